What follows belongs to an exercise in optimizing a design on an open flow for small area, a short achievable clock period and few clock cycles; a production flow would make more cautious choices.
Where RTL was checked, it was by simulation tests only, not by an equivalence proof against the original.
Runs are listed by start time; runs that overlapped did not see each other's results, and the first one shown may already differ from the original design.
Some runs may be left out. An edit can pass the tests and still lose a function that they never use.
Function not checked in runs 1 to 13, 17, 18, 34, 42 to 47 and 60: the RTL went through the layout flow alone.
In runs 16 to 60 the design's own scripts or RTL, not TritonCTS, make the clock network.
The flow treats the clock pin as an ideal source. Dropping or thinning the clock tree relies on that and would not hold on a real chip.

==> design/flow/design.v <==
module linear_layer_with_mem #(
    parameter DATA_WIDTH    = 8,
    parameter W_WIDTH       = 8,
    parameter ACC_WIDTH     = 32,
    parameter ADDR_WIDTH    = 8,
    parameter DATABUS_WIDTH = 32,
    parameter N = 8,
    parameter M = 8
)(
    input  wire clk,
    input  wire rst,
    input  wire start,
    input  wire [ADDR_WIDTH-1:0] activ_base,
    input  wire [ADDR_WIDTH-1:0] weight_base,
    input  wire [ADDR_WIDTH-1:0] bias_base,
    input  wire [ADDR_WIDTH-1:0] output_base,
    output reg mem_w,
    output reg mem_sel,
    output reg done,
    output reg out_valid,
    output wire [ADDR_WIDTH-1:0]    address_bus,
    input  wire [DATABUS_WIDTH-1:0] data_bus_in,
    output wire [DATABUS_WIDTH-1:0] data_bus_out,
    input  wire                     ready
);
    integer i, j;
    (* mem2reg *) reg signed [DATA_WIDTH-1:0] activations [0:N-1];
    (* mem2reg *) reg signed [W_WIDTH-1:0]    weights     [0:M-1][0:N-1];
    (* mem2reg *) reg signed [ACC_WIDTH-1:0]  bias        [0:M-1];
    reg signed [ACC_WIDTH-1:0]  acc;
    typedef enum logic [2:0] {
        IDLE,
        LOAD_ACTIV,
        LOAD_WEIGHTS,
        LOAD_BIAS,
        COMPUTE,
        WRITE_OUT,
        NEXT,
        FINISH
    } state_t;
    (* fsm_encoding = "none" *) state_t state;
    reg [ADDR_WIDTH-1:0] address;
    assign address_bus = address;
    reg [DATABUS_WIDTH-1:0] data;
    assign data_bus_out = data;
    reg stall;  
    always @(posedge clk or posedge rst) begin
        if (rst) begin
            state <= IDLE;
            i <= 0; j <= 0;
            mem_w <= 0; mem_sel <= 0;
            done <= 0; out_valid <= 0;
            acc <= 0;
            address <= 0; data <= 0;
            stall <= 0;
        end else begin
            if (stall) begin
                mem_sel <= 0;
                mem_w   <= 0;
                stall   <= 0;
            end else begin
                case(state)
                IDLE: begin
                    done <= 0;
                    out_valid <= 0;
                    mem_sel <= 0;
                    mem_w   <= 0;
                    if (start) begin
                        i <= 0;
                        address <= activ_base;
                        state <= LOAD_ACTIV;
                    end
                end
                LOAD_ACTIV: begin
                    mem_sel <= 1;
                    mem_w   <= 0;
                    if (ready) begin
                        activations[i] <= data_bus_in[DATA_WIDTH-1:0];
                        i <= i + 1;
                        address <= address + 1;
                        mem_sel <= 0;
                        stall <= 1;  
                        if (i == N-1) begin
                            i <= 0; j <= 0;
                            address <= weight_base;
                            state <= LOAD_WEIGHTS;
                        end
                    end
                end
                LOAD_WEIGHTS: begin
                    mem_sel <= 1;
                    mem_w   <= 0;
                    if (ready) begin
                        weights[i][j] <= data_bus_in[W_WIDTH-1:0];
                        j <= j + 1;
                        address <= address + 1;
                        mem_sel <= 0;
                        stall <= 1;
                        if (i == M-1 && j == N-1) begin
                            i <= 0; j <= 0;
                            address <= bias_base;
                            state <= LOAD_BIAS;
                        end else if (j == N-1) begin
                            j <= 0; i <= i + 1;
                        end
                    end
                end
                LOAD_BIAS: begin
                    mem_sel <= 1;
                    mem_w   <= 0;
                    if (ready) begin
                        bias[i] <= data_bus_in[ACC_WIDTH-1:0];
                        i <= i + 1;
                        address <= address + 1;
                        mem_sel <= 0;
                        stall <= 1;
                        if (i == M-1) begin
                            i <= 0; j <= 0;
                            acc <= bias[0];
                            state <= COMPUTE;
                        end
                    end
                end
                COMPUTE: begin
                    acc <= acc + activations[j] * weights[i][j];
                    if (j == N-1) begin
                        data <= acc + activations[j] * weights[i][j];
                        address <= output_base + i;
                        state <= WRITE_OUT;
                        j <= 0;
                    end else begin
                        j <= j + 1;
                    end
                end
                WRITE_OUT: begin
                    mem_sel <= 1;
                    mem_w   <= 1;
                    if (ready) begin
                        mem_sel <= 0;
                        mem_w   <= 0;
                        stall   <= 1;
                        out_valid <= 1;
                        state <= NEXT;
                    end
                end
                NEXT: begin
                    out_valid <= 0;
                    if (i == M-1) begin
                        state <= FINISH;
                    end else begin
                        i <= i + 1;
                        acc <= bias[i+1];
                        state <= COMPUTE;
                    end
                end
                FINISH: begin
                    done <= 1;
                end
                endcase
            end
        end
    end
endmodule
==> design/flow/run.sh <==
#!/bin/bash
# synth_recipe.tcl (not shown) runs the flow's synth.tcl, then flattens the netlist and writes it again
# the make line also repeats each setting of config.mk as NAME=value (left out here)
make -C /OpenROAD-flow-scripts/flow DESIGN_CONFIG=/design/flow/config.mk WORK_HOME=/design/flow/orfs CLKGATE_MAP_FILE= SYNTH_SCRIPT=/design/flow/synth_recipe.tcl finish
==> design/flow/config.mk <==
export PLATFORM = sky130hd
export DESIGN_NAME = linear_layer_with_mem
export DESIGN_NICKNAME = linear_layer_with_mem
export VERILOG_FILES = /design/flow/design.v
export SDC_FILE = /design/flow/constraint.sdc
export NUM_CORES = 8
export LEC_CHECK = 0
export CAP_MARGIN = 20
export CORE_MARGIN = 2
export CORE_UTILIZATION = 40
export SLEW_MARGIN = 20
==> design/flow/constraint.sdc <==
create_clock -name core_clock -period 11.0 [get_ports {clk}]
set_input_delay 2.2000 -clock core_clock [delete_from_list [all_inputs] [get_ports {clk}]]
set_output_delay 2.2000 -clock core_clock [all_outputs]
set_load 0.01 [all_outputs]
==> results of run 1 <==
==> cells by family (layout without fill, tap and decap cells) <==
group	after synthesis	after routing	synth area share [%]
compound gates	762	762	12.3
xor+xnor	94	94	1.89
fa+ha+maj	230	230	8.76
buf+inv	335	549	3.02
flops	976	976	63.9
mux	75	75	1.83
simple gates	764	764	8.29
==> synth_stat cells (6+ instances only) <==
library cell  instances
edfxtp_1            832
nand2_1             205
nor2_1              191
a21oi_1             144
dfrtp_1             144
fa_1                139
inv_1               137
o21ai_0             117
clkbuf_1            116
a222oi_1             97
ha_1                 91
a22oi_1              89
nor3_1               86
nand3_1              79
a221oi_1             65
xor2_1               53
a31oi_1              49
mux2i_1              43
buf_2                38
xnor2_1              38
and3_1               34
buf_1                29
mux2_2               28
nand4_1              26
nor2b_1              26
a22o_1               24
a211oi_1             18
nand2b_1             18
a21o_1               17
nor4_1               16
or3_1                15
o211ai_1             14
o22ai_1              12
a311oi_1             11
and2_1               11
o2111ai_1            11
o21a_1               11
and4_1               10
o31ai_1              10
and3b_1               9
a221o_1               8
buf_4                 8
or2_1                 8
o221ai_1              6
==> state kept, by name (all words and copies together) (netlist names), 3 cells and up <==
register	count
activations	64
data	32
acc	32
weights	512
address	8
bias	256
i	32
state	3
j	32
==> cells in the final DEF (no fill, tap or decap), types with 38 or more instances in the layout <==
| cell | instances |
|---|---|
| o21ai_0 | 117 |
| edfxtp_1 | 832 |
| nor3_2 | 39 |
| clkbuf_16 | 98 |
| xor2_1 | 53 |
| fa_1 | 138 |
| buf_4 | 113 |
| a31oi_1 | 48 |
| a21oi_1 | 144 |
| nor2_1 | 188 |
| xnor2_1 | 38 |
| mux2i_1 | 43 |
| inv_1 | 136 |
| ha_1 | 82 |
| nand2_1 | 205 |
| a22oi_1 | 89 |
| nand3_1 | 79 |
| clkdlybuf4s50_1 | 103 |
| dfrtp_1 | 143 |
| nor3_1 | 43 |
| a221oi_1 | 65 |
| a222oi_1 | 97 |
==> final cells by class <==
class / instances / share of cell area, %
clock buffers: 131 / 5.12
clock inverters: 51 / 1.01
inverters: 142 / 1.05
multi-input cells: 1925 / 29.6
flip-flops and latches: 976 / 55.8
well taps: 1488 / 3.63
repair buffers: 225 / 3.78
==> worst paths after layout <==
kind,start,end
setup reg to reg,i[0],data[22]
hold reg to reg,acc[5],acc[5]
setup / recovery,i[0],data[22]
max in group asynchronous,rst,data[9]
min in group asynchronous,rst,out_valid
hold / removal,acc[5],acc[5]
==> critical path: cells and delay by family (launching register included) <==
kind	cells	cell delay, ns
flops	1	0.51
simple gates	5	1.90
compound gates	12	3.79
fa+ha+maj	8	3.36
buf+inv	5	0.79
==> layer usage <==
metal	global-route usage, %	routed length [um]	vias up
met2	35.4	60900	1707
met1	33.4	57100	15100
met4	8.96	5630	2
met5	0	13	-
met3	6.15	14800	321
li1	-	-	12700
==> stage by stage <==
step                setup slack (ns)  area (um2)  instances
floorplan                       1.69       44800       3236
global placement               0.945       48100       4754
detailed placement             0.835       48100       4756
CTS                            0.721       51300       4938
global route                  0.0202       51300       4938
finish                         0.518       51300       4938
==> reports/metrics.cfg, run 1 <==
[outcome]
status = finished clean

[worst_setup_path]
slowest_stage = ha_4
required_ns = 11.59
crit_type = reg -> reg
ff2ff_setup_slack_ns = 0.52
start_kind = register
path_common_cell = fa_1
cp-end-kind = register
arrival_ns = 11.07
cp_max_fo = 34
reg2regPathDepth = 30
cpPeakStageDelay_ns = 0.71

[clock_network]
h-tree-depth = 3
cts_tree = yes
cts_resized = 0
path_clk_slew_ns = 0.06
cts_buffer_depth = 3
clk_latency_ns = 0.70
root_buffer = clkbuf_16
cts_setup_buffers = 0
numCtsBuffers = 97
cts_sinks = 976
hold_buffers = 0

[floorplanning]
start_util_pct = 40.4
die-area_um2 = 115000
ios = 112
core-area_um2 = 111000
die_y_um = 338
num_rows = 122
chipWidth_um = 338

[synthesis]
synth_edf_count = 832
syn_nets = 3534
ys_ff_latch = 976
synth_ff_type = edfxtp_1
synth.distinct_cells = 95
syn-instance-count = 3236
yosysTopAreaCell = edfxtp_1
yosys.area.top_type_share_pct = 55.8
synth.area.top_cells = edfxtp_1 (56%), dfrtp_1 (8.1%), fa_1 (6.2%)
syn_area_um2 = 44800
synth_warnings = 1
synth-seq-area-share_pct = 63.9
synth_area_per_cell_um2 = 13.8
async_flop_share_pct = 14.8

[sta]
post-route-period-util_pct = 95.3
fmax_ghz = 0.0954
layout_min_cycle_time_ns = 10.48
holdWs_ns = 0.482
finClkSkew_ns = 0.0559
slew_violations = 0
setup_violations = 0
worst_pin_slew_ns = 1.16
rsz0062_at_grt = false
hold_viol_final = 0
maxSlewHeadroom_pct = 22.6
finalSetupTns_ns = 0

[global_routing]
grt_max_degree = 83
gr-usage-all-layers_pct = 23.8
grt_pass1_vias = 29400
grt-ovfl-total = 0
antenna_found_initial = 2
grt_pass1_wl_um = 203000

[place]
gp_congestion = 1.01
io_buffers = 111
dpl.hpwl_um = 88600

[flow_run]
max-cap-violations = 0

[layout]
layout-drive-gt1-share_pct = 11.4
seq_area_um2 = 28600
nNetsFinal = 3665
fin_util_pct = 46.3
area_growth_pct = 14.6
multi_input_area_um2 = 15200
fill_cells = 9904
antenna_cells = 0

[routing]
vias = 29800
ant_nets = 0
drt-total-wl_um = 138000
detail_route.wl_per_cell_um = 28.0
drt_first_pass_iters = 8
drtIter0Drc = 4514
drcViolationCount = 0
viasPerCell = 6.04

[worst_hold_path]
whs_path_depth = 2
hold_path.class = reg -> reg

Power of run 1 is not shown: default switching activity piles up to over one toggle a cycle in this logic, so the estimate is an artifact.
==> inputs of run 2 (changes only) <==
==> design/flow/design.v (replaced) <==
module linear_layer_with_mem #(
    parameter DATA_WIDTH    = 8,
    parameter W_WIDTH       = 8,
    parameter ACC_WIDTH     = 32,
    parameter ADDR_WIDTH    = 8,
    parameter DATABUS_WIDTH = 32,
    parameter N = 8,
    parameter M = 8
)(
    input  wire clk,
    input  wire rst,
    input  wire start,
    input  wire [ADDR_WIDTH-1:0] activ_base,
    input  wire [ADDR_WIDTH-1:0] weight_base,
    input  wire [ADDR_WIDTH-1:0] bias_base,
    input  wire [ADDR_WIDTH-1:0] output_base,
    output reg mem_w,
    output reg mem_sel,
    output reg done,
    output reg out_valid,
    output wire [ADDR_WIDTH-1:0]    address_bus,
    input  wire [DATABUS_WIDTH-1:0] data_bus_in,
    output wire [DATABUS_WIDTH-1:0] data_bus_out,
    input  wire                     ready
);
    localparam PH_IDLE = 3'd0, PH_ACT = 3'd1, PH_BIAS = 3'd2, PH_WGT = 3'd3,
               PH_OUT = 3'd4, PH_DONE = 3'd5;
    reg [2:0] phase;
    reg [2:0] i, j;
    reg [1:0] k;           
    reg       busy;        
    reg       ov1;
    reg [7:0]  act [0:7];  
    reg [8:0]  wq;         
    reg [31:0] r;          
    reg [7:0]  address;
    assign address_bus  = address;
    assign data_bus_out = r;
    wire xfer = mem_sel & ready;
    wire [7:0] a  = act[0];
    wire       neg = wq[2] & ~(wq[1] & wq[0]);
    wire       one = wq[1] ^ wq[0];
    wire       two = (wq[2] & ~wq[1] & ~wq[0]) | (~wq[2] & wq[1] & wq[0]);
    wire [9:0] mag = one ? {{2{a[7]}}, a} : two ? {a[7], a, 1'b0} : 10'd0;
    wire [9:0] pp  = neg ? -mag : mag;
    wire [31:0] pps = {{22{pp[9]}}, pp} << {k, 1'b0};
    reg [7:0] nbase, noff;
    reg [2:0] nphase;
    always @* begin
        nphase = phase;
        case (phase)
            PH_ACT:  nphase = (j == 3'd7) ? PH_BIAS : PH_ACT;
            PH_BIAS: nphase = PH_WGT;
            PH_WGT:  nphase = (j == 3'd7) ? PH_OUT : PH_WGT;
            PH_OUT:  nphase = (i == 3'd7) ? PH_DONE : PH_BIAS;
            default: nphase = phase;
        endcase
    end
    wire [2:0] j1 = j + 3'd1;
    wire [2:0] i_n = (phase == PH_OUT) ? i + 3'd1 : i;
    wire [2:0] j_n = (phase == PH_ACT || phase == PH_WGT) ? j1 : j;
    always @* begin
        case (nphase)
            PH_ACT:  begin nbase = activ_base;  noff = {5'd0, j_n}; end
            PH_BIAS: begin nbase = bias_base;   noff = {5'd0, i_n}; end
            PH_WGT:  begin nbase = weight_base; noff = {2'd0, i_n, j_n}; end
            default: begin nbase = output_base; noff = {5'd0, i_n}; end
        endcase
    end
    integer n;
    always @(posedge clk or posedge rst) begin
        if (rst) begin
            phase <= PH_IDLE;
            i <= 0; j <= 0; k <= 0;
            busy <= 0;
            mem_sel <= 0; mem_w <= 0;
            done <= 0; out_valid <= 0; ov1 <= 0;
        end else begin
            ov1 <= xfer & mem_w;
            out_valid <= (xfer & mem_w) | ov1;
            if (busy) begin
                k <= k + 2'd1;
                if (k == 2'd3) busy <= 0;
            end
            case (phase)
                PH_IDLE: if (start) begin
                    phase <= PH_ACT;
                    mem_sel <= 1;
                end
                PH_DONE: ;
                default: begin
                    if (xfer) begin
                        mem_sel <= 0;
                        phase <= nphase;
                        i <= i_n;
                        j <= j_n;
                        mem_w <= (nphase == PH_OUT);
                        if (nphase == PH_DONE) done <= 1;
                        if (phase == PH_WGT) begin
                            busy <= 1;
                            k <= 0;
                        end
                    end else begin
                        mem_sel <= 1;
                    end
                end
            endcase
        end
    end
    always @(posedge clk) begin
        if (phase == PH_IDLE)
            address <= activ_base;
        else if (xfer)
            address <= nbase + noff;
        if (xfer && phase == PH_ACT) begin
            for (n = 0; n < 7; n = n + 1) act[n] <= act[n+1];
            act[7] <= data_bus_in[7:0];
        end else if (busy && k == 2'd3) begin
            for (n = 0; n < 7; n = n + 1) act[n] <= act[n+1];
            act[7] <= act[0];
        end
        if (xfer && phase == PH_WGT)
            wq <= {data_bus_in[7:0], 1'b0};
        else if (busy)
            wq <= {2'b00, wq[8:2]};
        if (xfer && phase == PH_BIAS)
            r <= data_bus_in;
        else if (busy)
            r <= r + pps;
    end
endmodule
==> reports/metrics.cfg, run 2 <==
[worst_setup_path]
reg2reg_from = wq[1]
cp-end-kind = register
crit_end = r[26]
cp_max_fo = 19  ; -44%
cp_top_family = compound AO/OA/AOI/OAI gates
cp.depth = 19  ; -37%
crit_type = reg -> reg
path_buf_inv = 0  ; -5
timing.rr.end = r[26]
required_ns = 11.15  ; -0.44 ns
start_kind = register
path_cells = ha_1 > or3_1 > nand2_1 > ha_1 > o21ai_0 > a22oi_1 > a31oi_1 > nor2_1 > a21oi_1 > a21o_1 > ha_1 > and2_1 > a311o_1 > a221o_1 > a211oi_2 > a21oi_2 > a31oi_1 > xor2_1 > a21oi_1
reg2regPathDepth = 19  ; -37%
ff2ff_setup_slack_ns = 5.76  ; +5.24 ns
arrival_ns = 5.39  ; -5.68 ns
slowest_stage = or3_1
path_common_cell = ha_1
cpPeakStageDelay_ns = 0.59  ; -0.12 ns
crit_start = wq[1]

[flow_run]
max-cap-violations = 0  ; unchanged

[layout]
layout_common_cells = edfxtp_1 (112), clkdlybuf4s50_1 (111), nand2_1 (70), a21oi_1 (70), nor2_1 (68)
largestRegisters = act x64, r x32, wq x9
layout-drive-gt1-share_pct = 8.16  ; -3.2 points
area_growth_pct = 24.9
largest_reg_flops = 64  ; -88%
fill_cells = 1755  ; -82%
finalNonFillerCells = 1147  ; -77%
layout.cells.most_common = edfxtp_1
regMostFlops = act
nNetsFinal = 983  ; -73%
antenna_cells = 0  ; unchanged

[sta]
finClkSkew_ns = 0.0102  ; -0.0457 ns
layout_min_cycle_time_ns = 5.24  ; -5.24 ns
post-route-period-util_pct = 47.7  ; -48 points
rsz0062_at_grt = false
hold_viol_final = 0  ; unchanged
holdWs_ns = 0.413  ; -0.0689 ns
fmax_ghz = 0.191  ; +100%
maxSlewHeadroom_pct = 32.7  ; +10 points
finalSetupTns_ns = 0  ; unchanged
setup_violations = 0  ; unchanged
worst_pin_slew_ns = 1.01  ; -0.152 ns
slew_violations = 0  ; unchanged

[clock_network]
root_buffer = clkbuf_16
h-tree-depth = 4  ; +1
numCtsBuffers = 17  ; -82%
hold_buffers = 0  ; unchanged
cts_resized = 0  ; unchanged
clk_latency_ns = 0.43  ; -0.27 ns
cts_tree = yes
cts_sinks = 130  ; -87%
cts_buffer_depth = 2  ; -1
cts_setup_buffers = 0  ; unchanged
path_clk_slew_ns = 0.07  ; about the same

[routing]
drcViolationCount = 0  ; unchanged
viasPerCell = 5.42  ; -10%
drt-total-wl_um = 19400  ; -86%
drt_first_pass_iters = 5  ; -3
vias = 6212  ; -79%
drtIter0Drc = 360  ; -92%
ant_nets = 0  ; unchanged
detail_route.wl_per_cell_um = 16.9  ; -40%

[synthesis]
yosysTopAreaCell = edfxtp_1
synth.distinct_cells = 67  ; -29%
yosysMostFrequentCell = edfxtp_1
syn_area_um2 = 7920  ; -82%
synth-seq-area-share_pct = 48.1  ; -16 points
synth_area_per_cell_um2 = 10.3  ; -25%
yosys-top-cells-count = edfxtp_1 (112), a21oi_1 (70), nand2_1 (70)
syn_nets = 880  ; -75%
yosys.area.top_type_share_pct = 42.4  ; -13 points
synth_ff_type = edfxtp_1
async_flop_share_pct = 13.1  ; -1.7 points
syn-instance-count = 766  ; -76%
synth_edf_count = 112  ; -87%
ys_ff_latch = 130  ; -87%
synth_warnings = 2  ; +1
synth.area.top_cells = edfxtp_1 (42%), ha_1 (6.9%), dfrtp_1 (5.4%)

[global_routing]
grt_pass1_wl_um = 30900  ; -85%
grt_max_degree = 65  ; -22%
antenna_found_initial = 0  ; -2
gr-usage-all-layers_pct = 19.1  ; -4.7 points
grt_pass1_vias = 6073  ; -79%
grt-ovfl-total = 0  ; unchanged

[floorplanning]
chipWidth_um = 145  ; -57%
ios = 112  ; unchanged
die-area_um2 = 21000  ; -82%
die_y_um = 145  ; -57%
core-area_um2 = 19500  ; -82%
start_util_pct = 40.7  ; +0.33 points
num_rows = 51  ; -58%

[place]
dpl.hpwl_um = 14100  ; -84%
gp_congestion = 0.899  ; -11%
io_buffers = 111  ; unchanged
placedCellCount = 1115  ; -77%

[worst_hold_path]
whs_path_depth = 0  ; -2
hold_path.class = reg -> reg

[outcome]
status = finished clean

## run 2: changes by cell type after synthesis, sizes merged, moves of 70 or more
cell and delta:
buf -71, nor3 -75, a22oi -83, nand3 -70, a21oi -74, a222oi -97, fa -137, nand2 -135
clkbuf -90, nor2 -124, o21ai -71, inv -119, dfrtp -127, edfxtp -720
## run 2: cells by family after synthesis
| group | Yosys count | synth area share (%) |
|---|---|---|
| AO/OA/AOI/OAI | 233 | 19.2 |
| XOR/XNOR | 39 | 4.31 |
| adder cells (fa/ha/maj) | 46 | 7.45 |
| buffers and inverters | 53 | 2.57 |
| flip-flops | 130 | 48.1 |
| multiplexers | 28 | 3.85 |
| AND/OR/NAND/NOR | 237 | 14.6 |
## run 2: layer usage
layer | vias up | wire, um | GRT usage (%)
met2 | 150 | 9540 | 32.0
li1 | 3066 | - | -
met5 | - | 0 | 0
met4 | 0 | 335 | 5.93
met3 | 25 | 716 | 3.92
met1 | 2971 | 8850 | 24.8
## run 2: final cells by class
class | instances | area [um2] | share of cell area [%]
well taps | 265 | 332 | 3.35
flip-flops and latches | 130 | 3810 | 38.5
clock buffers | 17 | 425 | 4.30
inverters | 21 | 78.8 | 0.796
repair buffers | 116 | 1150 | 11.6
multi-input cells | 583 | 3920 | 39.6
clock inverters | 15 | 186 | 1.88
## run 2: worst min-delay path by stage
stage | startpoint | endpoint | slack, ns
3_5_place_dp | act[1][2] | act[0][2] | 0.40
2_1_floorplan | act[1][0] | act[0][0] | 0.40
3_3_place_gp | act[7][4] | act[6][4] | 0.40
4_1_cts | act[6][1] | act[5][1] | 0.41
6_report | act[6][1] | act[5][1] | 0.41
5_1_grt | act[6][1] | act[5][1] | 0.42
## run 2: metrics by stage
step	setup slack, ns	instance area (um2)	util (%)
global placement	5.90	9290	47.7
CTS	5.80	9900	50.9
global route	5.33	9900	50.9
finish	5.76	9900	50.9
floorplan	6.02	7920	-
detailed placement	5.82	9290	47.7
Power of run 2 is not shown: the default activity estimate is doubtful for this run.
==> inputs of run 3 (changes only) <==
==> design/flow/design.v (replaced) <==
module linear_layer_with_mem #(
    parameter DATA_WIDTH    = 8,
    parameter W_WIDTH       = 8,
    parameter ACC_WIDTH     = 32,
    parameter ADDR_WIDTH    = 8,
    parameter DATABUS_WIDTH = 32,
    parameter N = 8,
    parameter M = 8
)(
    input  wire clk,
    input  wire rst,
    input  wire start,
    input  wire [ADDR_WIDTH-1:0] activ_base,
    input  wire [ADDR_WIDTH-1:0] weight_base,
    input  wire [ADDR_WIDTH-1:0] bias_base,
    input  wire [ADDR_WIDTH-1:0] output_base,
    output reg mem_w,
    output reg mem_sel,
    output reg done,
    output reg out_valid,
    output wire [ADDR_WIDTH-1:0]    address_bus,
    input  wire [DATABUS_WIDTH-1:0] data_bus_in,
    output wire [DATABUS_WIDTH-1:0] data_bus_out,
    input  wire                     ready
);
    localparam PH_IDLE = 3'd0, PH_ACT = 3'd1, PH_BIAS = 3'd2, PH_WGT = 3'd3,
               PH_OUT = 3'd4, PH_DONE = 3'd5;
    reg [2:0] phase;
    reg [2:0] i, j;        
    reg [1:0] k;           
    reg       busy;        
    reg       rdy_q, rdy_qq;    
    reg       ov1;
    reg [7:0]  act [0:7];
    reg [6:0]  wq;         
    reg [15:0] bl;         
    reg        pneg;       
    reg        psgn;       
    reg [31:0] r;
    reg [7:0]  address;
    assign address_bus  = address;
    assign data_bus_out = r;
    wire xfer = mem_sel & ready;
    wire [7:0] a = act[0];
    wire w0 = data_bus_in[0];
    wire w1 = data_bus_in[1];
    wire [9:0] ppx_new = (({10{w0}} & {{2{a[7]}}, a}) |
                          ({10{w1 & ~w0}} & {a[7], a, 1'b0})) ^ {10{w1}};
    wire [2:0] trip = wq[2:0];
    wire s_neg = trip[2] & ~(trip[1] & trip[0]);
    wire s_one = trip[1] ^ trip[0];
    wire s_two = (trip[2] & ~trip[1] & ~trip[0]) | (~trip[2] & trip[1] & trip[0]);
    wire [9:0] ppx_s = (({10{s_one}} & {{2{a[7]}}, a}) |
                        ({10{s_two}} & {a[7], a, 1'b0})) ^ {10{s_neg}};
    reg  [15:0] bl_s;
    always @* begin
        case (k)
            2'd0: bl_s = {{4{ppx_s[9]}}, ppx_s, {2{s_neg}}};
            2'd1: bl_s = {{2{ppx_s[9]}}, ppx_s, {4{s_neg}}};
            default: bl_s = {ppx_s, {6{s_neg}}};
        endcase
    end
    wire new_w   = xfer & (phase == PH_WGT);
    wire more    = busy & (k != 2'd3);
    wire [15:0] bl_n   = new_w ? {{6{ppx_new[9]}}, ppx_new} : more ? bl_s : 16'd0;
    wire        pneg_n = new_w ? w1 : more & s_neg;
    wire        psgn_n = new_w ? ppx_new[9] : more & ppx_s[9];
    wire [15:0] lsum;
    wire        c16;
    llwm_add16 u_add (.a(r[15:0]), .b(bl), .ci(pneg), .s(lsum), .co(c16));
    wire [15:0] hi1, hi0;
    llwm_hi u_hi (.h(r[31:16]), .sgn(psgn), .o1(hi1), .o0(hi0));
    wire [31:0] sum = {c16 ? hi1 : hi0, lsum};
    reg [7:0] nbase, noff;
    always @* begin
        case (phase)
            PH_BIAS: begin nbase = bias_base;   noff = {5'd0, i}; end
            PH_WGT:  begin nbase = weight_base; noff = {2'd0, i, j}; end
            PH_OUT:  begin nbase = output_base; noff = {5'd0, i}; end
            default: begin nbase = activ_base;  noff = {5'd0, j}; end
        endcase
    end
    always @(posedge clk or posedge rst) begin
        if (rst) begin
            phase <= PH_IDLE;
            i <= 0; j <= 0; k <= 0;
            busy <= 0; rdy_q <= 0; rdy_qq <= 0;
            mem_sel <= 0; mem_w <= 0;
            done <= 0; out_valid <= 0; ov1 <= 0;
        end else begin
            rdy_q <= xfer;
            rdy_qq <= rdy_q;
            ov1 <= xfer & mem_w;
            out_valid <= (xfer & mem_w) | ov1;
            mem_w <= (phase == PH_OUT);
            if (busy) begin
                k <= k + 2'd1;
                if (k == 2'd3) busy <= 0;
            end
            case (phase)
                PH_IDLE: if (start) begin
                    phase <= PH_ACT;
                    mem_sel <= 1;
                end
                PH_DONE: ;
                default: begin
                    mem_sel <= ~xfer;
                    if (xfer) begin
                        case (phase)
                            PH_ACT: begin
                                j <= j + 3'd1;
                                if (j == 3'd7) phase <= PH_BIAS;
                            end
                            PH_BIAS: phase <= PH_WGT;
                            PH_WGT: begin
                                busy <= 1;
                                j <= j + 3'd1;
                                if (j == 3'd7) phase <= PH_OUT;
                            end
                            default: begin
                                i <= i + 3'd1;
                                if (i == 3'd7) begin
                                    phase <= PH_DONE;
                                    done <= 1;
                                end else
                                    phase <= PH_BIAS;
                            end
                        endcase
                    end
                end
            endcase
        end
    end
    wire rot = busy & (k == 2'd3);
    integer n;
    always @(posedge clk) begin
        if (phase == PH_IDLE)
            address <= activ_base;
        else if (rdy_q)
            address <= nbase;
        else
            address <= address + (rdy_qq ? noff : 8'd0);
        wq <= busy ? {2'b00, wq[6:2]} : data_bus_in[7:1];
        bl <= bl_n;
        pneg <= pneg_n;
        psgn <= psgn_n;
        if (phase == PH_ACT)
            act[7] <= data_bus_in[7:0];
        else if (rot)
            act[7] <= act[0];
        if ((rdy_q && phase == PH_ACT) || rot)
            for (n = 0; n < 7; n = n + 1) act[n] <= act[n+1];
        r <= (phase == PH_BIAS) ? data_bus_in : sum;
    end
endmodule
module llwm_add16 (
    input  wire [15:0] a,
    input  wire [15:0] b,
    input  wire        ci,
    output wire [15:0] s,
    output wire        co
);
    wire [15:0] g0 = a & b;
    wire [15:0] p0 = a ^ b;
    reg  [15:0] G [0:4];
    reg  [15:0] P [0:4];
    integer lv, n;
    always @* begin
        G[0] = g0; P[0] = p0;
        for (lv = 0; lv < 4; lv = lv + 1) begin
            G[lv+1] = G[lv]; P[lv+1] = P[lv];
            for (n = (1 << lv); n < 16; n = n + 1) begin
                G[lv+1][n] = G[lv][n] | (P[lv][n] & G[lv][n - (1 << lv)]);
                P[lv+1][n] = P[lv][n] & P[lv][n - (1 << lv)];
            end
        end
    end
    wire [16:0] c = {G[4] | (P[4] & {16{ci}}), ci};
    assign s  = p0 ^ c[15:0];
    assign co = c[16];
endmodule
module llwm_hi (
    input  wire [15:0] h,
    input  wire        sgn,
    output wire [15:0] o1,
    output wire [15:0] o0
);
    wire [15:0] all1, all0;
    assign all1[0] = 1'b1;
    assign all0[0] = 1'b1;
    genvar gi;
    generate for (gi = 1; gi < 16; gi = gi + 1) begin : pre
        assign all1[gi] = &h[gi-1:0];
        assign all0[gi] = ~|h[gi-1:0];
    end endgenerate
    assign o1 = h ^ ({16{~sgn}} & all1);
    assign o0 = h ^ ({16{sgn}} & all0);
endmodule
--- a/design/flow/config.mk
+++ b/design/flow/config.mk
@@ -10,2 +10,4 @@
 export CORE_UTILIZATION = 40
 export SLEW_MARGIN = 20
+export SYNTH_HIERARCHICAL = 1
+export SYNTH_MINIMUM_KEEP_SIZE = 0
==> reports/metrics.cfg, run 3 <==
[layout]
layout-drive-gt1-share_pct = 11.8  ; +3.7 points
area_growth_pct = 24.4
antenna_cells = 0  ; unchanged
nNetsFinal = 925  ; -5.9%
largest_reg_flops = 64  ; unchanged
layout.cells.most_common = clkdlybuf4s50_1
largestRegisters = act x64, r x32, bl x14
fin_area_um2 = 9710  ; -1.9%
regMostFlops = act
fin_util_pct = 50.2  ; -0.63 points
layout_common_cells = clkdlybuf4s50_1 (111), nand2_1 (71), edfxtp_1 (64)
finalNonFillerCells = 1101  ; -4.0%

[clock_network]
numCtsBuffers = 17  ; unchanged
cts_setup_buffers = 0  ; unchanged
root_buffer = clkbuf_16
clk_latency_ns = 0.43  ; about the same
path_clk_slew_ns = 0.07  ; about the same
cts_resized = 0  ; unchanged
cts_sinks = 146  ; +12%
cts_tree = yes
h-tree-depth = 4  ; unchanged
cts_buffer_depth = 2  ; unchanged
hold_buffers = 0  ; unchanged

[synthesis]
synth.distinct_cells = 81  ; +21%
yosysMostFrequentCell = nand2_1
syn_area_um2 = 7800  ; -1.5%
async_flop_share_pct = 13.0  ; -0.063 points
synth_area_per_cell_um2 = 10.7  ; +3.8%
synth_warnings = 11  ; +9
yosysTopAreaCell = edfxtp_1
syn-instance-count = 727  ; -5.1%
yosys.area.top_type_share_pct = 24.6  ; -18 points
synth-seq-area-share_pct = 46.9  ; -1.2 points
ys_ff_latch = 146  ; +12%
synth_ff_type = edfxtp_1
yosys-top-cells-count = nand2_1 (71), edfxtp_1 (64), dfxtp_1 (63)
synth.area.top_cells = edfxtp_1 (25%), dfxtp_1 (16%), dfrtp_1 (6.1%)
synth_edf_count = 64  ; -43%
syn_nets = 829  ; -5.8%

[place]
dpl.hpwl_um = 13800  ; -2.2%
gp_congestion = 0.847  ; -5.8%
io_buffers = 111  ; unchanged
placedCellCount = 1069  ; -4.1%
place_area_um2 = 9100  ; -2.0%

[sta]
maxSlewHeadroom_pct = 31.6  ; -1.1 points
rsz0062_at_grt = false
fmax_ghz = 0.245  ; +29%
setup_violations = 0  ; unchanged
layout_min_cycle_time_ns = 4.08  ; -1.17 ns
slew_violations = 0  ; unchanged
hold_viol_final = 0  ; unchanged
finalSetupTns_ns = 0  ; unchanged
post-route-period-util_pct = 37.1  ; -11 points
worst_pin_slew_ns = 1.02  ; +0.00837 ns
finClkSkew_ns = 0.0124  ; +0.00222 ns

[floorplanning]
die-area_um2 = 20600  ; -1.5%
start_util_pct = 40.4  ; -0.35 points
num_rows = 51  ; unchanged
die_y_um = 144  ; -0.73%
core-area_um2 = 19300  ; -0.66%
ios = 112  ; unchanged
chipWidth_um = 144  ; -0.73%

[global_routing]
grt_use_met3_pct = 3.90  ; -0.017 points
gr-usage-all-layers_pct = 18.9  ; -0.19 points
busiest_layer = met2
grt_pass1_wl_um = 30300  ; -1.7%
grt.met2_usage_pct = 29.5  ; -2.5 points
grt_pass1_vias = 5750  ; -5.3%
grt_use_met1_pct = 26.0  ; +1.1 points
grt_max_degree = 57  ; -12%
grt-ovfl-total = 0  ; unchanged
antenna_found_initial = 0  ; unchanged

[outcome]
status = finished clean

[routing]
drcViolationCount = 0  ; unchanged
vias = 5957  ; -4.1%
viasPerCell = 5.41  ; about the same
drtIter0Drc = 317  ; -12%
drt-total-wl_um = 19100  ; -1.7%
ant_nets = 0  ; unchanged
drt_first_pass_iters = 5  ; unchanged
detail_route.wl_per_cell_um = 17.4  ; +2.4%

[worst_setup_path]
crit_type = in -> reg
cp-end-kind = register
arrival_ns = 4.41  ; -0.98 ns
start_kind = input port
cp_max_fo = 11  ; -8
required_ns = 11.34  ; +0.19 ns

[worst_hold_path]
hold_path.class = reg -> reg

[flow_run]
max-cap-violations = 0  ; unchanged

[run 3: changes by cell type in the layout (fill, tap and decap cells not counted), sizes merged, moves of 15 or more]
cell	before	now
mux2	20	35
edfxtp	112	64
a21oi	71	38
nor2	68	32
dfxtp	1	63
mux2i	8	30
[run 3: cells by family (layout without fill, tap and decap cells)]
kind of cell / count (synthesis) / in the layout / share of synthesized area [%]
compound gates: 179 / 179 / 15.5
xor+xnor: 53 / 53 / 5.95
fa+ha+maj: 34 / 34 / 5.64
buf+inv: 55 / 164 / 3.22
flops: 146 / 146 / 46.9
mux: 65 / 65 / 8.90
simple gates: 195 / 195 / 13.9
[run 3: worst max-delay path: stages]
cell	delay, ns
clkdlybuf4s50_1	0.87
nor2b_1	0.55
nand2_1	0.19
a21o_1	0.23
and3_1	0.18
a22oi_1	0.19
[run 3: path summary, 6_finish.rpt]
path	startpoint	to	slack [ns]	depth (start not counted)
worst max-delay path	data_bus_in[0]	bl[10]	6.92	6
worst min-delay path	act[3][3]	act[2][3]	0.41	0
worst max register to register	phase[2]	address[6]	7.29	13
worst min register to register	act[3][3]	act[2][3]	0.41	0
max in group asynchronous	rst	i[0]	8.27	2
min in group asynchronous	rst	i[2]	2.24	2
[run 3: per-stage QoR]
stage               setup slack, ns  hold slack (ns)
floorplan                      7.78            0.352
global placement               6.61            0.403
detailed placement             6.55            0.405
CTS                            6.98            0.411
global route                   6.82            0.424
finish                         6.92            0.412
[run 3: final cells by class]
| type | instances | area (um2) |
|---|---|---|
| clock buffer | 17 | 425 |
| clock inverter | 15 | 179 |
| fill | 1702 | 9620 |
| inverter | 17 | 63.8 |
| multi-input combinational | 526 | 3910 |
| sequential | 146 | 3660 |
| tap | 265 | 332 |
| timing repair buffer | 115 | 1140 |
[run 3: metal layers]
layer,up-vias,share of wire [%]
li1,2898,-
met1,2883,47
met2,153,47
met3,23,4.4
met4,0,1.7
met5,-,0
Power of run 3 is not shown: the default activity estimate is doubtful for this run.
==> inputs of run 4 (changes only) <==
==> design/flow/flow/run.sh (new file) <==
#!/bin/bash
# Own layout flow: the standard ORFS flow (standard.sh, unchanged synthesis),
# with small port buffers and timing repair aimed past the clock period.
# Each tool's full output goes to the ORFS logs under orfs/logs/; make's own
# output goes to flow_make.log in the work folder.
set -euo pipefail
MARGIN=$(cat flow/margin.txt 2>/dev/null || echo 7.4)
bash standard.sh \
  "BUFFER_PORTS_ARGS=-buffer_cell sky130_fd_sc_hd__buf_2" \
  "SETUP_SLACK_MARGIN=$MARGIN" \
  finish > flow_make.log 2>&1
==> design/flow/flow/margin.txt (new file) <==
7.4
==> design/flow/standard.sh (new file) <==
#!/bin/bash
# synth_recipe.tcl (not shown) runs the flow's synth.tcl, then flattens the netlist and writes it again
# the make line also repeats each setting of config.mk as NAME=value (left out here)
make -C /OpenROAD-flow-scripts/flow DESIGN_CONFIG=/design/flow/config.mk WORK_HOME=/design/flow/orfs CLKGATE_MAP_FILE= SYNTH_SCRIPT=/design/flow/synth_recipe.tcl "${@:-finish}"
removed: design/flow/run.sh
==> reports/metrics.cfg, run 4 <==
[floorplanning]
die_y_um = 144  ; unchanged
num_rows = 51  ; unchanged
ios = 112  ; unchanged
core-area_um2 = 19300  ; unchanged
die-area_um2 = 20600  ; unchanged
start_util_pct = 40.4  ; unchanged
chipWidth_um = 144  ; unchanged

[outcome]
status = finished clean

[routing]
drt_first_pass_iters = 4  ; -1
viasPerCell = 5.31  ; -1.8%
drt-total-wl_um = 17400  ; -9.1%
drtIter0Drc = 312  ; -1.6%
detail_route.wl_per_cell_um = 15.8  ; -9.2%
ant_nets = 0  ; unchanged
vias = 5857  ; -1.7%
drcViolationCount = 0  ; unchanged

[clock_network]
cts_sinks = 146  ; unchanged
clk_latency_ns = 0.43  ; about the same
root_buffer = clkbuf_16
path_clk_slew_ns = 0.06  ; about the same
numCtsBuffers = 17  ; unchanged
cts_tree = yes
cts_buffer_depth = 2  ; unchanged
cts_resized = 0  ; unchanged
hold_buffers = 0  ; unchanged
cts_setup_buffers = 0  ; unchanged
h-tree-depth = 4  ; unchanged

[global_routing]
grt_pass1_vias = 5304  ; -7.8%
grt_pass1_wl_um = 27200  ; -10%
gr-usage-all-layers_pct = 16.9  ; -2.0 points
grt-ovfl-total = 0  ; unchanged
antenna_found_initial = 2  ; +2
grt_max_degree = 57  ; unchanged

[worst_setup_path]
path_cells = buf_2
cp_max_fo = 11  ; unchanged
cpPeakStageDelay_ns = 0.57  ; -0.30 ns
crit_start = r[24]
path_buf_inv = 1  ; unchanged
crit_type = reg -> out
required_ns = 8.80  ; -2.54 ns
reg2reg_from = phase[2]
arrival_ns = 1.21  ; -3.20 ns
cp-end-kind = output pin
start_kind = register
cp_top_family = flip-flops
slowest_stage = dfxtp_1

[place]
io_buffers = 111  ; unchanged
placedCellCount = 1069  ; unchanged
gp_congestion = 0.888  ; +4.9%
place_area_um2 = 8540  ; -6.1%
dpl.hpwl_um = 12500  ; -9.2%

[sta]
worst_pin_slew_ns = 0.759  ; -0.259 ns
layout_min_cycle_time_ns = 3.41  ; -0.671 ns
slew_violations = 0  ; unchanged
fmax_ghz = 0.294  ; +20%
maxSlewHeadroom_pct = 49.4  ; +18 points
hold_viol_final = 0  ; unchanged
rsz0062_at_grt = true
finClkSkew_ns = 0.0151  ; +0.00265 ns
post-route-period-util_pct = 31.0  ; -6.1 points
setup_violations = 0  ; unchanged
finalSetupTns_ns = 0  ; unchanged

[layout]
antenna_cells = 0  ; unchanged
layout-drive-gt1-share_pct = 25.1  ; +13 points
fin_area_um2 = 9190  ; -5.4%
nNetsFinal = 926  ; +0.11%
layout_common_cells = buf_2 (112), nand2_1 (71), edfxtp_1 (64)
finalNonFillerCells = 1102  ; +0.091%
largestRegisters = act x64, r x32, bl x14
largest_reg_flops = 64  ; unchanged
layout.cells.most_common = buf_2
fill_cells = 1814  ; +6.6%
area_growth_pct = 17.7
regMostFlops = act

[synthesis]
synth.area.top_cells = edfxtp_1 (25%), dfxtp_1 (16%), dfrtp_1 (6.1%)
synth_ff_type = edfxtp_1
synth_area_per_cell_um2 = 10.7  ; unchanged
synth-seq-area-share_pct = 46.9  ; unchanged
syn-instance-count = 727  ; unchanged
async_flop_share_pct = 13.0  ; unchanged
syn_area_um2 = 7800  ; unchanged
yosys-top-cells-count = nand2_1 (71), edfxtp_1 (64), dfxtp_1 (63)
ys_ff_latch = 146  ; unchanged
yosys.area.top_type_share_pct = 24.6  ; unchanged
syn_nets = 829  ; unchanged
yosysTopAreaCell = edfxtp_1
synth_edf_count = 64  ; unchanged
yosysMostFrequentCell = nand2_1
synth.distinct_cells = 81  ; unchanged
synth_warnings = 11  ; unchanged

[flow_run]
max-cap-violations = 0  ; unchanged

[worst_hold_path]
hp-start = act[4][5]
hold_path.class = reg -> reg

==> run 4: cell counts after synthesis <==
No cell type changed its count.
==> run 4: final timing paths <==
path                               endpoint  slack [ns]  depth (start not counted)
min in group asynchronous          phase[1]        1.92                          2
setup / recovery           data_bus_out[24]        7.59                          1
max in group asynchronous          phase[2]        8.56                          2
hold / removal                    act[3][5]        0.42                          0
hold reg to reg                   act[3][5]        0.42                          0
setup reg to reg                 address[6]        7.71                         13
==> run 4: cells by family (layout without fill, tap and decap cells) <==
logic type                 after synthesis  in the layout  synth area share, %
and+or+nand+nor                        195            195                 13.9
AOI/OAI and AO/OA                      179            179                 15.5
DFF                                    146            146                 46.9
muxes                                   65             65                 8.90
buffers and inverters                   55            165                 3.22
xor gates and xnor gates                53             53                 5.95
adders and majority gates               34             34                 5.64
==> run 4: layout make-up <==
type	instances	area [um2]	area share, %
multi-input cells	526	3920	42.6
repair buffers	116	594	6.47
clock buffers	21	440	4.79
flip-flops and latches	146	3660	39.9
clock inverters	11	178	1.93
well taps	265	332	3.61
inverters	17	63.8	0.695
==> run 4: per-module statistics from Yosys (local to each module, per instance) <==
module,cells inside,flops+latches
llwm_add16,106,0
llwm_hi,78,0
linear_layer_with_mem,543,146
==> run 4: stage by stage <==
| stage | setup WS [ns] | hold WS [ns] | utilization, % |
|---|---|---|---|
| floorplan | 7.78 | 0.352 | - |
| global placement | 7.07 | 0.401 | 44.2 |
| detailed placement | 7.02 | 0.405 | 44.2 |
| CTS | 7.41 | 0.417 | 47.4 |
| global route | 7.39 | 0.420 | 47.5 |
| finish | 7.59 | 0.416 | 47.5 |
==> run 4: layer usage <==
metal | track usage, % | vias up | wire [um]
met1 | 24.0 | 2800 | 8450
li1 | - | 2891 | -
met4 | 6.30 | 0 | 248
met3 | 3.37 | 22 | 813
met2 | 25.6 | 144 | 7850
met5 | 0 | - | 0
Power of run 4 is not shown: the default activity estimate is doubtful for this run.
==> inputs of run 5 (changes only) <==
==> design/flow/flow/run.sh (replaced) <==
#!/bin/bash
# Own layout flow: the standard ORFS flow (standard.sh, unchanged
# synthesis) with the make settings listed in flow/knobs.txt (one per line):
# smaller port buffers and clock buffers, and timing repair aimed past the
# clock period. Each tool's full output goes to its ORFS log under orfs/logs/;
# make's own output goes to flow_make.log in the work folder.
set -euo pipefail
args=()
while IFS= read -r line; do
  [[ -z "$line" || "$line" == \#* ]] && continue
  args+=("$line")
done < flow/knobs.txt
bash standard.sh "${args[@]}" finish > flow_make.log 2>&1
==> design/flow/flow/knobs.txt (new file) <==
BUFFER_PORTS_ARGS=-buffer_cell sky130_fd_sc_hd__buf_2
SETUP_SLACK_MARGIN=8.0
removed: design/flow/flow/margin.txt
==> reports/metrics.cfg, run 5 <==
[clock_network]
cts_tree = yes
h-tree-depth = 4  ; unchanged
numCtsBuffers = 17  ; unchanged
clk_latency_ns = 0.43  ; about the same
path_clk_slew_ns = 0.07  ; about the same
root_buffer = clkbuf_16
cts_buffer_depth = 2  ; unchanged
cts_sinks = 146  ; unchanged

[floorplanning]
num_rows = 51  ; unchanged
core-area_um2 = 19300  ; unchanged
start_util_pct = 40.4  ; unchanged
chipWidth_um = 144  ; unchanged
ios = 112  ; unchanged
die_y_um = 144  ; unchanged
die-area_um2 = 20600  ; unchanged

[synthesis]
synth.area.top_cells = edfxtp_1 (25%), dfxtp_1 (16%), dfrtp_1 (6.1%)
yosysTopAreaCell = edfxtp_1
synth.distinct_cells = 81  ; unchanged
yosysMostFrequentCell = nand2_1
syn_area_um2 = 7800  ; unchanged
yosys-top-cells-count = nand2_1 (71), edfxtp_1 (64), dfxtp_1 (63)
syn_nets = 829  ; unchanged
synth_area_per_cell_um2 = 10.7  ; unchanged
synth_warnings = 11  ; unchanged
ys_ff_latch = 146  ; unchanged
synth-seq-area-share_pct = 46.9  ; unchanged
syn-instance-count = 727  ; unchanged
synth_ff_type = edfxtp_1
synth_edf_count = 64  ; unchanged
yosys.area.top_type_share_pct = 24.6  ; unchanged
async_flop_share_pct = 13.0  ; unchanged

[place]
io_buffers = 111  ; unchanged
dpl.hpwl_um = 12400  ; -0.77%
gp_congestion = 0.847  ; -4.6%

[global_routing]
gr-usage-all-layers_pct = 17.5  ; +0.54 points
grt_pass1_wl_um = 28100  ; +3.4%
grt_max_degree = 57  ; unchanged
antenna_found_initial = 0  ; -2
grt-ovfl-total = 0  ; unchanged
grt_pass1_vias = 5515  ; +4.0%

[worst_setup_path]
cp_top_family = flip-flops
required_ns = 8.80  ; about the same
path_buf_inv = 1  ; unchanged
path_cells = buf_6
crit_start = mem_sel
reg2regPathDepth = 14  ; +1
ff2ff_setup_slack_ns = 8.13  ; +0.42 ns
cp-end-kind = output pin
start_kind = register
timing.rr.end = address[6]
crit_end = mem_sel
crit_type = reg -> out
cpPeakStageDelay_ns = 0.42  ; -0.15 ns
cp_max_fo = 2  ; -9
reg2reg_from = phase[0]
slowest_stage = dfrtp_2
cp.depth = 1  ; unchanged
arrival_ns = 0.96  ; -0.25 ns

[sta]
rsz0062_at_grt = true
worst_pin_slew_ns = 1.02  ; +0.265 ns
maxSlewHeadroom_pct = 31.2  ; -18 points
finalSetupTns_ns = 0  ; unchanged
finClkSkew_ns = 0.0153  ; +0.000279 ns
setup_violations = 0  ; unchanged
post-route-period-util_pct = 28.7  ; -2.2 points
fmax_ghz = 0.316  ; +7.8%
hold_viol_final = 0  ; unchanged
slew_violations = 0  ; unchanged
layout_min_cycle_time_ns = 3.16  ; -0.246 ns

[layout]
fill_cells = 1736  ; -4.3%
largestRegisters = act x64, r x32, bl x14
layout.cells.most_common = nand2_1
nNetsFinal = 973  ; +5.1%
largest_reg_flops = 64  ; unchanged
area_growth_pct = 27.5
layout_common_cells = nand2_1 (69), buf_2 (67), edfxtp_1 (64)
regMostFlops = act
layout-drive-gt1-share_pct = 35.3  ; +10 points
antenna_cells = 0  ; unchanged

[routing]
detail_route.wl_per_cell_um = 15.8  ; about the same
ant_nets = 0  ; unchanged
vias = 5992  ; +2.3%
drtIter0Drc = 365  ; +17%
drt_first_pass_iters = 4  ; unchanged
drt-total-wl_um = 18100  ; +4.3%
drcViolationCount = 0  ; unchanged
viasPerCell = 5.21  ; -1.9%

[worst_hold_path]
hold_path.class = reg -> reg

[flow_run]
max-cap-violations = 0  ; unchanged

[outcome]
status = finished clean

## run 5: logic make-up (layout without fill, tap and decap cells)
group           after synthesis  in the layout  synth area share [%]
simple gates                195            195                  13.9
compound gates              179            179                  15.5
flops                       146            146                  46.9
mux                          65             65                  8.90
buf+inv                      55            212                  3.22
xor+xnor                     53             53                  5.95
fa+ha+maj                    34             34                  5.64
## run 5: through the flow
step / area (um2) / utilization (%) / hold slack [ns] / setup slack [ns] / std cells
4_1_cts: 9830 / 50.8 / 0.419 / 7.82 / 1140
3_5_place_dp: 8600 / 44.5 / 0.405 / 7.26 / 1069
5_1_grt: 9950 / 51.5 / 0.423 / 7.81 / 1149
6_report: 9950 / 51.5 / 0.416 / 7.84 / 1149
3_3_place_gp: 8600 / 44.5 / 0.400 / 7.30 / 1069
2_1_floorplan: 7870 / - / 0.352 / 7.90 / 727
## run 5: how the worst min path moves through the flow
stage / start / end / depth (start not counted) / slack, ns
after global routing: act[2][4] / act[1][4] / 0 / 0.42
after detailed placement: act[2][3] / act[1][3] / 0 / 0.40
after floorplan: rdy_q / rdy_qq / 0 / 0.35
after CTS: act[6][5] / act[5][5] / 0 / 0.42
after global placement: act[1][4] / act[0][4] / 0 / 0.40
final: act[6][5] / act[5][5] / 0 / 0.42
## run 5: repair_timing
action	4_1_cts	5_1_grt
gates cloned	0	1
resized for setup	106	9
hold buffers	0	0
pin swaps	0	1
buffers inserted	39	8
setup endpoints to repair	69	53
## run 5: cell type report
class	count	area [um2]	share of cell area, %
Timing Repair Buffer	163	1260	12.7
Clock buffer	17	425	4.27
Multi-Input combinational cell	526	3980	40.0
Tap cell	265	332	3.33
Inverter	17	66.3	0.666
Clock inverter	15	141	1.42
Sequential cell	146	3750	37.7
## run 5: metal layers
| metal | vias up | part of all wire, % | global-route usage (%) | wire length [um] |
|---|---|---|---|---|
| met5 | - | 0 | 0 | 0 |
| met4 | 0 | 1.2 | 5.47 | 213 |
| met3 | 19 | 4.4 | 4.27 | 803 |
| met2 | 126 | 46 | 26.2 | 8250 |
| met1 | 2860 | 49 | 24.8 | 8850 |
| li1 | 2987 | - | - | - |
Power of run 5 is not shown: the default activity estimate is doubtful for this run.
==> inputs of run 6 (changes only) <==
==> design/flow/flow/knobs.txt (replaced) <==
BUFFER_PORTS_ARGS=-buffer_cell sky130_fd_sc_hd__buf_1
SETUP_SLACK_MARGIN=7.8
CTS_ARGS=-sink_clustering_enable -repair_clock_nets -dont_use_dummy_load -buf_list sky130_fd_sc_hd__clkbuf_8 -sink_clustering_size 40 -sink_clustering_max_diameter 100
==> reports/metrics.cfg, run 6 <==
[layout]
layout.cells.most_common = buf_1
regMostFlops = act
nNetsFinal = 946  ; -2.8%
fill_cells = 1854  ; +6.8%
largestRegisters = act x64, r x32, bl x14
antenna_cells = 0  ; unchanged
layout_common_cells = buf_1 (79), nand2_1 (71), edfxtp_1 (64)
layout-drive-gt1-share_pct = 20.3  ; -15 points
largest_reg_flops = 64  ; unchanged
area_growth_pct = 15.4

[sta]
finalSetupTns_ns = 0  ; unchanged
slew_violations = 0  ; unchanged
fmax_ghz = 0.315  ; -0.37%
worst_pin_slew_ns = 1.03  ; +0.00910 ns
hold_viol_final = 0  ; unchanged
rsz0062_at_grt = true
post-route-period-util_pct = 28.8  ; +0.11 points
finClkSkew_ns = 0.0303  ; +0.0150 ns
maxSlewHeadroom_pct = 30.6  ; -0.61 points
setup_violations = 0  ; unchanged
holdWs_ns = 0.398  ; -0.0173 ns
layout_min_cycle_time_ns = 3.17  ; +0.0119 ns

[routing]
detail_route.wl_per_cell_um = 15.6  ; -0.86%
drtIter0Drc = 362  ; -0.82%
drt_first_pass_iters = 5  ; +1
ant_nets = 0  ; unchanged
drt-total-wl_um = 17300  ; -4.5%
vias = 5818  ; -2.9%
viasPerCell = 5.26  ; +0.78%
drcViolationCount = 0  ; unchanged

[clock_network]
cts_tree = yes
cts_buffer_depth = 2  ; unchanged
h-tree-depth = 4  ; unchanged
path_clk_slew_ns = 0.09  ; +0.02 ns
root_buffer = clkbuf_8
hold_buffers = 0  ; unchanged
numCtsBuffers = 17  ; unchanged
clk_latency_ns = 0.44  ; about the same
cts_sinks = 146  ; unchanged

[floorplanning]
die-area_um2 = 20600  ; unchanged
die_y_um = 144  ; unchanged
start_util_pct = 40.4  ; unchanged
num_rows = 51  ; unchanged
ios = 112  ; unchanged
core-area_um2 = 19300  ; unchanged
chipWidth_um = 144  ; unchanged

[worst_setup_path]
reg2reg_from = phase[2]
cp_max_fo = 2  ; unchanged
slowest_stage = dfrtp_1
required_ns = 8.80  ; about the same
cpPeakStageDelay_ns = 0.40  ; -0.02 ns
arrival_ns = 0.97  ; about the same
cp_top_family = flip-flops
ff2ff_setup_slack_ns = 7.95  ; -0.18 ns
timing.rr.end = address[6]
path_cells = clkbuf_2
start_kind = register
crit_type = reg -> out
cp-end-kind = output pin
path_buf_inv = 1  ; unchanged
reg2regPathDepth = 13  ; -1

[global_routing]
busiest_layer = met2
grt_max_degree = 57  ; unchanged
grt_pass1_wl_um = 26200  ; -6.7%
grt_use_met1_pct = 23.6  ; -1.3 points
antenna_found_initial = 1  ; +1
grt_pass1_vias = 5179  ; -6.1%
gr-usage-all-layers_pct = 16.4  ; -1.1 points
grt.met2_usage_pct = 23.8  ; -2.4 points
grt_use_met3_pct = 4.07  ; -0.20 points
grt-ovfl-total = 0  ; unchanged

[worst_hold_path]
hold_end = act[1][6]
whs_path_depth = 0  ; unchanged
hold_path.class = reg -> reg
hp-start = act[2][6]

[synthesis]
synth_compound_area_share_pct = 15.5  ; unchanged
synth_top_family_by_area = compound AO/OA/AOI/OAI gates
synth_ff_type = edfxtp_1
yosys.area.top_type_share_pct = 24.6  ; unchanged
synthAdderAreaFrac_pct = 5.64  ; unchanged
synth-seq-area-share_pct = 46.9  ; unchanged
ys_ff_latch = 146  ; unchanged
synth_warnings = 11  ; unchanged
synthMuxAreaShare_pct = 8.90  ; unchanged
yosys-top-cells-count = nand2_1 (71), edfxtp_1 (64), dfxtp_1 (63)
synth_edf_count = 64  ; unchanged
synth_area_per_cell_um2 = 10.7  ; unchanged
synth.distinct_cells = 81  ; unchanged
synth.area.top_cells = edfxtp_1 (25%), dfxtp_1 (16%), dfrtp_1 (6.1%)
syn_area_um2 = 7800  ; unchanged
synth_xor_xnor_area_share_pct = 5.95  ; unchanged
syn-instance-count = 727  ; unchanged
syn_nets = 829  ; unchanged
yosysTopAreaCell = edfxtp_1
async_flop_share_pct = 13.0  ; unchanged
synthSimpleGateAreaFrac_pct = 13.9  ; unchanged
yosysMostFrequentCell = nand2_1

[flow_run]
max-cap-violations = 0  ; unchanged

[place]
gp_congestion = 0.875  ; +3.2%
dpl.hpwl_um = 12300  ; -0.79%
io_buffers = 111  ; unchanged

[outcome]
status = finished clean

[run 6: cell counts after synthesis]
Identical to the previous run, type by type.
[run 6: stage by stage]
stage / setup slack [ns] / area [um2] / util [%] / cells
CTS: 7.66 / 8790 / 45.5 / 1092
detailed placement: 7.05 / 8410 / 43.5 / 1069
global placement: 7.08 / 8410 / 43.5 / 1069
global route: 7.76 / 9000 / 46.6 / 1107
floorplan: 7.81 / 7810 / - / 727
finish: 7.83 / 9000 / 46.6 / 1107
[run 6: per-module statistics from Yosys (local to each module, per instance)]
| module | copies in the design | flip-flops and latches | area [um2] | cells |
|---|---|---|---|---|
| llwm_add16 | 1 | 0 | 774 | 106 |
| llwm_hi | 1 | 0 | 613 | 78 |
| linear_layer_with_mem | 1 | 146 | 6420 | 543 |
[run 6: final cells by class]
cell class / count / area [um2] / area share, %
Multi-Input combinational cell: 526 / 3960 / 44.0
Sequential cell: 146 / 3730 / 41.4
Timing Repair Buffer: 136 / 683 / 7.59
Tap cell: 265 / 332 / 3.68
Clock buffer: 17 / 234 / 2.60
Inverter: 17 / 66.3 / 0.737
[run 6: how the worst max path moves through the flow]
stage | cells after the start | startpoint | endpoint | slack, ns
3_5_place_dp | 6 | data_bus_in[0] | bl[10] | 7.05
4_1_cts | 14 | phase[2] | address[6] | 7.66
2_1_floorplan | 6 | ready | bl[9] | 7.81
6_report | 1 | mem_sel | mem_sel | 7.83
3_3_place_gp | 6 | data_bus_in[0] | bl[10] | 7.08
5_1_grt | 13 | phase[2] | address[6] | 7.76
[run 6: layer usage]
| layer | vias to the layer above | share of wire (%) |
|---|---|---|
| li1 | 2916 | - |
| met1 | 2723 | 49 |
| met2 | 153 | 44 |
| met3 | 26 | 5.5 |
| met4 | 0 | 1.6 |
| met5 | - | 0 |
[run 6: repair_timing]
item                                    CTS  global route
pin swaps                                 0             1
endpoints found under the hold margin     0             0
cloned                                    0             1
endpoints found under the setup margin   36            39
setup buffers                             6            14
resized for setup                        56            35
Power of run 6 is not shown: the default activity estimate is doubtful for this run.
==> inputs of run 7 (changes only) <==
==> design/flow/flow/knobs.txt (replaced) <==
BUFFER_PORTS_ARGS=-buffer_cell sky130_fd_sc_hd__buf_1
SETUP_SLACK_MARGIN=7.6
CTS_ARGS=-sink_clustering_enable -repair_clock_nets -dont_use_dummy_load -buf_list sky130_fd_sc_hd__clkbuf_8 -sink_clustering_size 40 -sink_clustering_max_diameter 100
==> reports/metrics.cfg, run 7 <==
[sta]
finClkSkew_ns = 0.0287  ; -0.00164 ns
hold_viol_final = 0  ; unchanged
finalSetupTns_ns = 0  ; unchanged
layout_min_cycle_time_ns = 3.33  ; +0.154 ns
fmax_ghz = 0.301  ; -4.6%
setup_ws_ns = 7.67  ; -0.154 ns
worst_pin_slew_ns = 1.12  ; +0.0870 ns
slew_violations = 0  ; unchanged
rsz0062_at_grt = true
maxSlewHeadroom_pct = 25.3  ; -5.3 points
post-route-period-util_pct = 30.2  ; +1.4 points
holdWs_ns = 0.406  ; +0.00785 ns
setup_violations = 0  ; unchanged

[global_routing]
grt_pass1_vias = 5156  ; -0.44%
gr-usage-all-layers_pct = 16.6  ; +0.26 points
grt.met2_usage_pct = 25.1  ; +1.3 points
antenna_found_initial = 0  ; -1
grt_use_met3_pct = 3.27  ; -0.80 points
grt-ovfl-total = 0  ; unchanged
grt_use_met1_pct = 24.0  ; +0.43 points
grt_pass1_wl_um = 26800  ; +2.2%
busiest_layer = met2
grt_max_degree = 57  ; unchanged

[layout]
layout_common_cells = buf_1 (110), nand2_1 (71), edfxtp_1 (64)
area_growth_pct = 11.2
regMostFlops = act
fin_util_pct = 44.9  ; -1.7 points
multi_input_area_um2 = 3920  ; -0.89%
largestRegisters = act x64, r x32, bl x14
layout.cells.most_common = buf_1
largest_reg_flops = 64  ; unchanged
seq_area_um2 = 3670  ; -1.6%
nNetsFinal = 925  ; -2.2%
antenna_cells = 0  ; unchanged
fill_cells = 1892  ; +2.0%
layout-drive-gt1-share_pct = 12.1  ; -8.3 points

[synthesis]
synth_warnings = 11  ; unchanged
synth_edf_count = 64  ; unchanged
ys_ff_latch = 146  ; unchanged
synth.area.top_cells = edfxtp_1 (25%), dfxtp_1 (16%), dfrtp_1 (6.1%)
yosys-top-cells-count = nand2_1 (71), edfxtp_1 (64), dfxtp_1 (63)
syn-instance-count = 727  ; unchanged
yosysTopAreaCell = edfxtp_1
syn_nets = 829  ; unchanged
syn_area_um2 = 7800  ; unchanged
synth.distinct_cells = 81  ; unchanged
async_flop_share_pct = 13.0  ; unchanged
synth_area_per_cell_um2 = 10.7  ; unchanged
synth-seq-area-share_pct = 46.9  ; unchanged
yosysMostFrequentCell = nand2_1
yosys.area.top_type_share_pct = 24.6  ; unchanged
synth_ff_type = edfxtp_1

[floorplanning]
ios = 112  ; unchanged
core-area_um2 = 19300  ; unchanged
chipWidth_um = 144  ; unchanged
start_util_pct = 40.4  ; unchanged
die_y_um = 144  ; unchanged
die-area_um2 = 20600  ; unchanged
num_rows = 51  ; unchanged

[worst_setup_path]
start_kind = register
cpPeakStageDelay_ns = 0.48  ; +0.08 ns
path_buf_inv = 1  ; unchanged
cp_max_fo = 5  ; +3
crit_type = reg -> out
slowest_stage = dfxtp_1
cp-end-kind = output pin
path_cells = buf_1
cp_top_family = flip-flops
arrival_ns = 1.13  ; +0.16 ns
required_ns = 8.80  ; about the same

[clock_network]
h-tree-depth = 4  ; unchanged
path_clk_slew_ns = 0.09  ; about the same
numCtsBuffers = 17  ; unchanged
clk_latency_ns = 0.46  ; +0.02 ns
root_buffer = clkbuf_8
cts_buffer_depth = 2  ; unchanged
cts_setup_buffers = 0  ; -6
cts_sinks = 146  ; unchanged
cts_tree = yes

[place]
io_buffers = 111  ; unchanged
dpl.hpwl_um = 12500  ; +1.5%
gp_congestion = 0.893  ; +2.0%
post-place-ws_ns = 6.99  ; -0.0534 ns

[flow_run]
max-cap-violations = 0  ; unchanged

[routing]
drt_first_pass_iters = 7  ; +2
drtIter0Drc = 407  ; +12%
vias = 5733  ; -1.5%
detail_route.wl_per_cell_um = 15.9  ; +1.8%
viasPerCell = 5.28  ; +0.44%
drcViolationCount = 0  ; unchanged
drt-total-wl_um = 17300  ; -0.17%
ant_nets = 0  ; unchanged

[outcome]
status = finished clean

[worst_hold_path]
hold_path.class = reg -> reg

-- run 7: cell counts after synthesis --
Identical to the previous run, type by type.
-- run 7: final timing paths --
kind,to,cells after the start,startpoint,slack [ns]
min in group asynchronous,k[0],2,rst,1.88
setup reg to reg,address[6],13,phase[2],7.83
setup / recovery,data_bus_out[18],1,r[18],7.67
hold / removal,act[5][4],0,act[6][4],0.41
hold reg to reg,act[5][4],0,act[6][4],0.41
max in group asynchronous,phase[2],2,rst,8.56
-- run 7: Yosys stat by module, one instance, submodules excluded --
module	cells inside	copies in the design	area (um2)	flip-flops and latches
llwm_add16	106	1	774	0
linear_layer_with_mem	543	1	6420	146
llwm_hi	78	1	613	0
-- run 7: cell type report --
type,count,area share (%)
well taps,265,3.82
multi-input cells,526,45.2
clock buffers,17,2.70
inverters,17,0.735
repair buffers,115,5.25
flip-flops and latches,146,42.3
-- run 7: cells by family after synthesis --
kind of cell               count (synthesis)  share of synthesized area (%)
adders and majority gates                 34                           5.64
muxes                                     65                           8.90
DFF                                      146                           46.9
AOI/OAI and AO/OA                        179                           15.5
and+or+nand+nor                          195                           13.9
buffers and inverters                     55                           3.22
xor gates and xnor gates                  53                           5.95
-- run 7: repair_timing --
item / 4_1_cts / 5_1_grt
gates resized for setup: 6 / 13
hold buffers: 0 / 0
setup endpoints to repair: 11 / 16
-- run 7: routing by layer --
metal | part of all wire (%) | routed length (um)
met5 | 0 | 0
met3 | 4.6 | 800
met1 | 49 | 8480
met4 | 1.3 | 227
met2 | 45 | 7770
-- run 7: through the flow --
step	std cells	cell area, um2
finish	1086	8680
global route	1086	8680
CTS	1086	8650
global placement	1069	8410
floorplan	727	7800
detailed placement	1069	8410
Power of run 7 is not shown: the default activity estimate is doubtful for this run.
==> inputs of run 8 (changes only) <==
==> design/flow/flow/knobs.txt (replaced) <==
BUFFER_PORTS_ARGS=-buffer_cell sky130_fd_sc_hd__buf_1
SETUP_SLACK_MARGIN=7.9
CTS_ARGS=-sink_clustering_enable -repair_clock_nets -dont_use_dummy_load -buf_list sky130_fd_sc_hd__clkbuf_8 -sink_clustering_size 40 -sink_clustering_max_diameter 100
==> reports/metrics.cfg, run 8 <==
[global_routing]
grt_pass1_wl_um = 28400  ; +6.0%
gr-usage-all-layers_pct = 17.6  ; +1.0 points
antenna_found_initial = 0  ; unchanged
grt_pass1_vias = 5630  ; +9.2%
grt-ovfl-total = 0  ; unchanged
grt_max_degree = 57  ; unchanged

[floorplanning]
die-area_um2 = 20600  ; unchanged
num_rows = 51  ; unchanged
start_util_pct = 40.4  ; unchanged
chipWidth_um = 144  ; unchanged
die_y_um = 144  ; unchanged
core-area_um2 = 19300  ; unchanged
ios = 112  ; unchanged

[layout]
largestRegisters = act x64, r x32, bl x14
area_growth_pct = 22.0
antenna_cells = 0  ; unchanged
nNetsFinal = 977  ; +5.6%
fin_util_pct = 49.2  ; +4.4 points
finalNonFillerCells = 1138  ; +4.8%
layout-drive-gt1-share_pct = 26.8  ; +15 points
layout.cells.most_common = nand2_1
layout_common_cells = nand2_1 (69), buf_1 (66), edfxtp_1 (64)
regMostFlops = act
largest_reg_flops = 64  ; unchanged

[worst_hold_path]
hold_path.class = reg -> reg
hold_end = act[4][4]
whs_path_depth = 0  ; unchanged
hp-start = act[5][4]

[sta]
fmax_ghz = 0.316  ; +5.0%
setup_violations = 0  ; unchanged
maxSlewHeadroom_pct = 31.1  ; +5.7 points
rsz0062_at_grt = true
hold_viol_final = 0  ; unchanged
finClkSkew_ns = 0.0350  ; +0.00629 ns
layout_min_cycle_time_ns = 3.17  ; -0.157 ns
worst_pin_slew_ns = 1.03  ; -0.0935 ns
slew_violations = 0  ; unchanged
post-route-period-util_pct = 28.8  ; -1.4 points
finalSetupTns_ns = 0  ; unchanged

[worst_setup_path]
required_ns = 8.80  ; about the same
arrival_ns = 0.97  ; -0.16 ns
slowest_stage = dfrtp_1
crit_type = reg -> out
timing.rr.end = address[6]
reg2reg_from = phase[2]
start_kind = register
cp_max_fo = 2  ; -3
path_buf_inv = 1  ; unchanged
ff2ff_setup_slack_ns = 8.04  ; +0.21 ns
cp-end-kind = output pin
cp_top_family = flip-flops
path_cells = clkbuf_2
cpPeakStageDelay_ns = 0.40  ; -0.08 ns
reg2regPathDepth = 13  ; unchanged

[synthesis]
synth.area.top_cells = edfxtp_1 (25%), dfxtp_1 (16%), dfrtp_1 (6.1%)
yosysMostFrequentCell = nand2_1
syn_nets = 829  ; unchanged
synth_area_per_cell_um2 = 10.7  ; unchanged
yosysTopAreaCell = edfxtp_1
synth-seq-area-share_pct = 46.9  ; unchanged
synth_ff_type = edfxtp_1
yosys.area.top_type_share_pct = 24.6  ; unchanged
syn_area_um2 = 7800  ; unchanged
synth.distinct_cells = 81  ; unchanged
syn-instance-count = 727  ; unchanged
async_flop_share_pct = 13.0  ; unchanged
synth_edf_count = 64  ; unchanged
synth_warnings = 11  ; unchanged
ys_ff_latch = 146  ; unchanged
yosys-top-cells-count = nand2_1 (71), edfxtp_1 (64), dfxtp_1 (63)

[routing]
viasPerCell = 5.23  ; -0.97%
detail_route.wl_per_cell_um = 15.6  ; -1.8%
drcViolationCount = 0  ; unchanged
drt_first_pass_iters = 4  ; -3
vias = 5949  ; +3.8%
drtIter0Drc = 437  ; +7.4%
ant_nets = 0  ; unchanged
drt-total-wl_um = 17800  ; +2.9%

[outcome]
status = finished clean

[place]
dpl.hpwl_um = 12200  ; -2.3%
gp_congestion = 0.867  ; -2.9%
io_buffers = 111  ; unchanged
placedCellCount = 1069  ; unchanged

[clock_network]
cts_tree = yes
root_buffer = clkbuf_8
numCtsBuffers = 17  ; unchanged
cts_sinks = 146  ; unchanged
cts_buffer_depth = 2  ; unchanged
clk_latency_ns = 0.45  ; about the same
h-tree-depth = 4  ; unchanged
hold_buffers = 0  ; unchanged
path_clk_slew_ns = 0.09  ; about the same

[flow_run]
max-cap-violations = 0  ; unchanged

-- run 8: how the worst max path moves through the flow --
stage / from / end / slack, ns / cells after the start
2_1_floorplan: data_bus_in[0] / bl[10] / 7.90 / 6
5_1_grt: done / done / 7.78 / 1
6_report: mem_sel / mem_sel / 7.83 / 1
3_3_place_gp: data_bus_in[0] / bl[10] / 7.06 / 6
3_5_place_dp: data_bus_in[0] / bl[10] / 6.96 / 6
4_1_cts: mem_sel / mem_sel / 7.80 / 1
-- run 8: area by class of cell --
| cell class | count | area, um2 |
|---|---|---|
| clock buffer | 17 | 234 |
| fill | 1770 | 9810 |
| sequential | 146 | 3750 |
| tap | 265 | 332 |
| inverter | 17 | 66.3 |
| timing repair buffer | 167 | 1170 |
| multi-input combinational | 526 | 3980 |
-- run 8: logic make-up (layout without fill, tap and decap cells) --
kind of cell | Yosys count | after routing | share of synthesized area (%)
and+or+nand+nor | 195 | 195 | 13.9
AOI/OAI and AO/OA | 179 | 179 | 15.5
DFF | 146 | 146 | 46.9
muxes | 65 | 65 | 8.90
buffers and inverters | 55 | 201 | 3.22
xor gates and xnor gates | 53 | 53 | 5.95
adders and majority gates | 34 | 34 | 5.64
-- run 8: per-module statistics from Yosys (local to each module, per instance) --
module                 cells inside  area [um2]  flops+latches
linear_layer_with_mem           543        6420            146
llwm_add16                      106         774              0
llwm_hi                          78         613              0
-- run 8: stage by stage --
step	worst slack, ns	hold WS (ns)	cell area, um2
2_1_floorplan	7.90	0.352	7850
3_3_place_gp	7.06	0.401	8440
3_5_place_dp	6.96	0.405	8440
4_1_cts	7.80	0.406	9370
5_1_grt	7.78	0.413	9520
6_report	7.83	0.402	9520
-- run 8: what timing repair did --
item,CTS,global route
endpoints found under the setup margin,63,56
gates resized for setup,144,13
endpoints found under the hold margin,0,0
pin swaps,0,0
setup buffers,38,14
-- run 8: routing by layer --
layer  share of wire [%]  track usage [%]
met2                  45             27.0
met1                  49             24.9
met3                 3.7             4.07
met4                 1.4             5.42
met5                   0                0
Power of run 8 is not shown: the default activity estimate is doubtful for this run.
==> inputs of run 9 (changes only) <==
==> design/flow/flow/knobs.txt (replaced) <==
BUFFER_PORTS_ARGS=-buffer_cell sky130_fd_sc_hd__buf_1
SETUP_SLACK_MARGIN=7.8
CTS_ARGS=-sink_clustering_enable -repair_clock_nets -dont_use_dummy_load -buf_list sky130_fd_sc_hd__clkbuf_8 -sink_clustering_size 40 -sink_clustering_max_diameter 100
--- a/design/flow/config.mk
+++ b/design/flow/config.mk
@@ -8,5 +8,5 @@
 export CAP_MARGIN = 20
 export CORE_MARGIN = 2
-export CORE_UTILIZATION = 40
+export CORE_UTILIZATION = 65
 export SLEW_MARGIN = 20
 export SYNTH_HIERARCHICAL = 1
==> reports/metrics.cfg, run 9 <==
[routing]
ant_nets = 0  ; unchanged
drt_first_pass_iters = 5  ; +1
drtIter0Drc = 544  ; +24%
detail_route.wl_per_cell_um = 17.6  ; +13%
drt-total-wl_um = 17400  ; -2.4%
drcViolationCount = 0  ; unchanged
viasPerCell = 6.15  ; +18%
vias = 6059  ; +1.8%

[sta]
fmax_ghz = 0.316  ; +0.15%
layout_min_cycle_time_ns = 3.16  ; -0.00479 ns
post-route-period-util_pct = 28.8  ; -0.044 points
finClkSkew_ns = 0.0259  ; -0.00903 ns
rsz0062_at_grt = false
finalSetupTns_ns = 0  ; unchanged
hold_viol_final = 0  ; unchanged
slew_violations = 0  ; unchanged
maxSlewHeadroom_pct = 34.4  ; +3.3 points
worst_pin_slew_ns = 0.977  ; -0.0493 ns
setup_violations = 0  ; unchanged

[worst_hold_path]
hold_path.class = reg -> reg
hp-start = act[5][2]
whs_path_depth = 0  ; unchanged

[global_routing]
grt_pass1_wl_um = 27800  ; -2.1%
grt_pass1_vias = 5688  ; +1.0%
grt-ovfl-total = 0  ; unchanged
antenna_found_initial = 0  ; unchanged
gr-usage-all-layers_pct = 27.2  ; +9.5 points
grt_max_degree = 57  ; unchanged

[floorplanning]
start_util_pct = 65.8  ; +25 points
die-area_um2 = 12900  ; -38%
ios = 112  ; unchanged
die_y_um = 114  ; -21%
num_rows = 40  ; -22%
core-area_um2 = 11900  ; -39%
chipWidth_um = 114  ; -21%

[synthesis]
synth_edf_count = 64  ; unchanged
synth_ff_type = edfxtp_1
synth_area_per_cell_um2 = 10.7  ; unchanged
ys_ff_latch = 146  ; unchanged
yosysMostFrequentCell = nand2_1
async_flop_share_pct = 13.0  ; unchanged
yosysTopAreaCell = edfxtp_1
synth-seq-area-share_pct = 46.9  ; unchanged
synth_warnings = 11  ; unchanged
syn-instance-count = 727  ; unchanged
synth.area.top_cells = edfxtp_1 (25%), dfxtp_1 (16%), dfrtp_1 (6.1%)
yosys.area.top_type_share_pct = 24.6  ; unchanged
synth.distinct_cells = 81  ; unchanged
syn_area_um2 = 7800  ; unchanged
syn_nets = 829  ; unchanged
yosys-top-cells-count = nand2_1 (71), edfxtp_1 (64), dfxtp_1 (63)

[worst_setup_path]
reg2regPathDepth = 13  ; unchanged
crit_end = address_bus[7]
crit_start = address[7]
ff2ff_setup_slack_ns = 8.06  ; +0.02 ns
arrival_ns = 0.96  ; about the same
path_cells = buf_1
cp.depth = 1  ; unchanged
crit_type = reg -> out
cp_max_fo = 2  ; unchanged
path_buf_inv = 1  ; unchanged
required_ns = 8.80  ; about the same
start_kind = register
timing.rr.end = address[6]
reg2reg_from = phase[1]
cp-end-kind = output pin
cp_top_family = flip-flops
cpPeakStageDelay_ns = 0.37  ; -0.03 ns
slowest_stage = dfxtp_1

[clock_network]
h-tree-depth = 4  ; unchanged
numCtsBuffers = 17  ; unchanged
hold_buffers = 0  ; unchanged
cts_buffer_depth = 2  ; unchanged
cts_sinks = 146  ; unchanged
cts_tree = yes
path_clk_slew_ns = 0.07  ; -0.02 ns
root_buffer = clkbuf_8
clk_latency_ns = 0.44  ; about the same

[layout]
largestRegisters = act x64, r x32, bl x14
area_growth_pct = 12.4
layout.cells.most_common = buf_1
antenna_cells = 0  ; unchanged
layout_common_cells = buf_1 (89), nand2_1 (70), edfxtp_1 (64)
layout-drive-gt1-share_pct = 18.1  ; -8.7 points
largest_reg_flops = 64  ; unchanged
regMostFlops = act
nNetsFinal = 943  ; -3.5%

[outcome]
status = finished clean

[place]
dpl.hpwl_um = 12000  ; -2.1%
io_buffers = 111  ; unchanged
gp_congestion = 0.927  ; +7.0%

[flow_run]
max-cap-violations = 0  ; unchanged

-- run 9: worst min-delay path by stage --
stage / slack, ns / end
finish: 0.41 / act[4][2]
CTS: 0.41 / act[4][2]
detailed placement: 0.40 / act[0][1]
global route: 0.42 / act[0][7]
global placement: 0.40 / act[0][4]
floorplan: 0.35 / rdy_qq
-- run 9: layout make-up --
cell class | count | area (um2)
inverter | 17 | 66.3
sequential | 146 | 3720
multi-input combinational | 528 | 3970
fill | 859 | 3090
timing repair buffer | 131 | 594
tap | 147 | 184
clock buffer | 17 | 234
-- run 9: metal layers --
metal  GRT usage (%)  wire length, um
met5               0                0
met1            39.1             8000
met3            5.05             1070
met2            42.8             8060
met4            7.40              223
-- run 9: stage by stage --
stage / setup slack [ns] / hold WS (ns) / std cells / util [%] / instance area [um2]
2_1_floorplan: 7.81 / 0.352 / 727 / - / 7810
3_3_place_gp: 7.07 / 0.402 / 949 / 69.5 / 8250
3_5_place_dp: 6.98 / 0.405 / 949 / 69.5 / 8250
4_1_cts: 7.80 / 0.411 / 972 / 72.6 / 8610
6_report: 7.84 / 0.414 / 986 / 73.9 / 8770
5_1_grt: 7.80 / 0.418 / 986 / 73.9 / 8770
-- run 9: cells by family after synthesis --
kind of cell	synth area share, %
AOI/OAI and AO/OA	15.5
xor gates and xnor gates	5.95
adders and majority gates	5.64
buffers and inverters	3.22
DFF	46.9
muxes	8.90
and+or+nand+nor	13.9
-- run 9: repair_timing --
action                                  4_1_cts  5_1_grt
pin swaps                                     1        0
gates resized for setup                      45       23
endpoints found under the setup margin       34       28
gates cloned                                  2        0
setup buffers                                 4       14
-- run 9: modules after synthesis (local to each module, per instance) --
module / flip-flops and latches / cells / copies in the design
llwm_add16: 0 / 106 / 1
llwm_hi: 0 / 78 / 1
linear_layer_with_mem: 146 / 543 / 1
Power of run 9 is not shown: the default activity estimate is doubtful for this run.
==> inputs of run 10 (changes only) <==
--- a/design/flow/config.mk
+++ b/design/flow/config.mk
@@ -9,4 +9,5 @@
 export CORE_MARGIN = 2
 export CORE_UTILIZATION = 65
+export PLACE_DENSITY = 0.8
 export SLEW_MARGIN = 20
 export SYNTH_HIERARCHICAL = 1
==> reports/metrics.cfg, run 10 <==
[routing]
vias = 6042  ; -0.28%
ant_nets = 0  ; unchanged
drt_first_pass_iters = 5  ; unchanged
viasPerCell = 6.12  ; -0.38%
drcViolationCount = 0  ; unchanged
drt-total-wl_um = 17100  ; -1.6%
detail_route.wl_per_cell_um = 17.3  ; -1.7%
drtIter0Drc = 621  ; +14%

[synthesis]
synth.distinct_cells = 81  ; unchanged
synth_area_per_cell_um2 = 10.7  ; unchanged
synth-seq-area-share_pct = 46.9  ; unchanged
synth_edf_count = 64  ; unchanged
yosysMostFrequentCell = nand2_1
yosys.area.top_type_share_pct = 24.6  ; unchanged
synth.area.top_cells = edfxtp_1 (25%), dfxtp_1 (16%), dfrtp_1 (6.1%)
syn-instance-count = 727  ; unchanged
syn_nets = 829  ; unchanged
async_flop_share_pct = 13.0  ; unchanged
yosysTopAreaCell = edfxtp_1
ys_ff_latch = 146  ; unchanged
syn_area_um2 = 7800  ; unchanged
synth_ff_type = edfxtp_1
synth_warnings = 11  ; unchanged
yosys-top-cells-count = nand2_1 (71), edfxtp_1 (64), dfxtp_1 (63)

[layout]
layout_common_cells = buf_1 (83), nand2_1 (71), edfxtp_1 (64)
largest_reg_flops = 64  ; unchanged
fill_cells = 846  ; -1.5%
multi_input_area_um2 = 3970  ; about the same
fin_util_pct = 74.0  ; +0.084 points
area_growth_pct = 12.5
antenna_cells = 0  ; unchanged
seq_area_um2 = 3720  ; unchanged
layout-drive-gt1-share_pct = 19.0  ; +0.93 points
regMostFlops = act
nNetsFinal = 944  ; +0.11%
largestRegisters = act x64, r x32, bl x14
layout.cells.most_common = buf_1

[clock_network]
cts_buffer_depth = 2  ; unchanged
cts_tree = yes
hold_buffers = 0  ; unchanged
clk_latency_ns = 0.45  ; about the same
h-tree-depth = 4  ; unchanged
numCtsBuffers = 17  ; unchanged
cts_sinks = 146  ; unchanged
root_buffer = clkbuf_8
path_clk_slew_ns = 0.07  ; about the same

[worst_setup_path]
ff2ff_setup_slack_ns = 8.05  ; about the same
cp_top_family = flip-flops
cp_max_fo = 2  ; unchanged
required_ns = 8.80  ; about the same
reg2reg_from = phase[2]
cpPeakStageDelay_ns = 0.40  ; +0.03 ns
cp-end-kind = output pin
path_cells = clkbuf_2
slowest_stage = dfrtp_1
crit_start = mem_w
arrival_ns = 0.98  ; +0.02 ns
crit_type = reg -> out
start_kind = register
path_buf_inv = 1  ; unchanged

[global_routing]
grt_max_degree = 57  ; unchanged
antenna_found_initial = 0  ; unchanged
grt_pass1_vias = 5676  ; -0.21%
gr-usage-all-layers_pct = 26.7  ; -0.44 points
grt-ovfl-total = 0  ; unchanged
grt_pass1_wl_um = 27000  ; -3.0%

[floorplanning]
die-area_um2 = 12900  ; unchanged
num_rows = 40  ; unchanged
chipWidth_um = 114  ; unchanged
die_y_um = 114  ; unchanged
ios = 112  ; unchanged
start_util_pct = 65.8  ; unchanged
core-area_um2 = 11900  ; unchanged

[sta]
layout_min_cycle_time_ns = 3.18  ; +0.0181 ns
fmax_ghz = 0.314  ; -0.57%
finClkSkew_ns = 0.0263  ; +0.000316 ns
finalSetupTns_ns = 0  ; unchanged
hold_viol_final = 0  ; unchanged
slew_violations = 0  ; unchanged
worst_pin_slew_ns = 1.03  ; +0.0577 ns
post-route-period-util_pct = 28.9  ; +0.16 points
holdWs_ns = 0.415  ; +0.00109 ns
maxSlewHeadroom_pct = 30.5  ; -3.9 points
setup_violations = 0  ; unchanged
rsz0062_at_grt = true

[worst_hold_path]
hp-start = act[1][2]
hold_path.class = reg -> reg

[place]
gp_congestion = 0.930  ; +0.36%
dpl.hpwl_um = 12100  ; +0.83%
io_buffers = 111  ; unchanged

[flow_run]
max-cap-violations = 0  ; unchanged

[outcome]
status = finished clean

-- run 10: cell counts after synthesis --
No cell type changed its count.
-- run 10: per-stage QoR --
step | area, um2 | std cells | setup WS [ns]
2_1_floorplan | 7810 | 727 | 7.81
3_3_place_gp | 8250 | 949 | 7.21
3_5_place_dp | 8250 | 949 | 7.09
4_1_cts | 8660 | 978 | 7.80
5_1_grt | 8780 | 987 | 7.77
6_report | 8780 | 987 | 7.82
-- run 10: metal layers --
| metal | global-route usage, % | wire [um] |
|---|---|---|
| met1 | 36.9 | 7810 |
| met2 | 42.7 | 7990 |
| met3 | 5.47 | 1010 |
| met4 | 8.78 | 280 |
| met5 | 0 | 0 |
-- run 10: per-module statistics from Yosys (local to each module, per instance) --
module / times used / flops+latches
linear_layer_with_mem: 1 / 146
llwm_add16: 1 / 0
llwm_hi: 1 / 0
-- run 10: kinds of logic after synthesis --
logic type / Yosys count / synth area share (%)
xor gates and xnor gates: 53 / 5.95
and+or+nand+nor: 195 / 13.9
AOI/OAI and AO/OA: 179 / 15.5
buffers and inverters: 55 / 3.22
adders and majority gates: 34 / 5.64
DFF: 146 / 46.9
muxes: 65 / 8.90
-- run 10: area by class of cell --
class	count	share of cell area, %
sequential	146	42.4
timing repair buffer	132	6.94
inverter	17	0.727
clock buffer	17	2.66
multi-input combinational	528	45.2
tap	147	2.09
-- run 10: repair_timing --
item                                    in CTS  in global routing
cloned                                       2                  0
endpoints found under the setup margin      37                 26
resized for setup                           54                 19
buffers inserted                            10                  9
pin swaps                                    1                  0
-- run 10: final timing paths --
kind,cells past startpoint,endpoint
setup / recovery,1,mem_w
hold / removal,0,act[0][2]
setup reg to reg,13,address[6]
hold reg to reg,0,act[0][2]
max in group asynchronous,2,phase[0]
min in group asynchronous,2,rdy_qq
Power of run 10 is not shown: the default activity estimate is doubtful for this run.
==> inputs of run 11 (changes only) <==
--- a/design/flow/design.v
+++ b/design/flow/design.v
@@ -33,5 +33,5 @@
     reg       ov1;
     reg [7:0]  act [0:7];
-    reg [6:0]  wq;         
+    reg [8:0]  wq;         
     reg [15:0] bl;         
     reg        pneg;       
@@ -42,28 +42,8 @@
     assign data_bus_out = r;
     wire xfer = mem_sel & ready;
-    wire [7:0] a = act[0];
-    wire w0 = data_bus_in[0];
-    wire w1 = data_bus_in[1];
-    wire [9:0] ppx_new = (({10{w0}} & {{2{a[7]}}, a}) |
-                          ({10{w1 & ~w0}} & {a[7], a, 1'b0})) ^ {10{w1}};
-    wire [2:0] trip = wq[2:0];
-    wire s_neg = trip[2] & ~(trip[1] & trip[0]);
-    wire s_one = trip[1] ^ trip[0];
-    wire s_two = (trip[2] & ~trip[1] & ~trip[0]) | (~trip[2] & trip[1] & trip[0]);
-    wire [9:0] ppx_s = (({10{s_one}} & {{2{a[7]}}, a}) |
-                        ({10{s_two}} & {a[7], a, 1'b0})) ^ {10{s_neg}};
-    reg  [15:0] bl_s;
-    always @* begin
-        case (k)
-            2'd0: bl_s = {{4{ppx_s[9]}}, ppx_s, {2{s_neg}}};
-            2'd1: bl_s = {{2{ppx_s[9]}}, ppx_s, {4{s_neg}}};
-            default: bl_s = {ppx_s, {6{s_neg}}};
-        endcase
-    end
-    wire new_w   = xfer & (phase == PH_WGT);
-    wire more    = busy & (k != 2'd3);
-    wire [15:0] bl_n   = new_w ? {{6{ppx_new[9]}}, ppx_new} : more ? bl_s : 16'd0;
-    wire        pneg_n = new_w ? w1 : more & s_neg;
-    wire        psgn_n = new_w ? ppx_new[9] : more & ppx_s[9];
+    wire [15:0] bl_n;
+    wire        pneg_n, psgn_n;
+    llwm_pp u_pp (.a(act[0]), .trip(wq[2:0]), .k(k), .en(busy),
+                  .bl(bl_n), .pneg(pneg_n), .psgn(psgn_n));
     wire [15:0] lsum;
     wire        c16;
@@ -72,13 +52,10 @@
     llwm_hi u_hi (.h(r[31:16]), .sgn(psgn), .o1(hi1), .o0(hi0));
     wire [31:0] sum = {c16 ? hi1 : hi0, lsum};
-    reg [7:0] nbase, noff;
-    always @* begin
-        case (phase)
-            PH_BIAS: begin nbase = bias_base;   noff = {5'd0, i}; end
-            PH_WGT:  begin nbase = weight_base; noff = {2'd0, i, j}; end
-            PH_OUT:  begin nbase = output_base; noff = {5'd0, i}; end
-            default: begin nbase = activ_base;  noff = {5'd0, j}; end
-        endcase
-    end
+    wire [7:0] addr_n;
+    llwm_addr u_addr (.phase(phase), .i(i), .j(j), .rdy_q(rdy_q), .rdy_qq(rdy_qq),
+                      .address(address),
+                      .activ_base(activ_base), .weight_base(weight_base),
+                      .bias_base(bias_base), .output_base(output_base),
+                      .o(addr_n));
     always @(posedge clk or posedge rst) begin
         if (rst) begin
@@ -105,5 +82,5 @@
                 PH_DONE: ;
                 default: begin
-                    mem_sel <= ~xfer;
+                    mem_sel <= ~xfer & ~((rdy_q | rdy_qq) & (phase == PH_OUT));
                     if (xfer) begin
                         case (phase)
@@ -135,11 +112,6 @@
     integer n;
     always @(posedge clk) begin
-        if (phase == PH_IDLE)
-            address <= activ_base;
-        else if (rdy_q)
-            address <= nbase;
-        else
-            address <= address + (rdy_qq ? noff : 8'd0);
-        wq <= busy ? {2'b00, wq[6:2]} : data_bus_in[7:1];
+        address <= addr_n;
+        wq <= busy ? {2'b00, wq[8:2]} : {data_bus_in[7:0], 1'b0};
         bl <= bl_n;
         pneg <= pneg_n;
@@ -153,4 +125,55 @@
         r <= (phase == PH_BIAS) ? data_bus_in : sum;
     end
+endmodule
+module llwm_pp (
+    input  wire [7:0]  a,
+    input  wire [2:0]  trip,
+    input  wire [1:0]  k,
+    input  wire        en,
+    output wire [15:0] bl,
+    output wire        pneg,
+    output wire        psgn
+);
+    wire s_neg = trip[2] & ~(trip[1] & trip[0]);
+    wire s_one = trip[1] ^ trip[0];
+    wire s_two = (trip[2] & ~trip[1] & ~trip[0]) | (~trip[2] & trip[1] & trip[0]);
+    wire [9:0] ppx = (({10{s_one}} & {{2{a[7]}}, a}) |
+                      ({10{s_two}} & {a[7], a, 1'b0})) ^ {10{s_neg}};
+    reg  [15:0] b;
+    always @* begin
+        case (k)
+            2'd0: b = {{6{ppx[9]}}, ppx};
+            2'd1: b = {{4{ppx[9]}}, ppx, {2{s_neg}}};
+            2'd2: b = {{2{ppx[9]}}, ppx, {4{s_neg}}};
+            default: b = {ppx, {6{s_neg}}};
+        endcase
+    end
+    assign bl   = en ? b : 16'd0;
+    assign pneg = en & s_neg;
+    assign psgn = en & ppx[9];
+endmodule
+module llwm_addr (
+    input  wire [2:0] phase,
+    input  wire [2:0] i,
+    input  wire [2:0] j,
+    input  wire       rdy_q,
+    input  wire       rdy_qq,
+    input  wire [7:0] address,
+    input  wire [7:0] activ_base,
+    input  wire [7:0] weight_base,
+    input  wire [7:0] bias_base,
+    input  wire [7:0] output_base,
+    output wire [7:0] o
+);
+    reg [7:0] nbase, noff;
+    always @* begin
+        case (phase)
+            3'd2:    begin nbase = bias_base;   noff = {5'd0, i}; end
+            3'd3:    begin nbase = weight_base; noff = {2'd0, i, j}; end
+            3'd4:    begin nbase = output_base; noff = {5'd0, i}; end
+            default: begin nbase = activ_base;  noff = {5'd0, j}; end
+        endcase
+    end
+    assign o = (phase == 3'd0 || rdy_q) ? nbase : address + (rdy_qq ? noff : 8'd0);
 endmodule
 module llwm_add16 (
==> design/flow/flow/knobs.txt (replaced) <==
BUFFER_PORTS_ARGS=-buffer_cell sky130_fd_sc_hd__buf_1
SETUP_SLACK_MARGIN=7.6
CTS_ARGS=-sink_clustering_enable -repair_clock_nets -dont_use_dummy_load -buf_list sky130_fd_sc_hd__clkbuf_8 -sink_clustering_size 40 -sink_clustering_max_diameter 100
--- a/design/flow/config.mk
+++ b/design/flow/config.mk
@@ -8,6 +8,5 @@
 export CAP_MARGIN = 20
 export CORE_MARGIN = 2
-export CORE_UTILIZATION = 65
-export PLACE_DENSITY = 0.8
+export CORE_UTILIZATION = 40
 export SLEW_MARGIN = 20
 export SYNTH_HIERARCHICAL = 1
==> reports/metrics.cfg, run 11 <==
[outcome]
status = finished clean

[worst_hold_path]
hold_path.class = reg -> reg

[worst_setup_path]
slowest_stage = dfxtp_1
required_ns = 8.80  ; about the same
cpPeakStageDelay_ns = 0.51  ; +0.11 ns
ff2ff_setup_slack_ns = 8.02  ; -0.03 ns
reg2reg_from = phase[2]
crit_start = r[16]
cp_max_fo = 7  ; +5
path_buf_inv = 1  ; unchanged

[layout]
inverters = 25  ; +8
multi_input_area_share_pct = 44.7  ; -0.47 points
largest_class = multi-input combinational cells
area_growth_pct = 9.72
fill_cells = 1911  ; +130%
seq_cells = 150  ; +2.7%
largestRegisters = act x64, r x32, bl x16
clkCellAreaFrac_pct = 2.66  ; about the same
clkbuf_count = 17  ; unchanged
layout-drive-gt1-share_pct = 12.2  ; -6.9 points
regMostFlops = act
num-multi-input-gates = 513  ; -2.8%
largest_reg_flops = 64  ; unchanged
buffers = 116  ; -12%

[clock_network]
cts_buffer_depth = 2  ; unchanged
cts_sinks = 150  ; +2.7%
cts_setup_buffers = 0  ; -10
h-tree-depth = 4  ; unchanged
cts_tree = yes
hold_buffers = 0  ; unchanged
path_clk_slew_ns = 0.09  ; +0.02 ns
clk_latency_ns = 0.45  ; about the same

[synthesis]
synth.distinct_cells = 83  ; +2.5%
synth_area_per_cell_um2 = 11.0  ; +2.8%
synth-seq-area-share_pct = 46.7  ; -0.20 points
synthAdderAreaFrac_pct = 5.19  ; -0.46 points
synth_warnings = 14  ; +3
syn-instance-count = 726  ; -0.14%
yosys.area.top_type_share_pct = 24.0  ; -0.63 points
syn_nets = 826  ; -0.36%
yosysMostFrequentCell = dfxtp_1
syn_area_um2 = 8010  ; +2.6%
synth_edf_count = 64  ; unchanged
synth_compound_area_share_pct = 15.3  ; -0.26 points
synth_xor_xnor_area_share_pct = 5.58  ; -0.37 points
synthSimpleGateAreaFrac_pct = 14.1  ; +0.19 points

[floorplanning]
ios = 112  ; unchanged
nWellTaps = 265  ; +80%
num_rows = 51  ; +28%
chipWidth_um = 146  ; +28%

[global_routing]
gr-usage-all-layers_pct = 16.0  ; -11 points
grt_pass1_vias = 5351  ; -5.7%
grt_pass1_wl_um = 27400  ; +1.4%
grt-ovfl-total = 0  ; unchanged

[place]
dpl.hpwl_um = 12000  ; -0.72%
post-place-ws_ns = 7.65  ; +0.561 ns
gp_congestion = 0.832  ; -11%

[routing]
drcViolationCount = 0  ; unchanged
ant_nets = 0  ; unchanged
drt_first_pass_iters = 4  ; -1

[sta]
layout_min_cycle_time_ns = 3.33  ; +0.148 ns
post-route-period-util_pct = 30.3  ; +1.3 points
holdWs_ns = 0.408  ; -0.00773 ns
hold_viol_final = 0  ; unchanged
finClkSkew_ns = 0.0318  ; +0.00553 ns
rsz0062_at_grt = false
finalSetupTns_ns = 0  ; unchanged
slew_violations = 0  ; unchanged
maxSlewHeadroom_pct = 37.6  ; +7.1 points
fmax_ghz = 0.300  ; -4.4%
setup_ws_ns = 7.67  ; -0.148 ns

-- run 11: cell types whose count changed in the layout (fill, tap and decap cells not counted), sizes merged, moves of 7 or more --
cell / delta
nor3: +8
nor2: +15
nand2: -29
buf: -8
clkbuf: -8
a21oi: -7
a21o: +7
o21ai: -12
a22oi: -7
inv: +8
-- run 11: through the flow --
stage               util, %  cell area (um2)
CTS                    45.0             8780
finish                 45.0             8790
detailed placement     43.8             8550
floorplan                 -             8010
global route           45.0             8790
global placement       43.8             8550
-- run 11: what timing repair did --
action / in CTS / in global routing
resized for setup: 2 / 3
setup endpoints to repair: 2 / 3
pin swaps: 0 / 0
-- run 11: kinds of logic (layout without fill, tap and decap cells) --
| kind of cell | count (synthesis) | in the layout |
|---|---|---|
| adders and majority gates | 32 | 32 |
| buffers and inverters | 63 | 158 |
| muxes | 66 | 66 |
| xor gates and xnor gates | 51 | 51 |
| DFF | 150 | 150 |
| AOI/OAI and AO/OA | 167 | 167 |
| and+or+nand+nor | 197 | 197 |
-- run 11: per-module statistics from Yosys, one instance, submodules excluded --
module                 cell area [um2]  flip-flops and latches  copies in the design
linear_layer_with_mem             4880                     150                     1
llwm_addr                          826                       0                     1
llwm_pp                            831                       0                     1
llwm_add16                         861                       0                     1
llwm_hi                            613                       0                     1
-- run 11: worst reg2reg max path, stage by stage, from the launching register on --
cell,delay [ns]
dfrtp_1,0.32
buf_4,0.29
and2b_1,0.33
o21ba_2,0.28
mux2i_1,0.13
nor2b_1,0.12
ha_1,0.19
inv_1,0.07
fa_1,0.42
nor2b_1,0.17
o31a_1,0.17
o21ai_0,0.11
mux2i_1,0.17
nand3_1,0.08
-- run 11: per-layer routing --
layer | track usage [%] | part of all wire, %
met2 | 24.8 | 46
met5 | 0 | 0
met1 | 22.2 | 48
met4 | 4.51 | 1.3
met3 | 4.17 | 4.7
-- run 11: path summary, 6_finish.rpt --
path / to / cells after the start
setup / recovery: data_bus_out[16] / 1
hold / removal: act[3][3] / 0
setup reg to reg: address[6] / 13
hold reg to reg: act[3][3] / 0
max in group asynchronous: k[0] / 2
min in group asynchronous: ov1 / 2
Power of run 11 is not shown: the default activity estimate is doubtful for this run.
==> inputs of run 12 (changes only) <==
==> design/flow/flow/knobs.txt (replaced) <==
BUFFER_PORTS_ARGS=-buffer_cell sky130_fd_sc_hd__buf_1
SETUP_SLACK_MARGIN=7.8
CTS_ARGS=-sink_clustering_enable -repair_clock_nets -dont_use_dummy_load -buf_list sky130_fd_sc_hd__clkbuf_8 -sink_clustering_size 40 -sink_clustering_max_diameter 100
==> reports/metrics.cfg, run 12 <==
[global_routing]
gr-usage-all-layers_pct = 16.1  ; +0.12 points
busiest_layer = met2
grt.met2_usage_pct = 25.0  ; +0.24 points
grt_pass1_vias = 5405  ; +1.0%
grt_use_met3_pct = 4.17  ; unchanged
grt_max_degree = 57
grt-ovfl-total = 0  ; unchanged
antenna_found_initial = 0
grt_use_met1_pct = 22.4  ; +0.16 points
grt_pass1_wl_um = 27600  ; +0.76%

[layout]
nNetsFinal = 939
layout.cells.most_common = buf_1
finalNonFillerCells = 1102
antenna_cells = 0
layout-drive-gt1-share_pct = 20.4  ; +8.2 points
regMostFlops = act
largest_reg_flops = 64  ; unchanged
largestRegisters = act x64, r x32, bl x16
layout_common_cells = buf_1 (74), edfxtp_1 (64), nor2_1 (48)
area_growth_pct = 12.7
fin_area_um2 = 9020  ; +2.7%

[worst_setup_path]
arrival_ns = 0.97
start_kind = register
cp_top_family = flip-flops
path_buf_inv = 1  ; unchanged
required_ns = 8.80  ; about the same
cp_max_fo = 2  ; -5
cpPeakStageDelay_ns = 0.41  ; -0.10 ns
slowest_stage = dfrtp_2
crit_type = reg -> out
path_cells = clkbuf_2
cp-end-kind = output pin

[synthesis]
yosys-top-cells-count = dfxtp_1 (67), edfxtp_1 (64), nor2_1 (48)
synth-seq-area-share_pct = 46.7  ; unchanged
synth.distinct_cells = 83  ; unchanged
synth_ff_type = dfxtp_1
synth_area_per_cell_um2 = 11.0  ; unchanged
ys_ff_latch = 150
yosysTopAreaCell = edfxtp_1
synth_warnings = 14  ; unchanged
syn_area_um2 = 8010  ; unchanged
yosys.area.top_type_share_pct = 24.0  ; unchanged
synth_edf_count = 64  ; unchanged
syn_nets = 826  ; unchanged
synth.area.top_cells = edfxtp_1 (24%), dfxtp_1 (17%), dfrtp_1 (5.9%)
yosysMostFrequentCell = dfxtp_1
syn-instance-count = 726  ; unchanged
async_flop_share_pct = 12.7

[clock_network]
cts_tree = yes
root_buffer = clkbuf_8
numCtsBuffers = 17
cts_buffer_depth = 2  ; unchanged
clk_latency_ns = 0.45  ; about the same
cts_sinks = 150  ; unchanged
path_clk_slew_ns = 0.09  ; about the same
h-tree-depth = 4  ; unchanged

[floorplanning]
die-area_um2 = 21200
core-area_um2 = 19500
num_rows = 51  ; unchanged
start_util_pct = 41.0
chipWidth_um = 146  ; unchanged
ios = 112  ; unchanged
die_y_um = 146

[sta]
rsz0062_at_grt = true
setup_violations = 0
finalSetupTns_ns = 0  ; unchanged
maxSlewHeadroom_pct = 36.7  ; -0.97 points
worst_pin_slew_ns = 0.950
slew_violations = 0  ; unchanged
layout_min_cycle_time_ns = 3.17  ; -0.163 ns
hold_viol_final = 0  ; unchanged
fmax_ghz = 0.316  ; +5.2%
finClkSkew_ns = 0.0317  ; -0.0000623 ns
post-route-period-util_pct = 28.8  ; -1.5 points

[place]
dpl.hpwl_um = 12000  ; unchanged
io_buffers = 111
gp_congestion = 0.832  ; unchanged
placedCellCount = 1069
place_area_um2 = 8550  ; unchanged

[routing]
drt-total-wl_um = 16900
vias = 5774
drcViolationCount = 0  ; unchanged
drtIter0Drc = 312
ant_nets = 0  ; unchanged
drt_first_pass_iters = 4  ; unchanged
detail_route.wl_per_cell_um = 15.4
viasPerCell = 5.24

[flow_run]
max-cap-violations = 0

[outcome]
status = finished clean

[worst_hold_path]
hold_path.class = reg -> reg

run 12: cell counts after synthesis:
No cell type changed its count.
run 12: worst paths after layout:
path	startpoint	to	slack, ns	cells past startpoint
min in group asynchronous	rst	ov1	1.85	2
max in group asynchronous	rst	mem_sel	8.65	2
worst max register to register	r[0]	r[30]	8.06	8
worst min register to register	act[4][3]	act[3][3]	0.41	0
worst min-delay path	act[4][3]	act[3][3]	0.41	0
worst max-delay path	mem_sel	mem_sel	7.83	1
run 12: cell type report:
cell class	count	area (um2)
well taps	265	332
flip-flops and latches	150	3810
multi-input cells	513	3930
clock buffers	17	234
fillers	1885	10500
repair buffers	132	627
inverters	25	93.8
run 12: repair_timing:
item | in CTS | in global routing
gates resized for setup | 57 | 21
cloned | 0 | 0
setup buffers | 7 | 9
setup endpoints to repair | 29 | 26
hold buffers | 0 | 0
run 12: kinds of logic after synthesis:
group           Yosys count  share of synthesized area [%]
compound gates          167                           15.3
xor+xnor                 51                           5.58
fa+ha+maj                32                           5.19
buf+inv                  63                           4.36
flops                   150                           46.7
mux                      66                           8.86
simple gates            197                           14.1
run 12: per-module statistics from Yosys (local to each module, per instance):
module	flops+latches	times used	cells inside	area, um2
llwm_hi	0	1	78	613
llwm_add16	0	1	116	861
llwm_addr	0	1	123	826
linear_layer_with_mem	150	1	299	4880
llwm_pp	0	1	110	831
run 12: metrics by stage:
step	util, %	setup WS [ns]	hold WS, ns
2_1_floorplan	-	7.92	0.400
3_3_place_gp	43.8	7.68	0.401
3_5_place_dp	43.8	7.65	0.405
4_1_cts	45.7	7.77	0.411
5_1_grt	46.2	7.79	0.422
6_report	46.2	7.83	0.408
run 12: layer usage:
| metal | up-vias | wire, um |
|---|---|---|
| li1 | 2902 | - |
| met3 | 11 | 819 |
| met2 | 142 | 7830 |
| met5 | - | 0 |
| met1 | 2719 | 8050 |
| met4 | 0 | 215 |
Power of run 12 is not shown: the default activity estimate is doubtful for this run.
==> inputs of run 13 (changes only) <==
==> design/flow/flow/knobs.txt (replaced) <==
BUFFER_PORTS_ARGS=-buffer_cell sky130_fd_sc_hd__buf_1
SETUP_SLACK_MARGIN=7.8
CTS_ARGS=-sink_clustering_enable -repair_clock_nets -dont_use_dummy_load -buf_list sky130_fd_sc_hd__clkbuf_16 -sink_clustering_size 100 -sink_clustering_max_diameter 300
==> reports/metrics.cfg, run 13 <==
[outcome]
status = finished clean

[synthesis]
syn_area_um2 = 8010  ; unchanged
synth_edf_count = 64  ; unchanged
yosys.area.top_type_share_pct = 24.0  ; unchanged
synth_area_per_cell_um2 = 11.0  ; unchanged
synth_ff_type = dfxtp_1
synth-seq-area-share_pct = 46.7  ; unchanged
yosys-top-cells-count = dfxtp_1 (67), edfxtp_1 (64), nor2_1 (48)
syn_nets = 826  ; unchanged
synth.area.top_cells = edfxtp_1 (24%), dfxtp_1 (17%), dfrtp_1 (5.9%)
yosysMostFrequentCell = dfxtp_1
ys_ff_latch = 150  ; unchanged
synth.distinct_cells = 83  ; unchanged
syn-instance-count = 726  ; unchanged
yosysTopAreaCell = edfxtp_1
synth_warnings = 14  ; unchanged
async_flop_share_pct = 12.7  ; unchanged

[clock_network]
hold_buffers = 0  ; unchanged
h-tree-depth = 4  ; unchanged
numCtsBuffers = 17  ; unchanged
path_clk_slew_ns = 0.07  ; -0.02 ns
cts_buffer_depth = 2  ; unchanged
clk_latency_ns = 0.42  ; -0.03 ns
cts_sinks = 150  ; unchanged
root_buffer = clkbuf_16
cts_tree = yes

[global_routing]
grt_max_degree = 57  ; unchanged
gr-usage-all-layers_pct = 16.1  ; -0.044 points
grt-ovfl-total = 0  ; unchanged
antenna_found_initial = 0  ; unchanged
grt_pass1_vias = 5392  ; -0.24%
grt_pass1_wl_um = 27500  ; -0.22%

[sta]
post-route-period-util_pct = 28.9  ; +0.13 points
worst_pin_slew_ns = 0.942  ; -0.00783 ns
setup_violations = 0  ; unchanged
slew_violations = 0  ; unchanged
layout_min_cycle_time_ns = 3.18  ; +0.0148 ns
hold_viol_final = 0  ; unchanged
finalSetupTns_ns = 0  ; unchanged
holdWs_ns = 0.410  ; +0.00245 ns
setup_ws_ns = 7.82  ; -0.0148 ns
fmax_ghz = 0.314  ; -0.46%
maxSlewHeadroom_pct = 37.2  ; +0.52 points
rsz0062_at_grt = true
finClkSkew_ns = 0.0217  ; -0.0101 ns

[routing]
detail_route.wl_per_cell_um = 15.5  ; +0.83%
viasPerCell = 5.22  ; -0.38%
drtIter0Drc = 347  ; +11%
ant_nets = 0  ; unchanged
drcViolationCount = 0  ; unchanged
vias = 5674  ; -1.7%
drt-total-wl_um = 16800  ; -0.54%
drt_first_pass_iters = 4  ; unchanged

[worst_setup_path]
cpPeakStageDelay_ns = 0.41  ; about the same
cp_max_fo = 11  ; +9
crit_start = r[24]
reg2reg_from = phase[2]
start_kind = register
path_buf_inv = 1  ; unchanged
slowest_stage = dfxtp_4
path_cells = clkbuf_2
arrival_ns = 0.98  ; about the same
required_ns = 8.80  ; about the same
cp-end-kind = output pin
crit_type = reg -> out
cp_top_family = flip-flops

[place]
io_buffers = 111  ; unchanged
place_area_um2 = 8550  ; unchanged
dpl.hpwl_um = 12000  ; unchanged
post-place-ws_ns = 7.65  ; unchanged
placedCellCount = 1069  ; unchanged
gp_congestion = 0.832  ; unchanged

[floorplanning]
die_y_um = 146  ; unchanged
die-area_um2 = 21200  ; unchanged
ios = 112  ; unchanged
num_rows = 51  ; unchanged
chipWidth_um = 146  ; unchanged
core-area_um2 = 19500  ; unchanged
start_util_pct = 41.0  ; unchanged

[layout]
largestRegisters = act x64, r x32, bl x16
finalNonFillerCells = 1087  ; -1.4%
nNetsFinal = 924  ; -1.6%
fin_util_pct = 46.4  ; +0.15 points
largest_reg_flops = 64  ; unchanged
regMostFlops = act
area_growth_pct = 13.0
layout.cells.most_common = buf_1
fill_cells = 1866  ; -1.0%
antenna_cells = 0  ; unchanged
layout_common_cells = buf_1 (98), edfxtp_1 (64), dfxtp_1 (49)
fin_area_um2 = 9050  ; +0.32%
layout-drive-gt1-share_pct = 15.6  ; -4.9 points

[flow_run]
max-cap-violations = 0  ; unchanged

[worst_hold_path]
hold_path.class = reg -> reg
hp-start = act[4][3]

run 13: cell count changes in the layout (fill, tap and decap cells not counted), sizes merged:
cell / change
buf: -10
clkbuf: -5
run 13: modules after synthesis (local to each module, per instance):
| module | area (um2) | flops+latches |
|---|---|---|
| llwm_pp | 831 | 0 |
| llwm_addr | 826 | 0 |
| linear_layer_with_mem | 4880 | 150 |
| llwm_hi | 613 | 0 |
| llwm_add16 | 861 | 0 |
run 13: layer usage:
metal | up-vias | share of wire (%) | global-route usage [%]
met5 | - | 0 | 0
met4 | 0 | 1.4 | 4.51
met3 | 12 | 4.8 | 4.08
met2 | 137 | 45 | 25.0
met1 | 2661 | 48 | 22.3
li1 | 2864 | - | -
run 13: path summary, 6_finish.rpt:
check / slack (ns) / endpoint / cells after the start
max reg2reg: 8.08 / address[6] / 13
max: 7.82 / data_bus_out[24] / 1
max in group asynchronous: 8.62 / mem_sel / 2
min reg2reg: 0.41 / act[3][3] / 0
min: 0.41 / act[3][3] / 0
min in group asynchronous: 1.87 / ov1 / 2
run 13: worst register-to-register path: stages (launching register included):
cell and delay, ns:
dfrtp_1 0.33, buf_6 0.23, and2b_1 0.32, o21ba_2 0.28, mux2i_1 0.13, nor2b_1 0.12, ha_1 0.19, inv_1 0.07
fa_1 0.42, nor2b_1 0.17, o31a_1 0.17, o21ai_0 0.11, mux2i_1 0.17, nand3_1 0.08
run 13: logic make-up after synthesis:
group,count (synthesis),synth area share (%)
simple gates,197,14.1
compound gates,167,15.3
flops,150,46.7
mux,66,8.86
buf+inv,63,4.36
xor+xnor,51,5.58
fa+ha+maj,32,5.19
run 13: layout make-up:
class / instances / area, um2 / area share [%]
Clock buffer: 17 / 425 / 4.70
Inverter: 25 / 93.8 / 1.04
Multi-Input combinational cell: 513 / 3930 / 43.4
Sequential cell: 150 / 3790 / 41.9
Tap cell: 265 / 332 / 3.66
Timing Repair Buffer: 117 / 482 / 5.32
run 13: repair_timing:
item	in CTS	in global routing
resized for setup	30	14
gates cloned	0	0
setup endpoints to repair	18	13
endpoints found under the hold margin	0	0
setup buffers	1	0
Power of run 13 is not shown: the default activity estimate is doubtful for this run.
==> inputs of run 14 (changes only) <==
--- a/design/flow/design.v
+++ b/design/flow/design.v
@@ -24,6 +24,6 @@
     input  wire                     ready
 );
-    localparam PH_IDLE = 3'd0, PH_ACT = 3'd1, PH_BIAS = 3'd2, PH_WGT = 3'd3,
-               PH_OUT = 3'd4, PH_DONE = 3'd5;
+    localparam PH_IDLE = 3'b100, PH_ACT = 3'b000, PH_BIAS = 3'b001,
+               PH_WGT = 3'b010, PH_OUT = 3'b011, PH_DONE = 3'b111;
     reg [2:0] phase;
     reg [2:0] i, j;        
@@ -166,14 +166,16 @@
     output wire [7:0] o
 );
-    reg [7:0] nbase, noff;
+    reg [7:0] nbase;
     always @* begin
-        case (phase)
-            3'd2:    begin nbase = bias_base;   noff = {5'd0, i}; end
-            3'd3:    begin nbase = weight_base; noff = {2'd0, i, j}; end
-            3'd4:    begin nbase = output_base; noff = {5'd0, i}; end
-            default: begin nbase = activ_base;  noff = {5'd0, j}; end
+        case (phase[1:0])
+            2'd0: nbase = activ_base;
+            2'd1: nbase = bias_base;
+            2'd2: nbase = weight_base;
+            default: nbase = output_base;
         endcase
     end
-    assign o = (phase == 3'd0 || rdy_q) ? nbase : address + (rdy_qq ? noff : 8'd0);
+    wire [5:0] off = {i & {3{phase[1] & ~phase[0]}}, j | (i & {3{phase[0]}})};
+    wire [5:0] offg = off & {6{rdy_qq}};
+    assign o = (phase[2] | rdy_q) ? nbase : address + {2'd0, offg};
 endmodule
 module llwm_add16 (
@@ -186,18 +188,22 @@
     wire [15:0] g0 = a & b;
     wire [15:0] p0 = a ^ b;
-    reg  [15:0] G [0:4];
-    reg  [15:0] P [0:4];
+    reg  [15:0] G, P;
     integer lv, n;
     always @* begin
-        G[0] = g0; P[0] = p0;
-        for (lv = 0; lv < 4; lv = lv + 1) begin
-            G[lv+1] = G[lv]; P[lv+1] = P[lv];
-            for (n = (1 << lv); n < 16; n = n + 1) begin
-                G[lv+1][n] = G[lv][n] | (P[lv][n] & G[lv][n - (1 << lv)]);
-                P[lv+1][n] = P[lv][n] & P[lv][n - (1 << lv)];
-            end
-        end
-    end
-    wire [16:0] c = {G[4] | (P[4] & {16{ci}}), ci};
+        G = g0; P = p0;
+        for (lv = 0; lv < 4; lv = lv + 1)
+            for (n = 0; n < 16; n = n + 1)
+                if ((n % (2 << lv)) == (2 << lv) - 1) begin
+                    G[n] = G[n] | (P[n] & G[n - (1 << lv)]);
+                    P[n] = P[n] & P[n - (1 << lv)];
+                end
+        for (lv = 2; lv >= 0; lv = lv - 1)
+            for (n = 0; n < 16; n = n + 1)
+                if ((n % (2 << lv)) == (1 << lv) - 1 && n >= (2 << lv)) begin
+                    G[n] = G[n] | (P[n] & G[n - (1 << lv)]);
+                    P[n] = P[n] & P[n - (1 << lv)];
+                end
+    end
+    wire [16:0] c = {G | (P & {16{ci}}), ci};
     assign s  = p0 ^ c[15:0];
     assign co = c[16];
==> design/flow/flow/knobs.txt (replaced) <==
BUFFER_PORTS_ARGS=-buffer_cell sky130_fd_sc_hd__buf_1
SETUP_SLACK_MARGIN=7.6
CTS_ARGS=-sink_clustering_enable -repair_clock_nets -dont_use_dummy_load -buf_list sky130_fd_sc_hd__clkbuf_8 -sink_clustering_size 40 -sink_clustering_max_diameter 100
--- a/design/flow/config.mk
+++ b/design/flow/config.mk
@@ -10,4 +10,2 @@
 export CORE_UTILIZATION = 40
 export SLEW_MARGIN = 20
-export SYNTH_HIERARCHICAL = 1
-export SYNTH_MINIMUM_KEEP_SIZE = 0
==> reports/metrics.cfg, run 14 <==
[clock_network]
root_buffer = clkbuf_8
path_clk_slew_ns = 0.08  ; about the same
cts_tree = yes
h-tree-depth = 4  ; unchanged
cts_sinks = 149  ; -0.67%
clk_latency_ns = 0.45  ; +0.03 ns
cts_setup_buffers = 0  ; -1
cts_buffer_depth = 2  ; unchanged
numCtsBuffers = 17  ; unchanged

[global_routing]
grt_pass1_vias = 4842  ; -10%
grt-ovfl-total = 0  ; unchanged
gr-usage-all-layers_pct = 16.4  ; +0.35 points
grt_pass1_wl_um = 23500  ; -15%
antenna_found_initial = 0  ; unchanged
grt_max_degree = 57  ; unchanged

[worst_setup_path]
start_kind = register
required_ns = 8.80  ; about the same
crit_type = reg -> out
arrival_ns = 1.14  ; +0.16 ns
path_buf_inv = 1  ; unchanged
cp_top_family = flip-flops
cpPeakStageDelay_ns = 0.49  ; +0.08 ns
cp-end-kind = output pin
path_cells = buf_1
cp.depth = 1  ; unchanged
reg2regPathDepth = 9  ; -4
cp_max_fo = 7  ; -4
slowest_stage = dfxtp_1

[sta]
rsz0062_at_grt = false
post-route-period-util_pct = 30.4  ; +1.4 points
worst_pin_slew_ns = 0.893  ; -0.0491 ns
maxSlewHeadroom_pct = 40.4  ; +3.1 points
finalSetupTns_ns = 0  ; unchanged
setup_ws_ns = 7.66  ; -0.157 ns
hold_viol_final = 0  ; unchanged
slew_violations = 0  ; unchanged
layout_min_cycle_time_ns = 3.34  ; +0.157 ns
fmax_ghz = 0.300  ; -4.7%
setup_violations = 0  ; unchanged
finClkSkew_ns = 0.0242  ; +0.00250 ns

[synthesis]
ys_ff_latch = 149  ; -0.67%
syn-instance-count = 620  ; -15%
synth_edf_count = 64  ; unchanged
synth_ff_type = dfxtp_1
async_flop_share_pct = 12.8  ; +0.085 points
synth.distinct_cells = 64  ; -23%
synth.area.top_cells = edfxtp_1 (28%), dfxtp_1 (19%), dfrtp_1 (6.5%)
syn_area_um2 = 6950  ; -13%
synth-seq-area-share_pct = 53.5  ; +6.9 points
yosys-top-cells-count = dfxtp_1 (66), nand2_1 (66), edfxtp_1 (64)
syn_nets = 721  ; -13%
synth_warnings = 6  ; -8
synth_area_per_cell_um2 = 11.2  ; +1.6%
yosys.area.top_type_share_pct = 27.7  ; +3.7 points
yosysTopAreaCell = edfxtp_1

[layout]
layout_common_cells = buf_1 (111), nand2_1 (66), dfxtp_1 (66)
nNetsFinal = 828  ; -10%
regMostFlops = act
layout-drive-gt1-share_pct = 8.83  ; -6.7 points
largestRegisters = act x64, r x32, bl x15
largest_reg_flops = 64  ; unchanged
area_growth_pct = 12.6
antenna_cells = 0  ; unchanged
layout.cells.most_common = buf_1

[floorplanning]
core-area_um2 = 17100  ; -12%
start_util_pct = 40.6  ; -0.43 points
num_rows = 48  ; -5.9%
die-area_um2 = 18400  ; -13%
chipWidth_um = 136  ; -6.7%
ios = 112  ; unchanged
die_y_um = 136  ; -6.7%

[flow_run]
max-cap-violations = 0  ; unchanged

[worst_hold_path]
whs_path_depth = 0  ; unchanged
hold_path.class = reg -> reg

[place]
gp_congestion = 0.829  ; -0.25%
io_buffers = 111  ; unchanged
dpl.hpwl_um = 10500  ; -12%
post-place-ws_ns = 7.49  ; -0.159 ns

[routing]
drtIter0Drc = 367  ; +5.8%
drt_first_pass_iters = 5  ; +1
drcViolationCount = 0  ; unchanged
detail_route.wl_per_cell_um = 15.5  ; about the same
ant_nets = 0  ; unchanged
vias = 4961  ; -13%
viasPerCell = 5.22  ; about the same
drt-total-wl_um = 14700  ; -13%

[outcome]
status = finished clean

run 14: cell count changes in the layout (fill, tap and decap cells not counted), moves of 14 or more:
cell       before  now
clkbuf_16      17    0
dfxtp_1        49   66
mux2i_1        27   10
nor2_1         48   34
clkbuf_8        0   17
mux2_2         37   19
nand2_1        42   66
run 14: final timing paths:
kind,startpoint,endpoint,slack (ns)
setup / recovery,r[23],data_bus_out[23],7.66
hold / removal,act[1][4],act[0][4],0.42
setup reg to reg,r[6],r[20],7.92
hold reg to reg,act[1][4],act[0][4],0.42
max in group asynchronous,rst,phase[0],8.63
min in group asynchronous,rst,done,1.86
run 14: routing by layer:
layer  track usage [%]  up-vias  wire (um)
met3              4.08       14        708
met1              21.6     2375       6750
met4              5.56        0        181
met2              26.6      126       7050
met5                 0        -          0
li1                  -     2446          -
run 14: area by class of cell:
type / count / area, um2
Multi-Input combinational cell: 425 / 3080
Tap cell: 225 / 282
Sequential cell: 149 / 3720
Clock buffer: 17 / 234
Timing Repair Buffer: 114 / 439
Inverter: 20 / 75.1
Fill cell: 1619 / 9290
run 14: through the flow:
step	hold slack, ns	area [um2]	util, %	instances
finish	0.416	7830	45.7	950
global route	0.428	7830	45.7	950
CTS	0.413	7820	45.7	950
detailed placement	0.405	7590	44.3	933
global placement	0.402	7590	44.3	933
floorplan	0.387	6950	-	620
run 14: timing repair:
action | CTS | global route
hold buffers | 0 | 0
setup endpoints to repair | 0 | 10
resized for setup | 0 | 1
run 14: kinds of logic (layout without fill, tap and decap cells):
| kind of cell | Yosys count | in the layout | share of synthesized area, % |
|---|---|---|---|
| buf+inv | 46 | 151 | 2.50 |
| fa+ha+maj | 33 | 33 | 6.16 |
| compound gates | 140 | 140 | 12.7 |
| xor+xnor | 39 | 39 | 4.92 |
| mux | 37 | 37 | 7.11 |
| flops | 149 | 149 | 53.5 |
| simple gates | 176 | 176 | 13.1 |
Testbench counts for the RTL of run 14, summed over its fixed seeds: cycles 85,824.
Power of run 14 is not shown: the default activity estimate is doubtful for this run.
==> inputs of run 15 (changes only) <==
==> design/flow/flow/knobs.txt (replaced) <==
BUFFER_PORTS_ARGS=-buffer_cell sky130_fd_sc_hd__buf_1
SETUP_SLACK_MARGIN=7.8
CTS_ARGS=-sink_clustering_enable -repair_clock_nets -dont_use_dummy_load -buf_list sky130_fd_sc_hd__clkbuf_8 -sink_clustering_size 40 -sink_clustering_max_diameter 100
==> reports/metrics.cfg, run 15 <==
[outcome]
status = finished clean

[synthesis]
synth.distinct_cells = 64  ; unchanged
ys_ff_latch = 149  ; unchanged
synth_area_per_cell_um2 = 11.2  ; unchanged
syn-instance-count = 620  ; unchanged
synth_edf_count = 64  ; unchanged
yosys.area.top_type_share_pct = 27.7  ; unchanged
yosys-top-cells-count = dfxtp_1 (66), nand2_1 (66), edfxtp_1 (64)
async_flop_share_pct = 12.8  ; unchanged
yosysTopAreaCell = edfxtp_1
synth.area.top_cells = edfxtp_1 (28%), dfxtp_1 (19%), dfrtp_1 (6.5%)
syn_nets = 721  ; unchanged
syn_area_um2 = 6950  ; unchanged
synth_ff_type = dfxtp_1
synth-seq-area-share_pct = 53.5  ; unchanged
synth_warnings = 6  ; unchanged

[routing]
drt-total-wl_um = 15200  ; +3.1%
wl_met2_um = 7320  ; +3.9%
vias = 5001  ; +0.81%
drt_first_pass_iters = 5  ; unchanged
wl_met1_um = 6910  ; +2.4%
wl_met3_um = 734  ; +3.7%
drtIter0Drc = 360  ; -1.9%
detail_route.wl_per_cell_um = 15.7  ; +1.5%
drcViolationCount = 0  ; unchanged
routed.top_layer = met4
viasPerCell = 5.18  ; -0.76%
ant_nets = 0  ; unchanged

[global_routing]
antenna_found_initial = 0  ; unchanged
gr-usage-all-layers_pct = 16.6  ; +0.16 points
grt-ovfl-total = 0  ; unchanged
grt.met2_usage_pct = 27.1  ; +0.53 points
grt_pass1_vias = 4895  ; +1.1%
grt_max_degree = 57  ; unchanged
grt_use_met3_pct = 4.08  ; unchanged
busiest_layer = met2
grt_use_met1_pct = 21.6  ; +0.024 points
grt_pass1_wl_um = 23700  ; +1.0%

[sta]
worst_pin_slew_ns = 0.899  ; +0.00612 ns
post-route-period-util_pct = 28.6  ; -1.7 points
slew_violations = 0  ; unchanged
setup_violations = 0  ; unchanged
setup_ws_ns = 7.85  ; +0.189 ns
holdWs_ns = 0.418  ; +0.00213 ns
finClkSkew_ns = 0.0246  ; +0.000481 ns
hold_viol_final = 0  ; unchanged
maxSlewHeadroom_pct = 39.9  ; -0.41 points
layout_min_cycle_time_ns = 3.15  ; -0.189 ns
fmax_ghz = 0.317  ; +6.0%
rsz0062_at_grt = false
finalSetupTns_ns = 0  ; unchanged

[floorplanning]
chipWidth_um = 136  ; unchanged
start_util_pct = 40.6  ; unchanged
die_y_um = 136  ; unchanged
die-area_um2 = 18400  ; unchanged
ios = 112  ; unchanged
core-area_um2 = 17100  ; unchanged
num_rows = 48  ; unchanged

[worst_setup_path]
arrival_ns = 0.95  ; -0.19 ns
cp_top_family = flip-flops
cp_max_fo = 2  ; -5
path_buf_inv = 1  ; unchanged
ff2ff_setup_slack_ns = 8.10  ; +0.18 ns
reg2regPathDepth = 9  ; unchanged
start_kind = register
slowest_stage = dfxtp_1
cp.depth = 1  ; unchanged
required_ns = 8.80  ; about the same
cp-end-kind = output pin
cpPeakStageDelay_ns = 0.36  ; -0.13 ns
path_cells = buf_1
crit_type = reg -> out

[layout]
fin_util_pct = 47.0  ; +1.3 points
layout.cells.most_common = buf_1
layout-drive-gt1-share_pct = 17.6  ; +8.7 points
nNetsFinal = 843  ; +1.8%
largestRegisters = act x64, r x32, bl x15
regMostFlops = act
layout_common_cells = buf_1 (79), nand2_1 (66), edfxtp_1 (64)
antenna_cells = 0  ; unchanged
area_growth_pct = 15.9
largest_reg_flops = 64  ; unchanged

[clock_network]
path_clk_slew_ns = 0.06  ; -0.02 ns
root_buffer = clkbuf_8
cts_tree = yes
cts_sinks = 149  ; unchanged
numCtsBuffers = 17  ; unchanged
hold_buffers = 0  ; unchanged
h-tree-depth = 4  ; unchanged
cts_buffer_depth = 2  ; unchanged
clk_latency_ns = 0.45  ; about the same

[flow_run]
max-cap-violations = 0  ; unchanged

[worst_hold_path]
hold_path.class = reg -> reg
whs_path_depth = 0  ; unchanged

[place]
post-place-ws_ns = 7.49  ; unchanged
dpl.hpwl_um = 10500  ; unchanged
gp_congestion = 0.829  ; unchanged
io_buffers = 111  ; unchanged

==> run 15: cell count changes in the layout (fill, tap and decap cells not counted), moves of 4 or more <==
| cell | change |
|---|---|
| buf_1 | -32 |
| buf_2 | +20 |
| dfxtp_1 | -17 |
| buf_4 | +15 |
| dfxtp_4 | +13 |
| clkbuf_2 | +12 |
| dfxtp_2 | +4 |
==> run 15: final timing paths <==
check | from | end
max in group asynchronous | rst | phase[0]
max reg2reg | r[17] | r[31]
min in group asynchronous | rst | rdy_q
min | act[1][4] | act[0][4]
min reg2reg | act[1][4] | act[0][4]
max | r[8] | data_bus_out[8]
==> run 15: worst reg2reg max path: cells and delay by family (launching register included) <==
| kind | cells | cell delay (ns) |
|---|---|---|
| DFF | 1 | 0.35 |
| and+or+nand+nor | 5 | 1.83 |
| xor gates and xnor gates | 1 | 0.16 |
| muxes | 1 | 0.21 |
| buffers and inverters | 1 | 0.14 |
| AOI/OAI and AO/OA | 1 | 0.08 |
==> run 15: layout make-up <==
| cell class | instances | area, um2 |
|---|---|---|
| Sequential cell | 149 | 3770 |
| Tap cell | 225 | 282 |
| Multi-Input combinational cell | 425 | 3090 |
| Clock buffer | 17 | 234 |
| Inverter | 20 | 75.1 |
| Timing Repair Buffer | 129 | 592 |
| Fill cell | 1624 | 9060 |
==> run 15: through the flow <==
stage / cells / instance area, um2
floorplan: 620 / 6950
global placement: 933 / 7590
detailed placement: 933 / 7590
CTS: 953 / 7920
global route: 965 / 8050
finish: 965 / 8050
==> run 15: repair_timing <==
item                                    in CTS  in global routing
endpoints found under the setup margin      22                 34
setup buffers                                3                 12
cloned                                       0                  0
resized for setup                           46                 20
==> run 15: cells by family (layout without fill, tap and decap cells) <==
| family | after synthesis | in the layout | synth area share (%) |
|---|---|---|---|
| compound gates | 140 | 140 | 12.7 |
| simple gates | 176 | 176 | 13.1 |
| fa+ha+maj | 33 | 33 | 6.16 |
| flops | 149 | 149 | 53.5 |
| xor+xnor | 39 | 39 | 4.92 |
| mux | 37 | 37 | 7.11 |
| buf+inv | 46 | 166 | 2.50 |
Power of run 15 is not shown: the default activity estimate is doubtful for this run.
==> inputs of run 16 (changes only) <==
==> design/flow/flow/run.sh (replaced) <==
#!/bin/bash
# Own layout flow: the standard ORFS flow (standard.sh; the synthesis is
# the standard one, run first on its own), with
#  - the make settings listed in flow/knobs.txt (one per line): small port
#    buffers and timing repair aimed past the clock period;
#  - the clock tree built by flow/mycts.tcl instead of TritonCTS: the clock
#    port drives a few clkbuf_16 cells, each driving the flip-flops of one
#    region, all with the same number of buffers on the clock path. Only that
#    call in a copy of ORFS's cts.tcl is changed.
# Each tool's full output goes to its ORFS log under orfs/logs/; make's own
# output goes to flow_make_*.log in the work folder.
set -euo pipefail
args=()
while IFS= read -r line; do
  [[ -z "$line" || "$line" == \#* ]] && continue
  args+=("$line")
done < flow/knobs.txt
bash standard.sh "${args[@]}" synth > flow_make_synth.log 2>&1
rm -rf myscripts
cp -r "$FLOW_HOME/scripts" myscripts
python3 - <<'PY'
p = 'myscripts/cts.tcl'
s = open(p).read()
old = 'log_cmd clock_tree_synthesis {*}$cts_args'
assert s.count(old) == 1
s = s.replace(old, 'source $::env(MYCTS_TCL)\nmy_cts_auto')
open(p, 'w').write(s)
PY
bash standard.sh "${args[@]}" "SCRIPTS_DIR=$PWD/myscripts" "MYCTS_TCL=$PWD/flow/mycts.tcl" finish > flow_make_finish.log 2>&1
==> design/flow/flow/knobs.txt (replaced) <==
BUFFER_PORTS_ARGS=-buffer_cell sky130_fd_sc_hd__buf_1
SETUP_SLACK_MARGIN=7.8
MYCTS_NR=4
MYCTS_NL=8
MYCTS_ROOT=sky130_fd_sc_hd__clkbuf_8
MYCTS_LEAF=sky130_fd_sc_hd__clkbuf_16
==> design/flow/flow/mycts.tcl (new file) <==
# Clock tree built by hand: the clock port drives NR root buffers; each root
# drives its share of NL leaf buffers; each leaf drives the flip-flops of
# one region. Regions come from a size-balanced k-means on the flip-flop
# positions. With NR = 0 the port drives the leaf buffers directly.
proc mycts_kmeans {pts k} {
  set n [llength $pts]
  set cap [expr {int(ceil(double($n) / $k))}]
  set cent {}
  set xs [lsort -real -index 0 $pts]
  for {set c 0} {$c < $k} {incr c} { lappend cent [lindex $xs [expr {int(($c + 0.5) * $n / $k)}]] }
  for {set iter 0} {$iter < 40} {incr iter} {
    # balanced assignment: points in order of their best-distance advantage
    set cand {}
    set idx 0
    foreach p $pts {
      set ds {}
      for {set c 0} {$c < $k} {incr c} {
        set q [lindex $cent $c]
        lappend ds [list $c [expr {abs([lindex $p 0]-[lindex $q 0]) + abs([lindex $p 1]-[lindex $q 1])}]]
      }
      set ds [lsort -real -index 1 $ds]
      set gap [expr {$k > 1 ? [lindex $ds 1 1] - [lindex $ds 0 1] : 0}]
      lappend cand [list $idx $gap $ds]
      incr idx
    }
    set cand [lsort -real -decreasing -index 1 $cand]
    set cnt [lrepeat $k 0]
    set asg [lrepeat $n 0]
    foreach cd $cand {
      foreach d [lindex $cd 2] {
        set c [lindex $d 0]
        if {[lindex $cnt $c] < $cap} {
          lset asg [lindex $cd 0] $c
          lset cnt $c [expr {[lindex $cnt $c] + 1}]
          break
        }
      }
    }
    set newc {}
    for {set c 0} {$c < $k} {incr c} {
      set xl {}; set yl {}
      foreach p $pts a $asg { if {$a == $c} { lappend xl [lindex $p 0]; lappend yl [lindex $p 1] } }
      if {[llength $xl] > 0} {
        set xl [lsort -real $xl]; set yl [lsort -real $yl]
        set m [expr {[llength $xl] / 2}]
        lappend newc [list [lindex $xl $m] [lindex $yl $m]]
      } else { lappend newc [lindex $cent $c] }
    }
    set cent $newc
  }
  return [list $asg $cent]
}

proc mycts_inst_center {inst} {
  set b [$inst getBBox]
  return [list [expr {([$b xMin]+[$b xMax])/2.0}] [expr {([$b yMin]+[$b yMax])/2.0}]]
}

proc mycts_add_buf {block master name innet x y} {
  set inst [odb::dbInst_create $block $master $name]
  set net [odb::dbNet_create $block "${name}_net"]
  $net setSigType CLOCK
  [$inst findITerm A] connect $innet
  [$inst findITerm X] connect $net
  # place with the cell centred on (x, y)
  set w [[$inst getMaster] getWidth]
  set h [[$inst getMaster] getHeight]
  $inst setLocation [expr {int($x - $w/2)}] [expr {int($y - $h/2)}]
  $inst setPlacementStatus PLACED
  return [list $inst $net]
}

proc my_cts {nr nl root_master leaf_master {clkname clk}} {
  set db [ord::get_db]
  set block [ord::get_db_block]
  set rm [$db findMaster $root_master]
  set lm [$db findMaster $leaf_master]
  set clknet [$block findNet $clkname]
  set sinks {}
  set pts {}
  foreach it [$clknet getITerms] {
    set inst [$it getInst]
    if {[[$inst getMaster] isSequential]} {
      lappend sinks $it
      lappend pts [mycts_inst_center $inst]
    }
  }
  lassign [mycts_kmeans $pts $nl] asg cent
  # roots
  set rootnets {}
  set rasg {}
  if {$nr > 0} {
    lassign [mycts_kmeans $cent $nr] rasg rcent
    for {set r 0} {$r < $nr} {incr r} {
      set q [lindex $rcent $r]
      lassign [mycts_add_buf $block $rm "mycts_root_$r" $clknet [lindex $q 0] [lindex $q 1]] inst net
      lappend rootnets $net
    }
  }
  for {set c 0} {$c < $nl} {incr c} {
    set q [lindex $cent $c]
    set innet $clknet
    if {$nr > 0} { set innet [lindex $rootnets [lindex $rasg $c]] }
    lassign [mycts_add_buf $block $lm "mycts_leaf_$c" $innet [lindex $q 0] [lindex $q 1]] inst net
    set cnt 0
    foreach it $sinks a $asg { if {$a == $c} { $it disconnect; $it connect $net; incr cnt } }
    puts "mycts: leaf $c at $q drives $cnt flip-flops"
  }
}

# Called from the patched cts.tcl in place of clock_tree_synthesis.
proc my_cts_auto {} {
  my_cts $::env(MYCTS_NR) $::env(MYCTS_NL) $::env(MYCTS_ROOT) $::env(MYCTS_LEAF)
}
--- a/design/flow/config.mk
+++ b/design/flow/config.mk
@@ -8,4 +8,4 @@
 export CAP_MARGIN = 20
 export CORE_MARGIN = 2
-export CORE_UTILIZATION = 40
+export CORE_UTILIZATION = 65
 export SLEW_MARGIN = 20
==> reports/metrics.cfg, run 16 <==
[outcome]
status = finished clean

[sta]
finClkSkew_ns = 0.0236  ; -0.00107 ns
maxSlewHeadroom_pct = 40.9  ; +0.92 points
hold_viol_final = 0  ; unchanged
worst_pin_slew_ns = 0.887  ; -0.0120 ns
post-route-period-util_pct = 28.6  ; -0.086 points
fmax_ghz = 0.318  ; +0.30%
finalSetupTns_ns = 0  ; unchanged
rsz0062_at_grt = false
layout_min_cycle_time_ns = 3.14  ; -0.00943 ns
setup_violations = 0  ; unchanged
slew_violations = 0  ; unchanged

[layout]
layout_common_cells = buf_1 (111), nand2_1 (65), dfxtp_1 (65)
multi_input_area_um2 = 3120  ; +0.81%
antenna_cells = 0  ; unchanged
layout-drive-gt1-share_pct = 9.02  ; -8.6 points
regMostFlops = act
fill_cells = 731  ; -55%
largest_reg_flops = 64  ; unchanged
seq_area_um2 = 3720  ; -1.4%
nNetsFinal = 824  ; -2.3%
largestRegisters = act x64, r x32, bl x15
area_growth_pct = 12.1
layout.cells.most_common = buf_1

[worst_setup_path]
start_kind = register
path_cells = buf_1
arrival_ns = 0.94  ; about the same
required_ns = 8.80  ; about the same
slowest_stage = dfxtp_1
cp_top_family = flip-flops
crit_type = reg -> out
path_buf_inv = 1  ; unchanged
cpPeakStageDelay_ns = 0.47  ; +0.11 ns
cp_max_fo = 6  ; +4
crit_start = r[24]
reg2reg_from = bl[6]
cp-end-kind = output pin

[synthesis]
synth.area.top_cells = edfxtp_1 (28%), dfxtp_1 (19%), dfrtp_1 (6.5%)
synth_warnings = 6  ; unchanged
syn-instance-count = 620  ; unchanged
yosys-top-cells-count = dfxtp_1 (66), nand2_1 (66), edfxtp_1 (64)
synth_area_per_cell_um2 = 11.2  ; unchanged
syn_nets = 721  ; unchanged
synthAdderAreaFrac_pct = 6.16  ; unchanged
synth_top_family_by_area = simple AND/OR/NAND/NOR gates
synth.distinct_cells = 64  ; unchanged
synth_edf_count = 64  ; unchanged
async_flop_share_pct = 12.8  ; unchanged
synthSimpleGateAreaFrac_pct = 13.1  ; unchanged
synth_ff_type = dfxtp_1
synthMuxAreaShare_pct = 7.11  ; unchanged
synth_xor_xnor_area_share_pct = 4.92  ; unchanged
yosysTopAreaCell = edfxtp_1
synth_compound_area_share_pct = 12.7  ; unchanged
yosys.area.top_type_share_pct = 27.7  ; unchanged
ys_ff_latch = 149  ; unchanged
syn_area_um2 = 6950  ; unchanged
synth-seq-area-share_pct = 53.5  ; unchanged

[routing]
vias = 4950  ; -1.0%
drcViolationCount = 0  ; unchanged
drt-total-wl_um = 14100  ; -7.1%
viasPerCell = 5.78  ; +11%
drtIter0Drc = 402  ; +12%
detail_route.wl_per_cell_um = 16.4  ; +4.7%
drt_first_pass_iters = 5  ; unchanged
ant_nets = 0  ; unchanged

[place]
dpl.hpwl_um = 9810  ; -6.9%
gp_congestion = 0.860  ; +3.7%
io_buffers = 111  ; unchanged

[worst_hold_path]
hp-start = act[1][6]
hold_path.class = reg -> reg

[clock_network]
path_clk_slew_ns = 0.08  ; +0.02 ns
hold_buffers = 0  ; unchanged
clk_latency_ns = 0.30  ; -0.15 ns

[floorplanning]
start_util_pct = 67.0  ; +26 points
core-area_um2 = 10400  ; -39%
num_rows = 37  ; -23%
ios = 112  ; unchanged
die_y_um = 107  ; -21%
chipWidth_um = 107  ; -21%
die-area_um2 = 11500  ; -37%

[global_routing]
grt_pass1_wl_um = 22500  ; -5.1%
grt-ovfl-total = 0  ; unchanged
grt_max_degree = 57  ; unchanged
antenna_found_initial = 0  ; unchanged
grt_pass1_vias = 4685  ; -4.3%
gr-usage-all-layers_pct = 24.1  ; +7.5 points

[flow_run]
max-cap-violations = 0  ; unchanged

## run 16: stage by stage
step | setup slack (ns) | hold WS [ns] | std cells | instance area (um2) | util (%)
2_1_floorplan | 7.83 | 0.387 | 620 | 6950 | -
3_3_place_gp | 7.61 | 0.403 | 844 | 7470 | 72.1
3_5_place_dp | 7.50 | 0.405 | 844 | 7470 | 72.1
4_1_cts | 7.75 | 0.405 | 857 | 7770 | 75.0
5_1_grt | 7.80 | 0.417 | 857 | 7790 | 75.1
6_report | 7.86 | 0.407 | 857 | 7790 | 75.1
## run 16: layout make-up
class	count	area share, %
multi-input combinational	425	40.0
inverter	20	0.964
timing repair buffer	115	5.73
buffer	12	3.28
sequential	149	47.8
tap	136	2.18
## run 16: cells by family (layout without fill, tap and decap cells)
kind of cell	count (synthesis)	in the layout
and+or+nand+nor	176	176
DFF	149	149
AOI/OAI and AO/OA	140	140
buffers and inverters	46	147
xor gates and xnor gates	39	39
muxes	37	37
adders and majority gates	33	33
## run 16: routing by layer
layer / GRT usage, % / vias up / share of wire [%]
met4: 5.04 / 0 / 2.1
met1: 33.8 / 2346 / 45
li1: - / 2445 / -
met3: 2.72 / 24 / 5.1
met2: 40.9 / 135 / 48
met5: 0 / - / 0
## run 16: final timing paths
path / slack (ns) / end / cells past startpoint
hold / removal: 0.41 / act[0][6] / 0
hold reg to reg: 0.41 / act[0][6] / 0
setup reg to reg: 8.18 / r[20] / 9
max in group asynchronous: 8.52 / phase[0] / 2
min in group asynchronous: 1.98 / j[2] / 2
setup / recovery: 7.86 / data_bus_out[24] / 1
## run 16: timing repair
action                                  in CTS  in global routing
endpoints found under the setup margin       7                  4
buffers inserted                             1                  0
cloned                                       0                  0
endpoints found under the hold margin        0                  0
resized for setup                            6                  3
pin swaps                                    2                  0
Power of run 16 is not shown: the default activity estimate is doubtful for this run.
==> inputs of run 17 (changes only) <==
--- a/design/flow/design.v
+++ b/design/flow/design.v
@@ -30,5 +30,5 @@
     reg [1:0] k;           
     reg       busy;        
-    reg       rdy_q, rdy_qq;    
+    reg       rdy_q, rdy_qq, rdy_q3;   
     reg       ov1;
     reg [7:0]  act [0:7];
@@ -53,14 +53,15 @@
     wire [31:0] sum = {c16 ? hi1 : hi0, lsum};
     wire [7:0] addr_n;
-    llwm_addr u_addr (.phase(phase), .i(i), .j(j), .rdy_q(rdy_q), .rdy_qq(rdy_qq),
+    llwm_addr u_addr (.phase(phase), .i(i), .j(j), .rdy_q(rdy_qq), .rdy_qq(rdy_q3),
                       .address(address),
                       .activ_base(activ_base), .weight_base(weight_base),
                       .bias_base(bias_base), .output_base(output_base),
                       .o(addr_n));
+    wire last_w = (phase == PH_WGT) & (j == 3'd7);
     always @(posedge clk or posedge rst) begin
         if (rst) begin
             phase <= PH_IDLE;
             i <= 0; j <= 0; k <= 0;
-            busy <= 0; rdy_q <= 0; rdy_qq <= 0;
+            busy <= 0; rdy_q <= 0; rdy_qq <= 0; rdy_q3 <= 0;
             mem_sel <= 0; mem_w <= 0;
             done <= 0; out_valid <= 0; ov1 <= 0;
@@ -68,4 +69,5 @@
             rdy_q <= xfer;
             rdy_qq <= rdy_q;
+            rdy_q3 <= rdy_qq;
             ov1 <= xfer & mem_w;
             out_valid <= (xfer & mem_w) | ov1;
@@ -75,34 +77,31 @@
                 if (k == 2'd3) busy <= 0;
             end
+            if (xfer && phase == PH_WGT) busy <= 1;
+            if (xfer && phase == PH_OUT && i == 3'd7) done <= 1;
+            if (phase == PH_IDLE)
+                mem_sel <= start;
+            else if (phase != PH_DONE && !done)
+                mem_sel <= ~xfer & ~(rdy_q & last_w) & ~(rdy_qq & (phase == PH_OUT));
+            else
+                mem_sel <= 0;
             case (phase)
-                PH_IDLE: if (start) begin
-                    phase <= PH_ACT;
-                    mem_sel <= 1;
-                end
+                PH_IDLE: if (start) phase <= PH_ACT;
                 PH_DONE: ;
-                default: begin
-                    mem_sel <= ~xfer & ~((rdy_q | rdy_qq) & (phase == PH_OUT));
-                    if (xfer) begin
-                        case (phase)
-                            PH_ACT: begin
-                                j <= j + 3'd1;
-                                if (j == 3'd7) phase <= PH_BIAS;
-                            end
-                            PH_BIAS: phase <= PH_WGT;
-                            PH_WGT: begin
-                                busy <= 1;
-                                j <= j + 3'd1;
-                                if (j == 3'd7) phase <= PH_OUT;
-                            end
-                            default: begin
-                                i <= i + 3'd1;
-                                if (i == 3'd7) begin
-                                    phase <= PH_DONE;
-                                    done <= 1;
-                                end else
-                                    phase <= PH_BIAS;
-                            end
-                        endcase
-                    end
+                default: if (rdy_q) begin
+                    case (phase)
+                        PH_ACT: begin
+                            j <= j + 3'd1;
+                            if (j == 3'd7) phase <= PH_BIAS;
+                        end
+                        PH_BIAS: phase <= PH_WGT;
+                        PH_WGT: begin
+                            j <= j + 3'd1;
+                            if (j == 3'd7) phase <= PH_OUT;
+                        end
+                        default: begin
+                            i <= i + 3'd1;
+                            phase <= (i == 3'd7) ? PH_DONE : PH_BIAS;
+                        end
+                    endcase
                 end
             endcase
@@ -110,4 +109,6 @@
     end
     wire rot = busy & (k == 2'd3);
+    wire act_ph = (phase == PH_ACT);
+    wire act_last = rdy_q & (j == 3'd7);
     integer n;
     always @(posedge clk) begin
@@ -117,11 +118,11 @@
         pneg <= pneg_n;
         psgn <= psgn_n;
-        if (phase == PH_ACT)
+        if (act_ph && !act_last)
             act[7] <= data_bus_in[7:0];
         else if (rot)
             act[7] <= act[0];
-        if ((rdy_q && phase == PH_ACT) || rot)
+        if ((act_ph && rdy_q && !act_last) || rot)
             for (n = 0; n < 7; n = n + 1) act[n] <= act[n+1];
-        r <= (phase == PH_BIAS) ? data_bus_in : sum;
+        r <= (phase == PH_BIAS && !rdy_q) ? data_bus_in : sum;
     end
 endmodule
==> reports/metrics.cfg, run 17 <==
[outcome]
status = finished clean

[global_routing]
grt.met2_usage_pct = 43.2  ; +2.3 points
grt_use_met3_pct = 2.00  ; -0.73 points
antenna_found_initial = 0  ; unchanged
busiest_layer = met2
gr-usage-all-layers_pct = 24.6  ; +0.54 points
grt-ovfl-total = 0  ; unchanged
grt_pass1_wl_um = 23900  ; +6.2%
grt_max_degree = 57  ; unchanged
grt_use_met1_pct = 33.5  ; -0.28 points
grt_pass1_vias = 5134  ; +9.6%

[clock_network]
clk_latency_ns = 0.31  ; about the same
path_clk_slew_ns = 0.08  ; about the same

[worst_setup_path]
cp_max_fo = 8  ; +2
crit_type = reg -> out
required_ns = 8.80  ; about the same
cpPeakStageDelay_ns = 0.47  ; about the same
cp-end-kind = output pin
path_buf_inv = 1  ; unchanged
cp_top_family = flip-flops
slowest_stage = dfxtp_1
path_cells = buf_1
start_kind = register
arrival_ns = 0.95  ; about the same

[routing]
ant_nets = 0  ; unchanged
drt-total-wl_um = 15300  ; +8.7%
drtIter0Drc = 451  ; +12%
viasPerCell = 6.06  ; +4.9%
detail_route.wl_per_cell_um = 16.6  ; +1.1%
drcViolationCount = 0  ; unchanged
drt_first_pass_iters = 6  ; +1
vias = 5582  ; +13%

[synthesis]
synth_ff_type = dfxtp_1
yosys.area.top_type_share_pct = 26.1  ; -1.5 points
synth.distinct_cells = 71  ; +11%
synth_area_per_cell_um2 = 10.7  ; -4.6%
yosys-top-cells-count = dfxtp_1 (66), edfxtp_1 (64), nand2_1 (57)
yosysTopAreaCell = edfxtp_1
synth.area.top_cells = edfxtp_1 (26%), dfxtp_1 (18%), dfrtp_1 (6.5%)
syn_nets = 789  ; +9.4%
syn_area_um2 = 7350  ; +5.8%
async_flop_share_pct = 13.3  ; +0.58 points
synth_warnings = 6  ; unchanged
ys_ff_latch = 150  ; +0.67%
synth_edf_count = 64  ; unchanged
synth-seq-area-share_pct = 50.9  ; -2.6 points
syn-instance-count = 688  ; +11%
yosysMostFrequentCell = dfxtp_1

[floorplanning]
start_util_pct = 67.2  ; +0.23 points
chipWidth_um = 110  ; +2.8%
ios = 112  ; unchanged
die_y_um = 110  ; +2.8%
core-area_um2 = 10900  ; +5.5%
die-area_um2 = 12200  ; +5.6%
num_rows = 38  ; +2.7%

[sta]
post-route-period-util_pct = 28.6  ; +0.074 points
worst_pin_slew_ns = 0.804  ; -0.0828 ns
finalSetupTns_ns = 0  ; unchanged
fmax_ghz = 0.318  ; -0.26%
slew_violations = 0  ; unchanged
maxSlewHeadroom_pct = 46.1  ; +5.2 points
hold_viol_final = 0  ; unchanged
rsz0062_at_grt = false
setup_violations = 0  ; unchanged
layout_min_cycle_time_ns = 3.15  ; +0.00810 ns
finClkSkew_ns = 0.0321  ; +0.00856 ns

[flow_run]
max-cap-violations = 0  ; unchanged

[layout]
layout_common_cells = buf_1 (111), edfxtp_1 (64), dfxtp_1 (64)
antenna_cells = 0  ; unchanged
area_growth_pct = 10.6
regMostFlops = act
largestRegisters = act x64, r x32, bl x15
layout.cells.most_common = buf_1
largest_reg_flops = 64  ; unchanged
layout-drive-gt1-share_pct = 8.45  ; -0.56 points
nNetsFinal = 884  ; +7.3%

[place]
io_buffers = 111  ; unchanged
dpl.hpwl_um = 10700  ; +9.1%
gp_congestion = 0.857  ; -0.36%

[worst_hold_path]
hold_path.class = reg -> reg

[run 17: cell types whose count changed after synthesis, moves of 5 or more]
cell and change:
nand3_1 +9, o21ai_0 -7, a21oi_1 +11, nor2b_1 +5, nor3_1 +7, nor2_1 +15
xor2_1 -6, and3_1 +5, mux2i_1 -7, nand2_1 -9, nand2b_1 +5, o211ai_1 +5
o2111ai_1 +5
[run 17: final timing paths]
path / start / endpoint / slack [ns] / depth (start not counted)
setup / recovery: r[16] / data_bus_out[16] / 7.85 / 1
hold / removal: rdy_qq / rdy_q3 / 0.38 / 0
setup reg to reg: j[0] / act[2][7] / 8.12 / 6
hold reg to reg: rdy_qq / rdy_q3 / 0.38 / 0
max in group asynchronous: rst / phase[1] / 8.50 / 2
min in group asynchronous: rst / rdy_q / 1.98 / 2
[run 17: timing repair]
item                                    4_1_cts  5_1_grt
gates resized for setup                       1        3
buffers inserted                              0        0
endpoints found under the setup margin       56        3
hold buffers                                  0        0
[run 17: cell families after synthesis]
group                      synth area share [%]
and+or+nand+nor                            15.1
AOI/OAI and AO/OA                          16.2
DFF                                        50.9
buffers and inverters                      2.84
adders and majority gates                  5.82
xor gates and xnor gates                   3.57
muxes                                      5.46
[run 17: final cells by class]
type / count / area [um2]
inverters: 21 / 78.8
fillers: 789 / 2800
well taps: 140 / 175
flip-flops and latches: 150 / 3750
multi-input cells: 483 / 3430
plain buffers: 12 / 255
repair buffers: 115 / 447
[run 17: routing by layer]
layer	part of all wire, %	vias up
met5	0	-
li1	-	2724
met2	49	160
met3	4.1	27
met4	2.2	0
met1	45	2671
[run 17: stage by stage]
step	worst slack [ns]	hold slack (ns)	instances	instance area [um2]	util, %
6_report	7.85	0.383	921	8130	74.4
5_1_grt	7.80	0.389	921	8130	74.4
4_1_cts	7.90	0.364	921	8130	74.3
3_5_place_dp	7.76	0.366	909	7860	71.9
3_3_place_gp	7.92	0.352	909	7860	71.9
2_1_floorplan	7.93	0.346	688	7360	-
Power of run 17 is not shown: the default activity estimate is doubtful for this run.
==> inputs of run 18 (changes only) <==
==> design/flow/flow/knobs.txt (replaced) <==
BUFFER_PORTS_ARGS=-buffer_cell sky130_fd_sc_hd__buf_1
SETUP_SLACK_MARGIN=8.0
MYCTS_NR=4
MYCTS_NL=8
MYCTS_ROOT=sky130_fd_sc_hd__clkbuf_8
MYCTS_LEAF=sky130_fd_sc_hd__clkbuf_16
==> reports/metrics.cfg, run 18 <==
[outcome]
status = finished clean

[global_routing]
grt_max_degree = 57  ; unchanged
gr-usage-all-layers_pct = 24.7  ; +0.13 points
grt_pass1_vias = 5235  ; +2.0%
grt-ovfl-total = 0  ; unchanged
antenna_found_initial = 0  ; unchanged
grt_pass1_wl_um = 24300  ; +1.6%

[synthesis]
yosysMostFrequentCell = dfxtp_1
synth_warnings = 6  ; unchanged
yosysTopAreaCell = edfxtp_1
synth.area.top_cells = edfxtp_1 (26%), dfxtp_1 (18%), dfrtp_1 (6.5%)
synthAdderAreaFrac_pct = 5.82  ; unchanged
synth_xor_xnor_area_share_pct = 3.57  ; unchanged
synth_compound_area_share_pct = 16.2  ; unchanged
synth.distinct_cells = 71  ; unchanged
ys_ff_latch = 150  ; unchanged
synth_ff_type = dfxtp_1
synth-seq-area-share_pct = 50.9  ; unchanged
synth_area_per_cell_um2 = 10.7  ; unchanged
yosys.area.top_type_share_pct = 26.1  ; unchanged
synthSimpleGateAreaFrac_pct = 15.1  ; unchanged
async_flop_share_pct = 13.3  ; unchanged
syn_area_um2 = 7350  ; unchanged
syn_nets = 789  ; unchanged
syn-instance-count = 688  ; unchanged
synthMuxAreaShare_pct = 5.46  ; unchanged
yosys-top-cells-count = dfxtp_1 (66), edfxtp_1 (64), nand2_1 (57)
synth_edf_count = 64  ; unchanged
synth_top_family_by_area = compound AO/OA/AOI/OAI gates

[layout]
largest_reg_flops = 64  ; unchanged
layout-drive-gt1-share_pct = 19.8  ; +11 points
antenna_cells = 0  ; unchanged
fill_cells = 735  ; -6.8%
layout_common_cells = buf_1 (69), edfxtp_1 (64), nand2_1 (57)
nNetsFinal = 899  ; +1.7%
regMostFlops = act
largestRegisters = act x64, r x32, bl x15
area_growth_pct = 14.7
layout.cells.most_common = buf_1
fin_util_pct = 77.1  ; +2.7 points

[floorplanning]
num_rows = 38  ; unchanged
core-area_um2 = 10900  ; unchanged
die-area_um2 = 12200  ; unchanged
start_util_pct = 67.2  ; unchanged
ios = 112  ; unchanged
chipWidth_um = 110  ; unchanged
die_y_um = 110  ; unchanged

[worst_setup_path]
path_buf_inv = 1  ; unchanged
cp_max_fo = 12  ; +4
crit_type = reg -> out
cp_top_family = flip-flops
slowest_stage = dfxtp_2
cpPeakStageDelay_ns = 0.45  ; -0.02 ns
path_cells = buf_1
start_kind = register
ff2ff_setup_slack_ns = 8.15  ; +0.03 ns
crit_start = r[24]
arrival_ns = 0.92  ; -0.03 ns
cp-end-kind = output pin
reg2reg_from = r[7]
required_ns = 8.80  ; about the same

[sta]
finalSetupTns_ns = 0  ; unchanged
layout_min_cycle_time_ns = 3.12  ; -0.0289 ns
finClkSkew_ns = 0.0228  ; -0.00930 ns
setup_violations = 0  ; unchanged
fmax_ghz = 0.321  ; +0.93%
hold_viol_final = 0  ; unchanged
worst_pin_slew_ns = 0.778  ; -0.0258 ns
rsz0062_at_grt = true
post-route-period-util_pct = 28.4  ; -0.26 points
maxSlewHeadroom_pct = 47.8  ; +1.7 points
slew_violations = 0  ; unchanged
setup_ws_ns = 7.88  ; +0.0289 ns

[place]
dpl.hpwl_um = 10500  ; -1.5%
post-place-ws_ns = 7.82  ; +0.0574 ns
io_buffers = 111  ; unchanged
gp_congestion = 0.855  ; -0.22%

[routing]
drt_first_pass_iters = 5  ; -1
drcViolationCount = 0  ; unchanged
ant_nets = 0  ; unchanged
viasPerCell = 6.03  ; -0.44%
vias = 5648  ; +1.2%
drtIter0Drc = 350  ; -22%
drt-total-wl_um = 15500  ; +0.94%
detail_route.wl_per_cell_um = 16.5  ; -0.68%

[clock_network]
path_clk_slew_ns = 0.09  ; about the same
clk_latency_ns = 0.30  ; about the same

[worst_hold_path]
hp-start = rdy_qq
hold_path.class = reg -> reg

[flow_run]
max-cap-violations = 0  ; unchanged

## run 18: area by class of cell
type / count / area, um2 / area share (%)
flip-flops and latches: 150 / 3820 / 45.3
multi-input cells: 483 / 3430 / 40.7
well taps: 140 / 175 / 2.08
plain buffers: 12 / 255 / 3.03
repair buffers: 130 / 672 / 7.97
inverters: 21 / 78.8 / 0.935
## run 18: what timing repair did
action | CTS | global route
setup buffers | 0 | 15
hold buffers | 0 | 0
gates cloned | 0 | 0
resized for setup | 6 | 110
endpoints found under the setup margin | 61 | 102
## run 18: cells by family (layout without fill, tap and decap cells)
kind of cell	Yosys count	after routing
buf+inv	55	163
flops	150	150
xor+xnor	30	30
compound gates	174	174
fa+ha+maj	33	33
simple gates	218	218
mux	28	28
## run 18: final timing paths
path / to / cells after the start
max in group asynchronous: phase[1] / 2
min in group asynchronous: j[1] / 2
max: data_bus_out[24] / 1
max reg2reg: r[27] / 8
min reg2reg: rdy_q3 / 0
min: rdy_q3 / 0
## run 18: per-stage QoR
| stage | area [um2] | instances | hold slack [ns] |
|---|---|---|---|
| after floorplan | 7360 | 688 | 0.346 |
| after global placement | 7860 | 909 | 0.353 |
| after detailed placement | 7860 | 909 | 0.364 |
| after CTS | 8130 | 921 | 0.358 |
| after global routing | 8430 | 936 | 0.386 |
| final | 8430 | 936 | 0.376 |
## run 18: per-layer routing
layer,global-route usage (%),part of all wire (%)
met1,34.7,45
met2,43.1,49
met3,1.82,4.6
met4,4.38,2.1
met5,0,0
Power of run 18 is not shown: the default activity estimate is doubtful for this run.
==> inputs of run 19 (changes only) <==
--- a/design/flow/design.v
+++ b/design/flow/design.v
@@ -42,20 +42,41 @@
     assign data_bus_out = r;
     wire xfer = mem_sel & ready;
-    wire [15:0] bl_n;
-    wire        pneg_n, psgn_n;
-    llwm_pp u_pp (.a(act[0]), .trip(wq[2:0]), .k(k), .en(busy),
-                  .bl(bl_n), .pneg(pneg_n), .psgn(psgn_n));
+    wire [2:0] trip = wq[2:0];
+    wire [7:0] a = act[0];
+    wire s_neg = trip[2] & ~(trip[1] & trip[0]);
+    wire s_one = trip[1] ^ trip[0];
+    wire s_two = (trip[2] & ~trip[1] & ~trip[0]) | (~trip[2] & trip[1] & trip[0]);
+    wire [9:0] ppx = (({10{s_one}} & {{2{a[7]}}, a}) |
+                      ({10{s_two}} & {a[7], a, 1'b0})) ^ {10{s_neg}};
+    reg  [15:0] bsh;
+    always @* begin
+        case (k)
+            2'd0: bsh = {{6{ppx[9]}}, ppx};
+            2'd1: bsh = {{4{ppx[9]}}, ppx, {2{s_neg}}};
+            2'd2: bsh = {{2{ppx[9]}}, ppx, {4{s_neg}}};
+            default: bsh = {ppx, {6{s_neg}}};
+        endcase
+    end
+    wire [15:0] bl_n   = busy ? bsh : 16'd0;
+    wire        pneg_n = busy & s_neg;
+    wire        psgn_n = busy & ppx[9];
     wire [15:0] lsum;
     wire        c16;
     llwm_add16 u_add (.a(r[15:0]), .b(bl), .ci(pneg), .s(lsum), .co(c16));
-    wire [15:0] hi1, hi0;
-    llwm_hi u_hi (.h(r[31:16]), .sgn(psgn), .o1(hi1), .o0(hi0));
-    wire [31:0] sum = {c16 ? hi1 : hi0, lsum};
-    wire [7:0] addr_n;
-    llwm_addr u_addr (.phase(phase), .i(i), .j(j), .rdy_q(rdy_qq), .rdy_qq(rdy_q3),
-                      .address(address),
-                      .activ_base(activ_base), .weight_base(weight_base),
-                      .bias_base(bias_base), .output_base(output_base),
-                      .o(addr_n));
+    wire [15:0] hpm;
+    llwm_hi u_hi (.h(r[31:16]), .sgn(psgn), .o(hpm));
+    wire [31:0] sum = {r[31:16] ^ (hpm & {16{c16 ^ psgn}}), lsum};
+    reg [7:0] nbase;
+    always @* begin
+        case (phase[1:0])
+            2'd0: nbase = activ_base;
+            2'd1: nbase = bias_base;
+            2'd2: nbase = weight_base;
+            default: nbase = output_base;
+        endcase
+    end
+    wire [5:0] off  = {i & {3{phase[1] & ~phase[0]}}, j | (i & {3{phase[0]}})};
+    wire [5:0] offg = off & {6{rdy_q3}};
+    wire [7:0] addr_n = (phase[2] | rdy_qq) ? nbase : address + {2'd0, offg};
     wire last_w = (phase == PH_WGT) & (j == 3'd7);
     always @(posedge clk or posedge rst) begin
@@ -127,57 +148,4 @@
     end
 endmodule
-module llwm_pp (
-    input  wire [7:0]  a,
-    input  wire [2:0]  trip,
-    input  wire [1:0]  k,
-    input  wire        en,
-    output wire [15:0] bl,
-    output wire        pneg,
-    output wire        psgn
-);
-    wire s_neg = trip[2] & ~(trip[1] & trip[0]);
-    wire s_one = trip[1] ^ trip[0];
-    wire s_two = (trip[2] & ~trip[1] & ~trip[0]) | (~trip[2] & trip[1] & trip[0]);
-    wire [9:0] ppx = (({10{s_one}} & {{2{a[7]}}, a}) |
-                      ({10{s_two}} & {a[7], a, 1'b0})) ^ {10{s_neg}};
-    reg  [15:0] b;
-    always @* begin
-        case (k)
-            2'd0: b = {{6{ppx[9]}}, ppx};
-            2'd1: b = {{4{ppx[9]}}, ppx, {2{s_neg}}};
-            2'd2: b = {{2{ppx[9]}}, ppx, {4{s_neg}}};
-            default: b = {ppx, {6{s_neg}}};
-        endcase
-    end
-    assign bl   = en ? b : 16'd0;
-    assign pneg = en & s_neg;
-    assign psgn = en & ppx[9];
-endmodule
-module llwm_addr (
-    input  wire [2:0] phase,
-    input  wire [2:0] i,
-    input  wire [2:0] j,
-    input  wire       rdy_q,
-    input  wire       rdy_qq,
-    input  wire [7:0] address,
-    input  wire [7:0] activ_base,
-    input  wire [7:0] weight_base,
-    input  wire [7:0] bias_base,
-    input  wire [7:0] output_base,
-    output wire [7:0] o
-);
-    reg [7:0] nbase;
-    always @* begin
-        case (phase[1:0])
-            2'd0: nbase = activ_base;
-            2'd1: nbase = bias_base;
-            2'd2: nbase = weight_base;
-            default: nbase = output_base;
-        endcase
-    end
-    wire [5:0] off = {i & {3{phase[1] & ~phase[0]}}, j | (i & {3{phase[0]}})};
-    wire [5:0] offg = off & {6{rdy_qq}};
-    assign o = (phase[2] | rdy_q) ? nbase : address + {2'd0, offg};
-endmodule
 module llwm_add16 (
     input  wire [15:0] a,
@@ -213,16 +181,13 @@
     input  wire [15:0] h,
     input  wire        sgn,
-    output wire [15:0] o1,
-    output wire [15:0] o0
+    output wire [15:0] o
 );
-    wire [15:0] all1, all0;
-    assign all1[0] = 1'b1;
-    assign all0[0] = 1'b1;
+    wire [15:0] t = h ^ {16{sgn}};
+    wire [15:0] m;
+    assign m[0] = 1'b1;
     genvar gi;
     generate for (gi = 1; gi < 16; gi = gi + 1) begin : pre
-        assign all1[gi] = &h[gi-1:0];
-        assign all0[gi] = ~|h[gi-1:0];
+        assign m[gi] = m[gi-1] & t[gi-1];
     end endgenerate
-    assign o1 = h ^ ({16{~sgn}} & all1);
-    assign o0 = h ^ ({16{sgn}} & all0);
+    assign o = m;
 endmodule
==> design/flow/flow/knobs.txt (replaced) <==
BUFFER_PORTS_ARGS=-buffer_cell sky130_fd_sc_hd__buf_1
SETUP_SLACK_MARGIN=7.8
MYCTS_NR=4
MYCTS_NL=8
MYCTS_ROOT=sky130_fd_sc_hd__buf_8
MYCTS_LEAF=sky130_fd_sc_hd__clkbuf_16
==> reports/metrics.cfg, run 19 <==
[outcome]
status = finished clean

[place]
dpl.hpwl_um = 10200  ; -2.8%
io_buffers = 111  ; unchanged
gp_congestion = 0.843  ; -1.4%
post-place-ws_ns = 7.96  ; +0.135 ns

[global_routing]
gr-usage-all-layers_pct = 24.5  ; -0.22 points
antenna_found_initial = 0  ; unchanged
grt_pass1_wl_um = 23700  ; -2.3%
grt_max_degree = 57  ; unchanged
grt-ovfl-total = 0  ; unchanged
grt_pass1_vias = 5114  ; -2.3%

[flow_run]
max-cap-violations = 0  ; unchanged

[synthesis]
syn_nets = 779  ; -1.3%
syn_area_um2 = 7220  ; -1.8%
synth_area_per_cell_um2 = 10.6  ; -0.34%
synth_warnings = 3  ; -3
synth-seq-area-share_pct = 51.9  ; +0.93 points
synth.distinct_cells = 68  ; -4.2%
yosysTopAreaCell = edfxtp_1
yosysMostFrequentCell = nand2_1
synth_ff_type = dfxtp_1
yosys.area.top_type_share_pct = 26.6  ; +0.48 points
synth.area.top_cells = edfxtp_1 (27%), dfxtp_1 (18%), dfrtp_1 (6.6%)
yosys-top-cells-count = nand2_1 (67), dfxtp_1 (66), edfxtp_1 (64)
async_flop_share_pct = 13.3  ; unchanged
synth_edf_count = 64  ; unchanged
syn-instance-count = 678  ; -1.5%
ys_ff_latch = 150  ; unchanged

[routing]
viasPerCell = 6.04  ; +0.12%
drt_first_pass_iters = 5  ; unchanged
ant_nets = 0  ; unchanged
drcViolationCount = 0  ; unchanged
drt-total-wl_um = 14800  ; -4.1%
detail_route.wl_per_cell_um = 16.2  ; -1.6%
vias = 5510  ; -2.4%
drtIter0Drc = 376  ; +7.4%

[worst_setup_path]
cp_top_family = flip-flops
path_cells = buf_1
required_ns = 8.80  ; about the same
cp_max_fo = 7  ; -5
reg2reg_from = r[2]
cp-end-kind = output pin
arrival_ns = 0.90  ; -0.02 ns
path_buf_inv = 1  ; unchanged
slowest_stage = dfxtp_1
cpPeakStageDelay_ns = 0.44  ; about the same
crit_start = r[17]
start_kind = register
crit_type = reg -> out

[layout]
regMostFlops = act
area_growth_pct = 10.7
layout-drive-gt1-share_pct = 7.77  ; -12 points
antenna_cells = 0  ; unchanged
largest_reg_flops = 64  ; unchanged
largestRegisters = act x64, r x32, bl x15
layout_common_cells = buf_1 (111), nand2_1 (67), dfxtp_1 (66)
nNetsFinal = 875  ; -2.7%
layout.cells.most_common = buf_1

[clock_network]
clk_latency_ns = 0.26  ; -0.04 ns
hold_buffers = 0  ; unchanged
cts_resized = 0  ; -6
cts_setup_buffers = 0  ; unchanged
path_clk_slew_ns = 0.09  ; about the same

[sta]
maxSlewHeadroom_pct = 25.0  ; -23 points
finClkSkew_ns = 0.0277  ; +0.00483 ns
post-route-period-util_pct = 28.2  ; -0.16 points
setup_violations = 0  ; unchanged
slew_violations = 0  ; unchanged
fmax_ghz = 0.322  ; +0.57%
worst_pin_slew_ns = 1.12  ; +0.346 ns
finalSetupTns_ns = 0  ; unchanged
layout_min_cycle_time_ns = 3.10  ; -0.0178 ns
setup_ws_ns = 7.90  ; +0.0178 ns
hold_viol_final = 0  ; unchanged
rsz0062_at_grt = false

[floorplanning]
num_rows = 38  ; unchanged
chipWidth_um = 109  ; -0.87%
ios = 112  ; unchanged
start_util_pct = 66.6  ; -0.62 points
die_y_um = 109  ; -0.87%
core-area_um2 = 10800  ; -0.87%
die-area_um2 = 12000  ; -1.7%

[worst_hold_path]
hold_path.class = reg -> reg
hp-start = rdy_qq

run 19: layout make-up:
class / count / area, um2
Inverter: 14 / 52.6
Tap cell: 140 / 175
Sequential cell: 150 / 3750
Timing Repair Buffer: 115 / 447
Multi-Input combinational cell: 481 / 3310
Buffer: 12 / 260
Fill cell: 789 / 2850
run 19: kinds of logic after synthesis:
family                   synth area share, %
AO/OA/AOI/OAI                           14.6
multiplexers                            6.01
flip-flops                              51.9
XOR/XNOR                                2.43
buffers and inverters                   2.50
adder cells (fa/ha/maj)                 5.93
AND/OR/NAND/NOR                         16.7
run 19: through the flow:
stage / utilization [%] / cells / hold slack (ns) / instance area [um2]
6_report: 73.7 / 912 / 0.398 / 7990
5_1_grt: 73.7 / 912 / 0.414 / 7990
4_1_cts: 73.7 / 912 / 0.405 / 7990
3_5_place_dp: 71.3 / 900 / 0.404 / 7730
3_3_place_gp: 71.3 / 900 / 0.401 / 7730
2_1_floorplan: - / 678 / 0.352 / 7220
run 19: path summary, 6_finish.rpt:
path / depth (start not counted) / slack, ns / endpoint
worst max-delay path: 1 / 7.90 / data_bus_out[17]
max in group asynchronous: 2 / 8.42 / phase[0]
worst min-delay path: 0 / 0.40 / rdy_q3
worst min register to register: 0 / 0.40 / rdy_q3
min in group asynchronous: 2 / 2.03 / rdy_q3
worst max register to register: 8 / 8.15 / r[30]
run 19: routing by layer:
metal  vias to the layer above  GRT usage (%)  routed length [um]
met1                      2596           34.0                6520
met2                       188           42.0                7110
met4                         0           5.88                 331
met5                         -              0                   0
met3                        26           2.25                 853
li1                       2700              -                   -
Testbench counts for the RTL of run 19, summed over its fixed seeds: cycles 85,824.
Power of run 19 is not shown: the default activity estimate is doubtful for this run.
==> inputs of run 20 (changes only) <==
==> design/flow/flow/knobs.txt (replaced) <==
BUFFER_PORTS_ARGS=-buffer_cell sky130_fd_sc_hd__buf_1
SETUP_SLACK_MARGIN=7.9
MYCTS_NR=4
MYCTS_NL=8
MYCTS_ROOT=sky130_fd_sc_hd__buf_8
MYCTS_LEAF=sky130_fd_sc_hd__clkbuf_16
==> reports/metrics.cfg, run 20 <==
[routing]
ant_nets = 0  ; unchanged
drt_first_pass_iters = 7  ; +2
vias = 5535  ; +0.45%
viasPerCell = 6.07  ; +0.45%
drcViolationCount = 0  ; unchanged
detail_route.wl_per_cell_um = 16.3  ; +0.38%
drt-total-wl_um = 14900  ; +0.38%
drtIter0Drc = 438  ; +16%

[place]
dpl.hpwl_um = 10200  ; unchanged
gp_congestion = 0.843  ; unchanged
io_buffers = 111  ; unchanged

[worst_setup_path]
slowest_stage = dfxtp_1
arrival_ns = 0.86  ; -0.04 ns
crit_type = reg -> out
start_kind = register
reg2regPathDepth = 8  ; unchanged
crit_start = r[28]
cp-end-kind = output pin
path_cells = buf_1
cp_max_fo = 5  ; -2
cp_top_family = flip-flops
path_buf_inv = 1  ; unchanged
crit_end = data_bus_out[28]
required_ns = 8.80  ; about the same
cpPeakStageDelay_ns = 0.43  ; about the same
cp.depth = 1  ; unchanged
timing.rr.end = r[30]
reg2reg_from = r[2]
ff2ff_setup_slack_ns = 8.16  ; about the same

[synthesis]
syn_nets = 779  ; unchanged
syn_area_um2 = 7220  ; unchanged
yosysMostFrequentCell = nand2_1
syn-instance-count = 678  ; unchanged
yosysTopAreaCell = edfxtp_1
async_flop_share_pct = 13.3  ; unchanged
yosys.area.top_type_share_pct = 26.6  ; unchanged
yosys-top-cells-count = nand2_1 (67), dfxtp_1 (66), edfxtp_1 (64)
synth_area_per_cell_um2 = 10.6  ; unchanged
synth_ff_type = dfxtp_1
synth.distinct_cells = 68  ; unchanged
ys_ff_latch = 150  ; unchanged
synth_edf_count = 64  ; unchanged
synth_warnings = 3  ; unchanged
synth-seq-area-share_pct = 51.9  ; unchanged
synth.area.top_cells = edfxtp_1 (27%), dfxtp_1 (18%), dfrtp_1 (6.6%)

[sta]
rsz0062_at_grt = false
slew_violations = 0  ; unchanged
fmax_ghz = 0.327  ; +1.5%
post-route-period-util_pct = 27.8  ; -0.41 points
finClkSkew_ns = 0.0278  ; +0.000108 ns
hold_viol_final = 0  ; unchanged
maxSlewHeadroom_pct = 24.2  ; -0.87 points
finalSetupTns_ns = 0  ; unchanged
layout_min_cycle_time_ns = 3.06  ; -0.0452 ns
setup_violations = 0  ; unchanged
worst_pin_slew_ns = 1.14  ; +0.0131 ns

[layout]
layout-drive-gt1-share_pct = 8.81  ; +1.0 points
largest_reg_flops = 64  ; unchanged
area_growth_pct = 10.8
regMostFlops = act
largestRegisters = act x64, r x32, bl x15
layout.cells.most_common = buf_1
layout_common_cells = buf_1 (111), nand2_1 (67), edfxtp_1 (64)
antenna_cells = 0  ; unchanged
nNetsFinal = 875  ; unchanged

[global_routing]
grt_pass1_wl_um = 23700  ; unchanged
grt_pass1_vias = 5114  ; unchanged
gr-usage-all-layers_pct = 24.5  ; unchanged
grt-ovfl-total = 0  ; unchanged
antenna_found_initial = 0  ; unchanged
grt_max_degree = 57  ; unchanged

[worst_hold_path]
hold_path.class = reg -> reg
whs_path_depth = 0  ; unchanged

[clock_network]
clk_latency_ns = 0.26  ; about the same
cts_setup_buffers = 0  ; unchanged
path_clk_slew_ns = 0.09  ; about the same

[floorplanning]
die_y_um = 109  ; unchanged
die-area_um2 = 12000  ; unchanged
start_util_pct = 66.6  ; unchanged
ios = 112  ; unchanged
chipWidth_um = 109  ; unchanged
num_rows = 38  ; unchanged
core-area_um2 = 10800  ; unchanged

[outcome]
status = finished clean

[flow_run]
max-cap-violations = 0  ; unchanged

run 20: cell counts after synthesis:
Identical to the previous run, type by type.
run 20: layout make-up:
| type | instances | area, um2 |
|---|---|---|
| timing repair buffer | 115 | 447 |
| fill | 794 | 2840 |
| buffer | 12 | 260 |
| sequential | 150 | 3760 |
| multi-input combinational | 481 | 3310 |
| tap | 140 | 175 |
| inverter | 14 | 52.6 |
run 20: logic make-up (layout without fill, tap and decap cells):
logic type | Yosys count | after routing | synth area share (%)
DFF | 150 | 150 | 51.9
xor gates and xnor gates | 20 | 20 | 2.43
buffers and inverters | 47 | 141 | 2.50
AOI/OAI and AO/OA | 164 | 164 | 14.6
adders and majority gates | 33 | 33 | 5.93
and+or+nand+nor | 234 | 234 | 16.7
muxes | 30 | 30 | 6.01
run 20: per-stage QoR:
step	utilization, %	hold WS (ns)	instances	setup WS [ns]	area, um2
floorplan	-	0.352	678	7.95	7220
global placement	71.3	0.401	900	8.02	7730
detailed placement	71.3	0.404	900	7.96	7730
CTS	73.7	0.405	912	7.96	7990
global route	73.8	0.414	912	7.90	8000
finish	73.8	0.398	912	7.94	8000
run 20: worst min-delay path by stage:
stage	slack, ns	from	endpoint
CTS	0.40	act[1][2]	act[0][2]
global route	0.41	rdy_qq	rdy_q3
global placement	0.40	act[3][5]	act[2][5]
detailed placement	0.40	rdy_qq	rdy_q3
finish	0.40	rdy_qq	rdy_q3
floorplan	0.35	rdy_q	rdy_qq
run 20: routing by layer:
| metal | routed length (um) | vias up | track usage, % |
|---|---|---|---|
| met5 | 0 | - | 0 |
| met4 | 342 | 0 | 5.88 |
| met3 | 882 | 30 | 2.25 |
| met2 | 7120 | 195 | 42.0 |
| met1 | 6530 | 2614 | 34.0 |
| li1 | - | 2696 | - |
run 20: timing repair:
item	in CTS	in global routing
hold endpoints to repair	0	0
gates resized for setup	0	8
hold buffers	0	0
endpoints found under the setup margin	0	8
Power of run 20 is not shown: the default activity estimate is doubtful for this run.
==> inputs of run 21 (changes only) <==
==> design/flow/flow/knobs.txt (replaced) <==
BUFFER_PORTS_ARGS=-buffer_cell sky130_fd_sc_hd__buf_1
SETUP_SLACK_MARGIN=7.7
MYCTS_NR=4
MYCTS_NL=8
MYCTS_ROOT=sky130_fd_sc_hd__buf_8
MYCTS_LEAF=sky130_fd_sc_hd__clkbuf_16
==> reports/metrics.cfg, run 21 <==
[layout]
fin_util_pct = 73.7  ; -0.092 points
area_growth_pct = 10.7
fill_cells = 789  ; -0.63%
antenna_cells = 0  ; unchanged
finalNonFillerCells = 912  ; unchanged
layout.cells.most_common = buf_1
layout_common_cells = buf_1 (111), nand2_1 (67), dfxtp_1 (66)
layout-drive-gt1-share_pct = 7.77  ; -1.0 points
largest_reg_flops = 64  ; unchanged
largestRegisters = act x64, r x32, bl x15
regMostFlops = act
nNetsFinal = 875  ; unchanged

[worst_setup_path]
cp_top_family = flip-flops
path_cells = buf_1
cp-end-kind = output pin
cp_max_fo = 7  ; +2
arrival_ns = 0.90  ; +0.04 ns
crit_type = reg -> out
cpPeakStageDelay_ns = 0.44  ; about the same
slowest_stage = dfxtp_1
path_buf_inv = 1  ; unchanged
required_ns = 8.80  ; about the same
start_kind = register

[routing]
vias = 5510  ; -0.45%
drt-total-wl_um = 14800  ; -0.38%
drcViolationCount = 0  ; unchanged
detail_route.wl_per_cell_um = 16.2  ; -0.38%
ant_nets = 0  ; unchanged
drt_first_pass_iters = 5  ; -2
drtIter0Drc = 376  ; -14%
viasPerCell = 6.04  ; -0.45%

[place]
placedCellCount = 900  ; unchanged
dpl.hpwl_um = 10200  ; unchanged
gp_congestion = 0.843  ; unchanged
io_buffers = 111  ; unchanged

[sta]
worst_pin_slew_ns = 1.12  ; -0.0131 ns
rsz0062_at_grt = false
hold_viol_final = 0  ; unchanged
finClkSkew_ns = 0.0277  ; -0.000108 ns
holdWs_ns = 0.398  ; -0.0000940 ns
setup_violations = 0  ; unchanged
slew_violations = 0  ; unchanged
fmax_ghz = 0.322  ; -1.5%
layout_min_cycle_time_ns = 3.10  ; +0.0452 ns
maxSlewHeadroom_pct = 25.0  ; +0.87 points
finalSetupTns_ns = 0  ; unchanged
post-route-period-util_pct = 28.2  ; +0.41 points

[clock_network]
clk_latency_ns = 0.26  ; about the same
cts_resized = 0  ; unchanged
path_clk_slew_ns = 0.09  ; about the same
cts_setup_buffers = 0  ; unchanged
hold_buffers = 0  ; unchanged

[synthesis]
yosys.area.top_type_share_pct = 26.6  ; unchanged
ys_ff_latch = 150  ; unchanged
synth_area_per_cell_um2 = 10.6  ; unchanged
syn_nets = 779  ; unchanged
syn-instance-count = 678  ; unchanged
yosysTopAreaCell = edfxtp_1
synth.area.top_cells = edfxtp_1 (27%), dfxtp_1 (18%), dfrtp_1 (6.6%)
synth_edf_count = 64  ; unchanged
synth-seq-area-share_pct = 51.9  ; unchanged
async_flop_share_pct = 13.3  ; unchanged
synth_ff_type = dfxtp_1
synth.distinct_cells = 68  ; unchanged
syn_area_um2 = 7220  ; unchanged
yosys-top-cells-count = nand2_1 (67), dfxtp_1 (66), edfxtp_1 (64)
yosysMostFrequentCell = nand2_1
synth_warnings = 3  ; unchanged

[global_routing]
grt_pass1_vias = 5114  ; unchanged
gr-usage-all-layers_pct = 24.5  ; unchanged
antenna_found_initial = 0  ; unchanged
grt.met2_usage_pct = 42.0  ; unchanged
busiest_layer = met2
grt-ovfl-total = 0  ; unchanged
grt_use_met1_pct = 34.0  ; unchanged
grt_use_met3_pct = 2.25  ; unchanged
grt_max_degree = 57  ; unchanged
grt_pass1_wl_um = 23700  ; unchanged

[floorplanning]
num_rows = 38  ; unchanged
chipWidth_um = 109  ; unchanged
start_util_pct = 66.6  ; unchanged
core-area_um2 = 10800  ; unchanged
die-area_um2 = 12000  ; unchanged
ios = 112  ; unchanged
die_y_um = 109  ; unchanged

[flow_run]
max-cap-violations = 0  ; unchanged

[outcome]
status = finished clean

[worst_hold_path]
hold_path.class = reg -> reg

-- run 21: cell counts after synthesis --
Identical to the previous run, type by type.
-- run 21: routing by layer --
metal	wire length [um]	share of wire, %
met1	6520	44
met2	7110	48
met3	853	5.8
met4	331	2.2
met5	0	0
-- run 21: per-stage QoR --
| stage | setup slack, ns | area (um2) |
|---|---|---|
| floorplan | 7.95 | 7220 |
| global placement | 8.02 | 7730 |
| detailed placement | 7.96 | 7730 |
| CTS | 7.96 | 7990 |
| global route | 7.84 | 7990 |
| finish | 7.90 | 7990 |
-- run 21: path summary, 6_finish.rpt --
| check | slack (ns) | cells after the start | to | startpoint |
|---|---|---|---|---|
| setup / recovery | 7.90 | 1 | data_bus_out[17] | r[17] |
| hold / removal | 0.40 | 0 | rdy_q3 | rdy_qq |
| setup reg to reg | 8.15 | 8 | r[30] | r[2] |
| hold reg to reg | 0.40 | 0 | rdy_q3 | rdy_qq |
| max in group asynchronous | 8.42 | 2 | phase[0] | rst |
| min in group asynchronous | 2.03 | 2 | rdy_q3 | rst |
-- run 21: kinds of logic (layout without fill, tap and decap cells) --
kind of cell             count (synthesis)  in the layout  share of synthesized area (%)
XOR/XNOR                                20             20                           2.43
adder cells (fa/ha/maj)                 33             33                           5.93
AO/OA/AOI/OAI                          164            164                           14.6
flip-flops                             150            150                           51.9
AND/OR/NAND/NOR                        234            234                           16.7
multiplexers                            30             30                           6.01
buffers and inverters                   47            141                           2.50
-- run 21: layout make-up --
cell class	count	area (um2)	share of cell area, %
Buffer	12	260	3.26
Inverter	14	52.6	0.657
Multi-Input combinational cell	481	3310	41.4
Sequential cell	150	3750	46.9
Tap cell	140	175	2.19
Timing Repair Buffer	115	447	5.59
Power of run 21 is not shown: the default activity estimate is doubtful for this run.
==> inputs of run 22 (changes only) <==
--- a/design/flow/flow/run.sh
+++ b/design/flow/flow/run.sh
@@ -2,6 +2,7 @@
 # Own layout flow: the standard ORFS flow (standard.sh; the synthesis is
 # the standard one, run first on its own), with
-#  - the make settings listed in flow/knobs.txt (one per line): small port
-#    buffers and timing repair aimed past the clock period;
+#  - the make settings listed in flow/knobs.txt (one per line, @WORK@ stands
+#    for the work folder): small port buffers and timing repair aimed past the
+#    clock period;
 #  - the clock tree built by flow/mycts.tcl instead of TritonCTS: the clock
 #    port drives a few clkbuf_16 cells, each driving the flip-flops of one
@@ -14,5 +15,5 @@
 while IFS= read -r line; do
   [[ -z "$line" || "$line" == \#* ]] && continue
-  args+=("$line")
+  args+=("${line//@WORK@/$PWD}")
 done < flow/knobs.txt
 bash standard.sh "${args[@]}" synth > flow_make_synth.log 2>&1
==> design/flow/flow/knobs.txt (replaced) <==
BUFFER_PORTS_ARGS=-buffer_cell sky130_fd_sc_hd__buf_1
SETUP_SLACK_MARGIN=8.0
MYCTS_NR=4
MYCTS_NL=8
MYCTS_ROOT=sky130_fd_sc_hd__buf_8
MYCTS_LEAF=sky130_fd_sc_hd__clkbuf_16
==> reports/metrics.cfg, run 22 <==
[sta]
maxSlewHeadroom_pct = 47.8  ; +23 points
setup_violations = 0  ; unchanged
hold_viol_final = 0  ; unchanged
finalSetupTns_ns = 0  ; unchanged
layout_min_cycle_time_ns = 2.99  ; -0.107 ns
rsz0062_at_grt = true
fmax_ghz = 0.334  ; +3.6%
post-route-period-util_pct = 27.2  ; -0.97 points
worst_pin_slew_ns = 0.782  ; -0.342 ns
slew_violations = 0  ; unchanged
finClkSkew_ns = 0.0232  ; -0.00441 ns

[worst_setup_path]
cp_max_fo = 4  ; -3
required_ns = 8.80  ; about the same
cp.depth = 1  ; unchanged
slowest_stage = dfxtp_4
reg2regPathDepth = 8  ; unchanged
cp-end-kind = output pin
ff2ff_setup_slack_ns = 8.21  ; +0.06 ns
cp_top_family = flip-flops
arrival_ns = 0.79  ; -0.11 ns
crit_type = reg -> out
cpPeakStageDelay_ns = 0.39  ; -0.05 ns
path_cells = clkbuf_2
path_buf_inv = 1  ; unchanged
start_kind = register

[worst_hold_path]
whs_path_depth = 0  ; unchanged
hold_path.class = reg -> reg

[routing]
drtIter0Drc = 397  ; +5.6%
drt_first_pass_iters = 5  ; unchanged
drcViolationCount = 0  ; unchanged
viasPerCell = 6.09  ; +0.85%
detail_route.wl_per_cell_um = 16.6  ; +2.2%
ant_nets = 0  ; unchanged
drt-total-wl_um = 15200  ; +2.6%
vias = 5575  ; +1.2%

[synthesis]
synthAdderAreaFrac_pct = 5.93  ; unchanged
synth.area.top_cells = edfxtp_1 (27%), dfxtp_1 (18%), dfrtp_1 (6.6%)
ys_ff_latch = 150  ; unchanged
synth-seq-area-share_pct = 51.9  ; unchanged
yosysTopAreaCell = edfxtp_1
async_flop_share_pct = 13.3  ; unchanged
synth.distinct_cells = 68  ; unchanged
synthMuxAreaShare_pct = 6.01  ; unchanged
yosysMostFrequentCell = nand2_1
yosys.area.top_type_share_pct = 26.6  ; unchanged
synth_compound_area_share_pct = 14.6  ; unchanged
yosys-top-cells-count = nand2_1 (67), dfxtp_1 (66), edfxtp_1 (64)
synth_ff_type = dfxtp_1
synth_area_per_cell_um2 = 10.6  ; unchanged
syn-instance-count = 678  ; unchanged
syn_area_um2 = 7220  ; unchanged
synthSimpleGateAreaFrac_pct = 16.7  ; unchanged
synth_warnings = 3  ; unchanged
syn_nets = 779  ; unchanged
synth_xor_xnor_area_share_pct = 2.43  ; unchanged
synth_top_family_by_area = simple AND/OR/NAND/NOR gates
synth_edf_count = 64  ; unchanged

[place]
placedCellCount = 900  ; unchanged
io_buffers = 111  ; unchanged
dpl.hpwl_um = 10300  ; +0.30%
gp_congestion = 0.836  ; -0.85%

[clock_network]
path_clk_slew_ns = 0.09  ; about the same
hold_buffers = 0  ; unchanged
clk_latency_ns = 0.27  ; about the same

[floorplanning]
start_util_pct = 66.6  ; unchanged
chipWidth_um = 109  ; unchanged
core-area_um2 = 10800  ; unchanged
die_y_um = 109  ; unchanged
die-area_um2 = 12000  ; unchanged
ios = 112  ; unchanged
num_rows = 38  ; unchanged

[global_routing]
grt_use_met3_pct = 2.25  ; unchanged
gr-usage-all-layers_pct = 24.5  ; about the same
grt_pass1_wl_um = 23800  ; +0.27%
grt_use_met1_pct = 34.3  ; +0.33 points
grt-ovfl-total = 0  ; unchanged
busiest_layer = met2
antenna_found_initial = 0  ; unchanged
grt.met2_usage_pct = 42.5  ; +0.44 points
grt_max_degree = 57  ; unchanged
grt_pass1_vias = 5088  ; -0.51%

[layout]
largestRegisters = act x64, r x32, bl x15
layout-drive-gt1-share_pct = 15.9  ; +8.1 points
regMostFlops = act
fill_cells = 785  ; -0.51%
layout_common_cells = buf_1 (76), nand2_1 (67), edfxtp_1 (64)
largest_reg_flops = 64  ; unchanged
nNetsFinal = 878  ; +0.34%
finalNonFillerCells = 915  ; +0.33%
layout.cells.most_common = buf_1
area_growth_pct = 12.4
antenna_cells = 0  ; unchanged

[flow_run]
max-cap-violations = 0  ; unchanged

[outcome]
status = finished clean

-- run 22: final cells by class --
| cell class | count | area, um2 | area share, % |
|---|---|---|---|
| Multi-Input combinational cell | 481 | 3310 | 40.8 |
| Sequential cell | 150 | 3800 | 46.8 |
| Buffer | 12 | 260 | 3.21 |
| Inverter | 14 | 52.6 | 0.648 |
| Timing Repair Buffer | 118 | 513 | 6.32 |
| Tap cell | 140 | 175 | 2.16 |
-- run 22: logic make-up (layout without fill, tap and decap cells) --
family                     Yosys count  count (layout)
AOI/OAI and AO/OA                  164             164
xor gates and xnor gates            20              20
adders and majority gates           33              33
buffers and inverters               47             144
DFF                                150             150
muxes                               30              30
and+or+nand+nor                    234             234
-- run 22: worst paths after layout --
check | startpoint | end
min reg2reg | act[6][2] | act[5][2]
min in group asynchronous | rst | busy
max | r[21] | data_bus_out[21]
max reg2reg | r[2] | r[30]
min | act[6][2] | act[5][2]
max in group asynchronous | rst | phase[0]
-- run 22: metal layers --
layer | share of wire [%] | up-vias
met3 | 5.1 | 25
met2 | 48 | 194
met5 | 0 | -
met1 | 45 | 2642
li1 | - | 2714
met4 | 1.9 | 0
-- run 22: repair_timing --
item                                    in CTS  in global routing
endpoints found under the setup margin       4                 36
setup buffers                                0                  3
gates cloned                                 0                  0
gates resized for setup                      1                 68
-- run 22: metrics by stage --
step | cell area, um2 | hold WS [ns] | util (%) | setup WS, ns
4_1_cts | 7990 | 0.405 | 73.7 | 7.98
6_report | 8110 | 0.415 | 74.8 | 8.01
3_3_place_gp | 7730 | 0.402 | 71.3 | 8.02
5_1_grt | 8110 | 0.429 | 74.8 | 7.98
3_5_place_dp | 7730 | 0.405 | 71.3 | 7.95
2_1_floorplan | 7230 | 0.352 | - | 8.10
Power of run 22 is not shown: the default activity estimate is doubtful for this run.
==> inputs of run 23 (changes only) <==
==> design/flow/flow/knobs.txt (replaced) <==
BUFFER_PORTS_ARGS=-buffer_cell sky130_fd_sc_hd__buf_1
SETUP_SLACK_MARGIN=8.1
MYCTS_NR=4
MYCTS_NL=8
MYCTS_ROOT=sky130_fd_sc_hd__buf_8
MYCTS_LEAF=sky130_fd_sc_hd__clkbuf_16
==> reports/metrics.cfg, run 23 <==
[outcome]
status = finished clean

[sta]
finClkSkew_ns = 0.0218  ; -0.00144 ns
fmax_ghz = 0.335  ; +0.24%
rsz0062_at_grt = true
layout_min_cycle_time_ns = 2.99  ; -0.00718 ns
worst_pin_slew_ns = 0.773  ; -0.00964 ns
post-route-period-util_pct = 27.2  ; -0.065 points
holdWs_ns = 0.416  ; +0.00139 ns
hold_viol_final = 0  ; unchanged
maxSlewHeadroom_pct = 48.4  ; +0.64 points
finalSetupTns_ns = 0  ; unchanged
slew_violations = 0  ; unchanged
setup_violations = 0  ; unchanged

[layout]
antenna_cells = 0  ; unchanged
regMostFlops = act
nNetsFinal = 905  ; +3.1%
layout-drive-gt1-share_pct = 22.6  ; +6.7 points
layout_common_cells = nand2_1 (67), edfxtp_1 (64), buf_1 (64)
layout.cells.most_common = nand2_1
area_growth_pct = 19.3
largestRegisters = act x64, r x32, bl x15
largest_reg_flops = 64  ; unchanged

[worst_setup_path]
cpPeakStageDelay_ns = 0.39  ; about the same
cp_top_family = flip-flops
reg2regPathDepth = 9  ; +1
required_ns = 8.80  ; about the same
start_kind = register
path_cells = clkbuf_2
cp-end-kind = output pin
crit_type = reg -> out
slowest_stage = dfxtp_4
path_buf_inv = 1  ; unchanged
cp_max_fo = 4  ; unchanged
reg2reg_from = r[3]
arrival_ns = 0.79  ; about the same
crit_start = r[21]
cp.depth = 1  ; unchanged

[synthesis]
syn_area_um2 = 7220  ; unchanged
yosysMostFrequentCell = nand2_1
synth-seq-area-share_pct = 51.9  ; unchanged
yosys.area.top_type_share_pct = 26.6  ; unchanged
yosysTopAreaCell = edfxtp_1
syn-instance-count = 678  ; unchanged
synth.area.top_cells = edfxtp_1 (27%), dfxtp_1 (18%), dfrtp_1 (6.6%)
synth_warnings = 3  ; unchanged
synth_edf_count = 64  ; unchanged
syn_nets = 779  ; unchanged
ys_ff_latch = 150  ; unchanged
synth_ff_type = dfxtp_1
synth.distinct_cells = 68  ; unchanged
yosys-top-cells-count = nand2_1 (67), dfxtp_1 (66), edfxtp_1 (64)
async_flop_share_pct = 13.3  ; unchanged
synth_area_per_cell_um2 = 10.6  ; unchanged

[global_routing]
grt-ovfl-total = 0  ; unchanged
gr-usage-all-layers_pct = 24.6  ; +0.038 points
antenna_found_initial = 0  ; unchanged
grt_max_degree = 57  ; unchanged
grt_pass1_vias = 5071  ; -0.33%
grt_pass1_wl_um = 23800  ; about the same

[place]
dpl.hpwl_um = 10300  ; unchanged
io_buffers = 111  ; unchanged
gp_congestion = 0.836  ; unchanged

[clock_network]
path_clk_slew_ns = 0.09  ; about the same
hold_buffers = 0  ; unchanged
clk_latency_ns = 0.26  ; about the same

[routing]
drt_first_pass_iters = 6  ; +1
drt-total-wl_um = 16000  ; +5.4%
viasPerCell = 6.09  ; about the same
detail_route.wl_per_cell_um = 17.0  ; +2.4%
vias = 5734  ; +2.9%
drtIter0Drc = 457  ; +15%
drcViolationCount = 0  ; unchanged
ant_nets = 0  ; unchanged

[worst_hold_path]
whs_path_depth = 0  ; unchanged
hp-start = act[6][2]
hold_path.class = reg -> reg

[floorplanning]
ios = 112  ; unchanged
start_util_pct = 66.6  ; unchanged
die-area_um2 = 12000  ; unchanged
num_rows = 38  ; unchanged
core-area_um2 = 10800  ; unchanged
chipWidth_um = 109  ; unchanged
die_y_um = 109  ; unchanged

[flow_run]
max-cap-violations = 0  ; unchanged

## run 23: cell counts after synthesis
Identical to the previous run, type by type.
## run 23: stage by stage
| step | setup slack, ns | instances | instance area (um2) | utilization (%) |
|---|---|---|---|---|
| 3_3_place_gp | 8.02 | 900 | 7730 | 71.3 |
| 6_report | 8.01 | 942 | 8610 | 79.5 |
| 3_5_place_dp | 7.95 | 900 | 7730 | 71.3 |
| 5_1_grt | 7.99 | 942 | 8610 | 79.5 |
| 4_1_cts | 7.98 | 912 | 8010 | 73.9 |
| 2_1_floorplan | 8.10 | 678 | 7230 | - |
## run 23: cell type report
cell class / instances / area, um2
buffer: 12 / 260
multi-input combinational: 481 / 3330
inverter: 14 / 52.6
timing repair buffer: 145 / 968
tap: 140 / 175
fill: 691 / 2230
sequential: 150 / 3820
## run 23: routing by layer
| layer | routed length [um] | share of wire, % | track usage, % | up-vias |
|---|---|---|---|---|
| li1 | - | - | - | 2763 |
| met1 | 7030 | 44 | 34.3 | 2742 |
| met2 | 7900 | 49 | 42.6 | 204 |
| met3 | 804 | 5.0 | 2.25 | 25 |
| met4 | 289 | 1.8 | 4.16 | 0 |
| met5 | 0 | 0 | 0 | - |
## run 23: kinds of logic after synthesis
kind of cell	synth area share [%]
AND/OR/NAND/NOR	16.7
AO/OA/AOI/OAI	14.6
flip-flops	51.9
buffers and inverters	2.50
adder cells (fa/ha/maj)	5.93
multiplexers	6.01
XOR/XNOR	2.43
## run 23: what timing repair did
action | in CTS | in global routing
setup endpoints to repair | 14 | 51
resized for setup | 9 | 175
setup buffers | 0 | 30
cloned | 0 | 0
pin swaps | 2 | 0
## run 23: worst paths after layout
check / slack, ns / end
min in group asynchronous: 2.04 / busy
max reg2reg: 8.25 / r[27]
max: 8.01 / data_bus_out[21]
max in group asynchronous: 8.42 / phase[0]
min: 0.42 / act[5][2]
min reg2reg: 0.42 / act[5][2]
Power of run 23 is not shown: the default activity estimate is doubtful for this run.
==> inputs of run 24 (changes only) <==
--- a/design/flow/design.v
+++ b/design/flow/design.v
@@ -33,5 +33,5 @@
     reg       ov1;
     reg [7:0]  act [0:7];
-    reg [8:0]  wq;         
+    reg [6:0]  wq;         
     reg [15:0] bl;         
     reg        pneg;       
@@ -42,23 +42,33 @@
     assign data_bus_out = r;
     wire xfer = mem_sel & ready;
+    wire [7:0] a = act[0];
+    wire [9:0] ax = {{2{a[7]}}, a};
+    wire [1:0] w = data_bus_in[1:0];
+    reg  [9:0] ppx0;
+    always @* begin
+        case (w)
+            2'd0: ppx0 = 10'd0;
+            2'd1: ppx0 = ax;
+            2'd2: ppx0 = ~{ax[8:0], 1'b0};
+            default: ppx0 = ~ax;
+        endcase
+    end
     wire [2:0] trip = wq[2:0];
-    wire [7:0] a = act[0];
     wire s_neg = trip[2] & ~(trip[1] & trip[0]);
     wire s_one = trip[1] ^ trip[0];
     wire s_two = (trip[2] & ~trip[1] & ~trip[0]) | (~trip[2] & trip[1] & trip[0]);
-    wire [9:0] ppx = (({10{s_one}} & {{2{a[7]}}, a}) |
-                      ({10{s_two}} & {a[7], a, 1'b0})) ^ {10{s_neg}};
+    wire [9:0] ppx = (({10{s_one}} & ax) | ({10{s_two}} & {ax[8:0], 1'b0})) ^ {10{s_neg}};
     reg  [15:0] bsh;
     always @* begin
         case (k)
-            2'd0: bsh = {{6{ppx[9]}}, ppx};
-            2'd1: bsh = {{4{ppx[9]}}, ppx, {2{s_neg}}};
-            2'd2: bsh = {{2{ppx[9]}}, ppx, {4{s_neg}}};
+            2'd0: bsh = {{4{ppx[9]}}, ppx, {2{s_neg}}};
+            2'd1: bsh = {{2{ppx[9]}}, ppx, {4{s_neg}}};
             default: bsh = {ppx, {6{s_neg}}};
         endcase
     end
-    wire [15:0] bl_n   = busy ? bsh : 16'd0;
-    wire        pneg_n = busy & s_neg;
-    wire        psgn_n = busy & ppx[9];
+    wire new_w = xfer & (phase == PH_WGT);
+    wire [15:0] bl_n   = new_w ? {{6{ppx0[9]}}, ppx0} : busy ? bsh : 16'd0;
+    wire        pneg_n = new_w ? w[1] : busy & s_neg;
+    wire        psgn_n = new_w ? ppx0[9] : busy & ppx[9];
     wire [15:0] lsum;
     wire        c16;
@@ -79,5 +89,4 @@
     wire [5:0] offg = off & {6{rdy_q3}};
     wire [7:0] addr_n = (phase[2] | rdy_qq) ? nbase : address + {2'd0, offg};
-    wire last_w = (phase == PH_WGT) & (j == 3'd7);
     always @(posedge clk or posedge rst) begin
         if (rst) begin
@@ -95,6 +104,6 @@
             mem_w <= (phase == PH_OUT);
             if (busy) begin
-                k <= k + 2'd1;
-                if (k == 2'd3) busy <= 0;
+                k <= (k == 2'd2) ? 2'd0 : k + 2'd1;
+                if (k == 2'd2) busy <= 0;
             end
             if (xfer && phase == PH_WGT) busy <= 1;
@@ -103,5 +112,5 @@
                 mem_sel <= start;
             else if (phase != PH_DONE && !done)
-                mem_sel <= ~xfer & ~(rdy_q & last_w) & ~(rdy_qq & (phase == PH_OUT));
+                mem_sel <= ~xfer;
             else
                 mem_sel <= 0;
@@ -129,5 +138,5 @@
         end
     end
-    wire rot = busy & (k == 2'd3);
+    wire rot = busy & (k == 2'd2);
     wire act_ph = (phase == PH_ACT);
     wire act_last = rdy_q & (j == 3'd7);
@@ -135,5 +144,5 @@
     always @(posedge clk) begin
         address <= addr_n;
-        wq <= busy ? {2'b00, wq[8:2]} : {data_bus_in[7:0], 1'b0};
+        wq <= busy ? {2'b00, wq[6:2]} : data_bus_in[7:1];
         bl <= bl_n;
         pneg <= pneg_n;
==> design/flow/flow/knobs.txt (replaced) <==
BUFFER_PORTS_ARGS=-inputs -buffer_cell sky130_fd_sc_hd__buf_1
SETUP_SLACK_MARGIN=7.9
MYCTS_NR=4
MYCTS_NL=8
MYCTS_ROOT=sky130_fd_sc_hd__buf_8
MYCTS_LEAF=sky130_fd_sc_hd__clkbuf_16
PRE_GLOBAL_PLACE_TCL=@WORK@/flow/pre_gpl.tcl
==> design/flow/flow/pre_gpl.tcl (new file) <==
buffer_ports -outputs -buffer_cell sky130_fd_sc_hd__buf_2
==> reports/metrics.cfg, run 24 <==
[place]
place_area_um2 = 7660  ; -0.87%
gp_congestion = 0.920  ; +10%
post-place-ws_ns = 7.14  ; -0.813 ns
io_buffers = 111  ; unchanged
dpl.hpwl_um = 10800  ; +5.0%

[layout]
nNetsFinal = 852  ; -5.9%
seq_area_um2 = 3690  ; -3.6%
fin_area_um2 = 8030  ; -6.8%
largest_reg_flops = 64  ; unchanged
largestRegisters = act x64, r x32, bl x15
layout-drive-gt1-share_pct = 10.5  ; -12 points
antenna_cells = 0  ; unchanged
regMostFlops = act
layout_common_cells = buf_1 (65), edfxtp_1 (64), dfxtp_1 (63)
multi_input_area_um2 = 3520  ; +5.7%
area_growth_pct = 9.04
fill_cells = 802  ; +16%
layout.cells.most_common = buf_1

[sta]
layout_min_cycle_time_ns = 2.99  ; +0.00241 ns
setup_violations = 0  ; unchanged
hold_viol_final = 0  ; unchanged
rsz0062_at_grt = true
worst_pin_slew_ns = 0.774  ; +0.00152 ns
finalSetupTns_ns = 0  ; unchanged
post-route-period-util_pct = 27.2  ; about the same
finClkSkew_ns = 0.0206  ; -0.00120 ns
maxSlewHeadroom_pct = 48.3  ; -0.10 points
fmax_ghz = 0.334  ; about the same
setup_ws_ns = 8.01  ; -0.00241 ns
slew_violations = 0  ; unchanged

[clock_network]
path_clk_slew_ns = 0.08  ; about the same
clk_latency_ns = 0.26  ; about the same

[routing]
drt_first_pass_iters = 5  ; -1
detail_route.wl_per_cell_um = 17.0  ; about the same
viasPerCell = 6.14  ; +0.87%
drtIter0Drc = 405  ; -11%
ant_nets = 0  ; unchanged
vias = 5483  ; -4.4%
drt-total-wl_um = 15200  ; -5.3%
drcViolationCount = 0  ; unchanged

[floorplanning]
core-area_um2 = 10900  ; +0.88%
start_util_pct = 67.3  ; +0.73 points
die-area_um2 = 12200  ; +1.9%
ios = 112  ; unchanged
num_rows = 38  ; unchanged
chipWidth_um = 110  ; +0.95%
die_y_um = 110  ; +0.95%

[global_routing]
grt_use_met1_pct = 34.3  ; about the same
grt_use_met3_pct = 2.47  ; +0.22 points
grt.met2_usage_pct = 41.5  ; -1.2 points
gr-usage-all-layers_pct = 24.1  ; -0.46 points
grt-ovfl-total = 0  ; unchanged
grt_pass1_wl_um = 25300  ; +6.2%
grt_max_degree = 57  ; unchanged
busiest_layer = met2
grt_pass1_vias = 5289  ; +4.3%
antenna_found_initial = 0  ; unchanged

[flow_run]
max-cap-violations = 0  ; unchanged

[synthesis]
synth.area.top_cells = edfxtp_1 (26%), dfxtp_1 (17%), dfrtp_1 (6.5%)
yosys.area.top_type_share_pct = 26.1  ; -0.52 points
synth_area_per_cell_um2 = 10.4  ; -1.9%
yosysTopAreaCell = edfxtp_1
syn-instance-count = 705  ; +4.0%
synth_ff_type = edfxtp_1
synth_warnings = 3  ; unchanged
synth-seq-area-share_pct = 50.0  ; -1.8 points
yosys-top-cells-count = edfxtp_1 (64), nand2_1 (64), dfxtp_1 (63)
synth_edf_count = 64  ; unchanged
async_flop_share_pct = 13.6  ; +0.27 points
synth.distinct_cells = 66  ; -2.9%
syn_area_um2 = 7360  ; +2.0%
ys_ff_latch = 147  ; -2.0%
syn_nets = 802  ; +3.0%

[worst_setup_path]
start_kind = register
cp_max_fo = 8  ; +4
cp-end-kind = output pin
crit_type = reg -> out
arrival_ns = 0.79  ; about the same
required_ns = 8.80  ; about the same

[outcome]
status = finished clean

[worst_hold_path]
hold_path.class = reg -> reg

## run 24: cell types whose count changed in the layout (fill, tap and decap cells not counted), sizes merged, moves of 4 or more
cell | before | now
nor2 | 40 | 49
mux2i | 5 | 16
a22oi | 10 | 14
clkbuf | 14 | 8
o22ai | 2 | 9
ha | 31 | 27
buf | 143 | 81
## run 24: path summary, 6_finish.rpt
kind	startpoint	slack (ns)	endpoint	cells past startpoint
max	r[27]	8.01	data_bus_out[27]	0
min	rdy_qq	0.39	rdy_q3	0
max reg2reg	bl[14]	8.05	r[18]	7
min reg2reg	rdy_qq	0.39	rdy_q3	0
max in group asynchronous	rst	8.39	phase[0]	2
min in group asynchronous	rst	2.06	j[2]	2
## run 24: repair_timing
action	4_1_cts	5_1_grt
pin swaps	1	0
hold buffers	0	0
gates resized for setup	14	3
setup endpoints to repair	19	3
buffers inserted	6	0
## run 24: kinds of logic (layout without fill, tap and decap cells)
| logic type | Yosys count | after routing | share of synthesized area (%) |
|---|---|---|---|
| buffers and inverters | 55 | 103 | 2.94 |
| AND/OR/NAND/NOR | 244 | 244 | 17.3 |
| AO/OA/AOI/OAI | 167 | 167 | 14.6 |
| adder cells (fa/ha/maj) | 29 | 29 | 5.13 |
| flip-flops | 147 | 147 | 50.0 |
| multiplexers | 40 | 40 | 7.24 |
| XOR/XNOR | 23 | 23 | 2.74 |
## run 24: metal layers
metal | vias to the layer above | wire length (um)
li1 | 2690 | -
met1 | 2612 | 6750
met2 | 163 | 7360
met3 | 18 | 866
met4 | 0 | 208
met5 | - | 0
## run 24: stage by stage
| step | hold WS [ns] | instances | util (%) |
|---|---|---|---|
| floorplan | 0.352 | 705 | - |
| global placement | 0.377 | 875 | 70.1 |
| detailed placement | 0.375 | 875 | 70.1 |
| CTS | 0.379 | 893 | 73.3 |
| global route | 0.417 | 893 | 73.4 |
| finish | 0.395 | 893 | 73.4 |
## run 24: cell type report
type                            count  area share [%]
Multi-Input combinational cell    503            43.9
Inverter                           14           0.655
Sequential cell                   147            45.9
Tap cell                          140            2.18
Buffer                             12            3.24
Timing Repair Buffer               77            4.13
Testbench counts for the RTL of run 24, summed over its fixed seeds: cycles 84,288.
Power of run 24 is not shown: the default activity estimate is doubtful for this run.
==> inputs of run 25 (changes only) <==
--- a/design/flow/flow/knobs.txt
+++ b/design/flow/flow/knobs.txt
@@ -1,4 +1,4 @@
 BUFFER_PORTS_ARGS=-inputs -buffer_cell sky130_fd_sc_hd__buf_1
-SETUP_SLACK_MARGIN=7.9
+SETUP_SLACK_MARGIN=8.0
 MYCTS_NR=4
 MYCTS_NL=8
==> reports/metrics.cfg, run 25 <==
[worst_setup_path]
start_kind = register
cp-end-kind = output pin
required_ns = 8.80  ; about the same
crit_type = reg -> out
cp_max_fo = 4  ; -4
arrival_ns = 0.77  ; -0.02 ns

[clock_network]
clk_latency_ns = 0.27  ; about the same
path_clk_slew_ns = 0.08  ; about the same
hold_buffers = 0  ; unchanged

[routing]
drcViolationCount = 0  ; unchanged
drt_first_pass_iters = 4  ; -1
drt-total-wl_um = 15100  ; -0.66%
detail_route.wl_per_cell_um = 16.9  ; -0.44%
viasPerCell = 6.14  ; about the same
drtIter0Drc = 345  ; -15%
vias = 5472  ; -0.20%
ant_nets = 0  ; unchanged

[floorplanning]
die_y_um = 110  ; unchanged
num_rows = 38  ; unchanged
die-area_um2 = 12200  ; unchanged
chipWidth_um = 110  ; unchanged
ios = 112  ; unchanged
start_util_pct = 67.3  ; unchanged
core-area_um2 = 10900  ; unchanged

[place]
gp_congestion = 0.918  ; -0.28%
dpl.hpwl_um = 10500  ; -2.5%
io_buffers = 111  ; unchanged

[layout]
layout-drive-gt1-share_pct = 10.8  ; +0.29 points
nNetsFinal = 850  ; -0.23%
largestRegisters = act x64, r x32, bl x15
largest_reg_flops = 64  ; unchanged
antenna_cells = 0  ; unchanged
layout_common_cells = buf_1 (65), edfxtp_1 (64), nand2_1 (62)
layout.cells.most_common = buf_1
regMostFlops = act
area_growth_pct = 9.01  ; about the same

[synthesis]
synth_warnings = 3  ; unchanged
synth_ff_type = edfxtp_1
synth.distinct_cells = 66  ; unchanged
ys_ff_latch = 147  ; unchanged
synth_area_per_cell_um2 = 10.4  ; unchanged
yosys-top-cells-count = edfxtp_1 (64), nand2_1 (64), dfxtp_1 (63)
syn-instance-count = 705  ; unchanged
yosysTopAreaCell = edfxtp_1
synth_edf_count = 64  ; unchanged
synth.area.top_cells = edfxtp_1 (26%), dfxtp_1 (17%), dfrtp_1 (6.5%)
syn_area_um2 = 7360  ; unchanged
syn_nets = 802  ; unchanged
synth-seq-area-share_pct = 50.0  ; unchanged
yosys.area.top_type_share_pct = 26.1  ; unchanged
async_flop_share_pct = 13.6  ; unchanged

[sta]
maxSlewHeadroom_pct = 48.9  ; +0.61 points
finClkSkew_ns = 0.0304  ; +0.00985 ns
rsz0062_at_grt = true
hold_viol_final = 0  ; unchanged
slew_violations = 0  ; unchanged
setup_violations = 0  ; unchanged
worst_pin_slew_ns = 0.765  ; -0.00914 ns
finalSetupTns_ns = 0  ; unchanged
post-route-period-util_pct = 27.0  ; -0.17 points
fmax_ghz = 0.337  ; +0.64%
layout_min_cycle_time_ns = 2.97  ; -0.0190 ns

[global_routing]
antenna_found_initial = 0  ; unchanged
grt_pass1_wl_um = 24700  ; -2.3%
grt_max_degree = 57  ; unchanged
grt_pass1_vias = 5127  ; -3.1%
gr-usage-all-layers_pct = 23.8  ; -0.33 points
grt-ovfl-total = 0  ; unchanged

[worst_hold_path]
hold_path.class = reg -> reg

[flow_run]
max-cap-violations = 0  ; unchanged

[outcome]
status = finished clean

[run 25: changes by cell type in the layout (fill, tap and decap cells not counted), moves of 2 or more]
cell,previous run,this run
dfxtp_2,0,3
buf_4,11,9
o21ai_0,38,29
o21ai_1,0,8
dfxtp_1,63,60
[run 25: kinds of logic after synthesis]
logic type / synth area share [%]
buffers and inverters: 2.94
and+or+nand+nor: 17.3
adders and majority gates: 5.13
AOI/OAI and AO/OA: 14.6
muxes: 7.24
xor gates and xnor gates: 2.74
DFF: 50.0
[run 25: routing by layer]
layer / wire length, um / share of wire [%] / GRT usage, %
met5: 0 / 0 / 0
met4: 323 / 2.1 / 4.92
met3: 971 / 6.4 / 3.07
met2: 7110 / 47 / 40.1
met1: 6680 / 44 / 33.4
[run 25: path summary, 6_finish.rpt]
path | start | slack [ns] | depth (start not counted) | end
worst max-delay path | r[21] | 8.03 | 0 | data_bus_out[21]
worst min-delay path | rdy_qq | 0.40 | 0 | rdy_q3
worst max register to register | bl[14] | 8.09 | 7 | r[18]
worst min register to register | rdy_qq | 0.40 | 0 | rdy_q3
max in group asynchronous | rst | 8.42 | 2 | phase[0]
min in group asynchronous | rst | 2.03 | 2 | busy
[run 25: through the flow]
stage	instances	utilization [%]	cell area, um2	hold slack [ns]	worst slack (ns)
after CTS	891	73.2	8010	0.376	7.92
after global placement	875	70.2	7670	0.382	7.33
final	891	73.4	8030	0.400	8.03
after floorplan	705	-	7390	0.352	8.01
after global routing	891	73.4	8030	0.402	7.96
after detailed placement	875	70.2	7670	0.375	7.21
[run 25: timing repair]
action | 4_1_cts | 5_1_grt
setup buffers | 4 | 0
pin swaps | 2 | 0
resized for setup | 23 | 7
endpoints found under the setup margin | 27 | 10
endpoints found under the hold margin | 0 | 0
[run 25: area by class of cell]
cell class | instances | area [um2]
plain buffers | 12 | 260
fillers | 782 | 2910
inverters | 14 | 52.6
multi-input cells | 503 | 3520
flip-flops and latches | 147 | 3690
well taps | 140 | 175
repair buffers | 75 | 323
Power of run 25 is not shown: the default activity estimate is doubtful for this run.
==> inputs of run 26 (changes only) <==
==> design/flow/design.v: back to that of run 19 <==
--- a/design/flow/flow/knobs.txt
+++ b/design/flow/flow/knobs.txt
@@ -1,4 +1,4 @@
 BUFFER_PORTS_ARGS=-inputs -buffer_cell sky130_fd_sc_hd__buf_1
-SETUP_SLACK_MARGIN=8.0
+SETUP_SLACK_MARGIN=7.9
 MYCTS_NR=4
 MYCTS_NL=8
==> design/flow/flow/pre_gpl.tcl (replaced) <==
buffer_ports -outputs -buffer_cell sky130_fd_sc_hd__buf_4
==> reports/metrics.cfg, run 26 <==
[synthesis]
async_flop_share_pct = 13.3  ; -0.27 points
yosysTopAreaCell = edfxtp_1
yosys-top-cells-count = nand2_1 (67), dfxtp_1 (66), edfxtp_1 (64)
synth-seq-area-share_pct = 51.9  ; +1.8 points
synth_edf_count = 64  ; unchanged
syn_nets = 779  ; -2.9%
syn-instance-count = 678  ; -3.8%
ys_ff_latch = 150  ; +2.0%
synth.area.top_cells = edfxtp_1 (27%), dfxtp_1 (18%), dfrtp_1 (6.6%)
yosysMostFrequentCell = nand2_1
synth.distinct_cells = 68  ; +3.0%
synth_warnings = 3  ; unchanged
syn_area_um2 = 7220  ; -1.9%
synth_area_per_cell_um2 = 10.6  ; +2.0%
synth_ff_type = dfxtp_1
yosys.area.top_type_share_pct = 26.6  ; +0.52 points

[routing]
detail_route.wl_per_cell_um = 16.7  ; -1.5%
drt-total-wl_um = 14500  ; -4.0%
drcViolationCount = 0  ; unchanged
vias = 5260  ; -3.9%
drt_first_pass_iters = 5  ; +1
viasPerCell = 6.06  ; -1.3%
ant_nets = 0  ; unchanged
drtIter0Drc = 451  ; +31%

[worst_setup_path]
crit_type = reg -> out
cp-end-kind = output pin
reg2reg_from = r[3]
start_kind = register
ff2ff_setup_slack_ns = 8.18  ; +0.09 ns
required_ns = 8.80  ; about the same
timing.rr.end = r[30]
reg2regPathDepth = 8  ; +1
arrival_ns = 0.78  ; about the same
cp_max_fo = 8  ; +4

[layout]
regMostFlops = act
area_growth_pct = 8.42
fin_area_um2 = 7830  ; -2.5%
fill_cells = 779  ; -0.38%
layout_common_cells = nand2_1 (67), buf_1 (67), dfxtp_1 (66)
antenna_cells = 0  ; unchanged
largest_reg_flops = 64  ; unchanged
layout-drive-gt1-share_pct = 8.38  ; -2.4 points
largestRegisters = act x64, r x32, bl x15
nNetsFinal = 831  ; -2.2%
fin_util_pct = 72.2  ; -1.2 points

[clock_network]
cts_setup_buffers = 0  ; -4
cts_resized = 0  ; -100%
hold_buffers = 0  ; unchanged
clk_latency_ns = 0.27  ; about the same
path_clk_slew_ns = 0.08  ; about the same

[floorplanning]
num_rows = 38  ; unchanged
ios = 112  ; unchanged
start_util_pct = 66.6  ; -0.73 points
core-area_um2 = 10800  ; -0.87%
die-area_um2 = 12000  ; -1.9%
die_y_um = 109  ; -0.94%
chipWidth_um = 109  ; -0.94%

[sta]
maxSlewHeadroom_pct = 39.4  ; -9.5 points
fmax_ghz = 0.336  ; -0.26%
finalSetupTns_ns = 0  ; unchanged
layout_min_cycle_time_ns = 2.98  ; +0.00780 ns
slew_violations = 0  ; unchanged
worst_pin_slew_ns = 0.909  ; +0.144 ns
post-route-period-util_pct = 27.1  ; +0.071 points
setup_violations = 0  ; unchanged
rsz0062_at_grt = false
finClkSkew_ns = 0.0296  ; -0.000832 ns
hold_viol_final = 0  ; unchanged

[global_routing]
grt-ovfl-total = 0  ; unchanged
grt_max_degree = 57  ; unchanged
antenna_found_initial = 0  ; unchanged
grt_pass1_vias = 4960  ; -3.3%
grt_pass1_wl_um = 23100  ; -6.6%
gr-usage-all-layers_pct = 23.9  ; +0.095 points

[flow_run]
max-cap-violations = 0  ; unchanged

[worst_hold_path]
hold_path.class = reg -> reg
hp-start = act[4][5]
whs_path_depth = 0  ; unchanged
hold_end = act[3][5]

[place]
place_area_um2 = 7570  ; -1.4%
gp_congestion = 0.828  ; -9.8%
dpl.hpwl_um = 10100  ; -4.3%
io_buffers = 111  ; unchanged

[outcome]
status = finished clean

-- run 26: cell count changes in the layout (fill, tap and decap cells not counted), sizes merged, moves of 4 or more --
cell and change:
mux2i -11, ha +4, nor2 -9, buf -4
o22ai -7, a22oi -4
-- run 26: cells by family after synthesis --
family / Yosys count / synth area share [%]
flip-flops: 150 / 51.9
multiplexers: 30 / 6.01
AO/OA/AOI/OAI: 164 / 14.6
buffers and inverters: 47 / 2.50
adder cells (fa/ha/maj): 33 / 5.93
AND/OR/NAND/NOR: 234 / 16.7
XOR/XNOR: 20 / 2.43
-- run 26: worst max path at each step --
stage | from | to | slack (ns) | depth (start not counted)
floorplan | k[0] | act[0][0] | 7.95 | 5
global placement | output_base[7] | address[7] | 8.02 | 4
detailed placement | output_base[7] | address[7] | 7.95 | 4
CTS | output_base[7] | address[7] | 7.95 | 4
global route | phase[1] | address[6] | 7.98 | 9
finish | r[16] | data_bus_out[16] | 8.02 | 0
-- run 26: area by class of cell --
cell class / count / area (um2) / share of cell area [%]
buffer: 12 / 260 / 3.32
inverter: 14 / 52.6 / 0.671
multi-input combinational: 481 / 3310 / 42.3
sequential: 150 / 3750 / 47.9
tap: 140 / 175 / 2.24
timing repair buffer: 71 / 282 / 3.60
-- run 26: metrics by stage --
stage               hold slack [ns]  worst slack [ns]  std cells
floorplan                     0.352              7.95        678
global placement              0.401              8.02        856
detailed placement            0.405              7.95        856
CTS                           0.405              7.95        868
global route                  0.419              7.98        868
finish                        0.407              8.02        868
-- run 26: routing by layer --
layer | vias up | share of wire (%) | track usage (%)
met4 | 0 | 2.0 | 4.79
met3 | 25 | 5.5 | 2.79
met1 | 2485 | 45 | 32.7
met5 | - | 0 | 0
li1 | 2609 | - | -
met2 | 141 | 48 | 41.4
Testbench counts for the RTL of run 26, summed over its fixed seeds: cycles 85,824.
Power of run 26 is not shown: the default activity estimate is doubtful for this run.
==> inputs of run 27 (changes only) <==
==> design/flow/flow/pre_gpl.tcl (replaced) <==
buffer_ports -outputs -buffer_cell sky130_fd_sc_hd__buf_2
==> reports/metrics.cfg, run 27 <==
[layout]
fin_area_um2 = 7830  ; unchanged
antenna_cells = 0  ; unchanged
layout-drive-gt1-share_pct = 8.38  ; unchanged
multi_input_area_um2 = 3310  ; unchanged
seq_area_um2 = 3750  ; unchanged
largest_reg_flops = 64  ; unchanged
regMostFlops = act
layout_common_cells = nand2_1 (67), buf_1 (67), dfxtp_1 (66)
largestRegisters = act x64, r x32, bl x15
fill_cells = 779  ; unchanged
area_growth_pct = 8.42  ; unchanged
nNetsFinal = 831  ; unchanged

[synthesis]
synth-seq-area-share_pct = 51.9  ; unchanged
yosys-top-cells-count = nand2_1 (67), dfxtp_1 (66), edfxtp_1 (64)
synth_ff_type = dfxtp_1
ys_ff_latch = 150  ; unchanged
syn_area_um2 = 7220  ; unchanged
yosysMostFrequentCell = nand2_1
synth_area_per_cell_um2 = 10.6  ; unchanged
syn-instance-count = 678  ; unchanged
synth.distinct_cells = 68  ; unchanged
yosys.area.top_type_share_pct = 26.6  ; unchanged
synth_warnings = 3  ; unchanged
async_flop_share_pct = 13.3  ; unchanged
yosysTopAreaCell = edfxtp_1
synth_edf_count = 64  ; unchanged
syn_nets = 779  ; unchanged
synth.area.top_cells = edfxtp_1 (27%), dfxtp_1 (18%), dfrtp_1 (6.6%)

[sta]
finalSetupTns_ns = 0  ; unchanged
rsz0062_at_grt = false
slew_violations = 0  ; unchanged
setup_violations = 0  ; unchanged
holdWs_ns = 0.407  ; unchanged
fmax_ghz = 0.336  ; unchanged
layout_min_cycle_time_ns = 2.98  ; unchanged
maxSlewHeadroom_pct = 39.4  ; unchanged
hold_viol_final = 0  ; unchanged
post-route-period-util_pct = 27.1  ; unchanged
finClkSkew_ns = 0.0296  ; unchanged
worst_pin_slew_ns = 0.909  ; unchanged

[clock_network]
cts_setup_buffers = 0  ; unchanged
hold_buffers = 0  ; unchanged
clk_latency_ns = 0.27  ; about the same
cts_resized = 0  ; unchanged
path_clk_slew_ns = 0.08  ; about the same

[floorplanning]
core-area_um2 = 10800  ; unchanged
die_y_um = 109  ; unchanged
chipWidth_um = 109  ; unchanged
num_rows = 38  ; unchanged
die-area_um2 = 12000  ; unchanged
start_util_pct = 66.6  ; unchanged
ios = 112  ; unchanged

[routing]
drt_first_pass_iters = 5  ; unchanged
ant_nets = 0  ; unchanged
drcViolationCount = 0  ; unchanged
drt-total-wl_um = 14500  ; unchanged
vias = 5260  ; unchanged
viasPerCell = 6.06  ; unchanged
detail_route.wl_per_cell_um = 16.7  ; unchanged
drtIter0Drc = 451  ; unchanged

[place]
dpl.hpwl_um = 10100  ; unchanged
io_buffers = 111  ; unchanged
place_area_um2 = 7570  ; unchanged
gp_congestion = 0.828  ; unchanged

[worst_setup_path]
crit_type = reg -> out
reg2reg_from = r[3]
arrival_ns = 0.78  ; about the same
cp-end-kind = output pin
start_kind = register
required_ns = 8.80  ; about the same
crit_start = r[16]
cp_max_fo = 8  ; unchanged

[worst_hold_path]
hp-start = act[4][5]
hold_path.class = reg -> reg

[outcome]
status = finished clean

[global_routing]
grt_pass1_wl_um = 23100  ; unchanged
grt_max_degree = 57  ; unchanged
antenna_found_initial = 0  ; unchanged
gr-usage-all-layers_pct = 23.9  ; unchanged
grt-ovfl-total = 0  ; unchanged
grt_pass1_vias = 4960  ; unchanged

[flow_run]
max-cap-violations = 0  ; unchanged

[run 27: per-layer routing]
metal	track usage, %	up-vias	part of all wire, %	wire [um]
met2	41.4	141	48	6900
li1	-	2609	-	-
met3	2.79	25	5.5	803
met4	4.79	0	2.0	287
met5	0	-	0	0
met1	32.7	2485	45	6480
[run 27: cells by family (layout without fill, tap and decap cells)]
family          count (synthesis)  after routing  share of synthesized area, %
simple gates                  234            234                          16.7
mux                            30             30                          6.01
flops                         150            150                          51.9
fa+ha+maj                      33             33                          5.93
compound gates                164            164                          14.6
xor+xnor                       20             20                          2.43
buf+inv                        47             97                          2.50
[run 27: worst paths after layout]
check	depth (start not counted)	slack, ns	endpoint
max	0	8.02	data_bus_out[16]
max reg2reg	8	8.18	r[30]
min	0	0.41	act[3][5]
min in group asynchronous	2	2.04	j[1]
max in group asynchronous	2	8.43	phase[0]
min reg2reg	0	0.41	act[3][5]
[run 27: layout make-up]
cell class	count	area share [%]
well taps	140	2.24
inverters	14	0.671
plain buffers	12	3.32
multi-input cells	481	42.3
repair buffers	71	3.60
flip-flops and latches	150	47.9
[run 27: metrics by stage]
step                utilization (%)  setup WS, ns  std cells
finish                         72.2          8.02        868
global route                   72.2          7.98        868
detailed placement             69.8          7.95        856
global placement               69.8          8.02        856
floorplan                         -          7.95        678
CTS                            72.2          7.95        868
Power of run 27 is not shown: the default activity estimate is doubtful for this run.
==> inputs of run 28 (changes only) <==
==> design/flow/design.v: back to that of run 24 <==
--- a/design/flow/config.mk
+++ b/design/flow/config.mk
@@ -6,4 +6,5 @@
 export NUM_CORES = 8
 export LEC_CHECK = 0
+export ABC_AREA = 1
 export CAP_MARGIN = 20
 export CORE_MARGIN = 2
==> reports/metrics.cfg, run 28 <==
[layout]
largest_reg_flops = 64  ; unchanged
antenna_cells = 0  ; unchanged
fin_util_pct = 72.9  ; +0.65 points
layout.cells.most_common = nand2_1
area_growth_pct = 9.54
largestRegisters = act x64, r x32, bl x15
layout-drive-gt1-share_pct = 8.44  ; +0.056 points
regMostFlops = act
layout_common_cells = nand2_1 (235), inv_1 (92), buf_1 (66)
nNetsFinal = 1000  ; +20%

[routing]
detail_route.wl_per_cell_um = 15.0  ; -10%
ant_nets = 0  ; unchanged
vias = 5757  ; +9.4%
viasPerCell = 5.53  ; -8.7%
drt_first_pass_iters = 5  ; unchanged
drt-total-wl_um = 15600  ; +7.8%
drtIter0Drc = 557  ; +24%
drcViolationCount = 0  ; unchanged

[synthesis]
synth.area.top_cells = edfxtp_1 (27%), dfxtp_1 (17%), nand2_1 (12%)
yosysMostFrequentCell = nand2_1
async_flop_share_pct = 13.6  ; +0.27 points
synth_ff_type = edfxtp_1
yosysTopAreaCell = edfxtp_1
syn-instance-count = 831  ; +23%
ys_ff_latch = 147  ; -2.0%
synth.distinct_cells = 53  ; -22%
synth_edf_count = 64  ; unchanged
synth_area_per_cell_um2 = 8.68  ; -19%
synth-seq-area-share_pct = 51.1  ; -0.76 points
yosys-top-cells-count = nand2_1 (238), inv_1 (94), edfxtp_1 (64)
syn_area_um2 = 7210  ; -0.14%
yosys.area.top_type_share_pct = 26.7  ; +0.037 points
synth_warnings = 3  ; unchanged
syn_nets = 928  ; +19%

[global_routing]
grt_max_degree = 57  ; unchanged
grt-ovfl-total = 0  ; unchanged
gr-usage-all-layers_pct = 26.0  ; +2.2 points
grt_pass1_vias = 5463  ; +10%
antenna_found_initial = 0  ; unchanged
grt_pass1_wl_um = 25000  ; +8.4%

[floorplanning]
die_y_um = 109  ; about the same
start_util_pct = 66.5  ; -0.092 points
ios = 112  ; unchanged
core-area_um2 = 10800  ; unchanged
num_rows = 38  ; unchanged
die-area_um2 = 12000  ; -0.13%
chipWidth_um = 109  ; about the same

[worst_setup_path]
cp_max_fo = 6  ; -2
arrival_ns = 0.74  ; -0.04 ns
cp-end-kind = output pin
crit_type = reg -> out
required_ns = 8.80  ; about the same
start_kind = register

[sta]
fmax_ghz = 0.340  ; +1.3%
post-route-period-util_pct = 26.7  ; -0.34 points
finClkSkew_ns = 0.0129  ; -0.0167 ns
rsz0062_at_grt = false
layout_min_cycle_time_ns = 2.94  ; -0.0377 ns
finalSetupTns_ns = 0  ; unchanged
worst_pin_slew_ns = 0.767  ; -0.142 ns
slew_violations = 0  ; unchanged
setup_violations = 0  ; unchanged
maxSlewHeadroom_pct = 48.8  ; +9.4 points
hold_viol_final = 0  ; unchanged

[flow_run]
max-cap-violations = 0  ; unchanged

[clock_network]
path_clk_slew_ns = 0.08  ; about the same
hold_buffers = 0  ; unchanged
clk_latency_ns = 0.26  ; about the same

[outcome]
status = finished clean

[place]
gp_congestion = 0.887  ; +7.2%
dpl.hpwl_um = 11100  ; +10%
io_buffers = 111  ; unchanged

[worst_hold_path]
hold_path.class = reg -> reg

-- run 28: kinds of logic (layout without fill, tap and decap cells) --
kind of cell             after synthesis  after routing  synth area share (%)
buffers and inverters                122            192                  6.96
adder cells (fa/ha/maj)               29             29                  5.24
multiplexers                           3              3                 0.468
AND/OR/NAND/NOR                      372            372                  22.3
AO/OA/AOI/OAI                        137            137                  11.4
XOR/XNOR                              21             21                  2.55
flip-flops                           147            147                  51.1
-- run 28: final cells by class --
class                           count  area [um2]
Sequential cell                   147        3680
Timing Repair Buffer               75         314
Tap cell                          140         175
Multi-Input combinational cell    562        3070
Inverter                          105         394
Buffer                             12         260
Fill cell                         816        2940
-- run 28: final timing paths --
check                                   endpoint  depth (start not counted)  startpoint  slack (ns)
worst max-delay path            data_bus_out[27]                          0       r[27]        8.06
worst min-delay path                      rdy_q3                          0      rdy_qq        0.39
worst max register to register             r[27]                         13      bl[14]        8.38
worst min register to register            rdy_q3                          0      rdy_qq        0.39
max in group asynchronous                   done                          2         rst        8.45
min in group asynchronous               phase[0]                          2         rst        2.05
-- run 28: what timing repair did --
action / in CTS / in global routing
endpoints found under the hold margin: 0 / 0
resized for setup: 15 / 0
buffers inserted: 7 / 0
endpoints found under the setup margin: 16 / 0
-- run 28: per-layer routing --
metal / global-route usage (%) / vias up / wire length [um]
met4: 6.24 / 0 / 379
met5: 0 / - / 0
met3: 3.91 / 32 / 1020
li1: - / 2870 / -
met2: 46.5 / 205 / 7670
met1: 33.3 / 2650 / 6530
-- run 28: metrics by stage --
stage	instances	hold slack (ns)	area (um2)	worst slack, ns
2_1_floorplan	831	0.355	7210	7.93
3_3_place_gp	1022	0.369	7550	7.42
3_5_place_dp	1022	0.369	7550	7.36
4_1_cts	1041	0.375	7900	7.91
5_1_grt	1041	0.392	7900	8.01
6_report	1041	0.385	7900	8.06
Testbench counts for the RTL of run 28, summed over its fixed seeds: cycles 84,288.
Power of run 28 is not shown: the default activity estimate is doubtful for this run.
==> inputs of run 29 (changes only) <==
--- a/design/flow/flow/knobs.txt
+++ b/design/flow/flow/knobs.txt
@@ -1,4 +1,4 @@
 BUFFER_PORTS_ARGS=-inputs -buffer_cell sky130_fd_sc_hd__buf_1
-SETUP_SLACK_MARGIN=7.9
+SETUP_SLACK_MARGIN=8.0
 MYCTS_NR=4
 MYCTS_NL=8
==> reports/metrics.cfg, run 29 <==
[outcome]
status = finished clean

[sta]
fmax_ghz = 0.339  ; -0.21%
setup_ws_ns = 8.05  ; -0.00625 ns
hold_viol_final = 0  ; unchanged
post-route-period-util_pct = 26.8  ; +0.057 points
setup_violations = 0  ; unchanged
slew_violations = 0  ; unchanged
layout_min_cycle_time_ns = 2.95  ; +0.00625 ns
worst_pin_slew_ns = 0.763  ; -0.00404 ns
rsz0062_at_grt = false
finClkSkew_ns = 0.0239  ; +0.0110 ns
maxSlewHeadroom_pct = 49.1  ; +0.27 points
finalSetupTns_ns = 0  ; unchanged

[global_routing]
gr-usage-all-layers_pct = 26.4  ; +0.37 points
grt-ovfl-total = 0  ; unchanged
grt_max_degree = 57  ; unchanged
antenna_found_initial = 0  ; unchanged
grt_pass1_vias = 5502  ; +0.71%
grt_pass1_wl_um = 25400  ; +1.5%

[floorplanning]
chipWidth_um = 109  ; unchanged
core-area_um2 = 10800  ; unchanged
die_y_um = 109  ; unchanged
ios = 112  ; unchanged
die-area_um2 = 12000  ; unchanged
num_rows = 38  ; unchanged
start_util_pct = 66.5  ; unchanged

[worst_setup_path]
reg2reg_from = bl[14]
cp-end-kind = output pin
crit_type = reg -> out
reg2regPathDepth = 13  ; unchanged
start_kind = register
arrival_ns = 0.75  ; about the same
timing.rr.end = r[27]
cp_max_fo = 3  ; -3
ff2ff_setup_slack_ns = 8.36  ; -0.02 ns
required_ns = 8.80  ; about the same

[synthesis]
yosysTopAreaCell = edfxtp_1
synth_edf_count = 64  ; unchanged
synth_warnings = 3  ; unchanged
ys_ff_latch = 147  ; unchanged
synth_ff_type = edfxtp_1
syn-instance-count = 831  ; unchanged
syn_area_um2 = 7210  ; unchanged
synth.area.top_cells = edfxtp_1 (27%), dfxtp_1 (17%), nand2_1 (12%)
async_flop_share_pct = 13.6  ; unchanged
synth-seq-area-share_pct = 51.1  ; unchanged
synth_area_per_cell_um2 = 8.68  ; unchanged
yosys-top-cells-count = nand2_1 (238), inv_1 (94), edfxtp_1 (64)
yosysMostFrequentCell = nand2_1
synth.distinct_cells = 53  ; unchanged
syn_nets = 928  ; unchanged
yosys.area.top_type_share_pct = 26.7  ; unchanged

[clock_network]
hold_buffers = 0  ; unchanged
clk_latency_ns = 0.26  ; about the same
path_clk_slew_ns = 0.09  ; about the same

[routing]
drtIter0Drc = 499  ; -10%
drt_first_pass_iters = 5  ; unchanged
ant_nets = 0  ; unchanged
vias = 5778  ; +0.36%
drt-total-wl_um = 15800  ; +1.3%
detail_route.wl_per_cell_um = 15.2  ; +1.3%
drcViolationCount = 0  ; unchanged
viasPerCell = 5.55  ; +0.36%

[layout]
regMostFlops = act
layout-drive-gt1-share_pct = 8.77  ; +0.33 points
layout.cells.most_common = nand2_1
area_growth_pct = 10.1
layout_common_cells = nand2_1 (234), inv_1 (92), buf_1 (65)
fill_cells = 821  ; +0.61%
largestRegisters = act x64, r x32, bl x15
antenna_cells = 0  ; unchanged
nNetsFinal = 1000  ; unchanged
largest_reg_flops = 64  ; unchanged

[place]
io_buffers = 111  ; unchanged
post-place-ws_ns = 7.41  ; +0.0476 ns
dpl.hpwl_um = 11300  ; +1.6%
gp_congestion = 0.904  ; +2.0%

[worst_hold_path]
hold_end = rdy_q3
whs_path_depth = 0  ; unchanged
hold_path.class = reg -> reg
hp-start = rdy_qq

[flow_run]
max-cap-violations = 0  ; unchanged

==> run 29: routing by layer <==
layer | track usage [%] | share of wire [%] | wire, um
met5 | 0 | 0 | 0
met4 | 6.60 | 2.7 | 431
met3 | 3.97 | 6.7 | 1060
met2 | 46.8 | 50 | 7880
met1 | 34.0 | 41 | 6420
==> run 29: worst max path at each step <==
stage               depth (start not counted)  slack [ns]  startpoint         endpoint
CTS                                         8        7.91       ready            bl[6]
detailed placement                          8        7.41       ready            bl[4]
finish                                      0        8.05        r[0]  data_bus_out[0]
global route                                0        8.01        r[0]  data_bus_out[0]
global placement                            8        7.41       ready            bl[4]
floorplan                                   6        8.08       ready            bl[7]
==> run 29: timing repair <==
action,4_1_cts,5_1_grt
setup endpoints to repair,17,1
resized for setup,24,1
pin swaps,3,0
endpoints found under the hold margin,0,0
buffers inserted,7,0
==> run 29: through the flow <==
step	util, %	cell area (um2)	instances	hold slack (ns)
2_1_floorplan	-	7220	831	0.355
3_3_place_gp	69.6	7550	1022	0.370
3_5_place_dp	69.6	7550	1022	0.367
4_1_cts	73.2	7940	1041	0.375
5_1_grt	73.2	7940	1041	0.405
6_report	73.2	7940	1041	0.391
==> run 29: kinds of logic after synthesis <==
logic type | count (synthesis) | synth area share (%)
xor+xnor | 21 | 2.55
compound gates | 137 | 11.4
mux | 3 | 0.468
buf+inv | 122 | 6.96
fa+ha+maj | 29 | 5.24
flops | 147 | 51.1
simple gates | 372 | 22.3
==> run 29: cell type report <==
cell class              instances  area [um2]  area share [%]
plain buffers                  12         260            3.28
repair buffers                 75         339            4.27
multi-input cells             562        3080            38.8
inverters                     105         399            5.03
well taps                     140         175            2.21
flip-flops and latches        147        3690            46.4
Power of run 29 is not shown: the default activity estimate is doubtful for this run.
==> inputs of run 30 (changes only) <==
==> design/flow/design.v: back to that of run 19 <==
--- a/design/flow/flow/knobs.txt
+++ b/design/flow/flow/knobs.txt
@@ -1,4 +1,4 @@
 BUFFER_PORTS_ARGS=-inputs -buffer_cell sky130_fd_sc_hd__buf_1
-SETUP_SLACK_MARGIN=8.0
+SETUP_SLACK_MARGIN=7.9
 MYCTS_NR=4
 MYCTS_NL=8
==> reports/metrics.cfg, run 30 <==
[routing]
ant_nets = 0  ; unchanged
drcViolationCount = 0  ; unchanged
detail_route.wl_per_cell_um = 14.7  ; -3.1%
drt-total-wl_um = 15000  ; -4.9%
vias = 5678  ; -1.7%
viasPerCell = 5.56  ; about the same
drt_first_pass_iters = 8  ; +3
drtIter0Drc = 458  ; -8.2%

[synthesis]
yosys.area.top_type_share_pct = 26.7  ; +0.042 points
synth-seq-area-share_pct = 52.0  ; +0.91 points
async_flop_share_pct = 13.3  ; -0.27 points
syn_nets = 922  ; -0.65%
syn-instance-count = 821  ; -1.2%
yosysTopAreaCell = edfxtp_1
synth.distinct_cells = 48  ; -9.4%
yosysMostFrequentCell = nand2_1
yosys-top-cells-count = nand2_1 (235), inv_1 (100), dfxtp_1 (66)
synth_warnings = 3  ; unchanged
syn_area_um2 = 7200  ; -0.16%
ys_ff_latch = 150  ; +2.0%
synth_edf_count = 64  ; unchanged
synth.area.top_cells = edfxtp_1 (27%), dfxtp_1 (18%), nand2_1 (12%)
synth_ff_type = dfxtp_1
synth_area_per_cell_um2 = 8.77  ; +1.1%

[layout]
layout.cells.most_common = nand2_1
layout_common_cells = nand2_1 (235), inv_1 (100), buf_1 (67)
fin_area_um2 = 7770  ; -2.1%
nNetsFinal = 985  ; -1.5%
largest_reg_flops = 64  ; unchanged
largestRegisters = act x64, r x32, bl x15
regMostFlops = act
antenna_cells = 0  ; unchanged
area_growth_pct = 7.92
layout-drive-gt1-share_pct = 5.56  ; -3.2 points

[global_routing]
grt_pass1_wl_um = 24000  ; -5.5%
grt_pass1_vias = 5264  ; -4.3%
grt-ovfl-total = 0  ; unchanged
gr-usage-all-layers_pct = 25.0  ; -1.4 points
antenna_found_initial = 0  ; unchanged
grt_max_degree = 57  ; unchanged

[worst_setup_path]
cp-end-kind = output pin
start_kind = register
cp_max_fo = 6  ; +3
crit_start = r[25]
cp.depth = 0  ; unchanged
required_ns = 8.80  ; about the same
arrival_ns = 0.76  ; about the same
crit_end = data_bus_out[25]
ff2ff_setup_slack_ns = 8.21  ; -0.15 ns
reg2regPathDepth = 5  ; -8
reg2reg_from = phase[0]
timing.rr.end = act[3][6]
crit_type = reg -> out

[floorplanning]
die-area_um2 = 11900  ; -0.16%
core-area_um2 = 10800  ; unchanged
ios = 112  ; unchanged
num_rows = 38  ; unchanged
start_util_pct = 66.4  ; -0.10 points
die_y_um = 109  ; about the same
chipWidth_um = 109  ; about the same

[sta]
post-route-period-util_pct = 26.9  ; +0.15 points
hold_viol_final = 0  ; unchanged
slew_violations = 0  ; unchanged
holdWs_ns = 0.394  ; +0.00256 ns
layout_min_cycle_time_ns = 2.96  ; +0.0167 ns
rsz0062_at_grt = false
setup_violations = 0  ; unchanged
maxSlewHeadroom_pct = 41.8  ; -7.3 points
finClkSkew_ns = 0.0241  ; +0.000245 ns
finalSetupTns_ns = 0  ; unchanged
fmax_ghz = 0.337  ; -0.56%
worst_pin_slew_ns = 0.869  ; +0.107 ns

[clock_network]
hold_buffers = 0  ; unchanged
cts_setup_buffers = 0  ; -7
path_clk_slew_ns = 0.09  ; about the same
clk_latency_ns = 0.26  ; about the same

[outcome]
status = finished clean

[place]
place_area_um2 = 7500  ; -0.63%
gp_congestion = 0.926  ; +2.5%
dpl.hpwl_um = 11000  ; -2.7%
io_buffers = 111  ; unchanged

[worst_hold_path]
hold_path.class = reg -> reg

[flow_run]
max-cap-violations = 0  ; unchanged

run 30: changes by cell type after synthesis, moves of 4 or more:
cell | before | now
o22ai_1 | 20 | 14
inv_2 | 11 | 6
inv_1 | 94 | 100
o21ai_1 | 15 | 3
ha_1 | 27 | 31
a21o_2 | 0 | 4
nand3_1 | 39 | 57
nor2_1 | 63 | 44
o211ai_1 | 4 | 9
run 30: cell families after synthesis:
group	share of synthesized area, %
simple gates	21.7
flops	52.0
buf+inv	7.54
compound gates	9.98
fa+ha+maj	5.94
xor+xnor	2.55
mux	0.313
run 30: layout make-up:
class	count	area, um2
Fill cell	857	3070
Inverter	107	402
Buffer	12	260
Timing Repair Buffer	69	270
Tap cell	140	175
Sequential cell	150	3740
Multi-Input combinational cell	544	2920
run 30: repair_timing:
| item | CTS | global route |
|---|---|---|
| hold endpoints to repair | 0 | 0 |
| gates resized for setup | 1 | 1 |
| setup endpoints to repair | 56 | 56 |
run 30: worst min path at each step:
| stage | cells past startpoint | from | slack (ns) | to |
|---|---|---|---|---|
| after CTS | 0 | rdy_qq | 0.38 | rdy_q3 |
| after global routing | 0 | rdy_qq | 0.41 | rdy_q3 |
| final | 0 | rdy_qq | 0.39 | rdy_q3 |
| after floorplan | 0 | rdy_qq | 0.35 | rdy_q3 |
| after global placement | 0 | rdy_qq | 0.38 | rdy_q3 |
| after detailed placement | 0 | rdy_qq | 0.38 | rdy_q3 |
run 30: layer usage:
layer / part of all wire [%] / GRT usage, % / routed length [um] / vias to the layer above
met3: 6.6 / 3.53 / 997 / 39
met4: 2.0 / 5.06 / 301 / 0
met2: 48 / 42.2 / 7140 / 213
li1: - / - / - / 2824
met5: 0 / 0 / 0 / -
met1: 44 / 34.7 / 6590 / 2602
run 30: per-stage QoR:
step	util, %	std cells	setup slack, ns
5_1_grt	71.7	1022	7.98
4_1_cts	71.6	1022	8.03
3_3_place_gp	69.2	1010	7.97
3_5_place_dp	69.2	1010	7.84
6_report	71.7	1022	8.04
2_1_floorplan	-	821	8.22
Testbench counts for the RTL of run 30, summed over its fixed seeds: cycles 85,824.
Power of run 30 is not shown: the default activity estimate is doubtful for this run.
==> inputs of run 31 (changes only) <==
==> design/flow/design.v: back to that of run 24 <==
==> design/flow/flow/knobs.txt (replaced) <==
BUFFER_PORTS_ARGS=-inputs -buffer_cell sky130_fd_sc_hd__buf_1
SETUP_SLACK_MARGIN=7.9
MYCTS_NR=4
MYCTS_NL=8
MYCTS_ROOT=sky130_fd_sc_hd__buf_8
MYCTS_LEAF=sky130_fd_sc_hd__clkbuf_8
PRE_GLOBAL_PLACE_TCL=@WORK@/flow/pre_gpl.tcl
==> reports/metrics.cfg, run 31 <==
[synthesis]
synth_edf_count = 64  ; unchanged
yosysMostFrequentCell = nand2_1
synth_ff_type = edfxtp_1
async_flop_share_pct = 13.6  ; +0.27 points
ys_ff_latch = 147  ; -2.0%
syn_nets = 928  ; +0.65%
synth-seq-area-share_pct = 51.1  ; -0.91 points
yosysTopAreaCell = edfxtp_1
yosys-top-cells-count = nand2_1 (238), inv_1 (94), edfxtp_1 (64)
synth.distinct_cells = 53  ; +10%
synth_area_per_cell_um2 = 8.68  ; -1.0%
yosys.area.top_type_share_pct = 26.7  ; -0.042 points
syn-instance-count = 831  ; +1.2%
syn_area_um2 = 7210  ; +0.16%
synth_warnings = 3  ; unchanged
synth.area.top_cells = edfxtp_1 (27%), dfxtp_1 (17%), nand2_1 (12%)

[sta]
maxSlewHeadroom_pct = 49.2  ; +7.4 points
post-route-period-util_pct = 27.0  ; about the same
worst_pin_slew_ns = 0.761  ; -0.108 ns
finClkSkew_ns = 0.0296  ; +0.00546 ns
hold_viol_final = 0  ; unchanged
fmax_ghz = 0.337  ; about the same
rsz0062_at_grt = false
finalSetupTns_ns = 0  ; unchanged
layout_min_cycle_time_ns = 2.97  ; +0.00237 ns
slew_violations = 0  ; unchanged
setup_violations = 0  ; unchanged

[outcome]
status = finished clean

[place]
io_buffers = 111  ; unchanged
gp_congestion = 0.887  ; -4.3%
dpl.hpwl_um = 11100  ; +1.2%

[layout]
multi_input_area_um2 = 3070  ; +5.2%
largestRegisters = act x64, r x32, bl x15
area_growth_pct = 8.29
layout_common_cells = nand2_1 (235), inv_1 (92), buf_1 (66)
largest_reg_flops = 64  ; unchanged
layout.cells.most_common = nand2_1
seq_area_um2 = 3680  ; -1.6%
regMostFlops = act
antenna_cells = 0  ; unchanged
fill_cells = 839  ; -2.1%
layout-drive-gt1-share_pct = 8.44  ; +2.9 points
nNetsFinal = 1000  ; +1.5%

[global_routing]
grt_use_met1_pct = 32.5  ; -2.2 points
grt_pass1_vias = 5481  ; +4.1%
busiest_layer = met2
grt.met2_usage_pct = 45.9  ; +3.7 points
antenna_found_initial = 0  ; unchanged
grt_max_degree = 57  ; unchanged
gr-usage-all-layers_pct = 25.6  ; +0.62 points
grt_use_met3_pct = 4.45  ; +0.92 points
grt-ovfl-total = 0  ; unchanged
grt_pass1_wl_um = 24700  ; +2.8%

[worst_setup_path]
arrival_ns = 0.77  ; about the same
required_ns = 8.80  ; about the same
crit_type = reg -> out
cp-end-kind = output pin
cp_max_fo = 6  ; unchanged
start_kind = register

[floorplanning]
ios = 112  ; unchanged
chipWidth_um = 109  ; about the same
die-area_um2 = 12000  ; +0.16%
core-area_um2 = 10800  ; unchanged
die_y_um = 109  ; about the same
start_util_pct = 66.5  ; +0.10 points
num_rows = 38  ; unchanged

[flow_run]
max-cap-violations = 0  ; unchanged

[routing]
detail_route.wl_per_cell_um = 14.8  ; +0.46%
drt_first_pass_iters = 5  ; -3
viasPerCell = 5.51  ; -0.91%
drcViolationCount = 0  ; unchanged
vias = 5731  ; +0.93%
drtIter0Drc = 463  ; +1.1%
drt-total-wl_um = 15400  ; +2.3%
ant_nets = 0  ; unchanged

[clock_network]
hold_buffers = 0  ; unchanged
path_clk_slew_ns = 0.12  ; +0.03 ns
clk_latency_ns = 0.27  ; about the same

[worst_hold_path]
hold_path.class = reg -> reg

[run 31: cell count changes after synthesis, sizes merged, moves of 4 or more]
cell / delta
o21ai: +14
o211ai: -4
ha: -4
nor2: +21
o22ai: +9
nand3: -18
[run 31: cell type report]
class	count	share of cell area (%)
tap	140	2.24
timing repair buffer	75	4.02
sequential	147	47.2
multi-input combinational	562	39.3
inverter	105	5.05
buffer	12	2.18
[run 31: cells by family after synthesis]
| group | Yosys count | share of synthesized area, % |
|---|---|---|
| xor gates and xnor gates | 21 | 2.55 |
| muxes | 3 | 0.468 |
| adders and majority gates | 29 | 5.24 |
| buffers and inverters | 122 | 6.96 |
| AOI/OAI and AO/OA | 137 | 11.4 |
| and+or+nand+nor | 372 | 22.3 |
| DFF | 147 | 51.1 |
[run 31: final timing paths]
path                       slack (ns)  cells after the start    from               end
min reg2reg                      0.38                      0  rdy_qq            rdy_q3
min                              0.38                      0  rdy_qq            rdy_q3
max                              8.03                      0   r[27]  data_bus_out[27]
max in group asynchronous        8.47                      2     rst             mem_w
min in group asynchronous        2.03                      2     rst              j[2]
max reg2reg                      8.34                     13  bl[14]             r[25]
[run 31: metal layers]
metal / vias to the layer above / share of wire [%]
li1: 2878 / -
met1: 2645 / 42
met2: 180 / 49
met3: 28 / 6.6
met4: 0 / 2.0
met5: - / 0
[run 31: through the flow]
stage,setup WS (ns),hold slack [ns],instances,utilization [%],area [um2]
finish,8.03,0.382,1041,72.0,7810
global route,7.99,0.393,1041,72.0,7810
CTS,7.92,0.375,1041,72.0,7810
detailed placement,7.36,0.369,1022,69.6,7550
global placement,7.42,0.369,1022,69.6,7550
floorplan,7.93,0.355,831,-,7210
[run 31: timing repair]
action                     CTS  global route
buffers inserted             7             0
gates resized for setup     15             0
setup endpoints to repair   16             0
Testbench counts for the RTL of run 31, summed over its fixed seeds: cycles 84,288.
Power of run 31 is not shown: the default activity estimate is doubtful for this run.
==> inputs of run 32 (changes only) <==
==> design/flow/flow/knobs.txt (replaced) <==
BUFFER_PORTS_ARGS=-inputs -buffer_cell sky130_fd_sc_hd__buf_1
SETUP_SLACK_MARGIN=7.9
MYCTS_NR=4
MYCTS_NL=6
MYCTS_ROOT=sky130_fd_sc_hd__buf_8
MYCTS_LEAF=sky130_fd_sc_hd__clkbuf_16
PRE_GLOBAL_PLACE_TCL=@WORK@/flow/pre_gpl.tcl
==> reports/metrics.cfg, run 32 <==
[place]
dpl.hpwl_um = 11100  ; unchanged
io_buffers = 111  ; unchanged
gp_congestion = 0.887  ; unchanged

[routing]
vias = 5700  ; -0.54%
drtIter0Drc = 550  ; +19%
viasPerCell = 5.49  ; -0.35%
drt_first_pass_iters = 6  ; +1
drcViolationCount = 0  ; unchanged
ant_nets = 0  ; unchanged
detail_route.wl_per_cell_um = 14.9  ; +0.69%
drt-total-wl_um = 15500  ; +0.50%

[layout]
nNetsFinal = 998  ; -0.20%
layout_common_cells = nand2_1 (235), inv_1 (92), buf_1 (66)
antenna_cells = 0  ; unchanged
largestRegisters = act x64, r x32, bl x15
largest_reg_flops = 64  ; unchanged
layout.cells.most_common = nand2_1
layout-drive-gt1-share_pct = 8.23  ; -0.20 points
regMostFlops = act
fill_cells = 824  ; -1.8%
area_growth_pct = 8.85

[worst_setup_path]
arrival_ns = 0.77  ; about the same
required_ns = 8.80  ; about the same
start_kind = register
cp_max_fo = 5  ; -1
crit_type = reg -> out
cp-end-kind = output pin

[synthesis]
synth_xor_xnor_area_share_pct = 2.55  ; unchanged
synth_area_per_cell_um2 = 8.68  ; unchanged
synth_warnings = 3  ; unchanged
yosysTopAreaCell = edfxtp_1
synthSimpleGateAreaFrac_pct = 22.3  ; unchanged
synth-seq-area-share_pct = 51.1  ; unchanged
synth_top_family_by_area = simple AND/OR/NAND/NOR gates
yosys.area.top_type_share_pct = 26.7  ; unchanged
syn_nets = 928  ; unchanged
async_flop_share_pct = 13.6  ; unchanged
ys_ff_latch = 147  ; unchanged
yosys-top-cells-count = nand2_1 (238), inv_1 (94), edfxtp_1 (64)
syn-instance-count = 831  ; unchanged
synth_compound_area_share_pct = 11.4  ; unchanged
synth_edf_count = 64  ; unchanged
synthMuxAreaShare_pct = 0.469  ; unchanged
synth_ff_type = edfxtp_1
yosysMostFrequentCell = nand2_1
synthAdderAreaFrac_pct = 5.24  ; unchanged
syn_area_um2 = 7210  ; unchanged
synth.area.top_cells = edfxtp_1 (27%), dfxtp_1 (17%), nand2_1 (12%)
synth.distinct_cells = 53  ; unchanged

[sta]
slew_violations = 0  ; unchanged
hold_viol_final = 0  ; unchanged
layout_min_cycle_time_ns = 2.97  ; +0.00435 ns
setup_violations = 0  ; unchanged
post-route-period-util_pct = 27.0  ; +0.040 points
finalSetupTns_ns = 0  ; unchanged
worst_pin_slew_ns = 0.757  ; -0.00463 ns
fmax_ghz = 0.337  ; -0.15%
maxSlewHeadroom_pct = 49.5  ; +0.31 points
finClkSkew_ns = 0.0396  ; +0.00995 ns
rsz0062_at_grt = false

[floorplanning]
die_y_um = 109  ; unchanged
core-area_um2 = 10800  ; unchanged
chipWidth_um = 109  ; unchanged
start_util_pct = 66.5  ; unchanged
num_rows = 38  ; unchanged
ios = 112  ; unchanged
die-area_um2 = 12000  ; unchanged

[global_routing]
grt_pass1_wl_um = 24900  ; +0.78%
grt_max_degree = 57  ; unchanged
antenna_found_initial = 0  ; unchanged
grt.met2_usage_pct = 46.8  ; +0.88 points
grt_pass1_vias = 5460  ; -0.38%
gr-usage-all-layers_pct = 25.7  ; +0.098 points
grt_use_met1_pct = 33.1  ; +0.60 points
grt-ovfl-total = 0  ; unchanged
grt_use_met3_pct = 3.32  ; -1.1 points
busiest_layer = met2

[clock_network]
hold_buffers = 0  ; unchanged
clk_latency_ns = 0.27  ; about the same
path_clk_slew_ns = 0.10  ; -0.02 ns

[worst_hold_path]
hold_path.class = reg -> reg

[outcome]
status = finished clean

[flow_run]
max-cap-violations = 0  ; unchanged

[run 32: cell types whose count changed in the layout (fill, tap and decap cells not counted), sizes merged]
cell and delta:
clkbuf -2
[run 32: repair_timing]
item	4_1_cts	5_1_grt
endpoints found under the setup margin	16	0
endpoints found under the hold margin	0	0
setup buffers	7	0
resized for setup	15	0
[run 32: path summary, 6_finish.rpt]
kind | startpoint | end | slack (ns) | cells after the start
setup reg to reg | bl[14] | r[27] | 8.31 | 13
max in group asynchronous | rst | busy | 8.48 | 2
min in group asynchronous | rst | rdy_qq | 2.03 | 2
hold reg to reg | rdy_qq | rdy_q3 | 0.40 | 0
hold / removal | rdy_qq | rdy_q3 | 0.40 | 0
setup / recovery | r[17] | data_bus_out[17] | 8.03 | 0
[run 32: metal layers]
| metal | up-vias | share of wire (%) |
|---|---|---|
| met1 | 2621 | 42 |
| li1 | 2867 | - |
| met2 | 189 | 50 |
| met4 | 0 | 1.6 |
| met3 | 23 | 5.9 |
| met5 | - | 0 |
[run 32: cells by family (layout without fill, tap and decap cells)]
family / after synthesis / in the layout
AOI/OAI and AO/OA: 137 / 137
xor gates and xnor gates: 21 / 21
adders and majority gates: 29 / 29
buffers and inverters: 122 / 190
DFF: 147 / 147
muxes: 3 / 3
and+or+nand+nor: 372 / 372
[run 32: final cells by class]
cell class | instances | area (um2) | area share, %
Timing Repair Buffer | 75 | 314 | 4.00
Tap cell | 140 | 175 | 2.23
Inverter | 105 | 394 | 5.02
Multi-Input combinational cell | 562 | 3070 | 39.1
Buffer | 10 | 210 | 2.68
Sequential cell | 147 | 3680 | 46.9
[run 32: per-stage QoR]
stage               area (um2)  hold WS [ns]  std cells  util [%]  setup slack [ns]
floorplan                 7210         0.355        831         -              7.93
global placement          7550         0.369       1022      69.6              7.42
detailed placement        7550         0.369       1022      69.6              7.36
CTS                       7850         0.380       1039      72.4              7.91
finish                    7850         0.399       1039      72.4              8.03
global route              7850         0.423       1039      72.4              8.00
Power of run 32 is not shown: the default activity estimate is doubtful for this run.
==> inputs of run 33 (changes only) <==
--- a/design/flow/flow/knobs.txt
+++ b/design/flow/flow/knobs.txt
@@ -2,5 +2,5 @@
 SETUP_SLACK_MARGIN=7.9
 MYCTS_NR=4
-MYCTS_NL=6
+MYCTS_NL=8
 MYCTS_ROOT=sky130_fd_sc_hd__buf_8
 MYCTS_LEAF=sky130_fd_sc_hd__clkbuf_16
--- a/design/flow/config.mk
+++ b/design/flow/config.mk
@@ -9,4 +9,4 @@
 export CAP_MARGIN = 20
 export CORE_MARGIN = 2
-export CORE_UTILIZATION = 65
+export CORE_UTILIZATION = 75
 export SLEW_MARGIN = 20
==> reports/metrics.cfg, run 33 <==
[synthesis]
synth_edf_count = 64  ; unchanged
synth_area_per_cell_um2 = 8.68  ; unchanged
yosys.area.top_type_share_pct = 26.7  ; unchanged
yosys-top-cells-count = nand2_1 (238), inv_1 (94), edfxtp_1 (64)
synth_warnings = 3  ; unchanged
synth_top_family_by_area = simple AND/OR/NAND/NOR gates
async_flop_share_pct = 13.6  ; unchanged
syn_nets = 928  ; unchanged
synthMuxAreaShare_pct = 0.469  ; unchanged
yosysTopAreaCell = edfxtp_1
syn-instance-count = 831  ; unchanged
synthSimpleGateAreaFrac_pct = 22.3  ; unchanged
synth_compound_area_share_pct = 11.4  ; unchanged
synth_ff_type = edfxtp_1
synth-seq-area-share_pct = 51.1  ; unchanged
ys_ff_latch = 147  ; unchanged
synth.distinct_cells = 53  ; unchanged
synth_xor_xnor_area_share_pct = 2.55  ; unchanged
synthAdderAreaFrac_pct = 5.24  ; unchanged
yosysMostFrequentCell = nand2_1
synth.area.top_cells = edfxtp_1 (27%), dfxtp_1 (17%), nand2_1 (12%)
syn_area_um2 = 7210  ; unchanged

[layout]
layout-drive-gt1-share_pct = 7.70  ; -0.53 points
layout_common_cells = nand2_1 (235), inv_1 (93), buf_1 (66)
fin_area_um2 = 7840  ; about the same
antenna_cells = 0  ; unchanged
largest_reg_flops = 64  ; unchanged
nNetsFinal = 995  ; -0.30%
layout.cells.most_common = nand2_1
area_growth_pct = 8.75  ; about the same
largestRegisters = act x64, r x32, bl x15
regMostFlops = act
fill_cells = 560  ; -32%

[sta]
fmax_ghz = 0.338  ; +0.32%
maxSlewHeadroom_pct = 47.2  ; -2.3 points
setup_ws_ns = 8.04  ; +0.00947 ns
rsz0062_at_grt = false
layout_min_cycle_time_ns = 2.96  ; -0.00947 ns
post-route-period-util_pct = 26.9  ; -0.086 points
finClkSkew_ns = 0.0125  ; -0.0270 ns
finalSetupTns_ns = 0  ; unchanged
setup_violations = 0  ; unchanged
slew_violations = 0  ; unchanged
hold_viol_final = 0  ; unchanged
worst_pin_slew_ns = 0.790  ; +0.0331 ns

[worst_hold_path]
hold_path.class = reg -> reg

[global_routing]
gr-usage-all-layers_pct = 32.3  ; +6.6 points
grt-ovfl-total = 0  ; unchanged
grt_pass1_vias = 5770  ; +5.7%
grt_pass1_wl_um = 26800  ; +7.7%
antenna_found_initial = 0  ; unchanged
grt_max_degree = 57  ; unchanged

[worst_setup_path]
arrival_ns = 0.76  ; about the same
crit_type = reg -> out
cp_max_fo = 6  ; +1
cp-end-kind = output pin
ff2ff_setup_slack_ns = 8.28  ; -0.03 ns
required_ns = 8.80  ; about the same
start_kind = register

[place]
dpl.hpwl_um = 11400  ; +2.3%
io_buffers = 111  ; unchanged
place_area_um2 = 7530  ; -0.18%
gp_congestion = 0.905  ; +2.1%
post-place-ws_ns = 7.41  ; +0.0415 ns

[routing]
detail_route.wl_per_cell_um = 16.6  ; +11%
drt-total-wl_um = 17000  ; +10%
drt_first_pass_iters = 5  ; -1
viasPerCell = 5.84  ; +6.5%
drcViolationCount = 0  ; unchanged
ant_nets = 0  ; unchanged
drtIter0Drc = 489  ; -11%
vias = 5988  ; +5.1%

[floorplanning]
die-area_um2 = 10400  ; -13%
chipWidth_um = 102  ; -6.7%
die_y_um = 102  ; -6.7%
start_util_pct = 77.7  ; +11 points
ios = 112  ; unchanged
num_rows = 35  ; -7.9%
core-area_um2 = 9280  ; -14%

[clock_network]
clk_latency_ns = 0.26  ; about the same
path_clk_slew_ns = 0.08  ; -0.02 ns

[outcome]
status = finished clean

[flow_run]
max-cap-violations = 0  ; unchanged

## run 33: cells by family (layout without fill, tap and decap cells)
family,after synthesis,in the layout
AO/OA/AOI/OAI,137,137
XOR/XNOR,21,21
adder cells (fa/ha/maj),29,29
buffers and inverters,122,186
flip-flops,147,147
multiplexers,3,3
AND/OR/NAND/NOR,372,373
## run 33: layout make-up
class / count / area [um2] / share of cell area [%]
Tap cell: 129 / 161 / 2.06
Timing Repair Buffer: 69 / 268 / 3.41
Buffer: 12 / 260 / 3.32
Inverter: 105 / 394 / 5.03
Sequential cell: 147 / 3680 / 47.0
Multi-Input combinational cell: 563 / 3070 / 39.2
## run 33: timing repair
action | in CTS | in global routing
resized for setup | 11 | 0
endpoints found under the setup margin | 16 | 0
setup buffers | 1 | 0
hold buffers | 0 | 0
## run 33: worst paths after layout
check                        from               end  cells after the start
max                         r[27]  data_bus_out[27]                      0
min                        rdy_qq            rdy_q3                      0
max reg2reg                bl[14]             r[25]                     13
min reg2reg                rdy_qq            rdy_q3                      0
max in group asynchronous     rst            rdy_qq                      2
min in group asynchronous     rst              i[1]                      2
## run 33: metrics by stage
| step | instances | hold slack (ns) | utilization, % |
|---|---|---|---|
| 4_1_cts | 1025 | 0.377 | 84.5 |
| 5_1_grt | 1025 | 0.426 | 84.5 |
| 2_1_floorplan | 831 | 0.355 | - |
| 6_report | 1025 | 0.396 | 84.5 |
| 3_3_place_gp | 1011 | 0.364 | 81.2 |
| 3_5_place_dp | 1011 | 0.376 | 81.2 |
## run 33: worst reg2reg max path, stage by stage, from the launching register on
cell	delay, ns
dfxtp_1	0.80
ha_1	0.41
nand2_1	0.14
inv_1	0.05
nand2_1	0.06
nand2_1	0.05
a21oi_2	0.20
nand2_2	0.12
nand2_1	0.08
nand2_2	0.25
nand3b_1	0.20
nand2_1	0.08
nand2_1	0.08
nand2_1	0.08
## run 33: routing by layer
layer	part of all wire, %	track usage, %	wire length [um]
met1	38	40.0	6510
met2	50	59.6	8540
met3	8.3	3.76	1410
met4	3.1	9.33	529
met5	0	0	0
Power of run 33 is not shown: the default activity estimate is doubtful for this run.
==> inputs of run 34 (changes only) <==
--- a/design/flow/design.v
+++ b/design/flow/design.v
@@ -30,6 +30,5 @@
     reg [1:0] k;           
     reg       busy;        
-    reg       rdy_q, rdy_qq, rdy_q3;   
-    reg       ov1;
+    reg       rdy_q, rdy_qq;    
     reg [7:0]  act [0:7];
     reg [6:0]  wq;         
@@ -87,19 +86,17 @@
     end
     wire [5:0] off  = {i & {3{phase[1] & ~phase[0]}}, j | (i & {3{phase[0]}})};
-    wire [5:0] offg = off & {6{rdy_q3}};
-    wire [7:0] addr_n = (phase[2] | rdy_qq) ? nbase : address + {2'd0, offg};
+    wire [5:0] offg = off & {6{rdy_qq}};
+    wire [7:0] addr_n = (phase[2] | rdy_q) ? nbase : address + {2'd0, offg};
     always @(posedge clk or posedge rst) begin
         if (rst) begin
             phase <= PH_IDLE;
             i <= 0; j <= 0; k <= 0;
-            busy <= 0; rdy_q <= 0; rdy_qq <= 0; rdy_q3 <= 0;
+            busy <= 0; rdy_q <= 0; rdy_qq <= 0;
             mem_sel <= 0; mem_w <= 0;
-            done <= 0; out_valid <= 0; ov1 <= 0;
+            done <= 0; out_valid <= 0;
         end else begin
             rdy_q <= xfer;
             rdy_qq <= rdy_q;
-            rdy_q3 <= rdy_qq;
-            ov1 <= xfer & mem_w;
-            out_valid <= (xfer & mem_w) | ov1;
+            out_valid <= mem_w & (xfer | rdy_q);
             mem_w <= (phase == PH_OUT);
             if (busy) begin
@@ -118,5 +115,5 @@
                 PH_IDLE: if (start) phase <= PH_ACT;
                 PH_DONE: ;
-                default: if (rdy_q) begin
+                default: if (xfer) begin
                     case (phase)
                         PH_ACT: begin
@@ -140,5 +137,4 @@
     wire rot = busy & (k == 2'd2);
     wire act_ph = (phase == PH_ACT);
-    wire act_last = rdy_q & (j == 3'd7);
     integer n;
     always @(posedge clk) begin
@@ -148,11 +144,11 @@
         pneg <= pneg_n;
         psgn <= psgn_n;
-        if (act_ph && !act_last)
+        if (act_ph)
             act[7] <= data_bus_in[7:0];
         else if (rot)
             act[7] <= act[0];
-        if ((act_ph && rdy_q && !act_last) || rot)
+        if ((act_ph && rdy_q) || rot)
             for (n = 0; n < 7; n = n + 1) act[n] <= act[n+1];
-        r <= (phase == PH_BIAS && !rdy_q) ? data_bus_in : sum;
+        r <= (phase == PH_BIAS) ? data_bus_in : sum;
     end
 endmodule
--- a/design/flow/config.mk
+++ b/design/flow/config.mk
@@ -9,4 +9,4 @@
 export CAP_MARGIN = 20
 export CORE_MARGIN = 2
-export CORE_UTILIZATION = 75
+export CORE_UTILIZATION = 65
 export SLEW_MARGIN = 20
==> reports/metrics.cfg, run 34 <==
[outcome]
status = finished clean

[layout]
layout_common_cells = nand2_1 (230), inv_1 (93), buf_1 (66)
layout.cells.most_common = nand2_1
largestRegisters = act x64, r x32, bl x15
seq_area_um2 = 3630  ; -1.4%
antenna_cells = 0  ; unchanged
nNetsFinal = 994  ; -0.10%
regMostFlops = act
largest_reg_flops = 64  ; unchanged
fill_cells = 789  ; +41%
multi_input_area_um2 = 3070  ; about the same
layout-drive-gt1-share_pct = 8.60  ; +0.90 points
area_growth_pct = 10.0

[routing]
drtIter0Drc = 449  ; -8.2%
drcViolationCount = 0  ; unchanged
viasPerCell = 5.64  ; -3.5%
ant_nets = 0  ; unchanged
drt-total-wl_um = 16800  ; -1.1%
vias = 5833  ; -2.6%
detail_route.wl_per_cell_um = 16.2  ; -2.1%
drt_first_pass_iters = 6  ; +1

[worst_setup_path]
reg2regPathDepth = 13  ; unchanged
start_kind = register
cp.depth = 0  ; unchanged
ff2ff_setup_slack_ns = 8.36  ; +0.08 ns
reg2reg_from = bl[14]
timing.rr.end = r[27]
arrival_ns = 0.76  ; about the same
required_ns = 8.80  ; about the same
cp_max_fo = 6  ; unchanged
crit_type = reg -> out
cp-end-kind = output pin

[global_routing]
grt.met2_usage_pct = 49.6  ; -10 points
gr-usage-all-layers_pct = 27.9  ; -4.4 points
grt_pass1_wl_um = 26200  ; -2.0%
busiest_layer = met2
grt_use_met3_pct = 3.95  ; +0.18 points
grt-ovfl-total = 0  ; unchanged
grt_pass1_vias = 5570  ; -3.5%
grt_max_degree = 57  ; unchanged
grt_use_met1_pct = 35.5  ; -4.5 points
antenna_found_initial = 0  ; unchanged

[sta]
hold_viol_final = 0  ; unchanged
setup_violations = 0  ; unchanged
rsz0062_at_grt = false
post-route-period-util_pct = 26.9  ; about the same
slew_violations = 0  ; unchanged
finClkSkew_ns = 0.0246  ; +0.0120 ns
maxSlewHeadroom_pct = 35.2  ; -12 points
fmax_ghz = 0.338  ; about the same
layout_min_cycle_time_ns = 2.96  ; +0.000220 ns
finalSetupTns_ns = 0  ; unchanged
worst_pin_slew_ns = 0.971  ; +0.182 ns

[floorplanning]
die-area_um2 = 11900  ; +14%
die_y_um = 109  ; +6.8%
ios = 112  ; unchanged
num_rows = 38  ; +8.6%
chipWidth_um = 109  ; +6.8%
core-area_um2 = 10800  ; +16%
start_util_pct = 66.4  ; -11 points

[synthesis]
yosys-top-cells-count = nand2_1 (234), inv_1 (97), edfxtp_1 (64)
ys_ff_latch = 145  ; -1.4%
yosys.area.top_type_share_pct = 26.8  ; +0.17 points
synth_area_per_cell_um2 = 8.68  ; about the same
async_flop_share_pct = 12.4  ; -1.2 points
syn_nets = 922  ; -0.65%
synth.distinct_cells = 51  ; -3.8%
synth_edf_count = 64  ; unchanged
synth.area.top_cells = edfxtp_1 (27%), dfxtp_1 (18%), nand2_1 (12%)
syn_area_um2 = 7160  ; -0.64%
syn-instance-count = 825  ; -0.72%
synth_ff_type = edfxtp_1
yosysMostFrequentCell = nand2_1
yosysTopAreaCell = edfxtp_1
synth_warnings = 3  ; unchanged
synth-seq-area-share_pct = 50.7  ; -0.37 points

[worst_hold_path]
whs_path_depth = 0  ; unchanged
hold_end = act[2][5]
hold_path.class = reg -> reg
hp-start = act[3][5]

[clock_network]
clk_latency_ns = 0.26  ; about the same
hold_buffers = 0  ; unchanged
path_clk_slew_ns = 0.08  ; about the same

[flow_run]
max-cap-violations = 0  ; unchanged

[place]
dpl.hpwl_um = 11800  ; +3.7%
io_buffers = 111  ; unchanged
gp_congestion = 0.934  ; +3.2%

-- run 34: cell count changes after synthesis, sizes merged, moves of 3 or more --
cell    delta
a211oi     +3
a21oi      +6
nand3     +13
buf        +3
nor2      -14
o21ai      -8
-- run 34: worst max path at each step --
| stage | from | end | slack [ns] |
|---|---|---|---|
| after floorplan | ready | i[1] | 7.91 |
| after global placement | ready | bl[4] | 7.60 |
| after detailed placement | ready | bl[4] | 7.55 |
| after CTS | ready | bl[6] | 7.84 |
| after global routing | ready | bl[6] | 7.96 |
| final | r[25] | data_bus_out[25] | 8.04 |
-- run 34: final cells by class --
class | count | area share [%]
tap | 140 | 2.22
timing repair buffer | 77 | 4.36
inverter | 105 | 5.02
multi-input combinational | 556 | 39.0
buffer | 12 | 3.30
sequential | 145 | 46.1
-- run 34: timing repair --
item | in CTS | in global routing
buffers inserted | 8 | 0
setup endpoints to repair | 20 | 0
gates resized for setup | 20 | 0
-- run 34: stage by stage --
step | setup slack [ns] | instances | hold slack [ns] | area, um2 | util (%)
6_report | 8.04 | 1035 | 0.415 | 7880 | 73.0
2_1_floorplan | 7.91 | 825 | 0.390 | 7170 | -
4_1_cts | 7.84 | 1035 | 0.405 | 7880 | 73.0
3_3_place_gp | 7.60 | 1015 | 0.401 | 7500 | 69.5
3_5_place_dp | 7.55 | 1015 | 0.405 | 7500 | 69.5
5_1_grt | 7.96 | 1035 | 0.428 | 7880 | 73.0
-- run 34: layer usage --
metal	share of wire [%]	wire length (um)
met4	2.5	419
met2	50	8380
met3	6.2	1040
met5	0	0
met1	41	6970
-- run 34: cells by family after synthesis --
kind of cell	count (synthesis)	synth area share, %
simple gates	369	23.0
flops	145	50.7
compound gates	134	10.7
buf+inv	124	7.26
fa+ha+maj	29	5.27
xor+xnor	22	2.69
mux	2	0.314
Power of run 34 is not shown: the default activity estimate is doubtful for this run.
==> inputs of run 35 (changes only) <==
--- a/design/flow/design.v
+++ b/design/flow/design.v
@@ -30,5 +30,6 @@
     reg [1:0] k;           
     reg       busy;        
-    reg       rdy_q, rdy_qq;    
+    reg       rdy_q, rdy_qq, rdy_q3;   
+    reg       ov1;
     reg [7:0]  act [0:7];
     reg [6:0]  wq;         
@@ -86,17 +87,19 @@
     end
     wire [5:0] off  = {i & {3{phase[1] & ~phase[0]}}, j | (i & {3{phase[0]}})};
-    wire [5:0] offg = off & {6{rdy_qq}};
-    wire [7:0] addr_n = (phase[2] | rdy_q) ? nbase : address + {2'd0, offg};
+    wire [5:0] offg = off & {6{rdy_q3}};
+    wire [7:0] addr_n = (phase[2] | rdy_qq) ? nbase : address + {2'd0, offg};
     always @(posedge clk or posedge rst) begin
         if (rst) begin
             phase <= PH_IDLE;
             i <= 0; j <= 0; k <= 0;
-            busy <= 0; rdy_q <= 0; rdy_qq <= 0;
+            busy <= 0; rdy_q <= 0; rdy_qq <= 0; rdy_q3 <= 0;
             mem_sel <= 0; mem_w <= 0;
-            done <= 0; out_valid <= 0;
+            done <= 0; out_valid <= 0; ov1 <= 0;
         end else begin
             rdy_q <= xfer;
             rdy_qq <= rdy_q;
-            out_valid <= mem_w & (xfer | rdy_q);
+            rdy_q3 <= rdy_qq;
+            ov1 <= xfer & mem_w;
+            out_valid <= (xfer & mem_w) | ov1;
             mem_w <= (phase == PH_OUT);
             if (busy) begin
@@ -115,5 +118,5 @@
                 PH_IDLE: if (start) phase <= PH_ACT;
                 PH_DONE: ;
-                default: if (xfer) begin
+                default: if (rdy_q) begin
                     case (phase)
                         PH_ACT: begin
@@ -137,4 +140,5 @@
     wire rot = busy & (k == 2'd2);
     wire act_ph = (phase == PH_ACT);
+    wire act_last = rdy_q & (j == 3'd7);
     integer n;
     always @(posedge clk) begin
@@ -144,11 +148,11 @@
         pneg <= pneg_n;
         psgn <= psgn_n;
-        if (act_ph)
+        if (act_ph && !act_last)
             act[7] <= data_bus_in[7:0];
         else if (rot)
             act[7] <= act[0];
-        if ((act_ph && rdy_q) || rot)
+        if ((act_ph && rdy_q && !act_last) || rot)
             for (n = 0; n < 7; n = n + 1) act[n] <= act[n+1];
-        r <= (phase == PH_BIAS) ? data_bus_in : sum;
+        r <= (phase == PH_BIAS && !rdy_q) ? data_bus_in : sum;
     end
 endmodule
--- a/design/flow/flow/run.sh
+++ b/design/flow/flow/run.sh
@@ -29,2 +29,4 @@
 PY
 bash standard.sh "${args[@]}" "SCRIPTS_DIR=$PWD/myscripts" "MYCTS_TCL=$PWD/flow/mycts.tcl" finish > flow_make_finish.log 2>&1
+# every port keeps its own buffer
+FINAL_ODB=orfs/results/$FLOW_PLATFORM/linear_layer_with_mem/base/6_final.odb openroad -no_init -exit flow/check_ports.tcl > flow_check_ports.log 2>&1
==> design/flow/flow/check_ports.tcl (new file) <==
# Fail unless every signal port but the clock connects to exactly one cell,
# a buffer (as the standard flow leaves them).
read_db $::env(FINAL_ODB)
set block [ord::get_db_block]
set bad {}
foreach bt [$block getBTerms] {
  set net [$bt getNet]
  if {[$net getSigType] eq "POWER" || [$net getSigType] eq "GROUND"} { continue }
  if {[$bt getName] eq "clk"} { continue }
  set its [$net getITerms]
  set ok [expr {[llength $its] == 1}]
  foreach it $its {
    if {![string match "*buf*" [[[$it getInst] getMaster] getName]]} { set ok 0 }
  }
  if {!$ok} { lappend bad [$bt getName] }
}
if {[llength $bad] > 0} {
  puts "check_ports: ports without their own buffer: $bad"
  exit 1
}
puts "check_ports: every port has its own buffer"
==> design/flow/flow/knobs.txt (replaced) <==
BUFFER_PORTS_ARGS=-buffer_cell sky130_fd_sc_hd__buf_1
SETUP_SLACK_MARGIN=7.9
SKIP_BUFFER_REMOVAL=1
MYCTS_NR=4
MYCTS_NL=8
MYCTS_ROOT=sky130_fd_sc_hd__buf_8
MYCTS_LEAF=sky130_fd_sc_hd__clkbuf_16
removed: design/flow/flow/pre_gpl.tcl
==> reports/metrics.cfg, run 35 <==
[layout]
fill_cells = 827  ; +4.8%
largestRegisters = act x64, r x32, bl x15
layout.cells.most_common = nand2_1
layout_common_cells = nand2_1 (235), buf_1 (108), inv_1 (92)
layout-drive-gt1-share_pct = 8.17  ; -0.43 points
regMostFlops = act
nNetsFinal = 1041  ; +4.7%
area_growth_pct = 11.8
largest_reg_flops = 64  ; unchanged
antenna_cells = 0  ; unchanged

[synthesis]
syn_nets = 928  ; +0.65%
async_flop_share_pct = 13.6  ; +1.2 points
synth_warnings = 3  ; unchanged
synth.area.top_cells = edfxtp_1 (27%), dfxtp_1 (17%), nand2_1 (12%)
yosys-top-cells-count = nand2_1 (238), inv_1 (94), edfxtp_1 (64)
syn-instance-count = 831  ; +0.73%
synth_edf_count = 64  ; unchanged
synth.distinct_cells = 53  ; +3.9%
syn_area_um2 = 7210  ; +0.65%
synth_area_per_cell_um2 = 8.68  ; about the same
yosys.area.top_type_share_pct = 26.7  ; -0.17 points
synth-seq-area-share_pct = 51.1  ; +0.37 points
ys_ff_latch = 147  ; +1.4%
yosysMostFrequentCell = nand2_1
yosysTopAreaCell = edfxtp_1
synth_ff_type = edfxtp_1

[routing]
drtIter0Drc = 567  ; +26%
detail_route.wl_per_cell_um = 14.7  ; -9.6%
viasPerCell = 5.51  ; -2.2%
drt_first_pass_iters = 5  ; -1
vias = 5961  ; +2.2%
drt-total-wl_um = 15900  ; -5.5%
ant_nets = 0  ; unchanged
drcViolationCount = 0  ; unchanged

[floorplanning]
num_rows = 38  ; unchanged
die_y_um = 109  ; +0.31%
ios = 112  ; unchanged
start_util_pct = 66.5  ; +0.14 points
chipWidth_um = 109  ; +0.31%
die-area_um2 = 12000  ; +0.63%
core-area_um2 = 10800  ; +0.44%

[sta]
finalSetupTns_ns = 0  ; unchanged
finClkSkew_ns = 0.0182  ; -0.00639 ns
setup_violations = 0  ; unchanged
maxSlewHeadroom_pct = 48.0  ; +13 points
worst_pin_slew_ns = 0.779  ; -0.193 ns
fmax_ghz = 0.328  ; -3.0%
rsz0062_at_grt = false
layout_min_cycle_time_ns = 3.05  ; +0.0909 ns
post-route-period-util_pct = 27.7  ; +0.83 points
slew_violations = 0  ; unchanged
hold_viol_final = 0  ; unchanged

[global_routing]
grt-ovfl-total = 0  ; unchanged
grt_max_degree = 57  ; unchanged
grt_pass1_vias = 5682  ; +2.0%
antenna_found_initial = 0  ; unchanged
gr-usage-all-layers_pct = 26.5  ; -1.5 points
grt_pass1_wl_um = 25600  ; -2.4%

[worst_hold_path]
hold_path.class = reg -> reg

[worst_setup_path]
start_kind = register
cp-end-kind = output pin
crit_type = reg -> out
cp_top_family = flip-flops
cpPeakStageDelay_ns = 0.43
required_ns = 8.80  ; about the same
path_buf_inv = 1
path_cells = buf_1
cp_max_fo = 5  ; -1
slowest_stage = dfxtp_1
arrival_ns = 0.85  ; +0.09 ns

[flow_run]
max-cap-violations = 0  ; unchanged

[clock_network]
clk_latency_ns = 0.26  ; about the same
hold_buffers = 0  ; unchanged
path_clk_slew_ns = 0.09  ; about the same

[place]
io_buffers = 111  ; unchanged
gp_congestion = 0.976  ; +4.5%
dpl.hpwl_um = 11400  ; -3.6%

[outcome]
status = finished clean

[run 35: cell types whose count changed in the layout (fill, tap and decap cells not counted), moves of 4 or more]
cell	delta
nor2_1	+15
nand2_1	+5
buf_4	-4
o21ai_1	+9
a21oi_1	-6
buf_1	+42
nand3_1	-11
[run 35: logic make-up after synthesis]
logic type | after synthesis | synth area share, %
AND/OR/NAND/NOR | 372 | 22.3
multiplexers | 3 | 0.468
adder cells (fa/ha/maj) | 29 | 5.24
AO/OA/AOI/OAI | 137 | 11.4
flip-flops | 147 | 51.1
buffers and inverters | 122 | 6.96
XOR/XNOR | 21 | 2.55
[run 35: area by class of cell]
type / instances / area, um2 / share of cell area, %
sequential: 147 / 3690 / 45.7
multi-input combinational: 562 / 3070 / 38.1
timing repair buffer: 116 / 470 / 5.83
inverter: 105 / 397 / 4.92
buffer: 12 / 260 / 3.23
tap: 140 / 175 / 2.17
[run 35: layer usage]
metal	wire (um)	GRT usage [%]	share of wire [%]
met1	6600	34.5	42
met3	985	2.43	6.2
met2	7910	47.5	50
met4	382	6.69	2.4
met5	0	0	0
[run 35: final timing paths]
path	from	endpoint	slack [ns]	cells past startpoint
max	r[20]	data_bus_out[20]	7.95	1
min	act[5][6]	act[4][6]	0.40	0
max reg2reg	bl[14]	r[21]	8.38	13
min reg2reg	act[5][6]	act[4][6]	0.40	0
max in group asynchronous	rst	mem_sel	8.46	2
min in group asynchronous	rst	i[1]	2.04	2
[run 35: metrics by stage]
stage	hold WS, ns	utilization [%]	area (um2)	worst slack, ns	std cells
2_1_floorplan	0.355	-	7210	7.93	831
6_report	0.399	74.4	8060	7.95	1082
3_3_place_gp	0.368	71.2	7710	7.48	1066
4_1_cts	0.378	74.4	8060	7.91	1082
3_5_place_dp	0.377	71.2	7710	7.38	1066
5_1_grt	0.416	74.4	8060	7.91	1082
[run 35: timing repair]
| item | CTS | global route |
|---|---|---|
| endpoints found under the setup margin | 16 | 3 |
| setup buffers | 4 | 0 |
| gates resized for setup | 16 | 3 |
| pin swaps | 3 | 0 |
| gates cloned | 0 | 0 |
Testbench counts for the RTL of run 35, summed over its fixed seeds: cycles 84,288.
Power of run 35 is not shown: the default activity estimate is doubtful for this run.
==> inputs of run 36 (changes only) <==
--- a/design/flow/flow/knobs.txt
+++ b/design/flow/flow/knobs.txt
@@ -6,2 +6,4 @@
 MYCTS_ROOT=sky130_fd_sc_hd__buf_8
 MYCTS_LEAF=sky130_fd_sc_hd__clkbuf_16
+POST_GLOBAL_PLACE_TCL=@WORK@/flow/post_gpl.tcl
+OUTBUF_CELL=sky130_fd_sc_hd__buf_4
==> design/flow/flow/post_gpl.tcl (new file) <==
# Resize the output ports' buffers (inserted by buffer_ports) to OUTBUF_CELL.
set block [ord::get_db_block]
set n 0
foreach bt [$block getBTerms] {
  if {[$bt getIoType] ne "OUTPUT"} { continue }
  foreach it [[$bt getNet] getITerms] {
    set inst [$it getInst]
    if {[string match "*buf*" [[$inst getMaster] getName]]} {
      replace_cell [get_cells [$inst getName]] $::env(OUTBUF_CELL)
      incr n
    }
  }
}
puts "post_gpl: $n output buffers are now $::env(OUTBUF_CELL)"
==> reports/metrics.cfg, run 36 <==
[synthesis]
ys_ff_latch = 147  ; unchanged
synth.distinct_cells = 53  ; unchanged
synth_ff_type = edfxtp_1
yosys-top-cells-count = nand2_1 (238), inv_1 (94), edfxtp_1 (64)
async_flop_share_pct = 13.6  ; unchanged
synth_warnings = 3  ; unchanged
synth_edf_count = 64  ; unchanged
yosysTopAreaCell = edfxtp_1
syn_nets = 928  ; unchanged
syn_area_um2 = 7210  ; unchanged
synth-seq-area-share_pct = 51.1  ; unchanged
yosys.area.top_type_share_pct = 26.7  ; unchanged
synth_area_per_cell_um2 = 8.68  ; unchanged
synth.area.top_cells = edfxtp_1 (27%), dfxtp_1 (17%), nand2_1 (12%)
syn-instance-count = 831  ; unchanged
yosysMostFrequentCell = nand2_1

[worst_setup_path]
arrival_ns = 0.86  ; about the same
slowest_stage = dfxtp_1
crit_start = r[27]
start_kind = register
reg2reg_from = bl[14]
path_cells = buf_4
required_ns = 8.80  ; about the same
cpPeakStageDelay_ns = 0.45  ; +0.02 ns
path_buf_inv = 1  ; unchanged
ff2ff_setup_slack_ns = 8.34  ; -0.04 ns
cp_max_fo = 6  ; +1
crit_type = reg -> out
cp_top_family = flip-flops
cp-end-kind = output pin

[sta]
worst_pin_slew_ns = 0.785  ; +0.00652 ns
finClkSkew_ns = 0.0174  ; -0.000825 ns
maxSlewHeadroom_pct = 47.6  ; -0.44 points
fmax_ghz = 0.327  ; -0.32%
post-route-period-util_pct = 27.8  ; +0.090 points
finalSetupTns_ns = 0  ; unchanged
layout_min_cycle_time_ns = 3.06  ; +0.00993 ns
setup_violations = 0  ; unchanged
rsz0062_at_grt = false
slew_violations = 0  ; unchanged
hold_viol_final = 0  ; unchanged
holdWs_ns = 0.400  ; +0.00124 ns

[floorplanning]
start_util_pct = 66.5  ; unchanged
chipWidth_um = 109  ; unchanged
ios = 112  ; unchanged
core-area_um2 = 10800  ; unchanged
die-area_um2 = 12000  ; unchanged
die_y_um = 109  ; unchanged
num_rows = 38  ; unchanged

[global_routing]
grt_pass1_vias = 5688  ; +0.11%
grt_pass1_wl_um = 25700  ; +0.51%
grt_max_degree = 57  ; unchanged
gr-usage-all-layers_pct = 26.6  ; +0.18 points
antenna_found_initial = 0  ; unchanged
grt-ovfl-total = 0  ; unchanged

[clock_network]
clk_latency_ns = 0.26  ; about the same
path_clk_slew_ns = 0.07  ; -0.02 ns

[routing]
drt_first_pass_iters = 5  ; unchanged
ant_nets = 0  ; unchanged
viasPerCell = 5.51  ; about the same
vias = 5964  ; +0.050%
drtIter0Drc = 658  ; +16%
detail_route.wl_per_cell_um = 14.8  ; +0.60%
drcViolationCount = 0  ; unchanged
drt-total-wl_um = 16000  ; +0.60%

[layout]
largest_reg_flops = 64  ; unchanged
layout-drive-gt1-share_pct = 12.3  ; +4.1 points
largestRegisters = act x64, r x32, bl x15
fin_area_um2 = 8200  ; +1.7%
antenna_cells = 0  ; unchanged
layout.cells.most_common = nand2_1
regMostFlops = act
fill_cells = 806  ; -2.5%
nNetsFinal = 1041  ; unchanged
layout_common_cells = nand2_1 (236), inv_1 (92), buf_1 (66)
area_growth_pct = 13.7

[worst_hold_path]
hold_path.class = reg -> reg
hp-start = rdy_qq

[place]
place_area_um2 = 7880  ; +2.1%
io_buffers = 111  ; unchanged
dpl.hpwl_um = 11500  ; +0.88%

[flow_run]
max-cap-violations = 0  ; unchanged

[outcome]
status = finished clean

run 36: cells by family (layout without fill, tap and decap cells):
group | after synthesis | in the layout | synth area share (%)
AO/OA/AOI/OAI | 137 | 137 | 11.4
XOR/XNOR | 21 | 21 | 2.55
adder cells (fa/ha/maj) | 29 | 29 | 5.24
buffers and inverters | 122 | 233 | 6.96
flip-flops | 147 | 147 | 51.1
multiplexers | 3 | 3 | 0.468
AND/OR/NAND/NOR | 372 | 372 | 22.3
run 36: repair_timing:
item,in CTS,in global routing
buffers inserted,4,0
gates resized for setup,11,1
hold buffers,0,0
pin swaps,3,0
setup endpoints to repair,16,1
run 36: final cells by class:
type / count / area [um2] / area share (%)
Buffer: 12 / 260 / 3.17
Sequential cell: 147 / 3690 / 44.9
Tap cell: 140 / 175 / 2.14
Timing Repair Buffer: 116 / 621 / 7.57
Multi-Input combinational cell: 562 / 3060 / 37.4
Inverter: 105 / 394 / 4.81
run 36: routing by layer:
| layer | vias to the layer above | track usage, % | share of wire (%) | routed length, um |
|---|---|---|---|---|
| met2 | 205 | 47.5 | 51 | 8090 |
| met3 | 33 | 2.61 | 6.3 | 1010 |
| met1 | 2777 | 34.7 | 41 | 6510 |
| li1 | 2949 | - | - | - |
| met4 | 0 | 7.32 | 2.2 | 353 |
| met5 | - | 0 | 0 | 0 |
run 36: worst paths after layout:
kind / to / cells after the start
min in group asynchronous: ov1 / 2
max reg2reg: r[27] / 13
max: data_bus_out[27] / 1
max in group asynchronous: k[0] / 2
min reg2reg: rdy_q3 / 0
min: rdy_q3 / 0
run 36: through the flow:
step | utilization [%] | instances | setup slack, ns
global route | 75.6 | 1082 | 7.90
CTS | 75.6 | 1082 | 7.87
floorplan | - | 831 | 7.93
finish | 75.6 | 1082 | 7.94
global placement | 71.2 | 1066 | 7.48
detailed placement | 72.7 | 1066 | 7.37
Power of run 36 is not shown: the default activity estimate is doubtful for this run.
==> inputs of run 37 (changes only) <==
--- a/design/flow/flow/knobs.txt
+++ b/design/flow/flow/knobs.txt
@@ -1,4 +1,4 @@
 BUFFER_PORTS_ARGS=-buffer_cell sky130_fd_sc_hd__buf_1
-SETUP_SLACK_MARGIN=7.9
+SETUP_SLACK_MARGIN=8.0
 SKIP_BUFFER_REMOVAL=1
 MYCTS_NR=4
==> reports/metrics.cfg, run 37 <==
[outcome]
status = finished clean

[clock_network]
hold_buffers = 0  ; unchanged
path_clk_slew_ns = 0.08  ; about the same
clk_latency_ns = 0.26  ; about the same

[synthesis]
synth_area_per_cell_um2 = 8.68  ; unchanged
synth_ff_type = edfxtp_1
yosysMostFrequentCell = nand2_1
yosysTopAreaCell = edfxtp_1
synthSimpleGateAreaFrac_pct = 22.3  ; unchanged
yosys-top-cells-count = nand2_1 (238), inv_1 (94), edfxtp_1 (64)
synth_top_family_by_area = simple AND/OR/NAND/NOR gates
synth_warnings = 3  ; unchanged
synth_xor_xnor_area_share_pct = 2.55  ; unchanged
syn_area_um2 = 7210  ; unchanged
synth_edf_count = 64  ; unchanged
synth-seq-area-share_pct = 51.1  ; unchanged
synth_compound_area_share_pct = 11.4  ; unchanged
syn_nets = 928  ; unchanged
synth.area.top_cells = edfxtp_1 (27%), dfxtp_1 (17%), nand2_1 (12%)
yosys.area.top_type_share_pct = 26.7  ; unchanged
synth.distinct_cells = 53  ; unchanged
ys_ff_latch = 147  ; unchanged
synthMuxAreaShare_pct = 0.469  ; unchanged
syn-instance-count = 831  ; unchanged
async_flop_share_pct = 13.6  ; unchanged
synthAdderAreaFrac_pct = 5.24  ; unchanged

[worst_setup_path]
cp_top_family = flip-flops
cp_max_fo = 1  ; -5
reg2regPathDepth = 13  ; unchanged
start_kind = register
required_ns = 8.80  ; about the same
ff2ff_setup_slack_ns = 8.33  ; about the same
cp-end-kind = output pin
path_cells = buf_4
slowest_stage = dfrtp_1
path_buf_inv = 1  ; unchanged
crit_type = reg -> out
arrival_ns = 0.80  ; -0.06 ns
cpPeakStageDelay_ns = 0.40  ; -0.05 ns
reg2reg_from = bl[14]
timing.rr.end = r[27]

[global_routing]
antenna_found_initial = 0  ; unchanged
grt_use_met3_pct = 3.38  ; +0.77 points
grt_pass1_vias = 5693  ; +0.088%
gr-usage-all-layers_pct = 26.7  ; about the same
grt.met2_usage_pct = 47.4  ; -0.13 points
grt_max_degree = 57  ; unchanged
busiest_layer = met2
grt-ovfl-total = 0  ; unchanged
grt_use_met1_pct = 35.0  ; +0.28 points
grt_pass1_wl_um = 25800  ; +0.32%

[routing]
drt_first_pass_iters = 8  ; +3
drt-total-wl_um = 16100  ; +0.56%
drtIter0Drc = 570  ; -13%
detail_route.wl_per_cell_um = 14.8  ; about the same
drcViolationCount = 0  ; unchanged
vias = 6068  ; +1.7%
viasPerCell = 5.58  ; +1.3%
ant_nets = 0  ; unchanged

[sta]
slew_violations = 0  ; unchanged
finClkSkew_ns = 0.0152  ; -0.00217 ns
rsz0062_at_grt = true
hold_viol_final = 0  ; unchanged
fmax_ghz = 0.334  ; +2.2%
worst_pin_slew_ns = 0.769  ; -0.0164 ns
post-route-period-util_pct = 27.2  ; -0.60 points
finalSetupTns_ns = 0  ; unchanged
setup_violations = 0  ; unchanged
layout_min_cycle_time_ns = 3.00  ; -0.0655 ns
maxSlewHeadroom_pct = 48.7  ; +1.1 points

[floorplanning]
ios = 112  ; unchanged
die_y_um = 109  ; unchanged
chipWidth_um = 109  ; unchanged
start_util_pct = 66.5  ; unchanged
die-area_um2 = 12000  ; unchanged
num_rows = 38  ; unchanged
core-area_um2 = 10800  ; unchanged

[layout]
layout-drive-gt1-share_pct = 14.9  ; +2.6 points
antenna_cells = 0  ; unchanged
nNetsFinal = 1046  ; +0.48%
layout_common_cells = nand2_1 (235), inv_1 (92), buf_1 (65)
largest_reg_flops = 64  ; unchanged
layout.cells.most_common = nand2_1
area_growth_pct = 15.4
largestRegisters = act x64, r x32, bl x15
regMostFlops = act
fill_cells = 764  ; -5.2%

[worst_hold_path]
hp-start = rdy_qq
whs_path_depth = 0  ; unchanged
hold_path.class = reg -> reg
hold_end = rdy_q3

[place]
io_buffers = 111  ; unchanged
dpl.hpwl_um = 11300  ; -1.0%

[flow_run]
max-cap-violations = 0  ; unchanged

## run 37: cell counts after synthesis
No cell type changed its count.
## run 37: per-layer routing
layer	share of wire, %	vias to the layer above	routed length, um
met5	0	-	0
met4	2.0	0	327
met3	7.2	34	1160
met2	50	246	8030
met1	41	2820	6540
li1	-	2968	-
## run 37: worst max path at each step
stage / start / end / depth (start not counted)
after floorplan: ready / bl[7] / 6
after global placement: ready / bl[4] / 8
after detailed placement: ready / bl[4] / 8
after CTS: ready / bl[4] / 8
after global routing: done / done / 1
final: out_valid / out_valid / 1
## run 37: area by class of cell
type	count	area, um2	share of cell area [%]
repair buffers	121	683	8.21
well taps	140	175	2.10
inverters	105	402	4.83
flip-flops and latches	147	3710	44.6
multi-input cells	562	3090	37.1
plain buffers	12	260	3.13
## run 37: logic make-up (layout without fill, tap and decap cells)
kind of cell,count (synthesis),after routing
AO/OA/AOI/OAI,137,137
adder cells (fa/ha/maj),29,29
XOR/XNOR,21,21
flip-flops,147,147
multiplexers,3,3
AND/OR/NAND/NOR,372,372
buffers and inverters,122,238
## run 37: repair_timing
item,in CTS,in global routing
buffers inserted,7,2
setup endpoints to repair,17,20
gates cloned,0,0
pin swaps,4,0
resized for setup,27,22
## run 37: per-stage QoR
stage               util [%]  hold slack [ns]  setup WS [ns]  cells  area [um2]
floorplan                  -            0.355           8.08    831        7220
global placement        71.2            0.368           7.48   1066        7710
detailed placement      72.7            0.387           7.35   1066        7880
CTS                     76.3            0.389           7.95   1085        8270
global route            76.8            0.421           7.98   1087        8320
finish                  76.8            0.412           8.00   1087        8320
Power of run 37 is not shown: the default activity estimate is doubtful for this run.
==> inputs of run 38 (changes only) <==
--- a/design/flow/flow/run.sh
+++ b/design/flow/flow/run.sh
@@ -6,7 +6,8 @@
 #    clock period;
 #  - the clock tree built by flow/mycts.tcl instead of TritonCTS: the clock
-#    port drives a few clkbuf_16 cells, each driving the flip-flops of one
-#    region, all with the same number of buffers on the clock path. Only that
-#    call in a copy of ORFS's cts.tcl is changed.
+#    port drives a few root cells, each driving some of the leaf cells, each
+#    leaf driving the flip-flops of one region; every flip-flop has the same
+#    cells on its clock path (two inverters: the clock keeps its polarity).
+#    Only that call in a copy of ORFS's cts.tcl is changed.
 # Each tool's full output goes to its ORFS log under orfs/logs/; make's own
 # output goes to flow_make_*.log in the work folder.
==> design/flow/flow/knobs.txt (replaced) <==
BUFFER_PORTS_ARGS=-buffer_cell sky130_fd_sc_hd__buf_1
SETUP_SLACK_MARGIN=7.9
SKIP_BUFFER_REMOVAL=1
MYCTS_NR=4
MYCTS_NL=8
MYCTS_ROOT=sky130_fd_sc_hd__clkinv_8
MYCTS_LEAF=sky130_fd_sc_hd__clkinv_8
--- a/design/flow/flow/mycts.tcl
+++ b/design/flow/flow/mycts.tcl
@@ -62,5 +62,7 @@
   $net setSigType CLOCK
   [$inst findITerm A] connect $innet
-  [$inst findITerm X] connect $net
+  set out [$inst findITerm X]
+  if {$out eq "NULL"} { set out [$inst findITerm Y] }
+  $out connect $net
   # place with the cell centred on (x, y)
   set w [[$inst getMaster] getWidth]
removed: design/flow/flow/post_gpl.tcl
==> reports/metrics.cfg, run 38 <==
[layout]
regMostFlops = act
fin_area_um2 = 8000  ; -3.9%
layout_common_cells = nand2_1 (235), buf_1 (109), inv_1 (92)
area_growth_pct = 10.9
multi_input_area_um2 = 3070  ; -0.57%
fill_cells = 841  ; +10%
largest_reg_flops = 64  ; unchanged
seq_area_um2 = 3680  ; -0.71%
largestRegisters = act x64, r x32, bl x15
nNetsFinal = 1041  ; -0.48%
layout-drive-gt1-share_pct = 7.86  ; -7.0 points
antenna_cells = 0  ; unchanged
layout.cells.most_common = nand2_1

[synthesis]
yosys-top-cells-count = nand2_1 (238), inv_1 (94), edfxtp_1 (64)
synth_warnings = 3  ; unchanged
syn-instance-count = 831  ; unchanged
synth.area.top_cells = edfxtp_1 (27%), dfxtp_1 (17%), nand2_1 (12%)
yosysMostFrequentCell = nand2_1
synth_edf_count = 64  ; unchanged
ys_ff_latch = 147  ; unchanged
yosys.area.top_type_share_pct = 26.7  ; unchanged
synth_area_per_cell_um2 = 8.68  ; unchanged
syn_area_um2 = 7210  ; unchanged
syn_nets = 928  ; unchanged
async_flop_share_pct = 13.6  ; unchanged
yosysTopAreaCell = edfxtp_1
synth_ff_type = edfxtp_1
synth.distinct_cells = 53  ; unchanged
synth-seq-area-share_pct = 51.1  ; unchanged

[sta]
finClkSkew_ns = 0.0146  ; -0.000630 ns
setup_violations = 0  ; unchanged
hold_viol_final = 0  ; unchanged
post-route-period-util_pct = 26.9  ; -0.34 points
finalSetupTns_ns = 0  ; unchanged
maxSlewHeadroom_pct = 49.2  ; +0.46 points
worst_pin_slew_ns = 0.762  ; -0.00690 ns
fmax_ghz = 0.338  ; +1.2%
slew_violations = 0  ; unchanged
layout_min_cycle_time_ns = 2.96  ; -0.0369 ns
rsz0062_at_grt = false

[worst_hold_path]
whs_path_depth = 0  ; unchanged
hold_path.class = reg -> reg
hp-start = rdy_qq
hold_end = rdy_q3

[worst_setup_path]
reg2regPathDepth = 13  ; unchanged
crit_type = reg -> out
cp_top_family = flip-flops
timing.rr.end = r[25]
path_buf_inv = 1  ; unchanged
slowest_stage = dfxtp_1
cp_max_fo = 5  ; +4
path_cells = buf_1
ff2ff_setup_slack_ns = 8.36  ; +0.03 ns
cp-end-kind = output pin
required_ns = 8.80  ; about the same
arrival_ns = 0.76  ; -0.04 ns
cpPeakStageDelay_ns = 0.44  ; +0.04 ns
reg2reg_from = bl[14]
start_kind = register

[global_routing]
antenna_found_initial = 0  ; unchanged
busiest_layer = met2
grt_use_met1_pct = 34.4  ; -0.54 points
grt_pass1_vias = 5712  ; +0.33%
grt_pass1_wl_um = 25800  ; about the same
grt_use_met3_pct = 3.32  ; -0.059 points
grt.met2_usage_pct = 48.0  ; +0.66 points
grt_max_degree = 57  ; unchanged
grt-ovfl-total = 0  ; unchanged
gr-usage-all-layers_pct = 26.7  ; about the same

[floorplanning]
start_util_pct = 66.5  ; unchanged
die-area_um2 = 12000  ; unchanged
chipWidth_um = 109  ; unchanged
core-area_um2 = 10800  ; unchanged
ios = 112  ; unchanged
die_y_um = 109  ; unchanged
num_rows = 38  ; unchanged

[routing]
drt_first_pass_iters = 6  ; -2
ant_nets = 0  ; unchanged
drt-total-wl_um = 15900  ; -0.75%
vias = 6029  ; -0.64%
drcViolationCount = 0  ; unchanged
viasPerCell = 5.57  ; -0.18%
detail_route.wl_per_cell_um = 14.7  ; -0.29%
drtIter0Drc = 555  ; -2.6%

[clock_network]
clk_latency_ns = 0.15  ; -0.11 ns
path_clk_slew_ns = 0.07  ; about the same

[outcome]
status = finished clean

[place]
gp_congestion = 0.976
place_area_um2 = 7710  ; -2.1%
dpl.hpwl_um = 11400  ; +0.13%
io_buffers = 111  ; unchanged

[flow_run]
max-cap-violations = 0  ; unchanged

==> run 38: cell types whose count changed in the layout (fill, tap and decap cells not counted), sizes merged <==
cell and delta:
clkinv +12, clkbuf -8, buf -9
==> run 38: worst max path at each step <==
stage | start | endpoint | cells past startpoint
floorplan | j[0] | act[0][0] | 6
global placement | ready | bl[4] | 8
detailed placement | ready | bl[4] | 8
CTS | data_bus_in[0] | bl[12] | 7
global route | r[17] | data_bus_out[17] | 1
finish | r[17] | data_bus_out[17] | 1
==> run 38: kinds of logic (layout without fill, tap and decap cells) <==
group | count (synthesis) | count (layout) | synth area share (%)
XOR/XNOR | 21 | 21 | 2.55
buffers and inverters | 122 | 233 | 6.96
flip-flops | 147 | 147 | 51.1
adder cells (fa/ha/maj) | 29 | 29 | 5.24
multiplexers | 3 | 3 | 0.468
AO/OA/AOI/OAI | 137 | 137 | 11.4
AND/OR/NAND/NOR | 372 | 372 | 22.3
==> run 38: final cells by class <==
class / instances / share of cell area (%)
Timing Repair Buffer: 116 / 5.87
Inverter: 117 / 7.40
Sequential cell: 147 / 46.1
Tap cell: 140 / 2.19
Multi-Input combinational cell: 562 / 38.5
==> run 38: through the flow <==
| stage | setup slack [ns] | util [%] | hold WS [ns] | std cells |
|---|---|---|---|---|
| after floorplan | 7.93 | - | 0.355 | 831 |
| after global placement | 7.48 | 71.2 | 0.368 | 1066 |
| after detailed placement | 7.38 | 71.2 | 0.377 | 1066 |
| after CTS | 7.91 | 73.8 | 0.378 | 1082 |
| after global routing | 7.99 | 73.8 | 0.416 | 1082 |
| final | 8.04 | 73.8 | 0.394 | 1082 |
==> run 38: layer usage <==
layer	part of all wire (%)	vias to the layer above
li1	-	2960
met1	41	2784
met2	50	246
met3	6.7	39
met4	2.1	0
met5	0	-
==> run 38: repair_timing <==
| item | CTS | global route |
|---|---|---|
| hold buffers | 0 | 0 |
| resized for setup | 16 | 0 |
| hold endpoints to repair | 0 | 0 |
| setup buffers | 4 | 0 |
| setup endpoints to repair | 16 | 0 |
Power of run 38 is not shown: the default activity estimate is doubtful for this run.
==> inputs of run 39 (changes only) <==
==> design/flow/design.v: back to that of run 19 <==
==> design/flow/flow/knobs.txt (replaced) <==
BUFFER_PORTS_ARGS=-buffer_cell sky130_fd_sc_hd__buf_1
SETUP_SLACK_MARGIN=8.05
SKIP_BUFFER_REMOVAL=1
MYCTS_NR=4
MYCTS_NL=8
MYCTS_ROOT=sky130_fd_sc_hd__clkinv_8
MYCTS_LEAF=sky130_fd_sc_hd__clkinv_8
==> reports/metrics.cfg, run 39 <==
[synthesis]
yosysTopAreaCell = edfxtp_1
synth.area.top_cells = edfxtp_1 (27%), dfxtp_1 (18%), nand2_1 (12%)
syn_area_um2 = 7200  ; -0.16%
syn-instance-count = 821  ; -1.2%
ys_ff_latch = 150  ; +2.0%
synth.distinct_cells = 48  ; -9.4%
synth_edf_count = 64  ; unchanged
syn_nets = 922  ; -0.65%
yosysMostFrequentCell = nand2_1
yosys.area.top_type_share_pct = 26.7  ; +0.042 points
synth_warnings = 3  ; unchanged
yosys-top-cells-count = nand2_1 (235), inv_1 (100), dfxtp_1 (66)
synth_ff_type = dfxtp_1
synth-seq-area-share_pct = 52.0  ; +0.91 points
async_flop_share_pct = 13.3  ; -0.27 points
synth_area_per_cell_um2 = 8.77  ; +1.1%

[worst_setup_path]
arrival_ns = 0.72  ; -0.04 ns
crit_type = reg -> out
start_kind = register
cp-end-kind = output pin
required_ns = 8.80  ; about the same
cp_top_family = flip-flops
path_buf_inv = 1  ; unchanged
path_cells = buf_1
slowest_stage = dfxtp_1
cpPeakStageDelay_ns = 0.41  ; -0.03 ns
cp_max_fo = 3  ; -2

[global_routing]
gr-usage-all-layers_pct = 25.4  ; -1.2 points
grt_pass1_wl_um = 24100  ; -6.6%
grt_pass1_vias = 5286  ; -7.5%
grt.met2_usage_pct = 45.3  ; -2.7 points
grt-ovfl-total = 0  ; unchanged
grt_use_met3_pct = 2.09  ; -1.2 points
grt_max_degree = 57  ; unchanged
antenna_found_initial = 0  ; unchanged
grt_use_met1_pct = 34.3  ; -0.16 points
busiest_layer = met2

[sta]
worst_pin_slew_ns = 0.870  ; +0.109 ns
maxSlewHeadroom_pct = 41.8  ; -7.4 points
layout_min_cycle_time_ns = 2.92  ; -0.0380 ns
fmax_ghz = 0.342  ; +1.3%
slew_violations = 0  ; unchanged
finalSetupTns_ns = 0  ; unchanged
hold_viol_final = 0  ; unchanged
setup_violations = 0  ; unchanged
rsz0062_at_grt = false
finClkSkew_ns = 0.0224  ; +0.00788 ns
post-route-period-util_pct = 26.6  ; -0.35 points

[layout]
largest_reg_flops = 64  ; unchanged
fin_area_um2 = 7890  ; -1.3%
antenna_cells = 0  ; unchanged
fill_cells = 859  ; +2.1%
area_growth_pct = 9.61
largestRegisters = act x64, r x32, bl x15
finalNonFillerCells = 1066  ; -1.5%
layout.cells.most_common = nand2_1
regMostFlops = act
fin_util_pct = 72.8  ; -0.96 points
nNetsFinal = 1029  ; -1.2%
layout-drive-gt1-share_pct = 6.48  ; -1.4 points
layout_common_cells = nand2_1 (235), buf_1 (110), inv_1 (100)

[outcome]
status = finished clean

[place]
placedCellCount = 1054  ; -1.1%
gp_congestion = 0.912  ; -6.6%
place_area_um2 = 7670  ; -0.62%
io_buffers = 111  ; unchanged
dpl.hpwl_um = 11100  ; -2.4%

[routing]
vias = 5846  ; -3.0%
detail_route.wl_per_cell_um = 14.5  ; -1.7%
viasPerCell = 5.48  ; -1.6%
ant_nets = 0  ; unchanged
drcViolationCount = 0  ; unchanged
drtIter0Drc = 460  ; -17%
drt_first_pass_iters = 6  ; unchanged
drt-total-wl_um = 15400  ; -3.1%

[floorplanning]
num_rows = 38  ; unchanged
ios = 112  ; unchanged
die_y_um = 109  ; about the same
chipWidth_um = 109  ; about the same
die-area_um2 = 11900  ; -0.16%
start_util_pct = 66.4  ; -0.10 points
core-area_um2 = 10800  ; unchanged

[flow_run]
max-cap-violations = 0  ; unchanged

[worst_hold_path]
hold_path.class = reg -> reg

[clock_network]
clk_latency_ns = 0.15  ; about the same
path_clk_slew_ns = 0.08  ; about the same
hold_buffers = 0  ; unchanged

[run 39: cell types whose count changed in the layout (fill, tap and decap cells not counted), moves of 5 or more]
cell,change
dfxtp_1,-5
dfxtp_2,+8
inv_1,+8
inv_2,-6
nand3_1,+17
nor2_1,-19
o211ai_1,+5
o21ai_1,-12
o22ai_1,-6
[run 39: cell families after synthesis]
logic type | Yosys count | synth area share (%)
multiplexers | 2 | 0.313
AO/OA/AOI/OAI | 123 | 9.98
flip-flops | 150 | 52.0
XOR/XNOR | 21 | 2.55
AND/OR/NAND/NOR | 365 | 21.7
buffers and inverters | 127 | 7.54
adder cells (fa/ha/maj) | 33 | 5.94
[run 39: cell type report]
| type | instances | area, um2 | share of cell area (%) |
|---|---|---|---|
| tap | 140 | 175 | 2.22 |
| timing repair buffer | 113 | 437 | 5.53 |
| inverter | 119 | 597 | 7.56 |
| sequential | 150 | 3750 | 47.6 |
| multi-input combinational | 544 | 2930 | 37.1 |
[run 39: metal layers]
| layer | share of wire [%] | vias up |
|---|---|---|
| met5 | 0 | - |
| met2 | 49 | 208 |
| li1 | - | 2908 |
| met1 | 44 | 2708 |
| met4 | 1.8 | 0 |
| met3 | 5.3 | 22 |
[run 39: repair_timing]
item	CTS	global route
setup endpoints to repair	57	66
setup buffers	0	0
gates resized for setup	2	12
[run 39: worst register-to-register path: stages, from the launching register on]
cell and delay (ns):
dfrtp_1 0.56, nor2_4 0.33, nand3_2 0.32, nand2_1 0.43, o21a_2 0.21, buf_6 0.39
[run 39: stage by stage]
stage               worst slack (ns)  hold slack, ns
global placement                7.98           0.365
finish                          8.08           0.394
detailed placement              7.90           0.384
CTS                             8.06           0.384
floorplan                       8.22           0.355
global route                    8.05           0.415
[run 39: worst paths after layout]
path,startpoint,endpoint,slack [ns],cells after the start
setup / recovery,r[0],data_bus_out[0],8.08,1
hold / removal,rdy_qq,rdy_q3,0.39,0
setup reg to reg,phase[0],act[3][5],8.37,5
hold reg to reg,rdy_qq,rdy_q3,0.39,0
max in group asynchronous,rst,out_valid,8.33,2
min in group asynchronous,rst,i[1],2.16,2
Testbench counts for the RTL of run 39, summed over its fixed seeds: cycles 85,824.
Power of run 39 is not shown: the default activity estimate is doubtful for this run.
==> inputs of run 40 (changes only) <==
==> design/flow/design.v: back to that of run 24 <==
==> reports/metrics.cfg, run 40 <==
[worst_setup_path]
path_cells = buf_1
required_ns = 8.80  ; about the same
slowest_stage = dfrtp_1
crit_type = reg -> out
cp_top_family = flip-flops
arrival_ns = 0.71  ; about the same
start_kind = register
path_buf_inv = 1  ; unchanged
reg2regPathDepth = 13  ; +8
cp-end-kind = output pin
cp_max_fo = 3  ; unchanged
ff2ff_setup_slack_ns = 8.39  ; +0.02 ns
cpPeakStageDelay_ns = 0.40  ; about the same
cp.depth = 1  ; unchanged
crit_start = done
timing.rr.end = r[27]
reg2reg_from = bl[14]
crit_end = done

[layout]
antenna_cells = 0  ; unchanged
layout.cells.most_common = nand2_1
area_growth_pct = 11.5
largest_reg_flops = 64  ; unchanged
layout_common_cells = nand2_1 (234), buf_1 (107), inv_1 (92)
nNetsFinal = 1041  ; +1.2%
layout-drive-gt1-share_pct = 9.24  ; +2.8 points
regMostFlops = act
fin_area_um2 = 8040  ; +1.9%
largestRegisters = act x64, r x32, bl x15
finalNonFillerCells = 1082  ; +1.5%
fin_util_pct = 74.2  ; +1.4 points

[synthesis]
ys_ff_latch = 147  ; -2.0%
synthAdderAreaFrac_pct = 5.24  ; -0.70 points
synth_edf_count = 64  ; unchanged
synthSimpleGateAreaFrac_pct = 22.3  ; +0.61 points
synth_warnings = 3  ; unchanged
syn-instance-count = 831  ; +1.2%
yosys.area.top_type_share_pct = 26.7  ; -0.042 points
synth_ff_type = edfxtp_1
yosys-top-cells-count = nand2_1 (238), inv_1 (94), edfxtp_1 (64)
synth.distinct_cells = 53  ; +10%
synth_top_family_by_area = simple AND/OR/NAND/NOR gates
syn_nets = 928  ; +0.65%
synth-seq-area-share_pct = 51.1  ; -0.91 points
synthMuxAreaShare_pct = 0.469  ; +0.16 points
async_flop_share_pct = 13.6  ; +0.27 points
synth.area.top_cells = edfxtp_1 (27%), dfxtp_1 (17%), nand2_1 (12%)
synth_compound_area_share_pct = 11.4  ; +1.4 points
synth_xor_xnor_area_share_pct = 2.55  ; -0.0040 points
syn_area_um2 = 7210  ; +0.16%
yosysMostFrequentCell = nand2_1
synth_area_per_cell_um2 = 8.68  ; -1.0%
yosysTopAreaCell = edfxtp_1

[place]
post-place-ws_ns = 7.38  ; -0.520 ns
dpl.hpwl_um = 11200  ; +1.0%
place_area_um2 = 7710  ; +0.62%
gp_congestion = 0.972  ; +6.6%
placedCellCount = 1066  ; +1.1%
io_buffers = 111  ; unchanged

[sta]
setup_ws_ns = 8.09  ; +0.0161 ns
slew_violations = 0  ; unchanged
post-route-period-util_pct = 26.4  ; -0.15 points
hold_viol_final = 0  ; unchanged
finalSetupTns_ns = 0  ; unchanged
rsz0062_at_grt = true
layout_min_cycle_time_ns = 2.91  ; -0.0161 ns
worst_pin_slew_ns = 0.772  ; -0.0984 ns
setup_violations = 0  ; unchanged
holdWs_ns = 0.374  ; -0.0195 ns
maxSlewHeadroom_pct = 48.5  ; +6.7 points
finClkSkew_ns = 0.0195  ; -0.00297 ns
fmax_ghz = 0.344  ; +0.56%

[floorplanning]
start_util_pct = 66.5  ; +0.10 points
core-area_um2 = 10800  ; unchanged
die_y_um = 109  ; about the same
num_rows = 38  ; unchanged
chipWidth_um = 109  ; about the same
die-area_um2 = 12000  ; +0.16%
ios = 112  ; unchanged

[routing]
detail_route.wl_per_cell_um = 14.5  ; about the same
drt_first_pass_iters = 5  ; -1
drcViolationCount = 0  ; unchanged
drtIter0Drc = 556  ; +21%
viasPerCell = 5.57  ; +1.5%
ant_nets = 0  ; unchanged
vias = 6025  ; +3.1%
drt-total-wl_um = 15700  ; +1.6%

[global_routing]
gr-usage-all-layers_pct = 26.2  ; +0.75 points
grt_pass1_vias = 5610  ; +6.1%
antenna_found_initial = 0  ; unchanged
grt_pass1_wl_um = 25400  ; +5.2%
grt-ovfl-total = 0  ; unchanged
grt_max_degree = 57  ; unchanged

[clock_network]
clk_latency_ns = 0.15  ; about the same
path_clk_slew_ns = 0.08  ; about the same
hold_buffers = 0  ; unchanged

[flow_run]
max-cap-violations = 0  ; unchanged

[worst_hold_path]
hold_path.class = reg -> reg

[outcome]
status = finished clean

==> run 40: changes by cell type after synthesis, moves of 6 or more <==
| cell | change |
|---|---|
| o22ai_1 | +6 |
| o21ai_1 | +12 |
| nand3_1 | -18 |
| nor2_1 | +19 |
| inv_1 | -6 |
==> run 40: worst min-delay path by stage <==
stage	start	to	cells past startpoint
5_1_grt	rdy_qq	rdy_q3	0
4_1_cts	rdy_qq	rdy_q3	0
3_3_place_gp	rdy_qq	rdy_q3	0
6_report	rdy_qq	rdy_q3	0
2_1_floorplan	rdy_qq	rdy_q3	0
3_5_place_dp	rdy_qq	rdy_q3	0
==> run 40: per-layer routing <==
| metal | GRT usage [%] | wire, um | vias to the layer above |
|---|---|---|---|
| li1 | - | - | 2957 |
| met1 | 34.6 | 6500 | 2817 |
| met2 | 47.4 | 7930 | 226 |
| met3 | 2.37 | 960 | 25 |
| met4 | 4.97 | 298 | 0 |
| met5 | 0 | 0 | - |
==> run 40: kinds of logic (layout without fill, tap and decap cells) <==
family,count (synthesis),in the layout
AO/OA/AOI/OAI,137,137
XOR/XNOR,21,21
adder cells (fa/ha/maj),29,29
buffers and inverters,122,233
flip-flops,147,147
multiplexers,3,3
AND/OR/NAND/NOR,372,372
==> run 40: cell type report <==
| type | instances | area (um2) |
|---|---|---|
| Sequential cell | 147 | 3700 |
| Multi-Input combinational cell | 562 | 3090 |
| Fill cell | 826 | 2800 |
| Inverter | 117 | 597 |
| Timing Repair Buffer | 116 | 480 |
| Tap cell | 140 | 175 |
==> run 40: worst reg2reg max path: cells and delay by family, from the launching register on <==
family | cells | cell delay (ns)
AOI/OAI and AO/OA | 1 | 0.22
adders and majority gates | 1 | 0.39
buffers and inverters | 1 | 0.05
DFF | 1 | 0.75
and+or+nand+nor | 10 | 1.08
==> run 40: repair_timing <==
item / in CTS / in global routing
resized for setup: 29 / 12
pin swaps: 7 / 1
setup buffers: 4 / 0
endpoints found under the setup margin: 18 / 15
Testbench counts for the RTL of run 40, summed over its fixed seeds: cycles 84,288.
Power of run 40 is not shown: the default activity estimate is doubtful for this run.
==> inputs of run 41 (changes only) <==
==> design/flow/flow/knobs.txt (replaced) <==
BUFFER_PORTS_ARGS=-buffer_cell sky130_fd_sc_hd__buf_1
SETUP_SLACK_MARGIN=8.15
SKIP_BUFFER_REMOVAL=1
MYCTS_NR=4
MYCTS_NL=8
MYCTS_ROOT=sky130_fd_sc_hd__clkinv_8
MYCTS_LEAF=sky130_fd_sc_hd__clkinv_8
==> reports/metrics.cfg, run 41 <==
[sta]
rsz0062_at_grt = true
slew_violations = 0  ; unchanged
worst_pin_slew_ns = 0.759  ; -0.0134 ns
setup_violations = 0  ; unchanged
finClkSkew_ns = 0.0140  ; -0.00543 ns
layout_min_cycle_time_ns = 2.91  ; -0.000500 ns
finalSetupTns_ns = 0  ; unchanged
fmax_ghz = 0.344  ; about the same
post-route-period-util_pct = 26.4  ; about the same
setup_ws_ns = 8.09  ; +0.000500 ns
maxSlewHeadroom_pct = 49.4  ; +0.90 points
hold_viol_final = 0  ; unchanged

[clock_network]
clk_latency_ns = 0.14  ; about the same
hold_buffers = 0  ; unchanged
path_clk_slew_ns = 0.08  ; about the same

[routing]
vias = 6125  ; +1.7%
detail_route.wl_per_cell_um = 15.2  ; +4.8%
drtIter0Drc = 478  ; -14%
drt_first_pass_iters = 5  ; unchanged
viasPerCell = 5.55  ; -0.28%
ant_nets = 0  ; unchanged
drcViolationCount = 0  ; unchanged
drt-total-wl_um = 16800  ; +6.8%

[layout]
antenna_cells = 0  ; unchanged
layout.cells.most_common = nand2_1
fill_cells = 767  ; -7.1%
largest_reg_flops = 64  ; unchanged
regMostFlops = act
layout-drive-gt1-share_pct = 19.9  ; +11 points
nNetsFinal = 1062  ; +2.0%
layout_common_cells = nand2_1 (230), inv_1 (87), buf_1 (65)
multi_input_area_um2 = 3160  ; +2.2%
seq_area_um2 = 3760  ; +1.6%
largestRegisters = act x64, r x32, bl x15
area_growth_pct = 16.9

[synthesis]
synth.distinct_cells = 53  ; unchanged
yosys.area.top_type_share_pct = 26.7  ; unchanged
yosysMostFrequentCell = nand2_1
ys_ff_latch = 147  ; unchanged
synth_edf_count = 64  ; unchanged
async_flop_share_pct = 13.6  ; unchanged
syn_area_um2 = 7210  ; unchanged
yosys-top-cells-count = nand2_1 (238), inv_1 (94), edfxtp_1 (64)
synth_warnings = 3  ; unchanged
synth_ff_type = edfxtp_1
synth_area_per_cell_um2 = 8.68  ; unchanged
syn-instance-count = 831  ; unchanged
synth-seq-area-share_pct = 51.1  ; unchanged
yosysTopAreaCell = edfxtp_1
synth.area.top_cells = edfxtp_1 (27%), dfxtp_1 (17%), nand2_1 (12%)
syn_nets = 928  ; unchanged

[worst_hold_path]
hold_path.class = reg -> reg

[floorplanning]
ios = 112  ; unchanged
die-area_um2 = 12000  ; unchanged
die_y_um = 109  ; unchanged
core-area_um2 = 10800  ; unchanged
start_util_pct = 66.5  ; unchanged
chipWidth_um = 109  ; unchanged
num_rows = 38  ; unchanged

[place]
gp_congestion = 0.914  ; -6.0%
io_buffers = 111  ; unchanged
dpl.hpwl_um = 11400  ; +1.8%
post-place-ws_ns = 7.57  ; +0.186 ns

[global_routing]
antenna_found_initial = 0  ; unchanged
grt-ovfl-total = 0  ; unchanged
gr-usage-all-layers_pct = 26.4  ; +0.22 points
grt_pass1_wl_um = 25200  ; -0.89%
grt_pass1_vias = 5427  ; -3.3%
grt_max_degree = 57  ; unchanged

[worst_setup_path]
cp_max_fo = 7  ; +4
arrival_ns = 2.92  ; +2.21 ns
crit_type = in -> reg
cp-end-kind = register
start_kind = input port
required_ns = 11.02  ; +2.22 ns

[flow_run]
max-cap-violations = 0  ; unchanged

[outcome]
status = finished clean

run 41: path summary, 6_finish.rpt:
check                               startpoint         to  slack, ns  cells after the start
worst max-delay path            data_bus_in[0]     bl[12]       8.09                      7
worst min-delay path                    rdy_qq     rdy_q3       0.38                      0
worst max register to register        phase[0]  act[6][7]       8.53                      4
worst min register to register          rdy_qq     rdy_q3       0.38                      0
max in group asynchronous                  rst       busy       8.35                      2
min in group asynchronous                  rst       k[0]       2.17                      2
run 41: routing by layer:
layer	global-route usage [%]	wire length, um	vias up
met5	0	0	-
met1	37.4	7090	2836
met3	2.43	1030	28
met2	45.3	8400	261
met4	4.43	241	0
li1	-	-	3000
run 41: through the flow:
| stage | instances | instance area, um2 | hold slack, ns | util (%) |
|---|---|---|---|---|
| 6_report | 1103 | 8430 | 0.380 | 77.7 |
| 5_1_grt | 1103 | 8430 | 0.384 | 77.7 |
| 4_1_cts | 1085 | 8080 | 0.375 | 74.5 |
| 3_5_place_dp | 1066 | 7730 | 0.373 | 71.3 |
| 3_3_place_gp | 1066 | 7730 | 0.370 | 71.3 |
| 2_1_floorplan | 831 | 7240 | 0.355 | - |
run 41: logic make-up after synthesis:
family | Yosys count | share of synthesized area [%]
AO/OA/AOI/OAI | 137 | 11.4
XOR/XNOR | 21 | 2.55
adder cells (fa/ha/maj) | 29 | 5.24
buffers and inverters | 122 | 6.96
flip-flops | 147 | 51.1
multiplexers | 3 | 0.468
AND/OR/NAND/NOR | 372 | 22.3
run 41: worst max-delay path, stage by stage:
cell,delay [ns]
buf_12,0.11
inv_8,0.06
nor2_4,0.04
nand2_2,0.07
o21ai_4,0.07
o21ai_4,0.25
o21ai_1,0.11
run 41: area by class of cell:
type | count | share of cell area, %
Sequential cell | 147 | 44.6
Multi-Input combinational cell | 562 | 37.5
Timing Repair Buffer | 137 | 8.74
Inverter | 117 | 7.08
Tap cell | 140 | 2.08
run 41: what timing repair did:
item                       CTS  global route
pin swaps                    9             8
hold endpoints to repair     0             0
resized for setup           32           124
buffers inserted             7            17
setup endpoints to repair   26            70
cloned                       0             1
Power of run 41 is not shown: the default activity estimate is doubtful for this run.
==> inputs of run 42 (changes only) <==
--- a/design/flow/design.v
+++ b/design/flow/design.v
@@ -30,6 +30,5 @@
     reg [1:0] k;           
     reg       busy;        
-    reg       rdy_q, rdy_qq, rdy_q3;   
-    reg       ov1;
+    reg       rdy_q, rdy_qq;    
     reg [7:0]  act [0:7];
     reg [6:0]  wq;         
@@ -87,19 +86,17 @@
     end
     wire [5:0] off  = {i & {3{phase[1] & ~phase[0]}}, j | (i & {3{phase[0]}})};
-    wire [5:0] offg = off & {6{rdy_q3}};
-    wire [7:0] addr_n = (phase[2] | rdy_qq) ? nbase : address + {2'd0, offg};
+    wire [5:0] offg = off & {6{rdy_qq}};
+    wire [7:0] addr_n = (phase[2] | rdy_q) ? nbase : address + {2'd0, offg};
     always @(posedge clk or posedge rst) begin
         if (rst) begin
             phase <= PH_IDLE;
             i <= 0; j <= 0; k <= 0;
-            busy <= 0; rdy_q <= 0; rdy_qq <= 0; rdy_q3 <= 0;
+            busy <= 0; rdy_q <= 0; rdy_qq <= 0;
             mem_sel <= 0; mem_w <= 0;
-            done <= 0; out_valid <= 0; ov1 <= 0;
+            done <= 0; out_valid <= 0;
         end else begin
             rdy_q <= xfer;
             rdy_qq <= rdy_q;
-            rdy_q3 <= rdy_qq;
-            ov1 <= xfer & mem_w;
-            out_valid <= (xfer & mem_w) | ov1;
+            out_valid <= mem_w & (xfer | rdy_q);
             mem_w <= (phase == PH_OUT);
             if (busy) begin
@@ -118,5 +115,5 @@
                 PH_IDLE: if (start) phase <= PH_ACT;
                 PH_DONE: ;
-                default: if (rdy_q) begin
+                default: if (xfer) begin
                     case (phase)
                         PH_ACT: begin
@@ -140,5 +137,4 @@
     wire rot = busy & (k == 2'd2);
     wire act_ph = (phase == PH_ACT);
-    wire act_last = rdy_q & (j == 3'd7);
     integer n;
     always @(posedge clk) begin
@@ -148,11 +144,11 @@
         pneg <= pneg_n;
         psgn <= psgn_n;
-        if (act_ph && !act_last)
+        if (act_ph)
             act[7] <= data_bus_in[7:0];
         else if (rot)
             act[7] <= act[0];
-        if ((act_ph && rdy_q && !act_last) || rot)
+        if ((act_ph && rdy_q) || rot)
             for (n = 0; n < 7; n = n + 1) act[n] <= act[n+1];
-        r <= (phase == PH_BIAS && !rdy_q) ? data_bus_in : sum;
+        r <= (phase == PH_BIAS) ? data_bus_in : sum;
     end
 endmodule
==> design/flow/flow/knobs.txt (replaced) <==
BUFFER_PORTS_ARGS=-buffer_cell sky130_fd_sc_hd__buf_1
SETUP_SLACK_MARGIN=8.05
SKIP_BUFFER_REMOVAL=1
MYCTS_NR=4
MYCTS_NL=8
MYCTS_ROOT=sky130_fd_sc_hd__clkinv_8
MYCTS_LEAF=sky130_fd_sc_hd__clkinv_8
==> reports/metrics.cfg, run 42 <==
[worst_setup_path]
required_ns = 11.04  ; +0.02 ns
arrival_ns = 2.98  ; +0.06 ns
start_kind = input port
ff2ff_setup_slack_ns = 8.34  ; -0.19 ns
reg2reg_from = bl[14]
timing.rr.end = r[25]
cp-end-kind = register
cp_max_fo = 5  ; -2
reg2regPathDepth = 11  ; +7
crit_type = in -> reg

[sta]
fmax_ghz = 0.340  ; -1.3%
rsz0062_at_grt = true
slew_violations = 0  ; unchanged
maxSlewHeadroom_pct = 34.0  ; -15 points
worst_pin_slew_ns = 0.989  ; +0.230 ns
finalSetupTns_ns = 0  ; unchanged
layout_min_cycle_time_ns = 2.94  ; +0.0382 ns
post-route-period-util_pct = 26.8  ; +0.35 points
hold_viol_final = 0  ; unchanged
finClkSkew_ns = 0.0274  ; +0.0134 ns
setup_violations = 0  ; unchanged
setup_ws_ns = 8.06  ; -0.0382 ns

[routing]
vias = 5960  ; -2.7%
drtIter0Drc = 513  ; +7.3%
detail_route.wl_per_cell_um = 15.1  ; -0.89%
drcViolationCount = 0  ; unchanged
drt_first_pass_iters = 4  ; -1
ant_nets = 0  ; unchanged
drt-total-wl_um = 16300  ; -2.6%
viasPerCell = 5.50  ; -0.99%

[synthesis]
synth_ff_type = edfxtp_1
async_flop_share_pct = 12.4  ; -1.2 points
synth-seq-area-share_pct = 50.7  ; -0.37 points
yosys-top-cells-count = nand2_1 (234), inv_1 (97), edfxtp_1 (64)
syn_area_um2 = 7160  ; -0.64%
syn_nets = 922  ; -0.65%
synth_edf_count = 64  ; unchanged
ys_ff_latch = 145  ; -1.4%
synth.distinct_cells = 51  ; -3.8%
yosys.area.top_type_share_pct = 26.8  ; +0.17 points
synth.area.top_cells = edfxtp_1 (27%), dfxtp_1 (18%), nand2_1 (12%)
syn-instance-count = 825  ; -0.72%
yosysTopAreaCell = edfxtp_1
synth_area_per_cell_um2 = 8.68  ; about the same
synth_warnings = 3  ; unchanged
yosysMostFrequentCell = nand2_1

[global_routing]
grt-ovfl-total = 0  ; unchanged
grt_pass1_vias = 5672  ; +4.5%
antenna_found_initial = 0  ; unchanged
gr-usage-all-layers_pct = 27.5  ; +1.0 points
grt_pass1_wl_um = 26100  ; +3.8%
grt_max_degree = 57  ; unchanged

[layout]
nNetsFinal = 1043  ; -1.8%
layout_common_cells = nand2_1 (228), buf_1 (103), inv_1 (93)
antenna_cells = 0  ; unchanged
fill_cells = 810  ; +5.6%
largestRegisters = act x64, r x32, bl x15
layout.cells.most_common = nand2_1
largest_reg_flops = 64  ; unchanged
seq_area_um2 = 3640  ; -3.0%
multi_input_area_um2 = 3160  ; about the same
area_growth_pct = 13.9
layout-drive-gt1-share_pct = 11.3  ; -8.6 points
regMostFlops = act

[place]
gp_congestion = 0.911  ; -0.26%
dpl.hpwl_um = 11500  ; +0.45%
post-place-ws_ns = 7.52  ; -0.0444 ns
io_buffers = 111  ; unchanged

[floorplanning]
ios = 112  ; unchanged
die_y_um = 109  ; -0.31%
start_util_pct = 66.4  ; -0.14 points
num_rows = 38  ; unchanged
die-area_um2 = 11900  ; -0.62%
chipWidth_um = 109  ; -0.31%
core-area_um2 = 10800  ; -0.44%

[outcome]
status = finished clean

[flow_run]
max-cap-violations = 0  ; unchanged

[worst_hold_path]
hold_end = act[1][7]
whs_path_depth = 0  ; unchanged
hold_path.class = reg -> reg
hp-start = act[2][7]

[clock_network]
clk_latency_ns = 0.15  ; about the same
path_clk_slew_ns = 0.08  ; about the same

-- run 42: cell count changes after synthesis, moves of 4 or more --
cell,previous run,this run
nor2_1,63,47
nand3_1,39,51
o21ai_1,15,5
a21oi_1,19,25
inv_2,11,6
nand2_1,238,234
-- run 42: cell type report --
cell class	count	area share, %
inverters	117	7.42
multi-input cells	557	38.7
flip-flops and latches	145	44.7
well taps	140	2.15
repair buffers	125	7.02
-- run 42: logic make-up after synthesis --
family	after synthesis	share of synthesized area, %
compound gates	134	10.7
buf+inv	124	7.26
fa+ha+maj	29	5.27
xor+xnor	22	2.69
flops	145	50.7
simple gates	369	23.0
mux	2	0.314
-- run 42: worst max path at each step --
stage / start / end / slack, ns
3_5_place_dp: ready / bl[4] / 7.52
3_3_place_gp: ready / bl[4] / 7.62
2_1_floorplan: ready / i[1] / 8.05
4_1_cts: data_bus_in[0] / bl[14] / 7.92
5_1_grt: ready / i[1] / 8.05
6_report: ready / i[1] / 8.06
-- run 42: timing repair --
action,CTS,global route
cloned,1,0
hold endpoints to repair,0,0
endpoints found under the setup margin,28,19
buffers inserted,12,0
hold buffers,0,0
pin swaps,14,2
resized for setup,45,17
-- run 42: routing by layer --
metal | GRT usage [%] | routed length [um]
met1 | 36.2 | 6920
met3 | 2.33 | 982
met2 | 48.6 | 8010
met5 | 0 | 0
met4 | 7.51 | 413
-- run 42: per-stage QoR --
| step | hold slack, ns | area, um2 | util (%) | instances |
|---|---|---|---|---|
| after detailed placement | 0.405 | 7700 | 71.3 | 1059 |
| after CTS | 0.405 | 8130 | 75.3 | 1084 |
| after global routing | 0.410 | 8160 | 75.6 | 1084 |
| after floorplan | 0.390 | 7210 | - | 825 |
| final | 0.391 | 8160 | 75.6 | 1084 |
| after global placement | 0.401 | 7700 | 71.3 | 1059 |
-- run 42: worst max-delay path, cell delays in order --
cell and delay (ns):
buf_8 0.08, nand2_8 0.07, inv_8 0.07, nand3_2 0.07, inv_2 0.10, o21ai_4 0.08, mux2_4 0.30
Power of run 42 is not shown: the default activity estimate is doubtful for this run.
==> inputs of run 43 (changes only) <==
--- a/design/flow/design.v
+++ b/design/flow/design.v
@@ -28,12 +28,12 @@
     reg [2:0] phase;
     reg [2:0] i, j;        
-    reg [1:0] k;           
-    reg       busy;        
-    reg       rdy_q, rdy_qq;    
+    reg [2:0] st;          
+    wire      busy = |st;  
+    reg       rdy_q, rdy_qq, rdy_q3;   
     reg [7:0]  act [0:7];
     reg [6:0]  wq;         
     reg [15:0] bl;         
     reg        pneg;       
-    reg        psgn;       
+    wire       psgn = bl[15];   
     reg [31:0] r;
     reg [7:0]  address;
@@ -60,14 +60,11 @@
     reg  [15:0] bsh;
     always @* begin
-        case (k)
-            2'd0: bsh = {{4{ppx[9]}}, ppx, {2{s_neg}}};
-            2'd1: bsh = {{2{ppx[9]}}, ppx, {4{s_neg}}};
-            default: bsh = {ppx, {6{s_neg}}};
-        endcase
+        bsh = ({16{st[0]}} & {{4{ppx[9]}}, ppx, {2{s_neg}}}) |
+              ({16{st[1]}} & {{2{ppx[9]}}, ppx, {4{s_neg}}}) |
+              ({16{st[2]}} & {ppx, {6{s_neg}}});
     end
     wire new_w = xfer & (phase == PH_WGT);
     wire [15:0] bl_n   = new_w ? {{6{ppx0[9]}}, ppx0} : busy ? bsh : 16'd0;
     wire        pneg_n = new_w ? w[1] : busy & s_neg;
-    wire        psgn_n = new_w ? ppx0[9] : busy & ppx[9];
     wire [15:0] lsum;
     wire        c16;
@@ -86,11 +83,11 @@
     end
     wire [5:0] off  = {i & {3{phase[1] & ~phase[0]}}, j | (i & {3{phase[0]}})};
-    wire [5:0] offg = off & {6{rdy_qq}};
-    wire [7:0] addr_n = (phase[2] | rdy_q) ? nbase : address + {2'd0, offg};
+    wire [5:0] offg = off & {6{rdy_q3}};
+    wire [7:0] addr_n = (phase[2] | rdy_qq) ? nbase : address + {2'd0, offg};
     always @(posedge clk or posedge rst) begin
         if (rst) begin
             phase <= PH_IDLE;
-            i <= 0; j <= 0; k <= 0;
-            busy <= 0; rdy_q <= 0; rdy_qq <= 0;
+            i <= 0; j <= 0; st <= 0;
+            rdy_q <= 0; rdy_qq <= 0; rdy_q3 <= 0;
             mem_sel <= 0; mem_w <= 0;
             done <= 0; out_valid <= 0;
@@ -98,11 +95,8 @@
             rdy_q <= xfer;
             rdy_qq <= rdy_q;
+            rdy_q3 <= rdy_qq;
             out_valid <= mem_w & (xfer | rdy_q);
             mem_w <= (phase == PH_OUT);
-            if (busy) begin
-                k <= (k == 2'd2) ? 2'd0 : k + 2'd1;
-                if (k == 2'd2) busy <= 0;
-            end
-            if (xfer && phase == PH_WGT) busy <= 1;
+            st <= {st[1:0], xfer & (phase == PH_WGT)};
             if (xfer && phase == PH_OUT && i == 3'd7) done <= 1;
             if (phase == PH_IDLE)
@@ -115,5 +109,5 @@
                 PH_IDLE: if (start) phase <= PH_ACT;
                 PH_DONE: ;
-                default: if (xfer) begin
+                default: if (rdy_q) begin
                     case (phase)
                         PH_ACT: begin
@@ -135,6 +129,7 @@
         end
     end
-    wire rot = busy & (k == 2'd2);
+    wire rot = st[2];
     wire act_ph = (phase == PH_ACT);
+    wire act_last = rdy_q & (j == 3'd7);
     integer n;
     always @(posedge clk) begin
@@ -143,12 +138,11 @@
         bl <= bl_n;
         pneg <= pneg_n;
-        psgn <= psgn_n;
-        if (act_ph)
+        if (act_ph && !act_last)
             act[7] <= data_bus_in[7:0];
         else if (rot)
             act[7] <= act[0];
-        if ((act_ph && rdy_q) || rot)
+        if ((act_ph && rdy_q && !act_last) || rot)
             for (n = 0; n < 7; n = n + 1) act[n] <= act[n+1];
-        r <= (phase == PH_BIAS) ? data_bus_in : sum;
+        r <= (phase == PH_BIAS && !rdy_q) ? data_bus_in : sum;
     end
 endmodule
==> reports/metrics.cfg, run 43 <==
[worst_hold_path]
whs_path_depth = 0  ; unchanged
hold_path.class = reg -> reg
hold_end = rdy_q3
hp-start = rdy_qq

[synthesis]
synth-seq-area-share_pct = 51.2  ; +0.48 points
synth.area.top_cells = edfxtp_1 (27%), dfxtp_1 (18%), nand2_1 (14%)
yosysTopAreaCell = edfxtp_1
synth_warnings = 3  ; unchanged
syn_area_um2 = 7150  ; -0.26%
synth.distinct_cells = 53  ; +3.9%
ys_ff_latch = 146  ; +0.69%
syn_nets = 915  ; -0.76%
syn-instance-count = 818  ; -0.85%
synth_ff_type = edfxtp_1
async_flop_share_pct = 13.0  ; +0.60 points
yosys.area.top_type_share_pct = 26.9  ; +0.070 points
yosys-top-cells-count = nand2_1 (257), inv_1 (79), edfxtp_1 (64)
synth_edf_count = 64  ; unchanged
synth_area_per_cell_um2 = 8.74  ; +0.59%
yosysMostFrequentCell = nand2_1

[worst_setup_path]
cpPeakStageDelay_ns = 0.39  ; +0.09 ns
cp-end-kind = output pin
reg2reg_from = phase[0]
path_buf_inv = 1  ; -2
start_kind = register
ff2ff_setup_slack_ns = 8.39  ; +0.05 ns
path_cells = buf_1
slowest_stage = dfxtp_1
cp_max_fo = 2  ; -3
arrival_ns = 0.73  ; -2.25 ns
crit_type = reg -> out
timing.rr.end = act[1][5]
reg2regPathDepth = 5  ; -6
required_ns = 8.80  ; -2.24 ns
cp_top_family = flip-flops

[routing]
drtIter0Drc = 537  ; +4.7%
wl_met3_um = 1070  ; +8.6%
wl_met1_um = 6800  ; -1.7%
drt_first_pass_iters = 6  ; +2
viasPerCell = 5.55  ; +0.97%
drcViolationCount = 0  ; unchanged
wl_met2_um = 7570  ; -5.4%
drt-total-wl_um = 16000  ; -2.3%
detail_route.wl_per_cell_um = 14.9  ; -1.3%
ant_nets = 0  ; unchanged
routed.top_layer = met4
vias = 5957  ; -0.050%

[floorplanning]
num_rows = 38  ; unchanged
start_util_pct = 66.2  ; -0.17 points
ios = 112  ; unchanged
chipWidth_um = 109  ; -0.12%
die-area_um2 = 11800  ; -0.25%
die_y_um = 109  ; -0.12%
core-area_um2 = 10800  ; unchanged

[sta]
setup_violations = 0  ; unchanged
worst_pin_slew_ns = 0.868  ; -0.121 ns
layout_min_cycle_time_ns = 2.93  ; -0.0169 ns
finalSetupTns_ns = 0  ; unchanged
hold_viol_final = 0  ; unchanged
maxSlewHeadroom_pct = 41.9  ; +7.9 points
fmax_ghz = 0.342  ; +0.58%
finClkSkew_ns = 0.0214  ; -0.00601 ns
rsz0062_at_grt = false
post-route-period-util_pct = 26.6  ; -0.15 points
slew_violations = 0  ; unchanged

[layout]
layout_common_cells = nand2_1 (250), buf_1 (104), inv_1 (76)
layout-drive-gt1-share_pct = 10.1  ; -1.3 points
fill_cells = 816  ; +0.74%
area_growth_pct = 12.4
largest_reg_flops = 64  ; unchanged
regMostFlops = act
antenna_cells = 0  ; unchanged
layout.cells.most_common = nand2_1
largestRegisters = act x64, r x32, bl x15
nNetsFinal = 1032  ; -1.1%

[outcome]
status = finished clean

[global_routing]
grt.met2_usage_pct = 45.4  ; -3.3 points
grt_pass1_wl_um = 25500  ; -2.4%
grt_use_met3_pct = 2.51  ; +0.18 points
busiest_layer = met2
grt_use_met1_pct = 37.1  ; +0.93 points
grt_max_degree = 57  ; unchanged
gr-usage-all-layers_pct = 27.0  ; -0.47 points
antenna_found_initial = 0  ; unchanged
grt-ovfl-total = 0  ; unchanged
grt_pass1_vias = 5499  ; -3.1%

[place]
dpl.hpwl_um = 11400  ; -0.69%
io_buffers = 111  ; unchanged
gp_congestion = 0.914  ; +0.30%

[clock_network]
clk_latency_ns = 0.15  ; about the same
path_clk_slew_ns = 0.08  ; about the same

[flow_run]
max-cap-violations = 0  ; unchanged

run 43: changes by cell type after synthesis, moves of 2 or more:
cell,change
a21oi_1,-6
and2_1,-2
buf_4,-3
clkbuf_1,+3
inv_1,-18
inv_2,+2
nand2_1,+23
nor2_2,-5
o211ai_1,-3
o21ai_0,-22
o21ai_1,+12
o21bai_1,+3
run 43: through the flow:
stage / cells / instance area (um2) / hold slack [ns] / utilization, % / setup WS, ns
final: 1073 / 8030 / 0.385 / 74.4 / 8.07
after global routing: 1073 / 8030 / 0.404 / 74.4 / 8.05
after CTS: 1073 / 8020 / 0.363 / 74.3 / 8.00
after global placement: 1053 / 7660 / 0.360 / 71.0 / 7.55
after floorplan: 818 / 7160 / 0.355 / - / 8.06
after detailed placement: 1053 / 7660 / 0.362 / 71.0 / 7.49
run 43: timing repair:
item                                    CTS  global route
pin swaps                                10             0
hold endpoints to repair                  0             0
hold buffers                              0             0
setup buffers                             8             0
resized for setup                        37            12
endpoints found under the setup margin   20            12
run 43: logic make-up (layout without fill, tap and decap cells):
| family | after synthesis | in the layout | synth area share (%) |
|---|---|---|---|
| adders and majority gates | 29 | 29 | 5.29 |
| AOI/OAI and AO/OA | 121 | 121 | 10.1 |
| buffers and inverters | 109 | 224 | 6.29 |
| muxes | 3 | 3 | 0.473 |
| DFF | 146 | 146 | 51.2 |
| xor gates and xnor gates | 23 | 23 | 2.82 |
| and+or+nand+nor | 387 | 387 | 23.9 |
run 43: worst max-delay path by stage:
stage	from	end	slack, ns	cells after the start
5_1_grt	r[21]	data_bus_out[21]	8.05	1
3_5_place_dp	ready	pneg	7.49	8
2_1_floorplan	ready	bl[10]	8.06	7
4_1_cts	data_bus_in[0]	bl[13]	8.00	8
6_report	r[1]	data_bus_out[1]	8.07	1
3_3_place_gp	ready	pneg	7.55	8
run 43: layout make-up:
cell class	instances	area, um2	area share, %
multi-input combinational	563	3100	38.6
inverter	102	547	6.81
tap	140	175	2.18
timing repair buffer	122	541	6.73
sequential	146	3670	45.7
Power of run 43 is not shown: the default activity estimate is doubtful for this run.
==> inputs of run 44 (changes only) <==
==> design/flow/flow/knobs.txt (replaced) <==
BUFFER_PORTS_ARGS=-buffer_cell sky130_fd_sc_hd__buf_1
SETUP_SLACK_MARGIN=7.98
SKIP_BUFFER_REMOVAL=1
MYCTS_NR=4
MYCTS_NL=8
MYCTS_ROOT=sky130_fd_sc_hd__clkinv_8
MYCTS_LEAF=sky130_fd_sc_hd__clkinv_8
==> reports/metrics.cfg, run 44 <==
[outcome]
status = finished clean

[global_routing]
antenna_found_initial = 0  ; unchanged
grt_use_met1_pct = 36.8  ; -0.28 points
grt.met2_usage_pct = 45.1  ; -0.27 points
grt_pass1_wl_um = 25400  ; -0.33%
grt-ovfl-total = 0  ; unchanged
busiest_layer = met2
grt_use_met3_pct = 2.51  ; unchanged
gr-usage-all-layers_pct = 26.9  ; -0.12 points
grt_pass1_vias = 5499  ; unchanged
grt_max_degree = 57  ; unchanged

[clock_network]
path_clk_slew_ns = 0.09  ; about the same
hold_buffers = 0  ; unchanged
clk_latency_ns = 0.15  ; about the same

[synthesis]
synth_area_per_cell_um2 = 8.74  ; unchanged
syn_nets = 915  ; unchanged
async_flop_share_pct = 13.0  ; unchanged
synth.area.top_cells = edfxtp_1 (27%), dfxtp_1 (18%), nand2_1 (14%)
yosysMostFrequentCell = nand2_1
synth-seq-area-share_pct = 51.2  ; unchanged
synth.distinct_cells = 53  ; unchanged
syn_area_um2 = 7150  ; unchanged
yosysTopAreaCell = edfxtp_1
synth_warnings = 3  ; unchanged
yosys-top-cells-count = nand2_1 (257), inv_1 (79), edfxtp_1 (64)
synth_edf_count = 64  ; unchanged
ys_ff_latch = 146  ; unchanged
synth_ff_type = edfxtp_1
yosys.area.top_type_share_pct = 26.9  ; unchanged
syn-instance-count = 818  ; unchanged

[worst_setup_path]
path_buf_inv = 1  ; unchanged
path_cells = buf_1
slowest_stage = dfxtp_1
arrival_ns = 0.75  ; +0.02 ns
crit_type = reg -> out
cp_max_fo = 5  ; +3
cp_top_family = flip-flops
start_kind = register
cpPeakStageDelay_ns = 0.41  ; +0.02 ns
cp-end-kind = output pin
required_ns = 8.80  ; about the same

[routing]
ant_nets = 0  ; unchanged
vias = 5936  ; -0.35%
detail_route.wl_per_cell_um = 14.8  ; -0.23%
drt_first_pass_iters = 5  ; -1
viasPerCell = 5.55  ; about the same
drcViolationCount = 0  ; unchanged
drtIter0Drc = 536  ; -0.19%
drt-total-wl_um = 15900  ; -0.60%

[place]
gp_congestion = 0.914  ; unchanged
placedCellCount = 1053  ; unchanged
dpl.hpwl_um = 11400  ; unchanged
io_buffers = 111  ; unchanged
post-place-ws_ns = 7.49  ; unchanged

[layout]
largestRegisters = act x64, r x32, bl x15
area_growth_pct = 11.3
regMostFlops = act
finalNonFillerCells = 1069  ; -0.37%
layout_common_cells = nand2_1 (250), buf_1 (109), inv_1 (76)
fill_cells = 833  ; +2.1%
layout.cells.most_common = nand2_1
largest_reg_flops = 64  ; unchanged
antenna_cells = 0  ; unchanged
layout-drive-gt1-share_pct = 8.29  ; -1.8 points
nNetsFinal = 1028  ; -0.39%

[sta]
rsz0062_at_grt = false
fmax_ghz = 0.339  ; -0.70%
maxSlewHeadroom_pct = 40.7  ; -1.2 points
layout_min_cycle_time_ns = 2.95  ; +0.0207 ns
hold_viol_final = 0  ; unchanged
holdWs_ns = 0.386  ; +0.00156 ns
post-route-period-util_pct = 26.8  ; +0.19 points
slew_violations = 0  ; unchanged
finalSetupTns_ns = 0  ; unchanged
setup_violations = 0  ; unchanged
finClkSkew_ns = 0.0236  ; +0.00221 ns
worst_pin_slew_ns = 0.886  ; +0.0175 ns
setup_ws_ns = 8.05  ; -0.0207 ns

[floorplanning]
ios = 112  ; unchanged
chipWidth_um = 109  ; unchanged
core-area_um2 = 10800  ; unchanged
start_util_pct = 66.2  ; unchanged
die-area_um2 = 11800  ; unchanged
die_y_um = 109  ; unchanged
num_rows = 38  ; unchanged

[worst_hold_path]
hold_path.class = reg -> reg

[flow_run]
max-cap-violations = 0  ; unchanged

## run 44: cell families (layout without fill, tap and decap cells)
kind of cell,Yosys count,count (layout),share of synthesized area [%]
fa+ha+maj,29,29,5.29
buf+inv,109,220,6.29
flops,146,146,51.2
simple gates,387,387,23.9
compound gates,121,121,10.1
mux,3,3,0.473
xor+xnor,23,23,2.82
## run 44: layer usage
layer	vias to the layer above	wire length, um
li1	2926	-
met1	2746	6790
met2	227	7480
met3	37	1060
met4	0	527
met5	-	0
## run 44: area by class of cell
class / instances / area, um2 / share of cell area [%]
Inverter: 102 / 542 / 6.81
Multi-Input combinational cell: 563 / 3090 / 38.9
Sequential cell: 146 / 3660 / 46.0
Tap cell: 140 / 175 / 2.20
Timing Repair Buffer: 118 / 484 / 6.09
## run 44: final timing paths
kind                       slack (ns)          endpoint  startpoint  cells past startpoint
setup / recovery                 8.05  data_bus_out[28]       r[28]                      1
hold / removal                   0.39            rdy_q3      rdy_qq                      0
setup reg to reg                 8.28             r[23]      bl[14]                     13
hold reg to reg                  0.39            rdy_q3      rdy_qq                      0
max in group asynchronous        8.34             st[0]         rst                      2
min in group asynchronous        2.16         out_valid         rst                      2
## run 44: repair_timing
| item | 4_1_cts | 5_1_grt |
|---|---|---|
| gates cloned | 0 | 0 |
| setup endpoints to repair | 20 | 1 |
| pin swaps | 5 | 0 |
| resized for setup | 26 | 1 |
| buffers inserted | 4 | 0 |
## run 44: per-stage QoR
step / cell area [um2] / utilization [%]
floorplan: 7160 / -
detailed placement: 7660 / 71.0
CTS: 7950 / 73.6
global placement: 7660 / 71.0
finish: 7950 / 73.7
global route: 7950 / 73.7
Power of run 44 is not shown: the default activity estimate is doubtful for this run.
==> inputs of run 45 (changes only) <==
==> design/flow/flow/knobs.txt (replaced) <==
BUFFER_PORTS_ARGS=-buffer_cell sky130_fd_sc_hd__buf_1
SETUP_SLACK_MARGIN=8.05
SKIP_BUFFER_REMOVAL=1
MYCTS_NR=4
MYCTS_NL=6
MYCTS_ROOT=sky130_fd_sc_hd__clkinv_8
MYCTS_LEAF=sky130_fd_sc_hd__clkinv_8
==> reports/metrics.cfg, run 45 <==
[global_routing]
grt_max_degree = 57  ; unchanged
gr-usage-all-layers_pct = 26.3  ; -0.57 points
grt-ovfl-total = 0  ; unchanged
antenna_found_initial = 0  ; unchanged
grt_pass1_vias = 5455  ; -0.80%
grt_pass1_wl_um = 25100  ; -1.1%

[synthesis]
syn_area_um2 = 7150  ; unchanged
synth.distinct_cells = 53  ; unchanged
yosys.area.top_type_share_pct = 26.9  ; unchanged
syn_nets = 915  ; unchanged
ys_ff_latch = 146  ; unchanged
yosys-top-cells-count = nand2_1 (257), inv_1 (79), edfxtp_1 (64)
syn-instance-count = 818  ; unchanged
synth-seq-area-share_pct = 51.2  ; unchanged
synth_edf_count = 64  ; unchanged
yosysMostFrequentCell = nand2_1
async_flop_share_pct = 13.0  ; unchanged
synth_warnings = 3  ; unchanged
synth_area_per_cell_um2 = 8.74  ; unchanged
synth.area.top_cells = edfxtp_1 (27%), dfxtp_1 (18%), nand2_1 (14%)
yosysTopAreaCell = edfxtp_1
synth_ff_type = edfxtp_1

[worst_setup_path]
arrival_ns = 0.73  ; -0.02 ns
reg2regPathDepth = 5  ; -8
path_cells = buf_1
cp.depth = 1  ; unchanged
cpPeakStageDelay_ns = 0.40  ; about the same
start_kind = register
crit_type = reg -> out
timing.rr.end = act[0][7]
required_ns = 8.80  ; about the same
cp_max_fo = 5  ; unchanged
cp_top_family = flip-flops
ff2ff_setup_slack_ns = 8.40  ; +0.12 ns
slowest_stage = dfxtp_2
cp-end-kind = output pin
path_buf_inv = 1  ; unchanged
reg2reg_from = phase[0]

[layout]
fin_area_um2 = 8020  ; +0.90%
largest_reg_flops = 64  ; unchanged
fin_util_pct = 74.3  ; +0.66 points
antenna_cells = 0  ; unchanged
layout_common_cells = nand2_1 (250), buf_1 (106), inv_1 (76)
nNetsFinal = 1032  ; +0.39%
area_growth_pct = 12.3
largestRegisters = act x64, r x32, bl x15
regMostFlops = act
layout-drive-gt1-share_pct = 10.3  ; +2.0 points
fill_cells = 810  ; -2.8%
layout.cells.most_common = nand2_1

[place]
place_area_um2 = 7660  ; unchanged
io_buffers = 111  ; unchanged
post-place-ws_ns = 7.49  ; unchanged
gp_congestion = 0.914  ; unchanged
dpl.hpwl_um = 11400  ; unchanged

[sta]
slew_violations = 0  ; unchanged
hold_viol_final = 0  ; unchanged
layout_min_cycle_time_ns = 2.93  ; -0.0196 ns
setup_violations = 0  ; unchanged
post-route-period-util_pct = 26.6  ; -0.18 points
rsz0062_at_grt = true
fmax_ghz = 0.342  ; +0.67%
worst_pin_slew_ns = 0.862  ; -0.0238 ns
finalSetupTns_ns = 0  ; unchanged
finClkSkew_ns = 0.0380  ; +0.0144 ns
maxSlewHeadroom_pct = 42.3  ; +1.6 points
setup_ws_ns = 8.07  ; +0.0196 ns

[worst_hold_path]
hold_end = rdy_q3
hp-start = rdy_qq
hold_path.class = reg -> reg
whs_path_depth = 0  ; unchanged

[routing]
drtIter0Drc = 530  ; -1.1%
ant_nets = 0  ; unchanged
drt_first_pass_iters = 8  ; +3
drt-total-wl_um = 15700  ; -1.2%
detail_route.wl_per_cell_um = 14.6  ; -1.6%
drcViolationCount = 0  ; unchanged
vias = 5968  ; +0.54%
viasPerCell = 5.56  ; +0.16%

[outcome]
status = finished clean

[floorplanning]
core-area_um2 = 10800  ; unchanged
start_util_pct = 66.2  ; unchanged
num_rows = 38  ; unchanged
die_y_um = 109  ; unchanged
chipWidth_um = 109  ; unchanged
die-area_um2 = 11800  ; unchanged
ios = 112  ; unchanged

[clock_network]
clk_latency_ns = 0.16  ; about the same
path_clk_slew_ns = 0.10  ; about the same
hold_buffers = 0  ; unchanged

[flow_run]
max-cap-violations = 0  ; unchanged

-- run 45: layer usage --
layer  vias to the layer above  global-route usage [%]  wire (um)
li1                       2937                       -          -
met1                      2792                    36.1       6690
met2                       209                    46.2       7710
met3                        30                    1.97        958
met4                         0                    5.49        303
met5                         -                       0          0
-- run 45: repair_timing --
item	in CTS	in global routing
buffers inserted	10	0
endpoints found under the setup margin	20	13
pin swaps	10	0
resized for setup	38	13
-- run 45: how the worst max path moves through the flow --
| stage | from | end | slack (ns) |
|---|---|---|---|
| detailed placement | ready | pneg | 7.49 |
| finish | r[17] | data_bus_out[17] | 8.07 |
| CTS | data_bus_in[0] | bl[13] | 8.00 |
| floorplan | ready | bl[10] | 8.06 |
| global route | r[17] | data_bus_out[17] | 8.03 |
| global placement | ready | pneg | 7.55 |
-- run 45: per-stage QoR --
| step | cells | hold WS (ns) |
|---|---|---|
| after detailed placement | 1053 | 0.362 |
| after CTS | 1073 | 0.363 |
| after global routing | 1073 | 0.402 |
| final | 1073 | 0.389 |
| after floorplan | 818 | 0.355 |
| after global placement | 1053 | 0.360 |
-- run 45: kinds of logic (layout without fill, tap and decap cells) --
logic type | after synthesis | in the layout | share of synthesized area [%]
xor+xnor | 23 | 23 | 2.82
compound gates | 121 | 121 | 10.1
fa+ha+maj | 29 | 29 | 5.29
buf+inv | 109 | 224 | 6.29
simple gates | 387 | 387 | 23.9
flops | 146 | 146 | 51.2
mux | 3 | 3 | 0.473
-- run 45: cell type report --
type                       count  area, um2  area share, %
sequential                   146       3670           45.8
multi-input combinational    563       3110           38.7
timing repair buffer         124        553           6.89
inverter                     100        514           6.41
tap                          140        175           2.18
Power of run 45 is not shown: the default activity estimate is doubtful for this run.
==> inputs of run 46 (changes only) <==
==> design/flow/flow/knobs.txt (replaced) <==
BUFFER_PORTS_ARGS=-buffer_cell sky130_fd_sc_hd__buf_1
SETUP_SLACK_MARGIN=8.05
SKIP_BUFFER_REMOVAL=1
MYCTS_NR=4
MYCTS_NL=8
MYCTS_ROOT=sky130_fd_sc_hd__clkinv_8
MYCTS_LEAF=sky130_fd_sc_hd__clkinv_8
POST_GLOBAL_PLACE_TCL=@WORK@/flow/post_gpl.tcl
OUTBUF_CELL=sky130_fd_sc_hd__buf_2
==> design/flow/flow/post_gpl.tcl (new file) <==
# Resize the output ports' buffers (inserted by buffer_ports) to OUTBUF_CELL.
set block [ord::get_db_block]
set n 0
foreach bt [$block getBTerms] {
  if {[$bt getIoType] ne "OUTPUT"} { continue }
  foreach it [[$bt getNet] getITerms] {
    set inst [$it getInst]
    if {[string match "*buf*" [[$inst getMaster] getName]]} {
      replace_cell [get_cells [$inst getName]] $::env(OUTBUF_CELL)
      incr n
    }
  }
}
puts "post_gpl: $n output buffers are now $::env(OUTBUF_CELL)"
==> reports/metrics.cfg, run 46 <==
[global_routing]
grt.met2_usage_pct = 48.5  ; +2.3 points
antenna_found_initial = 0  ; unchanged
grt_use_met3_pct = 2.57  ; +0.60 points
grt-ovfl-total = 0  ; unchanged
grt_use_met1_pct = 36.5  ; +0.38 points
gr-usage-all-layers_pct = 27.8  ; +1.5 points
busiest_layer = met2
grt_pass1_wl_um = 26100  ; +4.0%
grt_pass1_vias = 5659  ; +3.7%
grt_max_degree = 57  ; unchanged

[clock_network]
clk_latency_ns = 0.15  ; about the same
path_clk_slew_ns = 0.08  ; -0.02 ns

[layout]
largest_reg_flops = 64  ; unchanged
layout.cells.most_common = nand2_1
nNetsFinal = 1032  ; unchanged
layout_common_cells = nand2_1 (247), inv_1 (76), buf_1 (65)
fill_cells = 784  ; -3.2%
largestRegisters = act x64, r x32, bl x15
antenna_cells = 0  ; unchanged
regMostFlops = act
area_growth_pct = 13.5
layout-drive-gt1-share_pct = 14.6  ; +4.3 points

[worst_setup_path]
cp_top_family = flip-flops
required_ns = 8.80  ; about the same
cp_max_fo = 5  ; unchanged
path_buf_inv = 1  ; unchanged
arrival_ns = 0.71  ; -0.02 ns
cp-end-kind = output pin
start_kind = register
ff2ff_setup_slack_ns = 8.29  ; -0.11 ns
reg2regPathDepth = 5  ; unchanged
slowest_stage = dfxtp_1
crit_type = reg -> out
path_cells = buf_2
cpPeakStageDelay_ns = 0.40  ; about the same
reg2reg_from = phase[0]
timing.rr.end = act[0][0]

[routing]
drcViolationCount = 0  ; unchanged
drt-total-wl_um = 16500  ; +5.2%
viasPerCell = 5.57  ; about the same
drt_first_pass_iters = 5  ; -3
ant_nets = 0  ; unchanged
drtIter0Drc = 443  ; -16%
detail_route.wl_per_cell_um = 15.4  ; +5.2%
vias = 5972  ; +0.067%

[synthesis]
yosys-top-cells-count = nand2_1 (257), inv_1 (79), edfxtp_1 (64)
synth-seq-area-share_pct = 51.2  ; unchanged
yosysMostFrequentCell = nand2_1
yosysTopAreaCell = edfxtp_1
yosys.area.top_type_share_pct = 26.9  ; unchanged
synth.area.top_cells = edfxtp_1 (27%), dfxtp_1 (18%), nand2_1 (14%)
ys_ff_latch = 146  ; unchanged
syn-instance-count = 818  ; unchanged
synth_warnings = 3  ; unchanged
synth.distinct_cells = 53  ; unchanged
synth_edf_count = 64  ; unchanged
synth_ff_type = edfxtp_1
async_flop_share_pct = 13.0  ; unchanged
synth_area_per_cell_um2 = 8.74  ; unchanged
syn_area_um2 = 7150  ; unchanged
syn_nets = 915  ; unchanged

[sta]
post-route-period-util_pct = 26.5  ; -0.13 points
finClkSkew_ns = 0.0227  ; -0.0153 ns
setup_violations = 0  ; unchanged
fmax_ghz = 0.343  ; +0.50%
hold_viol_final = 0  ; unchanged
rsz0062_at_grt = false
slew_violations = 0  ; unchanged
layout_min_cycle_time_ns = 2.91  ; -0.0146 ns
maxSlewHeadroom_pct = 40.8  ; -1.5 points
worst_pin_slew_ns = 0.884  ; +0.0226 ns
finalSetupTns_ns = 0  ; unchanged

[worst_hold_path]
whs_path_depth = 0  ; unchanged
hold_end = rdy_q3
hold_path.class = reg -> reg
hp-start = rdy_qq

[floorplanning]
start_util_pct = 66.2  ; unchanged
die_y_um = 109  ; unchanged
core-area_um2 = 10800  ; unchanged
num_rows = 38  ; unchanged
chipWidth_um = 109  ; unchanged
die-area_um2 = 11800  ; unchanged
ios = 112  ; unchanged

[flow_run]
max-cap-violations = 0  ; unchanged

[place]
io_buffers = 111  ; unchanged
dpl.hpwl_um = 11600  ; +1.8%

[outcome]
status = finished clean

## run 46: timing repair
item,CTS,global route
pin swaps,9,0
endpoints found under the setup margin,20,6
hold buffers,0,0
buffers inserted,8,0
gates resized for setup,46,6
hold endpoints to repair,0,0
cloned,0,0
## run 46: how the worst max path moves through the flow
stage          cells past startpoint      startpoint               end
6_report                           1           r[29]  data_bus_out[29]
5_1_grt                            7           start          phase[1]
4_1_cts                            8  data_bus_in[0]            bl[10]
3_5_place_dp                       8           ready              pneg
3_3_place_gp                       8           ready              pneg
2_1_floorplan                      7           ready            bl[10]
## run 46: routing by layer
layer | part of all wire (%) | vias up
met5 | 0 | -
met1 | 41 | 2764
met2 | 49 | 226
met4 | 3.8 | 0
li1 | - | 2933
met3 | 6.2 | 49
## run 46: final cells by class
| class | instances | area, um2 | share of cell area, % |
|---|---|---|---|
| inverter | 102 | 552 | 6.80 |
| multi-input combinational | 563 | 3130 | 38.6 |
| sequential | 146 | 3670 | 45.2 |
| tap | 140 | 175 | 2.16 |
| timing repair buffer | 122 | 586 | 7.22 |
## run 46: per-stage QoR
| stage | instance area, um2 | setup slack (ns) | util (%) | std cells | hold WS (ns) |
|---|---|---|---|---|---|
| CTS | 8100 | 8.00 | 75.0 | 1073 | 0.363 |
| global placement | 7660 | 7.55 | 71.0 | 1053 | 0.360 |
| floorplan | 7160 | 8.06 | - | 818 | 0.355 |
| global route | 8110 | 8.04 | 75.2 | 1073 | 0.401 |
| finish | 8110 | 8.09 | 75.2 | 1073 | 0.382 |
| detailed placement | 7720 | 7.50 | 71.5 | 1053 | 0.362 |
## run 46: cells by family after synthesis
family	synth area share [%]
buffers and inverters	6.29
flip-flops	51.2
XOR/XNOR	2.82
AO/OA/AOI/OAI	10.1
multiplexers	0.473
adder cells (fa/ha/maj)	5.29
AND/OR/NAND/NOR	23.9
Power of run 46 is not shown: the default activity estimate is doubtful for this run.
==> inputs of run 47 (changes only) <==
==> design/flow/flow/knobs.txt (replaced) <==
BUFFER_PORTS_ARGS=-buffer_cell sky130_fd_sc_hd__buf_1
SETUP_SLACK_MARGIN=8.1
SKIP_BUFFER_REMOVAL=1
MYCTS_NR=4
MYCTS_NL=8
MYCTS_ROOT=sky130_fd_sc_hd__clkinv_8
MYCTS_LEAF=sky130_fd_sc_hd__clkinv_8
removed: design/flow/flow/post_gpl.tcl
==> reports/metrics.cfg, run 47 <==
[worst_setup_path]
slowest_stage = dfxtp_2
ff2ff_setup_slack_ns = 8.34  ; +0.05 ns
crit_type = reg -> out
path_buf_inv = 1  ; unchanged
cp-end-kind = output pin
cpPeakStageDelay_ns = 0.39  ; about the same
cp.depth = 1  ; unchanged
path_cells = buf_1
crit_end = data_bus_out[17]
start_kind = register
timing.rr.end = r[21]
required_ns = 8.80  ; about the same
reg2regPathDepth = 11  ; +6
reg2reg_from = bl[14]
cp_max_fo = 5  ; unchanged
arrival_ns = 0.70  ; about the same
crit_start = r[17]
cp_top_family = flip-flops

[worst_hold_path]
hold_path.class = reg -> reg

[sta]
post-route-period-util_pct = 26.4  ; -0.11 points
slew_violations = 0  ; unchanged
fmax_ghz = 0.345  ; +0.42%
finalSetupTns_ns = 0  ; unchanged
worst_pin_slew_ns = 0.862  ; -0.0224 ns
hold_viol_final = 0  ; unchanged
setup_violations = 0  ; unchanged
finClkSkew_ns = 0.0245  ; +0.00179 ns
layout_min_cycle_time_ns = 2.90  ; -0.0122 ns
maxSlewHeadroom_pct = 42.3  ; +1.5 points
rsz0062_at_grt = true

[synthesis]
synth_top_family_by_area = simple AND/OR/NAND/NOR gates
yosysMostFrequentCell = nand2_1
synth.area.top_cells = edfxtp_1 (27%), dfxtp_1 (18%), nand2_1 (14%)
syn-instance-count = 818  ; unchanged
synth_ff_type = edfxtp_1
synthAdderAreaFrac_pct = 5.29  ; unchanged
synth_compound_area_share_pct = 10.1  ; unchanged
async_flop_share_pct = 13.0  ; unchanged
yosysTopAreaCell = edfxtp_1
synth_xor_xnor_area_share_pct = 2.82  ; unchanged
synthSimpleGateAreaFrac_pct = 23.9  ; unchanged
synth-seq-area-share_pct = 51.2  ; unchanged
synth.distinct_cells = 53  ; unchanged
syn_area_um2 = 7150  ; unchanged
syn_nets = 915  ; unchanged
synth_edf_count = 64  ; unchanged
yosys.area.top_type_share_pct = 26.9  ; unchanged
synthMuxAreaShare_pct = 0.473  ; unchanged
synth_area_per_cell_um2 = 8.74  ; unchanged
yosys-top-cells-count = nand2_1 (257), inv_1 (79), edfxtp_1 (64)
synth_warnings = 3  ; unchanged
ys_ff_latch = 146  ; unchanged

[layout]
largestRegisters = act x64, r x32, bl x15
area_growth_pct = 13.8
regMostFlops = act
layout_common_cells = nand2_1 (251), buf_1 (83), inv_1 (76)
layout-drive-gt1-share_pct = 13.9  ; -0.67 points
antenna_cells = 0  ; unchanged
fill_cells = 791  ; +0.89%
layout.cells.most_common = nand2_1
seq_area_um2 = 3680  ; +0.51%
nNetsFinal = 1034  ; +0.19%
fin_util_pct = 75.4  ; +0.19 points
multi_input_area_um2 = 3150  ; +0.36%
largest_reg_flops = 64  ; unchanged

[floorplanning]
chipWidth_um = 109  ; unchanged
num_rows = 38  ; unchanged
ios = 112  ; unchanged
die_y_um = 109  ; unchanged
core-area_um2 = 10800  ; unchanged
start_util_pct = 66.2  ; unchanged
die-area_um2 = 11800  ; unchanged

[routing]
ant_nets = 0  ; unchanged
drt_first_pass_iters = 5  ; unchanged
drtIter0Drc = 477  ; +7.7%
vias = 5995  ; +0.39%
detail_route.wl_per_cell_um = 15.3  ; -0.11%
viasPerCell = 5.58  ; +0.20%
drt-total-wl_um = 16500  ; about the same
drcViolationCount = 0  ; unchanged

[global_routing]
gr-usage-all-layers_pct = 27.6  ; -0.24 points
grt_pass1_wl_um = 26000  ; -0.45%
grt_max_degree = 57  ; unchanged
antenna_found_initial = 0  ; unchanged
grt_pass1_vias = 5715  ; +0.99%
grt-ovfl-total = 0  ; unchanged

[place]
dpl.hpwl_um = 12100  ; +4.2%
io_buffers = 111  ; unchanged
gp_congestion = 0.990

[clock_network]
hold_buffers = 0  ; unchanged
path_clk_slew_ns = 0.08  ; about the same
clk_latency_ns = 0.15  ; about the same

[flow_run]
max-cap-violations = 0  ; unchanged

[outcome]
status = finished clean

==> run 47: cell counts after synthesis <==
Identical to the previous run, type by type.
==> run 47: cell families after synthesis <==
kind of cell,count (synthesis)
muxes,3
xor gates and xnor gates,23
DFF,146
buffers and inverters,109
and+or+nand+nor,387
adders and majority gates,29
AOI/OAI and AO/OA,121
==> run 47: area by class of cell <==
type                    count  share of cell area, %
multi-input cells         563                   38.7
well taps                 140                   2.15
inverters                 102                   6.82
repair buffers            124                   7.05
flip-flops and latches    146                   45.3
==> run 47: worst min-delay path by stage <==
stage | start | end | slack, ns | cells after the start
final | rdy_qq | rdy_q3 | 0.38 | 0
after global routing | rdy_qq | rdy_q3 | 0.39 | 0
after CTS | rdy_qq | rdy_q3 | 0.37 | 0
after detailed placement | rdy_qq | rdy_q3 | 0.37 | 0
after global placement | rdy_qq | rdy_q3 | 0.36 | 0
after floorplan | rdy_qq | rdy_q3 | 0.35 | 0
==> run 47: repair_timing <==
item | CTS | global route
gates resized for setup | 34 | 53
pin swaps | 12 | 2
setup buffers | 9 | 1
setup endpoints to repair | 21 | 44
==> run 47: per-stage QoR <==
stage / setup slack, ns / hold slack [ns] / instances / cell area (um2)
global placement: 7.75 / 0.361 / 1053 / 7670
finish: 8.10 / 0.380 / 1075 / 8130
global route: 8.06 / 0.395 / 1075 / 8130
CTS: 7.99 / 0.365 / 1074 / 8030
detailed placement: 7.72 / 0.365 / 1053 / 7670
floorplan: 8.10 / 0.355 / 818 / 7170
==> run 47: per-layer routing <==
metal | up-vias | part of all wire, % | GRT usage (%)
met5 | - | 0 | 0
met2 | 227 | 51 | 49.9
met4 | 0 | 3.1 | 9.16
li1 | 2938 | - | -
met3 | 47 | 5.5 | 2.69
met1 | 2783 | 40 | 34.6
Power of run 47 is not shown: the default activity estimate is doubtful for this run.
==> inputs of run 48 (changes only) <==
--- a/design/flow/design.v
+++ b/design/flow/design.v
@@ -28,9 +28,9 @@
     reg [2:0] phase;
     reg [2:0] i, j;        
-    reg [2:0] st;          
-    wire      busy = |st;  
+    reg [3:0] st;          
+    wire      busy = |st;
     reg       rdy_q, rdy_qq, rdy_q3;   
     reg [7:0]  act [0:7];
-    reg [6:0]  wq;         
+    reg [8:0]  wq;         
     reg [15:0] bl;         
     reg        pneg;       
@@ -41,30 +41,20 @@
     assign data_bus_out = r;
     wire xfer = mem_sel & ready;
+    wire [2:0] trip = wq[2:0];
     wire [7:0] a = act[0];
-    wire [9:0] ax = {{2{a[7]}}, a};
-    wire [1:0] w = data_bus_in[1:0];
-    reg  [9:0] ppx0;
-    always @* begin
-        case (w)
-            2'd0: ppx0 = 10'd0;
-            2'd1: ppx0 = ax;
-            2'd2: ppx0 = ~{ax[8:0], 1'b0};
-            default: ppx0 = ~ax;
-        endcase
-    end
-    wire [2:0] trip = wq[2:0];
     wire s_neg = trip[2] & ~(trip[1] & trip[0]);
     wire s_one = trip[1] ^ trip[0];
     wire s_two = (trip[2] & ~trip[1] & ~trip[0]) | (~trip[2] & trip[1] & trip[0]);
-    wire [9:0] ppx = (({10{s_one}} & ax) | ({10{s_two}} & {ax[8:0], 1'b0})) ^ {10{s_neg}};
+    wire [9:0] ppx = (({10{s_one}} & {{2{a[7]}}, a}) |
+                      ({10{s_two}} & {a[7], a, 1'b0})) ^ {10{s_neg}};
     reg  [15:0] bsh;
     always @* begin
-        bsh = ({16{st[0]}} & {{4{ppx[9]}}, ppx, {2{s_neg}}}) |
-              ({16{st[1]}} & {{2{ppx[9]}}, ppx, {4{s_neg}}}) |
-              ({16{st[2]}} & {ppx, {6{s_neg}}});
+        bsh = ({16{st[0]}} & {{6{ppx[9]}}, ppx}) |
+              ({16{st[1]}} & {{4{ppx[9]}}, ppx, {2{s_neg}}}) |
+              ({16{st[2]}} & {{2{ppx[9]}}, ppx, {4{s_neg}}}) |
+              ({16{st[3]}} & {ppx, {6{s_neg}}});
     end
-    wire new_w = xfer & (phase == PH_WGT);
-    wire [15:0] bl_n   = new_w ? {{6{ppx0[9]}}, ppx0} : busy ? bsh : 16'd0;
-    wire        pneg_n = new_w ? w[1] : busy & s_neg;
+    wire [15:0] bl_n   = busy ? bsh : 16'd0;
+    wire        pneg_n = busy & s_neg;
     wire [15:0] lsum;
     wire        c16;
@@ -85,4 +75,5 @@
     wire [5:0] offg = off & {6{rdy_q3}};
     wire [7:0] addr_n = (phase[2] | rdy_qq) ? nbase : address + {2'd0, offg};
+    wire last_w = (phase == PH_WGT) & (j == 3'd7);
     always @(posedge clk or posedge rst) begin
         if (rst) begin
@@ -98,10 +89,10 @@
             out_valid <= mem_w & (xfer | rdy_q);
             mem_w <= (phase == PH_OUT);
-            st <= {st[1:0], xfer & (phase == PH_WGT)};
+            st <= {st[2:0], xfer & (phase == PH_WGT)};
             if (xfer && phase == PH_OUT && i == 3'd7) done <= 1;
             if (phase == PH_IDLE)
                 mem_sel <= start;
             else if (phase != PH_DONE && !done)
-                mem_sel <= ~xfer;
+                mem_sel <= ~xfer & ~(rdy_q & last_w) & ~(rdy_qq & (phase == PH_OUT));
             else
                 mem_sel <= 0;
@@ -129,5 +120,5 @@
         end
     end
-    wire rot = st[2];
+    wire rot = st[3];
     wire act_ph = (phase == PH_ACT);
     wire act_last = rdy_q & (j == 3'd7);
@@ -135,5 +126,5 @@
     always @(posedge clk) begin
         address <= addr_n;
-        wq <= busy ? {2'b00, wq[6:2]} : data_bus_in[7:1];
+        wq <= busy ? {2'b00, wq[8:2]} : {data_bus_in[7:0], 1'b0};
         bl <= bl_n;
         pneg <= pneg_n;
==> design/flow/flow/knobs.txt (replaced) <==
BUFFER_PORTS_ARGS=-buffer_cell sky130_fd_sc_hd__buf_1
SETUP_SLACK_MARGIN=8.12
SKIP_BUFFER_REMOVAL=1
MYCTS_NR=4
MYCTS_NL=8
MYCTS_ROOT=sky130_fd_sc_hd__clkinv_8
MYCTS_LEAF=sky130_fd_sc_hd__clkinv_8
==> reports/metrics.cfg, run 48 <==
[sta]
layout_min_cycle_time_ns = 2.88  ; -0.0174 ns
hold_viol_final = 0  ; unchanged
slew_violations = 0  ; unchanged
finalSetupTns_ns = 0  ; unchanged
finClkSkew_ns = 0.0188  ; -0.00563 ns
post-route-period-util_pct = 26.2  ; -0.16 points
setup_violations = 0  ; unchanged
fmax_ghz = 0.347  ; +0.60%
worst_pin_slew_ns = 1.00  ; +0.138 ns
rsz0062_at_grt = true
maxSlewHeadroom_pct = 33.1  ; -9.2 points

[synthesis]
yosys.area.top_type_share_pct = 27.4  ; +0.49 points
async_flop_share_pct = 13.4  ; +0.41 points
yosysTopAreaCell = edfxtp_1
syn_nets = 885  ; -3.3%
synth_edf_count = 64  ; unchanged
synth-seq-area-share_pct = 53.1  ; +1.9 points
syn-instance-count = 788  ; -3.7%
ys_ff_latch = 149  ; +2.1%
synth_area_per_cell_um2 = 8.90  ; +1.9%
yosys-top-cells-count = nand2_1 (227), inv_1 (92), dfxtp_1 (65)
yosysMostFrequentCell = nand2_1
synth.area.top_cells = edfxtp_1 (27%), dfxtp_1 (19%), nand2_1 (12%)
synth_ff_type = dfxtp_1
synth.distinct_cells = 50  ; -5.7%
synth_warnings = 3  ; unchanged
syn_area_um2 = 7020  ; -1.8%

[floorplanning]
die_y_um = 108  ; -0.87%
start_util_pct = 67.4  ; +1.2 points
num_rows = 37  ; -2.6%
chipWidth_um = 108  ; -0.87%
ios = 112  ; unchanged
die-area_um2 = 11600  ; -1.7%
core-area_um2 = 10400  ; -3.5%

[layout]
multi_input_area_um2 = 2840  ; -9.8%
fin_area_um2 = 7830  ; -3.7%
fin_util_pct = 75.2  ; -0.19 points
largest_reg_flops = 64  ; unchanged
layout_common_cells = nand2_1 (226), inv_1 (92), buf_1 (78)
area_growth_pct = 11.6
seq_area_um2 = 3760  ; +2.2%
antenna_cells = 0  ; unchanged
regMostFlops = act
layout.cells.most_common = nand2_1
largestRegisters = act x64, r x32, bl x15
fill_cells = 754  ; -4.7%
nNetsFinal = 998  ; -3.5%
finalNonFillerCells = 1035  ; -3.7%
layout-drive-gt1-share_pct = 11.9  ; -2.0 points

[worst_setup_path]
ff2ff_setup_slack_ns = 8.24  ; -0.10 ns
cp-end-kind = register
path_common_cell = nand2_1
path_buf_inv = 2  ; +1
required_ns = 11.01  ; +2.21 ns
cp_max_fo = 3  ; -2
start_kind = input port
arrival_ns = 2.89  ; +2.19 ns
cp_top_family = compound AO/OA/AOI/OAI gates
path_cells = buf_1 > nand2_1 > o21ai_1 > nand2_1 > a21oi_2 > buf_4 > o22ai_1
cpPeakStageDelay_ns = 0.16  ; -0.23 ns
slowest_stage = buf_4
crit_type = in -> reg

[routing]
vias = 5699  ; -4.9%
viasPerCell = 5.51  ; -1.3%
drtIter0Drc = 453  ; -5.0%
drcViolationCount = 0  ; unchanged
drt-total-wl_um = 15100  ; -8.5%
ant_nets = 0  ; unchanged
drt_first_pass_iters = 6  ; +1
detail_route.wl_per_cell_um = 14.6  ; -5.0%

[clock_network]
clk_latency_ns = 0.14  ; about the same
hold_buffers = 0  ; unchanged
path_clk_slew_ns = 0.07  ; about the same

[place]
placedCellCount = 1019  ; -3.2%
io_buffers = 111  ; unchanged
gp_congestion = 0.848  ; -14%
place_area_um2 = 7500  ; -2.2%
dpl.hpwl_um = 10700  ; -11%

[global_routing]
grt_max_degree = 57  ; unchanged
gr-usage-all-layers_pct = 25.0  ; -2.6 points
grt-ovfl-total = 0  ; unchanged
antenna_found_initial = 0  ; unchanged
grt_pass1_vias = 5259  ; -8.0%
grt_pass1_wl_um = 23800  ; -8.6%

[outcome]
status = finished clean

[flow_run]
max-cap-violations = 0  ; unchanged

[worst_hold_path]
hold_path.class = reg -> reg

[run 48: cell type report]
cell class / count / area share, %
Inverter: 111 / 7.24
Tap cell: 136 / 2.17
Multi-Input combinational cell: 524 / 36.2
Timing Repair Buffer: 115 / 6.26
Sequential cell: 149 / 48.1
[run 48: per-stage QoR]
step | hold WS, ns | setup slack [ns]
finish | 0.399 | 8.12
global route | 0.405 | 8.02
CTS | 0.405 | 8.05
detailed placement | 0.398 | 8.00
global placement | 0.401 | 8.05
floorplan | 0.352 | 8.18
[run 48: cell families (layout without fill, tap and decap cells)]
family          Yosys count  in the layout  share of synthesized area (%)
fa+ha+maj                29             29                           5.39
xor+xnor                 18             18                           2.25
mux                       2              2                          0.321
flops                   149            149                           53.1
simple gates            360            361                           21.9
compound gates          114            114                           10.0
buf+inv                 116            226                           7.03
[run 48: layer usage]
metal	track usage [%]	vias to the layer above	routed length, um
met5	0	-	0
met4	5.49	0	267
met1	34.8	2607	6510
met2	42.9	239	7260
li1	-	2829	-
met3	2.54	24	1040
[run 48: what timing repair did]
action / in CTS / in global routing
endpoints found under the setup margin: 4 / 116
pin swaps: 0 / 1
cloned: 0 / 1
setup buffers: 1 / 2
gates resized for setup: 1 / 66
[run 48: worst reg2reg max path, delay by kind of cell (launching register included)]
family	cells	cell delay (ns)
buf+inv	2	0.28
compound gates	2	0.42
flops	1	0.61
simple gates	8	1.12
fa+ha+maj	1	0.28
[run 48: worst paths after layout]
check	start	endpoint	cells past startpoint
worst max-delay path	start	phase[1]	7
worst min-delay path	act[2][1]	act[1][1]	0
worst max register to register	phase[1]	address[7]	13
worst min register to register	act[2][1]	act[1][1]	0
max in group asynchronous	rst	phase[1]	2
min in group asynchronous	rst	st[1]	2
Testbench counts for the RTL of run 48, summed over its fixed seeds: cycles 85,824.
Power of run 48 is not shown: the default activity estimate is doubtful for this run.
==> inputs of run 49 (changes only) <==
==> design/flow/flow/knobs.txt (replaced) <==
BUFFER_PORTS_ARGS=-buffer_cell sky130_fd_sc_hd__buf_1
SETUP_SLACK_MARGIN=8.05
SKIP_BUFFER_REMOVAL=1
MYCTS_NR=4
MYCTS_NL=8
MYCTS_ROOT=sky130_fd_sc_hd__clkinv_8
MYCTS_LEAF=sky130_fd_sc_hd__clkinv_8
==> reports/metrics.cfg, run 49 <==
[outcome]
status = finished clean

[layout]
layout.cells.most_common = nand2_1
regMostFlops = act
nNetsFinal = 996  ; -0.20%
largest_reg_flops = 64  ; unchanged
area_growth_pct = 10.3
fin_area_um2 = 7740  ; -1.1%
largestRegisters = act x64, r x32, bl x15
layout-drive-gt1-share_pct = 6.91  ; -5.0 points
layout_common_cells = nand2_1 (226), buf_1 (110), inv_1 (92)
antenna_cells = 0  ; unchanged

[sta]
rsz0062_at_grt = true
post-route-period-util_pct = 26.6  ; +0.39 points
finalSetupTns_ns = 0  ; unchanged
worst_pin_slew_ns = 1.01  ; +0.00862 ns
finClkSkew_ns = 0.0190  ; +0.000169 ns
hold_viol_final = 0  ; unchanged
maxSlewHeadroom_pct = 32.5  ; -0.58 points
slew_violations = 0  ; unchanged
layout_min_cycle_time_ns = 2.93  ; +0.0432 ns
fmax_ghz = 0.342  ; -1.5%
setup_violations = 0  ; unchanged

[global_routing]
grt_max_degree = 57  ; unchanged
antenna_found_initial = 0  ; unchanged
gr-usage-all-layers_pct = 25.0  ; unchanged
grt-ovfl-total = 0  ; unchanged
grt_pass1_wl_um = 23800  ; unchanged
grt_pass1_vias = 5261  ; +0.038%

[floorplanning]
chipWidth_um = 108  ; unchanged
core-area_um2 = 10400  ; unchanged
die-area_um2 = 11600  ; unchanged
num_rows = 37  ; unchanged
ios = 112  ; unchanged
die_y_um = 108  ; unchanged
start_util_pct = 67.4  ; unchanged

[synthesis]
synth-seq-area-share_pct = 53.1  ; unchanged
ys_ff_latch = 149  ; unchanged
yosys-top-cells-count = nand2_1 (227), inv_1 (92), dfxtp_1 (65)
synth_area_per_cell_um2 = 8.90  ; unchanged
synth_warnings = 3  ; unchanged
synth.distinct_cells = 50  ; unchanged
synth.area.top_cells = edfxtp_1 (27%), dfxtp_1 (19%), nand2_1 (12%)
syn_area_um2 = 7020  ; unchanged
synth_ff_type = dfxtp_1
async_flop_share_pct = 13.4  ; unchanged
yosysMostFrequentCell = nand2_1
syn-instance-count = 788  ; unchanged
synth_edf_count = 64  ; unchanged
syn_nets = 885  ; unchanged
yosys.area.top_type_share_pct = 27.4  ; unchanged
yosysTopAreaCell = edfxtp_1

[worst_setup_path]
cp_max_fo = 4  ; +1
cp_top_family = flip-flops
reg2regPathDepth = 13  ; unchanged
cpPeakStageDelay_ns = 0.41  ; +0.25 ns
path_cells = buf_1
slowest_stage = dfxtp_1
ff2ff_setup_slack_ns = 8.26  ; +0.02 ns
crit_type = reg -> out
required_ns = 8.80  ; -2.21 ns
cp-end-kind = output pin
start_kind = register
path_buf_inv = 1  ; -1
arrival_ns = 0.73  ; -2.16 ns
timing.rr.end = address[7]
reg2reg_from = phase[1]

[place]
place_area_um2 = 7500  ; unchanged
io_buffers = 111  ; unchanged
gp_congestion = 0.848  ; unchanged
dpl.hpwl_um = 10700  ; unchanged

[clock_network]
hold_buffers = 0  ; unchanged
path_clk_slew_ns = 0.07  ; about the same
clk_latency_ns = 0.14  ; about the same

[routing]
drcViolationCount = 0  ; unchanged
viasPerCell = 5.46  ; -0.77%
detail_route.wl_per_cell_um = 14.6  ; about the same
ant_nets = 0  ; unchanged
vias = 5644  ; -0.97%
drtIter0Drc = 481  ; +6.2%
drt-total-wl_um = 15000  ; -0.26%
drt_first_pass_iters = 5  ; -1

[worst_hold_path]
whs_path_depth = 0  ; unchanged
hold_path.class = reg -> reg
hold_end = act[1][1]
hp-start = act[2][1]

[flow_run]
max-cap-violations = 0  ; unchanged

run 49: worst max path at each step:
stage,from,endpoint,slack (ns),cells past startpoint
after global placement,start,phase[2],8.05,7
after floorplan,start,phase[2],8.18,6
after detailed placement,start,phase[0],8.00,7
after global routing,start,phase[0],8.02,7
after CTS,start,phase[0],8.05,7
final,r[24],data_bus_out[24],8.07,1
run 49: area by class of cell:
| class | instances | area, um2 |
|---|---|---|
| sequential | 149 | 3740 |
| timing repair buffer | 113 | 433 |
| multi-input combinational | 524 | 2840 |
| tap | 136 | 170 |
| fill | 776 | 2670 |
| inverter | 111 | 567 |
run 49: metal layers:
| layer | share of wire (%) | up-vias | GRT usage [%] |
|---|---|---|---|
| met3 | 5.8 | 27 | 2.54 |
| li1 | - | 2826 | - |
| met2 | 48 | 200 | 42.9 |
| met5 | 0 | - | 0 |
| met4 | 1.8 | 0 | 5.49 |
| met1 | 45 | 2591 | 34.8 |
run 49: what timing repair did:
action,in CTS,in global routing
gates cloned,0,1
setup endpoints to repair,3,70
pin swaps,0,1
buffers inserted,1,0
resized for setup,1,14
run 49: per-stage QoR:
| step | hold slack [ns] | setup slack, ns | std cells | util (%) |
|---|---|---|---|---|
| 6_report | 0.401 | 8.07 | 1033 | 74.3 |
| 5_1_grt | 0.405 | 8.02 | 1033 | 74.3 |
| 4_1_cts | 0.405 | 8.05 | 1032 | 74.0 |
| 3_5_place_dp | 0.398 | 8.00 | 1019 | 72.0 |
| 3_3_place_gp | 0.401 | 8.05 | 1019 | 72.0 |
| 2_1_floorplan | 0.352 | 8.18 | 788 | - |
run 49: logic make-up after synthesis:
group	Yosys count	share of synthesized area [%]
and+or+nand+nor	360	21.9
buffers and inverters	116	7.03
DFF	149	53.1
adders and majority gates	29	5.39
AOI/OAI and AO/OA	114	10.0
xor gates and xnor gates	18	2.25
muxes	2	0.321
Power of run 49 is not shown: the default activity estimate is doubtful for this run.
==> inputs of run 50 (changes only) <==
--- a/design/flow/design.v
+++ b/design/flow/design.v
@@ -75,4 +75,6 @@
     wire [5:0] offg = off & {6{rdy_q3}};
     wire [7:0] addr_n = (phase[2] | rdy_qq) ? nbase : address + {2'd0, offg};
+    wire stopped = phase[2];
+    wire [1:0] region = phase[1:0];
     wire last_w = (phase == PH_WGT) & (j == 3'd7);
     always @(posedge clk or posedge rst) begin
@@ -91,31 +93,29 @@
             st <= {st[2:0], xfer & (phase == PH_WGT)};
             if (xfer && phase == PH_OUT && i == 3'd7) done <= 1;
-            if (phase == PH_IDLE)
-                mem_sel <= start;
-            else if (phase != PH_DONE && !done)
-                mem_sel <= ~xfer & ~(rdy_q & last_w) & ~(rdy_qq & (phase == PH_OUT));
+            if (stopped)
+                mem_sel <= (region == 2'd0) & start;
             else
-                mem_sel <= 0;
-            case (phase)
-                PH_IDLE: if (start) phase <= PH_ACT;
-                PH_DONE: ;
-                default: if (rdy_q) begin
-                    case (phase)
-                        PH_ACT: begin
-                            j <= j + 3'd1;
-                            if (j == 3'd7) phase <= PH_BIAS;
-                        end
-                        PH_BIAS: phase <= PH_WGT;
-                        PH_WGT: begin
-                            j <= j + 3'd1;
-                            if (j == 3'd7) phase <= PH_OUT;
-                        end
-                        default: begin
-                            i <= i + 3'd1;
-                            phase <= (i == 3'd7) ? PH_DONE : PH_BIAS;
-                        end
-                    endcase
-                end
-            endcase
+                mem_sel <= ~xfer & ~done & ~(rdy_q & last_w) & ~(rdy_qq & (region == 2'd3));
+            if (stopped) begin
+                if (region == 2'd0 && start) phase[2] <= 1'b0;
+            end else if (rdy_q && region == 2'd3 && i == 3'd7)
+                phase[2] <= 1'b1;
+            if (!stopped && rdy_q) begin
+                case (region)
+                    2'd0: begin
+                        j <= j + 3'd1;
+                        if (j == 3'd7) phase[1:0] <= 2'd1;
+                    end
+                    2'd1: phase[1:0] <= 2'd2;
+                    2'd2: begin
+                        j <= j + 3'd1;
+                        if (j == 3'd7) phase[1:0] <= 2'd3;
+                    end
+                    default: begin
+                        i <= i + 3'd1;
+                        if (i != 3'd7) phase[1:0] <= 2'd1;
+                    end
+                endcase
+            end
         end
     end
==> design/flow/flow/knobs.txt (replaced) <==
BUFFER_PORTS_ARGS=-buffer_cell sky130_fd_sc_hd__buf_1
SETUP_SLACK_MARGIN=8.15
SKIP_BUFFER_REMOVAL=1
MYCTS_NR=4
MYCTS_NL=8
MYCTS_ROOT=sky130_fd_sc_hd__clkinv_8
MYCTS_LEAF=sky130_fd_sc_hd__clkinv_8
POST_GLOBAL_PLACE_TCL=@WORK@/flow/post_gpl.tcl
OUTBUF_CELL=sky130_fd_sc_hd__buf_2
OUTFF_DRIVE=2
==> design/flow/flow/post_gpl.tcl (new file) <==
# Resize the output ports' buffers (inserted by buffer_ports) to OUTBUF_CELL
# and, with OUTFF_DRIVE set, the flip-flops driving them to that drive
# strength (same cell type).
set block [ord::get_db_block]
set nb 0
set nf 0
foreach bt [$block getBTerms] {
  if {[$bt getIoType] ne "OUTPUT"} { continue }
  foreach it [[$bt getNet] getITerms] {
    set inst [$it getInst]
    if {![string match "*buf*" [[$inst getMaster] getName]]} { continue }
    if {[info exists ::env(OUTBUF_CELL)]} {
      replace_cell [get_cells [$inst getName]] $::env(OUTBUF_CELL)
      incr nb
    }
    if {[info exists ::env(OUTFF_DRIVE)]} {
      set in [$inst findITerm A]
      foreach d [[$in getNet] getITerms] {
        if {![$d isOutputSignal]} { continue }
        set dm [[$d getInst] getMaster]
        if {![$dm isSequential]} { continue }
        set nm [regsub {_[0-9]+$} [$dm getName] "_$::env(OUTFF_DRIVE)"]
        if {$nm ne [$dm getName]} {
          replace_cell [get_cells [[$d getInst] getName]] $nm
          incr nf
        }
      }
    }
  }
}
puts "post_gpl: $nb output buffers resized, $nf flip-flops resized"
==> reports/metrics.cfg, run 50 <==
[worst_setup_path]
start_kind = register
slowest_stage = dfrtp_2
cp-end-kind = output pin
arrival_ns = 0.71  ; -0.02 ns
path_buf_inv = 1  ; unchanged
cp_max_fo = 2  ; -2
crit_type = reg -> out
required_ns = 8.80  ; about the same
path_cells = buf_6
cpPeakStageDelay_ns = 0.42  ; about the same
cp_top_family = flip-flops

[floorplanning]
die_y_um = 108  ; about the same
num_rows = 37  ; unchanged
chipWidth_um = 108  ; about the same
die-area_um2 = 11700  ; +0.19%
ios = 112  ; unchanged
start_util_pct = 67.5  ; +0.13 points
core-area_um2 = 10400  ; unchanged

[sta]
post-route-period-util_pct = 26.5  ; -0.12 points
slew_violations = 0  ; unchanged
setup_violations = 0  ; unchanged
worst_pin_slew_ns = 0.840  ; -0.169 ns
finClkSkew_ns = 0.0363  ; +0.0173 ns
finalSetupTns_ns = 0  ; unchanged
fmax_ghz = 0.343  ; +0.45%
layout_min_cycle_time_ns = 2.91  ; -0.0131 ns
rsz0062_at_grt = true
hold_viol_final = 0  ; unchanged
holdWs_ns = 0.400  ; -0.00168 ns
maxSlewHeadroom_pct = 43.8  ; +11 points

[routing]
drt-total-wl_um = 14800  ; -1.6%
drcViolationCount = 0  ; unchanged
drtIter0Drc = 373  ; -22%
ant_nets = 0  ; unchanged
drt_first_pass_iters = 5  ; unchanged
detail_route.wl_per_cell_um = 14.3  ; -1.7%
viasPerCell = 5.49  ; +0.42%
vias = 5673  ; +0.51%

[global_routing]
busiest_layer = met2
antenna_found_initial = 0  ; unchanged
grt_use_met1_pct = 33.7  ; -1.1 points
grt_max_degree = 57  ; unchanged
gr-usage-all-layers_pct = 25.1  ; +0.036 points
grt_pass1_vias = 5265  ; +0.076%
grt.met2_usage_pct = 43.4  ; +0.58 points
grt-ovfl-total = 0  ; unchanged
grt_use_met3_pct = 3.19  ; +0.65 points
grt_pass1_wl_um = 23700  ; -0.12%

[synthesis]
yosys.area.top_type_share_pct = 27.3  ; -0.054 points
synth-seq-area-share_pct = 53.0  ; -0.10 points
yosysTopAreaCell = edfxtp_1
syn_nets = 882  ; -0.34%
synth.distinct_cells = 49  ; -2.0%
yosys-top-cells-count = nand2_1 (209), inv_1 (95), dfxtp_1 (65)
async_flop_share_pct = 13.4  ; unchanged
yosysMostFrequentCell = nand2_1
synth_ff_type = dfxtp_1
syn-instance-count = 780  ; -1.0%
syn_area_um2 = 7030  ; +0.20%
ys_ff_latch = 149  ; unchanged
synth_edf_count = 64  ; unchanged
synth_area_per_cell_um2 = 9.01  ; +1.2%
synth_warnings = 3  ; unchanged
synth.area.top_cells = edfxtp_1 (27%), dfxtp_1 (19%), nand2_1 (11%)

[layout]
area_growth_pct = 14.2
layout-drive-gt1-share_pct = 17.1  ; +10 points
regMostFlops = act
multi_input_area_um2 = 2850  ; +0.53%
largestRegisters = act x64, r x32, bl x15
layout.cells.most_common = nand2_1
fill_cells = 718  ; -7.5%
nNetsFinal = 1002  ; +0.60%
largest_reg_flops = 64  ; unchanged
layout_common_cells = nand2_1 (209), inv_1 (94), buf_1 (67)
seq_area_um2 = 3790  ; +1.5%
antenna_cells = 0  ; unchanged
finalNonFillerCells = 1034  ; +0.097%

[worst_hold_path]
hold_path.class = reg -> reg

[flow_run]
max-cap-violations = 0  ; unchanged

[clock_network]
path_clk_slew_ns = 0.08  ; about the same
clk_latency_ns = 0.17  ; +0.03 ns

[place]
dpl.hpwl_um = 10600  ; -0.47%
placedCellCount = 1011  ; -0.79%
io_buffers = 111  ; unchanged

[outcome]
status = finished clean

## run 50: changes by cell type after synthesis, moves of 4 or more
cell / change
nand2_1: -18
ha_1: +5
nand3_1: -10
clkbuf_1: +4
o21ai_0: +6
a21oi_1: +14
nor2_1: -9
buf_6: -4
o22ai_1: -6
a31o_2: +4
## run 50: area by class of cell
type / count / share of cell area (%)
Sequential cell: 149 / 47.2
Multi-Input combinational cell: 512 / 35.5
Timing Repair Buffer: 125 / 7.96
Inverter: 112 / 7.15
Tap cell: 136 / 2.12
## run 50: through the flow
step                cell area [um2]  worst slack, ns  util, %
floorplan                      7040             8.34        -
global route                   8030             8.08     77.1
CTS                            7870             8.16     75.5
global placement               7550             8.16     72.5
finish                         8030             8.09     77.1
detailed placement             7660             8.08     73.6
## run 50: cell families after synthesis
kind of cell	share of synthesized area [%]
buf+inv	6.82
compound gates	11.4
mux	0.160
flops	53.0
fa+ha+maj	6.26
xor+xnor	2.24
simple gates	20.2
## run 50: path summary, 6_finish.rpt
check | from | to | slack [ns] | cells past startpoint
setup reg to reg | phase[0] | address[7] | 8.37 | 14
min in group asynchronous | rst | j[0] | 2.03 | 2
max in group asynchronous | rst | mem_sel | 8.65 | 2
hold reg to reg | act[1][3] | act[0][3] | 0.40 | 0
hold / removal | act[1][3] | act[0][3] | 0.40 | 0
setup / recovery | mem_w | mem_w | 8.09 | 1
## run 50: timing repair
action                     4_1_cts  5_1_grt
hold buffers                     0        0
buffers inserted                 0       11
pin swaps                        1        0
setup endpoints to repair       77       75
resized for setup                4       19
## run 50: metal layers
metal,wire length (um),vias to the layer above
li1,-,2817
met1,6270,2618
met2,7200,209
met3,1000,29
met4,324,0
met5,0,-
Testbench counts for the RTL of run 50, summed over its fixed seeds: cycles 85,824.
Power of run 50 is not shown: the default activity estimate is doubtful for this run.
==> inputs of run 51 (changes only) <==
--- a/design/flow/flow/knobs.txt
+++ b/design/flow/flow/knobs.txt
@@ -7,4 +7,3 @@
 MYCTS_LEAF=sky130_fd_sc_hd__clkinv_8
 POST_GLOBAL_PLACE_TCL=@WORK@/flow/post_gpl.tcl
-OUTBUF_CELL=sky130_fd_sc_hd__buf_2
 OUTFF_DRIVE=2
==> reports/metrics.cfg, run 51 <==
[outcome]
status = finished clean

[synthesis]
yosys-top-cells-count = nand2_1 (209), inv_1 (95), dfxtp_1 (65)
syn_nets = 882  ; unchanged
synth.area.top_cells = edfxtp_1 (27%), dfxtp_1 (19%), nand2_1 (11%)
yosys.area.top_type_share_pct = 27.3  ; unchanged
async_flop_share_pct = 13.4  ; unchanged
yosysTopAreaCell = edfxtp_1
synth-seq-area-share_pct = 53.0  ; unchanged
syn_area_um2 = 7030  ; unchanged
synth_warnings = 3  ; unchanged
synth_area_per_cell_um2 = 9.01  ; unchanged
synth_ff_type = dfxtp_1
ys_ff_latch = 149  ; unchanged
yosysMostFrequentCell = nand2_1
synth_edf_count = 64  ; unchanged
synth.distinct_cells = 49  ; unchanged
syn-instance-count = 780  ; unchanged

[flow_run]
max-cap-violations = 0  ; unchanged

[sta]
layout_min_cycle_time_ns = 2.89  ; -0.0194 ns
worst_pin_slew_ns = 0.825  ; -0.0149 ns
slew_violations = 0  ; unchanged
holdWs_ns = 0.417  ; +0.0172 ns
fmax_ghz = 0.346  ; +0.67%
post-route-period-util_pct = 26.3  ; -0.18 points
finalSetupTns_ns = 0  ; unchanged
setup_violations = 0  ; unchanged
finClkSkew_ns = 0.0182  ; -0.0182 ns
maxSlewHeadroom_pct = 44.8  ; +1.0 points
rsz0062_at_grt = true
hold_viol_final = 0  ; unchanged

[floorplanning]
ios = 112  ; unchanged
die_y_um = 108  ; unchanged
start_util_pct = 67.5  ; unchanged
die-area_um2 = 11700  ; unchanged
chipWidth_um = 108  ; unchanged
num_rows = 37  ; unchanged
core-area_um2 = 10400  ; unchanged

[layout]
layout_common_cells = nand2_1 (209), inv_1 (94), buf_1 (72)
nNetsFinal = 1000  ; -0.20%
largestRegisters = act x64, r x32, bl x15
layout.cells.most_common = nand2_1
fin_util_pct = 76.9  ; -0.17 points
largest_reg_flops = 64  ; unchanged
seq_area_um2 = 3800  ; +0.16%
fill_cells = 744  ; +3.6%
layout-drive-gt1-share_pct = 16.5  ; -0.63 points
finalNonFillerCells = 1032  ; -0.19%
area_growth_pct = 13.9
multi_input_area_um2 = 2850  ; unchanged
regMostFlops = act
antenna_cells = 0  ; unchanged

[worst_setup_path]
path_buf_inv = 1  ; unchanged
crit_type = reg -> out
slowest_stage = dfrtp_2
cpPeakStageDelay_ns = 0.42  ; about the same
crit_start = mem_w
reg2reg_from = phase[0]
path_cells = buf_6
cp_top_family = flip-flops
start_kind = register
cp-end-kind = output pin
arrival_ns = 0.69  ; -0.02 ns
required_ns = 8.80  ; about the same
cp_max_fo = 2  ; unchanged

[clock_network]
path_clk_slew_ns = 0.07  ; about the same
clk_latency_ns = 0.15  ; -0.02 ns

[routing]
drcViolationCount = 0  ; unchanged
viasPerCell = 5.49  ; about the same
drtIter0Drc = 488  ; +31%
detail_route.wl_per_cell_um = 14.4  ; +0.42%
drt_first_pass_iters = 5  ; unchanged
ant_nets = 0  ; unchanged
vias = 5663  ; -0.18%
drt-total-wl_um = 14800  ; +0.23%

[worst_hold_path]
hold_path.class = reg -> reg
hp-start = act[6][5]

[global_routing]
grt_pass1_vias = 5235  ; -0.57%
grt_pass1_wl_um = 23500  ; -0.87%
gr-usage-all-layers_pct = 24.8  ; -0.25 points
antenna_found_initial = 0  ; unchanged
grt_max_degree = 57  ; unchanged
grt-ovfl-total = 0  ; unchanged

[place]
io_buffers = 111  ; unchanged
placedCellCount = 1011  ; unchanged
dpl.hpwl_um = 10700  ; about the same

run 51: cell types whose count changed in the layout (fill, tap and decap cells not counted), sizes merged:
cell / delta
clkbuf: +29
buf: -31
run 51: cells by family after synthesis:
logic type / share of synthesized area, %
muxes: 0.160
adders and majority gates: 6.26
xor gates and xnor gates: 2.24
AOI/OAI and AO/OA: 11.4
and+or+nand+nor: 20.2
DFF: 53.0
buffers and inverters: 6.82
run 51: path summary, 6_finish.rpt:
check	to	cells after the start	slack (ns)
worst max-delay path	mem_w	1	8.11
worst min-delay path	act[5][5]	0	0.42
worst max register to register	act[6][5]	5	8.42
worst min register to register	act[5][5]	0	0.42
max in group asynchronous	phase[2]	2	8.61
min in group asynchronous	i[2]	2	2.07
run 51: through the flow:
step	instance area [um2]	setup slack, ns
CTS	7810	8.16
floorplan	7040	8.34
detailed placement	7610	8.10
global placement	7550	8.16
finish	8010	8.11
global route	8010	8.09
run 51: timing repair:
| action | CTS | global route |
|---|---|---|
| gates resized for setup | 3 | 70 |
| setup buffers | 0 | 9 |
| endpoints found under the setup margin | 70 | 98 |
| hold buffers | 0 | 0 |
run 51: layout make-up:
| class | instances | share of cell area (%) |
|---|---|---|
| inverters | 112 | 7.17 |
| multi-input cells | 512 | 35.6 |
| flip-flops and latches | 149 | 47.4 |
| well taps | 136 | 2.12 |
| repair buffers | 123 | 7.69 |
run 51: per-layer routing:
metal	GRT usage, %	vias up	routed length (um)	share of wire [%]
li1	-	2822	-	-
met1	34.2	2606	6380	43
met2	42.9	205	7210	49
met3	2.89	30	941	6.3
met4	4.95	0	297	2.0
met5	0	-	0	0
Power of run 51 is not shown: the default activity estimate is doubtful for this run.
==> inputs of run 52 (changes only) <==
==> design/flow/flow/knobs.txt (replaced) <==
BUFFER_PORTS_ARGS=-buffer_cell sky130_fd_sc_hd__buf_1
SETUP_SLACK_MARGIN=8.08
SKIP_BUFFER_REMOVAL=1
MYCTS_NR=4
MYCTS_NL=8
MYCTS_ROOT=sky130_fd_sc_hd__clkinv_8
MYCTS_LEAF=sky130_fd_sc_hd__clkinv_8
--- a/design/flow/config.mk
+++ b/design/flow/config.mk
@@ -11,2 +11,3 @@
 export CORE_UTILIZATION = 65
 export SLEW_MARGIN = 20
+export TNS_END_PERCENT = 5
removed: design/flow/flow/post_gpl.tcl
==> reports/metrics.cfg, run 52 <==
[global_routing]
grt_use_met1_pct = 34.0  ; -0.13 points
grt_pass1_vias = 5178  ; -1.1%
grt-ovfl-total = 0  ; unchanged
gr-usage-all-layers_pct = 24.7  ; -0.11 points
antenna_found_initial = 0  ; unchanged
busiest_layer = met2
grt.met2_usage_pct = 42.8  ; -0.13 points
grt_max_degree = 57  ; unchanged
grt_pass1_wl_um = 23500  ; -0.14%
grt_use_met3_pct = 2.47  ; -0.42 points

[worst_setup_path]
cp-end-kind = output pin
start_kind = register
cp_max_fo = 5  ; +3
path_cells = buf_1
required_ns = 8.80  ; about the same
timing.rr.end = act[6][6]
reg2regPathDepth = 5  ; unchanged
crit_type = reg -> out
cp_top_family = flip-flops
path_buf_inv = 1  ; unchanged
cpPeakStageDelay_ns = 0.43  ; about the same
ff2ff_setup_slack_ns = 8.32  ; -0.10 ns
reg2reg_from = phase[0]
slowest_stage = dfxtp_1
arrival_ns = 0.74  ; +0.05 ns

[flow_run]
max-cap-violations = 0  ; unchanged

[clock_network]
cts_setup_buffers = 0  ; unchanged
clk_latency_ns = 0.14  ; about the same
path_clk_slew_ns = 0.08  ; about the same

[floorplanning]
die_y_um = 108  ; unchanged
core-area_um2 = 10400  ; unchanged
start_util_pct = 67.5  ; unchanged
die-area_um2 = 11700  ; unchanged
num_rows = 37  ; unchanged
chipWidth_um = 108  ; unchanged
ios = 112  ; unchanged

[synthesis]
synth_edf_count = 64  ; unchanged
yosys.area.top_type_share_pct = 27.3  ; unchanged
synth.distinct_cells = 49  ; unchanged
synth_warnings = 3  ; unchanged
ys_ff_latch = 149  ; unchanged
synth_ff_type = dfxtp_1
yosysTopAreaCell = edfxtp_1
yosysMostFrequentCell = nand2_1
syn-instance-count = 780  ; unchanged
synth_area_per_cell_um2 = 9.01  ; unchanged
syn_area_um2 = 7030  ; unchanged
async_flop_share_pct = 13.4  ; unchanged
syn_nets = 882  ; unchanged
yosys-top-cells-count = nand2_1 (209), inv_1 (95), dfxtp_1 (65)
synth.area.top_cells = edfxtp_1 (27%), dfxtp_1 (19%), nand2_1 (11%)
synth-seq-area-share_pct = 53.0  ; unchanged

[layout]
layout.cells.most_common = nand2_1
nNetsFinal = 991  ; -0.90%
layout_common_cells = nand2_1 (209), buf_1 (111), inv_1 (95)
largest_reg_flops = 64  ; unchanged
area_growth_pct = 10.3
largestRegisters = act x64, r x32, bl x15
regMostFlops = act
antenna_cells = 0  ; unchanged
layout-drive-gt1-share_pct = 5.98  ; -11 points
fin_util_pct = 74.4  ; -2.5 points

[sta]
post-route-period-util_pct = 26.7  ; +0.41 points
maxSlewHeadroom_pct = 44.8  ; about the same
finClkSkew_ns = 0.0163  ; -0.00189 ns
setup_violations = 0  ; unchanged
finalSetupTns_ns = 0  ; unchanged
fmax_ghz = 0.340  ; -1.5%
rsz0062_at_grt = true
hold_viol_final = 0  ; unchanged
worst_pin_slew_ns = 0.825  ; -0.00000268 ns
layout_min_cycle_time_ns = 2.94  ; +0.0455 ns
slew_violations = 0  ; unchanged

[worst_hold_path]
hold_path.class = reg -> reg
hold_end = act[0][2]
hp-start = act[1][2]
whs_path_depth = 0  ; unchanged

[routing]
drtIter0Drc = 479  ; -1.8%
ant_nets = 0  ; unchanged
vias = 5598  ; -1.1%
drt_first_pass_iters = 5  ; unchanged
detail_route.wl_per_cell_um = 14.1  ; -1.6%
drcViolationCount = 0  ; unchanged
drt-total-wl_um = 14500  ; -2.5%
viasPerCell = 5.47  ; -0.28%

[place]
dpl.hpwl_um = 10600  ; -0.83%
gp_congestion = 0.836
io_buffers = 111  ; unchanged

[outcome]
status = finished clean

## run 52: cell type report
type	instances	area [um2]
Inverter	112	571
Sequential cell	149	3720
Timing Repair Buffer	114	439
Fill cell	796	2660
Multi-Input combinational cell	512	2850
Tap cell	136	170
## run 52: timing repair
action | 4_1_cts | 5_1_grt
resized for setup | 0 | 1
setup endpoints to repair | 0 | 74
hold endpoints to repair | 0 | 0
hold buffers | 0 | 0
## run 52: logic make-up (layout without fill, tap and decap cells)
family          count (synthesis)  after routing  synth area share, %
simple gates                  325            325                 20.2
fa+ha+maj                      34             34                 6.26
buf+inv                       119            226                 6.82
compound gates                134            134                 11.4
mux                             1              1                0.160
flops                         149            149                 53.0
xor+xnor                       18             18                 2.24
## run 52: how the worst max path moves through the flow
stage	startpoint	endpoint	slack, ns	cells past startpoint
floorplan	weight_base[1]	address[1]	8.34	4
global placement	data_bus_in[4]	act[7][4]	8.16	3
detailed placement	phase[0]	act[4][3]	8.14	5
CTS	phase[0]	act[4][2]	8.14	5
global route	r[25]	data_bus_out[25]	8.01	1
finish	r[17]	data_bus_out[17]	8.06	1
## run 52: per-stage QoR
| step | worst slack [ns] | area, um2 | instances | hold slack, ns |
|---|---|---|---|---|
| 3_3_place_gp | 8.16 | 7550 | 1011 | 0.401 |
| 6_report | 8.06 | 7750 | 1023 | 0.405 |
| 2_1_floorplan | 8.34 | 7040 | 780 | 0.375 |
| 3_5_place_dp | 8.14 | 7550 | 1011 | 0.405 |
| 5_1_grt | 8.01 | 7750 | 1023 | 0.417 |
| 4_1_cts | 8.14 | 7750 | 1023 | 0.405 |
## run 52: metal layers
layer	part of all wire [%]	vias up
li1	-	2802
met1	44	2566
met2	48	204
met3	6.1	26
met4	2.1	0
met5	0	-
Power of run 52 is not shown: the default activity estimate is doubtful for this run.
==> inputs of run 53 (changes only) <==
==> design/flow/flow/knobs.txt (replaced) <==
BUFFER_PORTS_ARGS=-buffer_cell sky130_fd_sc_hd__buf_1
SETUP_SLACK_MARGIN=8.15
SKIP_BUFFER_REMOVAL=1
MYCTS_NR=4
MYCTS_NL=8
MYCTS_ROOT=sky130_fd_sc_hd__clkinv_8
MYCTS_LEAF=sky130_fd_sc_hd__clkinv_8
==> reports/metrics.cfg, run 53 <==
[sta]
slew_violations = 0  ; unchanged
setup_violations = 0  ; unchanged
rsz0062_at_grt = true
finalSetupTns_ns = 0  ; unchanged
maxSlewHeadroom_pct = 44.1  ; -0.71 points
finClkSkew_ns = 0.0149  ; -0.00139 ns
hold_viol_final = 0  ; unchanged
worst_pin_slew_ns = 0.836  ; +0.0106 ns
fmax_ghz = 0.343  ; +0.74%
layout_min_cycle_time_ns = 2.92  ; -0.0215 ns
holdWs_ns = 0.406  ; +0.00152 ns
setup_ws_ns = 8.08  ; +0.0215 ns
post-route-period-util_pct = 26.5  ; -0.20 points

[worst_setup_path]
cp_top_family = flip-flops
ff2ff_setup_slack_ns = 8.31  ; about the same
timing.rr.end = act[6][6]
reg2reg_from = phase[0]
cpPeakStageDelay_ns = 0.40  ; -0.03 ns
path_buf_inv = 1  ; unchanged
path_cells = buf_1
start_kind = register
cp-end-kind = output pin
cp_max_fo = 5  ; unchanged
reg2regPathDepth = 5  ; unchanged
slowest_stage = dfxtp_1
required_ns = 8.80  ; about the same
arrival_ns = 0.72  ; -0.02 ns
cp.depth = 1  ; unchanged
crit_type = reg -> out

[floorplanning]
die-area_um2 = 11700  ; unchanged
core-area_um2 = 10400  ; unchanged
num_rows = 37  ; unchanged
die_y_um = 108  ; unchanged
chipWidth_um = 108  ; unchanged
ios = 112  ; unchanged
start_util_pct = 67.5  ; unchanged

[layout]
layout_common_cells = nand2_1 (209), buf_1 (106), inv_1 (95)
multi_input_area_um2 = 2850  ; about the same
seq_area_um2 = 3740  ; +0.44%
layout-drive-gt1-share_pct = 7.75  ; +1.8 points
regMostFlops = act
antenna_cells = 0  ; unchanged
largest_reg_flops = 64  ; unchanged
fill_cells = 794  ; -0.25%
layout.cells.most_common = nand2_1
area_growth_pct = 11.1
largestRegisters = act x64, r x32, bl x15
nNetsFinal = 994  ; +0.30%

[synthesis]
synthSimpleGateAreaFrac_pct = 20.2  ; unchanged
synth-seq-area-share_pct = 53.0  ; unchanged
synth_compound_area_share_pct = 11.4  ; unchanged
synth.distinct_cells = 49  ; unchanged
synth_warnings = 3  ; unchanged
synth_area_per_cell_um2 = 9.01  ; unchanged
syn_nets = 882  ; unchanged
synthAdderAreaFrac_pct = 6.26  ; unchanged
synth_xor_xnor_area_share_pct = 2.24  ; unchanged
syn-instance-count = 780  ; unchanged
async_flop_share_pct = 13.4  ; unchanged
synth.area.top_cells = edfxtp_1 (27%), dfxtp_1 (19%), nand2_1 (11%)
yosys-top-cells-count = nand2_1 (209), inv_1 (95), dfxtp_1 (65)
synth_ff_type = dfxtp_1
synthMuxAreaShare_pct = 0.160  ; unchanged
syn_area_um2 = 7030  ; unchanged
yosys.area.top_type_share_pct = 27.3  ; unchanged
synth_edf_count = 64  ; unchanged
ys_ff_latch = 149  ; unchanged
yosysMostFrequentCell = nand2_1
yosysTopAreaCell = edfxtp_1
synth_top_family_by_area = simple AND/OR/NAND/NOR gates

[worst_hold_path]
hp-start = act[1][2]
hold_path.class = reg -> reg
hold_end = act[0][2]
whs_path_depth = 0  ; unchanged

[place]
gp_congestion = 0.836  ; unchanged
io_buffers = 111  ; unchanged
post-place-ws_ns = 8.14  ; unchanged
dpl.hpwl_um = 10600  ; unchanged

[global_routing]
grt_max_degree = 57  ; unchanged
grt_pass1_wl_um = 23500  ; about the same
grt-ovfl-total = 0  ; unchanged
grt_pass1_vias = 5180  ; +0.039%
antenna_found_initial = 0  ; unchanged
gr-usage-all-layers_pct = 24.7  ; +0.039 points

[routing]
drtIter0Drc = 496  ; +3.5%
ant_nets = 0  ; unchanged
drcViolationCount = 0  ; unchanged
drt-total-wl_um = 14500  ; +0.24%
detail_route.wl_per_cell_um = 14.1  ; about the same
drt_first_pass_iters = 5  ; unchanged
vias = 5563  ; -0.63%
viasPerCell = 5.42  ; -0.92%

[clock_network]
hold_buffers = 0  ; unchanged
path_clk_slew_ns = 0.08  ; about the same
clk_latency_ns = 0.14  ; about the same

[flow_run]
max-cap-violations = 0  ; unchanged

[outcome]
status = finished clean

## run 53: stage by stage
| stage | cell area (um2) | util [%] | std cells |
|---|---|---|---|
| global placement | 7550 | 72.5 | 1011 |
| CTS | 7750 | 74.4 | 1023 |
| global route | 7810 | 75.0 | 1026 |
| floorplan | 7040 | - | 780 |
| finish | 7810 | 75.0 | 1026 |
| detailed placement | 7550 | 72.5 | 1011 |
## run 53: cell type report
class,count,area share [%]
Inverter,112,7.31
Multi-Input combinational cell,512,36.5
Sequential cell,149,47.9
Tap cell,136,2.18
Timing Repair Buffer,117,6.10
## run 53: logic make-up (layout without fill, tap and decap cells)
group,Yosys count,count (layout)
fa+ha+maj,34,34
simple gates,325,325
buf+inv,119,229
xor+xnor,18,18
compound gates,134,134
mux,1,1
flops,149,149
## run 53: worst max-delay path by stage
stage                               from                to
after global routing               r[29]  data_bus_out[29]
after global placement    data_bus_in[4]         act[7][4]
final                              r[29]  data_bus_out[29]
after floorplan           weight_base[1]        address[1]
after CTS                            rst         out_valid
after detailed placement        phase[0]         act[4][3]
## run 53: repair_timing
action                                  in CTS  in global routing
cloned                                       0                  0
endpoints found under the setup margin      55                100
gates resized for setup                      1                 20
setup buffers                                0                  3
## run 53: metal layers
layer	share of wire (%)	vias to the layer above	routed length (um)	global-route usage [%]
li1	-	2807	-	-
met1	45	2567	6530	34.0
met2	48	169	6960	42.9
met3	5.4	20	781	2.53
met4	1.5	0	224	5.49
met5	0	-	0	0
Power of run 53 is not shown: the default activity estimate is doubtful for this run.
==> inputs of run 54 (changes only) <==
==> design/flow/flow/knobs.txt (replaced) <==
BUFFER_PORTS_ARGS=-buffer_cell sky130_fd_sc_hd__buf_1
SETUP_SLACK_MARGIN=8.03
SKIP_BUFFER_REMOVAL=1
MYCTS_NR=4
MYCTS_NL=8
MYCTS_ROOT=sky130_fd_sc_hd__clkinv_8
MYCTS_LEAF=sky130_fd_sc_hd__clkinv_8
--- a/design/flow/config.mk
+++ b/design/flow/config.mk
@@ -11,3 +11,2 @@
 export CORE_UTILIZATION = 65
 export SLEW_MARGIN = 20
-export TNS_END_PERCENT = 5
==> reports/metrics.cfg, run 54 <==
[outcome]
status = finished clean

[place]
io_buffers = 111  ; unchanged
placedCellCount = 1011  ; unchanged
place_area_um2 = 7550  ; unchanged
dpl.hpwl_um = 10600  ; unchanged
gp_congestion = 0.836  ; unchanged

[sta]
worst_pin_slew_ns = 0.803  ; -0.0329 ns
fmax_ghz = 0.340  ; -0.81%
slew_violations = 0  ; unchanged
rsz0062_at_grt = false
finClkSkew_ns = 0.0163  ; +0.00140 ns
hold_viol_final = 0  ; unchanged
post-route-period-util_pct = 26.7  ; +0.22 points
finalSetupTns_ns = 0  ; unchanged
maxSlewHeadroom_pct = 46.3  ; +2.2 points
setup_violations = 0  ; unchanged
layout_min_cycle_time_ns = 2.94  ; +0.0238 ns

[synthesis]
synth.area.top_cells = edfxtp_1 (27%), dfxtp_1 (19%), nand2_1 (11%)
syn_nets = 882  ; unchanged
synth_area_per_cell_um2 = 9.01  ; unchanged
synth_edf_count = 64  ; unchanged
async_flop_share_pct = 13.4  ; unchanged
yosysMostFrequentCell = nand2_1
syn_area_um2 = 7030  ; unchanged
syn-instance-count = 780  ; unchanged
yosysTopAreaCell = edfxtp_1
yosys-top-cells-count = nand2_1 (209), inv_1 (95), dfxtp_1 (65)
synth_warnings = 3  ; unchanged
ys_ff_latch = 149  ; unchanged
synth_ff_type = dfxtp_1
synth-seq-area-share_pct = 53.0  ; unchanged
synth.distinct_cells = 49  ; unchanged
yosys.area.top_type_share_pct = 27.3  ; unchanged

[floorplanning]
num_rows = 37  ; unchanged
die-area_um2 = 11700  ; unchanged
core-area_um2 = 10400  ; unchanged
chipWidth_um = 108  ; unchanged
ios = 112  ; unchanged
start_util_pct = 67.5  ; unchanged
die_y_um = 108  ; unchanged

[layout]
antenna_cells = 0  ; unchanged
area_growth_pct = 10.3
largestRegisters = act x64, r x32, bl x15
nNetsFinal = 991  ; -0.30%
fill_cells = 795  ; +0.13%
layout.cells.most_common = nand2_1
largest_reg_flops = 64  ; unchanged
finalNonFillerCells = 1023  ; -0.29%
regMostFlops = act
layout-drive-gt1-share_pct = 6.20  ; -1.6 points
fin_area_um2 = 7760  ; -0.69%
layout_common_cells = nand2_1 (209), buf_1 (111), inv_1 (95)

[worst_setup_path]
required_ns = 8.80  ; about the same
path_cells = buf_1
start_kind = register
path_buf_inv = 1  ; unchanged
cp-end-kind = output pin
cpPeakStageDelay_ns = 0.43  ; +0.03 ns
cp_max_fo = 5  ; unchanged
cp_top_family = flip-flops
arrival_ns = 0.74  ; +0.02 ns
slowest_stage = dfxtp_1
crit_type = reg -> out

[routing]
vias = 5586  ; +0.41%
drt-total-wl_um = 14500  ; -0.12%
drtIter0Drc = 471  ; -5.0%
drt_first_pass_iters = 7  ; +2
detail_route.wl_per_cell_um = 14.2  ; +0.18%
drcViolationCount = 0  ; unchanged
viasPerCell = 5.46  ; +0.71%
ant_nets = 0  ; unchanged

[global_routing]
grt_max_degree = 57  ; unchanged
grt_pass1_vias = 5178  ; -0.039%
antenna_found_initial = 0  ; unchanged
gr-usage-all-layers_pct = 24.7  ; -0.039 points
grt-ovfl-total = 0  ; unchanged
grt_pass1_wl_um = 23500  ; about the same

[clock_network]
clk_latency_ns = 0.14  ; about the same
cts_setup_buffers = 0  ; unchanged
hold_buffers = 0  ; unchanged
path_clk_slew_ns = 0.08  ; about the same
cts_resized = 0  ; -1

[flow_run]
max-cap-violations = 0  ; unchanged

[worst_hold_path]
hold_path.class = reg -> reg

## run 54: cell counts after synthesis
Identical to the previous run, type by type.
## run 54: kinds of logic (layout without fill, tap and decap cells)
kind of cell,after synthesis,after routing,synth area share [%]
AOI/OAI and AO/OA,134,134,11.4
xor gates and xnor gates,18,18,2.24
adders and majority gates,34,34,6.26
buffers and inverters,119,226,6.82
DFF,149,149,53.0
muxes,1,1,0.160
and+or+nand+nor,325,325,20.2
## run 54: layout make-up
type,count,area [um2],area share [%]
repair buffers,114,439,5.66
flip-flops and latches,149,3730,48.1
inverters,112,571,7.36
multi-input cells,512,2850,36.7
well taps,136,170,2.19
## run 54: layer usage
metal  wire (um)  GRT usage, %
met1        6370          34.0
met2        6960          42.8
met3         854          2.47
met4         289          5.40
met5           0             0
## run 54: metrics by stage
step                      hold WS (ns)  setup slack [ns]  util, %
final                            0.405              8.06     74.5
after global routing             0.417              8.03     74.5
after CTS                        0.405              8.14     74.4
after detailed placement         0.405              8.14     72.5
after global placement           0.401              8.16     72.5
after floorplan                  0.375              8.34        -
## run 54: worst paths after layout
check                      slack [ns]       from                to  cells past startpoint
hold / removal                   0.40  act[1][2]         act[0][2]                      0
max in group asynchronous        8.37        rst             mem_w                      2
setup / recovery                 8.06      r[17]  data_bus_out[17]                      1
hold reg to reg                  0.40  act[1][2]         act[0][2]                      0
min in group asynchronous        2.15        rst              j[1]                      2
setup reg to reg                 8.32   phase[0]         act[6][6]                      5
Power of run 54 is not shown: the default activity estimate is doubtful for this run.
==> inputs of run 55 (changes only) <==
==> design/flow/flow/knobs.txt (replaced) <==
BUFFER_PORTS_ARGS=-buffer_cell sky130_fd_sc_hd__buf_1
SETUP_SLACK_MARGIN=8.08
SKIP_BUFFER_REMOVAL=1
MYCTS_NR=4
MYCTS_NL=8
MYCTS_ROOT=sky130_fd_sc_hd__clkinv_8
MYCTS_LEAF=sky130_fd_sc_hd__clkinv_8
--- a/design/flow/config.mk
+++ b/design/flow/config.mk
@@ -6,5 +6,4 @@
 export NUM_CORES = 8
 export LEC_CHECK = 0
-export ABC_AREA = 1
 export CAP_MARGIN = 20
 export CORE_MARGIN = 2
==> reports/metrics.cfg, run 55 <==
[outcome]
status = finished clean

[layout]
antenna_cells = 0  ; unchanged
regMostFlops = act
seq_area_um2 = 3760  ; +0.81%
nNetsFinal = 818  ; -17%
layout-drive-gt1-share_pct = 10.6  ; +4.4 points
area_growth_pct = 11.7
layout_common_cells = buf_1 (102), edfxtp_1 (64), nand2_1 (62)
largest_reg_flops = 64  ; unchanged
multi_input_area_um2 = 3010  ; +5.8%
largestRegisters = act x64, r x32, bl x15
fill_cells = 725  ; -8.8%
layout.cells.most_common = buf_1

[synthesis]
synth-seq-area-share_pct = 54.4  ; +1.4 points
synth_ff_type = dfxtp_1
ys_ff_latch = 149  ; unchanged
syn-instance-count = 609  ; -22%
synth_area_per_cell_um2 = 11.2  ; +25%
yosysTopAreaCell = edfxtp_1
synth.distinct_cells = 61  ; +24%
syn_nets = 711  ; -19%
synth.area.top_cells = edfxtp_1 (28%), dfxtp_1 (19%), dfrtp_1 (6.9%)
synth_warnings = 3  ; unchanged
yosys-top-cells-count = dfxtp_1 (65), edfxtp_1 (64), nand2_1 (62)
async_flop_share_pct = 13.4  ; unchanged
yosys.area.top_type_share_pct = 28.1  ; +0.72 points
synth_edf_count = 64  ; unchanged
syn_area_um2 = 6850  ; -2.6%
yosysMostFrequentCell = dfxtp_1

[worst_setup_path]
arrival_ns = 3.09  ; +2.35 ns
cp_max_fo = 1  ; -4
cp-end-kind = register
start_kind = input port
crit_type = in -> reg
required_ns = 11.02  ; +2.22 ns

[global_routing]
grt_pass1_wl_um = 21900  ; -6.8%
grt_max_degree = 57  ; unchanged
antenna_found_initial = 0  ; unchanged
gr-usage-all-layers_pct = 23.4  ; -1.3 points
grt_pass1_vias = 4713  ; -9.0%
grt-ovfl-total = 0  ; unchanged

[sta]
rsz0062_at_grt = true
layout_min_cycle_time_ns = 3.07  ; +0.128 ns
hold_viol_final = 0  ; unchanged
maxSlewHeadroom_pct = 35.2  ; -11 points
slew_violations = 0  ; unchanged
finalSetupTns_ns = 0  ; unchanged
worst_pin_slew_ns = 0.964  ; +0.161 ns
setup_violations = 0  ; unchanged
finClkSkew_ns = 0.0278  ; +0.0115 ns
fmax_ghz = 0.326  ; -4.2%
post-route-period-util_pct = 27.9  ; +1.2 points

[floorplanning]
num_rows = 37  ; unchanged
chipWidth_um = 107  ; -1.2%
ios = 112  ; unchanged
die_y_um = 107  ; -1.2%
core-area_um2 = 10300  ; -1.3%
start_util_pct = 66.6  ; -0.85 points
die-area_um2 = 11400  ; -2.5%

[flow_run]
max-cap-violations = 0  ; unchanged

[routing]
detail_route.wl_per_cell_um = 15.9  ; +13%
viasPerCell = 5.87  ; +7.5%
drcViolationCount = 0  ; unchanged
drt-total-wl_um = 13600  ; -6.4%
drtIter0Drc = 299  ; -37%
drt_first_pass_iters = 5  ; -2
ant_nets = 0  ; unchanged
vias = 4988  ; -11%

[place]
dpl.hpwl_um = 9720  ; -8.0%
gp_congestion = 0.819  ; -2.0%
io_buffers = 111  ; unchanged

[clock_network]
clk_latency_ns = 0.15  ; about the same
hold_buffers = 0  ; unchanged
cts_setup_buffers = 0  ; unchanged
path_clk_slew_ns = 0.08  ; about the same

[worst_hold_path]
hold_path.class = reg -> reg

run 55: changes by cell type after synthesis, moves of 11 or more:
cell     delta
nand3_1    -43
a22oi_1    +18
nand2_1   -147
mux2_2     +19
a21o_1     +14
inv_1      -77
xnor2_1    +16
o22ai_1    -11
o21ai_0    -27
run 55: cell type report:
cell class	count	share of cell area, %
Timing Repair Buffer	113	5.84
Multi-Input combinational cell	422	39.4
Sequential cell	149	49.1
Tap cell	136	2.22
Inverter	30	3.43
run 55: logic make-up (layout without fill, tap and decap cells):
kind of cell	after synthesis	in the layout	share of synthesized area, %
simple gates	179	179	13.0
flops	149	149	54.4
compound gates	144	144	14.6
buf+inv	38	143	2.12
fa+ha+maj	34	34	6.43
xor+xnor	33	33	4.22
mux	32	32	5.24
run 55: timing repair:
item	CTS	global route
endpoints found under the setup margin	9	85
pin swaps	13	2
resized for setup	1	33
run 55: metal layers:
metal | global-route usage [%] | part of all wire (%) | wire length [um]
met2 | 40.4 | 48 | 6500
met4 | 4.55 | 1.9 | 264
met1 | 33.0 | 45 | 6160
met5 | 0 | 0 | 0
met3 | 1.82 | 4.7 | 631
run 55: final timing paths:
path / slack (ns) / cells past startpoint / to / start
worst max-delay path: 7.93 / 7 / address[7] / weight_base[7]
worst min-delay path: 0.42 / 0 / act[2][7] / act[3][7]
worst max register to register: 8.30 / 8 / r[25] / r[2]
worst min register to register: 0.42 / 0 / act[2][7] / act[3][7]
max in group asynchronous: 8.36 / 2 / out_valid / rst
min in group asynchronous: 2.15 / 2 / j[2] / rst
run 55: metrics by stage:
step           worst slack [ns]  util, %  hold WS (ns)  cell area (um2)  cells
6_report                   7.93     74.4         0.417             7650    850
5_1_grt                    7.85     74.4         0.427             7650    850
4_1_cts                    7.77     73.8         0.396             7590    850
3_5_place_dp               7.77     71.9         0.386             7390    838
3_3_place_gp               7.80     71.9         0.391             7390    838
2_1_floorplan              7.99        -         0.375             6860    609
run 55: critical path, cell delays in order:
cell and delay, ns:
buf_1 0.07, a222oi_1 0.31, nand2_1 0.09, o21ai_1 0.09, nor2_1 0.06, a31oi_1 0.17, o211ai_1 0.10
Power of run 55 is not shown: the default activity estimate is doubtful for this run.
==> inputs of run 56 (changes only) <==
--- a/design/flow/config.mk
+++ b/design/flow/config.mk
@@ -6,4 +6,5 @@
 export NUM_CORES = 8
 export LEC_CHECK = 0
+export ABC_AREA = 1
 export CAP_MARGIN = 20
 export CORE_MARGIN = 2
==> reports/metrics.cfg, run 56 <==
[floorplanning]
ios = 112  ; unchanged
core-area_um2 = 10400  ; +1.4%
chipWidth_um = 108  ; +1.3%
num_rows = 37  ; unchanged
die-area_um2 = 11700  ; +2.5%
die_y_um = 108  ; +1.3%
start_util_pct = 67.5  ; +0.85 points

[layout]
layout-drive-gt1-share_pct = 8.34  ; -2.3 points
finalNonFillerCells = 1023  ; +20%
nNetsFinal = 991  ; +21%
fill_cells = 798  ; +10%
antenna_cells = 0  ; unchanged
area_growth_pct = 10.7
largest_reg_flops = 64  ; unchanged
layout.cells.most_common = nand2_1
layout_common_cells = nand2_1 (209), buf_1 (101), inv_1 (95)
regMostFlops = act
largestRegisters = act x64, r x32, bl x15

[worst_setup_path]
required_ns = 8.80  ; -2.22 ns
start_kind = register
arrival_ns = 0.69  ; -2.40 ns
path_buf_inv = 1  ; unchanged
crit_type = reg -> out
slowest_stage = dfxtp_1
cp_top_family = flip-flops
path_cells = buf_1
cp_max_fo = 3  ; +2
cp-end-kind = output pin
cpPeakStageDelay_ns = 0.38  ; +0.07 ns

[worst_hold_path]
hold_path.class = reg -> reg

[routing]
vias = 5593  ; +12%
drtIter0Drc = 445  ; +49%
drcViolationCount = 0  ; unchanged
drt-total-wl_um = 14500  ; +7.0%
viasPerCell = 5.47  ; -6.8%
drt_first_pass_iters = 5  ; unchanged
detail_route.wl_per_cell_um = 14.2  ; -11%
ant_nets = 0  ; unchanged

[global_routing]
gr-usage-all-layers_pct = 24.7  ; +1.3 points
grt.met2_usage_pct = 42.8  ; +2.4 points
grt_pass1_wl_um = 23500  ; +7.3%
grt_pass1_vias = 5178  ; +9.9%
grt_use_met1_pct = 34.0  ; +1.0 points
grt-ovfl-total = 0  ; unchanged
busiest_layer = met2
antenna_found_initial = 0  ; unchanged
grt_use_met3_pct = 2.47  ; +0.65 points
grt_max_degree = 57  ; unchanged

[sta]
maxSlewHeadroom_pct = 44.7  ; +9.5 points
fmax_ghz = 0.346  ; +6.1%
slew_violations = 0  ; unchanged
hold_viol_final = 0  ; unchanged
post-route-period-util_pct = 26.3  ; -1.6 points
setup_violations = 0  ; unchanged
rsz0062_at_grt = false
finClkSkew_ns = 0.0153  ; -0.0125 ns
layout_min_cycle_time_ns = 2.89  ; -0.177 ns
worst_pin_slew_ns = 0.827  ; -0.137 ns
finalSetupTns_ns = 0  ; unchanged

[flow_run]
max-cap-violations = 0  ; unchanged

[synthesis]
yosysTopAreaCell = edfxtp_1
synth-seq-area-share_pct = 53.0  ; -1.4 points
synth_warnings = 3  ; unchanged
synth_area_per_cell_um2 = 9.01  ; -20%
synth_xor_xnor_area_share_pct = 2.24  ; -2.0 points
synth_ff_type = dfxtp_1
yosysMostFrequentCell = nand2_1
yosys.area.top_type_share_pct = 27.3  ; -0.72 points
synthSimpleGateAreaFrac_pct = 20.2  ; +7.2 points
synthMuxAreaShare_pct = 0.160  ; -5.1 points
syn_area_um2 = 7030  ; +2.6%
ys_ff_latch = 149  ; unchanged
synth_top_family_by_area = simple AND/OR/NAND/NOR gates
synthAdderAreaFrac_pct = 6.26  ; -0.17 points
syn_nets = 882  ; +24%
syn-instance-count = 780  ; +28%
synth.distinct_cells = 49  ; -20%
synth_edf_count = 64  ; unchanged
synth.area.top_cells = edfxtp_1 (27%), dfxtp_1 (19%), nand2_1 (11%)
async_flop_share_pct = 13.4  ; unchanged
yosys-top-cells-count = nand2_1 (209), inv_1 (95), dfxtp_1 (65)
synth_compound_area_share_pct = 11.4  ; -3.2 points

[place]
gp_congestion = 0.836  ; +2.0%
dpl.hpwl_um = 10600  ; +8.7%
placedCellCount = 1011  ; +21%
io_buffers = 111  ; unchanged

[clock_network]
path_clk_slew_ns = 0.08  ; about the same
cts_setup_buffers = 0  ; unchanged
clk_latency_ns = 0.14  ; about the same

[outcome]
status = finished clean

[run 56: changes by cell type after synthesis, sizes merged, moves of 11 or more]
| cell | delta |
|---|---|
| mux2i | -11 |
| nand3 | +45 |
| a22oi | -18 |
| o21ai | +32 |
| mux2 | -20 |
| inv | +82 |
| xnor2 | -16 |
| a21o | -14 |
| nand2 | +154 |
[run 56: cell families (layout without fill, tap and decap cells)]
family                     Yosys count  after routing
AOI/OAI and AO/OA                  134            134
xor gates and xnor gates            18             18
adders and majority gates           34             34
buffers and inverters              119            226
DFF                                149            149
muxes                                1              1
and+or+nand+nor                    325            325
[run 56: metal layers]
layer  part of all wire, %  vias up  routed length [um]
li1                      -     2799                   -
met4                   2.2        0                 317
met1                    44     2552                6320
met5                     0        -                   0
met2                    48      214                6900
met3                   6.6       28                 964
[run 56: path summary, 6_finish.rpt]
kind / startpoint / end / slack, ns / depth (start not counted)
setup reg to reg: phase[0] / act[6][6] / 8.33 / 5
hold reg to reg: act[1][2] / act[0][2] / 0.41 / 0
max in group asynchronous: rst / mem_w / 8.38 / 2
setup / recovery: r[26] / data_bus_out[26] / 8.11 / 1
min in group asynchronous: rst / phase[0] / 2.15 / 2
hold / removal: act[1][2] / act[0][2] / 0.41 / 0
[run 56: stage by stage]
step	utilization [%]	setup slack (ns)	instance area (um2)	hold WS, ns
global route	74.7	8.08	7780	0.417
CTS	74.4	8.14	7750	0.405
floorplan	-	8.34	7040	0.375
global placement	72.5	8.16	7550	0.401
finish	74.7	8.11	7780	0.406
detailed placement	72.5	8.14	7550	0.405
[run 56: layout make-up]
class,instances,area [um2],share of cell area (%)
inverters,112,571,7.33
multi-input cells,512,2850,36.6
flip-flops and latches,149,3740,48.0
well taps,136,170,2.19
repair buffers,114,452,5.80
[run 56: timing repair]
action / in CTS / in global routing
setup endpoints to repair: 0 / 74
resized for setup: 0 / 22
hold buffers: 0 / 0
Power of run 56 is not shown: the default activity estimate is doubtful for this run.
==> inputs of run 57 (changes only) <==
--- a/design/flow/config.mk
+++ b/design/flow/config.mk
@@ -9,4 +9,4 @@
 export CAP_MARGIN = 20
 export CORE_MARGIN = 2
-export CORE_UTILIZATION = 65
+export CORE_UTILIZATION = 50
 export SLEW_MARGIN = 20
==> reports/metrics.cfg, run 57 <==
[outcome]
status = finished clean

[synthesis]
synth_compound_area_share_pct = 11.4  ; unchanged
synthMuxAreaShare_pct = 0.160  ; unchanged
async_flop_share_pct = 13.4  ; unchanged
synth.area.top_cells = edfxtp_1 (27%), dfxtp_1 (19%), nand2_1 (11%)
synth_area_per_cell_um2 = 9.01  ; unchanged
synth_ff_type = dfxtp_1
synth-seq-area-share_pct = 53.0  ; unchanged
synthSimpleGateAreaFrac_pct = 20.2  ; unchanged
synth_edf_count = 64  ; unchanged
syn_area_um2 = 7030  ; unchanged
synth.distinct_cells = 49  ; unchanged
synthAdderAreaFrac_pct = 6.26  ; unchanged
yosys.area.top_type_share_pct = 27.3  ; unchanged
syn_nets = 882  ; unchanged
synth_warnings = 3  ; unchanged
yosysMostFrequentCell = nand2_1
yosysTopAreaCell = edfxtp_1
synth_top_family_by_area = simple AND/OR/NAND/NOR gates
yosys-top-cells-count = nand2_1 (209), inv_1 (95), dfxtp_1 (65)
ys_ff_latch = 149  ; unchanged
synth_xor_xnor_area_share_pct = 2.24  ; unchanged
syn-instance-count = 780  ; unchanged

[clock_network]
cts_resized = 0  ; unchanged
clk_latency_ns = 0.15  ; about the same
hold_buffers = 0  ; unchanged
path_clk_slew_ns = 0.08  ; about the same
cts_setup_buffers = 0  ; unchanged

[worst_hold_path]
whs_path_depth = 0  ; unchanged
hold_path.class = reg -> reg

[place]
gp_congestion = 0.881  ; +5.4%
post-place-ws_ns = 8.13  ; -0.00808 ns
io_buffers = 111  ; unchanged
dpl.hpwl_um = 10900  ; +3.4%

[global_routing]
grt-ovfl-total = 0  ; unchanged
grt_max_degree = 57  ; unchanged
grt_pass1_vias = 5068  ; -2.1%
antenna_found_initial = 0  ; unchanged
grt_pass1_wl_um = 23900  ; +1.8%
gr-usage-all-layers_pct = 19.6  ; -5.1 points

[floorplanning]
ios = 112  ; unchanged
die_y_um = 123  ; +13%
core-area_um2 = 13800  ; +33%
start_util_pct = 50.8  ; -17 points
num_rows = 43  ; +16%
die-area_um2 = 15000  ; +29%
chipWidth_um = 123  ; +13%

[routing]
drcViolationCount = 0  ; unchanged
viasPerCell = 5.15  ; -5.7%
detail_route.wl_per_cell_um = 14.1  ; -0.59%
drtIter0Drc = 433  ; -2.7%
drt_first_pass_iters = 5  ; unchanged
drt-total-wl_um = 15000  ; +3.6%
ant_nets = 0  ; unchanged
vias = 5494  ; -1.8%

[sta]
hold_viol_final = 0  ; unchanged
setup_violations = 0  ; unchanged
post-route-period-util_pct = 26.2  ; -0.049 points
layout_min_cycle_time_ns = 2.89  ; -0.00543 ns
maxSlewHeadroom_pct = 32.1  ; -13 points
rsz0062_at_grt = true
finalSetupTns_ns = 0  ; unchanged
worst_pin_slew_ns = 1.02  ; +0.191 ns
slew_violations = 0  ; unchanged
finClkSkew_ns = 0.0220  ; +0.00666 ns
fmax_ghz = 0.346  ; +0.19%
setup_ws_ns = 8.11  ; +0.00543 ns

[layout]
multi_input_area_um2 = 2850  ; about the same
largestRegisters = act x64, r x32, bl x15
fill_cells = 1249  ; +57%
area_growth_pct = 11.5
layout_common_cells = nand2_1 (209), buf_1 (96), inv_1 (95)
antenna_cells = 0  ; unchanged
layout-drive-gt1-share_pct = 8.92  ; +0.57 points
largest_reg_flops = 64  ; unchanged
regMostFlops = act
nNetsFinal = 990  ; -0.10%
layout.cells.most_common = nand2_1
seq_area_um2 = 3740  ; +0.13%

[worst_setup_path]
cp_top_family = flip-flops
path_buf_inv = 1  ; unchanged
cp-end-kind = output pin
slowest_stage = dfxtp_2
reg2regPathDepth = 8  ; +3
ff2ff_setup_slack_ns = 8.27  ; -0.06 ns
crit_start = r[25]
path_cells = buf_1
cpPeakStageDelay_ns = 0.39  ; about the same
crit_end = data_bus_out[25]
cp_max_fo = 6  ; +3
cp.depth = 1  ; unchanged
reg2reg_from = phase[1]
required_ns = 8.80  ; about the same
timing.rr.end = r[5]
arrival_ns = 0.69  ; about the same
start_kind = register
crit_type = reg -> out

[flow_run]
max-cap-violations = 0  ; unchanged

[run 57: cell counts after synthesis]
Identical to the previous run, type by type.
[run 57: worst min-delay path by stage]
stage,start,to
3_5_place_dp,rdy_qq,rdy_q3
3_3_place_gp,act[5][1],act[4][1]
5_1_grt,act[2][7],act[1][7]
4_1_cts,act[3][6],act[2][6]
2_1_floorplan,rdy_qq,rdy_q3
6_report,act[2][7],act[1][7]
[run 57: kinds of logic (layout without fill, tap and decap cells)]
logic type,count (synthesis),after routing
compound gates,134,134
xor+xnor,18,18
fa+ha+maj,34,34
buf+inv,119,225
flops,149,149
mux,1,1
simple gates,325,325
[run 57: cell type report]
cell class / instances / area share, %
sequential: 149 / 47.7
multi-input combinational: 512 / 36.3
inverter: 112 / 7.28
timing repair buffer: 113 / 5.79
tap: 180 / 2.87
[run 57: metal layers]
metal,global-route usage [%],wire length [um],vias up
met2,33.8,7050,157
met1,27.4,6920,2519
met5,0,0,-
met4,2.73,199,0
met3,2.09,856,20
li1,-,-,2798
[run 57: stage by stage]
stage / area (um2) / utilization [%] / hold WS (ns) / instances
5_1_grt: 7840 / 56.7 / 0.419 / 1066
3_5_place_dp: 7600 / 55.0 / 0.393 / 1054
2_1_floorplan: 7040 / - / 0.375 / 780
3_3_place_gp: 7600 / 55.0 / 0.402 / 1054
4_1_cts: 7800 / 56.4 / 0.405 / 1066
6_report: 7840 / 56.7 / 0.418 / 1066
Power of run 57 is not shown: the default activity estimate is doubtful for this run.
==> inputs of run 58 (changes only) <==
--- a/design/flow/config.mk
+++ b/design/flow/config.mk
@@ -9,4 +9,4 @@
 export CAP_MARGIN = 20
 export CORE_MARGIN = 2
-export CORE_UTILIZATION = 50
+export CORE_UTILIZATION = 80
 export SLEW_MARGIN = 20
==> reports/metrics.cfg, run 58 <==
[global_routing]
grt_max_degree = 57  ; unchanged
grt-ovfl-total = 0  ; unchanged
gr-usage-all-layers_pct = 37.1  ; +18 points
antenna_found_initial = 0  ; unchanged
grt_pass1_wl_um = 28800  ; +21%
grt_pass1_vias = 6070  ; +20%

[worst_setup_path]
start_kind = register
arrival_ns = 0.70  ; about the same
path_cells = buf_1
slowest_stage = dfxtp_2
crit_type = reg -> out
cpPeakStageDelay_ns = 0.39  ; about the same
required_ns = 8.80  ; about the same
cp_top_family = flip-flops
cp-end-kind = output pin
path_buf_inv = 1  ; unchanged
cp_max_fo = 6  ; unchanged

[synthesis]
synth.distinct_cells = 49  ; unchanged
yosys-top-cells-count = nand2_1 (209), inv_1 (95), dfxtp_1 (65)
yosys.area.top_type_share_pct = 27.3  ; unchanged
synth_edf_count = 64  ; unchanged
async_flop_share_pct = 13.4  ; unchanged
syn_area_um2 = 7030  ; unchanged
synth-seq-area-share_pct = 53.0  ; unchanged
ys_ff_latch = 149  ; unchanged
syn_nets = 882  ; unchanged
synth.area.top_cells = edfxtp_1 (27%), dfxtp_1 (19%), nand2_1 (11%)
synth_ff_type = dfxtp_1
yosysMostFrequentCell = nand2_1
synth_warnings = 3  ; unchanged
yosysTopAreaCell = edfxtp_1
synth_area_per_cell_um2 = 9.01  ; unchanged
syn-instance-count = 780  ; unchanged

[place]
dpl.hpwl_um = 12800  ; +18%
io_buffers = 111  ; unchanged
gp_congestion = 0.899  ; +2.1%

[routing]
drt-total-wl_um = 18300  ; +22%
vias = 6200  ; +13%
detail_route.wl_per_cell_um = 18.4  ; +30%
viasPerCell = 6.23  ; +21%
drt_first_pass_iters = 6  ; +1
ant_nets = 0  ; unchanged
drcViolationCount = 0  ; unchanged
drtIter0Drc = 558  ; +29%

[layout]
regMostFlops = act
layout.cells.most_common = nand2_1
largestRegisters = act x64, r x32, bl x15
layout_common_cells = nand2_1 (209), buf_1 (106), inv_1 (94)
area_growth_pct = 10.2
multi_input_area_um2 = 2850  ; about the same
largest_reg_flops = 64  ; unchanged
antenna_cells = 0  ; unchanged
nNetsFinal = 991  ; +0.10%
seq_area_um2 = 3740  ; -0.13%
layout-drive-gt1-share_pct = 7.89  ; -1.0 points
fill_cells = 368  ; -71%

[sta]
rsz0062_at_grt = true
fmax_ghz = 0.344  ; -0.56%
worst_pin_slew_ns = 0.898  ; -0.120 ns
finClkSkew_ns = 0.0174  ; -0.00460 ns
slew_violations = 0  ; unchanged
maxSlewHeadroom_pct = 39.9  ; +7.8 points
finalSetupTns_ns = 0  ; unchanged
hold_viol_final = 0  ; unchanged
setup_violations = 0  ; unchanged
post-route-period-util_pct = 26.4  ; +0.15 points
layout_min_cycle_time_ns = 2.90  ; +0.0163 ns

[clock_network]
clk_latency_ns = 0.14  ; about the same
cts_setup_buffers = 0  ; unchanged
path_clk_slew_ns = 0.08  ; about the same

[floorplanning]
die-area_um2 = 9550  ; -36%
die_y_um = 97.7  ; -20%
chipWidth_um = 97.7  ; -20%
start_util_pct = 81.4  ; +31 points
core-area_um2 = 8640  ; -38%
num_rows = 34  ; -21%
ios = 112  ; unchanged

[flow_run]
max-cap-violations = 0  ; unchanged

[worst_hold_path]
hold_path.class = reg -> reg

[outcome]
status = finished clean

==> run 58: metal layers <==
metal | part of all wire (%) | wire length [um] | track usage, %
met2 | 49 | 9040 | 66.3
met3 | 10 | 1850 | 5.87
met1 | 35 | 6360 | 44.4
met5 | 0 | 0 | 0
met4 | 5.6 | 1020 | 17.1
==> run 58: path summary, 6_finish.rpt <==
path                            from               end  slack (ns)  cells past startpoint
max                            r[25]  data_bus_out[25]        8.10                      1
min                        act[2][3]         act[1][3]        0.41                      0
max reg2reg                 phase[0]        address[7]        8.14                     14
min reg2reg                act[2][3]         act[1][3]        0.41                      0
max in group asynchronous        rst          phase[0]        8.37                      2
min in group asynchronous        rst         out_valid        2.16                      2
==> run 58: timing repair <==
item / 4_1_cts / 5_1_grt
hold buffers: 0 / 0
resized for setup: 1 / 19
setup endpoints to repair: 56 / 75
gates cloned: 0 / 1
==> run 58: layout make-up <==
| cell class | count | area share [%] |
|---|---|---|
| flip-flops and latches | 149 | 48.2 |
| multi-input cells | 512 | 36.8 |
| repair buffers | 113 | 5.70 |
| well taps | 108 | 1.74 |
| inverters | 112 | 7.41 |
| repair inverters | 1 | 0.0969 |
==> run 58: cell families (layout without fill, tap and decap cells) <==
group | count (synthesis) | in the layout | synth area share [%]
buffers and inverters | 119 | 226 | 6.82
XOR/XNOR | 18 | 18 | 2.24
adder cells (fa/ha/maj) | 34 | 34 | 6.26
multiplexers | 1 | 1 | 0.160
AND/OR/NAND/NOR | 325 | 325 | 20.2
flip-flops | 149 | 149 | 53.0
AO/OA/AOI/OAI | 134 | 134 | 11.4
==> run 58: metrics by stage <==
stage | std cells | area, um2 | worst slack (ns) | util [%] | hold WS (ns)
floorplan | 780 | 7040 | 8.34 | - | 0.375
global placement | 982 | 7510 | 8.19 | 87.0 | 0.398
detailed placement | 982 | 7510 | 8.07 | 87.0 | 0.398
CTS | 994 | 7710 | 8.08 | 89.3 | 0.405
global route | 995 | 7750 | 8.02 | 89.7 | 0.423
finish | 995 | 7750 | 8.10 | 89.7 | 0.410
Power of run 58 is not shown: the default activity estimate is doubtful for this run.
==> inputs of run 59 (changes only) <==
--- a/design/flow/config.mk
+++ b/design/flow/config.mk
@@ -9,4 +9,5 @@
 export CAP_MARGIN = 20
 export CORE_MARGIN = 2
-export CORE_UTILIZATION = 80
+export CORE_UTILIZATION = 65
+export GPL_ROUTABILITY_DRIVEN = 0
 export SLEW_MARGIN = 20
==> reports/metrics.cfg, run 59 <==
[worst_setup_path]
arrival_ns = 0.69  ; about the same
cp-end-kind = output pin
cpPeakStageDelay_ns = 0.37  ; -0.02 ns
cp_top_family = flip-flops
slowest_stage = dfxtp_1
path_cells = buf_1
start_kind = register
path_buf_inv = 1  ; unchanged
crit_type = reg -> out
required_ns = 8.80  ; about the same
cp_max_fo = 3  ; -3

[synthesis]
ys_ff_latch = 149  ; unchanged
synth_edf_count = 64  ; unchanged
syn_area_um2 = 7030  ; unchanged
synth_ff_type = dfxtp_1
yosys-top-cells-count = nand2_1 (209), inv_1 (95), dfxtp_1 (65)
syn_nets = 882  ; unchanged
synth.area.top_cells = edfxtp_1 (27%), dfxtp_1 (19%), nand2_1 (11%)
yosys.area.top_type_share_pct = 27.3  ; unchanged
synth_warnings = 3  ; unchanged
async_flop_share_pct = 13.4  ; unchanged
yosysTopAreaCell = edfxtp_1
yosysMostFrequentCell = nand2_1
synth_area_per_cell_um2 = 9.01  ; unchanged
synth.distinct_cells = 49  ; unchanged
syn-instance-count = 780  ; unchanged
synth-seq-area-share_pct = 53.0  ; unchanged

[routing]
viasPerCell = 5.48  ; -12%
vias = 5610  ; -9.5%
detail_route.wl_per_cell_um = 14.3  ; -22%
drcViolationCount = 0  ; unchanged
drtIter0Drc = 467  ; -16%
ant_nets = 0  ; unchanged
drt_first_pass_iters = 7  ; +1
drt-total-wl_um = 14600  ; -20%

[floorplanning]
core-area_um2 = 10400  ; +21%
die-area_um2 = 11700  ; +22%
ios = 112  ; unchanged
die_y_um = 108  ; +10%
start_util_pct = 67.5  ; -14 points
num_rows = 37  ; +8.8%
chipWidth_um = 108  ; +10%

[place]
dpl.hpwl_um = 10600  ; -18%
post-place-ws_ns = 8.15  ; +0.0867 ns
io_buffers = 111  ; unchanged
place_area_um2 = 7550  ; +0.57%

[sta]
finalSetupTns_ns = 0  ; unchanged
setup_ws_ns = 8.11  ; +0.0131 ns
slew_violations = 0  ; unchanged
finClkSkew_ns = 0.0267  ; +0.00932 ns
layout_min_cycle_time_ns = 2.89  ; -0.0131 ns
maxSlewHeadroom_pct = 43.6  ; +3.6 points
hold_viol_final = 0  ; unchanged
post-route-period-util_pct = 26.3  ; -0.12 points
worst_pin_slew_ns = 0.843  ; -0.0542 ns
holdWs_ns = 0.400  ; -0.0105 ns
setup_violations = 0  ; unchanged
rsz0062_at_grt = false
fmax_ghz = 0.346  ; +0.45%

[layout]
layout-drive-gt1-share_pct = 8.68  ; +0.79 points
largestRegisters = act x64, r x32, bl x15
seq_area_um2 = 3740  ; about the same
antenna_cells = 0  ; unchanged
multi_input_area_um2 = 2850  ; unchanged
fin_area_um2 = 7780  ; +0.48%
layout_common_cells = nand2_1 (209), buf_1 (99), inv_1 (95)
layout.cells.most_common = nand2_1
nNetsFinal = 991  ; unchanged
regMostFlops = act
fill_cells = 756  ; +110%
largest_reg_flops = 64  ; unchanged
area_growth_pct = 10.7

[outcome]
status = finished clean

[global_routing]
grt_pass1_vias = 5355  ; -12%
grt-ovfl-total = 0  ; unchanged
grt_pass1_wl_um = 23800  ; -17%
grt_max_degree = 57  ; unchanged
gr-usage-all-layers_pct = 25.0  ; -12 points
antenna_found_initial = 0  ; unchanged

[clock_network]
cts_setup_buffers = 0  ; unchanged
path_clk_slew_ns = 0.08  ; about the same
clk_latency_ns = 0.16  ; +0.02 ns

[flow_run]
max-cap-violations = 0  ; unchanged

[worst_hold_path]
hold_path.class = reg -> reg

[run 59: timing repair]
item,4_1_cts,5_1_grt
hold endpoints to repair,0,0
endpoints found under the setup margin,0,75
gates resized for setup,0,25
hold buffers,0,0
[run 59: kinds of logic after synthesis]
kind of cell    Yosys count  share of synthesized area, %
xor+xnor                 18                          2.24
fa+ha+maj                34                          6.26
compound gates          134                          11.4
buf+inv                 119                          6.82
flops                   149                          53.0
simple gates            325                          20.2
mux                       1                         0.160
[run 59: stage by stage]
| stage | instances | util (%) |
|---|---|---|
| 3_3_place_gp | 1011 | 72.5 |
| 2_1_floorplan | 780 | - |
| 6_report | 1023 | 74.7 |
| 5_1_grt | 1023 | 74.7 |
| 4_1_cts | 1023 | 74.4 |
| 3_5_place_dp | 1011 | 72.5 |
[run 59: worst paths after layout]
check	start	endpoint	slack, ns	cells past startpoint
setup / recovery	r[24]	data_bus_out[24]	8.11	1
hold / removal	act[1][3]	act[0][3]	0.40	0
setup reg to reg	phase[0]	act[6][0]	8.30	5
hold reg to reg	act[1][3]	act[0][3]	0.40	0
max in group asynchronous	rst	mem_sel	8.36	2
min in group asynchronous	rst	j[0]	2.14	2
[run 59: metal layers]
metal  up-vias  share of wire, %  GRT usage [%]  routed length (um)
li1       2795                 -              -                   -
met1      2581                43           33.2                6340
met2       208                48           43.8                7020
met3        26               6.4           3.01                 940
met4         0               2.1           6.32                 304
met5         -                 0              0                   0
[run 59: layout make-up]
cell class,instances,share of cell area (%)
flip-flops and latches,149,48.0
multi-input cells,512,36.6
inverters,112,7.33
repair buffers,114,5.83
well taps,136,2.19
Power of run 59 is not shown: the default activity estimate is doubtful for this run.
==> inputs of run 60 (changes only) <==
--- a/design/flow/design.v
+++ b/design/flow/design.v
@@ -62,5 +62,5 @@
     wire [15:0] hpm;
     llwm_hi u_hi (.h(r[31:16]), .sgn(psgn), .o(hpm));
-    wire [31:0] sum = {r[31:16] ^ (hpm & {16{c16 ^ psgn}}), lsum};
+    wire [31:0] sum = {(c16 ^ psgn) ? r[31:16] ^ hpm : r[31:16], lsum};
     reg [7:0] nbase;
     always @* begin
--- a/design/flow/config.mk
+++ b/design/flow/config.mk
@@ -10,4 +10,3 @@
 export CORE_MARGIN = 2
 export CORE_UTILIZATION = 65
-export GPL_ROUTABILITY_DRIVEN = 0
 export SLEW_MARGIN = 20
==> reports/metrics.cfg, run 60 <==
[clock_network]
clk_latency_ns = 0.15  ; about the same
path_clk_slew_ns = 0.08  ; about the same

[place]
dpl.hpwl_um = 10100  ; -4.9%
gp_congestion = 0.897
io_buffers = 111  ; unchanged
placedCellCount = 960  ; -5.0%
place_area_um2 = 7510  ; -0.63%

[sta]
hold_viol_final = 0  ; unchanged
post-route-period-util_pct = 27.2  ; +0.92 points
maxSlewHeadroom_pct = 33.0  ; -11 points
setup_violations = 0  ; unchanged
rsz0062_at_grt = true
worst_pin_slew_ns = 1.00  ; +0.158 ns
fmax_ghz = 0.334  ; -3.4%
layout_min_cycle_time_ns = 2.99  ; +0.102 ns
finalSetupTns_ns = 0  ; unchanged
slew_violations = 0  ; unchanged
finClkSkew_ns = 0.0282  ; +0.00152 ns

[routing]
viasPerCell = 5.45  ; -0.59%
vias = 5397  ; -3.8%
detail_route.wl_per_cell_um = 14.4  ; +0.93%
drcViolationCount = 0  ; unchanged
drt-total-wl_um = 14300  ; -2.3%
drtIter0Drc = 389  ; -17%
ant_nets = 0  ; unchanged
drt_first_pass_iters = 7  ; unchanged

[layout]
fill_cells = 754  ; -0.26%
largest_reg_flops = 64  ; unchanged
layout-drive-gt1-share_pct = 9.25  ; +0.57 points
largestRegisters = act x64, r x32, bl x15
layout_common_cells = nand2_1 (187), buf_1 (99), edfxtp_1 (80)
finalNonFillerCells = 990  ; -3.2%
layout.cells.most_common = nand2_1
antenna_cells = 0  ; unchanged
seq_area_um2 = 3890  ; +3.9%
area_growth_pct = 12.9
multi_input_area_um2 = 2720  ; -4.5%
regMostFlops = act
fin_area_um2 = 7860  ; +1.0%
nNetsFinal = 958  ; -3.3%

[global_routing]
grt_max_degree = 57  ; unchanged
grt-ovfl-total = 0  ; unchanged
grt_pass1_vias = 5083  ; -5.1%
grt_pass1_wl_um = 22800  ; -4.2%
gr-usage-all-layers_pct = 24.3  ; -0.72 points
antenna_found_initial = 1  ; +1

[worst_setup_path]
cp_top_family = flip-flops
path_cells = clkbuf_2
required_ns = 8.80  ; about the same
crit_type = reg -> out
path_buf_inv = 1  ; unchanged
ff2ff_setup_slack_ns = 8.29  ; about the same
crit_end = data_bus_out[19]
cp.depth = 1  ; unchanged
timing.rr.end = r[20]
reg2regPathDepth = 7  ; +2
cp_max_fo = 4  ; +1
slowest_stage = edfxtp_1
arrival_ns = 0.79  ; +0.10 ns
cpPeakStageDelay_ns = 0.47  ; +0.10 ns
reg2reg_from = phase[1]
start_kind = register
cp-end-kind = output pin
crit_start = r[19]

[floorplanning]
ios = 112  ; unchanged
num_rows = 37  ; unchanged
core-area_um2 = 10400  ; -0.44%
die_y_um = 108  ; -0.45%
chipWidth_um = 108  ; -0.45%
die-area_um2 = 11600  ; -0.91%
start_util_pct = 67.2  ; -0.34 points

[synthesis]
synth_edf_count = 80  ; +25%
yosys.area.top_type_share_pct = 34.5  ; +7.2 points
synth.area.top_cells = edfxtp_1 (34%), dfxtp_1 (14%), nand2_1 (10%)
synth_area_per_cell_um2 = 9.58  ; +6.3%
synth-seq-area-share_pct = 55.8  ; +2.8 points
synth.distinct_cells = 45  ; -8.2%
yosysTopAreaCell = edfxtp_1
syn-instance-count = 727  ; -6.8%
ys_ff_latch = 149  ; unchanged
async_flop_share_pct = 13.4  ; unchanged
syn_area_um2 = 6960  ; -0.94%
synth_ff_type = edfxtp_1
yosys-top-cells-count = nand2_1 (187), edfxtp_1 (80), inv_1 (77)
yosysMostFrequentCell = nand2_1
synth_warnings = 3  ; unchanged
syn_nets = 829  ; -6.0%

[flow_run]
max-cap-violations = 0  ; unchanged

[outcome]
status = finished clean

[worst_hold_path]
hold_path.class = reg -> reg

run 60: changes by cell type in the layout (fill, tap and decap cells not counted), moves of 8 or more:
cell / delta
buf_4: +17
dfxtp_2: -10
inv_1: -18
xor2_1: +8
o21ai_0: +12
edfxtp_1: +16
nand2_1: -22
nand3_1: -18
run 60: cell type report:
cell class                 instances  area share (%)
tap                              136            2.16
multi-input combinational        482            34.6
timing repair buffer             131            7.40
inverter                          92            6.38
sequential                       149            49.4
run 60: repair_timing:
action,in CTS,in global routing
resized for setup,2,14
setup endpoints to repair,16,74
cloned,0,0
buffers inserted,0,18
pin swaps,0,0
hold buffers,0,0
run 60: how the worst min path moves through the flow:
stage	startpoint	end	depth (start not counted)
finish	act[1][5]	act[0][5]	0
floorplan	st[2]	st[3]	0
global placement	act[1][4]	act[0][4]	0
global route	act[3][2]	act[2][2]	0
detailed placement	act[2][5]	act[1][5]	0
CTS	act[2][5]	act[1][5]	0
run 60: kinds of logic after synthesis:
| kind of cell | count (synthesis) | synth area share, % |
|---|---|---|
| buf+inv | 96 | 5.48 |
| xor+xnor | 25 | 3.14 |
| fa+ha+maj | 34 | 6.32 |
| simple gates | 283 | 17.4 |
| compound gates | 139 | 11.7 |
| flops | 149 | 55.8 |
| mux | 1 | 0.162 |
run 60: metal layers:
layer / global-route usage [%] / up-vias / wire length [um]
li1: - / 2693 / -
met1: 32.5 / 2486 / 6210
met2: 43.0 / 195 / 6920
met3: 2.48 / 23 / 862
met4: 5.22 / 0 / 265
met5: 0 / - / 0
run 60: metrics by stage:
step	hold WS (ns)	setup slack, ns	utilization, %
floorplan	0.352	8.31	-
global placement	0.401	7.94	72.4
detailed placement	0.405	7.74	72.4
CTS	0.405	8.09	74.3
global route	0.418	7.98	75.8
finish	0.405	8.01	75.8
Power of run 60 is not shown: the default activity estimate is doubtful for this run.

[static timing again, ports no longer ideal]
No port has a modelled driver above. Below, the same layouts with a new extraction and two added sets of constraints. Step 1 assumes that a clkbuf_16 drives the clock port and a buf_2 every other input. Step 2, shift: input delay + t, output delay - t, t = (earliest + latest rising clock arrival at the registers) / 2. This alone moves slack from input paths to output paths. Slacks: ideal ports / drivers / drivers and shift; pairs: ideal ports / drivers.
run | t, ns | slack for setup (ns) | clock arrival spread, ns | slew at the worst register clock pin (ns)
run 1 | 0.745 | 0.518 / 0.518 / 0.518 | 0.056 / 0.056 | 0.07 / 0.07
run 2 | 0.469 | 5.756 / 5.756 / 5.756 | 0.010 / 0.010 | 0.07 / 0.07
run 3 | 0.468 | 6.923 / 6.925 / 6.457 | 0.013 / 0.013 | 0.07 / 0.07
run 4 | 0.463 | 7.594 / 7.551 / 7.162 | 0.016 / 0.015 | 0.07 / 0.07
run 5 | 0.463 | 7.840 / 7.794 / 7.603 | 0.015 / 0.016 | 0.07 / 0.07
run 6 | 0.474 | 7.828 / 7.786 / 7.387 | 0.041 / 0.040 | 0.09 / 0.09
run 7 | 0.483 | 7.674 / 7.633 / 7.258 | 0.035 / 0.035 | 0.09 / 0.09
run 8 | 0.477 | 7.831 / 7.790 / 7.528 | 0.036 / 0.036 | 0.09 / 0.09
run 9 | 0.452 | 7.836 / 7.809 / 7.413 | 0.030 / 0.030 | 0.08 / 0.08
run 10 | 0.473 | 7.818 / 7.782 / 7.397 | 0.029 / 0.028 | 0.08 / 0.08
run 11 | 0.472 | 7.670 / 7.630 / 7.632 | 0.032 / 0.032 | 0.09 / 0.09
run 12 | 0.472 | 7.833 / 7.794 / 7.621 | 0.032 / 0.031 | 0.09 / 0.09
run 13 | 0.452 | 7.818 / 7.776 / 7.631 | 0.022 / 0.022 | 0.07 / 0.07
run 14 | 0.475 | 7.661 / 7.622 / 7.483 | 0.033 / 0.033 | 0.09 / 0.09
run 15 | 0.475 | 7.850 / 7.811 / 7.601 | 0.033 / 0.034 | 0.09 / 0.09
run 16 | 0.356 | 7.859 / 7.788 / 7.730 | 0.024 / 0.024 | 0.09 / 0.09
run 17 | 0.349 | 7.851 / 7.796 / 7.892 | 0.032 / 0.033 | 0.08 / 0.08
run 18 | 0.347 | 7.880 / 7.818 / 7.889 | 0.022 / 0.023 | 0.09 / 0.09
run 19 | 0.328 | 7.898 / 7.818 / 7.983 | 0.031 / 0.030 | 0.09 / 0.09
run 20 | 0.328 | 7.943 / 7.864 / 7.983 | 0.030 / 0.030 | 0.09 / 0.09
run 21 | 0.328 | 7.898 / 7.818 / 7.983 | 0.031 / 0.030 | 0.09 / 0.09
run 22 | 0.330 | 8.005 / 7.928 / 7.974 | 0.029 / 0.029 | 0.09 / 0.09
run 23 | 0.332 | 8.012 / 7.933 / 7.972 | 0.027 / 0.027 | 0.09 / 0.09
run 24 | 0.326 | 8.010 / 7.935 / 7.885 | 0.021 / 0.021 | 0.08 / 0.08
run 25 | 0.327 | 8.029 / 7.955 / 7.913 | 0.031 / 0.031 | 0.08 / 0.08
run 26 | 0.329 | 8.021 / 7.946 / 7.958 | 0.037 / 0.038 | 0.09 / 0.09
run 27 | 0.329 | 8.021 / 7.946 / 7.958 | 0.037 / 0.038 | 0.09 / 0.09
run 28 | 0.342 | 8.059 / 7.969 / 7.885 | 0.013 / 0.013 | 0.08 / 0.08
run 29 | 0.338 | 8.053 / 7.966 / 7.916 | 0.024 / 0.024 | 0.09 / 0.09
run 30 | 0.335 | 8.036 / 7.954 / 8.025 | 0.024 / 0.024 | 0.09 / 0.09
run 31 | 0.350 | 8.034 / 7.942 / 7.911 | 0.030 / 0.030 | 0.12 / 0.12
run 32 | 0.339 | 8.029 / 7.945 / 7.914 | 0.040 / 0.040 | 0.10 / 0.10
run 33 | 0.338 | 8.039 / 7.951 / 7.829 | 0.013 / 0.013 | 0.08 / 0.08
run 34 | 0.333 | 8.039 / 7.954 / 7.796 | 0.025 / 0.026 | 0.09 / 0.09
run 35 | 0.343 | 7.948 / 7.856 / 7.900 | 0.019 / 0.019 | 0.09 / 0.09
run 36 | 0.342 | 7.938 / 7.851 / 7.853 | 0.017 / 0.017 | 0.08 / 0.08
run 37 | 0.338 | 8.003 / 7.916 / 7.928 | 0.015 / 0.015 | 0.08 / 0.08
run 38 | 0.284 | 8.040 / 7.895 / 7.905 | 0.015 / 0.015 | 0.08 / 0.08
run 39 | 0.277 | 8.078 / 7.938 / 8.061 | 0.024 / 0.024 | 0.08 / 0.08
run 40 | 0.286 | 8.094 / 7.944 / 7.940 | 0.019 / 0.020 | 0.08 / 0.08
run 41 | 0.279 | 8.095 / 7.990 / 7.910 | 0.014 / 0.015 | 0.08 / 0.08
run 42 | 0.285 | 8.057 / 7.932 / 7.867 | 0.028 / 0.028 | 0.08 / 0.08
run 43 | 0.286 | 8.073 / 7.927 / 7.946 | 0.022 / 0.023 | 0.08 / 0.08
run 44 | 0.286 | 8.053 / 7.907 / 7.941 | 0.024 / 0.025 | 0.09 / 0.09
run 45 | 0.277 | 8.072 / 7.933 / 7.952 | 0.038 / 0.041 | 0.10 / 0.10
run 46 | 0.283 | 8.087 / 7.943 / 7.926 | 0.023 / 0.024 | 0.08 / 0.08
run 47 | 0.288 | 8.099 / 7.947 / 7.963 | 0.025 / 0.025 | 0.08 / 0.08
run 48 | 0.277 | 8.116 / 7.999 / 7.960 | 0.020 / 0.021 | 0.07 / 0.08
run 49 | 0.277 | 8.073 / 7.929 / 7.957 | 0.021 / 0.020 | 0.07 / 0.08
run 50 | 0.279 | 8.086 / 7.955 / 8.139 | 0.037 / 0.036 | 0.08 / 0.08
run 51 | 0.275 | 8.106 / 7.968 / 8.134 | 0.018 / 0.018 | 0.08 / 0.08
run 52 | 0.272 | 8.060 / 7.924 / 8.155 | 0.016 / 0.017 | 0.08 / 0.08
run 53 | 0.272 | 8.082 / 7.945 / 8.157 | 0.015 / 0.016 | 0.08 / 0.08
run 54 | 0.272 | 8.058 / 7.921 / 8.155 | 0.016 / 0.016 | 0.08 / 0.08
run 55 | 0.277 | 7.930 / 7.950 / 7.771 | 0.028 / 0.028 | 0.08 / 0.08
run 56 | 0.273 | 8.107 / 7.970 / 8.134 | 0.015 / 0.015 | 0.08 / 0.08
run 57 | 0.282 | 8.113 / 7.970 / 8.149 | 0.022 / 0.023 | 0.09 / 0.09
run 58 | 0.270 | 8.096 / 7.961 / 8.067 | 0.017 / 0.018 | 0.08 / 0.08
run 59 | 0.274 | 8.109 / 7.976 / 8.143 | 0.027 / 0.027 | 0.08 / 0.08
run 60 | 0.283 | 8.008 / 7.862 / 8.094 | 0.029 / 0.030 | 0.09 / 0.09
After both steps setup and hold are still met in every run listed. The setup slack of run 3, which loses most, moves by +0.002 ns with the drivers and by -0.466 ns with both steps.
